Source: an optimization exercise on an open RTL-to-GDS flow (aim: small area). Production flows keep margins and buffers that such runs may drop.
Only simulation tests tie the RTL to the original design; equivalence was not proved.
The runs stand in the order in which they began. Some may have run side by side, so a run need not build on the results above it, and the first need not be the original design.
Not every run is shown, and edits may drop behaviour that the tests do not exercise.

<file path="flow/run.sh">
#!/bin/bash
# synth_recipe.tcl (not shown) runs the flow's synth.tcl, then flattens the netlist and writes it again
# the make line also repeats each setting of config.mk as NAME=value (left out here)
make -C /OpenROAD-flow-scripts/flow DESIGN_CONFIG=/design/flow/config.mk WORK_HOME=/design/flow/orfs CLKGATE_MAP_FILE= SYNTH_SCRIPT=/design/flow/synth_recipe.tcl finish
</file>
<file path="flow/config.mk">
export PLATFORM = sky130hd
export DESIGN_NAME = gci_std_display_character
export DESIGN_NICKNAME = gci_std_display_character
export VERILOG_FILES = /design/flow/design.v
export SDC_FILE = /design/flow/constraint.sdc
export NUM_CORES = 4
export LEC_CHECK = 0
export CAP_MARGIN = 20
export CORE_MARGIN = 2
export CORE_UTILIZATION = 30
export PLACE_DENSITY = 0.45
export SLEW_MARGIN = 20
export SYNTH_MEMORY_MAX_BITS = 32768
</file>
<file path="flow/constraint.sdc">
create_clock -name core_clock -period 10.0 [get_ports {iCLOCK}]
set_input_delay 2.0000 -clock core_clock [delete_from_list [all_inputs] [get_ports {iCLOCK}]]
set_output_delay 2.0000 -clock core_clock [all_outputs]
set_load 0.01 [all_outputs]
</file>
<file path="flow/design.v">
`default_nettype none
module gci_std_display_font(
		input wire [6:0] iADDR,
		output wire [111:0] oDATA
	);	
	function [111:0] rom;	 
		input [6:0] funcADDR;
		begin
			case(funcADDR)
				7'd0:	rom	=	112'h0000000000000000000000000000;
				7'd1:	rom	=	112'h0000181818181010100000181800;
				7'd2:	rom	=	112'h006c6c2448000000000000000000;
				7'd3:	rom	=	112'h00002424247e2424487e48484800;
				7'd4:	rom	=	112'h0000103c525250381452523c1000;
				7'd5:	rom	=	112'h0000225254542818142a2a4A4400;
				7'd6:	rom	=	112'h0000102828102652524c442a1000;
				7'd7:	rom	=	112'h0030301020000000000000000000;
				7'd8:	rom	=	112'h0004081010202020202010100804;
				7'd9:	rom	=	112'h0020100808040404040408081020;
				7'd10:	rom	=	112'h0000001010d6543854d610100000;
				7'd11:	rom	=	112'h000000101010107e101010100000;
				7'd12:	rom	=	112'h0000000000000000000030301020;
				7'd13:	rom	=	112'h000000000000007e000000000000;
				7'd14:	rom	=	112'h0000000000000000000000303000;
				7'd15:	rom	=	112'h0202040408081010202040408080;
				7'd16:	rom	=	112'h0000182424424242411224180000;	 
				7'd17:	rom	=	112'h00001070101010101010107c0000;
				7'd18:	rom	=	112'h00001824422204081020227e0000;
				7'd19:	rom	=	112'h0000182442441804424112180000;
				7'd20:	rom	=	112'h0000040C141424247e04040e0000;
				7'd21:	rom	=	112'h00007c4040586442024112180000;
				7'd22:	rom	=	112'h00001c1122586442424112180000;
				7'd23:	rom	=	112'h00003e1122040408080808080000;
				7'd24:	rom	=	112'h0000182441121824424112180000;
				7'd25:	rom	=	112'h000018244242261a024424180000;
				7'd26:	rom	=	112'h0000000018180000001818000000;
				7'd27:	rom	=	112'h0000000018180000001818081000;
				7'd28:	rom	=	112'h0000020408102040201008040200;
				7'd29:	rom	=	112'h000000007e0000007E0000000000;
				7'd30:	rom	=	112'h0000402010080402040810204000;
				7'd31:	rom	=	112'h0000182442420408101000181800;
				7'd32:	rom	=	112'h00001824112A5656564A20221C00;
				7'd33:	rom	=	112'h00001010282828247c4444ee0000;
				7'd34:	rom	=	112'h0000782424283c22222112780000;
				7'd35:	rom	=	112'h00001a2611224040402226180000;
				7'd36:	rom	=	112'h0000782424222222211224780000;
				7'd37:	rom	=	112'h00007c2220243c242020227e0000;
				7'd38:	rom	=	112'h00007c2220243c24202020780000;
				7'd39:	rom	=	112'h00001a261122404e4222261a0000;
				7'd40:	rom	=	112'h0000ee4444447c44444444ee0000;
				7'd41:	rom	=	112'h00007c10101010101010107c0000;
				7'd42:	rom	=	112'h00001e0404040404444448300000;
				7'd43:	rom	=	112'h00006e2428283028242422760000;
				7'd44:	rom	=	112'h00007020202020202020227c0000;
				7'd45:	rom	=	112'h00004266666a5a52524242660000;
				7'd46:	rom	=	112'h000046626252524A4a4646620000;
				7'd47:	rom	=	112'h0000182442424242424112180000;
				7'd48:	rom	=	112'h0000782422211238202020700000;
				7'd49:	rom	=	112'h0000182442424242724e24180600;
				7'd50:	rom	=	112'h0000782422211238282424720000;
				7'd51:	rom	=	112'h00001a2642201804024264580000;
				7'd52:	rom	=	112'h00007e5210101010101010380000;
				7'd53:	rom	=	112'h0000762222222222222214080000;
				7'd54:	rom	=	112'h0000664112242428181010100000;
				7'd55:	rom	=	112'h0000929292525A6A6c2424240000;
				7'd56:	rom	=	112'h00006244242810182824444e0000;
				7'd57:	rom	=	112'h0000e64112281810101010380000;
				7'd58:	rom	=	112'h00003e44040808102020427c0000;
				7'd59:	rom	=	112'h003c20202020202020202020203C;
				7'd60:	rom	=	112'h8080404020201010080804040202;
				7'd61:	rom	=	112'h003c04040404040404040404043C;
				7'd62:	rom	=	112'h0010284482000000000000000000;
				7'd63:	rom	=	112'h00000000000000000000000000FE;
				7'd64:	rom	=	112'h0018181008000000000000000000;
				7'd65:	rom	=	112'h000000003844441c2444443a0000;
				7'd66:	rom	=	112'h0000602028342222222112380000;
				7'd67:	rom	=	112'h000000001a264240404226180000;
				7'd68:	rom	=	112'h00000c04142c44444444241e0000;
				7'd69:	rom	=	112'h000000001824427e4042221c0000;
				7'd70:	rom	=	112'h00000c12127c1010101010380000;
				7'd71:	rom	=	112'h000000001a24242418205c42423C;
				7'd72:	rom	=	112'h0000c04050684444444444c60000;
				7'd73:	rom	=	112'h00001818003808080808083c0000;
				7'd74:	rom	=	112'h00000c0c001c0404040404444830;
				7'd75:	rom	=	112'h0000c04046444858684444ce0000;
				7'd76:	rom	=	112'h00003808080808080808083e0000;
				7'd77:	rom	=	112'h00000000acd29292929292920000;
				7'd78:	rom	=	112'h00000000d8644444444444c60000;
				7'd79:	rom	=	112'h0000000018244242424112180000;
				7'd80:	rom	=	112'h0000000058242222222112382070;
				7'd81:	rom	=	112'h000000001a2444444444241c040E;
				7'd82:	rom	=	112'h000000005c222220202020700000;
				7'd83:	rom	=	112'h000000003c4440300c42625c0000;
				7'd84:	rom	=	112'h00001010107c10101010120c0000;
				7'd85:	rom	=	112'h00000000cc44444444444c320000;
				7'd86:	rom	=	112'h0000000066424424281810100000;
				7'd87:	rom	=	112'h00000000929292925A6c24240000;
				7'd88:	rom	=	112'h0000000066242818181424660000;
				7'd89:	rom	=	112'h0000000066222214140808485020;
				7'd90:	rom	=	112'h000000003e4408081010227e0000;
				7'd91:	rom	=	112'h0006081010101020101010100806;
				7'd92:	rom	=	112'h0010101010101010101010101010;
				7'd93:	rom	=	112'h0060100808080804080808081060;
				default:	rom	=	112'h0000000000000000000000000000;
			endcase
		end
	endfunction
	assign oDATA = rom(iADDR - 8'h20);	
endmodule
`default_nettype wire
`default_nettype none
module gci_std_display_character #(
		parameter P_AREA_H = 640,
		parameter P_AREA_V = 480,
		parameter P_AREAA_HV_N = 19,
		parameter P_MEM_ADDR_N = 23
	)(
		input wire iCLOCK,
		input wire inRESET,
		input wire iRESET_SYNC,
		input wire iIF_VALID,
		output wire oIF_BUSY,
		input wire [13:0] iIF_ADDR,	 
		input wire [31:0] iIF_DATA,
		output wire oIF_FINISH,
		output wire oIF_VALID,
		input wire iIF_BUSY,
		output wire [P_MEM_ADDR_N-1:0] oIF_ADDR,
		output wire [23:0] oIF_DATA
	);
	localparam P_L_CHARACT_STT_IDLE = 2'h0;
	localparam P_L_CHARACT_STT_OUT = 2'h1;
	localparam P_L_CHARACT_STT_END = 2'h2;
	reg [1:0] b_charact_state;
	reg [7:0] b_charact_font_color_r;
	reg [7:0] b_charact_font_color_g;
	reg [7:0] b_charact_font_color_b;
	reg [7:0] b_charact_back_color_r;
	reg [7:0] b_charact_back_color_g;
	reg [7:0] b_charact_back_color_b;
	reg [13:0] b_charact_base_addr;
	reg [6:0] b_charact_font;
	reg [P_AREAA_HV_N-1:0] b_charact_counter;
	always@(posedge iCLOCK or negedge inRESET)begin
		if(!inRESET)begin
			b_charact_state <= P_L_CHARACT_STT_IDLE;
			b_charact_font_color_r <= 8'h0;
			b_charact_font_color_g <= 8'h0;
			b_charact_font_color_b <= 8'h0;
			b_charact_back_color_r <= 8'h0;
			b_charact_back_color_g <= 8'h0;
			b_charact_back_color_b <= 8'h0;
			b_charact_base_addr <= 14'h0;
			b_charact_font <= 7'h0;
		end
		else if(iRESET_SYNC)begin
			b_charact_state <= P_L_CHARACT_STT_IDLE;
			b_charact_font_color_r <= 8'h0;
			b_charact_font_color_g <= 8'h0;
			b_charact_font_color_b <= 8'h0;
			b_charact_back_color_r <= 8'h0;
			b_charact_back_color_g <= 8'h0;
			b_charact_back_color_b <= 8'h0;
			b_charact_base_addr <= 14'h0;
			b_charact_font <= 7'h0;
		end
		else begin
			case(b_charact_state)
				P_L_CHARACT_STT_IDLE:
					begin
						if(iIF_VALID)begin
							b_charact_state <= P_L_CHARACT_STT_OUT;
							{b_charact_font_color_r,
							b_charact_font_color_g,
							b_charact_font_color_b} <= {iIF_DATA[19:16], iIF_DATA[19:16], iIF_DATA[15:12], iIF_DATA[15:12], iIF_DATA[11:8], iIF_DATA[11:8]}; 
							{b_charact_back_color_r,
							b_charact_back_color_g,
							b_charact_back_color_b} <= {iIF_DATA[31:28], iIF_DATA[31:28], iIF_DATA[27:24], iIF_DATA[27:24], iIF_DATA[23:20], iIF_DATA[23:20]}; 
							b_charact_base_addr <= iIF_ADDR;
							b_charact_font <= iIF_DATA[6:0];	
						end
					end
				P_L_CHARACT_STT_OUT:
					begin
						if(b_charact_counter == 7'd112)begin
							b_charact_state <= P_L_CHARACT_STT_END;
						end
					end
				P_L_CHARACT_STT_END:
					begin
						b_charact_state <= P_L_CHARACT_STT_IDLE;
					end
				default:
					begin
						b_charact_state <= P_L_CHARACT_STT_IDLE;
					end
			endcase
		end
	end
	always@(posedge iCLOCK or negedge inRESET)begin
		if(!inRESET)begin
			b_charact_counter <= 7'h0;
		end
		else if(iRESET_SYNC)begin
			b_charact_counter <= 7'h0;
		end
		else begin
			if(b_charact_state == P_L_CHARACT_STT_OUT)begin
				if(!iIF_BUSY)begin
					b_charact_counter <= b_charact_counter + 7'h1;
				end
			end
			else begin
				b_charact_counter <= 7'h0;
			end
		end
	end
	wire [111:0] font_rom_data;
	gci_std_display_font FONT14X8(
		.iADDR(b_charact_font),
		.oDATA(font_rom_data)
	);
	assign oIF_BUSY = b_charact_state != P_L_CHARACT_STT_IDLE;
	assign oIF_FINISH = b_charact_state == P_L_CHARACT_STT_END;
	assign oIF_VALID = !iIF_BUSY && (b_charact_state == P_L_CHARACT_STT_OUT) && (b_charact_counter != 7'd112);
	assign oIF_ADDR = b_charact_base_addr[13:8]*(640*14) + (b_charact_counter/8)*640 + b_charact_base_addr[7:0]*8 + b_charact_counter[2:0];
	assign oIF_DATA = (font_rom_data[7'd111 - b_charact_counter])? 
			{b_charact_font_color_r, b_charact_font_color_g, b_charact_font_color_b} : 
			{b_charact_back_color_r, b_charact_back_color_g, b_charact_back_color_b};
endmodule
`default_nettype wire
</file>
==> results of run 1 <==
-- flip-flops by register name (all words and copies together), names as in the netlist --
name and cells:
b_charact_state 2, b_charact_back_color_b 4, b_charact_base_addr 14, b_charact_font_color_b 4, b_charact_font_color_r 4, b_charact_counter 19
b_charact_font_color_g 4, b_charact_back_color_g 4, b_charact_back_color_r 4, b_charact_font 7
-- how the worst max path moves through the flow --
stage                                   from      endpoint  slack, ps  cells past startpoint
2_1_floorplan  b_charact_font[2]$_DFFE_PN0P_  oIF_DATA[12]       4170                     18
3_3_place_gp   b_charact_font[1]$_DFFE_PN0P_   oIF_DATA[4]       2040                     13
3_5_place_dp   b_charact_font[1]$_DFFE_PN0P_   oIF_DATA[4]       2160                     13
4_1_cts        b_charact_font[1]$_DFFE_PN0P_   oIF_DATA[4]       1750                     13
5_1_grt        b_charact_font[1]$_DFFE_PN0P_   oIF_DATA[0]       1360                     13
6_report       b_charact_font[1]$_DFFE_PN0P_   oIF_DATA[4]       1360                     13
-- metal layers --
layer  vias to the layer above  track usage [%]
li1                       6781                -
met5                         -                0
met2                      1373            56.30
met4                        10            26.06
met1                      8074            52.73
met3                       361            14.99
-- cell usage after synthesis, drive strengths merged, types with 22 or more instances --
library cell | count | area share (%)
o311ai | 27 | 1.8
a21oi | 165 | 6.4
nand2 | 195 | 5.6
nand2b | 47 | 2.3
a31oi | 31 | 1.5
xnor2 | 34 | 2.3
clkbuf | 82 | 2.4
ha | 90 | 8.7
nor3 | 38 | 1.5
o21ai | 113 | 4.4
mux2 | 22 | 2.2
nor2 | 108 | 3.1
dfrtp | 66 | 13
nand4 | 22 | 1.1
nor2b | 44 | 2.1
a211oi | 34 | 2.0
nand3 | 36 | 1.4
o211ai | 37 | 2.1
buf | 136 | 6.7
inv | 37 | 1.1
-- critical path: cells and delay by family (launching register included) --
kind | cells | cell delay [ps]
AOI/OAI and AO/OA | 7 | 3470
buffers and inverters | 3 | 1290
adders and majority gates | 1 | 590
muxes | 1 | 450
DFF | 1 | 380
and+or+nand+nor | 1 | 50
-- through the flow --
step | utilization, % | area, sq um | cells
after floorplan | - | 13000 | 1805
after global placement | 33.37 | 14310 | 2367
after detailed placement | 33.37 | 14310 | 2367
after CTS | 34.10 | 14620 | 2383
after global routing | 34.12 | 14630 | 2384
final | 34.13 | 14640 | 2386
-- logic make-up after synthesis --
family / count (synthesis) / share of synthesized area (%)
and+or+nand+nor: 614 / 24.01
DFF: 66 / 12.70
adders and majority gates: 97 / 9.740
muxes: 36 / 3.465
buffers and inverters: 257 / 10.18
AOI/OAI and AO/OA: 685 / 36.47
xor gates and xnor gates: 50 / 3.426
-- area by class of cell --
| class | count | area, sq um |
|---|---|---|
| Multi-Input combinational cell | 1482 | 10050 |
| Sequential cell | 66 | 1668 |
| Clock buffer | 10 | 239.0 |
| Inverter | 39 | 146.4 |
| Clock inverter | 6 | 72.57 |
| Antenna cell | 2 | 5.005 |
| Tap cell | 585 | 732.0 |
| Timing Repair Buffer | 196 | 1722 |
| Fill cell | 4662 | 28250 |
==> out/metrics.cfg, run 1 <==
[outcome]
status = finished clean

[floorplan]
ios = 101
start_util_pct = 30.31
die_w_microns = 212.2
row_count = 76
die_h_microns = 212.2
core-area_sq_um = 42890
die_area_sq_um = 45010

[placement]
gp_congestion = 1.077
dp_hpwl_microns = 66320
place_ws_ps = 2163
port_buffers = 99

[cts]
clk_latency_ps = 370
cts_buffer_depth = 2
hold_buffers = 0
cts_tree = yes
htreeDepth = 3
post_cts_resized = 0
clockRootBuffer = clkbuf_16
post_cts_buffers = 0
cts_sinks = 66
clk_transition_reported_paths_ps = 60
numCtsBuffers = 9

[finish]
layout_commonest_cell = nand2_1
nets = 1942
syn_to_final_growth_pct = 12.59
drive_gt1_share_pct = 10.62
layout_common_cells = nand2_1 (194), a21oi_1 (164), o21ai_0 (109)

[sta]
post-route-period-util_pct = 86.39
slew_violations = 0
final.setup.worst_slack_ps = 1361
fin_crit_ps = 8639
slew_headroom_pct = 15.72
hold_viol_final = 0
rsz0062_at_grt = false
setup_tns_ps = 0
hold_slack_ps = 522.9
setup_violations = 0
fmax_mhz = 115.8
fin_skew_ps = 10.02
tightest_slew_ps = 1248

[worst_hold_path]
whs_path_depth = 2
hold_class = reg -> reg
whs_endpoint = b_charact_font_color_b[4]$_DFFE_PN0P_
worstHoldStart = b_charact_font_color_b[4]$_DFFE_PN0P_

[detailed_routing]
drt_iter0_markers = 2464
wl_microns = 92540
vias = 16600
wl_met1_microns = 37090
drc_errors = 0
drt-wirelength-per-cell_microns = 38.78
via_per_inst = 6.957
routed.top_layer = met5
wl_met3_microns = 12070
routed-wl-met2_microns = 36320
final_antenna_net_count = 0
dr.pass1.iters = 6

[setup_path]
cp_max_fo = 12
required_ps = 8000
path_class = reg -> out
critPathMaxStageDelay_ps = 880
rrSetupSlack_ps = 7320
timing.rr.start = b_charact_counter[3]$_DFFE_PN0P_
r2r_end = b_charact_counter[11]$_DFFE_PN0P_
cp_common_cell = o211ai_1
slowest_stage = o311ai_0
path_cells = inv_1 > ha_2 > buf_4 > nor2_2 > o21ai_0 > a21oi_1 > o311ai_0 > o211ai_1 > o211ai_1 > o31ai_2 > o22ai_2 > mux2_2 > clkdlybuf4s50_1
r2r_cells = 9
cp-end-kind = output port
cp.arrival_ps = 6640
critPathLaunchType = register

[synth]
synthArstFlopShare_pct = 100.0
ys_types = 96
ys_seq_elements = 66
postSynthCellCount = 1805
ys_warn_count = 2
synth_area_sq_um = 13000
ys_seq_area_share_pct = 12.70
synth-edff-count = 0
avgSynthCellArea_sq_um = 7.202
ys.flop_type = dfrtp_1

[grt]
grt_util_all_layers_pct = 40.69
grt_pass1_wl_microns = 127600
gr-total-overflow = 0
grt_pass1_vias = 15790
grt_max_degree = 92
grt_antenna_before_repair = 9

[flow_run]
max_cap_viol_count = 0

Power of run 1 is not shown: the default activity estimate is doubtful for this run.
## Run 2: large edit since run 1, in outline
flow/design.v: 231 -> 1001 lines; modules unchanged: 0
  gci_std_display_font: edited, 108 -> 875 lines, shown in part
  gci_std_display_character: edited, 119 -> 122 lines
==> module gci_std_display_font as of run 2, first 70 of 875 lines <==
module gci_std_display_font(
		input wire [6:0] iCODE,
		input wire [3:0] iROW,
		output reg [7:0] oROW
	);
	always @* begin
		case({iCODE, iROW})
			11'h212: oROW = 8'h18;
			11'h213: oROW = 8'h18;
			11'h214: oROW = 8'h18;
			11'h215: oROW = 8'h18;
			11'h216: oROW = 8'h10;
			11'h217: oROW = 8'h10;
			11'h218: oROW = 8'h10;
			11'h21b: oROW = 8'h18;
			11'h21c: oROW = 8'h18;
			11'h221: oROW = 8'h6c;
			11'h222: oROW = 8'h6c;
			11'h223: oROW = 8'h24;
			11'h224: oROW = 8'h48;
			11'h232: oROW = 8'h24;
			11'h233: oROW = 8'h24;
			11'h234: oROW = 8'h24;
			11'h235: oROW = 8'h7e;
			11'h236: oROW = 8'h24;
			11'h237: oROW = 8'h24;
			11'h238: oROW = 8'h48;
			11'h239: oROW = 8'h7e;
			11'h23a: oROW = 8'h48;
			11'h23b: oROW = 8'h48;
			11'h23c: oROW = 8'h48;
			11'h242: oROW = 8'h10;
			11'h243: oROW = 8'h3c;
			11'h244: oROW = 8'h52;
			11'h245: oROW = 8'h52;
			11'h246: oROW = 8'h50;
			11'h247: oROW = 8'h38;
			11'h248: oROW = 8'h14;
			11'h249: oROW = 8'h52;
			11'h24a: oROW = 8'h52;
			11'h24b: oROW = 8'h3c;
			11'h24c: oROW = 8'h10;
			11'h252: oROW = 8'h22;
			11'h253: oROW = 8'h52;
			11'h254: oROW = 8'h54;
			11'h255: oROW = 8'h54;
			11'h256: oROW = 8'h28;
			11'h257: oROW = 8'h18;
			11'h258: oROW = 8'h14;
			11'h259: oROW = 8'h2a;
			11'h25a: oROW = 8'h2a;
			11'h25b: oROW = 8'h4a;
			11'h25c: oROW = 8'h44;
			11'h262: oROW = 8'h10;
			11'h263: oROW = 8'h28;
			11'h264: oROW = 8'h28;
			11'h265: oROW = 8'h10;
			11'h266: oROW = 8'h26;
			11'h267: oROW = 8'h52;
			11'h268: oROW = 8'h52;
			11'h269: oROW = 8'h4c;
			11'h26a: oROW = 8'h44;
			11'h26b: oROW = 8'h2a;
			11'h26c: oROW = 8'h10;
			11'h271: oROW = 8'h30;
			11'h272: oROW = 8'h30;
			11'h273: oROW = 8'h10;
			11'h274: oROW = 8'h20;
			11'h281: oROW = 8'h04;
			11'h282: oROW = 8'h08;
==> module gci_std_display_character as of run 2 <==
module gci_std_display_character #(
		parameter P_AREA_H = 640,
		parameter P_AREA_V = 480,
		parameter P_AREAA_HV_N = 19,
		parameter P_MEM_ADDR_N = 23
	)(
		input wire iCLOCK,
		input wire inRESET,
		input wire iRESET_SYNC,
		input wire iIF_VALID,
		output wire oIF_BUSY,
		input wire [13:0] iIF_ADDR,	 
		input wire [31:0] iIF_DATA,
		output wire oIF_FINISH,
		output wire oIF_VALID,
		input wire iIF_BUSY,
		output wire [P_MEM_ADDR_N-1:0] oIF_ADDR,
		output wire [23:0] oIF_DATA
	);
	reg b_busy;
	reg [6:0] b_pixel;
	reg [11:0] b_fore;
	reg [11:0] b_back;
	reg [13:0] b_base;
	reg [6:0] b_code;
	wire finish = b_busy & b_pixel[6] & b_pixel[5] & b_pixel[4];
	wire write = b_busy & !finish & !iIF_BUSY;
	always@(posedge iCLOCK or negedge inRESET)begin
		if(!inRESET)begin
			b_busy <= 1'b0;
		end
		else if(iRESET_SYNC)begin
			b_busy <= 1'b0;
		end
		else if(!b_busy)begin
			b_busy <= iIF_VALID;
		end
		else if(finish)begin
			b_busy <= 1'b0;
		end
	end
	always@(posedge iCLOCK)begin
		if(!b_busy)begin
			b_pixel <= 7'h0;
			b_fore <= iIF_DATA[19:8];
			b_back <= iIF_DATA[31:20];
			b_base <= iIF_ADDR;
			b_code <= iIF_DATA[6:0];
		end
		else if(write)begin
			b_pixel <= b_pixel + 7'h1;
		end
	end
	wire [7:0] font_row;
	gci_std_display_font FONT14X8(
		.iCODE(b_code),
		.iROW(b_pixel[6:3]),
		.oROW(font_row)
	);
	wire pixel_on = font_row[~b_pixel[2:0]];
	wire [5:0] r = b_base[13:8];
	wire [3:0] row = b_pixel[6:3];
	wire [3:0] chi = b_base[7:4];
	wire [12:0] hi;
	wire s0 = row[0] ^ chi[0];
	wire c0 = row[0] & chi[0];
	wire s1 = r[0] ^ row[1] ^ chi[1];
	wire c1 = (r[0] & row[1]) | (r[0] & chi[1]) | (row[1] & chi[1]);
	wire s2 = c0 ^ s1;
	wire c2 = c0 & s1;
	wire s3 = r[1] ^ r[0] ^ row[2];
	wire c3 = (r[1] & r[0]) | (r[1] & row[2]) | (r[0] & row[2]);
	wire s4 = row[0] ^ chi[2] ^ c1;
	wire c4 = (row[0] & chi[2]) | (row[0] & c1) | (chi[2] & c1);
	wire s5 = c2 ^ s3 ^ s4;
	wire c5 = (c2 & s3) | (c2 & s4) | (s3 & s4);
	wire s6 = r[2] ^ r[1] ^ row[3];
	wire c6 = (r[2] & r[1]) | (r[2] & row[3]) | (r[1] & row[3]);
	wire s7 = row[1] ^ chi[3] ^ c3;
	wire c7 = (row[1] & chi[3]) | (row[1] & c3) | (chi[3] & c3);
	wire s8 = c4 ^ c5 ^ s6;
	wire c8 = (c4 & c5) | (c4 & s6) | (c5 & s6);
	wire s9 = s7 ^ s8;
	wire c9 = s7 & s8;
	wire s10 = r[3] ^ r[2] ^ row[2];
	wire c10 = (r[3] & r[2]) | (r[3] & row[2]) | (r[2] & row[2]);
	wire s11 = c6 ^ c7 ^ c8;
	wire c11 = (c6 & c7) | (c6 & c8) | (c7 & c8);
	wire s12 = c9 ^ s10 ^ s11;
	wire c12 = (c9 & s10) | (c9 & s11) | (s10 & s11);
	wire s13 = r[4] ^ r[3] ^ row[3];
	wire c13 = (r[4] & r[3]) | (r[4] & row[3]) | (r[3] & row[3]);
	wire s14 = c10 ^ c11 ^ c12;
	wire c14 = (c10 & c11) | (c10 & c12) | (c11 & c12);
	wire s15 = s13 ^ s14;
	wire c15 = s13 & s14;
	wire s16 = r[5] ^ r[4] ^ r[0];
	wire c16 = (r[5] & r[4]) | (r[5] & r[0]) | (r[4] & r[0]);
	wire s17 = c13 ^ c14 ^ c15;
	wire c17 = (c13 & c14) | (c13 & c15) | (c14 & c15);
	wire s18 = s16 ^ s17;
	wire c18 = s16 & s17;
	wire s19 = r[5] ^ r[1] ^ c16;
	wire c19 = (r[5] & r[1]) | (r[5] & c16) | (r[1] & c16);
	wire s20 = c17 ^ c18 ^ s19;
	wire c20 = (c17 & c18) | (c17 & s19) | (c18 & s19);
	wire s21 = r[2] ^ c19 ^ c20;
	wire c21 = (r[2] & c19) | (r[2] & c20) | (c19 & c20);
	wire s22 = r[3] ^ c21;
	wire c22 = r[3] & c21;
	wire s23 = r[4] ^ c22;
	wire c23 = r[4] & c22;
	wire s24 = r[5] ^ c23;
	wire c24 = r[5] & c23;
	assign hi = {c24, s24, s23, s22, s21, s20, s18, s15, s12, s9, s5, s2, s0};
	assign oIF_BUSY = b_busy;
	assign oIF_FINISH = finish;
	assign oIF_VALID = write;
	assign oIF_ADDR = {3'b000, hi, b_base[3:0], b_pixel[2:0]};
	wire [11:0] color = pixel_on ? b_fore : b_back;
	assign oIF_DATA = {color[11:8], color[11:8], color[7:4], color[7:4], color[3:0], color[3:0]};
endmodule
new, not shown: flow/flow/combmap.v
removed: flow/run.sh
==> flow/flow/run.sh (new file) <==
#!/bin/bash
# Own flow: the standard flow, with the standard synthesis netlist's combinational
# logic re-mapped by an area-oriented ABC script before floorplanning.
set -euo pipefail
W=$(pwd)
R=$W/orfs/results/$FLOW_PLATFORM/gci_std_display_character/base
YOSYS=yosys
if ! command -v yosys >/dev/null 2>&1; then YOSYS=$FLOW_HOME/../tools/install/yosys/bin/yosys; fi
bash standard.sh synth > $W/std_synth.log 2>&1
cp $R/1_2_yosys.v $W/std_1_2_yosys.v
REMAP_LIB=$FLOW_HOME/platforms/$FLOW_PLATFORM/lib/sky130_fd_sc_hd__tt_025C_1v80.lib \
REMAP_COMBMAP=$W/flow/combmap.v REMAP_IN=$W/std_1_2_yosys.v REMAP_TOP=$FLOW_TOP \
REMAP_SCRIPT=$W/flow/area.abc REMAP_STAT=$W/remap_stat.txt REMAP_OUT=$W/remap.v \
  $YOSYS -c $W/flow/remap.tcl > $W/remap.log 2>&1
python3 $W/flow/same_regs.py $W/std_1_2_yosys.v $W/remap.v > $W/same_regs.log 2>&1
cp $W/remap.v $R/1_2_yosys.v
touch $R/1_2_yosys.v
bash standard.sh finish > $W/std_finish.log 2>&1
==> flow/flow/area.abc (new file) <==
strash
balance -l
resub -K 6 -l
rewrite -l
resub -K 6 -N 2 -l
refactor -l
resub -K 8 -l
balance -l
resub -K 8 -N 2 -l
rewrite -l
resub -K 10 -l
rewrite -z -l
resub -K 10 -N 2 -l
balance -l
resub -K 12 -l
refactor -z -l
resub -K 12 -N 2 -l
rewrite -z -l
balance -l
balance -l
resub -K 6 -l
rewrite -l
resub -K 6 -N 2 -l
refactor -l
resub -K 8 -l
balance -l
resub -K 8 -N 2 -l
rewrite -l
resub -K 10 -l
rewrite -z -l
resub -K 10 -N 2 -l
balance -l
resub -K 12 -l
refactor -z -l
resub -K 12 -N 2 -l
rewrite -z -l
balance -l
dch
map -a
mfs2 -a
strash
dch
map -a
topo
==> flow/flow/remap.tcl (new file) <==
# Re-map the combinational logic of the standard synthesis netlist for area.
# Registers (and any cell without a model in combmap.v) are kept as they are.
yosys -import
set lib $::env(REMAP_LIB)
read_liberty -lib $lib
read_verilog -defer $::env(REMAP_COMBMAP)
read_verilog $::env(REMAP_IN)
hierarchy -top $::env(REMAP_TOP)
techmap -map $::env(REMAP_COMBMAP)
techmap
opt -fast
opt_clean
abc -script $::env(REMAP_SCRIPT) -liberty $lib -dont_use *lpflow* -dont_use *probe*
splitnets
opt_clean -purge
hilomap -singleton -hicell sky130_fd_sc_hd__conb_1 HI -locell sky130_fd_sc_hd__conb_1 LO
insbuf -buf sky130_fd_sc_hd__buf_4 A X
check -assert -mapped
tee -o $::env(REMAP_STAT) stat -liberty $lib
write_verilog -noattr -nohex -nodec $::env(REMAP_OUT)
==> flow/flow/same_regs.py (new file) <==
import re, sys
def regs(path):
    s=open(path).read()
    out=set()
    for m in re.finditer(r'\b(sky130_fd_sc_hd__(?:df|edf|sdf|sedf|dl)\w*)\s+(\\\S+|\w+)\s*\(', s):
        out.add((m.group(1), m.group(2)))
    return out
a=regs(sys.argv[1]); b=regs(sys.argv[2])
print(len(a), "registers in the standard netlist,", len(b), "in the re-mapped one")
if a!=b:
    print("differ:", sorted(a^b)); sys.exit(1)
print("same")
==> flow/standard.sh (new file) <==
#!/bin/bash
# synth_recipe.tcl (not shown) runs the flow's synth.tcl, then flattens the netlist and writes it again
# the make line also repeats each setting of config.mk as NAME=value (left out here)
make -C /OpenROAD-flow-scripts/flow DESIGN_CONFIG=/design/flow/config.mk WORK_HOME=/design/flow/orfs CLKGATE_MAP_FILE= SYNTH_SCRIPT=/design/flow/synth_recipe.tcl "${@:-finish}"
==> run 2 against run 1 <==
Against the previous run: still clean on timing, DRC and antenna; synthesized area is 43% lower; first-iteration DRC count is 4.9% higher; final cell count is 30% lower; routed wire length is 32% lower; clock skew is 5.2 ps lower; die area is 43% lower; largest cell class unchanged.
==> out/metrics.cfg, run 2 <==
[outcome]
status = finished clean

[finish]
layout_commonest_cell = nor2_1
layout_common_cells = nor2_1 (304), clkinv_1 (166), nand2_1 (121)
nets = 1405  ; -28%
drive_gt1_share_pct = 6.421  ; -4.2 points
largestRegisters = b_base: 14 flops, b_back: 12 flops, b_fore: 12 flops
utilization_pct = 37.46  ; +3.3 points
syn_to_final_growth_pct = 22.99
regMostFlops = b_base
largest_reg_flops = 14  ; -5
instances_no_fill = 1681  ; -30%

[setup_path]
slowest_stage = dfxtp_1
r2r_cells = 11  ; +2
timing.rr.start = b_pixel[5]$_SDFFE_PN0P_
cp_max_fo = 12  ; unchanged
required_ps = 8000  ; about the same
path_cells = clkinv_1 > nor2_1 > clkinv_1 > nor2_1 > nor2_1 > nor2_1 > nor3_1 > clkinv_1 > nand3_1 > o2111ai_1 > o41ai_1 > o21ai_0 > a31oi_1 > o32ai_1 > a22oi_1 > a21oi_1 > buf_4 > mux2_2 > clkdlybuf4s50_1
rrSetupSlack_ps = 6560  ; -760 ps
path_class = reg -> out
critPathMaxStageDelay_ps = 670  ; -210 ps
critPathLaunchType = register
cp-end-kind = output port
r2r_end = b_pixel[4]$_SDFFE_PN0P_
cp.arrival_ps = 7150  ; +510 ps
cp_common_cell = nor2_1

[cts]
cts_buffer_depth = 2  ; unchanged
post_cts_buffers = 0  ; unchanged
htreeDepth = 2  ; -1
numCtsBuffers = 5  ; -4
clk_latency_ps = 290  ; -80 ps
hold_buffers = 0  ; unchanged
cts_sinks = 53  ; -20%
post_cts_resized = 0  ; unchanged
clockRootBuffer = clkbuf_16
cts_tree = yes
clk_transition_reported_paths_ps = 70  ; about the same

[detailed_routing]
vias = 11960  ; -28%
dr.pass1.iters = 9  ; +3
routed.top_layer = met5
wl_met3_microns = 11620  ; -3.8%
routed-wl-met2_microns = 23420  ; -36%
drc_errors = 0  ; unchanged
wl_met1_microns = 22150  ; -40%
via_per_inst = 7.112  ; +2.2%
drt-wirelength-per-cell_microns = 37.63  ; -3.0%
final_antenna_net_count = 0  ; unchanged
drt_iter0_markers = 2585  ; +4.9%
wl_microns = 63250  ; -32%

[grt]
gr-total-overflow = 0  ; unchanged
grt_util_all_layers_pct = 47.53  ; +6.8 points
grt_pass1_wl_microns = 85700  ; -33%
grt_pass1_vias = 11120  ; -30%
grt_antenna_before_repair = 3  ; -6
grt_max_degree = 49  ; -47%

[worst_hold_path]
hold_class = reg -> reg
whs_path_depth = 2  ; unchanged
worstHoldStart = b_pixel[2]$_SDFFE_PN0P_
whs_endpoint = b_pixel[2]$_SDFFE_PN0P_

[synth]
postSynthCellCount = 1228  ; -32%
avgSynthCellArea_sq_um = 5.996  ; -17%
ys_warn_count = 2  ; unchanged
synth_area_sq_um = 7363  ; -43%

[flow_run]
max_cap_viol_count = 0  ; unchanged

[floorplan]
core-area_sq_um = 24180  ; -44%
die_area_sq_um = 25810  ; -43%
row_count = 57  ; -25%
die_h_microns = 160.7  ; -24%
die_w_microns = 160.7  ; -24%
start_util_pct = 30.46  ; +0.14 points
ios = 101  ; unchanged

[sta]
fmax_mhz = 109.3  ; -5.6%
setup_tns_ps = 0  ; unchanged
slew_violations = 0  ; unchanged
slew_headroom_pct = 16.47  ; +0.75 points
final.setup.worst_slack_ps = 848.2  ; -512.7 ps
setup_violations = 0  ; unchanged
tightest_slew_ps = 1248  ; -0.04494 ps
hold_viol_final = 0  ; unchanged
fin_crit_ps = 9152  ; +512.7 ps
post-route-period-util_pct = 91.52  ; +5.1 points
fin_skew_ps = 4.783  ; -5.233 ps
rsz0062_at_grt = false

[placement]
dp.cells = 1671  ; -29%
gp_congestion = 1.199  ; +11%
port_buffers = 96  ; -3.0%
dp_hpwl_microns = 46380  ; -30%
place_ws_ps = 1873  ; -289.6 ps

[run 2: worst max-delay path by stage]
stage / slack, ps / end / cells past startpoint / from
6_report: 850 / oIF_DATA[13] / 19 / b_pixel[4]$_SDFFE_PN0P_
5_1_grt: 990 / oIF_DATA[13] / 21 / b_pixel[4]$_SDFFE_PN0P_
4_1_cts: 1500 / oIF_DATA[13] / 19 / b_pixel[4]$_SDFFE_PN0P_
3_5_place_dp: 1870 / oIF_DATA[13] / 19 / b_pixel[4]$_SDFFE_PN0P_
3_3_place_gp: 1690 / oIF_DATA[3] / 19 / b_pixel[4]$_SDFFE_PN0P_
2_1_floorplan: 2850 / oIF_DATA[12] / 13 / b_code[1]$_DFFE_PN_
[run 2: worst max-delay path, delay by kind of cell (launching register included)]
kind	cells	cell delay (ps)
DFF	1	670
and+or+nand+nor	6	2220
AOI/OAI and AO/OA	7	1670
buffers and inverters	5	1900
muxes	1	380
[run 2: per-layer routing]
layer	track usage, %	up-vias
li1	-	4660
met1	55.45	5538
met2	64.36	1341
met3	28.98	415
met4	31.70	2
met5	0	-
[run 2: per-stage QoR]
stage	hold WS, ps	instance area [sq um]
6_report	681.7	9056
5_1_grt	711.4	9051
4_1_cts	681.6	9049
3_5_place_dp	669.8	8897
3_3_place_gp	651.3	8897
2_1_floorplan	592.2	7371
[run 2: final cells by class]
type | count | area, sq um
fillers | 2754 | 15120
multi-input cells | 977 | 4985
flip-flops and latches | 53 | 1516
repair buffers | 150 | 1366
inverters | 167 | 626.9
well taps | 324 | 405.4
clock buffers | 5 | 125.1
clock inverters | 3 | 26.28
diodes | 2 | 5.005
Power of run 2 is not shown: the default activity estimate is doubtful for this run.
==> run 3, diff against run 2 <==
--- a/flow/flow/run.sh
+++ b/flow/flow/run.sh
@@ -17,2 +17,3 @@
 touch $R/1_2_yosys.v
-bash standard.sh finish > $W/std_finish.log 2>&1
+# Port buffers: the smallest buffer instead of the delay cell the resizer picks.
+bash standard.sh finish "BUFFER_PORTS_ARGS=-buffer_cell sky130_fd_sc_hd__buf_1" > $W/std_finish.log 2>&1
--- a/flow/config.mk
+++ b/flow/config.mk
@@ -7,6 +7,7 @@
 export LEC_CHECK = 0
+export ABC_AREA = 1
 export CAP_MARGIN = 20
 export CORE_MARGIN = 2
-export CORE_UTILIZATION = 30
-export PLACE_DENSITY = 0.45
+export CORE_UTILIZATION = 40
+export PLACE_DENSITY = 0.5
 export SLEW_MARGIN = 20
==> run 3 against run 2 <==
Against the previous run: critical path depth grew 5; die area down 28%; via count decreased by 8.2%; critical endpoint is now oIF_DATA[0].
==> out/metrics.cfg, run 3 <==
[grt]
grt_util_all_layers_pct = 52.57  ; +5.0 points
gr-total-overflow = 0  ; unchanged
grt_max_degree = 49  ; unchanged
grt_antenna_before_repair = 7  ; +4
grt_pass1_vias = 10050  ; -9.6%
grt_pass1_wl_microns = 68830  ; -20%

[synth]
avgSynthCellArea_sq_um = 6.021  ; +0.41%
synth_area_sq_um = 7038  ; -4.4%
postSynthCellCount = 1169  ; -4.8%
ys_warn_count = 2  ; unchanged

[finish]
utilization_pct = 45.91  ; +8.5 points
nets = 1332  ; -5.2%
nFillCells = 1829  ; -34%
regArea_sq_um = 1516  ; unchanged
regMostFlops = b_base
layout_commonest_cell = nor2_1
layout_common_cells = nor2_1 (268), clkinv_1 (150), nand2_1 (143)
multi_input_comb_area_sq_um = 4727  ; -5.2%
instances_no_fill = 1510  ; -10%
largest_reg_flops = 14  ; unchanged
largestRegisters = b_base: 14 flops, b_back: 12 flops, b_fore: 12 flops
drive_gt1_share_pct = 5.460  ; -0.96 points
syn_to_final_growth_pct = 12.44

[placement]
port_buffers = 96  ; unchanged
place_ws_ps = 2703  ; +829.5 ps
dp_hpwl_microns = 34940  ; -25%
dp.cells = 1499  ; -10%
gp_congestion = 1.158  ; -3.4%

[sta]
hold_viol_final = 0  ; unchanged
fin_skew_ps = 10.97  ; +6.187 ps
final.setup.worst_slack_ps = 1965  ; +1116 ps
slew_violations = 0  ; unchanged
slew_headroom_pct = 26.34  ; +9.9 points
fmax_mhz = 124.5  ; +14%
tightest_slew_ps = 1101  ; -147.4 ps
setup_tns_ps = 0  ; unchanged
rsz0062_at_grt = false
post-route-period-util_pct = 80.35  ; -11 points
fin_crit_ps = 8035  ; -1116 ps
setup_violations = 0  ; unchanged

[detailed_routing]
drc_errors = 0  ; unchanged
drt_iter0_markers = 2586  ; +0.039%
wl_microns = 49400  ; -22%
drt-wirelength-per-cell_microns = 32.71  ; -13%
via_per_inst = 7.272  ; +2.2%
vias = 10980  ; -8.2%
final_antenna_net_count = 0  ; unchanged
dr.pass1.iters = 11  ; +2

[floorplan]
die_h_microns = 136.6  ; -15%
die_w_microns = 136.6  ; -15%
die_area_sq_um = 18670  ; -28%
core-area_sq_um = 17240  ; -29%
row_count = 48  ; -16%
start_util_pct = 40.83  ; +10 points
ios = 101  ; unchanged

[cts]
post_cts_buffers = 0  ; unchanged
clk_transition_reported_paths_ps = 70  ; about the same
cts_sinks = 53  ; unchanged
cts_tree = yes
cts_buffer_depth = 2  ; unchanged
clockRootBuffer = clkbuf_16
htreeDepth = 2  ; unchanged
numCtsBuffers = 5  ; unchanged
hold_buffers = 0  ; unchanged
post_cts_resized = 0  ; unchanged
clk_latency_ps = 300  ; about the same

[setup_path]
required_ps = 8000  ; about the same
cp-end-kind = output port
endpoint = oIF_DATA[0]
slowest_stage = nor2_1
rrSetupSlack_ps = 7540  ; +980 ps
path_class = reg -> out
crit_start = b_pixel[6]$_SDFFE_PN0P_
r2r_cells = 7  ; -4
critPathLaunchType = register
r2r_end = b_pixel[5]$_SDFFE_PN0P_
timing.rr.start = b_busy$_DFF_PN0_
path_cells = buf_4 > nor2_1 > clkinv_1 > nor2_1 > clkinv_1 > nand2_1 > clkinv_1 > nor2_1 > nor2_1 > clkinv_1 > nor2_1 > a21oi_1 > o21ai_0 > nand4_1 > a21oi_1 > o221ai_1 > nand4_1 > nand3_1 > a21oi_1 > a31o_2 > a22oi_1 > buf_4 > mux2_2 > buf_1
cp.arrival_ps = 6040  ; -1110 ps
critPathMaxStageDelay_ps = 460  ; -210 ps
cp_max_fo = 24  ; +12
cp_common_cell = nor2_1

[flow_run]
max_cap_viol_count = 0  ; unchanged

[worst_hold_path]
hold_class = reg -> reg
whs_path_depth = 2  ; unchanged

[outcome]
status = finished clean

run 3: cell type report:
type                       instances  area share, %
timing repair buffer             136          8.348
clock buffer                       5          1.581
multi-input combinational        934          59.73
inverter                         151          7.162
clock inverter                     3         0.3636
tap                              225          3.557
antenna                            3        0.09486
sequential                        53          19.16
run 3: layer usage:
metal  wire, microns  track usage [%]  up-vias  part of all wire (%)
li1                -                -     4373                     -
met1           16080            60.27     4872                    33
met2           18420            70.39     1280                    37
met3            9099            29.93      450                    18
met4            5736            42.07        6                    12
met5              63            1.111        -                  0.13
run 3: metrics by stage:
stage	cell area, sq um	hold slack [ps]
after global routing	7911	688.6
after detailed placement	7740	615.7
after CTS	7894	626.2
after global placement	7740	602.4
final	7914	631.7
after floorplan	7046	548.8
run 3: how the worst min path moves through the flow:
stage	from	endpoint	slack (ps)
final	b_pixel[4]$_SDFFE_PN0P_	b_pixel[4]$_SDFFE_PN0P_	630
after floorplan	b_pixel[4]$_SDFFE_PN0P_	b_pixel[4]$_SDFFE_PN0P_	550
after CTS	b_pixel[4]$_SDFFE_PN0P_	b_pixel[4]$_SDFFE_PN0P_	630
after global routing	b_pixel[4]$_SDFFE_PN0P_	b_pixel[4]$_SDFFE_PN0P_	690
after global placement	b_pixel[4]$_SDFFE_PN0P_	b_pixel[4]$_SDFFE_PN0P_	600
after detailed placement	b_pixel[2]$_SDFFE_PN0P_	b_pixel[2]$_SDFFE_PN0P_	620
run 3: worst max-delay path: cells and delay by family (launching register included):
kind	cells	cell delay [ps]
multiplexers	1	380
AO/OA/AOI/OAI	7	1300
AND/OR/NAND/NOR	9	2030
buffers and inverters	7	1730
flip-flops	1	300
Power of run 3 is not shown: the default activity estimate is doubtful for this run.
--- run 4: outline of the changes from run 3 ---
flow/design.v: 1001 -> 839 lines; modules unchanged: 0
  gci_std_display_font: edited, 875 -> 713 lines, shown in part
  gci_std_display_character: edited, 122 -> 122 lines
==> module gci_std_display_font as of run 4, first 27 of 713 lines <==
module gci_std_display_font(
		input wire [6:0] iCODE,
		input wire [3:0] iROW,
		input wire [2:0] iCOL,
		output wire oPIXEL
	);
	wire [6:0] ch = iCODE;
	wire [3:0] row = iROW;
	wire [2:0] col = iCOL;
	wire new_n100, new_n101, new_n103, new_n104, new_n105, new_n106, new_n107, new_n108;
	wire new_n111, new_n112, new_n113, new_n114, new_n115, new_n116, new_n118, new_n119;
	wire new_n120, new_n122, new_n123, new_n127, new_n128, new_n130, new_n134, new_n135;
	wire new_n137, new_n138, new_n139, new_n140, new_n142, new_n143, new_n144, new_n146;
	wire new_n147, new_n148, new_n149, new_n151, new_n152, new_n153, new_n154, new_n155;
	wire new_n156, new_n157, new_n158, new_n160, new_n162, new_n163, new_n164, new_n165;
	wire new_n166, new_n167, new_n17, new_n170, new_n171, new_n172, new_n173, new_n175;
	wire new_n176, new_n177, new_n179, new_n180, new_n181, new_n183, new_n184, new_n185;
	wire new_n186, new_n187, new_n188, new_n189, new_n19, new_n190, new_n191, new_n193;
	wire new_n194, new_n195, new_n196, new_n197, new_n198, new_n199, new_n20, new_n200;
	wire new_n202, new_n203, new_n204, new_n205, new_n206, new_n207, new_n208, new_n209;
	wire new_n210, new_n212, new_n213, new_n218, new_n219, new_n22, new_n220, new_n221;
	wire new_n222, new_n223, new_n226, new_n227, new_n228, new_n229, new_n230, new_n232;
	wire new_n233, new_n234, new_n235, new_n236, new_n237, new_n238, new_n239, new_n24;
	wire new_n240, new_n241, new_n242, new_n243, new_n244, new_n245, new_n246, new_n247;
	wire new_n248, new_n249, new_n25, new_n250, new_n253, new_n256, new_n257, new_n258;
	wire new_n26, new_n260, new_n261, new_n262, new_n263, new_n264, new_n265, new_n266;
	wire new_n267, new_n268, new_n269, new_n270, new_n271, new_n272, new_n275, new_n276;
==> module gci_std_display_character, changes in run 4 <==
@@ -53,3 +53,3 @@
 	end
-	wire [7:0] font_row;
+	wire pixel_on;
 	gci_std_display_font FONT14X8(
@@ -57,5 +57,5 @@
 		.iROW(b_pixel[6:3]),
-		.oROW(font_row)
+		.iCOL(b_pixel[2:0]),
+		.oPIXEL(pixel_on)
 	);
-	wire pixel_on = font_row[~b_pixel[2:0]];
 	wire [5:0] r = b_base[13:8];
removed: flow/flow/area.abc
removed: flow/flow/combmap.v
==> flow/flow/run.sh (replaced) <==
#!/bin/bash
# Own flow: the standard flow, with the standard synthesis netlist's combinational
# logic re-mapped for area before floorplanning, and the smallest buffer on the ports.
set -euo pipefail
W=$(pwd)
R=$W/orfs/results/$FLOW_PLATFORM/gci_std_display_character/base
YOSYS=yosys
if ! command -v yosys >/dev/null 2>&1; then YOSYS=$FLOW_HOME/../tools/install/yosys/bin/yosys; fi
LIB=$FLOW_HOME/platforms/$FLOW_PLATFORM/lib/sky130_fd_sc_hd__tt_025C_1v80.lib
bash standard.sh synth > $W/std_synth.log 2>&1
cp $R/1_2_yosys.v $W/std_1_2_yosys.v
mkdir -p $W/maps
python3 $W/flow/mkmap.py $LIB $W/maps > $W/mkmap.log 2>&1
# Re-map with a few ABC scripts, keeping or re-mapping the full adders; keep the smallest.
# (A candidate far smaller than the standard netlist would mean ABC dropped logic.)
std_area=$(sed -n "s/.*Chip area for module .*: \([0-9.]*\).*/\1/p" $W/orfs/reports/$FLOW_PLATFORM/gci_std_display_character/base/synth_stat.txt | tail -1)
best=""; best_area=""
for s in nfm nf nf2 amap rs; do
  for m in combmap combmap_nofa; do
    t=remap_${s}_${m}
    if REMAP_LIB=$LIB REMAP_COMBMAP=$W/maps/$m.v REMAP_IN=$W/std_1_2_yosys.v REMAP_TOP=$FLOW_TOP \
       REMAP_SCRIPT=$W/flow/$s.abc REMAP_STAT=$W/$t.stat REMAP_OUT=$W/$t.v \
       $YOSYS -c $W/flow/remap.tcl > $W/$t.log 2>&1 \
       && python3 $W/flow/same_regs.py $W/std_1_2_yosys.v $W/$t.v > $W/$t.regs 2>&1; then
      a=$(sed -n "s/.*Chip area for module .*: \([0-9.]*\).*/\1/p" $W/$t.stat)
      echo "$t $a" >> $W/remap_areas.txt
      if python3 -c "import sys; sys.exit(0 if $a < 0.5 * $std_area else 1)"; then continue; fi
      if [[ -z "$best" ]] || python3 -c "import sys; sys.exit(0 if $a < $best_area else 1)"; then
        best=$t; best_area=$a
      fi
    fi
  done
done
echo "chosen $best $best_area" >> $W/remap_areas.txt
cp $W/$best.v $R/1_2_yosys.v
touch $R/1_2_yosys.v
# Port buffers: the smallest buffer instead of the delay cell the resizer picks.
bash standard.sh finish "BUFFER_PORTS_ARGS=-buffer_cell sky130_fd_sc_hd__buf_1" > $W/std_finish.log 2>&1
==> flow/flow/amap.abc (new file) <==
strash
dch
amap
topo
==> flow/flow/mkmap.py (new file) <==
# Writes Yosys techmap files that turn each combinational cell of the liberty
# file into its logic function: combmap.v (all cells) and combmap_nofa.v
# (all but the full adders, which then stay as they are).
import re, sys
lib=open(sys.argv[1]).read()
mods=[]
for c in re.split(r'\n\s*cell\s*\(', lib)[1:]:
    name=re.match(r'\s*"?(\w+)"?\s*\)',c).group(1)
    if "three_state" in c: continue
    if re.search(r'\b(ff|latch|statetable)\s*\(',c): continue
    pins=[]
    for pm in re.finditer(r'\n\s*pin\s*\(\s*"?(\w+)"?\s*\)\s*\{(.*?)\n\s{8}\}', c, re.S):
        pn,body=pm.group(1),pm.group(2)
        d=re.search(r'direction\s*:\s*"?(\w+)"?',body)
        f=re.search(r'function\s*:\s*"([^"]*)"',body)
        pins.append((pn,d.group(1) if d else None,f.group(1) if f else None))
    ins=[p for p,d,f in pins if d=='input']
    outs=[(p,f) for p,d,f in pins if d=='output']
    if not outs or any(f is None for p,f in outs): continue
    if any(re.search(r'VPWR|VGND|KAPWR',f) for p,f in outs): continue
    decl=", ".join([f"input {p}" for p in ins]+[f"output {p}" for p,_ in outs])
    body="".join(f"  assign {p} = {f.replace('!','~')};\n" for p,f in outs)
    mods.append((name,f"(* techmap_celltype = \"{name}\" *)\nmodule _map_{name}({decl});\n{body}endmodule\n"))
open(sys.argv[2]+'/combmap.v','w').write("\n".join(m for n,m in mods))
open(sys.argv[2]+'/combmap_nofa.v','w').write("\n".join(m for n,m in mods if not re.match(r'sky130_fd_sc_hd__fa_\d+$',n)))
==> flow/flow/nf.abc (new file) <==
strash
&get -n
&dch -f
&nf -a -R 1000
&put
topo
==> flow/flow/nf2.abc (new file) <==
strash
&get -n
&dch
&nf -R 1000
&put
topo
==> flow/flow/nfm.abc (new file) <==
strash
&get -n
&dch -f
&nf -p -R 1000
&put
mfs3 -ae
topo
==> flow/flow/rs.abc (new file) <==
strash
balance -l
resub -K 6 -l
rewrite -l
resub -K 6 -N 2 -l
refactor -l
resub -K 8 -l
balance -l
resub -K 8 -N 2 -l
rewrite -l
resub -K 10 -l
rewrite -z -l
resub -K 10 -N 2 -l
balance -l
resub -K 12 -l
refactor -z -l
resub -K 12 -N 2 -l
rewrite -z -l
balance -l
balance -l
resub -K 6 -l
rewrite -l
resub -K 6 -N 2 -l
refactor -l
resub -K 8 -l
balance -l
resub -K 8 -N 2 -l
rewrite -l
resub -K 10 -l
rewrite -z -l
resub -K 10 -N 2 -l
balance -l
resub -K 12 -l
refactor -z -l
resub -K 12 -N 2 -l
rewrite -z -l
balance -l
dch
map -a
mfs2 -a
strash
dch
map -a
topo
--- a/flow/config.mk
+++ b/flow/config.mk
@@ -10,4 +10,4 @@
 export CORE_MARGIN = 2
-export CORE_UTILIZATION = 40
-export PLACE_DENSITY = 0.5
+export CORE_UTILIZATION = 30
+export PLACE_DENSITY = 0.45
 export SLEW_MARGIN = 20
==> run 4 against run 3 <==
Against the previous run: critical path depth down 2; maximum frequency down 16%; die area up 9.7%; sequential share of layout area up 3.2 points; flip-flop and latch count unchanged; cell area down 14%; non-clock buffer count up 14; critical endpoint is now oIF_DATA[9]; worst setup slack worse by 1500 ps.
==> out/metrics.cfg, run 4 <==
[synth]
ys_warn_count = 1  ; -1
avgSynthCellArea_sq_um = 7.219  ; +20%
postSynthCellCount = 804  ; -31%
synth_area_sq_um = 5804  ; -18%

[sta]
setup_tns_ps = 0  ; unchanged
slew_violations = 0  ; unchanged
fin_crit_ps = 9535  ; +1499 ps
fmax_mhz = 104.9  ; -16%
slew_headroom_pct = 16.35  ; -10 points
hold_viol_final = 0  ; unchanged
setup_violations = 0  ; unchanged
fin_skew_ps = 6.412  ; -4.558 ps
tightest_slew_ps = 1242  ; +140.7 ps
rsz0062_at_grt = false
post-route-period-util_pct = 95.35  ; +15 points

[cts]
post_cts_resized = 0  ; unchanged
cts_buffer_depth = 2  ; unchanged
cts_sinks = 53  ; unchanged
cts_tree = yes
numCtsBuffers = 5  ; unchanged
htreeDepth = 2  ; unchanged
post_cts_buffers = 0  ; unchanged
clockRootBuffer = clkbuf_16
clk_transition_reported_paths_ps = 70  ; about the same
clk_latency_ps = 290  ; about the same
hold_buffers = 0  ; unchanged

[worst_hold_path]
whs_path_depth = 1  ; -1
worstHoldStart = b_pixel[0]$_SDFFE_PN0P_
whs_endpoint = b_pixel[0]$_SDFFE_PN0P_
hold_class = reg -> reg

[finish]
layout_common_cells = nand2_1 (103), nor2_1 (100), buf_1 (96)
layout_commonest_cell = nand2_1
antenna_cells = 0  ; -3
drive_gt1_share_pct = 6.781  ; +1.3 points
nets = 996  ; -25%
largest_reg_flops = 14  ; unchanged
syn_to_final_growth_pct = 17.05
regMostFlops = b_base
largestRegisters = b_base: 14 flops, b_back: 12 flops, b_fore: 12 flops

[setup_path]
critPathLaunchType = register
cp_max_fo = 12  ; -50%
crit_start = b_pixel[6]$_SDFFE_PN0P_
cp-end-kind = output port
required_ps = 8000  ; about the same
cp.arrival_ps = 7530  ; +1490 ps
r2r_end = b_pixel[5]$_SDFFE_PN0P_
timing.rr.start = b_busy$_DFF_PN0_
path_class = reg -> out
rrSetupSlack_ps = 7110  ; -430 ps
r2r_cells = 7  ; unchanged

[detailed_routing]
drt-wirelength-per-cell_microns = 32.93  ; +0.66%
drt_iter0_markers = 1313  ; -49%
via_per_inst = 6.638  ; -8.7%
drc_errors = 0  ; unchanged
dr.pass1.iters = 8  ; -3
vias = 7893  ; -28%
final_antenna_net_count = 0  ; unchanged
wl_microns = 39150  ; -21%

[floorplan]
core-area_sq_um = 18830  ; +9.2%
die_w_microns = 143.1  ; +4.7%
row_count = 50  ; +4.2%
die_area_sq_um = 20480  ; +9.7%
ios = 101  ; unchanged
die_h_microns = 143.1  ; +4.7%
start_util_pct = 30.82  ; -10 points

[grt]
grt_antenna_before_repair = 0  ; -7
grt_pass1_wl_microns = 54230  ; -21%
grt_util_all_layers_pct = 38.26  ; -14 points
use_met2_pct = 56.16  ; -14 points
grtUsageMet1_pct = 44.91  ; -15 points
gr-total-overflow = 0  ; unchanged
met3_usage_pct = 14.02  ; -16 points
grt_pass1_vias = 7444  ; -26%
grt.busiest_layer = met2
grt_max_degree = 50  ; +2.0%

[outcome]
status = finished clean

[flow_run]
max_cap_viol_count = 0  ; unchanged

[placement]
dp_hpwl_microns = 29730  ; -15%
port_buffers = 96  ; unchanged
gp_congestion = 1.096  ; -5.4%

-- run 4: changes by cell type in the layout (fill, tap and decap cells not counted), moves of 10 or more --
cell	change
nand3_1	-24
nor3_1	+12
nor4_1	+14
o211ai_1	-10
nand2_1	-40
mux2_1	+12
mux2_2	-12
clkinv_1	-88
fa_1	+17
nand2b_1	+17
nor2_1	-168
buf_4	+14
a21oi_1	-50
o21ai_0	-45
-- run 4: critical path: stages, from the launching register on --
cell and delay [ps]:
dfxtp_1 330, clkinv_1 290, nand2_1 310, clkinv_1 370, nand2_1 430, o22ai_1 300, o21ai_0 790, a21oi_1 80
a41oi_1 300, nor2_1 90, a21oi_1 230, or3_1 410, nand2_1 100, nand3_1 260, nand3_1 110, o21ai_0 990
a31oi_1 290, o311ai_0 500, nand3_1 140, o22ai_1 140, buf_4 240, mux2_1 380, buf_1 140
-- run 4: stage by stage --
step / worst slack, ps / utilization (%) / hold slack [ps] / std cells / area (sq um)
global placement: 1223 / 35.26 / 618.1 / 1181 / 6640
CTS: 1123 / 36.08 / 671.9 / 1189 / 6794
floorplan: 2324 / - / 636.2 / 806 / 5812
global route: 487.8 / 36.08 / 691.0 / 1189 / 6794
finish: 465.2 / 36.08 / 680.9 / 1189 / 6794
detailed placement: 1486 / 35.26 / 655.9 / 1181 / 6640
-- run 4: worst max-delay path by stage --
stage                        end
global route         oIF_DATA[9]
detailed placement   oIF_DATA[9]
floorplan           oIF_ADDR[18]
CTS                  oIF_DATA[9]
global placement     oIF_DATA[9]
finish               oIF_DATA[9]
-- run 4: area by class of cell --
type                    count  area [sq um]
fillers                  2055         12040
multi-input cells         655          3796
flip-flops and latches     53          1516
repair buffers            150         765.7
well taps                 260         325.3
inverters                  63         236.5
clock buffers               5         125.1
clock inverters             3         28.78
-- run 4: layer usage --
metal | routed length [microns] | share of wire [%]
met5 | 0 | 0
met4 | 3880 | 9.9
met3 | 5609 | 14
met1 | 13540 | 35
met2 | 16120 | 41
Power of run 4 is not shown: the default activity estimate is doubtful for this run.
==> run 5, diff against run 4 <==
--- a/flow/flow/run.sh
+++ b/flow/flow/run.sh
@@ -37,2 +37,5 @@
 # Port buffers: the smallest buffer instead of the delay cell the resizer picks.
-bash standard.sh finish "BUFFER_PORTS_ARGS=-buffer_cell sky130_fd_sc_hd__buf_1" > $W/std_finish.log 2>&1
+# Clock tree: clkbuf_8 buffers, larger sink clusters, no dummy loads.
+bash standard.sh finish "BUFFER_PORTS_ARGS=-buffer_cell sky130_fd_sc_hd__buf_1" \
+  "CTS_ARGS=-sink_clustering_enable -repair_clock_nets -dont_use_dummy_load -buf_list sky130_fd_sc_hd__clkbuf_8 -sink_clustering_size 30" \
+  > $W/std_finish.log 2>&1
==> run 5 against run 4 <==
Against the previous run: still clean on timing, DRC and antenna; global-route usage barely moved; routed wire length shrank 0.41%; cell area down 1.2%; critical path depth did not move; maximum frequency down 0.70%; worst hold slack got worse by 1.9 ps; clock skew increased by 25 ps; critical endpoint unchanged.
==> out/metrics.cfg, run 5 <==
[outcome]
status = finished clean

[cts]
cts_sinks = 53  ; unchanged
htreeDepth = 2  ; unchanged
clk_latency_ps = 310  ; +20 ps
post_cts_resized = 0  ; unchanged
hold_buffers = 0  ; unchanged
cts_tree = yes
clk_transition_reported_paths_ps = 80  ; about the same
numCtsBuffers = 5  ; unchanged
clockRootBuffer = clkbuf_8
post_cts_buffers = 0  ; unchanged
cts_buffer_depth = 2  ; unchanged

[floorplan]
core-area_sq_um = 18830  ; unchanged
die_h_microns = 143.1  ; unchanged
ios = 101  ; unchanged
row_count = 50  ; unchanged
die_w_microns = 143.1  ; unchanged
die_area_sq_um = 20480  ; unchanged
start_util_pct = 30.82  ; unchanged

[sta]
tightest_slew_ps = 1253  ; +11.59 ps
slew_violations = 0  ; unchanged
slew_headroom_pct = 15.57  ; -0.78 points
fin_skew_ps = 31.41  ; +25.00 ps
fin_crit_ps = 9602  ; +67.24 ps
rsz0062_at_grt = false
post-route-period-util_pct = 96.02  ; +0.67 points
fmax_mhz = 104.1  ; -0.70%
setup_tns_ps = 0  ; unchanged
hold_viol_final = 0  ; unchanged
setup_violations = 0  ; unchanged

[setup_path]
critPathMaxStageDelay_ps = 990  ; about the same
required_ps = 8000  ; about the same
critPathLaunchType = register
path_delay_family = compound AO/OA/AOI/OAI gates
slowest_stage = o21ai_0
rrSetupSlack_ps = 7090  ; -20 ps
cp-end-kind = output port
path_cells = clkinv_1 > nand2_1 > clkinv_1 > nand2_1 > o22ai_1 > o21ai_0 > a21oi_1 > a41oi_1 > nor2_1 > a21oi_1 > or3_1 > nand2_1 > nand3_1 > nand3_1 > o21ai_0 > a31oi_1 > o311ai_0 > nand3_1 > o22ai_1 > buf_4 > mux2_1 > buf_1
critical_path_buf_inv_count = 4  ; unchanged
cp.arrival_ps = 7600  ; +70 ps
path_class = reg -> out
cp_max_fo = 12  ; unchanged

[finish]
regMostFlops = b_base
drive_gt1_share_pct = 6.479  ; -0.30 points
regArea_sq_um = 1516  ; unchanged
layout_common_cells = nand2_1 (103), nor2_1 (100), buf_1 (96)
nFillCells = 2061  ; +0.29%
nets = 996  ; unchanged
syn_to_final_growth_pct = 15.63
layout_commonest_cell = nand2_1
largestRegisters = b_base: 14 flops, b_back: 12 flops, b_fore: 12 flops
largest_reg_flops = 14  ; unchanged
multi_input_comb_area_sq_um = 3796  ; unchanged
utilization_pct = 35.64  ; -0.44 points

[grt]
grt_pass1_vias = 7441  ; -0.040%
grt.busiest_layer = met2
grt_antenna_before_repair = 1  ; +1
use_met2_pct = 55.73  ; -0.43 points
met3_usage_pct = 14.42  ; +0.40 points
gr-total-overflow = 0  ; unchanged
grt_max_degree = 50  ; unchanged
grt_pass1_wl_microns = 54210  ; about the same
grtUsageMet1_pct = 44.76  ; -0.14 points
grt_util_all_layers_pct = 38.22  ; about the same

[flow_run]
max_cap_viol_count = 0  ; unchanged

[detailed_routing]
drc_errors = 0  ; unchanged
dr.pass1.iters = 6  ; -2
drt-wirelength-per-cell_microns = 32.85  ; -0.25%
drt_iter0_markers = 1209  ; -7.9%
wl_microns = 38990  ; -0.41%
final_antenna_net_count = 0  ; unchanged
via_per_inst = 6.639  ; about the same
vias = 7881  ; -0.15%

[synth]
synth_area_sq_um = 5804  ; unchanged
postSynthCellCount = 804  ; unchanged
avgSynthCellArea_sq_um = 7.219  ; unchanged
ys_warn_count = 1  ; unchanged

[placement]
port_buffers = 96  ; unchanged
gp_congestion = 1.096  ; unchanged
dp_hpwl_microns = 29730  ; unchanged

[worst_hold_path]
hold_class = reg -> reg

-- run 5: metrics by stage --
stage	setup slack (ps)	hold slack [ps]	instances	area, sq um
floorplan	2324	636.2	806	5812
global placement	1223	618.1	1181	6640
detailed placement	1486	655.9	1181	6640
CTS	1114	671.5	1186	6709
global route	478.5	689.7	1186	6709
finish	398.0	679.0	1187	6711
-- run 5: path summary, 6_finish.rpt --
kind	startpoint	cells past startpoint	endpoint
worst max-delay path	b_pixel[6]$_SDFFE_PN0P_	22	oIF_DATA[9]
worst max register to register	b_busy$_DFF_PN0_	7	b_pixel[5]$_SDFFE_PN0P_
worst min-delay path	b_pixel[0]$_SDFFE_PN0P_	1	b_pixel[0]$_SDFFE_PN0P_
max in group asynchronous	inRESET	1	b_busy$_DFF_PN0_
min in group asynchronous	inRESET	1	b_busy$_DFF_PN0_
worst min register to register	b_pixel[0]$_SDFFE_PN0P_	1	b_pixel[0]$_SDFFE_PN0P_
-- run 5: worst reg2reg max path: stages, from the launching register on --
cell and delay, ps:
dfrtp_1 500, inv_2 730, nor3_1 210, nor3_1 620, nand2_1 150, nor3_1 370
o21ai_0 130, a21oi_1 120
-- run 5: per-layer routing --
metal	vias to the layer above	routed length, microns
li1	3210	-
met4	0	3911
met1	3620	13420
met2	800	16070
met5	-	0
met3	251	5589
-- run 5: cell type report --
class                   count  share of cell area [%]
well taps                 260                   4.847
multi-input cells         655                   56.56
flip-flops and latches     53                   22.60
repair buffers            150                   11.41
diodes                      1                 0.03729
clock buffers               5                   1.025
inverters                  63                   3.523
Power of run 5 is not shown: the default activity estimate is doubtful for this run.
==> run 6, diff against run 5 <==
--- a/flow/design.v
+++ b/flow/design.v
@@ -737,2 +737,3 @@
 	reg [6:0] b_pixel;
+	reg b_pixel_on;
 	reg [11:0] b_fore;
@@ -741,4 +742,14 @@
 	reg [6:0] b_code;
-	wire finish = b_busy & b_pixel[6] & b_pixel[5] & b_pixel[4];
-	wire write = b_busy & !finish & !iIF_BUSY;
+	wire last = b_pixel[6] & b_pixel[5] & b_pixel[4];
+	wire fetch = last & b_pixel[3];
+	wire finish = b_busy & last & !b_pixel[3];
+	wire write = b_busy & !last & !iIF_BUSY;
+	wire [6:0] next_pixel = b_pixel + 7'h1;
+	wire font_pixel;
+	gci_std_display_font FONT14X8(
+		.iCODE(b_code),
+		.iROW(next_pixel[6:3]),
+		.iCOL(next_pixel[2:0]),
+		.oPIXEL(font_pixel)
+	);
 	always@(posedge iCLOCK or negedge inRESET)begin
@@ -759,3 +770,3 @@
 		if(!b_busy)begin
-			b_pixel <= 7'h0;
+			b_pixel <= 7'h7f;
 			b_fore <= iIF_DATA[19:8];
@@ -765,13 +776,7 @@
 		end
-		else if(write)begin
-			b_pixel <= b_pixel + 7'h1;
+		else if(fetch | write)begin
+			b_pixel <= next_pixel;
+			b_pixel_on <= font_pixel;
 		end
 	end
-	wire pixel_on;
-	gci_std_display_font FONT14X8(
-		.iCODE(b_code),
-		.iROW(b_pixel[6:3]),
-		.iCOL(b_pixel[2:0]),
-		.oPIXEL(pixel_on)
-	);
 	wire [5:0] r = b_base[13:8];
@@ -835,3 +840,3 @@
 	assign oIF_ADDR = {3'b000, hi, b_base[3:0], b_pixel[2:0]};
-	wire [11:0] color = pixel_on ? b_fore : b_back;
+	wire [11:0] color = b_pixel_on ? b_fore : b_back;
 	assign oIF_DATA = {color[11:8], color[11:8], color[7:4], color[7:4], color[3:0], color[3:0]};
==> run 6 against run 5 <==
Against the previous run: core utilization is 0.11 points lower; clock-buffer cell count stayed put; first-iteration DRC count is 1.7% higher; still clean; critical path depth is 6 higher; sequential share of layout area is 0.16 points lower; routed wire length is 6.9% higher; maximum frequency is 16% higher; via count is 1.8% higher; die area is 1.5% higher; global-route usage is 2.4 points higher; largest cell class unchanged; flip-flop and latch count is 1 higher.
==> out/metrics.cfg, run 6 <==
[setup_path]
critical_path_buf_inv_count = 4  ; unchanged
critPathMaxStageDelay_ps = 780  ; -210 ps
path_class = reg -> reg
required_ps = 10030  ; +2030 ps
cp_max_fo = 8  ; -4
slowest_stage = a2111oi_0
path_delay_family = simple AND/OR/NAND/NOR gates
cp-end-kind = register
cp_common_cell = nor2_1
critPathLaunchType = register
cp.arrival_ps = 8290  ; +690 ps

[finish]
layout_commonest_cell = nand2_1
layout_common_cells = nand2_1 (118), nor2_1 (97), buf_1 (96)
instances_no_fill = 1216  ; +2.4%
syn_to_final_growth_pct = 16.94
regMostFlops = b_base
nFillCells = 2199  ; +6.7%
drive_gt1_share_pct = 7.684  ; +1.2 points
largestRegisters = b_base: 14 flops, b_back: 12 flops, b_fore: 12 flops
nets = 1020  ; +2.4%
postLayoutCellArea_sq_um = 6893  ; +2.7%
largest_reg_flops = 14  ; unchanged

[sta]
final.setup.worst_slack_ps = 1732  ; +1334 ps
setup_tns_ps = 0  ; unchanged
setup_violations = 0  ; unchanged
slew_headroom_pct = 18.73  ; +3.2 points
tightest_slew_ps = 1206  ; -46.84 ps
slew_violations = 0  ; unchanged
fmax_mhz = 120.9  ; +16%
hold_viol_final = 0  ; unchanged
rsz0062_at_grt = false
fin_skew_ps = 37.58  ; +6.167 ps
fin_crit_ps = 8268  ; -1334 ps
post-route-period-util_pct = 82.68  ; -13 points

[detailed_routing]
routed-wl-met2_microns = 16520  ; +2.8%
wl_microns = 41690  ; +6.9%
drt_iter0_markers = 1230  ; +1.7%
dr.pass1.iters = 6  ; unchanged
routed.top_layer = met4
drc_errors = 0  ; unchanged
vias = 8024  ; +1.8%
wl_met3_microns = 6229  ; +11%
final_antenna_net_count = 0  ; unchanged
via_per_inst = 6.599  ; -0.61%
wl_met1_microns = 14620  ; +9.0%
drt-wirelength-per-cell_microns = 34.28  ; +4.4%

[flow_run]
max_cap_viol_count = 0  ; unchanged

[synth]
synth_area_sq_um = 5894  ; +1.6%
ys_warn_count = 1  ; unchanged
avgSynthCellArea_sq_um = 7.206  ; -0.19%
postSynthCellCount = 818  ; +1.7%

[floorplan]
die_w_microns = 144.2  ; +0.75%
die_h_microns = 144.2  ; +0.75%
start_util_pct = 30.39  ; -0.44 points
row_count = 51  ; +2.0%
die_area_sq_um = 20790  ; +1.5%
ios = 101  ; unchanged
core-area_sq_um = 19400  ; +3.0%

[cts]
cts_sinks = 54  ; +1.9%
clk_latency_ps = 320  ; about the same
cts_tree = yes
hold_buffers = 0  ; unchanged
cts_buffer_depth = 2  ; unchanged
post_cts_resized = 0  ; unchanged
numCtsBuffers = 5  ; unchanged
htreeDepth = 2  ; unchanged
clk_transition_reported_paths_ps = 100  ; +20 ps
post_cts_buffers = 0  ; unchanged
clockRootBuffer = clkbuf_8

[worst_hold_path]
hold_class = reg -> reg

[placement]
place_area_sq_um = 6802  ; +2.4%
dp.cells = 1208  ; +2.3%
place_ws_ps = 2190  ; +704.9 ps
port_buffers = 96  ; unchanged
gp_congestion = 1.119  ; +2.1%
dp_hpwl_microns = 31740  ; +6.8%

[grt]
grt_pass1_vias = 7791  ; +4.7%
grt_pass1_wl_microns = 57890  ; +6.8%
grt_antenna_before_repair = 1  ; unchanged
grt_max_degree = 48  ; -4.0%
gr-total-overflow = 0  ; unchanged
grt_util_all_layers_pct = 40.61  ; +2.4 points

[outcome]
status = finished clean

-- run 6: layout make-up --
class / instances / area [sq um] / area share [%]
multi-input combinational: 662 / 3849 / 55.84
sequential: 54 / 1546 / 22.44
timing repair buffer: 160 / 835.8 / 12.13
tap: 265 / 331.6 / 4.810
inverter: 69 / 259.0 / 3.757
clock buffer: 5 / 68.82 / 0.9984
antenna: 1 / 2.502 / 0.03630
-- run 6: routing by layer --
metal	up-vias	global-route usage [%]
li1	3247	-
met1	3669	47.98
met2	830	57.97
met3	278	17.12
met4	0	31.37
met5	-	0
-- run 6: final timing paths --
kind / to / startpoint / depth (start not counted) / slack (ps)
min in group asynchronous: b_busy$_DFF_PN0_ / inRESET / 1 / 1470
worst max register to register: b_pixel_on$_DFFE_PP_ / b_pixel[4]$_SDFFE_PN1N_ / 28 / 1730
worst min-delay path: b_pixel[1]$_SDFFE_PN1N_ / b_pixel[1]$_SDFFE_PN1N_ / 2 / 530
max in group asynchronous: b_busy$_DFF_PN0_ / inRESET / 1 / 8420
worst max-delay path: b_pixel_on$_DFFE_PP_ / b_pixel[4]$_SDFFE_PN1N_ / 28 / 1730
worst min register to register: b_pixel[1]$_SDFFE_PN1N_ / b_pixel[1]$_SDFFE_PN1N_ / 2 / 530
-- run 6: per-stage QoR --
stage / hold slack, ps / util (%)
global placement: 502.9 / 35.06
detailed placement: 509.7 / 35.06
global route: 566.3 / 35.52
CTS: 527.4 / 35.42
finish: 534.6 / 35.53
floorplan: 538.8 / -
-- run 6: tightest hold or removal path: cells and delay by family (launching register included) --
family,cells,cell delay [ps]
flops,1,340
compound gates,1,40
simple gates,1,110
Power of run 6 is not shown: the default activity estimate is doubtful for this run.
==> run 7, diff against run 6 <==
==> flow/design.v (replaced) <==
`default_nettype none
module gci_std_display_font(
		input wire [6:0] iCODE,
		input wire [3:0] iROW,
		input wire [2:0] iCOL,
		output wire oPIXEL
	);
	wire [6:0] ch = iCODE;
	wire [3:0] row = iROW;
	wire [2:0] col = iCOL;
	wire new_n100, new_n102, new_n103, new_n104, new_n105, new_n106, new_n107, new_n108;
	wire new_n109, new_n110, new_n111, new_n113, new_n115, new_n116, new_n117, new_n118;
	wire new_n119, new_n120, new_n122, new_n123, new_n125, new_n126, new_n127, new_n128;
	wire new_n129, new_n131, new_n132, new_n133, new_n134, new_n135, new_n139, new_n140;
	wire new_n141, new_n144, new_n145, new_n146, new_n147, new_n150, new_n152, new_n153;
	wire new_n154, new_n155, new_n156, new_n159, new_n161, new_n162, new_n163, new_n164;
	wire new_n165, new_n166, new_n167, new_n168, new_n170, new_n172, new_n174, new_n175;
	wire new_n176, new_n177, new_n178, new_n179, new_n180, new_n182, new_n183, new_n184;
	wire new_n187, new_n188, new_n189, new_n190, new_n191, new_n192, new_n193, new_n194;
	wire new_n195, new_n198, new_n199, new_n200, new_n201, new_n202, new_n203, new_n204;
	wire new_n205, new_n206, new_n207, new_n209, new_n210, new_n211, new_n212, new_n213;
	wire new_n214, new_n215, new_n216, new_n217, new_n218, new_n219, new_n22, new_n220;
	wire new_n221, new_n222, new_n223, new_n224, new_n225, new_n226, new_n227, new_n228;
	wire new_n229, new_n23, new_n230, new_n231, new_n233, new_n234, new_n235, new_n238;
	wire new_n239, new_n24, new_n240, new_n244, new_n245, new_n246, new_n247, new_n248;
	wire new_n249, new_n25, new_n250, new_n251, new_n252, new_n253, new_n254, new_n255;
	wire new_n256, new_n257, new_n258, new_n259, new_n260, new_n261, new_n262, new_n263;
	wire new_n264, new_n265, new_n267, new_n268, new_n269, new_n270, new_n271, new_n272;
	wire new_n273, new_n274, new_n275, new_n276, new_n277, new_n278, new_n279, new_n28;
	wire new_n280, new_n281, new_n282, new_n283, new_n285, new_n286, new_n287, new_n288;
	wire new_n289, new_n290, new_n291, new_n292, new_n293, new_n294, new_n295, new_n296;
	wire new_n297, new_n298, new_n299, new_n30, new_n300, new_n304, new_n305, new_n306;
	wire new_n309, new_n310, new_n311, new_n312, new_n313, new_n314, new_n315, new_n316;
	wire new_n318, new_n319, new_n32, new_n320, new_n321, new_n322, new_n323, new_n324;
	wire new_n326, new_n327, new_n33, new_n330, new_n331, new_n332, new_n333, new_n334;
	wire new_n335, new_n336, new_n337, new_n338, new_n339, new_n340, new_n341, new_n343;
	wire new_n344, new_n345, new_n346, new_n347, new_n348, new_n349, new_n35, new_n350;
	wire new_n351, new_n352, new_n353, new_n354, new_n355, new_n356, new_n357, new_n358;
	wire new_n359, new_n36, new_n361, new_n362, new_n363, new_n364, new_n365, new_n366;
	wire new_n367, new_n368, new_n369, new_n370, new_n371, new_n372, new_n373, new_n374;
	wire new_n375, new_n376, new_n377, new_n378, new_n379, new_n38, new_n380, new_n381;
	wire new_n382, new_n383, new_n384, new_n385, new_n386, new_n387, new_n388, new_n389;
	wire new_n39, new_n390, new_n391, new_n392, new_n394, new_n395, new_n396, new_n397;
	wire new_n398, new_n399, new_n400, new_n401, new_n402, new_n403, new_n404, new_n405;
	wire new_n406, new_n407, new_n408, new_n409, new_n41, new_n410, new_n411, new_n412;
	wire new_n415, new_n416, new_n417, new_n418, new_n419, new_n42, new_n420, new_n421;
	wire new_n422, new_n423, new_n424, new_n425, new_n426, new_n429, new_n430, new_n431;
	wire new_n432, new_n433, new_n434, new_n435, new_n436, new_n437, new_n438, new_n439;
	wire new_n44, new_n440, new_n442, new_n443, new_n445, new_n446, new_n447, new_n448;
	wire new_n449, new_n45, new_n450, new_n451, new_n452, new_n453, new_n454, new_n455;
	wire new_n456, new_n457, new_n458, new_n459, new_n46, new_n460, new_n461, new_n462;
	wire new_n463, new_n464, new_n465, new_n466, new_n467, new_n468, new_n469, new_n470;
	wire new_n471, new_n472, new_n473, new_n474, new_n475, new_n476, new_n477, new_n478;
	wire new_n479, new_n480, new_n481, new_n482, new_n483, new_n484, new_n485, new_n486;
	wire new_n487, new_n488, new_n489, new_n490, new_n491, new_n492, new_n493, new_n494;
	wire new_n495, new_n496, new_n497, new_n498, new_n499, new_n500, new_n501, new_n502;
	wire new_n503, new_n504, new_n505, new_n506, new_n507, new_n508, new_n509, new_n51;
	wire new_n510, new_n511, new_n512, new_n513, new_n514, new_n515, new_n516, new_n517;
	wire new_n518, new_n519, new_n520, new_n521, new_n522, new_n523, new_n524, new_n525;
	wire new_n528, new_n529, new_n53, new_n530, new_n531, new_n532, new_n533, new_n534;
	wire new_n535, new_n537, new_n538, new_n539, new_n540, new_n541, new_n542, new_n543;
	wire new_n544, new_n545, new_n546, new_n547, new_n548, new_n549, new_n550, new_n551;
	wire new_n552, new_n553, new_n554, new_n555, new_n556, new_n557, new_n558, new_n559;
	wire new_n56, new_n560, new_n561, new_n562, new_n565, new_n568, new_n57, new_n571;
	wire new_n572, new_n573, new_n577, new_n578, new_n579, new_n58, new_n580, new_n581;
	wire new_n582, new_n583, new_n584, new_n585, new_n586, new_n587, new_n588, new_n589;
	wire new_n59, new_n590, new_n591, new_n594, new_n595, new_n596, new_n597, new_n598;
	wire new_n599, new_n60, new_n600, new_n601, new_n602, new_n603, new_n604, new_n605;
	wire new_n606, new_n609, new_n610, new_n611, new_n612, new_n613, new_n614, new_n616;
	wire new_n617, new_n618, new_n619, new_n62, new_n620, new_n621, new_n622, new_n623;
	wire new_n624, new_n625, new_n626, new_n627, new_n628, new_n629, new_n630, new_n631;
	wire new_n632, new_n633, new_n634, new_n635, new_n636, new_n637, new_n638, new_n64;
	wire new_n640, new_n641, new_n642, new_n643, new_n644, new_n645, new_n646, new_n647;
	wire new_n648, new_n649, new_n65, new_n650, new_n651, new_n652, new_n653, new_n654;
	wire new_n655, new_n656, new_n657, new_n658, new_n659, new_n66, new_n660, new_n661;
	wire new_n662, new_n663, new_n664, new_n665, new_n666, new_n667, new_n668, new_n669;
	wire new_n67, new_n671, new_n672, new_n673, new_n674, new_n675, new_n676, new_n677;
	wire new_n678, new_n679, new_n681, new_n682, new_n683, new_n684, new_n685, new_n686;
	wire new_n687, new_n688, new_n689, new_n69, new_n690, new_n691, new_n692, new_n693;
	wire new_n694, new_n695, new_n696, new_n697, new_n698, new_n699, new_n70, new_n700;
	wire new_n701, new_n702, new_n703, new_n704, new_n705, new_n706, new_n707, new_n708;
	wire new_n709, new_n71, new_n72, new_n73, new_n74, new_n75, new_n77, new_n78;
	wire new_n79, new_n81, new_n82, new_n83, new_n84, new_n85, new_n86, new_n88;
	wire new_n90, new_n91, new_n92, new_n94, new_n95, new_n96, new_n97, new_n99;
	wire px;
	assign new_n22 = (col[1]) | (~col[2]);
	assign new_n23 = (col[2]&~col[0]);
	assign new_n24 = (~col[0]&~new_n22);
	assign new_n25 = (~row[0]&~row[1]);
	assign new_n28 = (~new_n619) | (~row[3]);
	assign new_n30 = (ch[0]) | (~row[3]);
	assign new_n32 = (~new_n619) | (~new_n623);
	assign new_n33 = (~new_n622&~new_n32);
	assign new_n35 = (~row[2]) | (~new_n620);
	assign new_n36 = (~ch[0]&~new_n619);
	assign new_n38 = (~new_n620) | (~new_n36);
	assign new_n39 = (~row[0]) | (~row[1]);
	assign new_n41 = (~new_n38&~new_n39) | (~new_n622&~new_n32);
	assign new_n42 = (~new_n24) | (~new_n41);
	assign new_n44 = (col[2]) | (~col[1]);
	assign new_n45 = (ch[0]&~col[2]);
	assign new_n46 = (col[1]&~col[0]);
	assign new_n51 = (~new_n46) | (~new_n630);
	assign new_n53 = (~new_n28) | (~new_n35);
	assign new_n56 = (col[0]) | (new_n44);
	assign new_n57 = (~new_n53) | (~new_n634);
	assign new_n58 = (new_n51&new_n57) | (ch[0]&new_n628);
	assign new_n59 = (~row[0]&~row[3]);
	assign new_n60 = (~new_n620) | (~new_n25);
	assign new_n62 = (~row[1]) | (~new_n619);
	assign new_n64 = (~row[1]&~new_n619);
	assign new_n65 = (~row[1]&~new_n35);
	assign new_n66 = (~ch[0]&~col[0]);
	assign new_n67 = (~ch[0]&~new_n56);
	assign new_n69 = (~new_n22) | (~new_n44);
	assign new_n70 = (col[0]&~col[2]);
	assign new_n71 = (~col[0]) | (~new_n628);
	assign new_n72 = (~col[0]&~new_n22) | (~new_n71);
	assign new_n73 = (~new_n23&~new_n70);
	assign new_n74 = (~row[0]&~new_n636);
	assign new_n75 = (~row[0]&~new_n636&~new_n73);
	assign new_n77 = (col[1]) | (~col[0]);
	assign new_n78 = (~col[2]) | (~new_n637);
	assign new_n79 = (~new_n56) | (~new_n78);
	assign new_n81 = (~row[0]) | (~new_n69);
	assign new_n82 = (~new_n46&~new_n637);
	assign new_n83 = (~row[0]&~new_n75) | (~new_n79&~new_n75);
	assign new_n84 = (~row[1]) | (~new_n69) | (~new_n83);
	assign new_n85 = (~new_n631&~new_n84);
	assign new_n86 = (col[0]&~row[0]);
	assign new_n88 = (row[0]&~col[0]);
	assign new_n90 = (new_n86) | (new_n88);
	assign new_n91 = (~new_n46&~new_n637) | (~new_n640);
	assign new_n92 = (~new_n81&~new_n30&~new_n62) | (~new_n91&~new_n30&~new_n62);
	assign new_n94 = (~row[1]) | (~new_n620);
	assign new_n95 = (~row[2]) | (~new_n641);
	assign new_n96 = (~row[1]&~new_n620);
	assign new_n97 = (~row[1]&~new_n28) | (~new_n95);
	assign new_n99 = (~ch[0]) | (~new_n637) | (~new_n97);
	assign new_n100 = (~new_n92&~new_n642);
	assign new_n102 = (row[1]) | (~row[0]);
	assign new_n103 = (~new_n70) | (~new_n102);
	assign new_n104 = (~new_n100&~new_n103) | (~new_n631&~new_n84);
	assign new_n105 = (~new_n65&~new_n104) | (~new_n67&~new_n104);
	assign new_n106 = (~row[1]) | (~col[0]);
	assign new_n107 = (~col[1]) | (~col[2]) | (~new_n39);
	assign new_n108 = (~new_n107&~new_n90) | (~new_n44&~new_n106);
	assign new_n109 = (ch[0]&~row[1]);
	assign new_n110 = (new_n28&new_n35&new_n109);
	assign new_n111 = (~row[0]) | (~new_n110);
	assign new_n113 = (~ch[0]) | (~new_n625);
	assign new_n115 = (~new_n631) | (~new_n113);
	assign new_n116 = (~ch[0]) | (~new_n641);
	assign new_n117 = (~ch[0]&~new_n619) | (~new_n96);
	assign new_n118 = (new_n645&new_n116&new_n117);
	assign new_n119 = (~new_n118&~new_n56) | (~new_n636&~new_n111);
	assign new_n120 = (~ch[0]) | (~row[0]);
	assign new_n122 = (~row[3]&~new_n62);
	assign new_n123 = (new_n644&new_n79) | (new_n122&new_n79);
	assign new_n125 = (~col[2]) | (~new_n46);
	assign new_n126 = (~row[2]) | (~new_n25) | (~new_n30);
	assign new_n127 = (~new_n125&~new_n126) | (~new_n646) | (~new_n647);
	assign new_n128 = (~new_n626&~new_n127) | (~new_n108);
	assign new_n129 = (~col[1]&~new_n73);
	assign new_n131 = (new_n635&new_n648);
	assign new_n132 = (~new_n79&~new_n129) | (~new_n131);
	assign new_n133 = (col[2]&~row[1]);
	assign new_n134 = (~new_n28&~new_n629&~new_n133) | (~new_n132);
	assign new_n135 = (new_n631) | (new_n91) | (new_n134);
	assign new_n139 = (~new_n36) | (~new_n641);
	assign new_n140 = (~ch[0]&~new_n636);
	assign new_n141 = (~new_n636&~new_n650&~new_n139);
	assign new_n144 = (~new_n102&~new_n645) | (~new_n652);
	assign new_n145 = (~row[3]&~new_n141) | (~col[2]&~new_n141) | (~new_n90&~new_n141) | (~new_n144&~new_n141);
	assign new_n146 = (~row[3]&~new_n62&~new_n83);
	assign new_n147 = (~col[2]&~new_n77);
	assign new_n150 = (~new_n644) | (~new_n654);
	assign new_n152 = (ch[0]) | (~new_n635);
	assign new_n153 = (~row[3]&~col[2]);
	assign new_n154 = (~new_n46&~new_n86) | (~new_n655) | (~new_n153);
	assign new_n155 = (~new_n622&~new_n44);
	assign new_n156 = (~new_n630) | (~new_n155);
	assign new_n159 = (~new_n105) | (~new_n128) | (~new_n135) | (~new_n657);
	assign new_n161 = (~col[2]&~new_n25);
	assign new_n162 = (~row[3]&~new_n41) | (~new_n161&~new_n41);
	assign new_n163 = (~new_n84&~new_n645);
	assign new_n164 = (~new_n71&~new_n95);
	assign new_n165 = (~new_n654&~new_n164) | (~new_n115);
	assign new_n166 = (new_n92) | (~new_n165) | (~new_n58);
	assign new_n167 = (~new_n163&~new_n166);
	assign new_n168 = (~new_n162&~new_n167);
	assign new_n170 = (~row[0]) | (~new_n635);
	assign new_n172 = (row[0]) | (~row[1]);
	assign new_n174 = (~new_n102) | (~new_n172);
	assign new_n175 = (~new_n46&~new_n174) | (~new_n46&~new_n637) | (~new_n660&~new_n174) | (~new_n660&~new_n637);
	assign new_n176 = (~new_n626) | (~new_n46);
	assign new_n177 = (~new_n133&~new_n161&~new_n176) | (~new_n175&~new_n32);
	assign new_n178 = (~new_n69&~new_n168) | (~new_n177&~new_n168);
	assign new_n179 = (ch[0]) | (~row[0]);
	assign new_n180 = (new_n88&~ch[0]);
	assign new_n182 = (~new_n626&~new_n660) | (~new_n179);
	assign new_n183 = (~row[1]&~new_n35) | (~new_n182);
	assign new_n184 = (~new_n633) | (~new_n638) | (~new_n183);
	assign new_n187 = (~new_n83&~new_n88&~new_n116);
	assign new_n188 = (~ch[0]) | (~new_n23);
	assign new_n189 = (~new_n46) | (~new_n122);
	assign new_n190 = (~new_n188&~new_n189);
	assign new_n191 = (~ch[2]&~new_n618&~new_n187);
	assign new_n192 = (~new_n659) | (~new_n178) | (~new_n664) | (~new_n191);
	assign new_n193 = (~new_n638) | (~new_n168);
	assign new_n194 = (~new_n175&~new_n645) | (~new_n193&~new_n645);
	assign new_n195 = (col[1]&col[2]&new_n194);
	assign new_n198 = (~new_n641&~new_n74) | (~new_n654&~new_n74);
	assign new_n199 = (~new_n62&~new_n198);
	assign new_n200 = (~new_n92&~new_n199) | (~new_n180);
	assign new_n201 = (~col[0]&~new_n660) | (~new_n53&~new_n660);
	assign new_n202 = (new_n71) | (new_n201);
	assign new_n203 = (~ch[0]&~new_n202) | (~new_n200);
	assign new_n204 = (~new_n127&~new_n195&~new_n666&~new_n203);
	assign new_n205 = (~new_n60&~new_n204) | (~new_n60&~new_n99) | (~new_n105&~new_n204) | (~new_n105&~new_n99);
	assign new_n206 = (~new_n95&~new_n120);
	assign new_n207 = (~new_n628) | (~new_n206);
	assign new_n209 = (~new_n628&~new_n667) | (~new_n628&~new_n621) | (~new_n206&~new_n667) | (~new_n206&~new_n621);
	assign new_n210 = (~new_n204&~new_n209);
	assign new_n211 = (~ch[0]&~col[0]) | (~row[0]);
	assign new_n212 = (~new_n73&~new_n211);
	assign new_n213 = (~new_n109&~new_n129&~new_n79) | (~new_n212&~new_n129&~new_n79);
	assign new_n214 = (~row[2]&~row[3]&~new_n662);
	assign new_n215 = (ch[0]) | (~new_n214);
	assign new_n216 = (~new_n102&~new_n645) | (~new_n215);
	assign new_n217 = (~new_n645) | (~new_n126);
	assign new_n218 = (~ch[0]&~new_n73) | (~new_n620&~new_n73);
	assign new_n219 = (~new_n217&~new_n216) | (~new_n218&~new_n216);
	assign new_n220 = (~new_n213&~new_n219);
	assign new_n221 = (~col[1]&~new_n147) | (~col[2]&~new_n147);
	assign new_n222 = (~ch[0]&~new_n221);
	assign new_n223 = (~row[2]&~new_n211);
	assign new_n224 = (~row[2]&~new_n66) | (~new_n70&~new_n66);
	assign new_n225 = (~row[0]&~new_n36&~new_n224) | (~new_n188);
	assign new_n226 = (new_n222&new_n223) | (new_n225) | (new_n220);
	assign new_n227 = (~row[2]&~col[0]&~col[1]) | (~new_n641) | (~new_n226);
	assign new_n228 = (~ch[1]) | (~ch[2]);
	assign new_n229 = (~new_n628&~new_n662);
	assign new_n230 = (~row[3]) | (~new_n621);
	assign new_n231 = (~new_n230&~new_n25) | (~new_n96&~new_n229);
	assign new_n233 = (~new_n84&~new_n231);
	assign new_n234 = (~new_n626&~new_n228) | (~new_n233&~new_n228);
	assign new_n235 = (~new_n28) | (~new_n94);
	assign new_n238 = (~new_n71&~new_n668);
	assign new_n239 = (~new_n35&~new_n102);
	assign new_n240 = (~new_n238&~new_n239) | (~new_n140);
	assign new_n244 = (~ch[0]&~new_n71);
	assign new_n245 = (~ch[0]&~new_n244) | (~new_n79&~new_n244);
	assign new_n246 = (~new_n28&~new_n245);
	assign new_n247 = (~new_n635&~new_n64);
	assign new_n248 = (~col[2]&~new_n46);
	assign new_n249 = (~new_n77&~new_n643) | (~new_n248) | (~new_n620) | (~ch[0]);
	assign new_n250 = (~new_n62&~new_n247&~new_n249) | (~new_n88&~new_n247&~new_n249);
	assign new_n251 = (~new_n634&~new_n246&~new_n250) | (~new_n651&~new_n246&~new_n250);
	assign new_n252 = (~new_n227) | (~new_n234) | (~new_n673) | (~new_n251);
	assign new_n253 = (~new_n205&~new_n210&~new_n252) | (~new_n192&~new_n190);
	assign new_n254 = (~new_n616) | (~ch[4]);
	assign new_n255 = (~new_n97) | (~new_n654);
	assign new_n256 = (~col[2]&~new_n255) | (~new_n116&~new_n255);
	assign new_n257 = (~new_n108&~new_n256);
	assign new_n258 = (new_n83) | (~new_n65);
	assign new_n259 = (new_n205) | (new_n258);
	assign new_n260 = (~new_n215&new_n72) | (~new_n259&new_n72);
	assign new_n261 = (~new_n638&~new_n260) | (~new_n168&~new_n260);
	assign new_n262 = (~new_n72) | (~new_n131) | (~new_n261);
	assign new_n263 = (~new_n32&~new_n257) | (~new_n262);
	assign new_n264 = (~new_n60&~new_n263) | (~new_n90&~new_n263) | (~new_n110&~new_n263);
	assign new_n265 = (~new_n44&~new_n264);
	assign new_n267 = (row[2]&~col[1]) | (~row[2]&col[1]);
	assign new_n268 = (new_n117) | (~new_n120) | (~new_n267) | (~new_n70);
	assign new_n269 = (~ch[0]&~new_n90);
	assign new_n270 = (~new_n72&~ch[2]) | (~new_n640&~ch[2]) | (~new_n651&~ch[2]);
	assign new_n271 = (~ch[0]) | (~col[0]);
	assign new_n272 = (~new_n630) | (~new_n129) | (~new_n231);
	assign new_n273 = (~new_n209&~new_n271) | (~new_n272) | (~new_n268) | (~new_n270);
	assign new_n274 = (~new_n96&~new_n273) | (~new_n265&~new_n273);
	assign new_n275 = (~new_n624&~new_n625);
	assign new_n276 = (~new_n82&~new_n275);
	assign new_n277 = (~new_n624&~new_n39) | (~new_n231) | (~new_n276);
	assign new_n278 = (~new_n62&~new_n74);
	assign new_n279 = (~new_n662&~new_n28) | (~row[1]&~new_n35);
	assign new_n280 = (~new_n74&~new_n278) | (~new_n279&~new_n278);
	assign new_n281 = (~col[1]&~new_n188&~new_n280) | (~new_n264&~new_n44);
	assign new_n282 = (~new_n24&~new_n617) | (~new_n630&~new_n617);
	assign new_n283 = (~ch[0]) | (~new_n24) | (~new_n625) | (~new_n174);
	assign new_n285 = (~new_n669&~new_n676);
	assign new_n286 = (~col[2]&~new_n77&~new_n111);
	assign new_n287 = (~ch[0]&~new_n71&~new_n285) | (~new_n283) | (~new_n282);
	assign new_n288 = (~new_n281&~new_n286&~new_n287);
	assign new_n289 = (~new_n42&~new_n288) | (~new_n673&~new_n288) | (~new_n274&~new_n288) | (~new_n277&~new_n288);
	assign new_n290 = (~col[2]&~new_n289) | (~new_n637&~new_n289) | (~new_n206&~new_n289);
	assign new_n291 = (~ch[0]) | (~new_n146);
	assign new_n292 = (~ch[0]&~col[1]&~col[2]&~new_n88);
	assign new_n293 = (~ch[0]) | (~new_n72);
	assign new_n294 = (~ch[0]&~new_n292) | (~new_n72&~new_n292);
	assign new_n295 = (~row[3]) | (~new_n64);
	assign new_n296 = (~new_n73&~new_n294&~new_n295);
	assign new_n297 = (~new_n265&~new_n296);
	assign new_n298 = (~row[0]&~new_n297);
	assign new_n299 = (~row[0]&~new_n297) | (~new_n291);
	assign new_n300 = (~ch[0]) | (~new_n209);
	assign new_n304 = (~new_n144&~new_n155&~new_n678&~new_n679);
	assign new_n305 = (~new_n300&~new_n202) | (~new_n304&~new_n202);
	assign new_n306 = (~col[2]) | (~new_n625);
	assign new_n309 = (~new_n38&~new_n77);
	assign new_n310 = (~new_n643&~new_n133) | (~new_n309);
	assign new_n311 = (~col[2]) | (~new_n663);
	assign new_n312 = (~new_n622&~new_n176) | (~ch[4]);
	assign new_n313 = (~new_n82&~new_n111);
	assign new_n314 = (~col[2]&~new_n312) | (~new_n313&~new_n312);
	assign new_n315 = (new_n92) | (~new_n310) | (~new_n311) | (~new_n314);
	assign new_n316 = (~new_n23&~new_n305&~new_n682&~new_n315) | (~new_n299&~new_n305&~new_n682&~new_n315);
	assign new_n318 = (~ch[1]) | (~new_n618);
	assign new_n319 = (~new_n617&~new_n618) | (~ch[1]);
	assign new_n320 = (~new_n630) | (~new_n108);
	assign new_n321 = (~ch[2]) | (~new_n320);
	assign new_n322 = (~row[0]&~new_n256&~new_n321) | (~new_n85&~new_n256&~new_n321);
	assign new_n323 = (~new_n636&~new_n637) | (~new_n88&~new_n637);
	assign new_n324 = (~ch[0]&~new_n323&new_n53);
	assign new_n326 = (~new_n106) | (~new_n684);
	assign new_n327 = (~new_n324) | (~new_n326);
	assign new_n330 = (~new_n316&~new_n319&~new_n686) | (~new_n290&~new_n254);
	assign new_n331 = (~new_n108&~new_n119);
	assign new_n332 = (~new_n200&~new_n32) | (~new_n331&~new_n32);
	assign new_n333 = (~new_n46&~new_n332) | (~new_n651&~new_n332);
	assign new_n334 = (new_n65&new_n90) | (new_n146);
	assign new_n335 = (~ch[0]&~new_n22);
	assign new_n336 = (new_n334&new_n335);
	assign new_n337 = (new_n105&~new_n336);
	assign new_n338 = (~new_n59&~new_n333) | (~new_n337);
	assign new_n339 = (~new_n330) | (~new_n338);
	assign new_n340 = (~ch[0]) | (~new_n640);
	assign new_n341 = (~new_n30) | (~new_n199) | (~new_n340);
	assign new_n343 = (~new_n616) | (~new_n341) | (~new_n687);
	assign new_n344 = (~new_n203&~new_n343) | (~ch[1]&~ch[2]) | (~ch[4]);
	assign new_n345 = (~new_n42&~new_n339) | (~new_n42&~new_n344) | (~new_n253&~new_n339) | (~new_n253&~new_n344);
	assign new_n346 = (~new_n78&~new_n163&~new_n95) | (~new_n204&~new_n163&~new_n95);
	assign new_n347 = (~new_n619&~col[1]) | (~new_n334);
	assign new_n348 = (~new_n255&~ch[0]) | (~new_n347&~ch[0]);
	assign new_n349 = (~row[1]&~new_n28) | (~new_n38);
	assign new_n350 = (~new_n56&~new_n275&~new_n349);
	assign new_n351 = (~new_n25) | (~new_n70);
	assign new_n352 = (~new_n30&~new_n44&~new_n351);
	assign new_n353 = (~new_n616) | (~new_n617) | (~new_n618);
	assign new_n354 = (~new_n24) | (~new_n115);
	assign new_n355 = (~new_n22&~new_n30&~new_n633) | (~new_n354);
	assign new_n356 = (~new_n25&~new_n59) | (~new_n355);
	assign new_n357 = (~new_n350&~new_n352&~new_n353);
	assign new_n358 = (~new_n650&~new_n155) | (~new_n630);
	assign new_n359 = (~new_n184) | (~new_n356) | (~new_n357) | (~new_n358);
	assign new_n361 = (~new_n257&~new_n688);
	assign new_n362 = (~new_n624&~new_n361) | (~new_n88&~new_n361) | (~new_n304&~new_n361);
	assign new_n363 = (new_n346) | (new_n348) | (new_n359) | (~new_n362);
	assign new_n364 = (~new_n624&~new_n159) | (~new_n634&~new_n159);
	assign new_n365 = (~ch[2]&~new_n364) | (~ch[4]);
	assign new_n366 = (~new_n168) | (~new_n662);
	assign new_n367 = (~col[2]) | (~new_n53) | (~new_n90);
	assign new_n368 = (~new_n176&~new_n304) | (~new_n367&~new_n304);
	assign new_n369 = (~col[2]&~new_n28&~new_n90) | (~new_n306&~col[0]);
	assign new_n370 = (~col[1]&~new_n368&~new_n146) | (~new_n622&~new_n368&~new_n146) | (~new_n369&~new_n368&~new_n146);
	assign new_n371 = (~ch[0]&~new_n370);
	assign new_n372 = (~ch[1]&~new_n371);
	assign new_n373 = (~ch[0]) | (~new_n134);
	assign new_n374 = (~new_n625&new_n154) | (~new_n634&new_n154);
	assign new_n375 = (~ch[0]&~new_n617) | (~new_n46&~new_n617) | (~new_n660&~new_n617);
	assign new_n376 = (~new_n647) | (~new_n373) | (~new_n374) | (~new_n375);
	assign new_n377 = (~new_n170&~new_n376) | (~new_n187&~new_n376);
	assign new_n378 = (~new_n632&~new_n190) | (~new_n174&~new_n190);
	assign new_n379 = (~new_n74) | (~new_n651);
	assign new_n380 = (~ch[1]) | (~new_n154) | (~new_n378) | (~new_n379);
	assign new_n381 = (~new_n131) | (~new_n140);
	assign new_n382 = (~new_n628&~new_n662&~new_n381);
	assign new_n383 = (~new_n73) | (~new_n82);
	assign new_n384 = (~new_n109&~new_n211&~new_n306);
	assign new_n385 = (~new_n383&~new_n382) | (~new_n384&~new_n382);
	assign new_n386 = (~new_n58) | (~new_n200) | (~new_n385);
	assign new_n387 = (~new_n104&~new_n386) | (~ch[2]);
	assign new_n388 = (~ch[4]&~new_n347&ch[0]);
	assign new_n389 = (~new_n380&~new_n388);
	assign new_n390 = (~new_n366&~new_n387) | (~new_n366&~new_n389) | (~new_n372&~new_n387) | (~new_n377&~new_n387) | (~new_n372&~new_n389) | (~new_n377&~new_n389);
	assign new_n391 = (~new_n363&~new_n345&~ch[3]) | (~new_n365&~new_n345&~ch[3]) | (~new_n390&~new_n345&~ch[3]);
	assign new_n392 = (~col[2]&~new_n650&~new_n92) | (~col[2]&~new_n45&~new_n92) | (~new_n116&~new_n650&~new_n92) | (~new_n116&~new_n45&~new_n92);
	assign new_n394 = (~new_n373&~new_n77) | (~new_n689&~new_n77);
	assign new_n395 = (~new_n661&~new_n113) | (~row[0]&~new_n152);
	assign new_n396 = (col[2]&new_n122&new_n650) | (new_n395&new_n24);
	assign new_n397 = (~new_n668&~col[0]) | (~row[0]&~new_n95);
	assign new_n398 = (~ch[0]) | (~new_n628) | (~new_n397);
	assign new_n399 = (new_n349&~new_n78);
	assign new_n400 = (~row[1]&~new_n396&~new_n399&~ch[2]) | (~new_n632&~new_n396&~new_n399&~ch[2]);
	assign new_n401 = (~new_n62&~new_n261) | (~new_n398) | (~new_n400);
	assign new_n402 = (~ch[0]&~new_n35&~new_n71&~new_n662);
	assign new_n403 = (~new_n653&~new_n152) | (~new_n175&~new_n152);
	assign new_n404 = (~new_n69&~new_n82&~new_n275) | (~new_n42);
	assign new_n405 = (~new_n177&~new_n402&~new_n403&~new_n404);
	assign new_n406 = (~new_n291&~new_n318) | (~new_n322&~new_n318) | (~new_n405&~new_n318);
	assign new_n407 = (~new_n394&~new_n401) | (~new_n406);
	assign new_n408 = (~ch[1]) | (~ch[4]);
	assign new_n409 = (new_n53&new_n254) | (new_n53&ch[2]) | (new_n179&new_n254) | (new_n408&new_n254) | (new_n179&ch[2]) | (new_n408&ch[2]);
	assign new_n410 = (~row[0]&~new_n36) | (~new_n65);
	assign new_n411 = (~new_n35) | (~new_n631);
	assign new_n412 = (~ch[0]&~new_n410) | (~ch[0]&~new_n411) | (~row[0]&~new_n410) | (~col[2]&~new_n410) | (~row[0]&~new_n411) | (~col[2]&~new_n411);
	assign new_n415 = (~new_n650) | (~new_n691);
	assign new_n416 = (~row[1]&~new_n178) | (~new_n415);
	assign new_n417 = (~new_n94&~new_n90) | (~new_n306&~new_n90);
	assign new_n418 = (~new_n625&~new_n650) | (~new_n629&~new_n650);
	assign new_n419 = (~new_n417) | (~new_n418);
	assign new_n420 = (~new_n71&~new_n412) | (~new_n283&~new_n412) | (~new_n419&~new_n412);
	assign new_n421 = (~new_n42) | (~new_n184) | (~new_n311);
	assign new_n422 = (~new_n412&~new_n420&~new_n421) | (~new_n416&~new_n420&~new_n421);
	assign new_n423 = (~new_n132&~ch[4]) | (~new_n379&~ch[4]);
	assign new_n424 = (~ch[0]&~ch[2]) | (~new_n238&~ch[2]);
	assign new_n425 = (~new_n655&~new_n324) | (~new_n650);
	assign new_n426 = (~new_n424) | (~new_n425);
	assign new_n429 = (ch[0]) | (new_n267) | (new_n692) | (new_n693);
	assign new_n430 = (~ch[0]) | (~col[2]) | (~new_n637);
	assign new_n431 = (~new_n636&~new_n111) | (~new_n429) | (~new_n430) | (~ch[4]);
	assign new_n432 = (~new_n426&~new_n423) | (~new_n431&~new_n423);
	assign new_n433 = (~ch[0]&~new_n374) | (~new_n641&~new_n374);
	assign new_n434 = (~new_n62&~new_n74) | (~new_n622&~new_n35);
	assign new_n435 = (new_n82) | (~new_n434) | (~ch[0]);
	assign new_n436 = (~ch[2]) | (~new_n618);
	assign new_n437 = (~new_n25) | (~new_n630) | (~new_n70);
	assign new_n438 = (new_n436) | (~new_n437) | (~new_n283) | (~new_n435);
	assign new_n439 = (~new_n166&~new_n433&~new_n438);
	assign new_n440 = (~col[2]&~new_n432&~new_n439&~ch[1]) | (~new_n285&~new_n432&~new_n439&~ch[1]);
	assign new_n442 = (~new_n119&~new_n336&~new_n695&new_n270);
	assign new_n443 = (~new_n622&~new_n35) | (~new_n62);
	assign new_n445 = (~new_n214&~new_n696) | (~new_n244&~new_n696);
	assign new_n446 = (~new_n108&~new_n445) | (~ch[2]);
	assign new_n447 = (~new_n66&~new_n446) | (~new_n280&~new_n446) | (~new_n443&~new_n446);
	assign new_n448 = (~new_n408&~new_n442&~new_n447);
	assign new_n449 = (~new_n440&~new_n448);
	assign new_n450 = (~new_n409&~new_n422) | (~new_n449) | (~new_n407) | (~ch[3]);
	assign new_n451 = (ch[5]) | (~ch[6]) | (~new_n450);
	assign new_n452 = (~new_n99) | (~new_n644);
	assign new_n453 = (new_n248) | (~new_n125);
	assign new_n454 = (~new_n73&~new_n295) | (~new_n189);
	assign new_n455 = (~row[1]) | (~new_n625) | (~new_n147);
	assign new_n456 = (~new_n62&~new_n78) | (~new_n455);
	assign new_n457 = (~col[1]&~new_n456) | (~col[2]&~new_n456) | (~new_n454&~new_n456);
	assign new_n458 = (~new_n72) | (~new_n279);
	assign new_n459 = (~new_n57&~new_n64) | (~new_n457) | (~new_n458);
	assign new_n460 = (~ch[0]&~new_n459) | (~ch[0]&~new_n269) | (~new_n667&~new_n459) | (~new_n383&~new_n459) | (~new_n667&~new_n269) | (~new_n383&~new_n269);
	assign new_n461 = (new_n453&~new_n460) | (~new_n453&new_n460);
	assign new_n462 = (~new_n452&~new_n461);
	assign new_n463 = (~new_n335) | (~new_n397);
	assign new_n464 = (~new_n381&~new_n233) | (~new_n463&~new_n233);
	assign new_n465 = (~new_n77) | (~new_n453);
	assign new_n466 = (~new_n631&~new_n465) | (~new_n311) | (~ch[2]);
	assign new_n467 = (~new_n462&~new_n464&~new_n466);
	assign new_n468 = (~new_n230&~new_n182) | (~new_n351&~new_n182);
	assign new_n469 = (~col[2]&~new_n239&~new_n122&~new_n660) | (~new_n235&~new_n239&~new_n122&~new_n660);
	assign new_n470 = (~new_n294&~new_n469) | (~new_n327);
	assign new_n471 = (~ch[2]&~new_n468&~new_n470&new_n184);
	assign new_n472 = (~new_n25&~col[1]) | (~new_n113&~col[1]);
	assign new_n473 = (new_n472&~new_n392);
	assign new_n474 = (~col[0]&~new_n473);
	assign new_n475 = (~new_n668&~new_n633) | (~new_n62&~new_n120);
	assign new_n476 = (~new_n336&~new_n474&~new_n475);
	assign new_n477 = (~ch[0]) | (~new_n205);
	assign new_n478 = (~new_n355&~new_n473);
	assign new_n479 = (~new_n477&~new_n476) | (~new_n478&~new_n476);
	assign new_n480 = (~new_n156&~new_n90) | (~new_n207&~new_n90);
	assign new_n481 = (~new_n623&~new_n244) | (~new_n628&~new_n244);
	assign new_n482 = (~new_n619&~new_n102&~new_n481) | (~new_n618) | (~new_n617);
	assign new_n483 = (new_n650&new_n298) | (new_n479) | (new_n482) | (new_n195);
	assign new_n484 = (~new_n480&~new_n483) | (~new_n330);
	assign new_n485 = (~ch[1]&~ch[4]&~new_n467&~new_n471) | (~new_n484);
	assign new_n486 = (~new_n77&~new_n452);
	assign new_n487 = (~row[0]) | (~new_n486);
	assign new_n488 = (~new_n623&~new_n209);
	assign new_n489 = (~new_n51&~new_n653&~new_n662) | (~new_n99&~new_n653&~new_n662);
	assign new_n490 = (~new_n408&~new_n468&~new_n488&~new_n489);
	assign new_n491 = (~new_n662&~new_n176) | (~new_n490);
	assign new_n492 = (~new_n168&~new_n491);
	assign new_n493 = (~new_n641&~new_n642) | (~new_n244&~new_n642);
	assign new_n494 = (~new_n159&~new_n493);
	assign new_n495 = (~new_n39&~new_n354);
	assign new_n496 = (ch[1]) | (ch[4]) | (new_n194) | (new_n495);
	assign new_n497 = (~new_n260&~new_n480&~new_n494&~new_n496);
	assign new_n498 = (~new_n487&~new_n497) | (~new_n492&~new_n497);
	assign new_n499 = (~new_n644&~new_n498) | (~new_n155&~new_n498);
	assign new_n500 = (~ch[0]) | (~new_n214);
	assign new_n501 = (~new_n38&~new_n90) | (~new_n500);
	assign new_n502 = (~new_n628) | (~new_n501);
	assign new_n503 = (~new_n374) | (~new_n502);
	assign new_n504 = (~new_n331&~new_n489&~new_n671&~new_n318) | (~new_n503&~new_n489&~new_n671&~new_n318);
	assign new_n505 = (~new_n67&~new_n212) | (~new_n340);
	assign new_n506 = (new_n430&new_n505) | (new_n295);
	assign new_n507 = (~new_n642&~new_n254&~new_n468);
	assign new_n508 = (~new_n506&~new_n504) | (~new_n507&~new_n504);
	assign new_n509 = (~new_n85&~new_n508&new_n333);
	assign new_n510 = (~new_n259&~new_n499) | (~new_n477&~new_n499) | (~new_n509&~new_n499);
	assign new_n511 = (~new_n259) | (~new_n309) | (~new_n460);
	assign new_n512 = (~new_n633&~new_n312) | (~new_n133&~new_n312) | (~new_n674&~new_n312);
	assign new_n513 = (~new_n627&~new_n57) | (~new_n512);
	assign new_n514 = (~new_n113&~new_n465) | (~new_n437);
	assign new_n515 = (~new_n622&~new_n513&~new_n514) | (~new_n246&~new_n513&~new_n514);
	assign new_n516 = (~new_n135) | (~new_n511) | (~new_n515);
	assign new_n517 = (new_n635&new_n369) | (new_n468) | (new_n324);
	assign new_n518 = (~new_n206&~new_n517) | (~new_n69);
	assign new_n519 = (~new_n616) | (~new_n311);
	assign new_n520 = (~new_n256&~new_n336&~new_n489&~new_n519);
	assign new_n521 = (~new_n204&~new_n518) | (~new_n204&~new_n520) | (~new_n268&~new_n518) | (~new_n683&~new_n518) | (~new_n268&~new_n520) | (~new_n683&~new_n520);
	assign new_n522 = (~new_n258&~new_n269);
	assign new_n523 = (~new_n382&~new_n521&~new_n522) | (~new_n516) | (~new_n254);
	assign new_n524 = (~new_n38&~new_n318) | (~new_n254);
	assign new_n525 = (~new_n25&~new_n666) | (~new_n472);
	assign new_n528 = (~new_n100&~new_n168) | (~new_n240&~new_n168) | (~new_n525&~new_n168) | (~new_n697&~new_n168);
	assign new_n529 = (~new_n194&~new_n528) | (~new_n524);
	assign new_n530 = (~ch[2]&~ch[3]) | (~new_n523&~ch[3]) | (~new_n529&~ch[3]);
	assign new_n531 = (~ch[2]&~new_n510) | (~new_n530);
	assign new_n532 = (~ch[6]) | (~new_n531);
	assign new_n533 = (~ch[3]&~new_n532) | (~new_n485&~new_n532);
	assign new_n534 = (~new_n617&~new_n180);
	assign new_n535 = (~new_n640) | (~new_n216);
	assign new_n537 = (~new_n535&~new_n83) | (~new_n698&~new_n83);
	assign new_n538 = (~new_n630&~new_n537) | (~new_n172&~new_n537);
	assign new_n539 = (~new_n538&~new_n71) | (~row[1]&~new_n150);
	assign new_n540 = (~ch[0]&~new_n175&~new_n364);
	assign new_n541 = (~new_n38&~new_n39&~new_n125) | (~new_n231&~new_n84);
	assign new_n542 = (new_n541&row[2]) | (new_n41&new_n355) | (new_n495);
	assign new_n543 = (~ch[2]&~new_n540&~new_n542&~new_n299) | (~new_n539&~new_n540&~new_n542&~new_n299);
	assign new_n544 = (~new_n543&~new_n274) | (~new_n458&~new_n534);
	assign new_n545 = (~ch[1]) | (~ch[4]) | (~new_n544);
	assign new_n546 = (~new_n653&~new_n452) | (~new_n83&~new_n139) | (~new_n135);
	assign new_n547 = (new_n222&new_n334) | (new_n546) | (new_n163);
	assign new_n548 = (~new_n146&~new_n263&~new_n402&~new_n547);
	assign new_n549 = (~ch[1]&~ch[2]&~new_n548);
	assign new_n550 = (~row[2]&~new_n247&~new_n30&~new_n44) | (~new_n640&~new_n247&~new_n30&~new_n44);
	assign new_n551 = (~new_n676&~new_n616&~new_n141) | (~new_n324&~new_n616&~new_n141);
	assign new_n552 = (~new_n550&~new_n551);
	assign new_n553 = (~new_n436) | (~new_n552);
	assign new_n554 = (~new_n202&~new_n552) | (~new_n436&~new_n552);
	assign new_n555 = (~new_n206&~new_n554) | (~new_n383&~new_n554);
	assign new_n556 = (~col[1]&~row[2]) | (~row[1]&~col[0]);
	assign new_n557 = (~ch[0]) | (~new_n692) | (~new_n556);
	assign new_n558 = (~new_n106&~new_n557) | (~new_n674&~new_n557);
	assign new_n559 = (~new_n164&~new_n228);
	assign new_n560 = (~new_n30&~new_n44&~new_n174&~new_n247) | (~new_n559);
	assign new_n561 = (~new_n558&~new_n560) | (~ch[2]&~new_n618);
	assign new_n562 = (~ch[4]&~new_n553&~new_n561) | (~ch[4]&~new_n555&~new_n561) | (~new_n460&~new_n553&~new_n561) | (~new_n460&~new_n555&~new_n561);
	assign new_n565 = (~new_n700&~new_n281) | (~new_n549&~new_n562);
	assign new_n568 = (~new_n304&~new_n263) | (~new_n396&~new_n263) | (~new_n460&~new_n263);
	assign new_n571 = (~new_n372&~new_n568) | (~new_n372&~new_n702) | (~new_n424&~new_n568) | (~new_n703&~new_n568) | (~new_n424&~new_n702) | (~new_n703&~new_n702);
	assign new_n572 = (~new_n33&~new_n161&~new_n571) | (~new_n33&~new_n309&~new_n571) | (~new_n147&~new_n161&~new_n571) | (~new_n147&~new_n309&~new_n571);
	assign new_n573 = (~new_n90) | (~new_n97) | (~new_n140) | (~new_n692);
	assign new_n577 = (~new_n573) | (~new_n704) | (~new_n706);
	assign new_n578 = (~new_n146&~new_n187&~new_n577);
	assign new_n579 = (~new_n71&~new_n410) | (~new_n283&~new_n410);
	assign new_n580 = (col[2]&~new_n206);
	assign new_n581 = (~new_n113&~new_n653&~new_n580) | (~new_n116&~new_n653&~new_n580);
	assign new_n582 = (~new_n56&~new_n139) | (~ch[2]);
	assign new_n583 = (~new_n33&~new_n582) | (~new_n383&~new_n582);
	assign new_n584 = (~new_n56&~new_n88&~new_n116);
	assign new_n585 = (~ch[1]&~new_n584);
	assign new_n586 = (~ch[0]&~new_n22&~new_n201) | (~new_n583) | (~new_n585);
	assign new_n587 = (~new_n233&~new_n579&~new_n581&~new_n586);
	assign new_n588 = (~new_n487&~new_n587) | (~new_n578&~new_n587);
	assign new_n589 = (~col[2]&~new_n135) | (~new_n311) | (~new_n320);
	assign new_n590 = (~new_n588&~new_n589);
	assign new_n591 = (~new_n262&~new_n572&~new_n618) | (~new_n590&~new_n572&~new_n618);
	assign new_n594 = (~new_n106&~new_n209) | (~new_n684&~new_n209);
	assign new_n595 = (~new_n71&~new_n152) | (~new_n81&~new_n152);
	assign new_n596 = (~new_n654) | (~new_n279);
	assign new_n597 = (~ch[0]&~new_n596) | (~new_n378);
	assign new_n598 = (~row[1]&~new_n595) | (~new_n24&~new_n595) | (~new_n115&~new_n595);
	assign new_n599 = (~new_n145) | (~new_n268) | (~new_n585) | (~new_n598);
	assign new_n600 = (new_n486) | (new_n594) | (new_n597) | (new_n599);
	assign new_n601 = (~new_n70&~new_n195&~new_n600) | (~new_n105&~new_n195&~new_n600) | (~new_n183&~new_n195&~new_n600);
	assign new_n602 = (~new_n66) | (~new_n69);
	assign new_n603 = (~new_n35&~new_n56) | (~new_n602);
	assign new_n604 = (~new_n434&~new_n177) | (~new_n603&~new_n177);
	assign new_n605 = (~new_n234&~new_n601) | (~new_n362&~new_n601) | (~new_n502&~new_n601) | (~new_n604&~new_n601);
	assign new_n606 = (~new_n123&~new_n220) | (~new_n683);
	assign new_n609 = (~new_n436) | (~new_n606) | (~new_n709);
	assign new_n610 = (~new_n352&~new_n605) | (~new_n609);
	assign new_n611 = (~new_n293&~new_n353&~new_n707) | (~new_n610);
	assign new_n612 = (~ch[3]&~new_n591&~new_n611);
	assign new_n613 = (~ch[3]&~new_n612) | (~new_n545&~new_n612) | (~new_n565&~new_n612);
	assign new_n614 = (~ch[6]&~new_n613) | (~ch[5]);
	assign px = (~new_n533&~new_n614) | (~new_n391&~new_n451);
	assign new_n616 = (~ch[1]);
	assign new_n617 = (~ch[2]);
	assign new_n618 = (~ch[4]);
	assign new_n619 = (~row[2]);
	assign new_n620 = (~row[3]);
	assign new_n621 = (~new_n22);
	assign new_n622 = (~new_n25);
	assign new_n623 = (~new_n30);
	assign new_n624 = (~new_n32);
	assign new_n625 = (~new_n35);
	assign new_n626 = (~new_n38);
	assign new_n627 = (~new_n41);
	assign new_n628 = (~new_n44);
	assign new_n629 = (~new_n46);
	assign new_n630 = (~new_n631);
	assign new_n631 = (new_n28) | (~ch[0]);
	assign new_n632 = (~new_n51);
	assign new_n633 = (new_n53&~col[0]);
	assign new_n634 = (~new_n56);
	assign new_n635 = (~new_n62);
	assign new_n636 = (~new_n69);
	assign new_n637 = (~new_n77);
	assign new_n638 = (~new_n81);
	assign new_n640 = (~new_n90);
	assign new_n641 = (~new_n94);
	assign new_n642 = (~new_n99);
	assign new_n643 = (~new_n102);
	assign new_n644 = (~new_n113);
	assign new_n645 = (~new_n115);
	assign new_n646 = (~new_n144&~new_n696) | (~new_n119);
	assign new_n647 = (~new_n60) | (~row[2]) | (~new_n123);
	assign new_n648 = (row[0]&row[3]) | (new_n59);
	assign new_n649 = (~new_n648) | (~new_n693);
	assign new_n650 = (~new_n649&~col[0]) | (~new_n77);
	assign new_n651 = (~new_n139);
	assign new_n652 = (col[1]) | (new_n126);
	assign new_n653 = (~new_n654);
	assign new_n654 = (~new_n73&~new_n221);
	assign new_n655 = (~new_n152);
	assign new_n656 = (~new_n150) | (~new_n154) | (~new_n156) | (~new_n145);
	assign new_n657 = (~new_n656&~new_n146);
	assign new_n658 = (~ch[0]) | (~new_n58);
	assign new_n659 = (~new_n658&~new_n443) | (~new_n159);
	assign new_n660 = (~new_n170);
	assign new_n661 = (~new_n172);
	assign new_n662 = (~new_n174);
	assign new_n663 = (~new_n170&~new_n475);
	assign new_n664 = (new_n277) | (~new_n88);
	assign new_n665 = (~row[1]&~new_n75) | (~new_n147&~new_n75);
	assign new_n666 = (~new_n665&~new_n631) | (~new_n341&~new_n631);
	assign new_n667 = (new_n25&new_n53);
	assign new_n668 = (~new_n669);
	assign new_n669 = (new_n53) | (~new_n94);
	assign new_n671 = (~new_n107&~new_n150);
	assign new_n672 = (~new_n240&~new_n259);
	assign new_n673 = (~new_n672&~new_n671);
	assign new_n674 = (~new_n267);
	assign new_n675 = (~new_n60) | (~new_n39);
	assign new_n676 = (~row[1]&~new_n675) | (~row[3]&~new_n675);
	assign new_n677 = (~row[3]) | (~new_n22);
	assign new_n678 = (~new_n677&~row[1]);
	assign new_n679 = (~col[1]&~new_n59&~new_n62);
	assign new_n681 = (~new_n102) | (~new_n603);
	assign new_n682 = (~new_n306&~new_n681) | (~new_n120&~new_n681);
	assign new_n683 = (~new_n318);
	assign new_n684 = (~row[3]) | (~new_n693);
	assign new_n685 = (~new_n258) | (~new_n322) | (~new_n327);
	assign new_n686 = (~new_n292&~new_n685) | (~new_n65&~new_n685);
	assign new_n687 = (~new_n669) | (~new_n46) | (~ch[0]) | (~new_n684);
	assign new_n688 = (~new_n146&~new_n41&~new_n250);
	assign new_n689 = (new_n28) | (~new_n392);
	assign new_n690 = (~col[1]&~new_n224) | (~new_n443);
	assign new_n691 = (~new_n690&~new_n75&~new_n386);
	assign new_n692 = (~row[3]&~new_n153) | (~col[2]&~new_n153);
	assign new_n693 = (row[1]&new_n106) | (col[0]&new_n106);
	assign new_n694 = (~new_n429) | (~new_n403);
	assign new_n695 = (~new_n694&~new_n88) | (~new_n381);
	assign new_n696 = (~new_n619&~new_n111);
	assign new_n697 = (~new_n218&~new_n123) | (~new_n239) | (~new_n629);
	assign new_n698 = (~new_n203&~new_n355) | (~new_n64);
	assign new_n699 = (~new_n353&~new_n494&~new_n537);
	assign new_n700 = (~new_n217&~new_n58) | (~new_n699);
	assign new_n701 = (~new_n282) | (~new_n419) | (~new_n697);
	assign new_n702 = (~new_n701&~new_n228&~new_n541);
	assign new_n703 = (~new_n119&~new_n220&~new_n246&~new_n581) | (~new_n660);
	assign new_n704 = (~new_n30) | (~new_n654) | (~new_n667);
	assign new_n705 = (~new_n102&~new_n176) | (~ch[1]);
	assign new_n706 = (~new_n705&~new_n92&~ch[2]);
	assign new_n707 = (~new_n514&~new_n183&~new_n299);
	assign new_n708 = (~row[0]&~new_n228);
	assign new_n709 = (~new_n708) | (~new_n376);
	assign oPIXEL = px;
endmodule
`default_nettype wire
`default_nettype none
module gci_std_display_character #(
		parameter P_AREA_H = 640,
		parameter P_AREA_V = 480,
		parameter P_AREAA_HV_N = 19,
		parameter P_MEM_ADDR_N = 23
	)(
		input wire iCLOCK,
		input wire inRESET,
		input wire iRESET_SYNC,
		input wire iIF_VALID,
		output wire oIF_BUSY,
		input wire [13:0] iIF_ADDR,	 
		input wire [31:0] iIF_DATA,
		output wire oIF_FINISH,
		output wire oIF_VALID,
		input wire iIF_BUSY,
		output wire [P_MEM_ADDR_N-1:0] oIF_ADDR,
		output wire [23:0] oIF_DATA
	);
	reg b_busy;
	reg [6:0] b_pixel;
	reg b_pixel_on;
	reg [11:0] b_fore;
	reg [11:0] b_back;
	reg [13:0] b_base;
	reg [6:0] b_code;
	wire last = b_pixel[6] & b_pixel[5] & b_pixel[4];
	wire fetch = last & b_pixel[3];
	wire finish = b_busy & last & !b_pixel[3];
	wire write = b_busy & !last & !iIF_BUSY;
	wire [6:0] next_pixel = b_pixel + 7'h1;
	wire font_pixel;
	gci_std_display_font FONT14X8(
		.iCODE(b_code),
		.iROW(next_pixel[6:3]),
		.iCOL(next_pixel[2:0]),
		.oPIXEL(font_pixel)
	);
	always@(posedge iCLOCK or negedge inRESET)begin
		if(!inRESET)begin
			b_busy <= 1'b0;
		end
		else if(iRESET_SYNC)begin
			b_busy <= 1'b0;
		end
		else if(!b_busy)begin
			b_busy <= iIF_VALID;
		end
		else if(finish)begin
			b_busy <= 1'b0;
		end
	end
	always@(posedge iCLOCK)begin
		if(!b_busy)begin
			b_pixel <= 7'h7f;
			b_fore <= iIF_DATA[19:8];
			b_back <= iIF_DATA[31:20];
			b_base <= iIF_ADDR;
			b_code <= iIF_DATA[6:0];
		end
		else if(fetch | write)begin
			b_pixel <= next_pixel;
			b_pixel_on <= font_pixel;
		end
	end
	wire [5:0] r = b_base[13:8];
	wire [3:0] row = b_pixel[6:3];
	wire [3:0] chi = b_base[7:4];
	wire [12:0] hi;
	wire s0 = row[0] ^ chi[0];
	wire c0 = row[0] & chi[0];
	wire s1 = r[0] ^ row[1] ^ chi[1];
	wire c1 = (r[0] & row[1]) | (r[0] & chi[1]) | (row[1] & chi[1]);
	wire s2 = c0 ^ s1;
	wire c2 = c0 & s1;
	wire s3 = r[1] ^ r[0] ^ row[2];
	wire c3 = (r[1] & r[0]) | (r[1] & row[2]) | (r[0] & row[2]);
	wire s4 = row[0] ^ chi[2] ^ c1;
	wire c4 = (row[0] & chi[2]) | (row[0] & c1) | (chi[2] & c1);
	wire s5 = c2 ^ s3 ^ s4;
	wire c5 = (c2 & s3) | (c2 & s4) | (s3 & s4);
	wire s6 = r[2] ^ r[1] ^ row[3];
	wire c6 = (r[2] & r[1]) | (r[2] & row[3]) | (r[1] & row[3]);
	wire s7 = row[1] ^ chi[3] ^ c3;
	wire c7 = (row[1] & chi[3]) | (row[1] & c3) | (chi[3] & c3);
	wire s8 = c4 ^ c5 ^ s6;
	wire c8 = (c4 & c5) | (c4 & s6) | (c5 & s6);
	wire s9 = s7 ^ s8;
	wire c9 = s7 & s8;
	wire s10 = r[3] ^ r[2] ^ row[2];
	wire c10 = (r[3] & r[2]) | (r[3] & row[2]) | (r[2] & row[2]);
	wire s11 = c6 ^ c7 ^ c8;
	wire c11 = (c6 & c7) | (c6 & c8) | (c7 & c8);
	wire s12 = c9 ^ s10 ^ s11;
	wire c12 = (c9 & s10) | (c9 & s11) | (s10 & s11);
	wire s13 = r[4] ^ r[3] ^ row[3];
	wire c13 = (r[4] & r[3]) | (r[4] & row[3]) | (r[3] & row[3]);
	wire s14 = c10 ^ c11 ^ c12;
	wire c14 = (c10 & c11) | (c10 & c12) | (c11 & c12);
	wire s15 = s13 ^ s14;
	wire c15 = s13 & s14;
	wire s16 = r[5] ^ r[4] ^ r[0];
	wire c16 = (r[5] & r[4]) | (r[5] & r[0]) | (r[4] & r[0]);
	wire s17 = c13 ^ c14 ^ c15;
	wire c17 = (c13 & c14) | (c13 & c15) | (c14 & c15);
	wire s18 = s16 ^ s17;
	wire c18 = s16 & s17;
	wire s19 = r[5] ^ r[1] ^ c16;
	wire c19 = (r[5] & r[1]) | (r[5] & c16) | (r[1] & c16);
	wire s20 = c17 ^ c18 ^ s19;
	wire c20 = (c17 & c18) | (c17 & s19) | (c18 & s19);
	wire s21 = r[2] ^ c19 ^ c20;
	wire c21 = (r[2] & c19) | (r[2] & c20) | (c19 & c20);
	wire s22 = r[3] ^ c21;
	wire c22 = r[3] & c21;
	wire s23 = r[4] ^ c22;
	wire c23 = r[4] & c22;
	wire s24 = r[5] ^ c23;
	wire c24 = r[5] & c23;
	assign hi = {c24, s24, s23, s22, s21, s20, s18, s15, s12, s9, s5, s2, s0};
	assign oIF_BUSY = b_busy;
	assign oIF_FINISH = finish;
	assign oIF_VALID = write;
	assign oIF_ADDR = {3'b000, hi, b_base[3:0], b_pixel[2:0]};
	wire [11:0] color = b_pixel_on ? b_fore : b_back;
	assign oIF_DATA = {color[11:8], color[11:8], color[7:4], color[7:4], color[3:0], color[3:0]};
endmodule
`default_nettype wire
==> flow/flow/run.sh (replaced) <==
#!/bin/bash
# Own flow: the standard flow with two changes.
# 1. Synthesis: ORFS's synthesis script as the standard synthesis runs it, but with
#    an area-oriented ABC script (a few are tried, optionally without Yosys's
#    full-adder extraction) in place of ORFS's delay-oriented one; the smallest
#    netlist whose registers are exactly the standard synthesis's is kept.
#    No buffers are added for outputs that share a net (OpenROAD reads the
#    assign statements; the port buffers follow in placement).
# 2. Layout: the smallest buffer on the ports, and a clock tree of clkbuf_8.
set -euo pipefail
W=$(pwd)
R=$W/orfs/results/$FLOW_PLATFORM/gci_std_display_character/base
REP=$W/orfs/reports/$FLOW_PLATFORM/gci_std_display_character/base
bash standard.sh synth > $W/std_synth.log 2>&1
cp $R/1_2_yosys.v $W/std_1_2_yosys.v
cp $R/1_2_yosys.sdc $W/std_1_2_yosys.sdc
cp $REP/synth_stat.txt $W/std_synth_stat.txt
std_area=$(sed -n "s/.*Chip area for module .*: \([0-9.]*\).*/\1/p" $W/std_synth_stat.txt | tail -1)
echo "standard $std_area" > $W/synth_areas.txt
best=""; best_area=$std_area
for s in nfm nf amap; do
  for fa in 0 1 2; do
    t=synth_${s}_fa${fa}
    # fa: 0 = Yosys's adder extraction as is, 1 = none, 2 = full adders only
    xfa="extract_fa {*}[dont_use_extract_fa_args]"
    [[ $fa == 1 ]] && xfa=""
    [[ $fa == 2 ]] && xfa="extract_fa -fa {*}[dont_use_extract_fa_args]"
    sed -e "s#^\(\s*\)extract_fa {\*}\[dont_use_extract_fa_args\]#\1$xfa#" \
        -e "s#^\(\s*\)insbuf -buf #\1\# insbuf -buf #" \
        -e "s#^\(\s*\)log_cmd abc {\*}\$abc_args#\1log_cmd abc -script $W/flow/$s.abc {*}[lrange \$abc_args 2 end]#" \
        $FLOW_HOME/scripts/synth.tcl > $W/$t.tcl
    sed -e "s#^source \$::env(SCRIPTS_DIR)/synth.tcl#source $W/$t.tcl#" $W/synth_recipe.tcl > $W/my_$t.tcl
    rm -f $R/1_2_yosys.v $R/1_2_yosys.sdc $R/1_synth.odb $R/1_synth.sdc
    if bash standard.sh "SYNTH_SCRIPT=$W/my_$t.tcl" $R/1_2_yosys.v > $W/$t.log 2>&1 \
       && cp $R/1_2_yosys.v $W/$t.v && cp $REP/synth_stat.txt $W/$t.stat \
       && python3 $W/flow/same_regs.py $W/std_1_2_yosys.v $W/$t.v > $W/$t.regs 2>&1; then
      a=$(sed -n "s/.*Chip area for module .*: \([0-9.]*\).*/\1/p" $W/$t.stat | tail -1)
      echo "$t $a" >> $W/synth_areas.txt
      # (far smaller than the standard netlist would mean lost logic)
      if python3 -c "import sys; sys.exit(0 if $a < $best_area and $a > 0.5 * $std_area else 1)"; then
        best=$t; best_area=$a
      fi
    fi
  done
done
echo "chosen ${best:-standard} $best_area" >> $W/synth_areas.txt
rm -f $R/1_2_yosys.v $R/1_2_yosys.sdc $R/1_synth.odb $R/1_synth.sdc
if [[ -n "$best" ]]; then cp $W/$best.v $R/1_2_yosys.v; else cp $W/std_1_2_yosys.v $R/1_2_yosys.v; fi
cp $W/std_1_2_yosys.sdc $R/1_2_yosys.sdc
bash standard.sh finish "BUFFER_PORTS_ARGS=-buffer_cell sky130_fd_sc_hd__buf_1" \
  "CTS_ARGS=-sink_clustering_enable -repair_clock_nets -dont_use_dummy_load -buf_list sky130_fd_sc_hd__clkbuf_8 -sink_clustering_size 30" \
  > $W/std_finish.log 2>&1
--- a/flow/config.mk
+++ b/flow/config.mk
@@ -11,3 +11,5 @@
 export CORE_UTILIZATION = 30
+export GPL_TIMING_DRIVEN = 0
 export PLACE_DENSITY = 0.45
+export SETUP_SLACK_MARGIN = 0.4
 export SLEW_MARGIN = 20
removed: flow/flow/mkmap.py
removed: flow/flow/nf2.abc
removed: flow/flow/remap.tcl
removed: flow/flow/rs.abc
==> run 7 against run 6 <==
Against the previous run: critical endpoint unchanged; flip-flop and latch count unchanged; routed wire length is 9.2% lower; core utilization is 1.4 points higher; die area is 5.2% lower; clock-buffer cell count did not move; synthesized cell count shrank 4.5%; first-iteration DRC count up 24%; synthesized area shrank 5.3%; register-to-register slack got worse by 1300 ps; maximum frequency down 13%.
==> out/metrics.cfg, run 7 <==
[worst_hold_path]
whs_endpoint = b_pixel[0]$_SDFFE_PN1N_
whs_path_depth = 1  ; -1
worstHoldStart = b_busy$_DFF_PN0_
hold_class = reg -> reg

[synth]
ys_warn_count = 1  ; unchanged
synth_area_sq_um = 5579  ; -5.3%
postSynthCellCount = 781  ; -4.5%
avgSynthCellArea_sq_um = 7.144  ; -0.87%

[finish]
largest_reg_flops = 14  ; unchanged
layout_commonest_cell = nand2_1
instances_no_fill = 1128  ; -7.2%
nets = 951  ; -6.8%
layout_common_cells = nand2_1 (120), buf_1 (96), nor2_1 (82)
regMostFlops = b_base
largestRegisters = b_base: 14 flops, b_back: 12 flops, b_fore: 12 flops
utilization_pct = 36.93  ; +1.4 points
postLayoutCellArea_sq_um = 6679  ; -3.1%
drive_gt1_share_pct = 5.122  ; -2.6 points
syn_to_final_growth_pct = 19.71

[sta]
setup_violations = 0  ; unchanged
final.setup.worst_slack_ps = 474.5  ; -1257 ps
post-route-period-util_pct = 95.25  ; +13 points
fin_crit_ps = 9525  ; +1257 ps
fin_skew_ps = 24.61  ; -12.97 ps
slew_violations = 0  ; unchanged
fmax_mhz = 105.0  ; -13%
tightest_slew_ps = 1130  ; -76.58 ps
hold_viol_final = 0  ; unchanged
rsz0062_at_grt = false
slew_headroom_pct = 24.35  ; +5.6 points

[grt]
grt_pass1_wl_microns = 53310  ; -7.9%
grt_max_degree = 45  ; -6.3%
grt_util_all_layers_pct = 38.10  ; -2.5 points
grt_pass1_vias = 7413  ; -4.9%
gr-total-overflow = 0  ; unchanged
grt_antenna_before_repair = 4  ; +3

[setup_path]
path_class = reg -> reg
cp_max_fo = 16  ; +8
timing.rr.start = b_pixel[2]$_SDFFE_PN1N_
r2r_cells = 27  ; -3.6%
critPathLaunchType = register
rrSetupSlack_ps = 470  ; -1260 ps
r2r_end = b_pixel_on$_DFFE_PP_
cp.arrival_ps = 9640  ; +1350 ps
required_ps = 10120  ; +90 ps
cp-end-kind = register

[floorplan]
die_w_microns = 140.4  ; -2.6%
die_area_sq_um = 19700  ; -5.2%
row_count = 49  ; -3.9%
die_h_microns = 140.4  ; -2.6%
start_util_pct = 30.85  ; +0.46 points
core-area_sq_um = 18090  ; -6.8%
ios = 101  ; unchanged

[detailed_routing]
vias = 7940  ; -1.0%
final_antenna_net_count = 0  ; unchanged
drt-wirelength-per-cell_microns = 33.55  ; -2.1%
wl_microns = 37850  ; -9.2%
via_per_inst = 7.039  ; +6.7%
dr.pass1.iters = 7  ; +1
drt_iter0_markers = 1527  ; +24%
drc_errors = 0  ; unchanged

[placement]
place_ws_ps = -440.3  ; -2631 ps
place_area_sq_um = 6515  ; -4.2%
dp_hpwl_microns = 28220  ; -11%
dp.cells = 1120  ; -7.3%
gp_congestion = 1.195  ; +6.8%
port_buffers = 96  ; unchanged

[cts]
cts_tree = yes
clk_transition_reported_paths_ps = 80  ; -20 ps
clk_latency_ps = 310  ; about the same
hold_buffers = 0  ; unchanged
clockRootBuffer = clkbuf_8
cts_sinks = 54  ; unchanged
cts_buffer_depth = 2  ; unchanged
htreeDepth = 2  ; unchanged
numCtsBuffers = 5  ; unchanged

[outcome]
status = finished clean

[flow_run]
max_cap_viol_count = 0  ; unchanged

==> run 7: worst max path at each step <==
| stage | startpoint | to | slack [ps] | cells past startpoint |
|---|---|---|---|---|
| finish | b_pixel[2]$_SDFFE_PN1N_ | b_pixel_on$_DFFE_PP_ | 470 | 27 |
| CTS | b_pixel[2]$_SDFFE_PN1N_ | b_pixel_on$_DFFE_PP_ | 570 | 31 |
| global placement | b_pixel[0]$_SDFFE_PN1N_ | b_pixel_on$_DFFE_PP_ | -2580 | 27 |
| detailed placement | b_pixel[2]$_SDFFE_PN1N_ | b_pixel_on$_DFFE_PP_ | -440 | 29 |
| floorplan | b_pixel[0]$_SDFFE_PN1N_ | b_pixel_on$_DFFE_PP_ | 3300 | 27 |
| global route | b_pixel[2]$_SDFFE_PN1N_ | b_pixel_on$_DFFE_PP_ | 420 | 31 |
==> run 7: through the flow <==
step,setup TNS (ps),hold slack (ps)
2_1_floorplan,0,578.4
3_3_place_gp,-2577,590.5
3_5_place_dp,-440.3,602.8
4_1_cts,0,619.9
5_1_grt,0,675.4
6_report,0,622.5
==> run 7: critical path, cell delays in order, from the launching register on <==
cell and delay, ps:
dfxtp_2 640, and3_1 460, nand2_1 210, xnor2_2 650
nand2_1 620, clkinv_1 440, o211ai_1 540, and3_1 430
a21oi_2 460, nand2_1 190, a21oi_1 360, nand3_1 220
nor4b_4 200, a22oi_1 280, or2_0 330, o21ai_0 220
nor4b_1 610, o21bai_1 370, o21ai_0 280, a21oi_1 360
a21oi_1 160, o2111ai_1 320, nand3_1 110, o22ai_1 250
a2bb2oi_1 120, a21oi_1 130, a311oi_1 90, o22ai_1 270
==> run 7: cell type report <==
cell class	instances	area (sq um)
flip-flops and latches	54	1553
clock buffers	5	68.82
repair buffers	110	590.6
fillers	2000	11410
well taps	229	286.5
diodes	1	2.502
multi-input cells	685	4008
inverters	44	170.2
==> run 7: timing repair <==
action | CTS | global route
hold endpoints to repair | 0 | 0
pin swaps | 0 | 1
gates resized for setup | 9 | 9
buffers inserted | 0 | 2
setup endpoints to repair | 1 | 1
==> run 7: routing by layer <==
layer	global-route usage, %	vias up	wire length, microns
met5	0	-	38
met4	28.71	6	3983
met3	14.56	277	5334
met2	56.97	783	15510
met1	44.14	3654	12980
li1	-	3220	-
Power of run 7 is not shown: the default activity estimate is doubtful for this run.
==> run 8, diff against run 7 <==
==> flow/design.v (replaced) <==
`default_nettype none
module gci_std_display_font(
		input wire [6:0] iCODE,
		input wire [3:0] iROW,
		input wire [2:0] iCOL,
		output wire oPIXEL
	);
	wire [6:0] ch = iCODE;
	wire [3:0] row = iROW;
	wire [2:0] col = iCOL;
	wire new_n103, new_n104, new_n105, new_n108, new_n109, new_n111, new_n112, new_n114;
	wire new_n115, new_n116, new_n117, new_n118, new_n119, new_n121, new_n122, new_n123;
	wire new_n124, new_n125, new_n126, new_n127, new_n129, new_n132, new_n134, new_n135;
	wire new_n136, new_n137, new_n140, new_n141, new_n142, new_n143, new_n145, new_n146;
	wire new_n147, new_n149, new_n150, new_n151, new_n153, new_n154, new_n155, new_n156;
	wire new_n157, new_n158, new_n159, new_n160, new_n161, new_n162, new_n163, new_n164;
	wire new_n165, new_n167, new_n169, new_n170, new_n171, new_n172, new_n174, new_n175;
	wire new_n176, new_n177, new_n178, new_n179, new_n180, new_n181, new_n182, new_n183;
	wire new_n184, new_n185, new_n186, new_n187, new_n188, new_n190, new_n191, new_n192;
	wire new_n193, new_n194, new_n195, new_n196, new_n197, new_n202, new_n203, new_n204;
	wire new_n205, new_n206, new_n208, new_n209, new_n21, new_n211, new_n212, new_n213;
	wire new_n214, new_n215, new_n217, new_n218, new_n219, new_n220, new_n221, new_n223;
	wire new_n224, new_n225, new_n226, new_n227, new_n228, new_n229, new_n23, new_n230;
	wire new_n231, new_n232, new_n233, new_n234, new_n235, new_n236, new_n237, new_n238;
	wire new_n241, new_n242, new_n244, new_n245, new_n246, new_n248, new_n249, new_n25;
	wire new_n250, new_n251, new_n252, new_n253, new_n254, new_n255, new_n256, new_n257;
	wire new_n258, new_n259, new_n260, new_n261, new_n262, new_n263, new_n264, new_n265;
	wire new_n266, new_n268, new_n269, new_n27, new_n270, new_n271, new_n272, new_n273;
	wire new_n275, new_n276, new_n277, new_n278, new_n279, new_n28, new_n280, new_n281;
	wire new_n282, new_n283, new_n284, new_n285, new_n286, new_n287, new_n288, new_n289;
	wire new_n290, new_n291, new_n295, new_n296, new_n297, new_n298, new_n299, new_n30;
	wire new_n300, new_n301, new_n304, new_n305, new_n306, new_n308, new_n309, new_n310;
	wire new_n313, new_n314, new_n315, new_n316, new_n317, new_n318, new_n319, new_n32;
	wire new_n320, new_n321, new_n322, new_n323, new_n324, new_n325, new_n326, new_n329;
	wire new_n330, new_n331, new_n332, new_n334, new_n335, new_n336, new_n337, new_n338;
	wire new_n339, new_n34, new_n340, new_n341, new_n342, new_n343, new_n344, new_n348;
	wire new_n349, new_n350, new_n351, new_n352, new_n354, new_n355, new_n356, new_n357;
	wire new_n358, new_n359, new_n36, new_n360, new_n361, new_n364, new_n365, new_n366;
	wire new_n367, new_n368, new_n369, new_n370, new_n371, new_n372, new_n373, new_n374;
	wire new_n375, new_n376, new_n377, new_n378, new_n379, new_n38, new_n380, new_n381;
	wire new_n382, new_n383, new_n384, new_n385, new_n386, new_n387, new_n388, new_n389;
	wire new_n39, new_n390, new_n391, new_n392, new_n393, new_n394, new_n395, new_n396;
	wire new_n397, new_n398, new_n399, new_n40, new_n400, new_n401, new_n402, new_n403;
	wire new_n404, new_n405, new_n406, new_n407, new_n408, new_n409, new_n41, new_n410;
	wire new_n413, new_n414, new_n416, new_n417, new_n419, new_n42, new_n420, new_n421;
	wire new_n422, new_n423, new_n424, new_n425, new_n426, new_n427, new_n429, new_n430;
	wire new_n431, new_n432, new_n433, new_n434, new_n435, new_n436, new_n437, new_n438;
	wire new_n439, new_n440, new_n441, new_n442, new_n443, new_n444, new_n445, new_n446;
	wire new_n447, new_n448, new_n449, new_n45, new_n450, new_n451, new_n453, new_n454;
	wire new_n455, new_n456, new_n457, new_n458, new_n459, new_n46, new_n460, new_n461;
	wire new_n462, new_n465, new_n466, new_n467, new_n468, new_n469, new_n47, new_n470;
	wire new_n471, new_n472, new_n473, new_n474, new_n476, new_n477, new_n478, new_n480;
	wire new_n481, new_n482, new_n483, new_n484, new_n485, new_n486, new_n487, new_n488;
	wire new_n489, new_n49, new_n490, new_n491, new_n492, new_n493, new_n494, new_n495;
	wire new_n496, new_n497, new_n498, new_n499, new_n50, new_n500, new_n501, new_n502;
	wire new_n505, new_n506, new_n507, new_n508, new_n509, new_n51, new_n510, new_n511;
	wire new_n512, new_n513, new_n514, new_n515, new_n516, new_n517, new_n518, new_n519;
	wire new_n52, new_n520, new_n521, new_n522, new_n523, new_n524, new_n525, new_n526;
	wire new_n527, new_n528, new_n529, new_n53, new_n530, new_n531, new_n532, new_n533;
	wire new_n534, new_n535, new_n536, new_n537, new_n540, new_n541, new_n542, new_n543;
	wire new_n544, new_n545, new_n546, new_n547, new_n548, new_n549, new_n55, new_n550;
	wire new_n551, new_n552, new_n553, new_n554, new_n555, new_n556, new_n557, new_n558;
	wire new_n560, new_n561, new_n564, new_n565, new_n566, new_n567, new_n568, new_n569;
	wire new_n57, new_n570, new_n571, new_n572, new_n573, new_n574, new_n575, new_n576;
	wire new_n578, new_n579, new_n58, new_n580, new_n581, new_n582, new_n583, new_n584;
	wire new_n585, new_n586, new_n587, new_n588, new_n589, new_n59, new_n592, new_n593;
	wire new_n594, new_n595, new_n596, new_n597, new_n598, new_n599, new_n60, new_n600;
	wire new_n601, new_n602, new_n603, new_n604, new_n605, new_n606, new_n607, new_n608;
	wire new_n609, new_n61, new_n610, new_n611, new_n612, new_n613, new_n614, new_n615;
	wire new_n617, new_n618, new_n619, new_n620, new_n621, new_n622, new_n623, new_n624;
	wire new_n625, new_n626, new_n627, new_n628, new_n629, new_n63, new_n630, new_n631;
	wire new_n632, new_n633, new_n634, new_n635, new_n636, new_n637, new_n638, new_n639;
	wire new_n64, new_n640, new_n641, new_n642, new_n643, new_n644, new_n645, new_n646;
	wire new_n647, new_n649, new_n65, new_n650, new_n651, new_n652, new_n654, new_n655;
	wire new_n656, new_n657, new_n658, new_n659, new_n660, new_n661, new_n662, new_n663;
	wire new_n664, new_n665, new_n667, new_n668, new_n669, new_n67, new_n670, new_n672;
	wire new_n673, new_n674, new_n675, new_n676, new_n677, new_n678, new_n679, new_n680;
	wire new_n681, new_n682, new_n683, new_n684, new_n685, new_n686, new_n687, new_n688;
	wire new_n689, new_n69, new_n690, new_n691, new_n692, new_n693, new_n695, new_n696;
	wire new_n697, new_n698, new_n699, new_n700, new_n701, new_n702, new_n703, new_n704;
	wire new_n705, new_n706, new_n707, new_n708, new_n709, new_n71, new_n710, new_n711;
	wire new_n712, new_n713, new_n714, new_n715, new_n716, new_n717, new_n718, new_n719;
	wire new_n720, new_n721, new_n722, new_n723, new_n724, new_n725, new_n726, new_n727;
	wire new_n728, new_n729, new_n73, new_n730, new_n732, new_n733, new_n734, new_n735;
	wire new_n736, new_n737, new_n738, new_n74, new_n740, new_n741, new_n742, new_n744;
	wire new_n745, new_n746, new_n747, new_n749, new_n75, new_n750, new_n751, new_n752;
	wire new_n753, new_n754, new_n755, new_n756, new_n757, new_n758, new_n759, new_n76;
	wire new_n760, new_n761, new_n762, new_n763, new_n764, new_n765, new_n766, new_n767;
	wire new_n768, new_n769, new_n77, new_n770, new_n771, new_n772, new_n773, new_n78;
	wire new_n79, new_n80, new_n82, new_n84, new_n86, new_n87, new_n89, new_n91;
	wire new_n93, new_n95, new_n98, new_n99;
	wire px;
	assign new_n21 = (row[3]) | (~col[2]);
	assign new_n23 = (~new_n676) | (~col[1]);
	assign new_n25 = (~new_n675) | (~row[3]);
	assign new_n27 = (row[3]) | (~row[2]);
	assign new_n28 = (~new_n25) | (~new_n27);
	assign new_n30 = (~ch[0]) | (~new_n28);
	assign new_n32 = (ch[0]&~row[3]);
	assign new_n34 = (~row[1]) | (~new_n675);
	assign new_n36 = (~new_n674) | (~row[2]);
	assign new_n38 = (~new_n34) | (~new_n36);
	assign new_n39 = (new_n32&new_n38);
	assign new_n40 = (~new_n680) | (~new_n39);
	assign new_n41 = (~new_n673) | (~col[2]);
	assign new_n42 = (~row[0]&~row[1]);
	assign new_n45 = (~col[1]) | (~col[2]);
	assign new_n46 = (~new_n42) | (~new_n45);
	assign new_n47 = (col[1]) | (~col[2]);
	assign new_n49 = (~row[0]) | (~row[1]);
	assign new_n50 = (~row[0]) | (~col[2]);
	assign new_n51 = (col[1]) | (~row[1]);
	assign new_n52 = (~new_n47&~new_n49) | (~new_n46);
	assign new_n53 = (~row[0]&~col[2]);
	assign new_n55 = (new_n53) | (~new_n50);
	assign new_n57 = (~col[0]) | (~col[1]);
	assign new_n58 = (~row[1]&~new_n41) | (~row[1]&~new_n52) | (~new_n687&~new_n41) | (~new_n688&~new_n41) | (~new_n687&~new_n52) | (~new_n688&~new_n52);
	assign new_n59 = (~ch[0]) | (~new_n675);
	assign new_n60 = (~ch[0]) | (~new_n678);
	assign new_n61 = (~new_n25&~new_n58);
	assign new_n63 = (col[0]) | (col[1]);
	assign new_n64 = (~new_n25&~ch[0]) | (~new_n27&~ch[0]) | (~new_n34&~ch[0]);
	assign new_n65 = (~col[2]) | (~new_n689) | (~new_n64);
	assign new_n67 = (~new_n673) | (~row[1]);
	assign new_n69 = (~row[0]) | (~new_n674);
	assign new_n71 = (~new_n67) | (~new_n69);
	assign new_n73 = (ch[0]) | (~new_n678);
	assign new_n74 = (~new_n71) | (~new_n692);
	assign new_n75 = (~new_n678) | (~new_n689) | (~new_n74);
	assign new_n76 = (~new_n65&~new_n42) | (~new_n75&~new_n42);
	assign new_n77 = (~ch[0]&~new_n76) | (~new_n23&~new_n76) | (~new_n61&~new_n76);
	assign new_n78 = (~new_n40&~row[0]&~new_n675) | (~new_n77&~row[0]&~new_n675);
	assign new_n79 = (~ch[0]&~new_n34&~new_n63);
	assign new_n80 = (~new_n78&~new_n79) | (~new_n21);
	assign new_n82 = (col[0]) | (col[2]);
	assign new_n84 = (~col[0]) | (~col[2]);
	assign new_n86 = (~new_n82) | (~new_n84);
	assign new_n87 = (~col[1]&~col[2]);
	assign new_n89 = (~new_n689&~new_n87) | (~new_n82);
	assign new_n91 = (new_n695&new_n696);
	assign new_n93 = (row[2]) | (row[3]);
	assign new_n95 = (ch[0]) | (~row[1]);
	assign new_n98 = (~row[0]) | (~new_n676);
	assign new_n99 = (~row[0]&~new_n676);
	assign new_n103 = (col[1]) | (new_n700);
	assign new_n104 = (~new_n699&~new_n103);
	assign new_n105 = (col[1]&~col[2]);
	assign new_n108 = (~new_n676) | (~new_n105);
	assign new_n109 = (~row[1]) | (~new_n679);
	assign new_n111 = (~new_n679) | (~new_n697);
	assign new_n112 = (~new_n704) | (~new_n705);
	assign new_n114 = (col[2]) | (~col[0]);
	assign new_n115 = (~row[1]&~new_n27);
	assign new_n116 = (~row[0]) | (~new_n706) | (~new_n115);
	assign new_n117 = (~new_n112) | (~new_n116);
	assign new_n118 = (~new_n91&~new_n104&~new_n117);
	assign new_n119 = (~new_n80) | (~new_n118);
	assign new_n121 = (~ch[0]) | (~new_n681);
	assign new_n122 = (~row[0]&~new_n50) | (~row[0]&~col[1]) | (~new_n23&~new_n50) | (~new_n82&~new_n50) | (~new_n23&~col[1]) | (~new_n82&~col[1]);
	assign new_n123 = (~new_n707) | (~new_n122);
	assign new_n124 = (~col[2]&~new_n688);
	assign new_n125 = (~new_n49) | (~new_n114);
	assign new_n126 = (~new_n692) | (~new_n124) | (~new_n125);
	assign new_n127 = (~new_n123) | (~new_n126);
	assign new_n129 = (~row[2]) | (~new_n32);
	assign new_n132 = (~new_n673) | (~new_n105) | (~new_n708);
	assign new_n134 = (~new_n675) | (~new_n686);
	assign new_n135 = (~row[3]) | (~new_n710);
	assign new_n136 = (~col[2]&~new_n135) | (~new_n132);
	assign new_n137 = (~row[1]&~new_n676);
	assign new_n140 = (~new_n89&~new_n711);
	assign new_n141 = (~new_n136&~new_n140);
	assign new_n142 = (~new_n682) | (~new_n701);
	assign new_n143 = (~row[3]) | (~new_n38) | (~new_n142);
	assign new_n145 = (col[1]) | (~col[0]);
	assign new_n146 = (~col[2]) | (~new_n712);
	assign new_n147 = (~col[2]) | (~new_n679) | (~new_n42) | (~new_n712);
	assign new_n149 = (~ch[0]) | (~new_n137) | (~new_n713);
	assign new_n150 = (~new_n127&~new_n141) | (~new_n149);
	assign new_n151 = (~new_n127&~new_n150&~new_n119) | (~new_n143&~new_n150&~new_n119);
	assign new_n153 = (col[2]) | (~row[3]);
	assign new_n154 = (~new_n21) | (~new_n153);
	assign new_n155 = (~row[2]&~col[1]);
	assign new_n156 = (~new_n154) | (~new_n155);
	assign new_n157 = (~new_n27&~new_n703) | (~new_n156);
	assign new_n158 = (new_n693&new_n157);
	assign new_n159 = (~row[1]) | (~new_n151) | (~new_n158);
	assign new_n160 = (~row[0]&~col[0]);
	assign new_n161 = (~new_n673&~col[2]) | (~row[3]);
	assign new_n162 = (~new_n714&~new_n161) | (~new_n714&~new_n712) | (~new_n160&~new_n161) | (~new_n160&~new_n712);
	assign new_n163 = (~new_n159) | (~new_n162);
	assign new_n164 = (~ch[0]) | (~new_n105);
	assign new_n165 = (~new_n30&~new_n703);
	assign new_n167 = (~new_n686) | (~new_n165);
	assign new_n169 = (~new_n60&~new_n89);
	assign new_n170 = (~new_n715&~new_n169);
	assign new_n171 = (~new_n121&~new_n170);
	assign new_n172 = (~row[2]&~new_n710) | (~new_n42&~new_n710);
	assign new_n174 = (~row[1]) | (~col[1]);
	assign new_n175 = (~col[2]&~new_n99);
	assign new_n176 = (~col[2]&~new_n99&~new_n174);
	assign new_n177 = (~new_n689&~new_n706);
	assign new_n178 = (~new_n49&~new_n176) | (~new_n122&~new_n176) | (~new_n177&~new_n176);
	assign new_n179 = (~new_n73&~new_n178);
	assign new_n180 = (~row[1]&~row[2]);
	assign new_n181 = (~row[1]&~new_n25);
	assign new_n182 = (~new_n679&~new_n181) | (~new_n684&~new_n181);
	assign new_n183 = (~new_n686&~new_n84);
	assign new_n184 = (~ch[0]&~new_n182&~new_n183);
	assign new_n185 = (~new_n712&~new_n179) | (~new_n184&~new_n179);
	assign new_n186 = (~new_n716) | (~new_n185);
	assign new_n187 = (~ch[0]) | (~new_n674);
	assign new_n188 = (~new_n679) | (~new_n187);
	assign new_n190 = (~ch[0]) | (~col[0]) | (~new_n678);
	assign new_n191 = (new_n98&new_n190) | (new_n188&new_n190);
	assign new_n192 = (~new_n64) | (~new_n712);
	assign new_n193 = (~col[2]&~new_n192);
	assign new_n194 = (~new_n53) | (~new_n698);
	assign new_n195 = (~new_n709&~new_n82) | (~new_n194&~new_n82);
	assign new_n196 = (~new_n193&~new_n195);
	assign new_n197 = (new_n47&new_n196) | (new_n191&new_n196);
	assign new_n202 = (~new_n63&~new_n720);
	assign new_n203 = (~new_n708&~new_n202) | (~new_n717);
	assign new_n204 = (ch[0]&~col[0]);
	assign new_n205 = (new_n51&new_n203&new_n167) | (new_n93&new_n203&new_n167) | (new_n204&new_n203&new_n167);
	assign new_n206 = (~new_n205&~new_n701) | (~col[1]&~new_n197);
	assign new_n208 = (~new_n206&~new_n186) | (~new_n721&~new_n186);
	assign new_n209 = (~row[0]) | (~new_n171);
	assign new_n211 = (~row[0]) | (~new_n45);
	assign new_n212 = (~row[0]) | (~new_n45) | (~new_n708);
	assign new_n213 = (~new_n203) | (~new_n723) | (~new_n212);
	assign new_n214 = (~new_n64) | (~new_n704);
	assign new_n215 = (~row[0]&~new_n93);
	assign new_n217 = (~row[1]&~row[2]) | (~ch[0]);
	assign new_n218 = (~row[3]&~new_n217);
	assign new_n219 = (~new_n719&~new_n218) | (~new_n712);
	assign new_n220 = (~new_n214) | (~new_n219);
	assign new_n221 = (~new_n724&~new_n220);
	assign new_n223 = (~new_n57) | (~new_n63);
	assign new_n224 = (~row[2]) | (~row[3]);
	assign new_n225 = (~new_n675&~new_n187);
	assign new_n226 = (~row[3]) | (~new_n225);
	assign new_n227 = (~new_n60) | (~new_n226);
	assign new_n228 = (~new_n696&~new_n227) | (~new_n223);
	assign new_n229 = (new_n60) | (new_n178);
	assign new_n230 = (~new_n203) | (~new_n229);
	assign new_n231 = (~new_n693&~new_n155) | (~row[2]&~col[2]) | (~new_n71);
	assign new_n232 = (~new_n718) | (~new_n231);
	assign new_n233 = (~new_n129&~new_n718);
	assign new_n234 = (new_n64&new_n232) | (new_n233) | (new_n230);
	assign new_n235 = (new_n234&~new_n228);
	assign new_n236 = (ch[0]) | (new_n153);
	assign new_n237 = (~new_n134&~new_n236);
	assign new_n238 = (~new_n134&~new_n236) | (~new_n194);
	assign new_n241 = (~new_n28) | (~new_n187) | (~new_n726);
	assign new_n242 = (~new_n213&~new_n241);
	assign new_n244 = (~new_n167) | (~new_n727);
	assign new_n245 = (~new_n162&~new_n225&~new_n244) | (~new_n163);
	assign new_n246 = (ch[0]) | (~row[2]);
	assign new_n248 = (ch[0]) | (new_n27);
	assign new_n249 = (new_n691) | (new_n197) | (new_n248);
	assign new_n250 = (new_n52&new_n692);
	assign new_n251 = (~col[0]&~new_n140) | (~new_n103&~new_n140) | (~new_n250&~new_n140);
	assign new_n252 = (~new_n685&~new_n87);
	assign new_n253 = (~new_n160) | (~new_n252);
	assign new_n254 = (~new_n42&~new_n164&~new_n191) | (~new_n720&~new_n253);
	assign new_n255 = (~new_n50&~new_n63&~new_n709);
	assign new_n256 = (~new_n679&~ch[2]) | (~new_n697&~ch[2]) | (~new_n701&~ch[2]) | (~new_n105&~ch[2]);
	assign new_n257 = (~col[1]&~new_n27&~new_n172) | (~new_n256);
	assign new_n258 = (~ch[1]&~new_n254&~new_n255&~new_n257);
	assign new_n259 = (~ch[0]&~col[2]&~new_n63);
	assign new_n260 = (~ch[0]&~new_n259) | (~new_n105&~new_n259);
	assign new_n261 = (~row[0]&~new_n28&~new_n683&~new_n260);
	assign new_n262 = (~new_n30) | (~new_n121);
	assign new_n263 = (~new_n30&~col[2]) | (~new_n121&~col[2]);
	assign new_n264 = (~new_n30&~new_n108) | (~new_n121&~new_n108);
	assign new_n265 = (new_n264&~new_n261) | (col[0]&new_n261);
	assign new_n266 = (~new_n25&~new_n95);
	assign new_n268 = (~new_n679) | (~new_n686) | (~new_n706);
	assign new_n269 = (~ch[0]&~new_n268);
	assign new_n270 = (~ch[0]&~row[1]&~row[2]);
	assign new_n271 = (~new_n714) | (~new_n160) | (~new_n270);
	assign new_n272 = (~col[1]&~new_n160) | (~new_n271);
	assign new_n273 = (~new_n238&~new_n269&~new_n272);
	assign new_n275 = (~new_n28&~new_n69);
	assign new_n276 = (ch[0]&col[2]&new_n275);
	assign new_n277 = (~new_n276&~new_n696) | (~new_n712&~new_n252);
	assign new_n278 = (~col[1]&~new_n697&~new_n188);
	assign new_n279 = (~row[1]&~new_n98);
	assign new_n280 = (~new_n729&~new_n279) | (~new_n278);
	assign new_n281 = (~ch[1]) | (~new_n730) | (~new_n277) | (~new_n280);
	assign new_n282 = (~new_n191&~new_n281) | (~new_n265&~new_n281);
	assign new_n283 = (~new_n245&~new_n282) | (~new_n249&~new_n282) | (~new_n251&~new_n282) | (~new_n258&~new_n282);
	assign new_n284 = (~col[2]&~new_n57);
	assign new_n285 = (~new_n692) | (~new_n174);
	assign new_n286 = (~new_n49&~new_n285) | (~new_n108&~new_n285);
	assign new_n287 = (~new_n705&~new_n286&~new_n283) | (~new_n284&~new_n286&~new_n283);
	assign new_n288 = (~ch[3]) | (~ch[4]);
	assign new_n289 = (row[1]&~col[0]) | (~row[1]&col[0]);
	assign new_n290 = (~new_n164&~new_n289);
	assign new_n291 = (~new_n134&new_n290) | (~new_n143&new_n290);
	assign new_n295 = (~ch[1]&~new_n733);
	assign new_n296 = (~col[2]&~new_n284) | (~new_n689&~new_n284);
	assign new_n297 = (~new_n132) | (~new_n147);
	assign new_n298 = (~new_n42&~new_n126);
	assign new_n299 = (~new_n42&~new_n255&~new_n297&~new_n298) | (~new_n233&~new_n255&~new_n297&~new_n298);
	assign new_n300 = (~new_n296&~new_n299);
	assign new_n301 = (~ch[0]) | (~new_n87) | (~new_n275);
	assign new_n304 = (~ch[2]) | (~new_n301) | (~new_n735);
	assign new_n305 = (~new_n137&~new_n295&~new_n300&~new_n304) | (~new_n165&~new_n295&~new_n300&~new_n304);
	assign new_n306 = (~ch[2]&~ch[3]);
	assign new_n308 = (~row[1]&~new_n27&~new_n737);
	assign new_n309 = (~new_n180&~new_n21) | (~row[1]&~new_n25);
	assign new_n310 = (~row[1]&~new_n309) | (~new_n679&~new_n309);
	assign new_n313 = (~new_n691&~new_n25) | (~row[1]&~new_n27);
	assign new_n314 = (~new_n105) | (~new_n313);
	assign new_n315 = (~row[3]&~new_n34) | (~col[0]&~new_n34);
	assign new_n316 = (~row[3]&~new_n315) | (~col[0]&~new_n315) | (~new_n682&~new_n315);
	assign new_n317 = (~new_n47) | (~new_n314);
	assign new_n318 = (~new_n47&~new_n316) | (~new_n314);
	assign new_n319 = (~new_n738&~new_n318);
	assign new_n320 = (~ch[0]&~new_n700&~new_n319) | (~new_n30&~new_n46);
	assign new_n321 = (~new_n308&~ch[4]) | (~new_n320&~ch[4]);
	assign new_n322 = (~new_n25) | (~new_n109);
	assign new_n323 = (~new_n687) | (~new_n322);
	assign new_n324 = (~new_n192&~new_n323) | (~new_n249);
	assign new_n325 = (~new_n114&~new_n172);
	assign new_n326 = (~new_n64) | (~new_n325);
	assign new_n329 = (~new_n36&~new_n55&~new_n221);
	assign new_n330 = (~new_n324&~new_n741&~new_n329);
	assign new_n331 = (ch[0]) | (row[2]) | (row[3]);
	assign new_n332 = (~new_n703&~new_n331) | (~new_n30&~new_n63);
	assign new_n334 = (~new_n27&~new_n114) | (~new_n135);
	assign new_n335 = (~ch[0]&~new_n742) | (~new_n174&~new_n742) | (~new_n334&~new_n742);
	assign new_n336 = (~row[3]&~new_n121);
	assign new_n337 = (~new_n719&~new_n336) | (~new_n695);
	assign new_n338 = (~new_n335) | (~new_n337);
	assign new_n339 = (~new_n71&~new_n338) | (~new_n71&~new_n42) | (~new_n332&~new_n338) | (~new_n332&~new_n42);
	assign new_n340 = (~new_n30&~new_n296) | (~new_n314);
	assign new_n341 = (~new_n42) | (~new_n340);
	assign new_n342 = (~row[1]&~new_n701) | (~col[2]&~new_n701);
	assign new_n343 = (~new_n36&~new_n339) | (~new_n341) | (~new_n126);
	assign new_n344 = (~new_n675&~new_n63&~new_n187&~new_n275);
	assign new_n348 = (~new_n278&~new_n343&~new_n321) | (~new_n342&~new_n343&~new_n321);
	assign new_n349 = (~new_n111&~new_n330) | (~new_n348) | (~new_n159) | (~new_n723);
	assign new_n350 = (~new_n208) | (~new_n321) | (~new_n330);
	assign new_n351 = (~new_n349) | (~new_n350);
	assign new_n352 = (~new_n744&new_n306) | (~new_n351&new_n306);
	assign new_n354 = (~new_n745&~new_n69) | (~new_n40&~new_n146);
	assign new_n355 = (~new_n225&~new_n354) | (~row[0]) | (~new_n695);
	assign new_n356 = (~new_n105&~new_n689) | (~new_n172&~new_n689);
	assign new_n357 = (~new_n153) | (~new_n252);
	assign new_n358 = (~new_n357&~new_n172) | (~new_n143&~new_n356) | (~new_n296);
	assign new_n359 = (~ch[0]&~row[3]) | (ch[0]&row[3]);
	assign new_n360 = (~row[0]&~new_n34) | (new_n86);
	assign new_n361 = (~new_n358) | (~new_n359) | (~new_n360);
	assign new_n364 = (~new_n177&~new_n747);
	assign new_n365 = (~row[0]) | (~new_n105);
	assign new_n366 = (~new_n226&~new_n365) | (~new_n89&~new_n709);
	assign new_n367 = (ch[3]) | (new_n364) | (new_n366);
	assign new_n368 = (~new_n42&~new_n367) | (~new_n165&~new_n367);
	assign new_n369 = (~new_n355) | (~new_n361) | (~new_n368);
	assign new_n370 = (~new_n242&~new_n329&~new_n369);
	assign new_n371 = (ch[4]) | (~ch[2]);
	assign new_n372 = (~new_n695&~new_n105);
	assign new_n373 = (~new_n689&~new_n372) | (~new_n689&~new_n61) | (~new_n322&~new_n372) | (~new_n322&~new_n61);
	assign new_n374 = (~ch[0]&~new_n373);
	assign new_n375 = (~row[0]) | (~col[2]) | (~new_n688);
	assign new_n376 = (~new_n699&~new_n375) | (~ch[3]);
	assign new_n377 = (new_n679&new_n259) | (new_n308) | (new_n376);
	assign new_n378 = (~new_n230&~new_n374&~new_n377);
	assign new_n379 = (~new_n370&~new_n371&~new_n378);
	assign new_n380 = (ch[4]) | (~ch[3]);
	assign new_n381 = (~ch[2]&~new_n380);
	assign new_n382 = (~new_n98) | (~new_n184) | (~new_n317);
	assign new_n383 = (row[1]&new_n335) | (new_n382&new_n335);
	assign new_n384 = (~row[0]&~col[0]&~new_n383);
	assign new_n385 = (~new_n25&~new_n284) | (~new_n109&~new_n284);
	assign new_n386 = (~new_n38&~new_n385);
	assign new_n387 = (~row[1]&~new_n63) | (~col[2]&~new_n63);
	assign new_n388 = (~new_n715&~new_n386&~new_n387) | (~new_n218&~new_n384);
	assign new_n389 = (~new_n36&~new_n236);
	assign new_n390 = (~col[1]) | (~new_n700);
	assign new_n391 = (~new_n747&~new_n703) | (~new_n699&~new_n296);
	assign new_n392 = (~new_n103&~new_n391) | (~new_n389&~new_n391) | (~new_n390&~new_n391);
	assign new_n393 = (~new_n77) | (~new_n149) | (~new_n388) | (~new_n392);
	assign new_n394 = (~new_n381) | (~new_n393);
	assign new_n395 = (~new_n672&~ch[3]);
	assign new_n396 = (~new_n89&~new_n111);
	assign new_n397 = (~new_n202&~new_n396) | (~row[0]);
	assign new_n398 = (~new_n129&~new_n146) | (~new_n397);
	assign new_n399 = (~new_n692&~new_n169) | (~new_n704&~new_n169);
	assign new_n400 = (row[3]) | (new_n121) | (new_n375);
	assign new_n401 = (~new_n714) | (~new_n160) | (~new_n719);
	assign new_n402 = (~new_n181) | (~new_n284);
	assign new_n403 = (~new_n704&~new_n183) | (new_n129);
	assign new_n404 = (~new_n42&~new_n399) | (~new_n401) | (~new_n403);
	assign new_n405 = (~new_n684&~new_n197) | (~new_n400) | (~new_n402);
	assign new_n406 = (~new_n398&~new_n404&~new_n405);
	assign new_n407 = (~col[1]&~new_n686&~new_n248&~new_n324) | (~new_n406);
	assign new_n408 = (~ch[4]) | (~new_n395) | (~new_n407);
	assign new_n409 = (~ch[1]) | (~new_n394) | (~new_n408);
	assign new_n410 = (~col[0]&~new_n266) | (~new_n746&~new_n266);
	assign new_n413 = (~ch[0]&~new_n63&~new_n310);
	assign new_n414 = (~col[0]&~new_n749&~new_n413&~ch[3]) | (~new_n742&~new_n749&~new_n413&~ch[3]);
	assign new_n416 = (~new_n744) | (~new_n414) | (~new_n750);
	assign new_n417 = (~new_n140&~new_n213&~new_n416);
	assign new_n419 = (~new_n174&~new_n751) | (~new_n174&~new_n690) | (~new_n175&~new_n751) | (~new_n737&~new_n751) | (~new_n175&~new_n690) | (~new_n737&~new_n690);
	assign new_n420 = (~row[3]&~new_n217&~new_n419);
	assign new_n421 = (~new_n250&~new_n269) | (~new_n688);
	assign new_n422 = (~ch[0]&~new_n47&~new_n135);
	assign new_n423 = (~new_n264&~new_n422) | (~new_n322&~new_n422);
	assign new_n424 = (~ch[3]) | (~new_n421) | (~new_n423);
	assign new_n425 = (~new_n223&~new_n236);
	assign new_n426 = (~ch[0]&~new_n425) | (~row[3]&~new_n425) | (~col[0]&~new_n425) | (~new_n685&~new_n425);
	assign new_n427 = (~new_n172&~new_n426);
	assign new_n429 = (~new_n680&~new_n427&~new_n752);
	assign new_n430 = (~new_n299) | (~new_n429);
	assign new_n431 = (~new_n718) | (~new_n238);
	assign new_n432 = (~new_n64) | (~new_n284);
	assign new_n433 = (~new_n400) | (~new_n430) | (~new_n431) | (~new_n432);
	assign new_n434 = (~new_n279&~new_n424&~new_n433) | (~new_n420&~new_n424&~new_n433);
	assign new_n435 = (~new_n371&~new_n417&~new_n434);
	assign new_n436 = (~new_n142&~new_n296&~new_n359) | (~new_n735) | (~new_n194);
	assign new_n437 = (~new_n64&~new_n291) | (~new_n704&~new_n291) | (~new_n182&~new_n291);
	assign new_n438 = (~ch[0]&~col[0]) | (ch[0]&col[0]);
	assign new_n439 = (~new_n275) | (~new_n438);
	assign new_n440 = (~new_n182&~new_n438) | (~new_n439);
	assign new_n441 = (~new_n221&~new_n440) | (~new_n221&~new_n695) | (~new_n436&~new_n440) | (~new_n436&~new_n695);
	assign new_n442 = (~new_n436&~new_n437) | (~new_n441);
	assign new_n443 = (~new_n135&~new_n442);
	assign new_n444 = (~new_n313&~new_n443) | (~new_n442&~new_n443);
	assign new_n445 = (~new_n30&~new_n63) | (~new_n214);
	assign new_n446 = (~new_n135) | (~new_n445);
	assign new_n447 = (~new_n134&~new_n745);
	assign new_n448 = (~col[2]&~new_n364) | (~new_n702&~new_n364) | (~new_n266&~new_n364);
	assign new_n449 = (~new_n447&new_n448&new_n400&new_n446);
	assign new_n450 = (~new_n703&~new_n444) | (~new_n449);
	assign new_n451 = (~ch[4]) | (~new_n395) | (~new_n450);
	assign new_n453 = (~new_n124&~new_n211);
	assign new_n454 = (~col[2]&~new_n453) | (~new_n689&~new_n453);
	assign new_n455 = (~new_n227) | (~new_n753);
	assign new_n456 = (~row[1]&~new_n47&~new_n700&~new_n129) | (~ch[4]);
	assign new_n457 = (~new_n36&~new_n688&~new_n160&~new_n236);
	assign new_n458 = (~new_n689&~new_n308&~new_n456&~new_n457) | (~new_n708&~new_n308&~new_n456&~new_n457);
	assign new_n459 = (~new_n454&~new_n455) | (~new_n458);
	assign new_n460 = (~new_n698&~new_n715&~new_n255&~new_n447) | (~new_n704&~new_n715&~new_n255&~new_n447);
	assign new_n461 = (~new_n186&~new_n235&~new_n324&~new_n459) | (~new_n306);
	assign new_n462 = (~new_n321&~new_n461) | (~new_n339&~new_n461) | (~new_n460&~new_n461);
	assign new_n465 = (~new_n209) | (~new_n754);
	assign new_n466 = (~new_n116) | (~new_n260);
	assign new_n467 = (~row[3]&~new_n683&~new_n42) | (~new_n753);
	assign new_n468 = (new_n466&new_n467) | (new_n693&new_n696) | (new_n465);
	assign new_n469 = (~new_n381&~new_n462&~ch[1]) | (~new_n468&~new_n462&~ch[1]);
	assign new_n470 = (~new_n451) | (~new_n469);
	assign new_n471 = (~new_n352&~new_n379&~new_n409) | (~new_n435&~new_n470);
	assign new_n472 = (~new_n287&~new_n288&~new_n305) | (~new_n471) | (~ch[5]);
	assign new_n473 = (~new_n677) | (~new_n42);
	assign new_n474 = (~new_n51&~new_n73) | (~new_n108&~new_n73) | (~new_n146&~new_n73) | (~new_n473&~new_n73);
	assign new_n476 = (~new_n104&~new_n264&~new_n465&~new_n755);
	assign new_n477 = (~new_n773&~new_n444) | (~new_n476);
	assign new_n478 = (~row[3]&~new_n474) | (~new_n681&~new_n474) | (~new_n477&~new_n474);
	assign new_n480 = (~row[0]) | (~new_n95);
	assign new_n481 = (~new_n756&~new_n478) | (~new_n480&~new_n478);
	assign new_n482 = (~ch[0]&~new_n718);
	assign new_n483 = (~ch[0]) | (~new_n87) | (~new_n710);
	assign new_n484 = (~ch[0]&~new_n27&~new_n42&~new_n718) | (~new_n483);
	assign new_n485 = (ch[3]) | (new_n91) | (new_n264) | (new_n484);
	assign new_n486 = (~new_n23&~new_n55&~row[1]) | (~new_n728&~new_n55&~row[1]);
	assign new_n487 = (~new_n234&~new_n728) | (~new_n486);
	assign new_n488 = (new_n737) | (~new_n336);
	assign new_n489 = (~new_n716) | (~new_n488);
	assign new_n490 = (col[1]&new_n755) | (new_n489);
	assign new_n491 = (~new_n55) | (~new_n115) | (~new_n717);
	assign new_n492 = (~ch[3]) | (~new_n491);
	assign new_n493 = (~new_n179&~new_n398&~new_n490&~new_n492);
	assign new_n494 = (~new_n487) | (~new_n493);
	assign new_n495 = (~new_n494&~new_n244) | (~new_n481&~new_n485);
	assign new_n496 = (~new_n673&~new_n89&~new_n699);
	assign new_n497 = (~ch[2]&~new_n496);
	assign new_n498 = (~ch[1]&~ch[2]&~new_n496);
	assign new_n499 = (~col[1]&~new_n271) | (~ch[4]);
	assign new_n500 = (~col[1]&~new_n499) | (~new_n238&~new_n499);
	assign new_n501 = (~new_n495) | (~new_n498) | (~new_n500);
	assign new_n502 = (~ch[3]&~ch[4]&~ch[1]) | (~new_n442&~ch[4]&~ch[1]);
	assign new_n505 = (~ch[3]) | (~ch[4]) | (~new_n320);
	assign new_n506 = (~new_n758&~new_n386) | (~ch[2]&~new_n502) | (~new_n505);
	assign new_n507 = (~ch[0]&~new_n134&~new_n372);
	assign new_n508 = (~new_n313&~new_n507&~new_n344&~ch[4]) | (~new_n482&~new_n507&~new_n344&~ch[4]);
	assign new_n509 = (~new_n697&~new_n290) | (~new_n342&~new_n290);
	assign new_n510 = (~new_n98&~new_n121) | (~new_n145&~new_n121);
	assign new_n511 = (~new_n167&~new_n254) | (~new_n360&~new_n254) | (~new_n510&~new_n254);
	assign new_n512 = (~new_n27&~new_n509) | (~new_n511) | (~new_n508);
	assign new_n513 = (~row[3]&~new_n384&~new_n512&~new_n242) | (~new_n354&~new_n384&~new_n512&~new_n242);
	assign new_n514 = (~ch[4]) | (~new_n229);
	assign new_n515 = (~new_n675&~new_n115) | (~new_n675&~new_n704) | (~col[0]&~new_n115) | (~new_n176&~new_n115) | (~col[0]&~new_n704) | (~new_n176&~new_n704);
	assign new_n516 = (~new_n250&~new_n396&new_n65);
	assign new_n517 = (~new_n515&~ch[0]) | (~new_n673&~new_n203) | (~new_n516);
	assign new_n518 = (~new_n420&~new_n514&~new_n517) | (~new_n395);
	assign new_n519 = (~new_n513&~new_n518);
	assign new_n520 = (~new_n501&~new_n519) | (~new_n506&~new_n519);
	assign new_n521 = (~col[2]&~new_n228&new_n69);
	assign new_n522 = (~row[1]&~new_n30&~new_n211);
	assign new_n523 = (~new_n691&~new_n177&~new_n331);
	assign new_n524 = (~new_n695&~new_n523) | (~new_n218&~new_n523);
	assign new_n525 = (~ch[4]&~new_n521&~new_n522&new_n524);
	assign new_n526 = (~new_n78) | (~new_n695);
	assign new_n527 = (new_n134&new_n488) | (new_n196&new_n488);
	assign new_n528 = (~col[1]&~new_n344&new_n410);
	assign new_n529 = (~new_n273&~new_n528) | (~new_n299);
	assign new_n530 = (~new_n235&~new_n514&~new_n529&new_n527);
	assign new_n531 = (~new_n526&~new_n525) | (~new_n530&~new_n525);
	assign new_n532 = (ch[3]) | (new_n496) | (new_n531);
	assign new_n533 = (~new_n215&~col[0]) | (~ch[0]&~new_n684);
	assign new_n534 = (~new_n28&~new_n681) | (~new_n86) | (~new_n533) | (~col[1]);
	assign new_n535 = (col[1]) | (new_n99) | (new_n125);
	assign new_n536 = (~ch[0]&~new_n182&~new_n535);
	assign new_n537 = (~new_n729&~new_n380&~new_n536&new_n212);
	assign new_n540 = (~new_n534&~ch[2]) | (~new_n537&~ch[2]);
	assign new_n541 = (~new_n532) | (~new_n760) | (~new_n540);
	assign new_n542 = (~ch[1]&~new_n520) | (~new_n541&~new_n520);
	assign new_n543 = (~new_n706) | (~new_n278);
	assign new_n544 = (~new_n178&~new_n248) | (~new_n543&~new_n248);
	assign new_n545 = (~new_n259&~new_n182) | (~new_n544&new_n182);
	assign new_n546 = (~new_n87) | (~new_n99);
	assign new_n547 = (~new_n382) | (~new_n546);
	assign new_n548 = (~new_n39&~new_n705) | (~new_n547);
	assign new_n549 = (~col[1]&~new_n32&~new_n160) | (~new_n252);
	assign new_n550 = (~new_n190&~new_n549) | (~new_n734&~new_n549) | (~new_n747&~new_n549);
	assign new_n551 = (~new_n93&~new_n98&~new_n174);
	assign new_n552 = (~ch[3]&~new_n550&~new_n551);
	assign new_n553 = (~new_n179&~new_n456);
	assign new_n554 = (~new_n545) | (~new_n548) | (~new_n552) | (~new_n553);
	assign new_n555 = (~new_n720&~new_n108) | (~new_n444&~new_n108);
	assign new_n556 = (~new_n674&~new_n261&~new_n288&~new_n555) | (~new_n233&~new_n261&~new_n288&~new_n555);
	assign new_n557 = (~new_n382) | (~new_n527) | (~new_n556);
	assign new_n558 = (~new_n223&~new_n554) | (~new_n223&~new_n557) | (~new_n244&~new_n554) | (~new_n244&~new_n557);
	assign new_n560 = (~col[0]&~new_n246) | (~new_n59);
	assign new_n561 = (~row[3]&~new_n762);
	assign new_n564 = (~new_n63&~new_n74) | (~new_n402&~new_n74);
	assign new_n565 = (~new_n236&~new_n473);
	assign new_n566 = (~ch[3]&~ch[4]);
	assign new_n567 = (new_n565) | (~new_n566) | (~new_n735) | (~new_n326);
	assign new_n568 = (~new_n560&~new_n764&~new_n564&~new_n567) | (~new_n561&~new_n764&~new_n564&~new_n567);
	assign new_n569 = (~new_n38) | (~new_n142) | (~new_n425);
	assign new_n570 = (~new_n212&~ch[1]&~ch[4]) | (~new_n569&~ch[1]&~ch[4]);
	assign new_n571 = (ch[0]&new_n157&new_n289) | (new_n380) | (new_n427);
	assign new_n572 = (~ch[1]&~new_n570) | (~new_n571&~new_n570);
	assign new_n573 = (~new_n548&~new_n572&~new_n558) | (~new_n568&~new_n572&~new_n558);
	assign new_n574 = (~ch[2]&~new_n542) | (~new_n573&~new_n542);
	assign new_n575 = (~ch[6]&~new_n574&ch[5]);
	assign new_n576 = (~ch[6]&~new_n575) | (~new_n472&~new_n575);
	assign new_n578 = (~new_n773&~new_n223) | (~new_n723&~new_n223);
	assign new_n579 = (~ch[0]&~new_n63) | (~new_n268);
	assign new_n580 = (~new_n579&~new_n724) | (~ch[0]&~new_n309);
	assign new_n581 = (~row[0]&~new_n34&~new_n236);
	assign new_n582 = (~new_n223&~new_n338) | (~new_n581&~new_n338);
	assign new_n583 = (~new_n580) | (~new_n582);
	assign new_n584 = (~new_n578&~new_n583) | (~ch[1]);
	assign new_n585 = (~new_n477&~new_n765) | (~new_n584);
	assign new_n586 = (~new_n381) | (~new_n585);
	assign new_n587 = (~new_n734&~col[2]) | (~new_n745&~col[2]);
	assign new_n588 = (~ch[1]&~new_n237&new_n132);
	assign new_n589 = (new_n677) | (new_n693) | (new_n438);
	assign new_n592 = (~ch[2]) | (~new_n588) | (~new_n767);
	assign new_n593 = (~new_n707&~new_n587&~new_n592) | (~new_n206&~new_n587&~new_n592);
	assign new_n594 = (~new_n151&~new_n756) | (~new_n593);
	assign new_n595 = (~new_n41) | (~new_n712);
	assign new_n596 = (~ch[0]&~new_n684&~new_n224&~new_n296);
	assign new_n597 = (~new_n689&~new_n117) | (~new_n322&~new_n117) | (~new_n560&~new_n117);
	assign new_n598 = (~new_n704&~new_n764&~new_n565&~new_n596) | (~new_n336&~new_n764&~new_n565&~new_n596);
	assign new_n599 = (~new_n498) | (~new_n597) | (~new_n598);
	assign new_n600 = (~new_n696&~new_n146&~new_n248);
	assign new_n601 = (new_n696&new_n677) | (ch[0]&new_n61) | (new_n600);
	assign new_n602 = (~new_n300&~new_n599&~new_n601);
	assign new_n603 = (~new_n478&~new_n595) | (~new_n602) | (~new_n383);
	assign new_n604 = (~new_n706&~new_n91) | (~new_n746&~new_n91);
	assign new_n605 = (~new_n208) | (~new_n497) | (~new_n604);
	assign new_n606 = (~new_n672&~new_n206) | (~new_n605);
	assign new_n607 = (~new_n78&~new_n238&~new_n354&~new_n490);
	assign new_n608 = (~ch[1]) | (~new_n606) | (~new_n607);
	assign new_n609 = (new_n566&new_n603&new_n608);
	assign new_n610 = (~new_n481&~new_n594) | (~new_n609);
	assign new_n611 = (~new_n710&~new_n154) | (~new_n119);
	assign new_n612 = (~new_n674&~new_n263) | (~new_n714&~new_n263) | (~new_n246&~new_n263);
	assign new_n613 = (~ch[0]) | (~new_n45) | (~new_n718) | (~new_n275);
	assign new_n614 = (~new_n256) | (~new_n431) | (~new_n613);
	assign new_n615 = (~new_n718) | (~new_n749);
	assign new_n617 = (~new_n145&~new_n612) | (~new_n615);
	assign new_n618 = (~new_n614&~new_n768&~new_n617);
	assign new_n619 = (ch[0]) | (row[0]) | (new_n34) | (new_n47);
	assign new_n620 = (new_n119&new_n618&new_n611) | (new_n619&new_n618&new_n611);
	assign new_n621 = (~new_n84&~new_n40) | (~new_n108&~new_n40);
	assign new_n622 = (~new_n42&~new_n621) | (~new_n73&~new_n621) | (~new_n158&~new_n621);
	assign new_n623 = (~row[0]&~new_n402) | (~new_n395) | (~new_n268);
	assign new_n624 = (~new_n698&~new_n297) | (~new_n122&~new_n297);
	assign new_n625 = (~new_n684&~new_n623) | (~new_n233&~new_n623);
	assign new_n626 = (~new_n149) | (~new_n622) | (~new_n625);
	assign new_n627 = (~new_n626&new_n624&new_n399&new_n249);
	assign new_n628 = (~new_n526) | (~new_n627);
	assign new_n629 = (~ch[1]) | (~new_n628);
	assign new_n630 = (~ch[2]&~new_n151);
	assign new_n631 = (~new_n121&~new_n253) | (~ch[2]);
	assign new_n632 = (~new_n631&~new_n726) | (~new_n424&~new_n630);
	assign new_n633 = (~new_n632&~ch[1]) | (~new_n620&~new_n629);
	assign new_n634 = (~new_n707) | (~new_n154) | (~new_n717);
	assign new_n635 = (~ch[1]) | (~new_n251) | (~new_n299) | (~new_n634);
	assign new_n636 = (~new_n53&~new_n453) | (~new_n57&~new_n453);
	assign new_n637 = (~new_n720&~new_n636);
	assign new_n638 = (~row[0]&~new_n47&~new_n226);
	assign new_n639 = (~ch[1]&~new_n233&~new_n637&~new_n638) | (~new_n635);
	assign new_n640 = (~new_n718&~new_n720) | (~new_n126);
	assign new_n641 = (~ch[3]&~new_n269&~new_n640&new_n194);
	assign new_n642 = (~new_n489&~new_n544);
	assign new_n643 = (~new_n497) | (~new_n639) | (~new_n641) | (~new_n642);
	assign new_n644 = (~new_n147&~ch[0]) | (~new_n765&~ch[0]);
	assign new_n645 = (~row[3]&~new_n104) | (~new_n225&~new_n104);
	assign new_n646 = (~new_n685) | (~new_n99);
	assign new_n647 = (~new_n211&~new_n645) | (~new_n646&~new_n645);
	assign new_n649 = (new_n376) | (new_n644) | (new_n647) | (new_n769);
	assign new_n650 = (~ch[4]) | (~new_n633) | (~new_n643) | (~new_n649);
	assign new_n651 = (~new_n248&~new_n63) | (~new_n734&~new_n63);
	assign new_n652 = (~ch[2]&~new_n477&~new_n651);
	assign new_n654 = (~new_n371&~new_n771) | (~ch[1]);
	assign new_n655 = (~col[1]) | (~new_n50) | (~new_n154);
	assign new_n656 = (~col[2]&~new_n674) | (~row[2]&~new_n676) | (~ch[2]);
	assign new_n657 = (~col[1]&~new_n589&~new_n656) | (~new_n49&~new_n589&~new_n656);
	assign new_n658 = (~new_n657&~new_n79) | (~new_n51&~new_n224);
	assign new_n659 = (~new_n589&~new_n655) | (~new_n658);
	assign new_n660 = (~new_n154) | (~new_n217);
	assign new_n661 = (~new_n270&~new_n660) | (~new_n659);
	assign new_n662 = (~ch[4]) | (~new_n112) | (~new_n613) | (~new_n661);
	assign new_n663 = (~row[0]&~new_n717) | (~new_n682&~new_n717) | (~new_n706&~new_n717);
	assign new_n664 = (~col[1]&~new_n172) | (~new_n663);
	assign new_n665 = (~new_n262&new_n401) | (~new_n664&new_n401);
	assign new_n667 = (~new_n196) | (~new_n588) | (~new_n665) | (~new_n772);
	assign new_n668 = (~ch[3]) | (~new_n654) | (~new_n662) | (~new_n667);
	assign new_n669 = (~new_n652&~new_n668);
	assign new_n670 = (~ch[5]&~new_n669);
	assign px = (~new_n586&~new_n576) | (~new_n610&~new_n576) | (~new_n650&~new_n576) | (~new_n670&~new_n576);
	assign new_n672 = (~ch[2]);
	assign new_n673 = (~row[0]);
	assign new_n674 = (~row[1]);
	assign new_n675 = (~row[2]);
	assign new_n676 = (~col[0]);
	assign new_n677 = (~new_n23);
	assign new_n678 = (~new_n25);
	assign new_n679 = (~new_n27);
	assign new_n680 = (new_n30) | (~new_n23);
	assign new_n681 = (~new_n34);
	assign new_n682 = (~new_n36);
	assign new_n683 = (~new_n38);
	assign new_n684 = (~new_n42);
	assign new_n685 = (~new_n45);
	assign new_n686 = (~new_n49);
	assign new_n687 = (~new_n55);
	assign new_n688 = (~new_n57);
	assign new_n689 = (~new_n63);
	assign new_n690 = (~new_n67);
	assign new_n691 = (~new_n71);
	assign new_n692 = (~new_n73);
	assign new_n693 = (~new_n82);
	assign new_n695 = (~new_n89);
	assign new_n696 = (~new_n684&~new_n248);
	assign new_n697 = (~new_n95);
	assign new_n698 = (~new_n699);
	assign new_n699 = (new_n331) | (~row[1]);
	assign new_n700 = (~new_n701);
	assign new_n701 = (~row[0]&~new_n160) | (~col[0]&~new_n160);
	assign new_n702 = (~new_n103);
	assign new_n703 = (~new_n105);
	assign new_n704 = (~new_n108);
	assign new_n705 = (~new_n111);
	assign new_n706 = (~new_n114);
	assign new_n707 = (~new_n121);
	assign new_n708 = (~new_n709);
	assign new_n709 = (new_n129) | (~row[1]);
	assign new_n710 = (~new_n134);
	assign new_n711 = (~new_n117&~new_n581&~new_n564);
	assign new_n712 = (~new_n145);
	assign new_n713 = (~new_n93&~new_n375) | (~new_n147);
	assign new_n714 = (~new_n153);
	assign new_n715 = (~new_n167);
	assign new_n716 = (~new_n171) | (~new_n335);
	assign new_n717 = (~new_n718);
	assign new_n718 = (col[1]) | (~new_n86);
	assign new_n719 = (~new_n720);
	assign new_n720 = (~ch[0]) | (~new_n181);
	assign new_n721 = (~new_n67&~new_n84) | (~new_n82);
	assign new_n722 = (~new_n103&~new_n161) | (~new_n167);
	assign new_n723 = (new_n121) | (~new_n722);
	assign new_n724 = (~col[1]&~new_n734);
	assign new_n725 = (~new_n291&~new_n482);
	assign new_n726 = (~new_n725&~new_n205) | (~new_n221) | (~new_n431);
	assign new_n727 = (~new_n366&~new_n398) | (row[0]);
	assign new_n728 = (~new_n248);
	assign new_n729 = (~new_n268);
	assign new_n730 = (~new_n272&~new_n237) | (~new_n266&~new_n237);
	assign new_n732 = (~new_n108&~new_n439) | (~new_n214) | (~new_n437);
	assign new_n733 = (~new_n732&~new_n565);
	assign new_n734 = (~row[1]) | (~new_n215);
	assign new_n735 = (new_n108) | (new_n734);
	assign new_n736 = (~new_n372&~new_n122);
	assign new_n737 = (~new_n736) | (~new_n365);
	assign new_n738 = (~new_n310&~new_n158&new_n87);
	assign new_n740 = (new_n403&~new_n193);
	assign new_n741 = (~new_n740&~new_n162);
	assign new_n742 = (~new_n703&~new_n194);
	assign new_n744 = (~new_n436&~new_n640) | (~new_n522);
	assign new_n745 = (new_n30) | (new_n145);
	assign new_n746 = (~new_n747);
	assign new_n747 = (new_n69) | (new_n248);
	assign new_n749 = (~new_n410&~new_n365) | (new_n422);
	assign new_n750 = (~new_n308) | (~new_n589);
	assign new_n751 = (~row[2]&~new_n372) | (~col[1]&~new_n372);
	assign new_n752 = (~row[2]&new_n84) | (~new_n42&new_n84);
	assign new_n753 = (~new_n322) | (~col[0]);
	assign new_n754 = (~new_n713&~new_n374) | (~new_n270&~new_n374);
	assign new_n755 = (~col[2]&~new_n248&~new_n67);
	assign new_n756 = (new_n86) | (row[0]);
	assign new_n757 = (~row[3]&~new_n164) | (~new_n71&~new_n164);
	assign new_n758 = (~new_n757) | (~new_n306);
	assign new_n759 = (~row[3]&~new_n288) | (~new_n291&~new_n288);
	assign new_n760 = (~new_n759) | (~new_n314);
	assign new_n761 = (~new_n108) | (~new_n441);
	assign new_n762 = (~new_n761) | (~row[0]);
	assign new_n763 = (~new_n322) | (~new_n482) | (~new_n231);
	assign new_n764 = (~new_n763&~new_n79);
	assign new_n765 = (new_n734) | (~new_n706);
	assign new_n766 = (~new_n188&~new_n441) | (~new_n744&~new_n441);
	assign new_n767 = (~new_n766&~new_n600&~new_n496);
	assign new_n768 = (~new_n42&~ch[3]) | (~new_n158&~ch[3]);
	assign new_n769 = (~new_n98&~new_n331&~new_n339) | (~ch[2]);
	assign new_n770 = (~new_n421) | (~new_n527) | (~new_n545);
	assign new_n771 = (~new_n770&~new_n234);
	assign new_n772 = (~new_n702&~new_n371) | (~new_n266&~new_n371);
	assign new_n773 = (~new_n136);
	assign oPIXEL = px;
endmodule
`default_nettype wire
`default_nettype none
module gci_std_display_character #(
		parameter P_AREA_H = 640,
		parameter P_AREA_V = 480,
		parameter P_AREAA_HV_N = 19,
		parameter P_MEM_ADDR_N = 23
	)(
		input wire iCLOCK,
		input wire inRESET,
		input wire iRESET_SYNC,
		input wire iIF_VALID,
		output wire oIF_BUSY,
		input wire [13:0] iIF_ADDR,	 
		input wire [31:0] iIF_DATA,
		output wire oIF_FINISH,
		output wire oIF_VALID,
		input wire iIF_BUSY,
		output wire [P_MEM_ADDR_N-1:0] oIF_ADDR,
		output wire [23:0] oIF_DATA
	);
	reg b_busy;
	reg [6:0] b_pixel;
	reg b_pixel_on;
	reg [11:0] b_fore;
	reg [11:0] b_back;
	reg [13:0] b_base;
	reg [6:0] b_code;
	wire last = b_pixel[6] & b_pixel[5] & b_pixel[4];
	wire fetch = last & b_pixel[3];
	wire finish = b_busy & last & !b_pixel[3];
	wire write = b_busy & !last & !iIF_BUSY;
	wire [6:0] next_pixel = b_pixel + 7'h1;
	wire font_pixel;
	gci_std_display_font FONT14X8(
		.iCODE(b_code),
		.iROW(b_pixel[6:3]),
		.iCOL(b_pixel[2:0]),
		.oPIXEL(font_pixel)
	);
	always@(posedge iCLOCK or negedge inRESET)begin
		if(!inRESET)begin
			b_busy <= 1'b0;
		end
		else if(iRESET_SYNC)begin
			b_busy <= 1'b0;
		end
		else if(!b_busy)begin
			b_busy <= iIF_VALID;
		end
		else if(finish)begin
			b_busy <= 1'b0;
		end
	end
	always@(posedge iCLOCK)begin
		if(!b_busy)begin
			b_pixel <= 7'h7f;
			b_fore <= iIF_DATA[19:8];
			b_back <= iIF_DATA[31:20];
			b_base <= iIF_ADDR;
			b_code <= iIF_DATA[6:0];
		end
		else if(fetch | write)begin
			b_pixel <= next_pixel;
			b_pixel_on <= font_pixel;
		end
	end
	wire [5:0] r = b_base[13:8];
	wire [3:0] row = b_pixel[6:3];
	wire [3:0] chi = b_base[7:4];
	wire [12:0] hi;
	wire s0 = row[0] ^ chi[0];
	wire c0 = row[0] & chi[0];
	wire s1 = r[0] ^ row[1] ^ chi[1];
	wire c1 = (r[0] & row[1]) | (r[0] & chi[1]) | (row[1] & chi[1]);
	wire s2 = c0 ^ s1;
	wire c2 = c0 & s1;
	wire s3 = r[1] ^ r[0] ^ row[2];
	wire c3 = (r[1] & r[0]) | (r[1] & row[2]) | (r[0] & row[2]);
	wire s4 = row[0] ^ chi[2] ^ c1;
	wire c4 = (row[0] & chi[2]) | (row[0] & c1) | (chi[2] & c1);
	wire s5 = c2 ^ s3 ^ s4;
	wire c5 = (c2 & s3) | (c2 & s4) | (s3 & s4);
	wire s6 = r[2] ^ r[1] ^ row[3];
	wire c6 = (r[2] & r[1]) | (r[2] & row[3]) | (r[1] & row[3]);
	wire s7 = row[1] ^ chi[3] ^ c3;
	wire c7 = (row[1] & chi[3]) | (row[1] & c3) | (chi[3] & c3);
	wire s8 = c4 ^ c5 ^ s6;
	wire c8 = (c4 & c5) | (c4 & s6) | (c5 & s6);
	wire s9 = s7 ^ s8;
	wire c9 = s7 & s8;
	wire s10 = r[3] ^ r[2] ^ row[2];
	wire c10 = (r[3] & r[2]) | (r[3] & row[2]) | (r[2] & row[2]);
	wire s11 = c6 ^ c7 ^ c8;
	wire c11 = (c6 & c7) | (c6 & c8) | (c7 & c8);
	wire s12 = c9 ^ s10 ^ s11;
	wire c12 = (c9 & s10) | (c9 & s11) | (s10 & s11);
	wire s13 = r[4] ^ r[3] ^ row[3];
	wire c13 = (r[4] & r[3]) | (r[4] & row[3]) | (r[3] & row[3]);
	wire s14 = c10 ^ c11 ^ c12;
	wire c14 = (c10 & c11) | (c10 & c12) | (c11 & c12);
	wire s15 = s13 ^ s14;
	wire c15 = s13 & s14;
	wire s16 = r[5] ^ r[4] ^ r[0];
	wire c16 = (r[5] & r[4]) | (r[5] & r[0]) | (r[4] & r[0]);
	wire s17 = c13 ^ c14 ^ c15;
	wire c17 = (c13 & c14) | (c13 & c15) | (c14 & c15);
	wire s18 = s16 ^ s17;
	wire c18 = s16 & s17;
	wire s19 = r[5] ^ r[1] ^ c16;
	wire c19 = (r[5] & r[1]) | (r[5] & c16) | (r[1] & c16);
	wire s20 = c17 ^ c18 ^ s19;
	wire c20 = (c17 & c18) | (c17 & s19) | (c18 & s19);
	wire s21 = r[2] ^ c19 ^ c20;
	wire c21 = (r[2] & c19) | (r[2] & c20) | (c19 & c20);
	wire s22 = r[3] ^ c21;
	wire c22 = r[3] & c21;
	wire s23 = r[4] ^ c22;
	wire c23 = r[4] & c22;
	wire s24 = r[5] ^ c23;
	wire c24 = r[5] & c23;
	assign hi = {c24, s24, s23, s22, s21, s20, s18, s15, s12, s9, s5, s2, s0};
	assign oIF_BUSY = b_busy;
	assign oIF_FINISH = finish;
	assign oIF_VALID = write;
	assign oIF_ADDR = {3'b000, hi, b_base[3:0], b_pixel[2:0]};
	wire [11:0] color = b_pixel_on ? b_fore : b_back;
	assign oIF_DATA = {color[11:8], color[11:8], color[7:4], color[7:4], color[3:0], color[3:0]};
endmodule
`default_nettype wire
==> run 8 against run 7 <==
Against the previous run: now fails the layout checks on max-capacitance violations, max-slew violations; critical path depth fell by 10; routed wire length up 9.6%; clock-buffer cell count did not move; register-to-register slack gained 2400 ps; non-clock buffer count fell by 5; clock skew is 4.2 ps higher; final cell count rose by 0.62%; die area increased by 2.9%; core utilization fell by 1.4 points; critical endpoint is now oIF_ADDR[18].
==> out/metrics.cfg, run 8 <==
[floorplan]
die_w_microns = 142.4  ; +1.5%
core-area_sq_um = 18770  ; +3.8%
start_util_pct = 30.63  ; -0.22 points
die_area_sq_um = 20280  ; +2.9%
die_h_microns = 142.4  ; +1.5%
ios = 101  ; unchanged
row_count = 50  ; +2.0%

[setup_path]
critical_path_buf_inv_count = 5  ; +4
r2r_cells = 21  ; -22%
rrSetupSlack_ps = 2830  ; +2360 ps
critPathLaunchType = register
critPathMaxStageDelay_ps = 1090  ; +440 ps
slowest_stage = dfxtp_1
path_cells = clkinv_1 > fa_1 > clkinv_1 > fa_1 > fa_1 > clkinv_1 > fa_1 > clkinv_1 > fa_1 > nand2b_1 > fa_1 > nand2b_1 > fa_1 > fa_1 > nor4_1 > nor2_1 > buf_1
cp_max_fo = 23  ; +7
cp-end-kind = output port
required_ps = 8000  ; -2120 ps
cp.arrival_ps = 6930  ; -2710 ps
path_class = reg -> out
timing.rr.start = b_pixel[6]$_SDFFE_PN1N_
path_delay_family = adder cells
cp_common_cell = fa_1
r2r_end = b_pixel_on$_DFFE_PP_

[finish]
layout_commonest_cell = nand2_1
syn_to_final_growth_pct = 15.85
nFillCells = 2089  ; +4.5%
largestRegisters = b_base: 14 flops, b_back: 12 flops, b_fore: 12 flops
regMostFlops = b_base
layout_common_cells = nand2_1 (108), buf_1 (96), nor2_1 (84)
largest_reg_flops = 14  ; unchanged
drive_gt1_share_pct = 2.892  ; -2.2 points
nets = 969  ; +1.9%

[grt]
grt_pass1_vias = 7589  ; +2.4%
grt_max_degree = 49  ; +8.9%
grt_util_all_layers_pct = 40.62  ; +2.5 points
gr-total-overflow = 0  ; unchanged
grt_pass1_wl_microns = 56830  ; +6.6%
grt_antenna_before_repair = 3  ; -1

[sta]
setup_violations = 0  ; unchanged
setup_tns_ps = 0  ; unchanged
fin_crit_ps = 8933  ; -593.0 ps
tightest_slew_ps = 1509  ; +379.6 ps
slew_headroom_pct = -1.549  ; -26 points
hold_viol_final = 0  ; unchanged
slew_violations = 2  ; +2
fmax_mhz = 112.0  ; +6.6%
post-route-period-util_pct = 89.33  ; -5.9 points
rsz0062_at_grt = false
fin_skew_ps = 28.78  ; +4.169 ps

[placement]
dp_hpwl_microns = 31040  ; +10%
gp_congestion = 1.151  ; -3.7%
port_buffers = 96  ; unchanged

[cts]
cts_tree = yes
hold_buffers = 0  ; unchanged
clk_transition_reported_paths_ps = 90  ; about the same
numCtsBuffers = 5  ; unchanged
clockRootBuffer = clkbuf_8
post_cts_buffers = 0  ; unchanged
clk_latency_ps = 310  ; about the same
cts_buffer_depth = 2  ; unchanged
post_cts_resized = 0  ; -9
htreeDepth = 2  ; unchanged
cts_sinks = 54  ; unchanged

[detailed_routing]
wl_microns = 41490  ; +9.6%
vias = 8057  ; +1.5%
final_antenna_net_count = 0  ; unchanged
drc_errors = 0  ; unchanged
drt-wirelength-per-cell_microns = 36.56  ; +8.9%
via_per_inst = 7.099  ; +0.85%
drt_iter0_markers = 1367  ; -10%
dr.pass1.iters = 7  ; unchanged

[worst_hold_path]
whs_endpoint = b_pixel[0]$_SDFFE_PN1N_
whs_path_depth = 1  ; unchanged
hold_class = reg -> reg
worstHoldStart = b_busy$_DFF_PN0_

[synth]
avgSynthCellArea_sq_um = 7.304  ; +2.2%
ys_warn_count = 1  ; unchanged
synth_area_sq_um = 5748  ; +3.0%
postSynthCellCount = 787  ; +0.77%

[outcome]
status = complete, but fails checks
violations = max-capacitance violations, max-slew violations

[flow_run]
max_cap_viol_count = 1  ; +1

[run 8: worst max-delay path by stage]
| stage | start | depth (start not counted) | to | slack (ps) |
|---|---|---|---|---|
| detailed placement | b_pixel[6]$_SDFFE_PN1N_ | 17 | oIF_ADDR[18] | 1560 |
| floorplan | b_pixel[4]$_SDFFE_PN1N_ | 18 | oIF_ADDR[18] | 2230 |
| CTS | b_pixel[6]$_SDFFE_PN1N_ | 17 | oIF_ADDR[18] | 1230 |
| global placement | b_pixel[6]$_SDFFE_PN1N_ | 17 | oIF_ADDR[18] | 1550 |
| global route | b_pixel[6]$_SDFFE_PN1N_ | 17 | oIF_ADDR[18] | 860 |
| finish | b_pixel[6]$_SDFFE_PN1N_ | 17 | oIF_ADDR[18] | 1070 |
[run 8: layer usage]
layer	share of wire [%]	GRT usage (%)	wire length [microns]
met3	15	17.56	6086
met2	41	59.95	16850
met1	35	47.01	14560
met4	9.6	28.87	3999
met5	0	1.504	0
[run 8: through the flow]
step                utilization, %  setup WS (ps)  std cells  cell area, sq um  hold WS, ps
global route                 35.47          864.7       1134              6656        676.3
global placement             34.15           1549       1119              6409        620.8
finish                       35.48           1067       1135              6659        634.9
detailed placement           35.03           1555       1127              6575        639.6
floorplan                        -           2234        789              5756        578.4
CTS                          35.40           1228       1132              6644        639.1
[run 8: area by class of cell]
| type | instances | area, sq um | share of cell area, % |
|---|---|---|---|
| multi-input combinational | 677 | 4018 | 60.33 |
| timing repair buffer | 105 | 503.0 | 7.554 |
| antenna | 2 | 5.005 | 0.07516 |
| tap | 234 | 292.8 | 4.397 |
| sequential | 54 | 1553 | 23.32 |
| inverter | 58 | 219.0 | 3.288 |
| clock buffer | 5 | 68.82 | 1.033 |
[run 8: worst reg2reg max path, cell delays in order, from the launching register on]
cell and delay (ps):
dfxtp_1 1090, clkinv_1 800, nand2_1 490, nand2_1 160
clkinv_1 240, nand2_1 130, nand2b_1 200, clkinv_1 220
nand2_1 220, nor2_1 90, nor2_1 380, a21boi_0 680
or3_1 310, o31ai_1 160, nor3_1 290, nor2_1 70
o41ai_1 360, a21boi_0 160, o22ai_1 370, o311ai_0 230
a22oi_1 180, a31oi_1 80
Power of run 8 is not shown: the default activity estimate is doubtful for this run.
==> run 9, diff against run 8 <==
--- a/flow/config.mk
+++ b/flow/config.mk
@@ -8,3 +8,3 @@
 export ABC_AREA = 1
-export CAP_MARGIN = 20
+export CAP_MARGIN = 40
 export CORE_MARGIN = 2
@@ -14,3 +14,3 @@
 export SETUP_SLACK_MARGIN = 0.4
-export SLEW_MARGIN = 20
+export SLEW_MARGIN = 40
 export SYNTH_MEMORY_MAX_BITS = 32768
==> run 9 against run 8 <==
Against the previous run: clock-buffer cell count is the same; register-to-register slack gained 440 ps; now clean on timing, DRC and antenna; critical path depth is the same; via count grew 0.32%; maximum frequency grew 7.6%; critical path type unchanged; worst hold slack lost 25 ps; cell area grew 0.90%; final cell count grew 0.18%; largest cell class unchanged.
==> out/metrics.cfg, run 9 <==
[floorplan]
die_h_microns = 142.4  ; unchanged
start_util_pct = 30.63  ; unchanged
core-area_sq_um = 18770  ; unchanged
row_count = 50  ; unchanged
die_w_microns = 142.4  ; unchanged
die_area_sq_um = 20280  ; unchanged
ios = 101  ; unchanged

[placement]
place_ws_ps = 2025  ; +469.4 ps
dp_hpwl_microns = 31060  ; about the same
gp_congestion = 1.151  ; unchanged
port_buffers = 96  ; unchanged

[finish]
multi_input_comb_area_sq_um = 4046  ; +0.72%
utilization_pct = 35.80  ; +0.32 points
largest_reg_flops = 14  ; unchanged
layout_common_cells = nand2_1 (108), buf_1 (96), nor2_1 (81)
regArea_sq_um = 1560  ; +0.48%
largestRegisters = b_base: 14 flops, b_back: 12 flops, b_fore: 12 flops
syn_to_final_growth_pct = 16.89
nFillCells = 2077  ; -0.57%
regMostFlops = b_base
layout_commonest_cell = nand2_1
drive_gt1_share_pct = 4.107  ; +1.2 points
nets = 971  ; +0.21%

[setup_path]
r2r_cells = 17  ; -19%
rrSetupSlack_ps = 3270  ; +440 ps
required_ps = 8000  ; about the same
cp_common_cell = fa_1
timing.rr.start = b_pixel[4]$_SDFFE_PN1N_
r2r_end = b_pixel_on$_DFFE_PP_
critPathLaunchType = register
cp-end-kind = output port
path_cells = clkinv_1 > fa_1 > clkinv_1 > fa_1 > fa_1 > clkinv_1 > fa_1 > clkinv_1 > fa_1 > nand2b_1 > fa_1 > nand2b_1 > fa_1 > fa_1 > nor4_1 > nor2_1 > buf_1
cp_max_fo = 23  ; unchanged
slowest_stage = dfxtp_2
path_class = reg -> out
cp.arrival_ps = 6300  ; -630 ps
critPathMaxStageDelay_ps = 720  ; -370 ps

[sta]
fmax_mhz = 120.5  ; +7.6%
hold_viol_final = 0  ; unchanged
slew_headroom_pct = 29.61  ; +31 points
final.setup.worst_slack_ps = 1699  ; +631.9 ps
setup_violations = 0  ; unchanged
fin_crit_ps = 8301  ; -631.9 ps
fin_skew_ps = 28.35  ; -0.4339 ps
post-route-period-util_pct = 83.01  ; -6.3 points
rsz0062_at_grt = false
setup_tns_ps = 0  ; unchanged
tightest_slew_ps = 1047  ; -462.4 ps
slew_violations = 0  ; -2

[cts]
post_cts_buffers = 0  ; unchanged
hold_buffers = 0  ; unchanged
cts_buffer_depth = 2  ; unchanged
numCtsBuffers = 5  ; unchanged
clk_transition_reported_paths_ps = 90  ; about the same
clk_latency_ps = 310  ; about the same
cts_sinks = 54  ; unchanged
cts_tree = yes
htreeDepth = 2  ; unchanged
clockRootBuffer = clkbuf_8
post_cts_resized = 0  ; unchanged

[detailed_routing]
drt-wirelength-per-cell_microns = 36.14  ; -1.1%
wl_microns = 41090  ; -0.97%
drt_iter0_markers = 1384  ; +1.2%
dr.pass1.iters = 7  ; unchanged
via_per_inst = 7.109  ; +0.15%
final_antenna_net_count = 0  ; unchanged
vias = 8083  ; +0.32%
drc_errors = 0  ; unchanged

[grt]
gr-total-overflow = 0  ; unchanged
grt_pass1_wl_microns = 56550  ; -0.49%
grt_util_all_layers_pct = 40.18  ; -0.44 points
grt_max_degree = 38  ; -22%
grt_pass1_vias = 7603  ; +0.18%
grt_antenna_before_repair = 2  ; -1

[outcome]
status = finished clean

[worst_hold_path]
whs_path_depth = 1  ; unchanged
whs_endpoint = b_pixel[0]$_SDFFE_PN1N_
worstHoldStart = b_busy$_DFF_PN0_
hold_class = reg -> reg

[synth]
postSynthCellCount = 787  ; unchanged
avgSynthCellArea_sq_um = 7.304  ; unchanged
synth_area_sq_um = 5748  ; unchanged
ys_warn_count = 1  ; unchanged

[flow_run]
max_cap_viol_count = 0  ; -1

## run 9: cell count changes in the layout (fill, tap and decap cells not counted), moves of 2 or more
cell	change
dfxtp_4	+2
o21ai_0	-2
nor2_1	-3
buf_6	+3
o21ai_1	+2
dfxtp_1	-2
nor2_2	+3
## run 9: stage by stage
stage	std cells	hold WS, ps	area, sq um
2_1_floorplan	789	578.4	5756
3_3_place_gp	1119	620.8	6409
3_5_place_dp	1130	626.7	6639
4_1_cts	1135	626.5	6708
5_1_grt	1135	655.0	6714
6_report	1137	610.3	6719
## run 9: worst max-delay path by stage
stage | from | to | slack, ps
6_report | b_pixel[6]$_SDFFE_PN1N_ | oIF_ADDR[18] | 1700
5_1_grt | b_pixel[6]$_SDFFE_PN1N_ | oIF_ADDR[18] | 1480
4_1_cts | b_pixel[6]$_SDFFE_PN1N_ | oIF_ADDR[18] | 1720
3_5_place_dp | b_pixel[6]$_SDFFE_PN1N_ | oIF_ADDR[18] | 2020
3_3_place_gp | b_pixel[6]$_SDFFE_PN1N_ | oIF_ADDR[18] | 1550
2_1_floorplan | b_pixel[4]$_SDFFE_PN1N_ | oIF_ADDR[18] | 2230
## run 9: area by class of cell
cell class | instances | share of cell area (%)
Antenna cell | 2 | 0.07449
Clock buffer | 5 | 1.024
Inverter | 58 | 3.259
Multi-Input combinational cell | 677 | 60.22
Sequential cell | 54 | 23.22
Tap cell | 234 | 4.358
Timing Repair Buffer | 107 | 7.840
## run 9: worst max-delay path: cells and delay by family (launching register included)
family	cells	cell delay [ps]
simple gates	4	760
buf+inv	5	920
flops	1	720
fa+ha+maj	8	3600
## run 9: per-layer routing
metal / track usage (%) / vias up / routed length [microns]
met3: 16.89 / 256 / 6139
met2: 58.94 / 857 / 16700
li1: - / 3182 / -
met5: 0 / - / 18
met4: 28.76 / 2 / 3993
met1: 47.13 / 3786 / 14230
Power of run 9 is not shown: the default activity estimate is doubtful for this run.
==> run 10, diff against run 9 <==
==> flow/design.v (replaced) <==
`default_nettype none
module gci_std_display_font(
		input wire [6:0] iCODE,
		input wire [3:0] iROW,
		input wire [2:0] iCOL,
		output wire oPIXEL
	);
	wire [6:0] ch = iCODE;
	wire [3:0] row = iROW;
	wire [2:0] col = iCOL;
	wire new_n100, new_n101, new_n102, new_n103, new_n104, new_n105, new_n106, new_n108;
	wire new_n109, new_n110, new_n111, new_n113, new_n114, new_n115, new_n116, new_n118;
	wire new_n119, new_n120, new_n121, new_n122, new_n123, new_n124, new_n125, new_n126;
	wire new_n127, new_n128, new_n129, new_n130, new_n131, new_n133, new_n134, new_n135;
	wire new_n136, new_n137, new_n138, new_n139, new_n140, new_n141, new_n143, new_n144;
	wire new_n146, new_n147, new_n148, new_n149, new_n150, new_n151, new_n152, new_n153;
	wire new_n156, new_n157, new_n158, new_n159, new_n160, new_n161, new_n163, new_n164;
	wire new_n165, new_n166, new_n169, new_n170, new_n172, new_n173, new_n174, new_n175;
	wire new_n176, new_n177, new_n178, new_n179, new_n180, new_n181, new_n182, new_n183;
	wire new_n184, new_n185, new_n186, new_n187, new_n188, new_n189, new_n191, new_n193;
	wire new_n194, new_n195, new_n196, new_n197, new_n198, new_n199, new_n203, new_n204;
	wire new_n205, new_n208, new_n209, new_n21, new_n211, new_n212, new_n213, new_n214;
	wire new_n215, new_n216, new_n217, new_n218, new_n221, new_n222, new_n223, new_n224;
	wire new_n226, new_n227, new_n228, new_n229, new_n23, new_n230, new_n231, new_n232;
	wire new_n233, new_n234, new_n235, new_n236, new_n237, new_n238, new_n239, new_n24;
	wire new_n240, new_n241, new_n242, new_n244, new_n245, new_n246, new_n247, new_n248;
	wire new_n249, new_n250, new_n252, new_n253, new_n254, new_n255, new_n257, new_n258;
	wire new_n259, new_n260, new_n261, new_n263, new_n264, new_n265, new_n266, new_n267;
	wire new_n268, new_n269, new_n27, new_n270, new_n272, new_n274, new_n275, new_n276;
	wire new_n277, new_n279, new_n28, new_n281, new_n282, new_n283, new_n284, new_n285;
	wire new_n286, new_n287, new_n288, new_n289, new_n290, new_n291, new_n292, new_n293;
	wire new_n294, new_n295, new_n296, new_n297, new_n30, new_n300, new_n301, new_n302;
	wire new_n304, new_n306, new_n307, new_n308, new_n309, new_n31, new_n310, new_n311;
	wire new_n312, new_n313, new_n314, new_n315, new_n316, new_n317, new_n318, new_n319;
	wire new_n32, new_n321, new_n322, new_n323, new_n325, new_n326, new_n327, new_n328;
	wire new_n329, new_n330, new_n331, new_n332, new_n333, new_n334, new_n335, new_n336;
	wire new_n337, new_n338, new_n339, new_n34, new_n340, new_n341, new_n342, new_n343;
	wire new_n344, new_n345, new_n349, new_n350, new_n352, new_n353, new_n354, new_n356;
	wire new_n357, new_n358, new_n359, new_n36, new_n361, new_n362, new_n363, new_n365;
	wire new_n366, new_n367, new_n368, new_n369, new_n37, new_n370, new_n371, new_n372;
	wire new_n373, new_n375, new_n376, new_n377, new_n378, new_n379, new_n38, new_n381;
	wire new_n382, new_n383, new_n384, new_n385, new_n386, new_n39, new_n390, new_n391;
	wire new_n392, new_n393, new_n394, new_n395, new_n396, new_n397, new_n398, new_n399;
	wire new_n400, new_n401, new_n402, new_n404, new_n406, new_n407, new_n408, new_n409;
	wire new_n41, new_n410, new_n411, new_n412, new_n413, new_n414, new_n415, new_n418;
	wire new_n42, new_n422, new_n423, new_n424, new_n425, new_n426, new_n427, new_n428;
	wire new_n429, new_n43, new_n430, new_n431, new_n432, new_n433, new_n434, new_n435;
	wire new_n436, new_n437, new_n438, new_n439, new_n44, new_n440, new_n441, new_n444;
	wire new_n445, new_n446, new_n447, new_n448, new_n449, new_n45, new_n450, new_n451;
	wire new_n452, new_n453, new_n454, new_n457, new_n458, new_n46, new_n460, new_n463;
	wire new_n465, new_n466, new_n467, new_n468, new_n469, new_n47, new_n470, new_n471;
	wire new_n472, new_n473, new_n474, new_n475, new_n476, new_n477, new_n478, new_n479;
	wire new_n48, new_n480, new_n484, new_n485, new_n486, new_n487, new_n488, new_n49;
	wire new_n490, new_n491, new_n492, new_n493, new_n494, new_n495, new_n496, new_n497;
	wire new_n498, new_n499, new_n500, new_n501, new_n503, new_n504, new_n505, new_n506;
	wire new_n507, new_n508, new_n509, new_n51, new_n510, new_n511, new_n512, new_n513;
	wire new_n514, new_n515, new_n516, new_n517, new_n518, new_n519, new_n520, new_n521;
	wire new_n522, new_n523, new_n524, new_n525, new_n526, new_n527, new_n528, new_n529;
	wire new_n53, new_n530, new_n531, new_n532, new_n533, new_n534, new_n535, new_n536;
	wire new_n537, new_n538, new_n539, new_n540, new_n541, new_n542, new_n543, new_n546;
	wire new_n547, new_n548, new_n549, new_n550, new_n551, new_n552, new_n553, new_n554;
	wire new_n555, new_n556, new_n557, new_n558, new_n559, new_n56, new_n560, new_n561;
	wire new_n562, new_n563, new_n564, new_n565, new_n567, new_n568, new_n57, new_n570;
	wire new_n571, new_n572, new_n573, new_n574, new_n575, new_n576, new_n577, new_n578;
	wire new_n579, new_n580, new_n581, new_n582, new_n583, new_n584, new_n585, new_n586;
	wire new_n587, new_n588, new_n589, new_n59, new_n590, new_n591, new_n592, new_n593;
	wire new_n594, new_n595, new_n596, new_n597, new_n60, new_n600, new_n601, new_n602;
	wire new_n603, new_n604, new_n605, new_n606, new_n607, new_n608, new_n609, new_n61;
	wire new_n613, new_n614, new_n615, new_n617, new_n618, new_n62, new_n621, new_n622;
	wire new_n624, new_n625, new_n626, new_n629, new_n630, new_n631, new_n632, new_n633;
	wire new_n634, new_n635, new_n636, new_n637, new_n638, new_n639, new_n64, new_n640;
	wire new_n641, new_n642, new_n645, new_n646, new_n647, new_n648, new_n649, new_n650;
	wire new_n652, new_n653, new_n656, new_n657, new_n658, new_n659, new_n66, new_n660;
	wire new_n661, new_n662, new_n663, new_n664, new_n665, new_n666, new_n667, new_n668;
	wire new_n669, new_n67, new_n670, new_n671, new_n672, new_n673, new_n674, new_n675;
	wire new_n677, new_n678, new_n679, new_n68, new_n680, new_n681, new_n682, new_n684;
	wire new_n685, new_n686, new_n687, new_n688, new_n689, new_n69, new_n690, new_n691;
	wire new_n692, new_n693, new_n694, new_n695, new_n696, new_n697, new_n698, new_n699;
	wire new_n700, new_n701, new_n702, new_n703, new_n704, new_n705, new_n706, new_n707;
	wire new_n708, new_n709, new_n710, new_n711, new_n712, new_n713, new_n714, new_n715;
	wire new_n716, new_n717, new_n718, new_n719, new_n722, new_n724, new_n725, new_n726;
	wire new_n727, new_n728, new_n729, new_n73, new_n730, new_n731, new_n732, new_n733;
	wire new_n734, new_n735, new_n736, new_n737, new_n738, new_n739, new_n74, new_n740;
	wire new_n741, new_n742, new_n743, new_n744, new_n745, new_n746, new_n747, new_n748;
	wire new_n749, new_n750, new_n751, new_n752, new_n753, new_n754, new_n755, new_n756;
	wire new_n757, new_n758, new_n759, new_n760, new_n761, new_n762, new_n763, new_n764;
	wire new_n765, new_n766, new_n767, new_n768, new_n769, new_n77, new_n770, new_n771;
	wire new_n772, new_n773, new_n774, new_n775, new_n776, new_n777, new_n778, new_n779;
	wire new_n78, new_n781, new_n782, new_n783, new_n784, new_n785, new_n786, new_n787;
	wire new_n788, new_n80, new_n81, new_n82, new_n83, new_n84, new_n85, new_n86;
	wire new_n87, new_n88, new_n89, new_n90, new_n92, new_n93, new_n95, new_n97;
	wire new_n99;
	wire px;
	assign new_n21 = (~ch[3]) | (~ch[4]);
	assign new_n23 = (col[2]) | (~col[1]);
	assign new_n24 = (row[2]&~row[3]);
	assign new_n27 = (row[1]) | (~row[2]);
	assign new_n28 = (~row[1]&~new_n690);
	assign new_n30 = (row[2]) | (~row[3]);
	assign new_n31 = (~row[0]&~row[1]);
	assign new_n32 = (row[0]) | (row[1]);
	assign new_n34 = (~row[0]) | (~row[1]);
	assign new_n36 = (~new_n32) | (~new_n34);
	assign new_n37 = (~new_n30&~new_n36) | (~row[1]&~new_n690);
	assign new_n38 = (~new_n689) | (~new_n37);
	assign new_n39 = (row[3]) | (~row[1]);
	assign new_n41 = (~row[1]) | (~new_n24);
	assign new_n42 = (~row[1]&~row[2]);
	assign new_n43 = (~row[1]&~new_n30);
	assign new_n44 = (row[3]) | (~col[2]);
	assign new_n45 = (~new_n42&~new_n44) | (~row[1]&~new_n30);
	assign new_n46 = (~new_n694&~new_n45);
	assign new_n47 = (~row[1]&~col[0]);
	assign new_n48 = (~new_n687&~col[2]);
	assign new_n49 = (col[2]) | (~row[1]);
	assign new_n51 = (row[2]) | (~row[1]);
	assign new_n53 = (row[3]) | (new_n51);
	assign new_n56 = (~row[3]) | (~new_n691);
	assign new_n57 = (~new_n696&~new_n697);
	assign new_n59 = (~col[0]) | (~col[2]);
	assign new_n60 = (col[2]&new_n57) | (col[2]&new_n59) | (new_n46&new_n57) | (new_n47&new_n57) | (new_n46&new_n59) | (new_n47&new_n59);
	assign new_n61 = (~col[1]&~new_n60) | (~new_n38);
	assign new_n62 = (~new_n686) | (~col[0]);
	assign new_n64 = (~row[0]) | (~new_n687);
	assign new_n66 = (~new_n62) | (~new_n64);
	assign new_n67 = (~col[1]) | (~col[2]);
	assign new_n68 = (~new_n31) | (~new_n67);
	assign new_n69 = (row[2]) | (row[3]);
	assign new_n73 = (row[3]) | (~ch[0]);
	assign new_n74 = (~ch[0]) | (~new_n24);
	assign new_n77 = (~new_n684&~new_n701);
	assign new_n78 = (~row[0]) | (~col[2]);
	assign new_n80 = (~new_n687) | (~new_n688);
	assign new_n81 = (~ch[0]&~new_n80);
	assign new_n82 = (~new_n695) | (~new_n81);
	assign new_n83 = (~new_n78&~new_n82);
	assign new_n84 = (new_n31&new_n67&new_n77) | (new_n83);
	assign new_n85 = (~new_n684&~new_n84) | (~new_n61&~new_n84) | (~new_n66&~new_n84);
	assign new_n86 = (~new_n21&~new_n85) | (~ch[2]);
	assign new_n87 = (~ch[0]) | (~new_n689);
	assign new_n88 = (col[2]) | (~row[0]);
	assign new_n89 = (~row[1]) | (~col[1]);
	assign new_n90 = (~new_n34&~new_n701&~new_n87);
	assign new_n92 = (~ch[0]) | (~new_n694);
	assign new_n93 = (~col[1]) | (~new_n78);
	assign new_n95 = (~new_n688) | (~col[2]);
	assign new_n97 = (col[0]) | (col[2]);
	assign new_n99 = (~new_n687) | (~col[1]);
	assign new_n100 = (~new_n687) | (~new_n95);
	assign new_n101 = (~row[0]&new_n93) | (~new_n100&new_n93);
	assign new_n102 = (~new_n48&~new_n705);
	assign new_n103 = (~new_n88&~new_n89) | (~new_n97&~new_n89);
	assign new_n104 = (~new_n34&~new_n103) | (~new_n101&~new_n103) | (~new_n102&~new_n103);
	assign new_n105 = (~ch[0]&~new_n30);
	assign new_n106 = (~ch[0]&~new_n30&~new_n104);
	assign new_n108 = (~col[0]) | (~new_n688);
	assign new_n109 = (~new_n24&~new_n43) | (~new_n32&~new_n43);
	assign new_n110 = (~ch[0]&~new_n109);
	assign new_n111 = (~new_n692&~new_n59) | (~new_n110);
	assign new_n113 = (~new_n59) | (~new_n97);
	assign new_n114 = (~col[1]&~new_n113);
	assign new_n115 = (~ch[0]) | (~new_n114);
	assign new_n116 = (~new_n87) | (~new_n115);
	assign new_n118 = (~row[0]) | (~new_n688);
	assign new_n119 = (~new_n711) | (~new_n712);
	assign new_n120 = (~row[0]&~new_n23) | (~new_n119);
	assign new_n121 = (~row[3]) | (~new_n695);
	assign new_n122 = (~new_n87&~new_n120&~new_n121) | (~new_n115&~new_n120&~new_n121);
	assign new_n123 = (~new_n106&~new_n122);
	assign new_n124 = (~new_n108&~new_n111) | (~new_n123);
	assign new_n125 = (~new_n686) | (~row[1]);
	assign new_n126 = (new_n69) | (new_n125);
	assign new_n127 = (~ch[0]&~col[2]);
	assign new_n128 = (~row[0]&~new_n69);
	assign new_n129 = (~col[2]&~new_n126);
	assign new_n130 = (~ch[0]&~col[2]&~new_n126);
	assign new_n131 = (~new_n706&~new_n130) | (~new_n708);
	assign new_n133 = (~new_n51) | (~new_n701);
	assign new_n134 = (~ch[0]&~new_n713);
	assign new_n135 = (~new_n48) | (~new_n134);
	assign new_n136 = (~col[1]&~new_n135) | (~new_n131);
	assign new_n137 = (~ch[0]) | (~col[0]);
	assign new_n138 = (row[1]) | (~ch[0]);
	assign new_n139 = (~new_n24&~new_n703) | (~new_n24&~col[0]) | (~new_n699&~new_n703) | (~new_n138&~new_n703) | (~new_n699&~col[0]) | (~new_n138&~col[0]);
	assign new_n140 = (~new_n95&~new_n139);
	assign new_n141 = (~new_n136&~new_n140);
	assign new_n143 = (~new_n688) | (~new_n113);
	assign new_n144 = (~new_n684&~col[0]);
	assign new_n146 = (~new_n47&~new_n706) | (~new_n703&~new_n706);
	assign new_n147 = (~new_n143&~new_n146);
	assign new_n148 = (~new_n73&~new_n125);
	assign new_n149 = (~col[1]&~new_n53&~new_n148);
	assign new_n150 = (~new_n90&~new_n147&~new_n149);
	assign new_n151 = (~new_n150&~new_n66) | (~col[1]&~new_n141);
	assign new_n152 = (~col[2]&~new_n711) | (~new_n125&~new_n711);
	assign new_n153 = (~new_n151&~new_n124) | (~new_n152&~new_n124);
	assign new_n156 = (~new_n116) | (~new_n715);
	assign new_n157 = (new_n156&new_n137) | (col[0]&new_n153);
	assign new_n158 = (~row[0]) | (~new_n67);
	assign new_n159 = (~new_n92&~new_n158);
	assign new_n160 = (~new_n147&~new_n159);
	assign new_n161 = (~new_n157) | (~new_n160);
	assign new_n163 = (~row[2]&~new_n34);
	assign new_n164 = (row[3]&~col[2]);
	assign new_n165 = (~new_n163) | (~new_n164);
	assign new_n166 = (~ch[0]&~new_n165);
	assign new_n169 = (~new_n130&~new_n166);
	assign new_n170 = (~new_n99) | (~new_n108);
	assign new_n172 = (~new_n684) | (~new_n24);
	assign new_n173 = (~ch[0]) | (~new_n691);
	assign new_n174 = (~new_n684&~new_n56) | (~new_n704);
	assign new_n175 = (~new_n31&~new_n174) | (~new_n717&~new_n174);
	assign new_n176 = (~new_n170&~new_n175);
	assign new_n177 = (~new_n704&~new_n104);
	assign new_n178 = (~new_n177&~new_n147);
	assign new_n179 = (~col[1]&~new_n690);
	assign new_n180 = (~new_n134&~new_n179);
	assign new_n181 = (~row[2]) | (~new_n708);
	assign new_n182 = (~row[2]&~new_n95) | (~new_n181);
	assign new_n183 = (~new_n693&~new_n714) | (~new_n182&~new_n714);
	assign new_n184 = (~new_n180&~new_n183) | (~new_n178);
	assign new_n185 = (~new_n176) | (~new_n184);
	assign new_n186 = (~new_n169&~new_n687) | (~new_n185&~new_n687);
	assign new_n187 = (~ch[0]&~new_n143);
	assign new_n188 = (~row[0]&~col[1]);
	assign new_n189 = (~new_n73&~new_n108) | (~new_n138&~new_n108);
	assign new_n191 = (~new_n687) | (~new_n689);
	assign new_n193 = (~new_n709) | (~new_n127);
	assign new_n194 = (~new_n189&~new_n719);
	assign new_n195 = (~new_n187&~new_n188) | (~new_n696);
	assign new_n196 = (~new_n713&~new_n194) | (~new_n195);
	assign new_n197 = (~new_n186&~new_n196);
	assign new_n198 = (~new_n700) | (~new_n138);
	assign new_n199 = (~new_n161&~new_n197&~new_n198);
	assign new_n203 = (~row[0]&~col[2]) | (row[0]&col[2]);
	assign new_n204 = (~new_n99&~new_n203&~row[1]) | (~new_n717&~new_n203&~row[1]);
	assign new_n205 = (~new_n717&~new_n184) | (~new_n204);
	assign new_n208 = (~new_n47&~new_n698) | (~new_n712);
	assign new_n209 = (~new_n208&~new_n146) | (~new_n119&~new_n724);
	assign new_n211 = (~ch[3]) | (~new_n726);
	assign new_n212 = (~new_n106&~new_n209&~new_n211);
	assign new_n213 = (~new_n24) | (~new_n127);
	assign new_n214 = (~new_n125&~new_n213);
	assign new_n215 = (~new_n695) | (~new_n120);
	assign new_n216 = (~new_n73&~new_n215) | (new_n122);
	assign new_n217 = (~col[1]&~new_n216) | (~new_n214&~new_n216);
	assign new_n218 = (~new_n722) | (~new_n205) | (~new_n212) | (~new_n217);
	assign new_n221 = (~new_n30) | (~new_n41);
	assign new_n222 = (~new_n81) | (~new_n221);
	assign new_n223 = (~new_n62&~new_n67) | (~new_n158);
	assign new_n224 = (~col[2]) | (~new_n223);
	assign new_n226 = (~new_n224&~new_n727) | (~new_n222);
	assign new_n227 = (~col[1]&~col[2]);
	assign new_n228 = (~col[1]&~col[2]&~new_n62);
	assign new_n229 = (~col[0]) | (~col[1]);
	assign new_n230 = (~new_n104&~new_n172);
	assign new_n231 = (~new_n36) | (~new_n67);
	assign new_n232 = (~new_n88) | (~new_n105);
	assign new_n233 = (~new_n231&~new_n232);
	assign new_n234 = (~col[0]&~new_n712&~new_n233) | (~new_n230&~new_n229);
	assign new_n235 = (~new_n169) | (~new_n234);
	assign new_n236 = (~new_n684) | (~col[0]);
	assign new_n237 = (~new_n686&~row[1]);
	assign new_n238 = (~row[0]) | (~new_n28);
	assign new_n239 = (~new_n236&~new_n238) | (~new_n727);
	assign new_n240 = (~new_n686&~row[1]&~new_n700);
	assign new_n241 = (~new_n80&~new_n173&~new_n240);
	assign new_n242 = (~col[1]&~new_n239&~new_n241) | (~new_n235);
	assign new_n244 = (row[3]) | (new_n78) | (new_n229);
	assign new_n245 = (new_n42&~new_n244);
	assign new_n246 = (~new_n116&~new_n245&~new_n226) | (~new_n116&~new_n684&~new_n226) | (~new_n715&~new_n245&~new_n226) | (~new_n715&~new_n684&~new_n226);
	assign new_n247 = (~ch[0]) | (~new_n695);
	assign new_n248 = (~ch[0]) | (~new_n133) | (~new_n718);
	assign new_n249 = (~new_n688) | (~new_n66);
	assign new_n250 = (~ch[0]&~new_n69);
	assign new_n252 = (~row[1]) | (~new_n250);
	assign new_n253 = (~new_n688) | (~new_n66) | (~new_n729);
	assign new_n254 = (~new_n59&~new_n214) | (~new_n99&~new_n214) | (~new_n715&~new_n214);
	assign new_n255 = (~new_n246) | (~new_n248) | (~new_n253) | (~new_n254);
	assign new_n257 = (~row[1]&~new_n224&~new_n236);
	assign new_n258 = (new_n700&new_n718) | (new_n163&new_n718) | (new_n700&new_n257) | (new_n163&new_n257);
	assign new_n259 = (~new_n32&~new_n99);
	assign new_n260 = (~new_n258&~new_n259) | (~new_n105);
	assign new_n261 = (~new_n728) | (~new_n730) | (~new_n260);
	assign new_n263 = (~col[1]&~new_n32&~new_n113&~new_n172);
	assign new_n264 = (~new_n118&~new_n247);
	assign new_n265 = (~col[2]&~new_n118&~new_n247);
	assign new_n266 = (~ch[3]&~new_n263&~new_n265);
	assign new_n267 = (~new_n24) | (~new_n32) | (~new_n187);
	assign new_n268 = (~new_n248) | (~new_n731) | (~new_n266) | (~new_n267);
	assign new_n269 = (~new_n119&~new_n252);
	assign new_n270 = (~ch[2]&~new_n269);
	assign new_n272 = (~new_n688) | (~new_n708);
	assign new_n274 = (~new_n688&~new_n169) | (~new_n270) | (~new_n733) | (~ch[4]);
	assign new_n275 = (~new_n218&~new_n274) | (~new_n268&~new_n274);
	assign new_n276 = (ch[4]) | (~ch[3]);
	assign new_n277 = (~row[0]&~new_n57);
	assign new_n279 = (~col[0]&~new_n277) | (~new_n695&~new_n277);
	assign new_n281 = (~new_n686) | (~new_n687);
	assign new_n282 = (~col[0]&~new_n279&~new_n87) | (~new_n277&~new_n279&~new_n87);
	assign new_n283 = (~new_n109) | (~new_n134) | (~new_n718);
	assign new_n284 = (ch[0]&~row[3]) | (~ch[0]&row[3]);
	assign new_n285 = (~col[2]&~new_n229);
	assign new_n286 = (row[2]&~row[0]);
	assign new_n287 = (~row[0]&~new_n27);
	assign new_n288 = (~new_n284&~new_n282&~new_n130) | (~new_n285&~new_n282&~new_n130) | (~new_n287&~new_n282&~new_n130);
	assign new_n289 = (~new_n283&~new_n136) | (~new_n288&~new_n136);
	assign new_n290 = (new_n144) | (~new_n236);
	assign new_n291 = (~new_n109) | (~new_n290);
	assign new_n292 = (new_n240) | (new_n290);
	assign new_n293 = (~new_n114&~new_n289) | (~new_n291&~new_n289) | (~new_n292&~new_n289);
	assign new_n294 = (new_n293&~new_n276);
	assign new_n295 = (~ch[3]&~ch[4]);
	assign new_n296 = (~new_n34&~row[2]) | (~row[0]&~new_n27);
	assign new_n297 = (~row[3]) | (~new_n687) | (~new_n31);
	assign new_n300 = (~ch[3]&~ch[4]&~new_n736);
	assign new_n301 = (~ch[1]&~new_n275&~new_n294&~new_n300);
	assign new_n302 = (~col[2]&~new_n237);
	assign new_n304 = (~new_n67) | (~new_n77) | (~new_n237);
	assign new_n306 = (~row[1]&~row[2]) | (~new_n702);
	assign new_n307 = (~new_n693) | (~new_n59) | (~new_n99) | (~new_n250);
	assign new_n308 = (~new_n114&~ch[4]) | (~new_n737&~ch[4]);
	assign new_n309 = (~new_n304) | (~new_n307) | (~new_n308);
	assign new_n310 = (~new_n176&~new_n309) | (~new_n302&~new_n309);
	assign new_n311 = (~new_n702&~new_n151) | (new_n215);
	assign new_n312 = (~new_n31) | (~new_n67) | (~new_n272);
	assign new_n313 = (~row[1]&~new_n203) | (~col[1]&~new_n203);
	assign new_n314 = (~new_n203&~new_n313&~new_n137) | (~new_n231&~new_n313&~new_n137);
	assign new_n315 = (~new_n705&~new_n314) | (~new_n312&~new_n314);
	assign new_n316 = (~col[2]) | (~new_n134);
	assign new_n317 = (~new_n704&~new_n315) | (~new_n716&~new_n315) | (~new_n316&~new_n315);
	assign new_n318 = (new_n286&new_n317);
	assign new_n319 = (new_n177) | (~ch[4]);
	assign new_n321 = (~new_n23&~new_n74);
	assign new_n322 = (~new_n686) | (~row[1]) | (~new_n321);
	assign new_n323 = (~col[1]&~new_n690&~new_n32);
	assign new_n325 = (~new_n74&~new_n143);
	assign new_n326 = (~new_n699&~new_n710) | (~new_n105);
	assign new_n327 = (~col[2]&~new_n47&~new_n326);
	assign new_n328 = (~new_n32) | (~new_n327);
	assign new_n329 = (~new_n31&~new_n738) | (~new_n325&~new_n738);
	assign new_n330 = (new_n739) | (~new_n328) | (~new_n329) | (~new_n322);
	assign new_n331 = (~new_n318&~new_n319&~new_n330);
	assign new_n332 = (~new_n185&~new_n310) | (~new_n242&~new_n310) | (~new_n311&~new_n310) | (~new_n331&~new_n310);
	assign new_n333 = (~ch[3]&~new_n269&~new_n332);
	assign new_n334 = (~row[3]) | (~new_n125);
	assign new_n335 = (~new_n39&~new_n81) | (~new_n39&~new_n34) | (~new_n187&~new_n81) | (~new_n334&~new_n81) | (~new_n187&~new_n34) | (~new_n334&~new_n34);
	assign new_n336 = (~new_n24) | (~new_n48);
	assign new_n337 = (~new_n34&~new_n336);
	assign new_n338 = (~new_n159&~new_n258&~new_n276);
	assign new_n339 = (~new_n109&~new_n335) | (~new_n338);
	assign new_n340 = (~new_n56&~new_n66) | (~new_n121);
	assign new_n341 = (~new_n282&~new_n21) | (~new_n340&~new_n21);
	assign new_n342 = (~new_n337&~new_n339) | (~ch[1]);
	assign new_n343 = (~new_n38&~new_n342&~new_n333&~ch[2]) | (~new_n341&~new_n342&~new_n333&~ch[2]);
	assign new_n344 = (~new_n301&~new_n343) | (~new_n86);
	assign new_n345 = (~new_n694&~new_n306) | (~new_n724);
	assign new_n349 = (~new_n228&~new_n742) | (~new_n345);
	assign new_n350 = (~new_n238&~ch[0]) | (~new_n687&~new_n704) | (~new_n126);
	assign new_n352 = (~new_n23) | (~new_n95);
	assign new_n353 = (~new_n73) | (~new_n281);
	assign new_n354 = (~col[1]&~new_n353) | (~new_n352) | (~new_n350);
	assign new_n356 = (~new_n710&~new_n732) | (~new_n710&~new_n110) | (~new_n109&~new_n732) | (~new_n717&~new_n732) | (~new_n109&~new_n110) | (~new_n717&~new_n110);
	assign new_n357 = (~new_n44&~new_n173&~new_n249) | (~ch[4]);
	assign new_n358 = (~row[0]&~new_n357&~ch[3]) | (~new_n696&~new_n357&~ch[3]) | (~new_n709&~new_n357&~ch[3]);
	assign new_n359 = (~new_n349) | (~new_n354) | (~new_n356) | (~new_n358);
	assign new_n361 = (~new_n277) | (~new_n744);
	assign new_n362 = (~ch[3]) | (~ch[4]) | (~new_n741) | (~new_n361);
	assign new_n363 = (~row[3]) | (~new_n125) | (~new_n248);
	assign new_n365 = (~new_n39) | (~new_n363);
	assign new_n366 = (~new_n745&~new_n365) | (~new_n311);
	assign new_n367 = (~new_n362&~new_n366) | (~new_n106&~new_n359);
	assign new_n368 = (~new_n170&~new_n722) | (~new_n367);
	assign new_n369 = (~new_n691&~new_n133);
	assign new_n370 = (~new_n189) | (~new_n369);
	assign new_n371 = (~row[3]&~new_n77&~new_n99&~new_n250);
	assign new_n372 = (~col[0]&~new_n371) | (~col[1]&~new_n371) | (~new_n105&~new_n371);
	assign new_n373 = (~new_n370&~new_n88) | (~new_n372&~new_n88);
	assign new_n375 = (~col[1]) | (~new_n127);
	assign new_n376 = (~new_n297&~new_n375);
	assign new_n377 = (~new_n36) | (~new_n165);
	assign new_n378 = (~new_n109&~new_n203) | (~new_n377);
	assign new_n379 = (~new_n187&~new_n376) | (~new_n221&~new_n376) | (~new_n378&~new_n376);
	assign new_n381 = (~new_n709) | (~new_n129);
	assign new_n382 = (~new_n295) | (~new_n747);
	assign new_n383 = (~new_n48&~new_n373&~new_n382) | (~new_n134&~new_n373&~new_n382) | (~new_n296&~new_n373&~new_n382);
	assign new_n384 = (~new_n349) | (~new_n379) | (~new_n381) | (~new_n383);
	assign new_n385 = (~new_n127) | (~new_n170);
	assign new_n386 = (~new_n127&~new_n159) | (~new_n170&~new_n159) | (~new_n340&~new_n159);
	assign new_n390 = (~new_n321&~new_n749) | (~new_n748);
	assign new_n391 = (~new_n67&~new_n137) | (~new_n385);
	assign new_n392 = (~row[3]&~new_n276) | (~new_n296&~new_n276) | (~new_n391&~new_n276);
	assign new_n393 = (~ch[4]&~new_n386);
	assign new_n394 = (~ch[1]&~new_n393);
	assign new_n395 = (~ch[1]&~new_n394) | (~new_n390&~new_n394) | (~new_n392&~new_n394);
	assign new_n396 = (~ch[2]) | (~new_n368) | (~new_n384) | (~new_n395);
	assign new_n397 = (~new_n716) | (~new_n336);
	assign new_n398 = (~ch[0]&~new_n130) | (~ch[0]&~col[1]) | (~new_n89&~new_n130) | (~new_n397&~new_n130) | (~new_n89&~col[1]) | (~new_n397&~col[1]);
	assign new_n399 = (row[1]&new_n398) | (new_n741&new_n398);
	assign new_n400 = (~new_n213&~new_n281) | (~new_n399&~new_n281);
	assign new_n401 = (new_n44&~new_n164);
	assign new_n402 = (new_n711) | (new_n247) | (new_n401);
	assign new_n404 = (~new_n23&~new_n74&~new_n748);
	assign new_n406 = (~new_n241&~new_n404&~new_n752);
	assign new_n407 = (~new_n714&~new_n188);
	assign new_n408 = (~new_n247&~new_n734&~new_n407);
	assign new_n409 = (~new_n37&~new_n408) | (~new_n187&~new_n408);
	assign new_n410 = (~new_n80) | (~new_n137);
	assign new_n411 = (~new_n39&~new_n88&~new_n410);
	assign new_n412 = (~new_n31&~new_n87&~new_n139);
	assign new_n413 = (~ch[4]&~new_n83&~new_n411&~new_n412);
	assign new_n414 = (~new_n406) | (~new_n409) | (~new_n413);
	assign new_n415 = (~row[3]&~new_n414&~new_n199&~new_n400) | (~new_n750&~new_n414&~new_n199&~new_n400);
	assign new_n418 = (~col[0]&~new_n147) | (~new_n695&~new_n147) | (~new_n746&~new_n147);
	assign new_n422 = (~new_n28&~new_n233) | (~new_n719&~new_n233);
	assign new_n423 = (~new_n686&~new_n418) | (~new_n756) | (~new_n422) | (~new_n754);
	assign new_n424 = (~new_n319&~new_n423) | (~ch[2]);
	assign new_n425 = (~ch[1]&~ch[3]&~new_n415&~new_n424);
	assign new_n426 = (~ch[6]&~new_n425);
	assign new_n427 = (~new_n344) | (~new_n396) | (~new_n426);
	assign new_n428 = (~ch[2]&~new_n276);
	assign new_n429 = (~new_n165) | (~new_n322);
	assign new_n430 = (~new_n157) | (~new_n165) | (~new_n322);
	assign new_n431 = (~new_n170) | (~new_n430);
	assign new_n432 = (~new_n43&~new_n696);
	assign new_n433 = (~new_n115&~new_n432) | (~new_n398);
	assign new_n434 = (~new_n696&~new_n337) | (~new_n188&~new_n337);
	assign new_n435 = (~new_n45) | (~new_n81);
	assign new_n436 = (new_n49&new_n435) | (new_n170&new_n435) | (new_n232&new_n435);
	assign new_n437 = (~new_n127&~new_n434) | (~new_n436) | (~new_n431);
	assign new_n438 = (~new_n433&~new_n437) | (~ch[1]);
	assign new_n439 = (~col[0]) | (~new_n129);
	assign new_n440 = (~new_n255&~new_n439) | (~new_n438);
	assign new_n441 = (~new_n428) | (~new_n440);
	assign new_n444 = (~new_n116) | (~new_n240);
	assign new_n445 = (~new_n705&~new_n169);
	assign new_n446 = (~ch[0]&~new_n42);
	assign new_n447 = (~col[2]&~new_n108&~new_n369&~new_n446);
	assign new_n448 = (~new_n694&~ch[2]) | (~new_n66&~ch[2]) | (~new_n746&~ch[2]);
	assign new_n449 = (~new_n444) | (~new_n448);
	assign new_n450 = (~new_n758&~new_n445&~new_n447&~new_n449);
	assign new_n451 = (~new_n32&~new_n74&~new_n99);
	assign new_n452 = (~new_n318&~new_n451);
	assign new_n453 = (~new_n82) | (~new_n452);
	assign new_n454 = (~new_n28&~new_n263) | (~new_n742&~new_n263);
	assign new_n457 = (~new_n253) | (~new_n454) | (~new_n759);
	assign new_n458 = (~new_n44&~new_n760&~new_n457) | (~new_n453&~new_n760&~new_n457);
	assign new_n460 = (~col[2]&~new_n238);
	assign new_n463 = (~new_n51&~new_n335);
	assign new_n465 = (~new_n458) | (~new_n463);
	assign new_n466 = (~new_n450) | (~new_n465);
	assign new_n467 = (~ch[0]&~new_n717) | (~ch[0]&~new_n710) | (~new_n114&~new_n717) | (~new_n114&~new_n710);
	assign new_n468 = (~new_n193&~new_n30) | (~new_n467&~new_n30);
	assign new_n469 = (~new_n32&~new_n337&~new_n739) | (~new_n325&~new_n337&~new_n739);
	assign new_n470 = (~ch[2]) | (~new_n322);
	assign new_n471 = (~new_n101&~new_n470) | (~new_n729&~new_n470);
	assign new_n472 = (~new_n245&~new_n739) | (~ch[0]);
	assign new_n473 = (~row[3]&~new_n711&~new_n227&~new_n247);
	assign new_n474 = (~new_n43) | (~new_n285);
	assign new_n475 = (~new_n686&~new_n404) | (~new_n43&~new_n404) | (~new_n285&~new_n404);
	assign new_n476 = (~new_n469) | (~new_n471) | (~new_n472) | (~new_n475);
	assign new_n477 = (~new_n468&~new_n473&~new_n476);
	assign new_n478 = (new_n36) | (new_n141) | (new_n172);
	assign new_n479 = (~new_n318&new_n758&new_n477&new_n478);
	assign new_n480 = (~new_n703&~new_n136) | (~new_n113&~new_n136);
	assign new_n484 = (~ch[3]&~new_n130&~new_n327);
	assign new_n485 = (~new_n270) | (~new_n484);
	assign new_n486 = (~new_n216&~new_n230&~new_n765&~new_n485);
	assign new_n487 = (~new_n134&~new_n445) | (~new_n285&~new_n445);
	assign new_n488 = (~new_n693&~new_n109&~new_n487);
	assign new_n490 = (~col[1]&~new_n402);
	assign new_n491 = (~new_n330&~new_n490);
	assign new_n492 = (~new_n486&~new_n479) | (~new_n767&~new_n479) | (~new_n491&~new_n479);
	assign new_n493 = (~new_n763&~new_n466) | (~new_n492) | (~ch[1]);
	assign new_n494 = (new_n728) | (~col[2]);
	assign new_n495 = (~new_n689) | (~new_n221);
	assign new_n496 = (~new_n684&~col[0]&~new_n495) | (~new_n494) | (~ch[3]);
	assign new_n497 = (~ch[0]&~new_n327) | (~new_n695&~new_n327) | (~new_n101&~new_n327);
	assign new_n498 = (~new_n429&~new_n762) | (~new_n497);
	assign new_n499 = (new_n340&new_n498&new_n458&new_n472) | (new_n497&new_n498&new_n458&new_n472);
	assign new_n500 = (~ch[2]&~new_n499);
	assign new_n501 = (~new_n247&~new_n281&~new_n743) | (~new_n197) | (~ch[2]);
	assign new_n503 = (~new_n249&~new_n30) | (~new_n768&~new_n30);
	assign new_n504 = (~col[2]&~new_n503) | (~new_n277&~new_n503);
	assign new_n505 = (~new_n138&~new_n504&new_n67);
	assign new_n506 = (~new_n325&~new_n505);
	assign new_n507 = (~new_n486&~ch[1]) | (~new_n506&~ch[1]);
	assign new_n508 = (~new_n488&~new_n496&~new_n500) | (~new_n501) | (~new_n507);
	assign new_n509 = (~new_n493) | (~new_n508);
	assign new_n510 = (~new_n77&~new_n250) | (~new_n77&~new_n689) | (~new_n705&~new_n250) | (~new_n705&~new_n689);
	assign new_n511 = (~new_n36&~new_n510);
	assign new_n512 = (~row[0]) | (~new_n709) | (~new_n511);
	assign new_n513 = (~new_n684&~new_n56) | (~new_n253);
	assign new_n514 = (~new_n223) | (~new_n513);
	assign new_n515 = (~col[0]&~new_n739) | (~new_n129&~new_n739);
	assign new_n516 = (new_n78&ch[3]&ch[2]) | (new_n229&ch[3]&ch[2]) | (new_n252&ch[3]&ch[2]);
	assign new_n517 = (~ch[0]&~new_n515) | (~new_n516) | (~new_n512) | (~new_n514);
	assign new_n518 = (~ch[4]) | (~new_n509) | (~new_n517);
	assign new_n519 = (ch[1]) | (new_n166) | (new_n470);
	assign new_n520 = (~new_n690&~new_n31) | (~col[2]);
	assign new_n521 = (~new_n700) | (~new_n520);
	assign new_n522 = (~new_n129&~new_n269&~new_n519);
	assign new_n523 = (~new_n467&~new_n521) | (~new_n522);
	assign new_n524 = (~ch[0]&~new_n523) | (~new_n695&~new_n523) | (~new_n151&~new_n523);
	assign new_n525 = (~row[0]&~new_n113&~new_n499) | (~new_n524) | (~new_n731);
	assign new_n526 = (~new_n710) | (~new_n261);
	assign new_n527 = (~new_n102&~new_n227);
	assign new_n528 = (~new_n330) | (~new_n527);
	assign new_n529 = (~new_n684&~new_n371) | (~row[3]&~new_n371) | (~new_n527&~new_n371);
	assign new_n530 = (~row[1]&~new_n287) | (~new_n708&~new_n287);
	assign new_n531 = (~ch[1]&~new_n752);
	assign new_n532 = (~new_n110) | (~new_n179) | (~new_n748);
	assign new_n533 = (~new_n529&~new_n530) | (~new_n531) | (~new_n532) | (~new_n270);
	assign new_n534 = (~new_n704&~new_n315) | (~new_n379);
	assign new_n535 = (~new_n533&~new_n534);
	assign new_n536 = (~new_n399) | (~new_n526) | (~new_n528) | (~new_n535);
	assign new_n537 = (~new_n153) | (~new_n270) | (~new_n454);
	assign new_n538 = (~new_n685&~new_n151) | (~new_n537);
	assign new_n539 = (~new_n217) | (~new_n452);
	assign new_n540 = (~new_n750&~new_n539);
	assign new_n541 = (~ch[1]) | (~new_n169) | (~new_n538) | (~new_n540);
	assign new_n542 = (~new_n295) | (~new_n525) | (~new_n536) | (~new_n541);
	assign new_n543 = (~new_n685&~ch[4]);
	assign new_n546 = (~new_n126&~new_n80) | (~new_n172&~new_n80);
	assign new_n547 = (~new_n68&~new_n480);
	assign new_n548 = (~new_n727&~new_n249);
	assign new_n549 = (~ch[4]&~new_n264&~new_n548);
	assign new_n550 = (~new_n714&~new_n323&~new_n760) | (~new_n133) | (~ch[0]);
	assign new_n551 = (~new_n549) | (~new_n550);
	assign new_n552 = (~new_n136&~new_n519&~new_n547&~new_n551);
	assign new_n553 = (~col[1]) | (~new_n34);
	assign new_n554 = (~row[2]&~new_n687) | (~new_n49) | (~new_n553) | (~ch[2]);
	assign new_n555 = (~new_n93&~new_n401) | (~new_n554);
	assign new_n556 = (~new_n100) | (~new_n290) | (~new_n555);
	assign new_n557 = (~ch[0]&~new_n42&~new_n401);
	assign new_n558 = (new_n556&new_n82) | (new_n688&new_n369) | (new_n557);
	assign new_n559 = (~ch[4]) | (~new_n444) | (~new_n759) | (~new_n558);
	assign new_n560 = (~ch[2]&~new_n255&~new_n546) | (~new_n559) | (~ch[3]);
	assign new_n561 = (ch[1]&new_n770) | (new_n552) | (new_n560);
	assign new_n562 = (~new_n441) | (~new_n518) | (~new_n542) | (~new_n561);
	assign new_n563 = (~ch[5]&~new_n562) | (~ch[5]&~ch[6]) | (~new_n427&~new_n562) | (~new_n427&~ch[6]);
	assign new_n564 = (~ch[0]) | (~new_n337);
	assign new_n565 = (~new_n169&~new_n564) | (~new_n169&~new_n727) | (~new_n234&~new_n564) | (~new_n234&~new_n727);
	assign new_n567 = (~new_n172&~new_n312) | (~ch[1]);
	assign new_n568 = (~ch[0]&~new_n567) | (~new_n707&~new_n567) | (~new_n240&~new_n567);
	assign new_n570 = (~new_n687&~new_n361) | (~new_n772) | (~new_n568) | (~new_n773);
	assign new_n571 = (~new_n272&~new_n51) | (~new_n41&~new_n191);
	assign new_n572 = (~new_n499) | (~new_n571);
	assign new_n573 = (~row[3]&~new_n108) | (~new_n88&~new_n108);
	assign new_n574 = (~new_n164&~new_n573) | (~new_n734&~new_n573);
	assign new_n575 = (~ch[0]&~new_n574) | (~new_n691&~new_n574);
	assign new_n576 = (~new_n572&~new_n575) | (~new_n572&~new_n722) | (~new_n574&~new_n575) | (~new_n574&~new_n722);
	assign new_n577 = (~new_n448) | (~new_n531);
	assign new_n578 = (~new_n738&~new_n323&~new_n412&~new_n577);
	assign new_n579 = (~new_n478) | (~new_n767) | (~new_n578);
	assign new_n580 = (~new_n576&~new_n579) | (~new_n565&~new_n570);
	assign new_n581 = (~new_n46&~new_n375&~new_n748) | (~new_n580) | (~new_n728);
	assign new_n582 = (~row[1]&~new_n128&~ch[1]) | (~row[2]&~new_n128&~ch[1]) | (~row[3]&~new_n128&~ch[1]);
	assign new_n583 = (~new_n719&~new_n282) | (~new_n582);
	assign new_n584 = (~new_n701&~new_n138) | (~new_n118&~new_n138);
	assign new_n585 = (~new_n700&~col[2]) | (~new_n229&~col[2]);
	assign new_n586 = (~ch[2]) | (~new_n381);
	assign new_n587 = (~new_n584&~new_n586) | (~new_n585&~new_n586);
	assign new_n588 = (~new_n528&~new_n21) | (~new_n583&~new_n21) | (~new_n587&~new_n21);
	assign new_n589 = (~new_n581) | (~new_n588);
	assign new_n590 = (~new_n28) | (~new_n120);
	assign new_n591 = (~new_n85&~new_n590);
	assign new_n592 = (~ch[4]&~new_n591);
	assign new_n593 = (~ch[0]&~new_n108&~new_n203);
	assign new_n594 = (~new_n221) | (~new_n593);
	assign new_n595 = (~new_n478) | (~new_n594);
	assign new_n596 = (~new_n194&~new_n238);
	assign new_n597 = (~ch[0]) | (~new_n24) | (~new_n34) | (~new_n698);
	assign new_n600 = (~new_n595&~new_n596&~new_n774);
	assign new_n601 = (~new_n153) | (~new_n592) | (~new_n600);
	assign new_n602 = (~new_n77&new_n38) | (~new_n527&new_n38);
	assign new_n603 = (~row[1]) | (~col[2]);
	assign new_n604 = (new_n66) | (~new_n179) | (~new_n603);
	assign new_n605 = (~new_n604&~new_n345) | (~new_n32&~new_n602);
	assign new_n606 = (~new_n31&~new_n511) | (~new_n433&~new_n511);
	assign new_n607 = (~new_n27&~new_n606);
	assign new_n608 = (~new_n327&~new_n592&~new_n605&~new_n607);
	assign new_n609 = (~new_n724&~new_n600) | (~new_n608) | (~new_n572) | (~new_n157);
	assign new_n613 = (~new_n601&~new_n776&~ch[2]) | (~new_n609&~new_n776&~ch[2]);
	assign new_n614 = (new_n136) | (new_n140) | (new_n335);
	assign new_n615 = (~new_n248&~new_n690) | (~new_n614&~new_n690);
	assign new_n617 = (~new_n244&~new_n247);
	assign new_n618 = (new_n685) | (new_n617);
	assign new_n621 = (~new_n547&~new_n615&~new_n778);
	assign new_n622 = (~ch[3]&~new_n543&~new_n613&~new_n621);
	assign new_n624 = (~col[2]&~new_n340);
	assign new_n625 = (~col[2]&~new_n340) | (~new_n183);
	assign new_n626 = (~new_n293&~new_n779&~new_n42&~new_n284) | (~new_n624&~new_n779&~new_n42&~new_n284);
	assign new_n629 = (~new_n706&~new_n750) | (~new_n114);
	assign new_n630 = (~ch[0]&~new_n102&~new_n238);
	assign new_n631 = (~row[0]&~new_n23&~new_n704);
	assign new_n632 = (~ch[3]&~new_n739&~new_n630&~new_n631);
	assign new_n633 = (~new_n782) | (~new_n629) | (~new_n632);
	assign new_n634 = (~new_n625&~new_n633&~new_n199) | (~new_n626&~new_n633&~new_n199);
	assign new_n635 = (~new_n705&~new_n90) | (~new_n603&~new_n90);
	assign new_n636 = (~new_n89&~new_n336) | (~new_n635);
	assign new_n637 = (~new_n306&new_n636) | (~new_n399&new_n636);
	assign new_n638 = (~new_n687&~new_n53) | (~new_n238);
	assign new_n639 = (~new_n746) | (~new_n638);
	assign new_n640 = (~new_n697) | (~new_n127) | (~new_n249) | (~new_n768);
	assign new_n641 = (~new_n472) | (~new_n639) | (~new_n640);
	assign new_n642 = (new_n317&ch[3]) | (new_n637&ch[3]) | (new_n641&ch[3]);
	assign new_n645 = (~new_n178&~ch[4]) | (~new_n784&~ch[4]);
	assign new_n646 = (~ch[2]&~new_n642) | (~new_n645);
	assign new_n647 = (~new_n634&~new_n646) | (~ch[1]);
	assign new_n648 = (~new_n28) | (~new_n120) | (~new_n236);
	assign new_n649 = (~new_n239) | (~new_n397);
	assign new_n650 = (~new_n743&~new_n649) | (~new_n648);
	assign new_n652 = (~ch[0]&~new_n46&~new_n80) | (~new_n785);
	assign new_n653 = (new_n762) | (new_n776) | (new_n650) | (new_n652);
	assign new_n656 = (~new_n698&~new_n287) | (~new_n787);
	assign new_n657 = (~new_n144&~new_n617) | (~new_n460&~new_n617);
	assign new_n658 = (~new_n487) | (~new_n656) | (~new_n657);
	assign new_n659 = (~new_n496&~new_n658);
	assign new_n660 = (~new_n161&~new_n653) | (~new_n543);
	assign new_n661 = (~new_n37&~new_n293) | (~new_n715&new_n293);
	assign new_n662 = (~new_n77&~new_n134) | (~new_n77&~new_n718) | (~new_n705&~new_n134) | (~new_n705&~new_n718);
	assign new_n663 = (~col[2]&~new_n618&~new_n630) | (~new_n548&~new_n618&~new_n630);
	assign new_n664 = (~new_n662&~new_n715) | (~new_n23&~new_n661) | (~new_n663);
	assign new_n665 = (~new_n718&~new_n738&~new_n90) | (~new_n729&~new_n738&~new_n90);
	assign new_n666 = (~new_n592) | (~new_n606) | (~new_n665);
	assign new_n667 = (~col[0]&~new_n664) | (~col[0]&~new_n666) | (~new_n703&~new_n664) | (~new_n264&~new_n664) | (~new_n703&~new_n666) | (~new_n264&~new_n666);
	assign new_n668 = (~new_n99) | (~new_n174) | (~new_n292) | (~new_n352);
	assign new_n669 = (~new_n697&~ch[2]) | (~new_n127&~ch[2]) | (~new_n229&~ch[2]) | (~new_n281&~ch[2]);
	assign new_n670 = (~new_n80&~new_n92) | (~new_n669);
	assign new_n671 = (~new_n357&~new_n670&new_n590);
	assign new_n672 = (new_n124) | (~new_n185) | (~new_n668) | (~new_n671);
	assign new_n673 = (~ch[3]&~new_n543&~new_n667);
	assign new_n674 = (~new_n595&~new_n672) | (~new_n673);
	assign new_n675 = (~new_n460) | (~new_n662);
	assign new_n677 = (~new_n137&~new_n495);
	assign new_n678 = (~new_n696&~new_n677) | (~new_n744&~new_n677);
	assign new_n679 = (~new_n246) | (~new_n675) | (~new_n788) | (~new_n678);
	assign new_n680 = (~new_n428&~ch[1]) | (~new_n679&~ch[1]);
	assign new_n681 = (~new_n659&~new_n660) | (~new_n674) | (~new_n680);
	assign new_n682 = (~new_n622&~new_n647) | (~new_n681);
	assign px = (~ch[5]&~new_n563) | (~ch[6]&~new_n563) | (~new_n589&~new_n563) | (~new_n682&~new_n563);
	assign new_n684 = (~ch[0]);
	assign new_n685 = (~ch[2]);
	assign new_n686 = (~row[0]);
	assign new_n687 = (~col[0]);
	assign new_n688 = (~col[1]);
	assign new_n689 = (~new_n23);
	assign new_n690 = (~new_n24);
	assign new_n691 = (~new_n27);
	assign new_n692 = (~new_n34);
	assign new_n693 = (~new_n36);
	assign new_n694 = (~new_n41);
	assign new_n695 = (~new_n51);
	assign new_n696 = (~new_n53);
	assign new_n697 = (~new_n56);
	assign new_n698 = (~new_n59);
	assign new_n699 = (~new_n64);
	assign new_n700 = (~new_n701);
	assign new_n701 = (new_n30&~new_n24);
	assign new_n702 = (~new_n73);
	assign new_n703 = (~new_n704);
	assign new_n704 = (~row[3]) | (~new_n77);
	assign new_n705 = (~new_n80);
	assign new_n706 = (~new_n92);
	assign new_n707 = (~new_n95);
	assign new_n708 = (~new_n97);
	assign new_n709 = (~new_n99);
	assign new_n710 = (~new_n108);
	assign new_n711 = (~new_n113);
	assign new_n712 = (~new_n118);
	assign new_n713 = (~new_n133);
	assign new_n714 = (~new_n143);
	assign new_n715 = (~new_n716);
	assign new_n716 = (~row[3]) | (~new_n163);
	assign new_n717 = (~new_n172);
	assign new_n718 = (~new_n191);
	assign new_n719 = (~new_n193);
	assign new_n722 = (~new_n97&~new_n90) | (~new_n148&~new_n90) | (~new_n179&~new_n90);
	assign new_n724 = (ch[0]) | (new_n41);
	assign new_n725 = (~row[1]&~new_n604);
	assign new_n726 = (~new_n725) | (~new_n714);
	assign new_n727 = (~row[1]) | (~new_n105);
	assign new_n728 = (~new_n226&~new_n228) | (~new_n565);
	assign new_n729 = (~new_n252);
	assign new_n730 = (new_n121) | (~new_n255);
	assign new_n731 = (~new_n261) | (~new_n574) | (~new_n649) | (~new_n372);
	assign new_n732 = (~new_n272);
	assign new_n733 = (~new_n732) | (~new_n233);
	assign new_n734 = (~new_n281);
	assign new_n735 = (~new_n296&~new_n571&~new_n345);
	assign new_n736 = (~new_n735&~new_n87) | (~new_n297&~new_n87);
	assign new_n737 = (~new_n306);
	assign new_n738 = (~new_n78&~new_n629);
	assign new_n739 = (~new_n690&~new_n32&~new_n104);
	assign new_n740 = (~new_n38&~new_n111) | (~new_n95&~new_n111);
	assign new_n741 = (~new_n740&~new_n318) | (~new_n64);
	assign new_n742 = (~new_n741);
	assign new_n743 = (~new_n352);
	assign new_n744 = (~ch[0]&~new_n272) | (~new_n87);
	assign new_n745 = (new_n334&new_n283&new_n506);
	assign new_n746 = (~new_n375);
	assign new_n747 = (new_n222) | (~new_n37);
	assign new_n748 = (~row[1]&~new_n47) | (~col[0]&~new_n47);
	assign new_n749 = (~row[2]&~col[1]&~new_n401&ch[0]);
	assign new_n750 = (~new_n402&new_n189) | (~new_n304&new_n189);
	assign new_n751 = (~new_n352) | (~new_n84);
	assign new_n752 = (~new_n751&~new_n297);
	assign new_n753 = (~new_n724) | (~new_n316);
	assign new_n754 = (~new_n753&~new_n148) | (~new_n114);
	assign new_n755 = (~col[1]) | (~new_n460);
	assign new_n756 = (new_n755&new_n361&new_n272) | (new_n306);
	assign new_n757 = (~new_n297&~new_n662) | (~new_n788&~new_n662);
	assign new_n758 = (~new_n757&~ch[3]);
	assign new_n759 = (new_n724) | (~new_n571);
	assign new_n760 = (~new_n238&~new_n336);
	assign new_n761 = (~new_n114) | (~new_n41) | (~new_n679);
	assign new_n762 = (~new_n761&~new_n36) | (~new_n728&~new_n36);
	assign new_n763 = (~new_n458&~new_n762&~new_n136&~new_n345);
	assign new_n764 = (~new_n189&~new_n209);
	assign new_n765 = (~new_n764&~new_n480) | (~new_n185&~new_n480) | (~new_n27&~new_n480);
	assign new_n766 = (~new_n727&~new_n526);
	assign new_n767 = (~new_n766&~new_n488&~new_n762);
	assign new_n768 = (new_n66) | (~col[1]);
	assign new_n769 = (~new_n311) | (~new_n356);
	assign new_n770 = (~new_n769&~new_n488&~new_n184) | (~new_n543);
	assign new_n771 = (~new_n248&~new_n277);
	assign new_n772 = (~new_n771) | (~new_n139);
	assign new_n773 = (~new_n237) | (~new_n546);
	assign new_n774 = (~new_n597&new_n573) | (~new_n135&new_n573);
	assign new_n775 = (new_n625&~new_n765);
	assign new_n776 = (~new_n775&~new_n304);
	assign new_n777 = (~new_n32&~new_n209&~new_n618) | (~new_n468&~new_n209&~new_n618);
	assign new_n778 = (~new_n777) | (~new_n597) | (~new_n474);
	assign new_n779 = (~new_n108&~new_n296);
	assign new_n781 = (~new_n590) | (~new_n514);
	assign new_n782 = (~new_n781) | (~new_n116);
	assign new_n783 = (~new_n516) | (~new_n590) | (~new_n773) | (~new_n788);
	assign new_n784 = (~new_n783&~new_n226);
	assign new_n785 = (~col[1]&~ch[3]) | (~new_n186&~ch[3]);
	assign new_n786 = (~new_n99) | (~new_n77) | (~new_n329);
	assign new_n787 = (~new_n163&~new_n786) | (~col[1]&~new_n786);
	assign new_n788 = (~row[2]) | (~new_n495) | (~new_n400);
	assign oPIXEL = px;
endmodule
`default_nettype wire
`default_nettype none
module gci_std_display_character #(
		parameter P_AREA_H = 640,
		parameter P_AREA_V = 480,
		parameter P_AREAA_HV_N = 19,
		parameter P_MEM_ADDR_N = 23
	)(
		input wire iCLOCK,
		input wire inRESET,
		input wire iRESET_SYNC,
		input wire iIF_VALID,
		output wire oIF_BUSY,
		input wire [13:0] iIF_ADDR,	 
		input wire [31:0] iIF_DATA,
		output wire oIF_FINISH,
		output wire oIF_VALID,
		input wire iIF_BUSY,
		output wire [P_MEM_ADDR_N-1:0] oIF_ADDR,
		output wire [23:0] oIF_DATA
	);
	reg b_busy;
	reg [6:0] b_pixel;
	reg b_pixel_on;
	reg [11:0] b_fore;
	reg [11:0] b_back;
	reg [13:0] b_base;
	reg [6:0] b_code;
	wire last = b_pixel[6] & b_pixel[5] & b_pixel[4];
	wire fetch = last & b_pixel[3];
	wire finish = b_busy & last & !b_pixel[3];
	wire write = b_busy & !last & !iIF_BUSY;
	wire [6:0] next_pixel = b_pixel + 7'h1;
	wire font_pixel;
	gci_std_display_font FONT14X8(
		.iCODE(b_code),
		.iROW(b_pixel[6:3]),
		.iCOL(b_pixel[2:0]),
		.oPIXEL(font_pixel)
	);
	always@(posedge iCLOCK or negedge inRESET)begin
		if(!inRESET)begin
			b_busy <= 1'b0;
		end
		else if(iRESET_SYNC)begin
			b_busy <= 1'b0;
		end
		else if(!b_busy)begin
			b_busy <= iIF_VALID;
		end
		else if(finish)begin
			b_busy <= 1'b0;
		end
	end
	always@(posedge iCLOCK)begin
		if(!b_busy)begin
			b_pixel <= 7'h7f;
			b_fore <= iIF_DATA[19:8];
			b_back <= iIF_DATA[31:20];
			b_base <= iIF_ADDR;
			b_code <= iIF_DATA[6:0];
		end
		else if(fetch | write)begin
			b_pixel <= next_pixel;
			b_pixel_on <= font_pixel;
		end
	end
	wire [5:0] r = b_base[13:8];
	wire [3:0] row = b_pixel[6:3];
	wire [3:0] chi = b_base[7:4];
	wire [12:0] hi;
	wire s0 = row[0] ^ chi[0];
	wire c0 = row[0] & chi[0];
	wire s1 = r[0] ^ row[1] ^ chi[1];
	wire c1 = (r[0] & row[1]) | (r[0] & chi[1]) | (row[1] & chi[1]);
	wire s2 = c0 ^ s1;
	wire c2 = c0 & s1;
	wire s3 = r[1] ^ r[0] ^ row[2];
	wire c3 = (r[1] & r[0]) | (r[1] & row[2]) | (r[0] & row[2]);
	wire s4 = row[0] ^ chi[2] ^ c1;
	wire c4 = (row[0] & chi[2]) | (row[0] & c1) | (chi[2] & c1);
	wire s5 = c2 ^ s3 ^ s4;
	wire c5 = (c2 & s3) | (c2 & s4) | (s3 & s4);
	wire s6 = r[2] ^ r[1] ^ row[3];
	wire c6 = (r[2] & r[1]) | (r[2] & row[3]) | (r[1] & row[3]);
	wire s7 = row[1] ^ chi[3] ^ c3;
	wire c7 = (row[1] & chi[3]) | (row[1] & c3) | (chi[3] & c3);
	wire s8 = c4 ^ c5 ^ s6;
	wire c8 = (c4 & c5) | (c4 & s6) | (c5 & s6);
	wire s9 = s7 ^ s8;
	wire c9 = s7 & s8;
	wire s10 = r[3] ^ r[2] ^ row[2];
	wire c10 = (r[3] & r[2]) | (r[3] & row[2]) | (r[2] & row[2]);
	wire s11 = c6 ^ c7 ^ c8;
	wire c11 = (c6 & c7) | (c6 & c8) | (c7 & c8);
	wire s12 = c9 ^ s10 ^ s11;
	wire c12 = (c9 & s10) | (c9 & s11) | (s10 & s11);
	wire s13 = r[4] ^ r[3] ^ row[3];
	wire c13 = (r[4] & r[3]) | (r[4] & row[3]) | (r[3] & row[3]);
	wire s14 = c10 ^ c11 ^ c12;
	wire c14 = (c10 & c11) | (c10 & c12) | (c11 & c12);
	wire s15 = s13 ^ s14;
	wire c15 = s13 & s14;
	wire s16 = r[5] ^ r[4] ^ r[0];
	wire c16 = (r[5] & r[4]) | (r[5] & r[0]) | (r[4] & r[0]);
	wire s17 = c13 ^ c14 ^ c15;
	wire c17 = (c13 & c14) | (c13 & c15) | (c14 & c15);
	wire s18 = s16 ^ s17;
	wire c18 = s16 & s17;
	wire s19 = r[5] ^ r[1] ^ c16;
	wire c19 = (r[5] & r[1]) | (r[5] & c16) | (r[1] & c16);
	wire s20 = c17 ^ c18 ^ s19;
	wire c20 = (c17 & c18) | (c17 & s19) | (c18 & s19);
	wire s21 = r[2] ^ c19 ^ c20;
	wire c21 = (r[2] & c19) | (r[2] & c20) | (c19 & c20);
	wire s22 = r[3] ^ c21;
	wire c22 = r[3] & c21;
	wire s23 = r[4] ^ c22;
	wire c23 = r[4] & c22;
	wire s24 = r[5] ^ c23;
	wire c24 = r[5] & c23;
	assign hi = {c24, s24, s23, s22, s21, s20, s18, s15, s12, s9, s5, s2, s0};
	assign oIF_BUSY = b_busy;
	assign oIF_FINISH = finish;
	assign oIF_VALID = write;
	assign oIF_ADDR = {3'b000, hi, b_base[3:0], b_pixel[2:0]};
	wire [11:0] color = b_pixel_on ? b_fore : b_back;
	assign oIF_DATA = {color[11:8], color[11:8], color[7:4], color[7:4], color[3:0], color[3:0]};
endmodule
`default_nettype wire
==> run 10 against run 9 <==
Against the previous run: flip-flop and latch count unchanged; global-route usage decreased by 3.2 points; still clean; maximum frequency increased by 16%; routed wire length decreased by 8.0%.
==> out/metrics.cfg, run 10 <==
[floorplan]
row_count = 50  ; unchanged
ios = 101  ; unchanged
core-area_sq_um = 18710  ; -0.33%
die_w_microns = 142.0  ; -0.30%
start_util_pct = 30.54  ; -0.085 points
die_area_sq_um = 20160  ; -0.60%
die_h_microns = 142.0  ; -0.30%

[placement]
dp_hpwl_microns = 29020  ; -6.6%
port_buffers = 96  ; unchanged
dp.cells = 1164  ; +3.0%
gp_congestion = 1.121  ; -2.6%

[cts]
clk_latency_ps = 310  ; about the same
post_cts_buffers = 0  ; unchanged
htreeDepth = 2  ; unchanged
numCtsBuffers = 5  ; unchanged
cts_buffer_depth = 2  ; unchanged
post_cts_resized = 0  ; unchanged
clk_transition_reported_paths_ps = 110  ; +20 ps
cts_sinks = 54  ; unchanged
cts_tree = yes
clockRootBuffer = clkbuf_8
hold_buffers = 0  ; unchanged

[sta]
hold_viol_final = 0  ; unchanged
setup_violations = 0  ; unchanged
post-route-period-util_pct = 71.50  ; -12 points
fin_crit_ps = 7150  ; -1151 ps
rsz0062_at_grt = false
fin_skew_ps = 34.47  ; +6.122 ps
setup_tns_ps = 0  ; unchanged
slew_violations = 0  ; unchanged
tightest_slew_ps = 930.4  ; -116.6 ps
hold_slack_ps = 669.5  ; +59.14 ps
slew_headroom_pct = 37.75  ; +8.1 points
fmax_mhz = 139.9  ; +16%

[flow_run]
max_cap_viol_count = 0  ; unchanged

[detailed_routing]
dr.pass1.iters = 8  ; +1
drt-wirelength-per-cell_microns = 32.31  ; -11%
vias = 8094  ; +0.14%
wl_microns = 37810  ; -8.0%
drt_iter0_markers = 1293  ; -6.6%
via_per_inst = 6.918  ; -2.7%
drc_errors = 0  ; unchanged
final_antenna_net_count = 0  ; unchanged

[worst_hold_path]
hold_class = reg -> reg
whs_path_depth = 1  ; unchanged
worstHoldStart = b_busy$_DFF_PN0_
whs_endpoint = b_pixel[4]$_SDFFE_PN1N_

[setup_path]
timing.rr.start = b_pixel[1]$_SDFFE_PN1N_
critPathLaunchType = register
cp.arrival_ps = 7260  ; +960 ps
path_class = reg -> reg
rrSetupSlack_ps = 2850  ; -420 ps
required_ps = 10110  ; +2110 ps
r2r_cells = 19  ; +2
cp_max_fo = 22  ; -4.3%
crit_start = b_pixel[1]$_SDFFE_PN1N_
cp-end-kind = register
r2r_end = b_pixel_on$_DFFE_PP_

[finish]
antenna_cells = 0  ; -2
regMostFlops = b_base
layout_common_cells = nand2_1 (130), nor2_1 (110), buf_1 (96)
regArea_sq_um = 1558  ; -0.16%
largestRegisters = b_base: 14 flops, b_back: 12 flops, b_fore: 12 flops
nets = 989  ; +1.9%
largest_reg_flops = 14  ; unchanged
instances_no_fill = 1170  ; +2.9%
drive_gt1_share_pct = 3.846  ; -0.26 points
layout_commonest_cell = nand2_1
nFillCells = 2105  ; +1.3%
multi_input_comb_area_sq_um = 4080  ; +0.83%
syn_to_final_growth_pct = 17.35

[synth]
avgSynthCellArea_sq_um = 6.959  ; -4.7%
postSynthCellCount = 821  ; +4.3%
ys_warn_count = 1  ; unchanged
synth_area_sq_um = 5713  ; -0.61%

[outcome]
status = finished clean

[grt]
gr-total-overflow = 0  ; unchanged
grt_antenna_before_repair = 0  ; -2
grt_util_all_layers_pct = 36.96  ; -3.2 points
grt_pass1_vias = 7551  ; -0.68%
grt_max_degree = 39  ; +2.6%
grt_pass1_wl_microns = 52940  ; -6.4%

==> run 10: cell type report <==
class | instances | share of cell area [%]
timing repair buffer | 108 | 8.249
tap | 234 | 4.367
sequential | 54 | 23.24
clock buffer | 5 | 1.027
multi-input combinational | 729 | 60.86
inverter | 40 | 2.258
==> run 10: worst max-delay path by stage <==
stage,cells after the start,endpoint
after CTS,20,oIF_ADDR[18]
after global routing,19,b_pixel_on$_DFFE_PP_
after detailed placement,18,b_pixel_on$_DFFE_PP_
after global placement,18,b_pixel_on$_DFFE_PP_
after floorplan,18,oIF_ADDR[18]
final,19,b_pixel_on$_DFFE_PP_
==> run 10: routing by layer <==
layer	vias to the layer above	share of wire, %	global-route usage (%)
met5	-	0.071	2.506
met4	2	8.7	24.11
met3	229	16	17.73
met2	763	39	52.30
met1	3768	36	44.27
li1	3332	-	-
==> run 10: through the flow <==
stage / area, sq um / util [%] / worst slack, ps
3_3_place_gp: 6374 / 34.07 / 2375
6_report: 6704 / 35.84 / 2850
2_1_floorplan: 5720 / - / 3759
3_5_place_dp: 6620 / 35.39 / 3296
5_1_grt: 6704 / 35.84 / 2849
4_1_cts: 6689 / 35.76 / 3196
==> run 10: critical path, cell delays in order, from the launching register on <==
cell and delay [ps]:
dfxtp_2 640, buf_16 220, or2_0 600, clkinv_1 450, nand2_1 220, clkinv_1 240, nor2_1 220, o21ai_0 300
a31oi_1 660, nor2_1 390, nor2_1 280, a21boi_0 420, a22oi_1 260, or3_1 410, nor4_1 550, nor4_1 150
o41ai_1 350, nor2_1 100, o2111a_1 240, nor3_1 200
Power of run 10 is not shown: the default activity estimate is doubtful for this run.
## Run 11: large edit since run 10, in outline
flow/design.v: 875 -> 805 lines; modules unchanged: 0
  gci_std_display_font: edited, 744 -> 679 lines, shown in part
  gci_std_display_character: edited, 127 -> 122 lines
==> module gci_std_display_font as of run 11, first 27 of 679 lines <==
module gci_std_display_font(
		input wire [6:0] iCODE,
		input wire [3:0] iROW,
		input wire [2:0] iCOL,
		output wire oPIXEL
	);
	wire [6:0] ch = iCODE;
	wire [3:0] row = iROW;
	wire [2:0] col = iCOL;
	wire new_n100, new_n102, new_n103, new_n104, new_n105, new_n106, new_n107, new_n108;
	wire new_n109, new_n110, new_n111, new_n113, new_n115, new_n116, new_n117, new_n118;
	wire new_n119, new_n120, new_n122, new_n123, new_n125, new_n126, new_n127, new_n128;
	wire new_n129, new_n131, new_n132, new_n133, new_n134, new_n135, new_n139, new_n140;
	wire new_n141, new_n144, new_n145, new_n146, new_n147, new_n150, new_n152, new_n153;
	wire new_n154, new_n155, new_n156, new_n159, new_n161, new_n162, new_n163, new_n164;
	wire new_n165, new_n166, new_n167, new_n168, new_n170, new_n172, new_n174, new_n175;
	wire new_n176, new_n177, new_n178, new_n179, new_n180, new_n182, new_n183, new_n184;
	wire new_n187, new_n188, new_n189, new_n190, new_n191, new_n192, new_n193, new_n194;
	wire new_n195, new_n198, new_n199, new_n200, new_n201, new_n202, new_n203, new_n204;
	wire new_n205, new_n206, new_n207, new_n209, new_n210, new_n211, new_n212, new_n213;
	wire new_n214, new_n215, new_n216, new_n217, new_n218, new_n219, new_n22, new_n220;
	wire new_n221, new_n222, new_n223, new_n224, new_n225, new_n226, new_n227, new_n228;
	wire new_n229, new_n23, new_n230, new_n231, new_n233, new_n234, new_n235, new_n238;
	wire new_n239, new_n24, new_n240, new_n244, new_n245, new_n246, new_n247, new_n248;
	wire new_n249, new_n25, new_n250, new_n251, new_n252, new_n253, new_n254, new_n255;
	wire new_n256, new_n257, new_n258, new_n259, new_n260, new_n261, new_n262, new_n263;
	wire new_n264, new_n265, new_n267, new_n268, new_n269, new_n270, new_n271, new_n272;
==> module gci_std_display_character, changes in run 11 <==
@@ -21,3 +21,2 @@
 	reg [6:0] b_pixel;
-	reg b_pixel_on;
 	reg [11:0] b_fore;
@@ -26,14 +25,4 @@
 	reg [6:0] b_code;
-	wire last = b_pixel[6] & b_pixel[5] & b_pixel[4];
-	wire fetch = last & b_pixel[3];
-	wire finish = b_busy & last & !b_pixel[3];
-	wire write = b_busy & !last & !iIF_BUSY;
-	wire [6:0] next_pixel = b_pixel + 7'h1;
-	wire font_pixel;
-	gci_std_display_font FONT14X8(
-		.iCODE(b_code),
-		.iROW(b_pixel[6:3]),
-		.iCOL(b_pixel[2:0]),
-		.oPIXEL(font_pixel)
-	);
+	wire finish = b_busy & b_pixel[6] & b_pixel[5] & b_pixel[4];
+	wire write = b_busy & !finish & !iIF_BUSY;
 	always@(posedge iCLOCK or negedge inRESET)begin
@@ -54,3 +43,3 @@
 		if(!b_busy)begin
-			b_pixel <= 7'h7f;
+			b_pixel <= 7'h0;
 			b_fore <= iIF_DATA[19:8];
@@ -60,7 +49,13 @@
 		end
-		else if(fetch | write)begin
-			b_pixel <= next_pixel;
-			b_pixel_on <= font_pixel;
+		else if(write)begin
+			b_pixel <= b_pixel + 7'h1;
 		end
 	end
+	wire pixel_on;
+	gci_std_display_font FONT14X8(
+		.iCODE(b_code),
+		.iROW(b_pixel[6:3]),
+		.iCOL(b_pixel[2:0]),
+		.oPIXEL(pixel_on)
+	);
 	wire [5:0] r = b_base[13:8];
@@ -124,3 +119,3 @@
 	assign oIF_ADDR = {3'b000, hi, b_base[3:0], b_pixel[2:0]};
-	wire [11:0] color = b_pixel_on ? b_fore : b_back;
+	wire [11:0] color = pixel_on ? b_fore : b_back;
 	assign oIF_DATA = {color[11:8], color[11:8], color[7:4], color[7:4], color[3:0], color[3:0]};
==> flow/flow/run.sh (replaced) <==
#!/bin/bash
# Own flow: the standard flow, with the standard synthesis netlist's combinational
# logic re-mapped for area before floorplanning, and the smallest buffer on the ports.
set -euo pipefail
W=$(pwd)
R=$W/orfs/results/$FLOW_PLATFORM/gci_std_display_character/base
YOSYS=yosys
if ! command -v yosys >/dev/null 2>&1; then YOSYS=$FLOW_HOME/../tools/install/yosys/bin/yosys; fi
LIB=$FLOW_HOME/platforms/$FLOW_PLATFORM/lib/sky130_fd_sc_hd__tt_025C_1v80.lib
bash standard.sh synth > $W/std_synth.log 2>&1
cp $R/1_2_yosys.v $W/std_1_2_yosys.v
mkdir -p $W/maps
python3 $W/flow/mkmap.py $LIB $W/maps > $W/mkmap.log 2>&1
# Re-map with a few ABC scripts, keeping or re-mapping the full adders; keep the smallest.
# (A candidate far smaller than the standard netlist would mean ABC dropped logic.)
std_area=$(sed -n "s/.*Chip area for module .*: \([0-9.]*\).*/\1/p" $W/orfs/reports/$FLOW_PLATFORM/gci_std_display_character/base/synth_stat.txt | tail -1)
best=""; best_area=""
for s in nfm nf nf2 amap rs; do
  for m in combmap combmap_nofa; do
    t=remap_${s}_${m}
    if REMAP_LIB=$LIB REMAP_COMBMAP=$W/maps/$m.v REMAP_IN=$W/std_1_2_yosys.v REMAP_TOP=$FLOW_TOP \
       REMAP_SCRIPT=$W/flow/$s.abc REMAP_STAT=$W/$t.stat REMAP_OUT=$W/$t.v \
       $YOSYS -c $W/flow/remap.tcl > $W/$t.log 2>&1 \
       && python3 $W/flow/same_regs.py $W/std_1_2_yosys.v $W/$t.v > $W/$t.regs 2>&1; then
      a=$(sed -n "s/.*Chip area for module .*: \([0-9.]*\).*/\1/p" $W/$t.stat)
      echo "$t $a" >> $W/remap_areas.txt
      if python3 -c "import sys; sys.exit(0 if $a < 0.5 * $std_area else 1)"; then continue; fi
      if [[ -z "$best" ]] || python3 -c "import sys; sys.exit(0 if $a < $best_area else 1)"; then
        best=$t; best_area=$a
      fi
    fi
  done
done
echo "chosen $best $best_area" >> $W/remap_areas.txt
cp $W/$best.v $R/1_2_yosys.v
touch $R/1_2_yosys.v
# Port buffers: the smallest buffer instead of the delay cell the resizer picks.
# Clock tree: clkbuf_8 buffers, larger sink clusters, no dummy loads.
bash standard.sh finish "BUFFER_PORTS_ARGS=-buffer_cell sky130_fd_sc_hd__buf_1" \
  "CTS_ARGS=-sink_clustering_enable -repair_clock_nets -dont_use_dummy_load -buf_list sky130_fd_sc_hd__clkbuf_8 -sink_clustering_size 30" \
  > $W/std_finish.log 2>&1
==> flow/flow/mkmap.py (new file) <==
# Writes Yosys techmap files that turn each combinational cell of the liberty
# file into its logic function: combmap.v (all cells) and combmap_nofa.v
# (all but the full adders, which then stay as they are).
import re, sys
lib=open(sys.argv[1]).read()
mods=[]
for c in re.split(r'\n\s*cell\s*\(', lib)[1:]:
    name=re.match(r'\s*"?(\w+)"?\s*\)',c).group(1)
    if "three_state" in c: continue
    if re.search(r'\b(ff|latch|statetable)\s*\(',c): continue
    pins=[]
    for pm in re.finditer(r'\n\s*pin\s*\(\s*"?(\w+)"?\s*\)\s*\{(.*?)\n\s{8}\}', c, re.S):
        pn,body=pm.group(1),pm.group(2)
        d=re.search(r'direction\s*:\s*"?(\w+)"?',body)
        f=re.search(r'function\s*:\s*"([^"]*)"',body)
        pins.append((pn,d.group(1) if d else None,f.group(1) if f else None))
    ins=[p for p,d,f in pins if d=='input']
    outs=[(p,f) for p,d,f in pins if d=='output']
    if not outs or any(f is None for p,f in outs): continue
    if any(re.search(r'VPWR|VGND|KAPWR',f) for p,f in outs): continue
    decl=", ".join([f"input {p}" for p in ins]+[f"output {p}" for p,_ in outs])
    body="".join(f"  assign {p} = {f.replace('!','~')};\n" for p,f in outs)
    mods.append((name,f"(* techmap_celltype = \"{name}\" *)\nmodule _map_{name}({decl});\n{body}endmodule\n"))
open(sys.argv[2]+'/combmap.v','w').write("\n".join(m for n,m in mods))
open(sys.argv[2]+'/combmap_nofa.v','w').write("\n".join(m for n,m in mods if not re.match(r'sky130_fd_sc_hd__fa_\d+$',n)))
==> flow/flow/nf2.abc (new file) <==
strash
&get -n
&dch
&nf -R 1000
&put
topo
==> flow/flow/remap.tcl (new file) <==
# Re-map the combinational logic of the standard synthesis netlist for area.
# Registers (and any cell without a model in combmap.v) are kept as they are.
yosys -import
set lib $::env(REMAP_LIB)
read_liberty -lib $lib
read_verilog -defer $::env(REMAP_COMBMAP)
read_verilog $::env(REMAP_IN)
hierarchy -top $::env(REMAP_TOP)
techmap -map $::env(REMAP_COMBMAP)
techmap
opt -fast
opt_clean
abc -script $::env(REMAP_SCRIPT) -liberty $lib -dont_use *lpflow* -dont_use *probe*
splitnets
opt_clean -purge
hilomap -singleton -hicell sky130_fd_sc_hd__conb_1 HI -locell sky130_fd_sc_hd__conb_1 LO
insbuf -buf sky130_fd_sc_hd__buf_4 A X
check -assert -mapped
tee -o $::env(REMAP_STAT) stat -liberty $lib
write_verilog -noattr -nohex -nodec $::env(REMAP_OUT)
==> flow/flow/rs.abc (new file) <==
strash
balance -l
resub -K 6 -l
rewrite -l
resub -K 6 -N 2 -l
refactor -l
resub -K 8 -l
balance -l
resub -K 8 -N 2 -l
rewrite -l
resub -K 10 -l
rewrite -z -l
resub -K 10 -N 2 -l
balance -l
resub -K 12 -l
refactor -z -l
resub -K 12 -N 2 -l
rewrite -z -l
balance -l
balance -l
resub -K 6 -l
rewrite -l
resub -K 6 -N 2 -l
refactor -l
resub -K 8 -l
balance -l
resub -K 8 -N 2 -l
rewrite -l
resub -K 10 -l
rewrite -z -l
resub -K 10 -N 2 -l
balance -l
resub -K 12 -l
refactor -z -l
resub -K 12 -N 2 -l
rewrite -z -l
balance -l
dch
map -a
mfs2 -a
strash
dch
map -a
topo
--- a/flow/config.mk
+++ b/flow/config.mk
@@ -8,9 +8,7 @@
 export ABC_AREA = 1
-export CAP_MARGIN = 40
+export CAP_MARGIN = 20
 export CORE_MARGIN = 2
 export CORE_UTILIZATION = 30
-export GPL_TIMING_DRIVEN = 0
 export PLACE_DENSITY = 0.45
-export SETUP_SLACK_MARGIN = 0.4
-export SLEW_MARGIN = 40
+export SLEW_MARGIN = 20
 export SYNTH_MEMORY_MAX_BITS = 32768
==> run 11 against run 10 <==
Against the previous run: still clean on timing, DRC and antenna; critical path depth increased by 11; maximum frequency down 20%; global-route usage grew 2.6 points; core utilization rose by 1.3 points; worst hold slack got worse by 1.8 ps; routed wire length increased by 5.2%; first-iteration DRC count down 0.70%; clock-buffer cell count unchanged; final cell count increased by 2.7%; clock skew down 24 ps; sequential share of layout area fell by 1.5 points; synthesized area is 0.57% higher.
==> out/metrics.cfg, run 11 <==
[finish]
postLayoutCellArea_sq_um = 6978  ; +4.1%
layout_common_cells = nand2_1 (127), buf_4 (101), buf_1 (96)
antenna_cells = 0  ; unchanged
regMostFlops = b_base
nFillCells = 2087  ; -0.86%
drive_gt1_share_pct = 11.16  ; +7.3 points
syn_to_final_growth_pct = 21.45
layout_commonest_cell = nand2_1
instances_no_fill = 1202  ; +2.7%
nets = 1038  ; +5.0%
largest_reg_flops = 14  ; unchanged
largestRegisters = b_base: 14 flops, b_back: 12 flops, b_fore: 12 flops

[floorplan]
start_util_pct = 30.61  ; +0.072 points
core-area_sq_um = 18770  ; +0.33%
die_area_sq_um = 20270  ; +0.56%
die_w_microns = 142.4  ; +0.28%
ios = 101  ; unchanged
die_h_microns = 142.4  ; +0.28%
row_count = 50  ; unchanged

[grt]
grt_antenna_before_repair = 1  ; +1
grt_pass1_wl_microns = 55830  ; +5.5%
grt_max_degree = 50  ; +28%
grt_util_all_layers_pct = 39.60  ; +2.6 points
grt_pass1_vias = 7629  ; +1.0%
gr-total-overflow = 0  ; unchanged

[detailed_routing]
drt-wirelength-per-cell_microns = 33.10  ; +2.4%
drc_errors = 0  ; unchanged
routed-wl-met2_microns = 16380  ; +10%
wl_met3_microns = 5042  ; -14%
wl_met1_microns = 14680  ; +6.5%
final_antenna_net_count = 0  ; unchanged
via_per_inst = 6.497  ; -6.1%
drt_iter0_markers = 1284  ; -0.70%
dr.pass1.iters = 7  ; -1
wl_microns = 39790  ; +5.2%
vias = 7809  ; -3.5%
routed.top_layer = met5

[sta]
slew_headroom_pct = 19.32  ; -18 points
rsz0062_at_grt = false
post-route-period-util_pct = 89.00  ; +18 points
setup_violations = 0  ; unchanged
fin_crit_ps = 8900  ; +1750 ps
hold_viol_final = 0  ; unchanged
setup_tns_ps = 0  ; unchanged
slew_violations = 0  ; unchanged
tightest_slew_ps = 1210  ; +279.8 ps
fmax_mhz = 112.4  ; -20%
fin_skew_ps = 10.81  ; -23.66 ps

[setup_path]
slowest_stage = dfxtp_1
critPathMaxStageDelay_ps = 550  ; -110 ps
cp.arrival_ps = 6900  ; -360 ps
cp_common_cell = a21oi_1
cp-end-kind = output port
critPathLaunchType = register
timing.rr.start = b_pixel[2]$_SDFFE_PN0P_
cp_max_fo = 12  ; -45%
path_class = reg -> out
crit_start = b_pixel[4]$_SDFFE_PN0P_
required_ps = 8000  ; -2110 ps

[flow_run]
max_cap_viol_count = 0  ; unchanged

[cts]
clk_transition_reported_paths_ps = 80  ; -30 ps
cts_buffer_depth = 2  ; unchanged
cts_sinks = 53  ; -1.9%
cts_tree = yes
htreeDepth = 2  ; unchanged
clk_latency_ps = 300  ; about the same
hold_buffers = 0  ; unchanged
clockRootBuffer = clkbuf_8
post_cts_resized = 0  ; unchanged
post_cts_buffers = 0  ; unchanged
numCtsBuffers = 5  ; unchanged

[placement]
dp.cells = 1196  ; +2.7%
port_buffers = 96  ; unchanged
dp_hpwl_microns = 31380  ; +8.2%
gp_congestion = 1.113  ; -0.69%
place_area_sq_um = 6902  ; +4.3%

[synth]
ys_warn_count = 1  ; unchanged
postSynthCellCount = 798  ; -2.8%
synth_area_sq_um = 5746  ; +0.57%
avgSynthCellArea_sq_um = 7.200  ; +3.5%

[worst_hold_path]
hold_class = reg -> reg
worstHoldStart = b_pixel[3]$_SDFFE_PN0P_

[outcome]
status = finished clean

## run 11: worst max-delay path: cells and delay by family (launching register included)
kind | cells | cell delay (ps)
AO/OA/AOI/OAI | 12 | 2220
buffers and inverters | 8 | 1610
AND/OR/NAND/NOR | 9 | 1870
multiplexers | 1 | 370
flip-flops | 1 | 550
## run 11: layout make-up
cell class,instances,area [sq um],share of cell area [%]
Tap cell,234,292.8,4.196
Clock buffer,5,68.82,0.9862
Inverter,75,281.5,4.034
Sequential cell,53,1516,21.73
Timing Repair Buffer,198,1126,16.14
Multi-Input combinational cell,637,3692,52.91
## run 11: path summary, 6_finish.rpt
check	endpoint	slack [ps]	cells past startpoint
min	b_pixel[3]$_SDFFE_PN0P_	670	1
min in group asynchronous	b_busy$_DFF_PN0_	1450	1
min reg2reg	b_pixel[3]$_SDFFE_PN0P_	670	1
max	oIF_DATA[14]	1100	30
max in group asynchronous	b_busy$_DFF_PN0_	8450	1
max reg2reg	b_pixel[5]$_SDFFE_PN0P_	7700	7
## run 11: metal layers
| metal | track usage (%) | vias up |
|---|---|---|
| met2 | 59.17 | 735 |
| li1 | - | 3242 |
| met5 | 0 | - |
| met1 | 48.55 | 3609 |
| met4 | 27.93 | 2 |
| met3 | 12.11 | 221 |
## run 11: through the flow
step,util (%),setup WS [ps],hold WS [ps]
6_report,37.18,1100,667.7
3_3_place_gp,36.77,1622,624.5
5_1_grt,37.18,616.7,705.7
3_5_place_dp,36.77,1783,645.0
4_1_cts,37.14,1393,664.6
2_1_floorplan,-,1713,625.5
Power of run 11 is not shown: the default activity estimate is doubtful for this run.
==> run 12, diff against run 11 <==
==> flow/design.v (replaced) <==
`default_nettype none
module gci_std_display_font(
		input wire [6:0] iCODE,
		input wire [3:0] iROW,
		input wire [2:0] iCOL,
		output wire oPIXEL
	);
	wire [6:0] ch = iCODE;
	wire [3:0] row = iROW;
	wire [2:0] col = iCOL;
	wire new_n100, new_n101, new_n103, new_n104, new_n105, new_n106, new_n107, new_n109;
	wire new_n111, new_n112, new_n113, new_n116, new_n117, new_n118, new_n119, new_n122;
	wire new_n123, new_n125, new_n126, new_n127, new_n128, new_n129, new_n130, new_n131;
	wire new_n132, new_n133, new_n134, new_n135, new_n136, new_n137, new_n138, new_n140;
	wire new_n142, new_n143, new_n144, new_n145, new_n146, new_n147, new_n148, new_n149;
	wire new_n150, new_n152, new_n153, new_n155, new_n156, new_n157, new_n158, new_n159;
	wire new_n160, new_n161, new_n162, new_n164, new_n165, new_n166, new_n168, new_n169;
	wire new_n170, new_n171, new_n172, new_n173, new_n174, new_n175, new_n176, new_n177;
	wire new_n178, new_n179, new_n180, new_n181, new_n182, new_n183, new_n184, new_n185;
	wire new_n186, new_n187, new_n188, new_n189, new_n190, new_n191, new_n192, new_n193;
	wire new_n194, new_n195, new_n196, new_n197, new_n198, new_n202, new_n203, new_n204;
	wire new_n205, new_n206, new_n207, new_n208, new_n209, new_n210, new_n211, new_n212;
	wire new_n213, new_n214, new_n215, new_n216, new_n217, new_n22, new_n221, new_n222;
	wire new_n223, new_n224, new_n226, new_n227, new_n228, new_n229, new_n230, new_n231;
	wire new_n232, new_n233, new_n234, new_n236, new_n237, new_n239, new_n24, new_n240;
	wire new_n241, new_n242, new_n243, new_n244, new_n245, new_n246, new_n247, new_n248;
	wire new_n249, new_n25, new_n250, new_n251, new_n252, new_n253, new_n254, new_n255;
	wire new_n257, new_n258, new_n259, new_n260, new_n263, new_n264, new_n265, new_n266;
	wire new_n267, new_n268, new_n269, new_n27, new_n270, new_n271, new_n272, new_n273;
	wire new_n274, new_n275, new_n276, new_n278, new_n279, new_n28, new_n280, new_n281;
	wire new_n282, new_n283, new_n284, new_n285, new_n286, new_n287, new_n288, new_n289;
	wire new_n290, new_n292, new_n293, new_n296, new_n297, new_n298, new_n299, new_n300;
	wire new_n301, new_n302, new_n303, new_n304, new_n305, new_n306, new_n308, new_n309;
	wire new_n31, new_n310, new_n311, new_n312, new_n313, new_n314, new_n315, new_n316;
	wire new_n317, new_n319, new_n320, new_n321, new_n322, new_n323, new_n324, new_n325;
	wire new_n326, new_n327, new_n328, new_n329, new_n33, new_n330, new_n331, new_n332;
	wire new_n333, new_n334, new_n335, new_n336, new_n337, new_n338, new_n339, new_n340;
	wire new_n341, new_n342, new_n343, new_n344, new_n345, new_n346, new_n347, new_n348;
	wire new_n349, new_n35, new_n350, new_n351, new_n352, new_n353, new_n354, new_n355;
	wire new_n356, new_n357, new_n358, new_n359, new_n360, new_n361, new_n362, new_n363;
	wire new_n366, new_n367, new_n368, new_n369, new_n37, new_n370, new_n371, new_n373;
	wire new_n374, new_n376, new_n377, new_n379, new_n38, new_n380, new_n381, new_n382;
	wire new_n383, new_n384, new_n385, new_n386, new_n387, new_n388, new_n389, new_n39;
	wire new_n390, new_n391, new_n392, new_n393, new_n394, new_n395, new_n396, new_n399;
	wire new_n400, new_n401, new_n402, new_n403, new_n404, new_n405, new_n406, new_n407;
	wire new_n408, new_n409, new_n41, new_n411, new_n412, new_n413, new_n414, new_n415;
	wire new_n416, new_n417, new_n418, new_n42, new_n421, new_n424, new_n425, new_n426;
	wire new_n427, new_n428, new_n429, new_n430, new_n431, new_n432, new_n434, new_n435;
	wire new_n436, new_n437, new_n438, new_n439, new_n44, new_n440, new_n441, new_n442;
	wire new_n443, new_n444, new_n445, new_n446, new_n447, new_n448, new_n449, new_n45;
	wire new_n450, new_n451, new_n452, new_n453, new_n454, new_n455, new_n456, new_n457;
	wire new_n458, new_n459, new_n460, new_n463, new_n466, new_n467, new_n468, new_n469;
	wire new_n47, new_n470, new_n471, new_n472, new_n473, new_n474, new_n475, new_n476;
	wire new_n477, new_n478, new_n479, new_n480, new_n481, new_n482, new_n485, new_n486;
	wire new_n487, new_n488, new_n489, new_n490, new_n491, new_n492, new_n493, new_n494;
	wire new_n495, new_n496, new_n497, new_n498, new_n499, new_n500, new_n501, new_n502;
	wire new_n503, new_n504, new_n505, new_n506, new_n507, new_n508, new_n509, new_n51;
	wire new_n510, new_n511, new_n512, new_n513, new_n514, new_n515, new_n516, new_n517;
	wire new_n518, new_n519, new_n52, new_n520, new_n521, new_n522, new_n523, new_n524;
	wire new_n527, new_n528, new_n529, new_n530, new_n531, new_n532, new_n533, new_n534;
	wire new_n535, new_n536, new_n537, new_n538, new_n539, new_n540, new_n541, new_n542;
	wire new_n543, new_n544, new_n545, new_n546, new_n547, new_n548, new_n549, new_n55;
	wire new_n550, new_n551, new_n553, new_n554, new_n555, new_n556, new_n557, new_n558;
	wire new_n559, new_n56, new_n560, new_n561, new_n562, new_n564, new_n565, new_n566;
	wire new_n567, new_n568, new_n569, new_n57, new_n570, new_n571, new_n572, new_n573;
	wire new_n574, new_n575, new_n576, new_n577, new_n58, new_n581, new_n582, new_n583;
	wire new_n584, new_n585, new_n586, new_n587, new_n588, new_n589, new_n59, new_n590;
	wire new_n594, new_n595, new_n596, new_n598, new_n599, new_n60, new_n600, new_n601;
	wire new_n602, new_n603, new_n605, new_n607, new_n608, new_n609, new_n61, new_n610;
	wire new_n611, new_n615, new_n616, new_n617, new_n618, new_n619, new_n620, new_n621;
	wire new_n622, new_n623, new_n624, new_n625, new_n626, new_n627, new_n628, new_n629;
	wire new_n630, new_n631, new_n632, new_n633, new_n634, new_n635, new_n636, new_n637;
	wire new_n638, new_n639, new_n64, new_n640, new_n641, new_n642, new_n643, new_n644;
	wire new_n645, new_n646, new_n647, new_n648, new_n649, new_n65, new_n650, new_n651;
	wire new_n652, new_n653, new_n654, new_n655, new_n657, new_n658, new_n659, new_n66;
	wire new_n660, new_n661, new_n662, new_n663, new_n664, new_n665, new_n666, new_n667;
	wire new_n668, new_n669, new_n67, new_n670, new_n671, new_n672, new_n673, new_n675;
	wire new_n676, new_n677, new_n678, new_n679, new_n680, new_n681, new_n682, new_n683;
	wire new_n684, new_n685, new_n686, new_n687, new_n688, new_n689, new_n69, new_n690;
	wire new_n691, new_n692, new_n693, new_n694, new_n695, new_n696, new_n697, new_n698;
	wire new_n699, new_n700, new_n701, new_n702, new_n703, new_n704, new_n705, new_n706;
	wire new_n707, new_n708, new_n709, new_n71, new_n710, new_n711, new_n712, new_n713;
	wire new_n715, new_n716, new_n717, new_n718, new_n719, new_n72, new_n720, new_n721;
	wire new_n722, new_n723, new_n724, new_n725, new_n726, new_n727, new_n728, new_n729;
	wire new_n73, new_n730, new_n731, new_n732, new_n733, new_n734, new_n735, new_n736;
	wire new_n737, new_n738, new_n739, new_n74, new_n740, new_n741, new_n742, new_n743;
	wire new_n744, new_n745, new_n746, new_n747, new_n748, new_n749, new_n75, new_n750;
	wire new_n751, new_n752, new_n753, new_n754, new_n76, new_n78, new_n80, new_n82;
	wire new_n84, new_n86, new_n87, new_n88, new_n89, new_n90, new_n91, new_n92;
	wire new_n96, new_n97;
	wire px;
	assign new_n22 = (~ch[3]) | (~ch[4]);
	assign new_n24 = (~col[1]) | (~new_n662);
	assign new_n25 = (row[2]&~row[3]);
	assign new_n27 = (~new_n659) | (~row[2]);
	assign new_n28 = (~row[1]&~new_n664);
	assign new_n31 = (row[2]) | (~row[3]);
	assign new_n33 = (~new_n658) | (~row[1]);
	assign new_n35 = (~row[0]) | (~new_n659);
	assign new_n37 = (~new_n33) | (~new_n35);
	assign new_n38 = (~new_n31&~new_n669) | (~new_n665);
	assign new_n39 = (~new_n663) | (~new_n38);
	assign new_n41 = (~col[0]) | (~col[2]);
	assign new_n42 = (~new_n659) | (~row[2]) | (~row[3]);
	assign new_n44 = (row[2]) | (~row[1]);
	assign new_n45 = (row[3]) | (~row[1]);
	assign new_n47 = (row[2]) | (row[3]);
	assign new_n51 = (~row[1]) | (~new_n25);
	assign new_n52 = (~row[1]&~row[2]);
	assign new_n55 = (~row[3]&~new_n662);
	assign new_n56 = (~new_n659) | (~new_n666);
	assign new_n57 = (~new_n52&~new_n55) | (new_n675);
	assign new_n58 = (new_n51&new_n57);
	assign new_n59 = (~row[1]&~col[0]);
	assign new_n60 = (~new_n660&~col[2]);
	assign new_n61 = (~col[2]&~new_n58&~new_n59);
	assign new_n64 = (~row[0]&~col[0]);
	assign new_n65 = (~row[0]) | (~col[0]);
	assign new_n66 = (new_n65&~new_n64);
	assign new_n67 = (new_n657&new_n677&new_n66);
	assign new_n69 = (~new_n660) | (~new_n661);
	assign new_n71 = (~new_n657) | (~new_n678);
	assign new_n72 = (~new_n671) | (~new_n679);
	assign new_n73 = (~row[0]) | (~col[2]);
	assign new_n74 = (~new_n72&~new_n73);
	assign new_n75 = (~col[1]) | (~col[2]);
	assign new_n76 = (~row[0]&~row[1]);
	assign new_n78 = (~new_n664) | (~new_n31);
	assign new_n80 = (row[3]) | (~ch[0]);
	assign new_n82 = (~ch[0]) | (~new_n25);
	assign new_n84 = (~ch[0]) | (~new_n666);
	assign new_n86 = (~ch[0]) | (~new_n78);
	assign new_n87 = (~new_n75&~new_n74&~new_n67) | (~new_n76&~new_n74&~new_n67) | (~new_n683&~new_n74&~new_n67);
	assign new_n88 = (~new_n22&~new_n87) | (~ch[2]);
	assign new_n89 = (~row[0]) | (~new_n662);
	assign new_n90 = (~row[1]) | (~col[1]);
	assign new_n91 = (~row[0]) | (~row[1]);
	assign new_n92 = (~new_n24&~new_n86&~new_n91);
	assign new_n96 = (~new_n657) | (~new_n662);
	assign new_n97 = (~row[0]&~new_n47);
	assign new_n100 = (~new_n96&~new_n688);
	assign new_n101 = (~new_n658&~new_n44);
	assign new_n103 = (~row[3]) | (~new_n101);
	assign new_n104 = (~col[2]&~new_n103);
	assign new_n105 = (~new_n687&~new_n689) | (~new_n686);
	assign new_n106 = (~ch[0]) | (~new_n660);
	assign new_n107 = (~new_n59&~new_n684) | (~new_n682&~new_n684);
	assign new_n109 = (~new_n660) | (~new_n662);
	assign new_n111 = (~new_n41) | (~new_n109);
	assign new_n112 = (~new_n661) | (~new_n111);
	assign new_n113 = (~new_n107&~new_n112);
	assign new_n116 = (~row[0]) | (~new_n661);
	assign new_n117 = (~new_n691) | (~new_n692);
	assign new_n118 = (~col[1]) | (~new_n73);
	assign new_n119 = (~new_n65) | (~new_n117) | (~new_n118);
	assign new_n122 = (~new_n660) | (~col[1]);
	assign new_n123 = (~new_n60&~new_n678);
	assign new_n125 = (~new_n660) | (~new_n663);
	assign new_n126 = (~new_n89&~new_n90) | (~new_n109&~new_n90);
	assign new_n127 = (~new_n91&~new_n126) | (~new_n693&~new_n126) | (~new_n123&~new_n126);
	assign new_n128 = (~new_n84&~new_n127);
	assign new_n129 = (~new_n113&~new_n128);
	assign new_n130 = (~new_n671&~new_n78);
	assign new_n131 = (~ch[0]&~new_n130);
	assign new_n132 = (~col[1]&~new_n664);
	assign new_n133 = (~new_n131&~new_n132);
	assign new_n134 = (~new_n661) | (~col[2]);
	assign new_n135 = (~row[2]) | (~new_n690);
	assign new_n136 = (~row[2]&~new_n134) | (~new_n135);
	assign new_n137 = (~new_n661&~new_n136) | (~new_n661&~new_n37) | (~new_n111&~new_n136) | (~new_n111&~new_n37);
	assign new_n138 = (~new_n133&~new_n137) | (~new_n129);
	assign new_n140 = (~col[0]) | (~col[1]);
	assign new_n142 = (~new_n69) | (~new_n140);
	assign new_n143 = (~ch[0]&~new_n664);
	assign new_n144 = (~new_n76) | (~new_n143);
	assign new_n145 = (~ch[0]) | (~new_n659);
	assign new_n146 = (~new_n657&~new_n27);
	assign new_n147 = (~row[3]&~new_n682) | (~new_n146&~new_n682);
	assign new_n148 = (~new_n144&~new_n697) | (~new_n147&~new_n697);
	assign new_n149 = (~new_n138) | (~new_n148);
	assign new_n150 = (~new_n105&~new_n660) | (~new_n149&~new_n660);
	assign new_n152 = (~col[1]) | (~new_n686);
	assign new_n153 = (~new_n96&~new_n122);
	assign new_n155 = (~col[0]) | (~new_n661);
	assign new_n156 = (~new_n80&~new_n155) | (~new_n145&~new_n155);
	assign new_n157 = (~new_n153&~new_n156);
	assign new_n158 = (~new_n130&~new_n157);
	assign new_n159 = (~ch[0]&~new_n112);
	assign new_n160 = (~col[1]&~new_n688);
	assign new_n161 = (new_n672&new_n159) | (new_n160) | (new_n150) | (new_n158);
	assign new_n162 = (row[3]&~ch[0]);
	assign new_n164 = (~new_n657) | (~new_n666);
	assign new_n165 = (~new_n127&~new_n164);
	assign new_n166 = (~ch[0]) | (~new_n663);
	assign new_n168 = (~new_n661) | (~new_n691);
	assign new_n169 = (~ch[0]) | (~new_n701);
	assign new_n170 = (~new_n663&~new_n701) | (~ch[0]);
	assign new_n171 = (~row[0]&~new_n24) | (~new_n117);
	assign new_n172 = (~row[1]) | (~new_n666);
	assign new_n173 = (~new_n170&~new_n171&~new_n172);
	assign new_n174 = (~new_n664&~new_n76);
	assign new_n175 = (~new_n659&~new_n174) | (~new_n666&~new_n174);
	assign new_n176 = (~new_n670&~new_n175&~ch[0]) | (~new_n91&~new_n175&~ch[0]);
	assign new_n177 = (~new_n699&~new_n173&~new_n165) | (~new_n176&~new_n173&~new_n165);
	assign new_n178 = (~new_n684&~new_n100) | (~new_n690);
	assign new_n179 = (~col[2]&~new_n155);
	assign new_n180 = (~new_n131&new_n178) | (~new_n179&new_n178);
	assign new_n181 = (~ch[0]) | (~col[0]);
	assign new_n182 = (~col[0]) | (~new_n682);
	assign new_n183 = (~new_n658&~col[0]);
	assign new_n184 = (~new_n25&~new_n682) | (~new_n25&~col[0]) | (~new_n145&~new_n682) | (~new_n183&~new_n682) | (~new_n145&~col[0]) | (~new_n183&~col[0]);
	assign new_n185 = (~new_n134&~new_n184) | (~new_n180);
	assign new_n186 = (~new_n667) | (~new_n681);
	assign new_n187 = (~new_n661&~new_n113&~new_n92) | (~new_n672&~new_n113&~new_n92) | (~new_n186&~new_n113&~new_n92);
	assign new_n188 = (~new_n66&~new_n187);
	assign new_n189 = (~new_n661&~new_n188) | (~new_n185&~new_n188);
	assign new_n190 = (~new_n667&~new_n690) | (~new_n670&~new_n690);
	assign new_n191 = (new_n189&new_n177) | (new_n190&new_n177);
	assign new_n192 = (new_n103&new_n181) | (new_n170&new_n181);
	assign new_n193 = (~col[0]&~new_n192) | (~new_n191&~new_n192);
	assign new_n194 = (~row[0]) | (~new_n75);
	assign new_n195 = (~new_n685&~new_n194);
	assign new_n196 = (~new_n113&~new_n193&~new_n195);
	assign new_n197 = (~new_n78) | (~new_n145) | (~new_n161) | (~new_n196);
	assign new_n198 = (~new_n658) | (~col[2]);
	assign new_n202 = (~new_n89) | (~new_n198);
	assign new_n203 = (~new_n122&~new_n704&~row[1]) | (~new_n143&~new_n704&~row[1]);
	assign new_n204 = (~new_n138&~new_n143) | (~new_n203);
	assign new_n205 = (~new_n657) | (~row[1]);
	assign new_n206 = (~row[1]) | (~new_n143);
	assign new_n207 = (~new_n670&~new_n59) | (~new_n692);
	assign new_n208 = (~new_n207&~new_n107) | (~new_n117&~new_n206);
	assign new_n209 = (~new_n665&~new_n66&~new_n112) | (~ch[3]);
	assign new_n210 = (~new_n165&~new_n208&~new_n209);
	assign new_n211 = (~new_n25) | (~new_n686);
	assign new_n212 = (~new_n33&~new_n211);
	assign new_n213 = (new_n671&new_n171);
	assign new_n214 = (~ch[0]) | (~new_n671);
	assign new_n215 = (~col[1]&~new_n213&~new_n173) | (~col[1]&~new_n681&~new_n173) | (~new_n212&~new_n213&~new_n173) | (~new_n212&~new_n681&~new_n173);
	assign new_n216 = (~new_n204) | (~new_n210) | (~new_n215);
	assign new_n217 = (~new_n703&~new_n216);
	assign new_n221 = (~new_n31) | (~new_n51);
	assign new_n222 = (~new_n140&~new_n198) | (~new_n194);
	assign new_n223 = (~row[1]) | (~col[2]) | (~new_n700) | (~new_n222);
	assign new_n224 = (~new_n71&~new_n705) | (~new_n223);
	assign new_n226 = (~new_n658) | (~new_n179);
	assign new_n227 = (~ch[0]&~new_n664&~new_n127);
	assign new_n228 = (~new_n89) | (~new_n700);
	assign new_n229 = (~new_n669) | (~new_n75);
	assign new_n230 = (~new_n228&~new_n229);
	assign new_n231 = (~col[0]&~new_n692&~new_n230) | (~new_n227&~new_n140);
	assign new_n232 = (~new_n105) | (~new_n231);
	assign new_n233 = (~row[0]) | (~new_n28);
	assign new_n234 = (~new_n668) | (~new_n143);
	assign new_n236 = (~new_n657) | (~col[0]);
	assign new_n237 = (~new_n234&~new_n660) | (~new_n31&~new_n205);
	assign new_n239 = (~new_n664) | (~new_n31) | (~new_n668);
	assign new_n240 = (~new_n678) | (~new_n146) | (~new_n239);
	assign new_n241 = (~col[1]&~new_n237);
	assign new_n242 = (~new_n240) | (~new_n241);
	assign new_n243 = (~new_n232) | (~new_n242);
	assign new_n244 = (~new_n224&~new_n706) | (~new_n232) | (~new_n242);
	assign new_n245 = (~new_n65&~new_n75&new_n675);
	assign new_n246 = (~new_n657&~new_n224) | (~new_n245&~new_n224);
	assign new_n247 = (~new_n103&~new_n170) | (~new_n246);
	assign new_n248 = (~new_n657&~new_n125&~new_n130);
	assign new_n249 = (~ch[0]&~new_n47);
	assign new_n250 = (~row[1]) | (~new_n249);
	assign new_n251 = (~new_n661) | (~new_n66);
	assign new_n252 = (~new_n250&~new_n251);
	assign new_n253 = (~new_n211&~new_n33) | (~new_n103&~new_n123);
	assign new_n254 = (new_n247) | (new_n248) | (new_n252) | (new_n253);
	assign new_n255 = (~row[3]) | (~new_n671) | (~new_n254);
	assign new_n257 = (~new_n695&~new_n710) | (~new_n78&~new_n101);
	assign new_n258 = (~new_n680&~new_n122) | (~new_n257);
	assign new_n259 = (~new_n700) | (~new_n258);
	assign new_n260 = (~new_n244) | (~new_n255) | (~new_n259);
	assign new_n263 = (~new_n116&~new_n214);
	assign new_n264 = (~new_n159&~new_n263&~new_n248) | (~new_n159&~new_n662&~new_n248) | (~new_n174&~new_n263&~new_n248) | (~new_n174&~new_n662&~new_n248);
	assign new_n265 = (~new_n712&~new_n217) | (~new_n713&~new_n217) | (~new_n264&~new_n217);
	assign new_n266 = (~new_n117&~new_n250);
	assign new_n267 = (~ch[2]&~new_n266);
	assign new_n268 = (~col[2]&~new_n69);
	assign new_n269 = (~new_n661&~new_n105);
	assign new_n270 = (~ch[4]) | (~new_n267);
	assign new_n271 = (~new_n230&~new_n269&~new_n270&~new_n265) | (~new_n268&~new_n269&~new_n270&~new_n265);
	assign new_n272 = (ch[4]) | (~ch[3]);
	assign new_n273 = (~new_n106) | (~new_n236);
	assign new_n274 = (~new_n175&~new_n168) | (~new_n273&~new_n168);
	assign new_n275 = (~new_n708&~new_n273) | (~new_n274);
	assign new_n276 = (~new_n42&~row[0]) | (~new_n673&~row[0]);
	assign new_n278 = (~col[0]&~new_n276) | (~new_n671&~new_n276);
	assign new_n279 = (~col[0]&~new_n278&~new_n166) | (~new_n276&~new_n278&~new_n166);
	assign new_n280 = (~new_n695) | (~new_n131);
	assign new_n281 = (~new_n695) | (~new_n131) | (~new_n175);
	assign new_n282 = (~col[0]) | (~new_n663);
	assign new_n283 = (~new_n658) | (~row[2]);
	assign new_n284 = (~row[0]&~new_n27);
	assign new_n285 = (~new_n681&~new_n162) | (~new_n284);
	assign new_n286 = (~new_n282&~new_n285) | (~new_n281);
	assign new_n287 = (~new_n100&~new_n279&~new_n286) | (~new_n180);
	assign new_n288 = (~new_n275) | (~new_n287);
	assign new_n289 = (~new_n272&~new_n288);
	assign new_n290 = (~ch[3]&~ch[4]);
	assign new_n292 = (~new_n91&~row[2]) | (~row[0]&~new_n27);
	assign new_n293 = (~row[3]) | (~new_n660) | (~new_n76);
	assign new_n296 = (~ch[3]&~ch[4]&~new_n716);
	assign new_n297 = (~ch[1]&~new_n271&~new_n289&~new_n296);
	assign new_n298 = (~new_n668) | (~new_n683);
	assign new_n299 = (~row[1]&~row[2]) | (~new_n681);
	assign new_n300 = (~new_n37) | (~new_n249);
	assign new_n301 = (~new_n300&~new_n123) | (~new_n168&~new_n299);
	assign new_n302 = (new_n668&new_n75&new_n683) | (new_n301) | (ch[4]);
	assign new_n303 = (~new_n662&~new_n302) | (~new_n35&~new_n302) | (~new_n148&~new_n302);
	assign new_n304 = (~new_n80) | (~new_n189);
	assign new_n305 = (~new_n213) | (~new_n304);
	assign new_n306 = (~new_n84&~new_n127) | (~ch[4]);
	assign new_n308 = (~new_n704) | (~new_n229);
	assign new_n309 = (~new_n90&~new_n181) | (~new_n202&~new_n181);
	assign new_n310 = (~new_n308&~new_n717) | (~new_n309&~new_n717);
	assign new_n311 = (~col[2]) | (~new_n131);
	assign new_n312 = (~new_n84&~new_n310) | (~new_n103&~new_n310) | (~new_n311&~new_n310);
	assign new_n313 = (~new_n658) | (~row[2]) | (~new_n312);
	assign new_n314 = (~new_n82&~new_n112);
	assign new_n315 = (~new_n699&~new_n183);
	assign new_n316 = (col[2]) | (new_n59) | (new_n164) | (new_n315);
	assign new_n317 = (~new_n76) | (~new_n314);
	assign new_n319 = (~new_n76) | (~new_n132);
	assign new_n320 = (~new_n41&~new_n319);
	assign new_n321 = (~row[0]&~new_n24&~new_n685);
	assign new_n322 = (~new_n718&~new_n320&~new_n321);
	assign new_n323 = (~new_n76&~new_n316) | (~new_n317) | (~new_n322);
	assign new_n324 = (~new_n138&~new_n306&~new_n323) | (~new_n148&~new_n306&~new_n323);
	assign new_n325 = (~new_n243&~new_n303) | (~new_n305&~new_n303) | (~new_n313&~new_n303) | (~new_n324&~new_n303);
	assign new_n326 = (~ch[3]&~new_n266&~new_n325);
	assign new_n327 = (~new_n42&~new_n66) | (~new_n172);
	assign new_n328 = (~new_n279&~new_n22) | (~new_n327&~new_n22);
	assign new_n329 = (~row[3]) | (~new_n33);
	assign new_n330 = (~new_n45&~new_n679) | (~new_n45&~new_n91) | (~new_n159&~new_n679) | (~new_n329&~new_n679) | (~new_n159&~new_n91) | (~new_n329&~new_n91);
	assign new_n331 = (~new_n25) | (~new_n60);
	assign new_n332 = (~new_n91&~new_n331);
	assign new_n333 = (~new_n195&~new_n272&~new_n332);
	assign new_n334 = (~new_n175&~new_n330) | (~new_n333) | (~new_n257);
	assign new_n335 = (ch[2]) | (~new_n334) | (~ch[1]);
	assign new_n336 = (~new_n39&~new_n335&~new_n326) | (~new_n328&~new_n335&~new_n326);
	assign new_n337 = (~new_n297&~new_n336) | (~new_n88);
	assign new_n338 = (~new_n39) | (~new_n134);
	assign new_n339 = (new_n183) | (~new_n338) | (~new_n176);
	assign new_n340 = (~row[1]&~new_n299) | (~new_n25&~new_n299);
	assign new_n341 = (~row[1]&~new_n340) | (~new_n143&~new_n340);
	assign new_n342 = (~new_n226&~new_n341) | (~new_n339&~new_n341);
	assign new_n343 = (~row[0]&~col[0]) | (~new_n80);
	assign new_n344 = (~new_n24) | (~new_n134);
	assign new_n345 = (~col[1]&~new_n343) | (~new_n344);
	assign new_n346 = (~new_n688&~new_n345) | (~new_n182&~new_n345) | (~new_n234&~new_n345);
	assign new_n347 = (~new_n143) | (~new_n699);
	assign new_n348 = (~col[2]&~new_n71);
	assign new_n349 = (~new_n175) | (~new_n347);
	assign new_n350 = (~new_n175&~new_n348) | (~new_n349);
	assign new_n351 = (~new_n55) | (~new_n146);
	assign new_n352 = (~new_n251&~new_n351) | (~ch[4]);
	assign new_n353 = (~row[0]&~new_n352&~ch[3]) | (~new_n672&~new_n352&~ch[3]) | (~new_n694&~new_n352&~ch[3]);
	assign new_n354 = (~new_n350) | (~new_n353);
	assign new_n355 = (~new_n165&~new_n342&~new_n346&~new_n354);
	assign new_n356 = (~row[3]&~new_n314) | (~new_n33&~new_n314);
	assign new_n357 = (~new_n248&~new_n329) | (~new_n45);
	assign new_n358 = (~new_n281&~new_n357) | (~new_n356&~new_n357);
	assign new_n359 = (~ch[0]&~new_n348) | (~new_n663&~new_n348);
	assign new_n360 = (new_n276&~new_n359);
	assign new_n361 = (~new_n22&~new_n358&~new_n360&new_n339);
	assign new_n362 = (~new_n305&~new_n355) | (~new_n361&~new_n355);
	assign new_n363 = (~new_n142&~new_n362) | (~new_n703&~new_n362);
	assign new_n366 = (~new_n152&~new_n293) | (~new_n719);
	assign new_n367 = (~row[2]&~new_n80);
	assign new_n368 = (~new_n143&~new_n367) | (~new_n694);
	assign new_n369 = (~new_n675&~new_n700) | (~new_n675&~new_n696) | (~new_n156&~new_n700) | (~new_n156&~new_n696);
	assign new_n370 = (~new_n368&~new_n89) | (~new_n369&~new_n89);
	assign new_n371 = (~new_n60) | (~new_n131) | (~new_n292);
	assign new_n373 = (~col[2]&~new_n688);
	assign new_n374 = (~new_n687) | (~new_n695);
	assign new_n376 = (~new_n686&~new_n195) | (~new_n697&~new_n195) | (~new_n327&~new_n195);
	assign new_n377 = (~ch[1]&~ch[4]&~new_n376);
	assign new_n379 = (~col[1]&~col[2]);
	assign new_n380 = (~row[2]&~new_n80&~new_n134) | (~new_n166&~new_n664);
	assign new_n381 = (~new_n682&~new_n380) | (~new_n379&~new_n380);
	assign new_n382 = (~new_n181&~new_n75) | (~new_n96&~new_n142);
	assign new_n383 = (row[3]&new_n292&new_n382);
	assign new_n384 = (~new_n272&~new_n383);
	assign new_n385 = (~new_n721&~new_n381) | (~new_n384);
	assign new_n386 = (~ch[1]&~new_n377) | (~new_n385&~new_n377);
	assign new_n387 = (~new_n342&~new_n366&~new_n370&~new_n720) | (~ch[2]);
	assign new_n388 = (~new_n103) | (~new_n331);
	assign new_n389 = (~ch[0]&~new_n100) | (~ch[0]&~col[1]) | (~new_n90&~new_n100) | (~new_n388&~new_n100) | (~new_n90&~col[1]) | (~new_n388&~col[1]);
	assign new_n390 = (row[1]&new_n389) | (new_n339&new_n389);
	assign new_n391 = (~new_n211) | (~new_n390);
	assign new_n392 = (~row[3]&~col[2]) | (row[3]&col[2]);
	assign new_n393 = (new_n691) | (new_n214) | (new_n392);
	assign new_n394 = (~new_n298&~new_n155) | (~new_n393&~new_n155);
	assign new_n395 = (~new_n64) | (~new_n344);
	assign new_n396 = (~new_n59) | (~new_n64) | (~new_n682) | (~new_n344);
	assign new_n399 = (~new_n76&~new_n166&~new_n184);
	assign new_n400 = (~new_n45&~new_n89);
	assign new_n401 = (new_n69&new_n181&new_n400) | (new_n74) | (ch[4]);
	assign new_n402 = (~new_n240) | (~new_n396) | (~new_n722);
	assign new_n403 = (~row[3]&~new_n723&~new_n399&~new_n402) | (~new_n394&~new_n723&~new_n399&~new_n402);
	assign new_n404 = (~new_n38&~new_n391&~new_n401) | (~new_n38&~new_n64&~new_n401) | (~new_n159&~new_n391&~new_n401) | (~new_n159&~new_n64&~new_n401);
	assign new_n405 = (~new_n197) | (~new_n403) | (~new_n404);
	assign new_n406 = (~new_n186&~new_n168) | (~new_n206&~new_n168) | (~new_n311&~new_n168);
	assign new_n407 = (~col[1]&~new_n678) | (~new_n91&~new_n678) | (~new_n283&~new_n678);
	assign new_n408 = (~col[2]&~new_n299&~new_n407);
	assign new_n409 = (~new_n28&~new_n230&~new_n408) | (~new_n153&~new_n230&~new_n408);
	assign new_n411 = (~new_n113&~new_n724) | (~row[0]);
	assign new_n412 = (~new_n409) | (~new_n411);
	assign new_n413 = (ch[1]) | (~ch[2]);
	assign new_n414 = (~ch[3]&~new_n413);
	assign new_n415 = (~new_n306&~new_n406&~new_n412) | (~new_n414) | (~new_n405);
	assign new_n416 = (~new_n363&~new_n386&~new_n387) | (~new_n415) | (~new_n337);
	assign new_n417 = (~new_n663) | (~new_n221);
	assign new_n418 = (~new_n417&~new_n106) | (~new_n662&~new_n244) | (~ch[3]);
	assign new_n421 = (~new_n339&~new_n665) | (~new_n144&~new_n168);
	assign new_n424 = (~row[0]) | (~new_n662) | (~new_n28);
	assign new_n425 = (~row[0]) | (~new_n28) | (~new_n60);
	assign new_n426 = (~new_n729) | (~new_n425);
	assign new_n427 = (new_n252) | (new_n727) | (new_n421) | (new_n426);
	assign new_n428 = (~new_n245&~new_n320) | (~ch[0]);
	assign new_n429 = (~new_n119&~new_n214) | (~new_n316);
	assign new_n430 = (~new_n37) | (~new_n89) | (~new_n700);
	assign new_n431 = (~new_n424&~new_n168) | (~new_n430&~new_n168);
	assign new_n432 = (~new_n104&~new_n321&~new_n431);
	assign new_n434 = (~new_n429&~new_n432) | (~new_n730) | (~new_n428);
	assign new_n435 = (~new_n427&~new_n434);
	assign new_n436 = (~ch[2]&~new_n435);
	assign new_n437 = (~new_n678&~new_n105);
	assign new_n438 = (~col[0]&~new_n437) | (~new_n663&~new_n437) | (~new_n131&~new_n437);
	assign new_n439 = (~new_n37&~new_n175&~new_n438);
	assign new_n440 = (~new_n418&~new_n436&~new_n439);
	assign new_n441 = (~new_n214&~new_n395) | (~ch[2]);
	assign new_n442 = (~new_n161&~new_n441);
	assign new_n443 = (~ch[3]&~new_n100);
	assign new_n444 = (~new_n267) | (~new_n316) | (~new_n443);
	assign new_n445 = (~new_n84&~new_n691) | (~new_n180);
	assign new_n446 = (~row[1]&~col[1]);
	assign new_n447 = (~new_n332&~new_n446) | (~new_n445);
	assign new_n448 = (~new_n681&~new_n227&~new_n444&~new_n173) | (~new_n213&~new_n227&~new_n444&~new_n173);
	assign new_n449 = (~new_n447) | (~new_n448);
	assign new_n450 = (~col[1]&~new_n66) | (col[1]&new_n66);
	assign new_n451 = (~col[2]) | (~new_n276);
	assign new_n452 = (~new_n31&~new_n450) | (~new_n451);
	assign new_n453 = (~col[1]&~new_n145) | (~col[2]&~new_n145);
	assign new_n454 = (~new_n452&~new_n314&~new_n449) | (~new_n453&~new_n314&~new_n449);
	assign new_n455 = (~ch[1]&~new_n440&~new_n442&~new_n454);
	assign new_n456 = (~row[1]&~ch[2]) | (~new_n25&~ch[2]) | (~new_n66&~ch[2]) | (~new_n698&~ch[2]);
	assign new_n457 = (~new_n678&~new_n105) | (~new_n456);
	assign new_n458 = (~new_n170&~new_n239);
	assign new_n459 = (~new_n125&~new_n664) | (~new_n69&~new_n84);
	assign new_n460 = (~new_n76&~ch[3]) | (~new_n459&~ch[3]);
	assign new_n463 = (~new_n457&~new_n458&~new_n460&~new_n733);
	assign new_n466 = (~new_n427) | (~new_n734);
	assign new_n467 = (~new_n44&~new_n330&~new_n427) | (~new_n463) | (~new_n466);
	assign new_n468 = (~row[0]&~new_n56&~new_n282);
	assign new_n469 = (~row[3]&~new_n691&~new_n214&~new_n379);
	assign new_n470 = (~new_n680&~new_n468&~new_n469) | (~new_n314&~new_n468&~new_n469);
	assign new_n471 = (new_n332) | (~new_n722) | (~new_n470) | (~ch[2]);
	assign new_n472 = (~new_n169) | (~new_n347);
	assign new_n473 = (~new_n153&~new_n472) | (~new_n666);
	assign new_n474 = (~new_n119&~new_n250) | (~new_n428) | (~new_n460) | (~new_n473);
	assign new_n475 = (~new_n320&~new_n321&~new_n471&~new_n474);
	assign new_n476 = (~new_n37) | (~new_n143) | (~new_n185);
	assign new_n477 = (new_n657&new_n689&new_n699) | (new_n431) | (new_n439);
	assign new_n478 = (~col[1]&~new_n393);
	assign new_n479 = (~new_n323&~new_n449&~new_n477&~new_n478);
	assign new_n480 = (~new_n313&~new_n479) | (~new_n475&~new_n479) | (~new_n476&~new_n479);
	assign new_n481 = (~ch[1]&~new_n455) | (~new_n467&~new_n455) | (~new_n480&~new_n455);
	assign new_n482 = (~new_n152&~new_n47) | (~new_n69&~new_n86);
	assign new_n485 = (~new_n60) | (~new_n687);
	assign new_n486 = (~col[0]&~new_n320) | (~new_n373&~new_n320);
	assign new_n487 = (~new_n73&~new_n140&~new_n250) | (~ch[3]) | (~ch[2]);
	assign new_n488 = (~new_n250&~new_n251) | (~new_n657&~new_n42);
	assign new_n489 = (~new_n222&~new_n487) | (~new_n488&~new_n487);
	assign new_n490 = (~ch[0]&~new_n486) | (~new_n489);
	assign new_n491 = (~new_n735&~new_n490) | (~ch[4]);
	assign new_n492 = (~ch[2]&~new_n272);
	assign new_n493 = (~new_n104&~new_n193&~new_n321);
	assign new_n494 = (~new_n142&~new_n493);
	assign new_n495 = (~new_n659&~new_n672) | (~new_n666&~new_n672);
	assign new_n496 = (~new_n169&~new_n495) | (~new_n389);
	assign new_n497 = (~new_n160&~new_n332) | (~new_n96);
	assign new_n498 = (~row[1]) | (~new_n662) | (~new_n142);
	assign new_n499 = (~new_n228&~new_n498) | (~new_n57&~new_n71) | (~new_n497);
	assign new_n500 = (~new_n494&~new_n496&~new_n499) | (~ch[1]);
	assign new_n501 = (~new_n254&~new_n485) | (~new_n500);
	assign new_n502 = (~row[0]&~new_n111&~new_n435);
	assign new_n503 = (new_n662&new_n472&new_n78) | (new_n174&new_n472&new_n78);
	assign new_n504 = (~new_n686&~new_n321&~new_n413) | (~new_n689&~new_n321&~new_n413);
	assign new_n505 = (~new_n266&~new_n373&~new_n503);
	assign new_n506 = (~new_n189&~new_n214) | (~new_n712) | (~new_n504) | (~new_n505);
	assign new_n507 = (~new_n502&~new_n506);
	assign new_n508 = (~new_n123&~new_n379);
	assign new_n509 = (~new_n323) | (~new_n508);
	assign new_n510 = (~new_n162) | (~new_n508);
	assign new_n511 = (~row[1]&~new_n284) | (~new_n690&~new_n284);
	assign new_n512 = (~new_n368&~new_n511) | (~new_n510&~new_n511);
	assign new_n513 = (~ch[0]&~new_n175&~new_n721&new_n132);
	assign new_n514 = (ch[1]) | (~new_n267) | (~new_n396);
	assign new_n515 = (~new_n366&~new_n512&~new_n513&~new_n514);
	assign new_n516 = (~new_n84&~new_n310) | (~new_n390) | (~new_n509) | (~new_n515);
	assign new_n517 = (~new_n699&~new_n516) | (~new_n260&~new_n516);
	assign new_n518 = (~new_n191&~new_n189) | (~new_n191&~ch[2]) | (~new_n267&~new_n189) | (~new_n728&~new_n189) | (~new_n267&~ch[2]) | (~new_n728&~ch[2]);
	assign new_n519 = (~ch[1]) | (~new_n105);
	assign new_n520 = (~new_n394&~new_n519);
	assign new_n521 = (~new_n215) | (~new_n313) | (~new_n726) | (~new_n520);
	assign new_n522 = (~new_n518&~new_n521);
	assign new_n523 = (~new_n507&~new_n517&~new_n522&new_n290);
	assign new_n524 = (ch[2]&~ch[4]);
	assign new_n527 = (~new_n118&~new_n392);
	assign new_n528 = (~col[2]&~new_n659) | (~row[2]&~new_n660) | (~ch[2]);
	assign new_n529 = (~col[1]&~new_n528) | (~new_n91&~new_n528);
	assign new_n530 = (~new_n106&~new_n134) | (~new_n236);
	assign new_n531 = (~new_n527&~new_n529) | (~new_n530);
	assign new_n532 = (~ch[0]&~new_n52&~new_n392) | (~new_n731&~col[1]);
	assign new_n533 = (~new_n72&~new_n532) | (~new_n531&~new_n532);
	assign new_n534 = (~ch[4]) | (~new_n729);
	assign new_n535 = (~new_n687&~new_n143) | (~new_n678);
	assign new_n536 = (ch[2]) | (~new_n535);
	assign new_n537 = (~new_n75) | (~new_n76) | (~new_n445);
	assign new_n538 = (~new_n112&~new_n130&~new_n657) | (~new_n319&~new_n130&~new_n657) | (~new_n425&~new_n130&~new_n657);
	assign new_n539 = (~new_n31&~new_n205&~new_n251);
	assign new_n540 = (~ch[4]&~new_n263&~new_n538&~new_n539);
	assign new_n541 = (~new_n180) | (~new_n504) | (~new_n537) | (~new_n540);
	assign new_n542 = (~new_n254&~new_n536) | (~ch[3]);
	assign new_n543 = (~new_n458&~new_n533&~new_n534) | (~new_n541);
	assign new_n544 = (~ch[1]&~new_n542&~new_n543) | (~new_n737&~new_n542&~new_n543);
	assign new_n545 = (~new_n492&~new_n523&~new_n544&~ch[5]) | (~new_n501&~new_n523&~new_n544&~ch[5]);
	assign new_n546 = (~new_n481&~new_n491) | (~new_n545);
	assign new_n547 = (~ch[5]&~new_n546) | (~ch[5]&~ch[6]) | (~new_n416&~new_n546) | (~new_n416&~ch[6]);
	assign new_n548 = (~ch[0]) | (~new_n332);
	assign new_n549 = (~new_n31&~new_n205) | (~new_n548);
	assign new_n550 = (~new_n184) | (~new_n248);
	assign new_n551 = (new_n657) | (new_n134) | (new_n239);
	assign new_n553 = (~new_n69&~new_n234) | (~new_n551) | (~new_n739) | (~ch[1]);
	assign new_n554 = (~col[0]&~new_n553) | (~new_n360&~new_n553);
	assign new_n555 = (~new_n360&~new_n550) | (~new_n554);
	assign new_n556 = (~new_n232&~new_n555) | (~new_n549&~new_n555);
	assign new_n557 = (~row[3]&~new_n155) | (~new_n89&~new_n155);
	assign new_n558 = (~new_n658&~new_n557) | (~row[3]&~new_n557) | (~new_n690&~new_n557);
	assign new_n559 = (row[1]&new_n25&new_n695) | (new_n268&new_n671);
	assign new_n560 = (~new_n435) | (~new_n559);
	assign new_n561 = (~new_n146&~new_n703&~new_n558);
	assign new_n562 = (~new_n558&~new_n561) | (~new_n560&~new_n561);
	assign new_n564 = (new_n718) | (~new_n319) | (~new_n476) | (~new_n741);
	assign new_n565 = (~new_n477&~new_n562&~new_n564);
	assign new_n566 = (~new_n698) | (~new_n721);
	assign new_n567 = (~new_n566&~new_n58) | (~new_n556&~new_n565) | (~new_n244);
	assign new_n568 = (~new_n153&~new_n279);
	assign new_n569 = (~row[1]&~new_n568&~new_n97&~ch[1]) | (~new_n130&~new_n568&~new_n97&~ch[1]);
	assign new_n570 = (~new_n78&~new_n145&~col[2]) | (~new_n140&~new_n145&~col[2]);
	assign new_n571 = (~new_n78&~new_n692) | (~new_n570);
	assign new_n572 = (~ch[2]) | (~new_n374) | (~new_n509) | (~new_n571);
	assign new_n573 = (~new_n569&~new_n572) | (~ch[3]) | (~ch[4]) | (~new_n567);
	assign new_n574 = (~new_n28) | (~new_n171);
	assign new_n575 = (~new_n87&~new_n574) | (ch[4]);
	assign new_n576 = (~ch[0]&~new_n155&~new_n704&~new_n705) | (~new_n476);
	assign new_n577 = (~new_n157&~new_n233);
	assign new_n581 = (~new_n576&~new_n577&~new_n744);
	assign new_n582 = (~new_n37&~new_n496) | (~new_n37&~new_n76) | (~new_n482&~new_n496) | (~new_n482&~new_n76);
	assign new_n583 = (~new_n683) | (~new_n508);
	assign new_n584 = (~new_n39&~new_n680) | (~new_n583&~new_n680);
	assign new_n585 = (~row[1]&~new_n66) | (~col[2]&~new_n66);
	assign new_n586 = (~new_n132&~new_n584) | (~new_n341&~new_n584) | (~new_n585&~new_n584);
	assign new_n587 = (~new_n206&~new_n581) | (~new_n586) | (~new_n316);
	assign new_n588 = (~new_n193&~new_n587);
	assign new_n589 = (~new_n27&~new_n582) | (~new_n588) | (~new_n560);
	assign new_n590 = (~new_n191&~new_n575) | (~new_n581&~new_n575);
	assign new_n594 = (~new_n575&~new_n590&~new_n747&~ch[2]) | (~new_n589&~new_n590&~new_n747&~ch[2]);
	assign new_n595 = (~new_n185&~new_n330);
	assign new_n596 = (~new_n248&~new_n595) | (~new_n25);
	assign new_n598 = (~ch[2]) | (~new_n749);
	assign new_n599 = (~new_n56&~new_n282) | (~new_n743);
	assign new_n600 = (~new_n208&~new_n598&~new_n599);
	assign new_n601 = (~new_n76&~new_n473) | (~new_n537) | (~new_n596) | (~new_n600);
	assign new_n602 = (~ch[3]&~new_n524&~new_n594&new_n601);
	assign new_n603 = (~col[2]&~new_n327) | (~new_n137);
	assign new_n605 = (~col[2]&~new_n288&~new_n327) | (~new_n603) | (~new_n751);
	assign new_n607 = (~new_n684&~new_n394) | (~new_n701);
	assign new_n608 = (~new_n123&~new_n234);
	assign new_n609 = (~row[0]&~new_n24&~new_n84);
	assign new_n610 = (~ch[3]&~new_n320&~new_n608&~new_n609);
	assign new_n611 = (new_n27&new_n607&new_n610) | (new_n170&new_n607&new_n610) | (new_n752&new_n607&new_n610);
	assign new_n615 = (~new_n299&~new_n754) | (~new_n390&~new_n754);
	assign new_n616 = (new_n42) | (~new_n686) | (~new_n450);
	assign new_n617 = (row[3]) | (~new_n724);
	assign new_n618 = (~new_n152&~new_n233) | (~new_n428) | (~new_n616) | (~new_n617);
	assign new_n619 = (new_n312&ch[3]) | (new_n615&ch[3]) | (new_n618&ch[3]);
	assign new_n620 = (~new_n25&~new_n487&~new_n224) | (~new_n348&~new_n487&~new_n224);
	assign new_n621 = (~new_n129&~ch[4]) | (~new_n574&~ch[4]) | (~new_n620&~ch[4]);
	assign new_n622 = (~ch[2]&~new_n619) | (~new_n621);
	assign new_n623 = (~new_n197&~new_n622) | (~new_n605&~new_n622) | (~new_n611&~new_n622);
	assign new_n624 = (~new_n602&~new_n623) | (~ch[1]);
	assign new_n625 = (~ch[5]) | (~ch[6]);
	assign new_n626 = (~new_n670&~new_n284) | (~new_n122);
	assign new_n627 = (new_n86) | (new_n323) | (new_n383) | (new_n626);
	assign new_n628 = (~new_n106&~new_n424) | (~new_n438) | (~new_n749) | (~new_n627);
	assign new_n629 = (~new_n100&~ch[3]) | (~new_n696&~ch[3]);
	assign new_n630 = (~new_n58&~new_n71) | (~new_n629);
	assign new_n631 = (~new_n237&~new_n431&~new_n630) | (~new_n344&~new_n431&~new_n630) | (~new_n388&~new_n431&~new_n630);
	assign new_n632 = (~new_n707&~new_n574) | (~new_n746) | (~new_n631) | (~new_n196);
	assign new_n633 = (~new_n418&~new_n628) | (~new_n632) | (~new_n524);
	assign new_n634 = (~new_n24&~new_n288) | (~new_n39);
	assign new_n635 = (~new_n689&~new_n288) | (~new_n634);
	assign new_n636 = (~new_n69&~new_n86) | (~new_n280);
	assign new_n637 = (new_n636&new_n103) | (col[2]&new_n539);
	assign new_n638 = (~new_n598&~new_n608&~new_n637&new_n635);
	assign new_n639 = (~new_n125&~new_n250) | (~new_n582);
	assign new_n640 = (~new_n92&~new_n718&~new_n575&~new_n639);
	assign new_n641 = (~new_n116&~new_n182&~new_n214) | (~new_n638&~new_n640);
	assign new_n642 = (~new_n42&~new_n96&~new_n315);
	assign new_n643 = (~new_n678&~new_n352&~new_n642&~ch[2]) | (~new_n684&~new_n352&~new_n642&~ch[2]);
	assign new_n644 = (~new_n134&~new_n147) | (~new_n282&~new_n147);
	assign new_n645 = (~new_n660&~new_n708) | (~new_n644);
	assign new_n646 = (~new_n177) | (~new_n574) | (~new_n643) | (~new_n645);
	assign new_n647 = (~new_n576&~new_n646);
	assign new_n648 = (~new_n149&~new_n524&~ch[3]) | (~new_n647&~new_n524&~ch[3]);
	assign new_n649 = (~new_n641) | (~new_n648);
	assign new_n650 = (~new_n424&~new_n636) | (~new_n673&~new_n359);
	assign new_n651 = (~new_n662) | (~new_n143) | (~new_n343) | (~new_n417);
	assign new_n652 = (~new_n181&~new_n417) | (~new_n651);
	assign new_n653 = (~new_n247&~new_n650&~new_n652) | (~new_n492);
	assign new_n654 = (~new_n633&~ch[1]) | (~new_n649&~ch[1]) | (~new_n653&~ch[1]);
	assign new_n655 = (~new_n625&~new_n654);
	assign px = (~new_n573&~new_n547) | (~new_n624&~new_n547) | (~new_n655&~new_n547);
	assign new_n657 = (~ch[0]);
	assign new_n658 = (~row[0]);
	assign new_n659 = (~row[1]);
	assign new_n660 = (~col[0]);
	assign new_n661 = (~col[1]);
	assign new_n662 = (~col[2]);
	assign new_n663 = (~new_n24);
	assign new_n664 = (~new_n25);
	assign new_n665 = (~new_n28);
	assign new_n666 = (~new_n31);
	assign new_n667 = (~new_n33);
	assign new_n668 = (~new_n35);
	assign new_n669 = (~new_n37);
	assign new_n670 = (~new_n41);
	assign new_n671 = (~new_n44);
	assign new_n672 = (~new_n673);
	assign new_n673 = (new_n47) | (~row[1]);
	assign new_n675 = (~new_n47&~row[1]);
	assign new_n676 = (new_n451&~new_n61);
	assign new_n677 = (~new_n676&~new_n251) | (~new_n39);
	assign new_n678 = (~new_n69);
	assign new_n679 = (~new_n71);
	assign new_n680 = (~new_n76);
	assign new_n681 = (~new_n80);
	assign new_n682 = (~new_n84);
	assign new_n683 = (~new_n86);
	assign new_n684 = (~new_n685);
	assign new_n685 = (new_n82) | (~row[1]);
	assign new_n686 = (~new_n96);
	assign new_n687 = (~new_n688);
	assign new_n688 = (row[0]) | (new_n673);
	assign new_n689 = (~new_n103);
	assign new_n690 = (~new_n109);
	assign new_n691 = (~new_n111);
	assign new_n692 = (~new_n116);
	assign new_n693 = (~new_n119);
	assign new_n694 = (~new_n122);
	assign new_n695 = (~new_n125);
	assign new_n696 = (~new_n140);
	assign new_n697 = (~new_n142);
	assign new_n698 = (~new_n152);
	assign new_n699 = (~new_n155);
	assign new_n700 = (~new_n164);
	assign new_n701 = (~new_n168);
	assign new_n702 = (~new_n109) | (~new_n132);
	assign new_n703 = (~new_n702&~new_n186) | (new_n92);
	assign new_n704 = (~new_n202);
	assign new_n705 = (~new_n221);
	assign new_n706 = (~new_n226);
	assign new_n707 = (~new_n236);
	assign new_n708 = (~new_n239);
	assign new_n709 = (~new_n670) | (~new_n222);
	assign new_n710 = (~new_n709&~ch[0]&~row[1]);
	assign new_n711 = (new_n223&new_n105&new_n260);
	assign new_n712 = (~new_n711) | (~new_n558) | (~new_n369);
	assign new_n713 = (~new_n143&~ch[3]) | (~new_n502&~ch[3]);
	assign new_n715 = (~new_n292&~new_n559&~new_n340);
	assign new_n716 = (~new_n715&~new_n166) | (~new_n293&~new_n166);
	assign new_n717 = (~col[2]&~new_n69) | (~new_n76&~new_n69);
	assign new_n718 = (~new_n73&~new_n607);
	assign new_n719 = (new_n539) | (~new_n308) | (~new_n221) | (~new_n159);
	assign new_n720 = (~new_n69&~new_n430) | (~new_n374) | (~new_n290) | (~new_n371);
	assign new_n721 = (row[1]&col[0]) | (new_n59);
	assign new_n722 = (~row[2]) | (~new_n721) | (~new_n380);
	assign new_n723 = (~new_n112&~new_n214&~new_n64) | (~new_n226&~new_n214&~new_n64);
	assign new_n724 = (~new_n44&~new_n566);
	assign new_n725 = (~new_n122&~new_n285);
	assign new_n726 = (~new_n725) | (~ch[0]);
	assign new_n727 = (~new_n72&~new_n55) | (~new_n726&~new_n55);
	assign new_n728 = (~new_n421);
	assign new_n729 = (~new_n153) | (~new_n559);
	assign new_n730 = (~new_n172) | (~new_n429);
	assign new_n731 = (~new_n130) | (~new_n42);
	assign new_n732 = (~new_n179) | (~new_n205);
	assign new_n733 = (~new_n732&~new_n143&~new_n532);
	assign new_n734 = (~new_n431&~new_n304&new_n122);
	assign new_n735 = (~new_n582&~new_n566);
	assign new_n736 = (~new_n305) | (~new_n350);
	assign new_n737 = (~new_n736&~new_n439&~new_n138) | (~new_n524);
	assign new_n738 = (~new_n348&~new_n144);
	assign new_n739 = (~new_n738) | (~new_n75);
	assign new_n740 = (~new_n456) | (~new_n396);
	assign new_n741 = (~new_n740&~ch[1]&~new_n399);
	assign new_n742 = (~new_n82&~new_n41);
	assign new_n743 = (~new_n742) | (~new_n91);
	assign new_n744 = (~new_n743&new_n557) | (~new_n180&new_n557);
	assign new_n745 = (~new_n308&~new_n403) | (~new_n149);
	assign new_n746 = (~new_n745) | (~row[0]);
	assign new_n747 = (~new_n746);
	assign new_n748 = (~new_n65&~new_n393);
	assign new_n749 = (~new_n748) | (~col[1]);
	assign new_n750 = (~new_n155&~new_n292) | (~new_n80);
	assign new_n751 = (~new_n750&~new_n52&~new_n162);
	assign new_n752 = (new_n239&new_n574);
	assign new_n753 = (~new_n228) | (~new_n240);
	assign new_n754 = (~new_n753&~new_n652&~new_n268&~new_n92);
	assign oPIXEL = px;
endmodule
`default_nettype wire
`default_nettype none
module gci_std_display_character #(
		parameter P_AREA_H = 640,
		parameter P_AREA_V = 480,
		parameter P_AREAA_HV_N = 19,
		parameter P_MEM_ADDR_N = 23
	)(
		input wire iCLOCK,
		input wire inRESET,
		input wire iRESET_SYNC,
		input wire iIF_VALID,
		output wire oIF_BUSY,
		input wire [13:0] iIF_ADDR,	 
		input wire [31:0] iIF_DATA,
		output wire oIF_FINISH,
		output wire oIF_VALID,
		input wire iIF_BUSY,
		output wire [P_MEM_ADDR_N-1:0] oIF_ADDR,
		output wire [23:0] oIF_DATA
	);
	reg b_busy;
	reg [6:0] b_pixel;
	reg b_pixel_on;
	reg [11:0] b_fore;
	reg [11:0] b_back;
	reg [13:0] b_base;
	reg [6:0] b_code;
	wire last = b_pixel[6] & b_pixel[5] & b_pixel[4];
	wire fetch = last & b_pixel[3];
	wire finish = b_busy & last & !b_pixel[3];
	wire write = b_busy & !last & !iIF_BUSY;
	wire [6:0] next_pixel = b_pixel + 7'h1;
	wire font_pixel;
	gci_std_display_font FONT14X8(
		.iCODE(b_code),
		.iROW(b_pixel[6:3]),
		.iCOL(b_pixel[2:0]),
		.oPIXEL(font_pixel)
	);
	always@(posedge iCLOCK or negedge inRESET)begin
		if(!inRESET)begin
			b_busy <= 1'b0;
		end
		else if(iRESET_SYNC)begin
			b_busy <= 1'b0;
		end
		else if(!b_busy)begin
			b_busy <= iIF_VALID;
		end
		else if(finish)begin
			b_busy <= 1'b0;
		end
	end
	always@(posedge iCLOCK)begin
		if(!b_busy)begin
			b_pixel <= 7'h7f;
			b_fore <= iIF_DATA[19:8];
			b_back <= iIF_DATA[31:20];
			b_base <= iIF_ADDR;
			b_code <= iIF_DATA[6:0];
		end
		else if(fetch | write)begin
			b_pixel <= next_pixel;
			b_pixel_on <= font_pixel;
		end
	end
	wire [5:0] r = b_base[13:8];
	wire [3:0] row = b_pixel[6:3];
	wire [3:0] chi = b_base[7:4];
	wire [12:0] hi;
	wire s0 = row[0] ^ chi[0];
	wire c0 = row[0] & chi[0];
	wire s1 = r[0] ^ row[1] ^ chi[1];
	wire c1 = (r[0] & row[1]) | (r[0] & chi[1]) | (row[1] & chi[1]);
	wire s2 = c0 ^ s1;
	wire c2 = c0 & s1;
	wire s3 = r[1] ^ r[0] ^ row[2];
	wire c3 = (r[1] & r[0]) | (r[1] & row[2]) | (r[0] & row[2]);
	wire s4 = row[0] ^ chi[2] ^ c1;
	wire c4 = (row[0] & chi[2]) | (row[0] & c1) | (chi[2] & c1);
	wire s5 = c2 ^ s3 ^ s4;
	wire c5 = (c2 & s3) | (c2 & s4) | (s3 & s4);
	wire s6 = r[2] ^ r[1] ^ row[3];
	wire c6 = (r[2] & r[1]) | (r[2] & row[3]) | (r[1] & row[3]);
	wire s7 = row[1] ^ chi[3] ^ c3;
	wire c7 = (row[1] & chi[3]) | (row[1] & c3) | (chi[3] & c3);
	wire s8 = c4 ^ c5 ^ s6;
	wire c8 = (c4 & c5) | (c4 & s6) | (c5 & s6);
	wire s9 = s7 ^ s8;
	wire c9 = s7 & s8;
	wire s10 = r[3] ^ r[2] ^ row[2];
	wire c10 = (r[3] & r[2]) | (r[3] & row[2]) | (r[2] & row[2]);
	wire s11 = c6 ^ c7 ^ c8;
	wire c11 = (c6 & c7) | (c6 & c8) | (c7 & c8);
	wire s12 = c9 ^ s10 ^ s11;
	wire c12 = (c9 & s10) | (c9 & s11) | (s10 & s11);
	wire s13 = r[4] ^ r[3] ^ row[3];
	wire c13 = (r[4] & r[3]) | (r[4] & row[3]) | (r[3] & row[3]);
	wire s14 = c10 ^ c11 ^ c12;
	wire c14 = (c10 & c11) | (c10 & c12) | (c11 & c12);
	wire s15 = s13 ^ s14;
	wire c15 = s13 & s14;
	wire s16 = r[5] ^ r[4] ^ r[0];
	wire c16 = (r[5] & r[4]) | (r[5] & r[0]) | (r[4] & r[0]);
	wire s17 = c13 ^ c14 ^ c15;
	wire c17 = (c13 & c14) | (c13 & c15) | (c14 & c15);
	wire s18 = s16 ^ s17;
	wire c18 = s16 & s17;
	wire s19 = r[5] ^ r[1] ^ c16;
	wire c19 = (r[5] & r[1]) | (r[5] & c16) | (r[1] & c16);
	wire s20 = c17 ^ c18 ^ s19;
	wire c20 = (c17 & c18) | (c17 & s19) | (c18 & s19);
	wire s21 = r[2] ^ c19 ^ c20;
	wire c21 = (r[2] & c19) | (r[2] & c20) | (c19 & c20);
	wire s22 = r[3] ^ c21;
	wire c22 = r[3] & c21;
	wire s23 = r[4] ^ c22;
	wire c23 = r[4] & c22;
	wire s24 = r[5] ^ c23;
	wire c24 = r[5] & c23;
	assign hi = {c24, s24, s23, s22, s21, s20, s18, s15, s12, s9, s5, s2, s0};
	assign oIF_BUSY = b_busy;
	assign oIF_FINISH = finish;
	assign oIF_VALID = write;
	assign oIF_ADDR = {3'b000, hi, b_base[3:0], b_pixel[2:0]};
	wire [11:0] color = b_pixel_on ? b_fore : b_back;
	assign oIF_DATA = {color[11:8], color[11:8], color[7:4], color[7:4], color[3:0], color[3:0]};
endmodule
`default_nettype wire
==> flow/flow/run.sh: back to that of run 7 <==
--- a/flow/config.mk
+++ b/flow/config.mk
@@ -8,7 +8,9 @@
 export ABC_AREA = 1
-export CAP_MARGIN = 20
+export CAP_MARGIN = 30
 export CORE_MARGIN = 2
 export CORE_UTILIZATION = 30
+export GPL_TIMING_DRIVEN = 0
 export PLACE_DENSITY = 0.45
-export SLEW_MARGIN = 20
+export SETUP_SLACK_MARGIN = 0.4
+export SLEW_MARGIN = 30
 export SYNTH_MEMORY_MAX_BITS = 32768
removed: flow/flow/mkmap.py
removed: flow/flow/nf2.abc
removed: flow/flow/remap.tcl
removed: flow/flow/rs.abc
==> run 12 against run 11 <==
Against the previous run: via count grew 1.1%; core utilization shrank 2.1 points; flip-flop and latch count grew 1; first-iteration DRC count shrank 1.1%; maximum frequency grew 1.3%; non-clock buffer count shrank 98; synthesized cell count shrank 0.13%; critical path depth shrank 12; worst hold slack lost 42 ps; worst setup slack gained 120 ps; critical path type unchanged; critical endpoint is now oIF_ADDR[18]; highest routed layer is now met4.
==> out/metrics.cfg, run 12 <==
[finish]
largestRegisters = b_base: 14 flops, b_back: 12 flops, b_fore: 12 flops
layout_commonest_cell = nand2_1
drive_gt1_share_pct = 2.323  ; -8.8 points
syn_to_final_growth_pct = 14.97
layout_common_cells = nand2_1 (132), nor2_1 (112), buf_1 (96)
regMostFlops = b_base
nets = 974  ; -6.2%
largest_reg_flops = 14  ; unchanged

[grt]
grt_pass1_wl_microns = 55060  ; -1.4%
grt_util_all_layers_pct = 38.98  ; -0.61 points
grt_max_degree = 37  ; -26%
gr-total-overflow = 0  ; unchanged
grt_antenna_before_repair = 0  ; -1
grt_pass1_vias = 7551  ; -1.0%

[detailed_routing]
final_antenna_net_count = 0  ; unchanged
wl_microns = 39700  ; -0.22%
dr.pass1.iters = 9  ; +2
drc_errors = 0  ; unchanged
drt-wirelength-per-cell_microns = 34.83  ; +5.2%
drt_iter0_markers = 1270  ; -1.1%
vias = 7894  ; +1.1%
via_per_inst = 6.925  ; +6.6%

[cts]
post_cts_resized = 0  ; unchanged
clk_transition_reported_paths_ps = 80  ; about the same
htreeDepth = 2  ; unchanged
cts_tree = yes
clk_latency_ps = 320  ; +20 ps
cts_sinks = 54  ; +1.9%
numCtsBuffers = 5  ; unchanged
post_cts_buffers = 0  ; unchanged
hold_buffers = 0  ; unchanged
clockRootBuffer = clkbuf_8
cts_buffer_depth = 2  ; unchanged

[worst_hold_path]
hold_class = reg -> reg

[setup_path]
rrSetupSlack_ps = 1750  ; -5950 ps
path_class = reg -> out
path_delay_family = adder cells
worst-path-stages = 18  ; -40%
critical_path_buf_inv_count = 5  ; -3
cp_max_fo = 17  ; +5
critPathLaunchType = register
critPathMaxStageDelay_ps = 980  ; +430 ps
cp_common_cell = fa_1
endpoint = oIF_ADDR[18]
path_cells = clkinv_1 > fa_1 > clkinv_1 > fa_1 > fa_1 > clkinv_1 > fa_1 > clkinv_1 > fa_1 > nand2b_1 > fa_1 > nand2b_1 > fa_1 > fa_1 > nor2_1 > a21oi_1 > nor2_1 > buf_1
required_ps = 8000  ; about the same
r2r_end = b_pixel_on$_DFFE_PP_
timing.rr.start = b_pixel[5]$_SDFFE_PN1N_
cp-end-kind = output port
r2r_cells = 21  ; +14
crit_start = b_pixel[6]$_SDFFE_PN1N_
cp.arrival_ps = 6780  ; -120 ps
slowest_stage = dfxtp_1

[synth]
postSynthCellCount = 797  ; -0.13%
avgSynthCellArea_sq_um = 7.141  ; -0.81%
ys_warn_count = 1  ; unchanged
synth_area_sq_um = 5692  ; -0.94%

[placement]
port_buffers = 96  ; unchanged
gp_congestion = 1.142  ; +2.6%
dp_hpwl_microns = 29550  ; -5.9%

[sta]
rsz0062_at_grt = false
post-route-period-util_pct = 87.83  ; -1.2 points
fin_crit_ps = 8783  ; -117.3 ps
setup_tns_ps = 0  ; unchanged
setup_violations = 0  ; unchanged
tightest_slew_ps = 1051  ; -159.3 ps
slew_headroom_pct = 29.32  ; +10 points
fin_skew_ps = 34.84  ; +24.03 ps
hold_viol_final = 0  ; unchanged
slew_violations = 0  ; unchanged
fmax_mhz = 113.9  ; +1.3%

[floorplan]
core-area_sq_um = 18640  ; -0.67%
die_area_sq_um = 20090  ; -0.91%
die_h_microns = 141.7  ; -0.46%
ios = 101  ; unchanged
die_w_microns = 141.7  ; -0.46%
start_util_pct = 30.53  ; -0.083 points
row_count = 50  ; unchanged

[flow_run]
max_cap_viol_count = 0  ; unchanged

[outcome]
status = finished clean

run 12: how the worst min path moves through the flow:
stage	from	end	cells past startpoint
6_report	b_busy$_DFF_PN0_	b_pixel[3]$_SDFFE_PN1N_	1
5_1_grt	b_busy$_DFF_PN0_	b_pixel[3]$_SDFFE_PN1N_	1
4_1_cts	b_busy$_DFF_PN0_	b_pixel[3]$_SDFFE_PN1N_	1
3_5_place_dp	b_busy$_DFF_PN0_	b_pixel[3]$_SDFFE_PN1N_	1
3_3_place_gp	b_busy$_DFF_PN0_	b_pixel[3]$_SDFFE_PN1N_	1
2_1_floorplan	b_busy$_DFF_PN0_	b_pixel[0]$_SDFFE_PN1N_	1
run 12: metal layers:
layer  vias to the layer above  global-route usage (%)  share of wire [%]
met5                         -                       0                  0
met2                       794                   56.16                 40
met3                       253                   14.75                 15
li1                       3183                       -                  -
met1                      3664                   46.10                 35
met4                         0                   31.74                 10
run 12: final cells by class:
| type | count | area [sq um] |
|---|---|---|
| clock buffer | 5 | 68.82 |
| sequential | 54 | 1553 |
| tap | 234 | 292.8 |
| inverter | 70 | 264.0 |
| fill | 2115 | 12100 |
| antenna | 2 | 5.005 |
| multi-input combinational | 675 | 3923 |
| timing repair buffer | 100 | 437.9 |
run 12: stage by stage:
stage                     area (sq um)  util, %  std cells  setup slack [ps]  hold WS, ps
after floorplan                   5699        -        799              2309        561.9
after global placement            6352    34.07       1129             756.3        585.5
after detailed placement          6464    34.67       1133              1615        604.9
after CTS                         6533    35.04       1138              1281        635.0
after global routing              6539    35.07       1138              1016        672.3
final                             6544    35.10       1140              1217        625.6
Power of run 12 is not shown: the default activity estimate is doubtful for this run.
==> run 13, diff against run 12 <==
--- a/flow/config.mk
+++ b/flow/config.mk
@@ -8,9 +8,8 @@
 export ABC_AREA = 1
-export CAP_MARGIN = 30
+export CAP_MARGIN = 40
 export CORE_MARGIN = 2
 export CORE_UTILIZATION = 30
-export GPL_TIMING_DRIVEN = 0
 export PLACE_DENSITY = 0.45
 export SETUP_SLACK_MARGIN = 0.4
-export SLEW_MARGIN = 30
+export SLEW_MARGIN = 40
 export SYNTH_MEMORY_MAX_BITS = 32768
==> run 13 against run 12 <==
Against the previous run: critical path type unchanged; synthesized cell count stayed put; sequential share of layout area shrank 0.72 points; critical path depth up 1; largest cell class unchanged; flip-flop and latch count did not move.
==> out/metrics.cfg, run 13 <==
[setup_path]
cp-end-kind = output port
endpoint = oIF_ADDR[18]
cp_max_fo = 3  ; -14
cp_common_cell = fa_1
slowest_stage = edfxtp_1
path_cells = fa_1 > fa_1 > clkinv_1 > fa_1 > clkinv_1 > fa_1 > fa_1 > clkinv_1 > fa_1 > clkinv_1 > fa_1 > nand2b_1 > fa_1 > nand2b_1 > fa_1 > fa_1 > nor4_1 > nor2_1 > buf_1
r2r_end = b_pixel_on$_DFFE_PP_
critPathLaunchType = register
crit_start = b_base[8]$_DFFE_PN_
path_class = reg -> out
cp.arrival_ps = 5950  ; -830 ps
required_ps = 8000  ; about the same
rrSetupSlack_ps = 3380  ; +1630 ps
critPathMaxStageDelay_ps = 500  ; -480 ps
r2r_cells = 22  ; +4.8%
timing.rr.start = b_pixel[5]$_SDFFE_PN1N_

[detailed_routing]
drc_errors = 0  ; unchanged
dr.pass1.iters = 11  ; +2
via_per_inst = 6.853  ; -1.0%
vias = 8025  ; +1.7%
drt_iter0_markers = 1452  ; +14%
wl_microns = 39960  ; +0.66%
final_antenna_net_count = 0  ; unchanged
drt-wirelength-per-cell_microns = 34.13  ; -2.0%

[grt]
grt_pass1_vias = 7442  ; -1.4%
grt_util_all_layers_pct = 39.23  ; +0.25 points
gr-total-overflow = 0  ; unchanged
grt_max_degree = 50  ; +35%
grt_antenna_before_repair = 4  ; +4
grt_pass1_wl_microns = 54880  ; -0.33%

[placement]
port_buffers = 96  ; unchanged
dp_hpwl_microns = 29840  ; +1.0%
gp_congestion = 1.179  ; +3.2%

[cts]
clk_transition_reported_paths_ps = 70  ; about the same
cts_buffer_depth = 2  ; unchanged
clk_latency_ps = 310  ; about the same
numCtsBuffers = 5  ; unchanged
htreeDepth = 2  ; unchanged
post_cts_resized = 0  ; unchanged
hold_buffers = 0  ; unchanged
cts_tree = yes
clockRootBuffer = clkbuf_8
cts_sinks = 54  ; unchanged
post_cts_buffers = 0  ; unchanged

[sta]
fin_crit_ps = 7946  ; -836.9 ps
fin_skew_ps = 35.55  ; +0.7121 ps
slew_headroom_pct = 34.83  ; +5.5 points
post-route-period-util_pct = 79.46  ; -8.4 points
setup_tns_ps = 0  ; unchanged
hold_viol_final = 0  ; unchanged
slew_violations = 0  ; unchanged
rsz0062_at_grt = false
tightest_slew_ps = 975.1  ; -75.71 ps
setup_violations = 0  ; unchanged
fmax_mhz = 125.8  ; +11%

[worst_hold_path]
worstHoldStart = b_busy$_DFF_PN0_
hold_class = reg -> reg

[synth]
ys_warn_count = 1  ; unchanged
postSynthCellCount = 797  ; unchanged
synth_area_sq_um = 5692  ; unchanged
avgSynthCellArea_sq_um = 7.141  ; unchanged

[finish]
nFillCells = 2112  ; -0.14%
drive_gt1_share_pct = 4.925  ; +2.6 points
multi_input_comb_area_sq_um = 3925  ; about the same
largest_reg_flops = 14  ; unchanged
regMostFlops = b_base
largestRegisters = b_base: 14 flops, b_back: 12 flops, b_fore: 12 flops
layout_common_cells = nand2_1 (132), nor2_1 (114), buf_1 (96)
layout_commonest_cell = nand2_1
nets = 1004  ; +3.1%
regArea_sq_um = 1546  ; -0.40%
syn_to_final_growth_pct = 18.09

[floorplan]
start_util_pct = 30.53  ; unchanged
ios = 101  ; unchanged
core-area_sq_um = 18640  ; unchanged
die_h_microns = 141.7  ; unchanged
row_count = 50  ; unchanged
die_w_microns = 141.7  ; unchanged
die_area_sq_um = 20090  ; unchanged

[flow_run]
max_cap_viol_count = 0  ; unchanged

[outcome]
status = finished clean

run 13: cell count changes in the layout (fill, tap and decap cells not counted), moves of 2 or more:
cell,delta
buf_4,+34
buf_8,-2
dfxtp_1,+5
dfxtp_2,-5
nor2_1,+2
o21ai_0,-2
o21ai_1,+2
run 13: metrics by stage:
step | worst slack [ps] | hold slack (ps) | cells | util (%) | area [sq um]
floorplan | 2309 | 561.9 | 799 | - | 5699
global placement | 2447 | 605.9 | 1163 | 35.44 | 6608
detailed placement | 2338 | 633.3 | 1163 | 35.56 | 6630
CTS | 2016 | 652.3 | 1168 | 35.93 | 6699
global route | 1732 | 678.3 | 1168 | 36.01 | 6714
finish | 2054 | 638.4 | 1171 | 36.05 | 6721
run 13: worst max-delay path, delay by kind of cell (launching register included):
family	cells	cell delay (ps)
DFF	1	500
and+or+nand+nor	4	690
adders and majority gates	10	4050
buffers and inverters	5	410
run 13: area by class of cell:
type	instances	share of cell area [%]
well taps	234	4.356
repair buffers	130	9.159
clock buffers	5	1.024
diodes	3	0.1117
flip-flops and latches	54	23.01
inverters	70	3.946
multi-input cells	675	58.40
run 13: worst min path at each step:
stage	cells past startpoint	endpoint	slack, ps
6_report	1	b_pixel[0]$_SDFFE_PN1N_	640
5_1_grt	1	b_pixel[0]$_SDFFE_PN1N_	680
4_1_cts	1	b_pixel[0]$_SDFFE_PN1N_	650
3_5_place_dp	1	b_pixel[0]$_SDFFE_PN1N_	630
3_3_place_gp	1	b_pixel[0]$_SDFFE_PN1N_	610
2_1_floorplan	1	b_pixel[0]$_SDFFE_PN1N_	560
run 13: per-layer routing:
layer / track usage (%) / routed length, microns / up-vias
met5: 0.2506 / 26 / -
met4: 34.00 / 4513 / 4
met3: 15.93 / 5885 / 277
met2: 55.14 / 15910 / 820
met1: 46.01 / 13630 / 3694
li1: - / - / 3230
Power of run 13 is not shown: the default activity estimate is doubtful for this run.
==> run 14, diff against run 13 <==
--- a/flow/config.mk
+++ b/flow/config.mk
@@ -8,8 +8,9 @@
 export ABC_AREA = 1
-export CAP_MARGIN = 40
+export CAP_MARGIN = 25
 export CORE_MARGIN = 2
 export CORE_UTILIZATION = 30
+export GPL_TIMING_DRIVEN = 0
 export PLACE_DENSITY = 0.45
 export SETUP_SLACK_MARGIN = 0.4
-export SLEW_MARGIN = 40
+export SLEW_MARGIN = 25
 export SYNTH_MEMORY_MAX_BITS = 32768
==> run 14 against run 13 <==
Against the previous run: first-iteration DRC count decreased by 6.9%; synthesized cell count is the same; final cell count down 2.6%; worst setup slack got worse by 830 ps; via count shrank 1.6%; routed wire length is 0.53% lower; core utilization shrank 0.95 points; critical endpoint unchanged; flip-flop and latch count is the same; clock-buffer cell count stayed put; register-to-register slack got worse by 1700 ps; maximum frequency shrank 9.5%.
==> out/metrics.cfg, run 14 <==
[outcome]
status = finished clean

[floorplan]
start_util_pct = 30.53  ; unchanged
ios = 101  ; unchanged
core-area_sq_um = 18640  ; unchanged
row_count = 50  ; unchanged
die_h_microns = 141.7  ; unchanged
die_area_sq_um = 20090  ; unchanged
die_w_microns = 141.7  ; unchanged

[finish]
drive_gt1_share_pct = 2.320  ; -2.6 points
layout_common_cells = nand2_1 (132), nor2_1 (112), buf_1 (96)
postLayoutCellArea_sq_um = 6545  ; -2.6%
layout_commonest_cell = nand2_1
syn_to_final_growth_pct = 14.99
regMostFlops = b_base
largestRegisters = b_base: 14 flops, b_back: 12 flops, b_fore: 12 flops
nets = 975  ; -2.9%
instances_no_fill = 1140  ; -2.6%
largest_reg_flops = 14  ; unchanged

[grt]
gr-total-overflow = 0  ; unchanged
grt.busiest_layer = met2
grt_max_degree = 37  ; -26%
met3_usage_pct = 14.04  ; -1.9 points
grt_pass1_vias = 7531  ; +1.2%
use_met2_pct = 56.92  ; +1.8 points
grt_pass1_wl_microns = 54960  ; +0.15%
grt_util_all_layers_pct = 39.15  ; -0.085 points
grt_antenna_before_repair = 1  ; -3
grtUsageMet1_pct = 46.90  ; +0.89 points

[sta]
post-route-period-util_pct = 87.77  ; +8.3 points
fin_crit_ps = 8777  ; +831.5 ps
tightest_slew_ps = 1157  ; +182.0 ps
setup_violations = 0  ; unchanged
fin_skew_ps = 32.89  ; -2.666 ps
slew_violations = 0  ; unchanged
slew_headroom_pct = 22.16  ; -13 points
setup_tns_ps = 0  ; unchanged
fmax_mhz = 113.9  ; -9.5%
hold_viol_final = 0  ; unchanged
rsz0062_at_grt = false
final.setup.worst_slack_ps = 1223  ; -831.5 ps

[cts]
numCtsBuffers = 5  ; unchanged
clk_transition_reported_paths_ps = 70  ; about the same
cts_sinks = 54  ; unchanged
htreeDepth = 2  ; unchanged
post_cts_resized = 0  ; unchanged
cts_tree = yes
cts_buffer_depth = 2  ; unchanged
hold_buffers = 0  ; unchanged
post_cts_buffers = 0  ; unchanged
clk_latency_ps = 310  ; about the same
clockRootBuffer = clkbuf_8

[detailed_routing]
vias = 7898  ; -1.6%
drt-wirelength-per-cell_microns = 34.87  ; +2.2%
wl_microns = 39750  ; -0.53%
via_per_inst = 6.928  ; +1.1%
drc_errors = 0  ; unchanged
drt_iter0_markers = 1352  ; -6.9%
final_antenna_net_count = 0  ; unchanged
dr.pass1.iters = 11  ; unchanged

[setup_path]
cp_max_fo = 17  ; +14
cp.arrival_ps = 6780  ; +830 ps
cp-end-kind = output port
required_ps = 8000  ; about the same
slowest_stage = dfxtp_1
critPathLaunchType = register
path_cells = clkinv_1 > fa_1 > clkinv_1 > fa_1 > fa_1 > clkinv_1 > fa_1 > clkinv_1 > fa_1 > nand2b_1 > fa_1 > nand2b_1 > fa_1 > fa_1 > nor4_1 > nor2_1 > buf_1
path_class = reg -> out
cp_common_cell = fa_1
path_delay_family = adder cells
critical_path_buf_inv_count = 5  ; unchanged
critPathMaxStageDelay_ps = 960  ; +460 ps

[placement]
dp_hpwl_microns = 29620  ; -0.74%
gp_congestion = 1.142  ; -3.1%
port_buffers = 96  ; unchanged
dp.cells = 1134  ; -2.5%
place_area_sq_um = 6471  ; -2.4%
place_ws_ps = 1651  ; -686.8 ps

[synth]
avgSynthCellArea_sq_um = 7.141  ; unchanged
synth_area_sq_um = 5692  ; unchanged
ys_warn_count = 1  ; unchanged
postSynthCellCount = 797  ; unchanged

[worst_hold_path]
hold_class = reg -> reg

[flow_run]
max_cap_viol_count = 0  ; unchanged

-- run 14: layout make-up --
class	instances	area (sq um)
Inverter	70	264.0
Antenna cell	1	2.502
Tap cell	234	292.8
Fill cell	2137	12100
Sequential cell	54	1553
Multi-Input combinational cell	675	3911
Timing Repair Buffer	101	452.9
Clock buffer	5	68.82
-- run 14: path summary, 6_finish.rpt --
kind / start / to / slack, ps / cells past startpoint
hold reg to reg: b_busy$_DFF_PN0_ / b_pixel[3]$_SDFFE_PN1N_ / 620 / 1
max in group asynchronous: inRESET / b_busy$_DFF_PN0_ / 8440 / 1
min in group asynchronous: inRESET / b_busy$_DFF_PN0_ / 1460 / 1
setup reg to reg: b_pixel[5]$_SDFFE_PN1N_ / b_pixel_on$_DFFE_PP_ / 1670 / 21
setup / recovery: b_pixel[6]$_SDFFE_PN1N_ / oIF_ADDR[18] / 1220 / 17
hold / removal: b_busy$_DFF_PN0_ / b_pixel[3]$_SDFFE_PN1N_ / 620 / 1
-- run 14: layer usage --
metal,part of all wire (%),up-vias
met3,14,245
met2,41,824
met5,0.033,-
li1,-,3172
met1,36,3655
met4,9.6,2
-- run 14: worst register-to-register path, delay by kind of cell, from the launching register on --
kind / cells / cell delay, ps
AOI/OAI and AO/OA: 11 / 3300
and+or+nand+nor: 7 / 2770
buffers and inverters: 3 / 1160
DFF: 1 / 830
-- run 14: through the flow --
step	utilization [%]	hold slack, ps
after floorplan	-	561.9
after global routing	35.09	642.8
after CTS	35.08	621.5
after global placement	34.07	585.5
after detailed placement	34.71	603.7
final	35.11	617.0
Power of run 14 is not shown: the default activity estimate is doubtful for this run.

## port drivers added, routing unchanged
Ports are ideal in the flow. The routed layouts listed here were re-timed in OpenROAD.
Step 1, drivers: a clkbuf_16 drives iCLOCK and a buf_2 each remaining input, both assumed.
Step 2 also shifts input and output timing later by t, the mid clock arrival at the registers, as if the neighbouring blocks saw the same clock.
Slacks: ideal / step 1 / step 2; pairs: ideal / step 1.
| run | shift t [ns] | slack for setup (ns) | slew at the worst register clock pin (ns) |
|---|---|---|---|
| run 1 | 0.419 | 1.361 / 1.311 / 1.730 | 0.06 / 0.06 |
| run 2 | 0.327 | 0.848 / 0.812 / 1.139 | 0.07 / 0.07 |
| run 3 | 0.335 | 1.965 / 1.926 / 2.261 | 0.08 / 0.08 |
| run 4 | 0.326 | 0.465 / 0.431 / 0.757 | 0.07 / 0.07 |
| run 5 | 0.332 | 0.398 / 0.363 / 0.694 | 0.10 / 0.10 |
| run 6 | 0.331 | 1.732 / 1.732 / 1.732 | 0.11 / 0.11 |
| run 7 | 0.333 | 0.475 / 0.475 / 0.475 | 0.10 / 0.10 |
| run 8 | 0.328 | 1.067 / 1.034 / 1.362 | 0.10 / 0.10 |
| run 9 | 0.324 | 1.699 / 1.669 / 1.993 | 0.10 / 0.10 |
| run 10 | 0.327 | 2.850 / 2.850 / 2.850 | 0.11 / 0.11 |
| run 11 | 0.318 | 1.100 / 1.079 / 1.397 | 0.09 / 0.09 |
| run 12 | 0.337 | 1.217 / 1.183 / 1.520 | 0.11 / 0.11 |
| run 13 | 0.326 | 2.054 / 2.024 / 2.350 | 0.11 / 0.11 |
| run 14 | 0.329 | 1.223 / 1.191 / 1.520 | 0.11 / 0.11 |
